Source: an optimization exercise on an open RTL-to-GDS flow (aim: small area). Production flows keep margins and buffers that such runs may drop. At most, simulation tests tie the RTL to the original design; equivalence was not proved. The runs stand in the order in which they began. Some may have run side by side, so a run need not build on the results above it, and the first need not be the original design. Not every run is shown, and edits may drop behaviour that the tests do not exercise. Function not checked in runs 4 and 5: the RTL went through the layout flow alone. Power is estimated from default activity; no workload was simulated.

==> design.v <==
`timescale 1ns / 1ps
module vga_theme_ctrl(clk, rst, chg, theme);
input clk, rst, chg;
output reg [3:0] theme;
reg [3:0]n_theme;
always@(posedge clk) begin
    if(rst == 1'b1) 
        theme <= 0;
    else
        theme <= n_theme;
end
always@(*) begin
    if(chg == 1'b1) begin
        n_theme = (theme == 2)? 0: theme + 1;
    end
    else begin
        n_theme = theme;
    end
end
endmodule
`timescale 1ns / 1ps
module vga_num2pixel(
    num, theme, max, 
    seg0, seg1, seg2, seg3, seg4, seg5, seg6, seg7, seg8
    );
input [3:0] num;
input [3:0] theme;
input max;
output reg [11:0] seg0, seg1, seg2, seg3, seg4, seg5, seg6, seg7, seg8;
reg [11:0] backgrond, wcolor1;
always@(*) begin
    if(max == 1) begin
        case(theme)
        0: begin
            backgrond = 12'h000;
        end
        1: begin
            backgrond = 12'hfff;
        end
        2: begin
            backgrond = 12'he7d;
        end
        default: begin
            backgrond = 12'h000;
        end
        endcase
        wcolor1 = 12'hfe8;
    end
    else begin
        case(theme)
        0: begin
            backgrond = 12'h000;
            wcolor1 = 12'hfff;
        end
        1: begin
            backgrond = 12'hfff;
            wcolor1 = 12'h000;
        end
        2: begin
            backgrond = 12'he7d;
            wcolor1 = 12'h8f0;
        end
        3: begin
            backgrond = 12'h000;
            wcolor1 = 12'h8f0;
        end
        4: begin
            backgrond = 12'hfff;
            wcolor1 = 12'h0d5;
        end
        5: begin
            backgrond = 12'he7d;
            wcolor1 = 12'h37f;
        end
        default: begin
            backgrond = 12'h000;
            wcolor1 = 12'hfff;
        end
        endcase
    end
end
always@(*) begin
    case(num)
        4'd0: begin
            seg0 = wcolor1;
            seg1 = wcolor1;
            seg2 = wcolor1;
            seg3 = wcolor1;
            seg4 = wcolor1;
            seg5 = wcolor1;
            seg6 = backgrond;
            seg7 = wcolor1;
            seg8 = wcolor1;
        end
        4'd1: begin
            seg0 = backgrond;
            seg1 = wcolor1;
            seg2 = wcolor1;
            seg3 = backgrond;
            seg4 = backgrond;
            seg5 = backgrond;
            seg6 = backgrond;
            seg7 = backgrond;
            seg8 = wcolor1;
        end
        4'd2: begin
            seg0 = wcolor1;
            seg1 = wcolor1;
            seg2 = backgrond;
            seg3 = wcolor1;
            seg4 = wcolor1;
            seg5 = backgrond;
            seg6 = wcolor1;
            seg7 = wcolor1;
            seg8 = wcolor1;
        end
        4'd3: begin
            seg0 = wcolor1;
            seg1 = wcolor1;
            seg2 = wcolor1;
            seg3 = wcolor1;
            seg4 = backgrond;
            seg5 = backgrond;
            seg6 = wcolor1;
            seg7 = wcolor1;
            seg8 = wcolor1;
        end
        4'd4: begin
            seg0 = backgrond;
            seg1 = wcolor1;
            seg2 = wcolor1;
            seg3 = backgrond;
            seg4 = backgrond;
            seg5 = wcolor1;
            seg6 = wcolor1;
            seg7 = wcolor1;
            seg8 = wcolor1;
        end
        4'd5: begin
            seg0 = wcolor1;
            seg1 = backgrond;
            seg2 = wcolor1;
            seg3 = wcolor1;
            seg4 = backgrond;
            seg5 = wcolor1;
            seg6 = wcolor1;
            seg7 = wcolor1;
            seg8 = wcolor1;
        end
        4'd6: begin
            seg0 = wcolor1;
            seg1 = backgrond;
            seg2 = wcolor1;
            seg3 = wcolor1;
            seg4 = wcolor1;
            seg5 = wcolor1;
            seg6 = wcolor1;
            seg7 = wcolor1;
            seg8 = wcolor1;
        end
        4'd7: begin
            seg0 = wcolor1;
            seg1 = wcolor1;
            seg2 = wcolor1;
            seg3 = backgrond;
            seg4 = backgrond;
            seg5 = backgrond;
            seg6 = backgrond;
            seg7 = backgrond;
            seg8 = wcolor1;
        end
        4'd8: begin
            seg0 = wcolor1;
            seg1 = wcolor1;
            seg2 = wcolor1;
            seg3 = wcolor1;
            seg4 = wcolor1;
            seg5 = wcolor1;
            seg6 = wcolor1;
            seg7 = wcolor1;
            seg8 = wcolor1;
        end
        4'd9: begin
            seg0 = wcolor1;
            seg1 = wcolor1;
            seg2 = wcolor1;
            seg3 = backgrond;
            seg4 = backgrond;
            seg5 = wcolor1;
            seg6 = wcolor1;
            seg7 = wcolor1;
            seg8 = wcolor1;
        end
        4'd10: begin
            seg0 = backgrond;
            seg1 = backgrond;
            seg2 = backgrond;
            seg3 = backgrond;
            seg4 = backgrond;
            seg5 = backgrond;
            seg6 = wcolor1;
            seg7 = wcolor1;
            seg8 = wcolor1;
        end
        4'd11: begin
            seg0 = backgrond;
            seg1 = backgrond;
            seg2 = backgrond;
            seg3 = backgrond;
            seg4 = backgrond;
            seg5 = backgrond;
            seg6 = backgrond;
            seg7 = backgrond;
            seg8 = backgrond;
        end
        default: begin
            seg0 = backgrond;
            seg1 = backgrond;
            seg2 = backgrond;
            seg3 = backgrond;
            seg4 = backgrond;
            seg5 = backgrond;
            seg6 = wcolor1;
            seg7 = wcolor1;
            seg8 = wcolor1;
        end
    endcase
end
endmodule
`timescale 1ns / 1ps
module vga_letter2pixel(
    letter, theme, ambiant, shine, clk, rst, hold, valid, steady,
    seg0, seg1, seg2, seg3, seg4, seg5, seg6, seg7, seg8, 
    seg9, sega, segb, segc, segd, sege, segf
    );
input [4:0] letter;
input [3:0]theme;
input ambiant, shine, clk, rst, hold, valid, steady;
output reg[11:0] seg0, seg1, seg2, seg3, seg4, seg5, seg6, seg7, seg8;
output reg[11:0] seg9, sega, segb, segc, segd, sege, segf;
reg [11:0] backgrond, wcolor1;
always@(posedge clk) begin
    if(rst) begin
        backgrond <= 12'h000;
        wcolor1 <= 12'hfff;
    end
    else if(!hold)
    case(theme)
        0: begin
            backgrond <= 12'h000;
            if(ambiant == 1'b1 && valid == 1'b1) begin
                wcolor1 <= (wcolor1[11:4] != 8'hff)? 12'hfff: wcolor1 - 12'h001;
            end
            else begin
                if(shine == 1'b1 && valid == 1'b1) begin
                    wcolor1 <= (wcolor1 == 12'hfff)? 12'hf00 : 12'hfff;
                end
                else begin
                    wcolor1 <= (steady == 1'b1)? 12'hfff : wcolor1;
                end
            end
        end
        1: begin
            backgrond <= 12'hfff;
            if(ambiant == 1'b1) begin
                wcolor1 <= (wcolor1[11:4] != 8'h00)? 12'h000: wcolor1 + 12'h001;
            end
            else begin
                if(shine == 1'b1) begin
                    wcolor1 <= (wcolor1 == 12'h000)? 12'hf00 : 12'h000;
                end
                else begin
                    wcolor1 <= (steady == 1'b1)? 12'h000 : wcolor1;
                end
            end
        end
        2: begin
            backgrond <= 12'he7d;
            if(ambiant == 1'b1) begin
                wcolor1 <= wcolor1 + 12'h001; 
            end
            else begin
                if(shine == 1'b1) begin
                    wcolor1 <= (wcolor1 == 12'hfff)? 12'h8f0 : 12'hfff;
                end
                else begin
                    wcolor1 <= (steady == 1'b1)? 12'hfff : wcolor1;
                end
            end
        end
        default: begin
            backgrond <= 12'h000;
            wcolor1 <= 12'hfff;
        end
    endcase
end
always@(*) begin
    case(letter)
        5'd0: begin
            seg0 = wcolor1;
            seg1 = wcolor1;
            seg2 = wcolor1;
            seg3 = backgrond;
            seg4 = backgrond;
            seg5 = wcolor1;
            seg6 = wcolor1;
            seg7 = wcolor1;
            seg8 = wcolor1;
            seg9 = wcolor1;
            sega = backgrond;
            segb = backgrond;
            segc = backgrond;
            segd = backgrond;
            sege = wcolor1;
            segf = wcolor1;
        end
        5'd1: begin
            seg0 = wcolor1;
            seg1 = wcolor1;
            seg2 = wcolor1;
            seg3 = wcolor1;
            seg4 = wcolor1;
            seg5 = wcolor1;
            seg6 = wcolor1;
            seg7 = wcolor1;
            seg8 = wcolor1;
            seg9 = wcolor1;
            sega = backgrond;
            segb = backgrond;
            segc = backgrond;
            segd = backgrond;
            sege = backgrond;
            segf = wcolor1;
        end
        5'd2: begin
            seg0 = wcolor1;
            seg1 = backgrond;
            seg2 = backgrond;
            seg3 = wcolor1;
            seg4 = wcolor1;
            seg5 = wcolor1;
            seg6 = backgrond;
            seg7 = backgrond;
            seg8 = wcolor1;
            seg9 = backgrond;
            sega = backgrond;
            segb = backgrond;
            segc = backgrond;
            segd = backgrond;
            sege = backgrond;
            segf = backgrond;
        end
        5'd4: begin
            seg0 = wcolor1;
            seg1 = backgrond;
            seg2 = backgrond;
            seg3 = wcolor1;
            seg4 = wcolor1;
            seg5 = wcolor1;
            seg6 = wcolor1;
            seg7 = wcolor1;
            seg8 = wcolor1;
            seg9 = backgrond;
            sega = backgrond;
            segb = backgrond;
            segc = backgrond;
            segd = backgrond;
            sege = backgrond;
            segf = wcolor1;
        end
        5'd6: begin
            seg0 = wcolor1;
            seg1 = backgrond;
            seg2 = wcolor1;
            seg3 = wcolor1;
            seg4 = wcolor1;
            seg5 = wcolor1;
            seg6 = backgrond;
            seg7 = wcolor1;
            seg8 = wcolor1;
            seg9 = backgrond;
            sega = backgrond;
            segb = backgrond;
            segc = backgrond;
            segd = backgrond;
            sege = backgrond;
            segf = wcolor1;
        end
        5'd8: begin
            seg0 = wcolor1;
            seg1 = backgrond;
            seg2 = backgrond;
            seg3 = wcolor1;
            seg4 = backgrond;
            seg5 = backgrond;
            seg6 = backgrond;
            seg7 = backgrond;
            seg8 = backgrond;
            seg9 = backgrond;
            sega = backgrond;
            segb = backgrond;
            segc = backgrond;
            segd = wcolor1;
            sege = wcolor1;
            segf = wcolor1;
        end
        5'd10: begin
            seg0 = backgrond;
            seg1 = backgrond;
            seg2 = backgrond;
            seg3 = backgrond;
            seg4 = wcolor1;
            seg5 = wcolor1;
            seg6 = backgrond;
            seg7 = backgrond;
            seg8 = wcolor1;
            seg9 = backgrond;
            sega = backgrond;
            segb = wcolor1;
            segc = backgrond;
            segd = wcolor1;
            sege = backgrond;
            segf = wcolor1;
        end
        5'd11: begin
            seg0 = backgrond;
            seg1 = backgrond;
            seg2 = backgrond;
            seg3 = wcolor1;
            seg4 = wcolor1;
            seg5 = wcolor1;
            seg6 = backgrond;
            seg7 = backgrond;
            seg8 = wcolor1;
            seg9 = backgrond;
            sega = backgrond;
            segb = backgrond;
            segc = backgrond;
            segd = backgrond;
            sege = backgrond;
            segf = backgrond;
        end
        5'd12: begin
            seg0 = backgrond;
            seg1 = wcolor1;
            seg2 = wcolor1;
            seg3 = backgrond;
            seg4 = wcolor1;
            seg5 = wcolor1;
            seg6 = backgrond;
            seg7 = backgrond;
            seg8 = wcolor1;
            seg9 = wcolor1;
            sega = wcolor1;
            segb = wcolor1;
            segc = backgrond;
            segd = backgrond;
            sege = backgrond;
            segf = wcolor1;
        end
        5'd14: begin
            seg0 = wcolor1;
            seg1 = wcolor1;
            seg2 = wcolor1;
            seg3 = wcolor1;
            seg4 = wcolor1;
            seg5 = wcolor1;
            seg6 = backgrond;
            seg7 = backgrond;
            seg8 = wcolor1;
            seg9 = wcolor1;
            sega = backgrond;
            segb = backgrond;
            segc = backgrond;
            segd = backgrond;
            sege = backgrond;
            segf = backgrond;
        end
        5'd15: begin
            seg0 = wcolor1;
            seg1 = wcolor1;
            seg2 = backgrond;
            seg3 = backgrond;
            seg4 = wcolor1;
            seg5 = wcolor1;
            seg6 = wcolor1;
            seg7 = wcolor1;
            seg8 = wcolor1;
            seg9 = wcolor1;
            sega = backgrond;
            segb = backgrond;
            segc = backgrond;
            segd = backgrond;
            sege = backgrond;
            segf = wcolor1;
        end
        5'd17: begin
            seg0 = wcolor1;
            seg1 = wcolor1;
            seg2 = backgrond;
            seg3 = backgrond;
            seg4 = wcolor1;
            seg5 = wcolor1;
            seg6 = wcolor1;
            seg7 = wcolor1;
            seg8 = wcolor1;
            seg9 = wcolor1;
            sega = backgrond;
            segb = backgrond;
            segc = backgrond;
            segd = wcolor1;
            sege = backgrond;
            segf = wcolor1;
        end
        5'd18: begin
            seg0 = wcolor1;
            seg1 = backgrond;
            seg2 = wcolor1;
            seg3 = wcolor1;
            seg4 = backgrond;
            seg5 = wcolor1;
            seg6 = wcolor1;
            seg7 = wcolor1;
            seg8 = wcolor1;
            seg9 = wcolor1;
            sega = backgrond;
            segb = backgrond;
            segc = backgrond;
            segd = backgrond;
            sege = backgrond;
            segf = wcolor1;
        end
        5'd19: begin
            seg0 = wcolor1;
            seg1 = backgrond;
            seg2 = backgrond;
            seg3 = backgrond;
            seg4 = backgrond;
            seg5 = backgrond;
            seg6 = backgrond;
            seg7 = backgrond;
            seg8 = backgrond;
            seg9 = backgrond;
            sega = backgrond;
            segb = backgrond;
            segc = backgrond;
            segd = backgrond;
            sege = wcolor1;
            segf = wcolor1;
        end
         5'd20: begin
            seg0 = backgrond;
            seg1 = wcolor1;
            seg2 = wcolor1;
            seg3 = wcolor1;
            seg4 = wcolor1;
            seg5 = wcolor1;
            seg6 = backgrond;
            seg7 = backgrond;
            seg8 = backgrond;
            seg9 = backgrond;
            sega = backgrond;
            segb = backgrond;
            segc = backgrond;
            segd = backgrond;
            sege = wcolor1;
            segf = wcolor1;
        end
        default: begin
            seg0 = backgrond;
            seg1 = backgrond;
            seg2 = backgrond;
            seg3 = backgrond;
            seg4 = backgrond;
            seg5 = backgrond;
            seg6 = backgrond;
            seg7 = backgrond;
            seg8 = backgrond;
            seg9 = backgrond;
            sega = backgrond;
            segb = backgrond;
            segc = backgrond;
            segd = backgrond;
            sege = backgrond;
            segf = backgrond;
        end
    endcase
end
endmodule
`timescale 1ns / 1ps
module vga_pixel_gen(
    h_cnt, v_cnt, valid, t_chg, ambiant, shine, clk, rst,  
    state, score0, score1, cnt0, cnt1,
    vgaRed, vgaGreen, vgaBlue
    );
    input [9:0] h_cnt, v_cnt;
    input valid, ambiant, shine, clk, t_chg, rst;
    input [3:0] state;
    input [3:0] score0, score1, cnt0, cnt1;
    output reg [3:0] vgaRed, vgaGreen, vgaBlue;
    wire [3:0] theme;
    wire max;
    reg [3:0] pass;
    assign max = (score0 == 9 && score1 == 9)? 1'b1 : 1'b0;
    always@(*) begin
        case(state)
            4'd3: pass = (score1 > 1 || (score1 == 1 && score0 >= 5))? theme + 3 : theme;
            4'd4: pass = (score1 >= 4 && score0 >= 0)? theme + 3 : theme;
            4'd5: pass = (score1 > 8 || (score1 == 8 && score0 >= 5))? theme + 3 : theme;
            default: pass = theme;
        endcase
    end
    wire [9:0] DRH0, DRH1, DRH2, DRH3, DV0, DV1, DV2, DV3, DV4, DV5;
    wire [9:0] DLH0, DLH1, DLH2, DLH3;
    wire [9:0] DCH0, DCH1, DCH2, DCH3, DCV0, DCV1, DCV2, DCV3, DCV4, DCV5;
    wire [9:0] DTH0, DTH1, DTH2, DTH3, DTV0, DTV1, DTV2, DTV3, DTV4, DTV5;
    wire [9:0] DDH0, DDH1, DDH2, DDH3;
    wire [9:0] S0H0, S0H1, S0H2, S0H3, S0V0, S0V1, S0V2, S0V3, S0V4, S0V5;
    wire [9:0] S1H0, S1H1, S1H2;
    wire [9:0] S2H0, S2H1, S2H2, S2H3;
    wire [9:0] S3H0, S3H1, S3H2, S3H3, S3H1a;
    wire [9:0] S4H0, S4H1, S4H2;
    wire [9:0] T0H0, T0H1, T0H2, T0H3, T0V0, T0V1, T0V2, T0V3, T0V4, T0V5;
    wire [9:0] T1H0, T1H1, T1H2, T1H3;
    wire [9:0] T2H0, T2H1, T2H2, T2H3, T2H1a, T2H1b, T2H1c, T2H1d, T2H1e, T2H1f;
    wire [9:0] T2H1g, T2H1h, T2H1i, T2H1j, T2H1k, T2V0a, T2V0b, T2V0c, T2V0d, T2V0e;  
    wire [9:0] T2Va1, T2Vb1, T2Vc1, T2Vd1, T2Ve1; 
    wire [9:0] T3H0, T3H1, T3H2;
    wire [9:0] B0H0, B0H1, B0H2, B0H3, B1H0, B1H1, B1H2, B1H3, B2H0, B2H1, B2H2, B2H3;
    wire [9:0] B3H0, B3H1, B3H2, B3H2a, B3H2b, B3H3, B0H2a, B6H2a;
    wire [9:0] B4H0, B4H1, B4H2, B5H0, B5H1, B5H2, B5H3, B6H0, B6H1, B6H2, B6H3;
    wire [9:0] B7H0, B7H1, B7H2, B7H3, B8H0, B8H1, B8H2, B9H0, B9H1, B9H2;
    wire [9:0] B0V0, B0V1, B0V2, B0V3, B0V4, B0V5;
    wire [9:0] P0H0, P0H1, P0H2, P0H3, P1H0, P1H1,P1H1a, P1H2, P1H3, P2H0, P2H1, P2H2;
    wire [9:0] P3H0, P3H1, P3H2, P3H3, P4H0, P4H1, P4H2, P4H3;
    wire [9:0] P5H0, P5H1, P5H2, P5H3, P6H0, P6H1, P6H2, P6H3, P7H0, P7H1, P7H2, P7H3;
    wire [9:0] P8H0, P8H1, P8H2, P8H3, P9H0, P9H1, P9H2, P9H3;
    wire [9:0] PaH0, PaH1, PaH2,PaH1a, PaH3, PbH0, PbH1, PbH2, PbH3;
    wire [9:0] P0V0, P0V1, P0V2, P0V3, P0V4, P0V5;  
    wire [9:0] Y0H0, Y0H1, Y0H2, Y0H3, Y1H0, Y1H1, Y1H2, Y1H3, Y2H0, Y2H1, Y2H2, Y2H3;
    wire [9:0] F0H0, F0H1, F0H2, F0H3, F1H0, F1H1, F1H2, F1H3, F2H0, F2H1, F2H2, F2H3;
    wire [9:0] F3H0, F3H1, F3H2, F3H3, F0V0, F0V1, F0V2, F0V3, F0V4, F0V5;
    wire [9:0] G0H0, G0H1,G0H1a, G0H2, G0H3, G1H0, G1H1, G1H2, G1H3;
    wire [9:0] G0V0, G0V1, G0V2, G0V3, G0V4, G0V5;
    wire [11:0] seg_sr [8:0];
    wire [11:0] seg_sl [8:0];
    wire [11:0] seg_cnt0 [8:0];
    wire [11:0] seg_cnt1 [8:0];
    wire [11:0] seg_la [15:0];
    wire [11:0] seg_las [15:0];
    wire [11:0] seg_laa [15:0];
    wire [11:0] seg_lb [15:0];
    wire [11:0] seg_lbs [15:0]; 
    wire [11:0] seg_lc [15:0];
    wire [11:0] seg_le [15:0];
    wire [11:0] seg_les [15:0];
    wire [11:0] seg_lea [15:0];
    wire [11:0] seg_lg [15:0];
    wire [11:0] seg_li [15:0];
    wire [11:0] seg_lk [15:0];
    wire [11:0] seg_lks [15:0];
    wire [11:0] seg_ll [15:0];
    wire [11:0] seg_lls [15:0];
    wire [11:0] seg_lm [15:0];
    wire [11:0] seg_lo [15:0];
    wire [11:0] seg_loa [15:0];
    wire [11:0] seg_lp [15:0];
    wire [11:0] seg_lpa [15:0];
    wire [11:0] seg_lr [15:0];
    wire [11:0] seg_lra [15:0];
    wire [11:0] seg_ls [15:0];
    wire [11:0] seg_lss [15:0];
    wire [11:0] seg_lsa [15:0];
    wire [11:0] seg_lt [15:0];
    wire [11:0] seg_lts [15:0];
    wire [11:0] seg_lta [15:0];
    reg [11:0] backgrond;
    assign DRH0 = 340;  
    assign DRH1 = 350;  
    assign DRH2 = 380;
    assign DRH3 = 390;
    assign DV0 = 190;
    assign DV1 = 200;
    assign DV2 = 230;
    assign DV3 = 240;
    assign DV4 = 270;
    assign DV5 = 280;
    assign DLH0 = 340 - 65;  
    assign DLH1 = 350 - 65;  
    assign DLH2 = 380 - 65;
    assign DLH3 = 390 - 65;
    assign DCH0 = 270;  
    assign DCH1 = 290;  
    assign DCH2 = 350;
    assign DCH3 = 370;
    assign DCV0 = 150;
    assign DCV1 = 170;
    assign DCV2 = 230;
    assign DCV3 = 250;
    assign DCV4 = 310;
    assign DCV5 = 330;
    assign DTH0 = 570;  
    assign DTH1 = 576;  
    assign DTH2 = 594;
    assign DTH3 = 600;
    assign DTV0 = 340;
    assign DTV1 = 346;
    assign DTV2 = 364;
    assign DTV3 = 370;
    assign DTV4 = 394;
    assign DTV5 = 400;
    assign DDH0 = 570 - 40;  
    assign DDH1 = 576 - 40;  
    assign DDH2 = 594 - 40;
    assign DDH3 = 600 - 40;
    assign S0H0 = 135;  
    assign S0H1 = 138;  
    assign S0H2 = 152; 
    assign S0H3 = 155;
    assign S0V0 = 150;
    assign S0V1 = 153;
    assign S0V2 = 169;
    assign S0V3 = 172;
    assign S0V4 = 187;
    assign S0V5 = 190;
    assign S1H0 = 160;  
    assign S1H1 = 163;  
    assign S1H2 = 180;
    assign S2H0 = 185;  
    assign S2H1 = 188;  
    assign S2H2 = 202;
    assign S2H3 = 205;
    assign S3H0 = 210;  
    assign S3H1 = 213;  
    assign S3H1a = 224;
    assign S3H2 = 227;
    assign S3H3 = 230;  
    assign S4H0 = 235;  
    assign S4H1 = 238;  
    assign S4H2 = 255;
    assign T0H0 = 423;  
    assign T0H1 = 432;  
    assign T0H2 = 435; 
    assign T0H3 = 444;
    assign T0V0 = 360;
    assign T0V1 = 363;
    assign T0V2 = 378;
    assign T0V3 = 381;
    assign T0V4 = 397;
    assign T0V5 = 400;
    assign T1H0 = 449;  
    assign T1H1 = 458;  
    assign T1H2 = 461;
    assign T1H3 = 470;
    assign T2H0 = 476;  
    assign T2H1 = 479;  
    assign T2H2 = 491;
    assign T2H3 = 494;
    assign T2H1a = 480;
    assign T2H1b = 481;
    assign T2H1c = 482;
    assign T2H1d = 483;
    assign T2H1e = 484;
    assign T2H1f = 485;
    assign T2H1g = 486;
    assign T2H1h = 487;
    assign T2H1i = 488;
    assign T2H1j = 489;
    assign T2H1k = 490;
    assign T2V0a = 363;
    assign T2Va1 = 364;
    assign T2V0b = 366;
    assign T2Vb1 = 367;
    assign T2V0c = 369;
    assign T2Vc1 = 370;
    assign T2v0d = 372;
    assign T2Vd1 = 373;
    assign T2V0e = 375;
    assign T2Ve1 = 376;
    assign T3H0 = 500;  
    assign T3H1 = 503;  
    assign T3H2 = 520;
    assign B0H0 = 130;  
    assign B0H1 = 135;  
    assign B0H2 = 155;
    assign B0H3 = 160;
    assign B0H2a = 157;
    assign B0V0 = 170;
    assign B0V1 = 175;
    assign B0V2 = 197;
    assign B0V3 = 202;
    assign B0V4 = 225;
    assign B0V5 = 230;
    assign B1H0 = 168;  
    assign B1H1 = 173;  
    assign B1H2 = 193;
    assign B1H3 = 198;
    assign B2H0 = 206;  
    assign B2H1 = 211;  
    assign B2H2 = 231;
    assign B2H3 = 236;
    assign B3H0 = 244;  
    assign B3H1 = 249;  
    assign B3H2 = 269;
    assign B3H3 = 274;
    assign B3H2a = 262;
    assign B3H2b = 267;
    assign B4H0 = 282;  
    assign B4H1 = 287;  
    assign B4H2 = 312; 
    assign B5H0 = 320;  
    assign B5H1 = 332;  
    assign B5H2 = 338;
    assign B5H3 = 350;    
    assign B6H0 = 358;  
    assign B6H1 = 363;  
    assign B6H2 = 382;
    assign B6H3 = 388;
    assign B6H2a = 384;
    assign B7H0 = 393;  
    assign B7H1 = 398;  
    assign B7H2 = 418;
    assign B7H3 = 423; 
    assign B8H0 = 431;  
    assign B8H1 = 436;  
    assign B8H2 = 461;
    assign B9H0 = 468;  
    assign B9H1 = 473;  
    assign B9H2 = 498; 
    assign P0H0 = 155;  
    assign P0H1 = 158;  
    assign P0H2 = 172;
    assign P0H3 = 175;
    assign P0V0 = 360;
    assign P0V1 = 363;
    assign P0V2 = 378;
    assign P0V3 = 381;
    assign P0V4 = 397;
    assign P0V5 = 400;
    assign P1H0 = 180;  
    assign P1H1 = 183;  
    assign P1H1a = 194;
    assign P1H2 = 197;
    assign P1H3 = 200;
    assign P2H0 = 205;  
    assign P2H1 = 208;  
    assign P2H2 = 225;
    assign P3H0 = 230;  
    assign P3H1 = 233;  
    assign P3H2 = 247;
    assign P3H3 = 250;
    assign P4H0 = 255;  
    assign P4H1 = 258;  
    assign P4H2 = 272;
    assign P4H3 = 275;
    assign P5H0 = 295;  
    assign P5H1 = 303;  
    assign P5H2 = 307;
    assign P5H3 = 315;
    assign P6H0 = 320;  
    assign P6H1 = 323;  
    assign P6H2 = 337;
    assign P6H3 = 340;
    assign P7H0 = 360;  
    assign P7H1 = 363;  
    assign P7H2 = 377;
    assign P7H3 = 380;
    assign P8H0 = 385;  
    assign P8H1 = 393;  
    assign P8H2 = 397;
    assign P8H3 = 405;
    assign P9H0 = 410;  
    assign P9H1 = 413;  
    assign P9H2 = 427;
    assign P9H3 = 430;
    assign PaH0 = 435;  
    assign PaH1 = 438;  
    assign PaH1a = 449;
    assign PaH2 = 452;
    assign PaH3 = 455;
    assign PbH0 = 460;  
    assign PbH1 = 468;  
    assign PbH2 = 472;
    assign PbH3 = 480;
    assign Y0H0 = 155;  
    assign Y0H1 = 161;  
    assign Y0H2 = 189;
    assign Y0H3 = 195;
    assign Y1H0 = 205;  
    assign Y1H1 = 211;  
    assign Y1H2 = 239;
    assign Y1H3 = 245;
    assign Y2H0 = 255;  
    assign Y2H1 = 261;  
    assign Y2H2 = 289;
    assign Y2H3 = 295;
    assign F0H0 = 325;  
    assign F0H1 = 331;  
    assign F0H2 = 359;
    assign F0H3 = 365;
    assign F0V0 = 200;
    assign F0V1 = 206;
    assign F0V2 = 237;
    assign F0V3 = 243;
    assign F0V4 = 274;
    assign F0V5 = 280;
    assign F1H0 = 375;  
    assign F1H1 = 381;  
    assign F1H2 = 409;
    assign F1H3 = 415;
    assign F2H0 = 425;  
    assign F2H1 = 431;  
    assign F2H2 = 459;
    assign F2H3 = 465;
    assign F3H0 = 475;  
    assign F3H1 = 481;  
    assign F3H2 = 509;
    assign F3H3 = 515;
    assign G0H0 = 270;  
    assign G0H1 = 276;  
    assign G0H1a = 290;
    assign G0H2 = 304;
    assign G0H3 = 310;
    assign G0V0 = 250;
    assign G0V1 = 256;
    assign G0V2 = 287;
    assign G0V3 = 293;
    assign G0V4 = 324;
    assign G0V5 = 330;
    assign G1H0 = 330;  
    assign G1H1 = 336;  
    assign G1H2 = 364;
    assign G1H3 = 370;
    vga_theme_ctrl theme_ctrl(.clk(clk), .rst(rst), .chg(t_chg), .theme(theme)); 
    always@(posedge clk) begin
    if(rst)
        backgrond <= 12'h000;
    else
    case(theme)
        4'd0: begin
            if(cnt0 <= 5 && cnt1 == 0 && shine == 1) begin
                    backgrond <= (backgrond == 12'h000)? 12'hf00 : 12'h000;
            end
            else begin
                backgrond <= 12'h000;
            end
        end
        4'd1: begin
            if(cnt0 <= 5 && cnt1 == 0 && shine == 1) begin
                    backgrond <= (backgrond == 12'hfff)? 12'hf00 : 12'hfff;
            end
            else begin
                backgrond <= 12'hfff;
            end
        end
        4'd2: begin
            if(cnt0 <= 5 && cnt1 == 0 && shine == 1) begin
                backgrond <= (backgrond == 12'he7d)? 12'hf00 : 12'he7d;
            end
            else begin
                backgrond <= 12'he7d;
            end
        end
        default: begin
            backgrond <= 12'h000;
        end
    endcase
    end
    vga_num2pixel n2p_sr(
        .num(score0), .theme(pass), .max(max), 
        .seg0(seg_sr[0]),.seg1(seg_sr[1]), .seg2(seg_sr[2]),
        .seg3(seg_sr[3]), .seg4(seg_sr[4]), .seg5(seg_sr[5]), .seg6(seg_sr[6]),
        .seg7(seg_sr[7]), .seg8(seg_sr[8])
        );
     vga_num2pixel n2p_sl(
        .num(score1), .theme(pass), .max(max), 
        .seg0(seg_sl[0]), .seg1(seg_sl[1]), .seg2(seg_sl[2]),
        .seg3(seg_sl[3]), .seg4(seg_sl[4]), .seg5(seg_sl[5]), .seg6(seg_sl[6]),
        .seg7(seg_sl[7]), .seg8(seg_sl[8])
        );
     vga_num2pixel n2p_cnt0(
        .num(cnt0), .theme(theme), .max(1'b0), 
        .seg0(seg_cnt0[0]),.seg1(seg_cnt0[1]), .seg2(seg_cnt0[2]),
        .seg3(seg_cnt0[3]), .seg4(seg_cnt0[4]), .seg5(seg_cnt0[5]), .seg6(seg_cnt0[6]),
        .seg7(seg_cnt0[7]), .seg8(seg_cnt0[8])
        );
     vga_num2pixel n2p_cnt1(
        .num(cnt1), .theme(theme), .max(1'b0), 
        .seg0(seg_cnt1[0]),.seg1(seg_cnt1[1]), .seg2(seg_cnt1[2]),
        .seg3(seg_cnt1[3]), .seg4(seg_cnt1[4]), .seg5(seg_cnt1[5]), .seg6(seg_cnt1[6]),
        .seg7(seg_cnt1[7]), .seg8(seg_cnt1[8])
        );
    vga_letter2pixel l2p_ls(
        .letter(5'd18), .theme(theme), .steady(1'b1), 
        .ambiant(1'b0), .shine(1'b0), .clk(clk), .rst(rst), .hold(t_chg), .valid(valid),
        .seg0(seg_ls[0]), .seg1(seg_ls[1]), .seg2(seg_ls[2]), .seg3(seg_ls[3]),
        .seg4(seg_ls[4]), .seg5(seg_ls[5]), .seg6(seg_ls[6]), .seg7(seg_ls[7]),
        .seg8(seg_ls[8]), .seg9(seg_ls[9]), .sega(seg_ls[10]), .segb(seg_ls[11]),
        .segc(seg_ls[12]), .segd(seg_ls[13]), .sege(seg_ls[14]), .segf(seg_ls[15])
    );
    vga_letter2pixel l2p_lc(
        .letter(5'd2), .theme(theme), .steady(1'b1), 
        .ambiant(1'b0), .shine(1'b0), .clk(clk), .rst(rst), .hold(t_chg), .valid(valid),
        .seg0(seg_lc[0]), .seg1(seg_lc[1]), .seg2(seg_lc[2]), .seg3(seg_lc[3]),
        .seg4(seg_lc[4]), .seg5(seg_lc[5]), .seg6(seg_lc[6]), .seg7(seg_lc[7]),
        .seg8(seg_lc[8]), .seg9(seg_lc[9]), .sega(seg_lc[10]), .segb(seg_lc[11]),
        .segc(seg_lc[12]), .segd(seg_lc[13]), .sege(seg_lc[14]), .segf(seg_lc[15])
    );
    vga_letter2pixel l2p_lo(
        .letter(5'd14), .theme(theme), .steady(1'b1), 
        .ambiant(1'b0), .shine(1'b0), .clk(clk), .rst(rst), .hold(t_chg), .valid(valid),
        .seg0(seg_lo[0]), .seg1(seg_lo[1]), .seg2(seg_lo[2]), .seg3(seg_lo[3]),
        .seg4(seg_lo[4]), .seg5(seg_lo[5]), .seg6(seg_lo[6]), .seg7(seg_lo[7]),
        .seg8(seg_lo[8]), .seg9(seg_lo[9]), .sega(seg_lo[10]), .segb(seg_lo[11]),
        .segc(seg_lo[12]), .segd(seg_lo[13]), .sege(seg_lo[14]), .segf(seg_lo[15])
    );
    vga_letter2pixel l2p_lr(
        .letter(5'd17), .theme(theme), .steady(1'b1), 
        .ambiant(1'b0), .shine(1'b0), .clk(clk), .rst(rst), .hold(t_chg), .valid(valid),
        .seg0(seg_lr[0]), .seg1(seg_lr[1]), .seg2(seg_lr[2]), .seg3(seg_lr[3]),
        .seg4(seg_lr[4]), .seg5(seg_lr[5]), .seg6(seg_lr[6]), .seg7(seg_lr[7]),
        .seg8(seg_lr[8]), .seg9(seg_lr[9]), .sega(seg_lr[10]), .segb(seg_lr[11]),
        .segc(seg_lr[12]), .segd(seg_lr[13]), .sege(seg_lr[14]), .segf(seg_lr[15])
    );
    vga_letter2pixel l2p_le(
        .letter(5'd4), .theme(theme), .steady(1'b1), 
        .ambiant(1'b0), .shine(1'b0), .clk(clk), .rst(rst), .hold(t_chg), .valid(valid),
        .seg0(seg_le[0]), .seg1(seg_le[1]), .seg2(seg_le[2]), .seg3(seg_le[3]),
        .seg4(seg_le[4]), .seg5(seg_le[5]), .seg6(seg_le[6]), .seg7(seg_le[7]),
        .seg8(seg_le[8]), .seg9(seg_le[9]), .sega(seg_le[10]), .segb(seg_le[11]),
        .segc(seg_le[12]), .segd(seg_le[13]), .sege(seg_le[14]), .segf(seg_le[15])
    );
    vga_letter2pixel l2p_lt(
        .letter(5'd19), .theme(theme), .steady(1'b1), 
        .ambiant(1'b0), .shine(1'b0), .clk(clk), .rst(rst), .hold(t_chg), .valid(valid),
        .seg0(seg_lt[0]), .seg1(seg_lt[1]), .seg2(seg_lt[2]), .seg3(seg_lt[3]),
        .seg4(seg_lt[4]), .seg5(seg_lt[5]), .seg6(seg_lt[6]), .seg7(seg_lt[7]),
        .seg8(seg_lt[8]), .seg9(seg_lt[9]), .sega(seg_lt[10]), .segb(seg_lt[11]),
        .segc(seg_lt[12]), .segd(seg_lt[13]), .sege(seg_lt[14]), .segf(seg_lt[15])
    );
    vga_letter2pixel l2p_li(
        .letter(5'd8), .theme(theme), .steady(1'b1), 
        .ambiant(1'b0), .shine(1'b0), .clk(clk), .rst(rst), .hold(t_chg), .valid(valid),
        .seg0(seg_li[0]), .seg1(seg_li[1]), .seg2(seg_li[2]), .seg3(seg_li[3]),
        .seg4(seg_li[4]), .seg5(seg_li[5]), .seg6(seg_li[6]), .seg7(seg_li[7]),
        .seg8(seg_li[8]), .seg9(seg_li[9]), .sega(seg_li[10]), .segb(seg_li[11]),
        .segc(seg_li[12]), .segd(seg_li[13]), .sege(seg_li[14]), .segf(seg_li[15])
    );
    vga_letter2pixel l2p_lm(
        .letter(5'd12), .theme(theme), .steady(1'b1), 
        .ambiant(1'b0), .shine(1'b0), .clk(clk), .rst(rst), .hold(t_chg),  .valid(valid),
        .seg0(seg_lm[0]), .seg1(seg_lm[1]), .seg2(seg_lm[2]), .seg3(seg_lm[3]),
        .seg4(seg_lm[4]), .seg5(seg_lm[5]), .seg6(seg_lm[6]), .seg7(seg_lm[7]),
        .seg8(seg_lm[8]), .seg9(seg_lm[9]), .sega(seg_lm[10]), .segb(seg_lm[11]),
        .segc(seg_lm[12]), .segd(seg_lm[13]), .sege(seg_lm[14]), .segf(seg_lm[15])
    );
    vga_letter2pixel l2p_lp(
        .letter(5'd15), .theme(theme), .steady(1'b1), 
        .ambiant(1'b0), .shine(1'b0), .clk(clk), .rst(rst), .hold(t_chg),  .valid(valid),
        .seg0(seg_lp[0]), .seg1(seg_lp[1]), .seg2(seg_lp[2]), .seg3(seg_lp[3]),
        .seg4(seg_lp[4]), .seg5(seg_lp[5]), .seg6(seg_lp[6]), .seg7(seg_lp[7]),
        .seg8(seg_lp[8]), .seg9(seg_lp[9]), .sega(seg_lp[10]), .segb(seg_lp[11]),
        .segc(seg_lp[12]), .segd(seg_lp[13]), .sege(seg_lp[14]), .segf(seg_lp[15])
    );
    vga_letter2pixel l2p_ll(
        .letter(5'd11), .theme(theme), .steady(1'b1), 
        .ambiant(1'b0), .shine(1'b0), .clk(clk), .rst(rst), .hold(t_chg),  .valid(valid),
        .seg0(seg_ll[0]), .seg1(seg_ll[1]), .seg2(seg_ll[2]), .seg3(seg_ll[3]),
        .seg4(seg_ll[4]), .seg5(seg_ll[5]), .seg6(seg_ll[6]), .seg7(seg_ll[7]),
        .seg8(seg_ll[8]), .seg9(seg_ll[9]), .sega(seg_ll[10]), .segb(seg_ll[11]),
        .segc(seg_ll[12]), .segd(seg_ll[13]), .sege(seg_ll[14]), .segf(seg_ll[15])
    );
    vga_letter2pixel l2p_la(
        .letter(5'd0), .theme(theme), .steady(1'b1), 
        .ambiant(1'b0), .shine(1'b0), .clk(clk), .rst(rst), .hold(t_chg),  .valid(valid),
        .seg0(seg_la[0]), .seg1(seg_la[1]), .seg2(seg_la[2]), .seg3(seg_la[3]),
        .seg4(seg_la[4]), .seg5(seg_la[5]), .seg6(seg_la[6]), .seg7(seg_la[7]),
        .seg8(seg_la[8]), .seg9(seg_la[9]), .sega(seg_la[10]), .segb(seg_la[11]),
        .segc(seg_la[12]), .segd(seg_la[13]), .sege(seg_la[14]), .segf(seg_la[15])
    );
    vga_letter2pixel l2p_lg(
        .letter(5'd6), .theme(theme), .steady(1'b1), 
        .ambiant(1'b0), .shine(1'b0), .clk(clk), .rst(rst), .hold(t_chg),  .valid(valid),
        .seg0(seg_lg[0]), .seg1(seg_lg[1]), .seg2(seg_lg[2]), .seg3(seg_lg[3]),
        .seg4(seg_lg[4]), .seg5(seg_lg[5]), .seg6(seg_lg[6]), .seg7(seg_lg[7]),
        .seg8(seg_lg[8]), .seg9(seg_lg[9]), .sega(seg_lg[10]), .segb(seg_lg[11]),
        .segc(seg_lg[12]), .segd(seg_lg[13]), .sege(seg_lg[14]), .segf(seg_lg[15])
    );
    vga_letter2pixel l2p_lbs(
        .letter(5'd1), .theme(theme), .steady(1'b0), 
        .ambiant(1'b0), .shine(shine), .clk(clk), .rst(rst), .hold(t_chg), .valid(valid),
        .seg0(seg_lbs[0]), .seg1(seg_lbs[1]), .seg2(seg_lbs[2]), .seg3(seg_lbs[3]),
        .seg4(seg_lbs[4]), .seg5(seg_lbs[5]), .seg6(seg_lbs[6]), .seg7(seg_lbs[7]),
        .seg8(seg_lbs[8]), .seg9(seg_lbs[9]), .sega(seg_lbs[10]), .segb(seg_lbs[11]),
        .segc(seg_lbs[12]), .segd(seg_lbs[13]), .sege(seg_lbs[14]), .segf(seg_lbs[15])
    );
    vga_letter2pixel l2p_las(
        .letter(5'd0), .theme(theme), .steady(1'b0),
        .ambiant(1'b0), .shine(shine), .clk(clk), .rst(rst), .hold(t_chg), .valid(valid),
        .seg0(seg_las[0]), .seg1(seg_las[1]), .seg2(seg_las[2]), .seg3(seg_las[3]),
        .seg4(seg_las[4]), .seg5(seg_las[5]), .seg6(seg_las[6]), .seg7(seg_las[7]),
        .seg8(seg_las[8]), .seg9(seg_las[9]), .sega(seg_las[10]), .segb(seg_las[11]),
        .segc(seg_las[12]), .segd(seg_las[13]), .sege(seg_las[14]), .segf(seg_las[15])
    );
    vga_letter2pixel l2p_lss(
        .letter(5'd18), .theme(theme), .steady(1'b0), 
        .ambiant(1'b0), .shine(shine), .clk(clk), .rst(rst), .hold(t_chg), .valid(valid),
        .seg0(seg_lss[0]), .seg1(seg_lss[1]), .seg2(seg_lss[2]), .seg3(seg_lss[3]),
        .seg4(seg_lss[4]), .seg5(seg_lss[5]), .seg6(seg_lss[6]), .seg7(seg_lss[7]),
        .seg8(seg_lss[8]), .seg9(seg_lss[9]), .sega(seg_lss[10]), .segb(seg_lss[11]),
        .segc(seg_lss[12]), .segd(seg_lss[13]), .sege(seg_lss[14]), .segf(seg_lss[15])
    );
     vga_letter2pixel l2p_lks(
        .letter(5'd10), .theme(theme), .steady(1'b0),
        .ambiant(1'b0), .shine(shine), .clk(clk), .rst(rst), .hold(t_chg), .valid(valid),
        .seg0(seg_lks[0]), .seg1(seg_lks[1]), .seg2(seg_lks[2]), .seg3(seg_lks[3]),
        .seg4(seg_lks[4]), .seg5(seg_lks[5]), .seg6(seg_lks[6]), .seg7(seg_lks[7]),
        .seg8(seg_lks[8]), .seg9(seg_lks[9]), .sega(seg_lks[10]), .segb(seg_lks[11]),
        .segc(seg_lks[12]), .segd(seg_lks[13]), .sege(seg_lks[14]), .segf(seg_lks[15])
    );
    vga_letter2pixel l2p_les(
        .letter(5'd4), .theme(theme), .steady(1'b0),
        .ambiant(1'b0), .shine(shine), .clk(clk), .rst(rst), .hold(t_chg), .valid(valid),
        .seg0(seg_les[0]), .seg1(seg_les[1]), .seg2(seg_les[2]), .seg3(seg_les[3]),
        .seg4(seg_les[4]), .seg5(seg_les[5]), .seg6(seg_les[6]), .seg7(seg_les[7]),
        .seg8(seg_les[8]), .seg9(seg_les[9]), .sega(seg_les[10]), .segb(seg_les[11]),
        .segc(seg_les[12]), .segd(seg_les[13]), .sege(seg_les[14]), .segf(seg_les[15])
    );
    vga_letter2pixel l2p_lts(
        .letter(5'd19), .theme(theme), .steady(1'b0),
        .ambiant(1'b0), .shine(shine), .clk(clk), .rst(rst), .hold(t_chg), .valid(valid),
        .seg0(seg_lts[0]), .seg1(seg_lts[1]), .seg2(seg_lts[2]), .seg3(seg_lts[3]),
        .seg4(seg_lts[4]), .seg5(seg_lts[5]), .seg6(seg_lts[6]), .seg7(seg_lts[7]),
        .seg8(seg_lts[8]), .seg9(seg_lts[9]), .sega(seg_lts[10]), .segb(seg_lts[11]),
        .segc(seg_lts[12]), .segd(seg_lts[13]), .sege(seg_lts[14]), .segf(seg_lts[15])
    );
    vga_letter2pixel l2p_lls(
        .letter(5'd11), .theme(theme), .steady(1'b0),
        .ambiant(1'b0), .shine(shine), .clk(clk), .rst(rst), .hold(t_chg), .valid(valid),
        .seg0(seg_lls[0]), .seg1(seg_lls[1]), .seg2(seg_lls[2]), .seg3(seg_lls[3]),
        .seg4(seg_lls[4]), .seg5(seg_lls[5]), .seg6(seg_lls[6]), .seg7(seg_lls[7]),
        .seg8(seg_lls[8]), .seg9(seg_lls[9]), .sega(seg_lls[10]), .segb(seg_lls[11]),
        .segc(seg_lls[12]), .segd(seg_lls[13]), .sege(seg_lls[14]), .segf(seg_lls[15])
    );
    vga_letter2pixel l2p_lpa(
        .letter(5'd15), .theme(theme), .steady(1'b0),
        .ambiant(ambiant), .shine(1'b0), .clk(clk), .rst(rst), .hold(t_chg), .valid(valid),
        .seg0(seg_lpa[0]), .seg1(seg_lpa[1]), .seg2(seg_lpa[2]), .seg3(seg_lpa[3]),
        .seg4(seg_lpa[4]), .seg5(seg_lpa[5]), .seg6(seg_lpa[6]), .seg7(seg_lpa[7]),
        .seg8(seg_lpa[8]), .seg9(seg_lpa[9]), .sega(seg_lpa[10]), .segb(seg_lpa[11]),
        .segc(seg_lpa[12]), .segd(seg_lpa[13]), .sege(seg_lpa[14]), .segf(seg_lpa[15])
    );
    vga_letter2pixel l2p_lra(
        .letter(5'd17), .theme(theme), .steady(1'b0),
        .ambiant(ambiant), .shine(1'b0), .clk(clk), .rst(rst), .hold(t_chg), .valid(valid),
        .seg0(seg_lra[0]), .seg1(seg_lra[1]), .seg2(seg_lra[2]), .seg3(seg_lra[3]),
        .seg4(seg_lra[4]), .seg5(seg_lra[5]), .seg6(seg_lra[6]), .seg7(seg_lra[7]),
        .seg8(seg_lra[8]), .seg9(seg_lra[9]), .sega(seg_lra[10]), .segb(seg_lra[11]),
        .segc(seg_lra[12]), .segd(seg_lra[13]), .sege(seg_lra[14]), .segf(seg_lra[15])
    );
    vga_letter2pixel l2p_lea(
        .letter(5'd4), .theme(theme), .steady(1'b0),
        .ambiant(ambiant), .shine(1'b0), .clk(clk), .rst(rst), .hold(t_chg), .valid(valid),
        .seg0(seg_lea[0]), .seg1(seg_lea[1]), .seg2(seg_lea[2]), .seg3(seg_lea[3]),
        .seg4(seg_lea[4]), .seg5(seg_lea[5]), .seg6(seg_lea[6]), .seg7(seg_lea[7]),
        .seg8(seg_lea[8]), .seg9(seg_lea[9]), .sega(seg_lea[10]), .segb(seg_lea[11]),
        .segc(seg_lea[12]), .segd(seg_lea[13]), .sege(seg_lea[14]), .segf(seg_lea[15])
    );
    vga_letter2pixel l2p_lsa(
        .letter(5'd18), .theme(theme), .steady(1'b0),
        .ambiant(ambiant), .shine(1'b0), .clk(clk), .rst(rst), .hold(t_chg), .valid(valid),
        .seg0(seg_lsa[0]), .seg1(seg_lsa[1]), .seg2(seg_lsa[2]), .seg3(seg_lsa[3]),
        .seg4(seg_lsa[4]), .seg5(seg_lsa[5]), .seg6(seg_lsa[6]), .seg7(seg_lsa[7]),
        .seg8(seg_lsa[8]), .seg9(seg_lsa[9]), .sega(seg_lsa[10]), .segb(seg_lsa[11]),
        .segc(seg_lsa[12]), .segd(seg_lsa[13]), .sege(seg_lsa[14]), .segf(seg_lsa[15])
    );
    vga_letter2pixel l2p_lta(
        .letter(5'd19), .theme(theme), .steady(1'b0),
        .ambiant(ambiant), .shine(1'b0), .clk(clk), .rst(rst), .hold(t_chg), .valid(valid),
        .seg0(seg_lta[0]), .seg1(seg_lta[1]), .seg2(seg_lta[2]), .seg3(seg_lta[3]),
        .seg4(seg_lta[4]), .seg5(seg_lta[5]), .seg6(seg_lta[6]), .seg7(seg_lta[7]),
        .seg8(seg_lta[8]), .seg9(seg_lta[9]), .sega(seg_lta[10]), .segb(seg_lta[11]),
        .segc(seg_lta[12]), .segd(seg_lta[13]), .sege(seg_lta[14]), .segf(seg_lta[15])
    );
    vga_letter2pixel l2p_loa(
        .letter(5'd14), .theme(theme), .steady(1'b0),
        .ambiant(ambiant), .shine(1'b0), .clk(clk), .rst(rst), .hold(t_chg), .valid(valid),
        .seg0(seg_loa[0]), .seg1(seg_loa[1]), .seg2(seg_loa[2]), .seg3(seg_loa[3]),
        .seg4(seg_loa[4]), .seg5(seg_loa[5]), .seg6(seg_loa[6]), .seg7(seg_loa[7]),
        .seg8(seg_loa[8]), .seg9(seg_loa[9]), .sega(seg_loa[10]), .segb(seg_loa[11]),
        .segc(seg_loa[12]), .segd(seg_loa[13]), .sege(seg_loa[14]), .segf(seg_loa[15])
    );
    vga_letter2pixel l2p_laa(
        .letter(5'd0), .theme(theme), .steady(1'b0),
        .ambiant(ambiant), .shine(1'b0), .clk(clk), .rst(rst), .hold(t_chg), .valid(valid),
        .seg0(seg_laa[0]), .seg1(seg_laa[1]), .seg2(seg_laa[2]), .seg3(seg_laa[3]),
        .seg4(seg_laa[4]), .seg5(seg_laa[5]), .seg6(seg_laa[6]), .seg7(seg_laa[7]),
        .seg8(seg_laa[8]), .seg9(seg_laa[9]), .sega(seg_laa[10]), .segb(seg_laa[11]),
        .segc(seg_laa[12]), .segd(seg_laa[13]), .sege(seg_laa[14]), .segf(seg_laa[15])
    );
    always @(*) begin
        if(!valid)
            {vgaRed, vgaGreen, vgaBlue} = 12'h0;
          else begin
            case(state)
            4'd0: begin
                if(v_cnt < B0V0) begin
                    {vgaRed, vgaGreen, vgaBlue} = backgrond;
                end
                else if(v_cnt < B0V1)begin
                    if(h_cnt >= B0H0 && h_cnt < B0H2a) begin
                        {vgaRed, vgaGreen, vgaBlue} = seg_lbs[0];
                    end
                    else if(h_cnt >= B1H0 && h_cnt < B1H3) begin
                        {vgaRed, vgaGreen, vgaBlue} = seg_las[0];
                    end
                    else if(h_cnt >= B2H0 && h_cnt < B2H3) begin
                        {vgaRed, vgaGreen, vgaBlue} = seg_lss[0];
                    end
                    else if((h_cnt >= B3H0 && h_cnt < B3H1)||(h_cnt >= B3H2 && h_cnt < B3H3)) begin
                        {vgaRed, vgaGreen, vgaBlue} = seg_lks[5];
                    end
                    else if(h_cnt >= B4H0 && h_cnt < B4H2) begin
                        {vgaRed, vgaGreen, vgaBlue} = seg_les[0];
                    end
                    else if(h_cnt >= B5H0 && h_cnt < B5H3) begin
                        {vgaRed, vgaGreen, vgaBlue} = seg_lts[0];
                    end
                    else if(h_cnt >= B6H0 && h_cnt < B6H2a) begin
                        {vgaRed, vgaGreen, vgaBlue} = seg_lbs[0];
                    end
                    else if(h_cnt >= B7H0 && h_cnt < B7H3) begin
                        {vgaRed, vgaGreen, vgaBlue} = seg_las[0];
                    end
                    else if(h_cnt >= B8H0 && h_cnt < B8H1) begin
                        {vgaRed, vgaGreen, vgaBlue} = seg_lls[5];
                    end
                    else if(h_cnt >= B9H0 && h_cnt < B9H1) begin
                        {vgaRed, vgaGreen, vgaBlue} = seg_lls[5];
                    end
                    else begin
                        {vgaRed, vgaGreen, vgaBlue} = backgrond;
                    end
                end
                else if(v_cnt < B0V2) begin
                    if((h_cnt >= B0H0 && h_cnt < B0H1)||(h_cnt >= B0H2 && h_cnt < B0H3)) begin
                        {vgaRed, vgaGreen, vgaBlue} = seg_lbs[1];
                    end
                    else if((h_cnt >= B1H0 && h_cnt < B1H1)||(h_cnt >= B1H2 && h_cnt < B1H3)) begin
                        {vgaRed, vgaGreen, vgaBlue} = seg_las[1];
                    end
                    else if(h_cnt >= B2H0 && h_cnt < B2H1) begin
                        {vgaRed, vgaGreen, vgaBlue} = seg_lss[5];
                    end
                    else if((h_cnt >= B3H0 && h_cnt < B3H1)||(h_cnt >= B3H2 && h_cnt < B3H3)) begin
                        {vgaRed, vgaGreen, vgaBlue} = seg_lks[4];
                    end
                    else if(h_cnt >= B4H0 && h_cnt < B4H1) begin
                        {vgaRed, vgaGreen, vgaBlue} = seg_les[5];
                    end
                    else if(h_cnt >= B5H1 && h_cnt < B5H2) begin
                        {vgaRed, vgaGreen, vgaBlue} = seg_lts[14];
                    end
                    else if((h_cnt >= B6H0 && h_cnt < B6H1)||(h_cnt >= B6H2 && h_cnt < B6H3)) begin
                        {vgaRed, vgaGreen, vgaBlue} = seg_lbs[1];
                    end
                    else if((h_cnt >= B7H0 && h_cnt < B7H1)||(h_cnt >= B7H2 && h_cnt < B7H3)) begin
                        {vgaRed, vgaGreen, vgaBlue} = seg_las[1];
                    end
                    else if(h_cnt >= B8H0 && h_cnt < B8H1) begin
                        {vgaRed, vgaGreen, vgaBlue} = seg_lls[4];
                    end
                    else if(h_cnt >= B9H0 && h_cnt < B9H1) begin
                        {vgaRed, vgaGreen, vgaBlue} = seg_lls[4];
                    end
                    else begin
                        {vgaRed, vgaGreen, vgaBlue} = backgrond;
                    end
                end
                else if(v_cnt < B0V3) begin
                    if(h_cnt >= B0H0 && h_cnt < B0H2a) begin
                        {vgaRed, vgaGreen, vgaBlue} = seg_lbs[3];
                    end
                    else if(h_cnt >= B1H0 && h_cnt < B1H3) begin
                        {vgaRed, vgaGreen, vgaBlue} = seg_las[15];
                    end
                    else if(h_cnt >= B2H0 && h_cnt < B2H3) begin
                        {vgaRed, vgaGreen, vgaBlue} = seg_lss[15];
                    end
                    else if(h_cnt >= B3H0 && h_cnt < B3H3) begin
                        {vgaRed, vgaGreen, vgaBlue} = seg_lks[15];
                    end
                    else if(h_cnt >= B4H0 && h_cnt < B4H2) begin
                        {vgaRed, vgaGreen, vgaBlue} = seg_les[15];
                    end
                    else if(h_cnt >= B5H1 && h_cnt < B5H2) begin
                        {vgaRed, vgaGreen, vgaBlue} = seg_lts[15];
                    end
                    else if(h_cnt >= B6H0 && h_cnt < B6H3) begin
                        {vgaRed, vgaGreen, vgaBlue} = seg_lbs[15];
                    end
                    else if(h_cnt >= B7H0 && h_cnt < B7H3) begin
                        {vgaRed, vgaGreen, vgaBlue} = seg_las[15];
                    end
                    else if(h_cnt >= B8H0 && h_cnt < B8H1) begin
                        {vgaRed, vgaGreen, vgaBlue} = seg_lls[8];
                    end
                    else if(h_cnt >= B9H0 && h_cnt < B9H1) begin
                        {vgaRed, vgaGreen, vgaBlue} = seg_lls[8];
                    end
                    else begin
                        {vgaRed, vgaGreen, vgaBlue} = backgrond;
                    end
                end
                else if(v_cnt < B0V4) begin
                    if((h_cnt >= B0H0 && h_cnt < B0H1)||(h_cnt >= B0H2 && h_cnt < B0H3)) begin
                        {vgaRed, vgaGreen, vgaBlue} = seg_lbs[2];
                    end
                    else if((h_cnt >= B1H0 && h_cnt < B1H1)||(h_cnt >= B1H2 && h_cnt < B1H3)) begin
                        {vgaRed, vgaGreen, vgaBlue} = seg_las[2];
                    end
                    else if(h_cnt >= B2H2 && h_cnt < B2H3) begin
                        {vgaRed, vgaGreen, vgaBlue} = seg_lss[2];
                    end
                    else if((h_cnt >= B3H0 && h_cnt < B3H1)||(h_cnt >= B3H2a && h_cnt < B3H2b)) begin
                        {vgaRed, vgaGreen, vgaBlue} = seg_lks[4];
                    end
                    else if(h_cnt >= B4H0 && h_cnt < B4H1) begin
                        {vgaRed, vgaGreen, vgaBlue} = seg_les[4];
                    end
                    else if(h_cnt >= B5H1 && h_cnt < B5H2) begin
                        {vgaRed, vgaGreen, vgaBlue} = seg_lts[14];
                    end
                    else if((h_cnt >= B6H0 && h_cnt < B6H1)||(h_cnt >= B6H2 && h_cnt < B6H3)) begin
                        {vgaRed, vgaGreen, vgaBlue} = seg_lbs[2];
                    end
                    else if((h_cnt >= B7H0 && h_cnt < B7H1)||(h_cnt >= B7H2 && h_cnt < B7H3)) begin
                        {vgaRed, vgaGreen, vgaBlue} = seg_las[2];
                    end
                    else if(h_cnt >= B8H0 && h_cnt < B8H1) begin
                        {vgaRed, vgaGreen, vgaBlue} = seg_lls[4];
                    end
                    else if(h_cnt >= B9H0 && h_cnt < B9H1) begin
                        {vgaRed, vgaGreen, vgaBlue} = seg_lls[4];
                    end
                    else begin
                        {vgaRed, vgaGreen, vgaBlue} = backgrond;
                    end
                end
                else if(v_cnt < B0V5) begin
                    if(h_cnt >= B0H0 && h_cnt < B0H2a) begin
                        {vgaRed, vgaGreen, vgaBlue} = seg_lbs[3];
                    end
                    else if((h_cnt >= B1H0 && h_cnt < B1H1)||(h_cnt >= B1H2 && h_cnt < B1H3)) begin
                        {vgaRed, vgaGreen, vgaBlue} = seg_las[2];
                    end
                    else if(h_cnt >= B2H0 && h_cnt < B2H3) begin
                        {vgaRed, vgaGreen, vgaBlue} = seg_lss[3];
                    end
                    else if((h_cnt >= B3H0 && h_cnt < B3H1)||(h_cnt >= B3H2a && h_cnt < B3H2b)) begin
                        {vgaRed, vgaGreen, vgaBlue} = seg_lks[4];
                    end
                    else if(h_cnt >= B4H0 && h_cnt < B4H2) begin
                        {vgaRed, vgaGreen, vgaBlue} = seg_les[3];
                    end
                    else if(h_cnt >= B5H1 && h_cnt < B5H2) begin
                        {vgaRed, vgaGreen, vgaBlue} = seg_lts[14];
                    end
                    else if(h_cnt >= B6H0 && h_cnt < B6H2a) begin
                        {vgaRed, vgaGreen, vgaBlue} = seg_lbs[3];
                    end
                    else if((h_cnt >= B7H0 && h_cnt < B7H1)||(h_cnt >= B7H2 && h_cnt < B7H3)) begin
                        {vgaRed, vgaGreen, vgaBlue} = seg_las[2];
                    end
                    else if(h_cnt >= B8H0 && h_cnt < B8H2) begin
                        {vgaRed, vgaGreen, vgaBlue} = seg_lls[3];
                    end
                    else if(h_cnt >= B9H0 && h_cnt < B9H2) begin
                        {vgaRed, vgaGreen, vgaBlue} = seg_lls[3];
                    end
                    else begin
                        {vgaRed, vgaGreen, vgaBlue} = backgrond;
                    end
                end
                else if(v_cnt < P0V0) begin
                    {vgaRed, vgaGreen, vgaBlue} = backgrond;
                end
                else if(v_cnt < P0V1) begin
                    if(h_cnt >= P0H0 && h_cnt < P0H3) begin
                        {vgaRed, vgaGreen, vgaBlue} = seg_lpa[0];
                    end
                    else if(h_cnt >= P1H0 && h_cnt < P1H3) begin
                        {vgaRed, vgaGreen, vgaBlue} = seg_lra[0];
                    end
                    else if(h_cnt >= P2H0 && h_cnt < P2H2) begin
                        {vgaRed, vgaGreen, vgaBlue} = seg_lea[0];
                    end
                    else if(h_cnt >= P3H0 && h_cnt < P3H3) begin
                        {vgaRed, vgaGreen, vgaBlue} = seg_lsa[0];
                    end
                    else if(h_cnt >= P4H0 && h_cnt < P4H3) begin
                        {vgaRed, vgaGreen, vgaBlue} = seg_lsa[0];
                    end
                    else if(h_cnt >= P5H0 && h_cnt < P5H3) begin
                        {vgaRed, vgaGreen, vgaBlue} = seg_lta[0];
                    end
                    else if(h_cnt >= P6H0 && h_cnt < P6H3) begin
                        {vgaRed, vgaGreen, vgaBlue} = seg_loa[0];
                    end
                    else if(h_cnt >= P7H0 && h_cnt < P7H3) begin
                        {vgaRed, vgaGreen, vgaBlue} = seg_lsa[0];
                    end
                    else if(h_cnt >= P8H0 && h_cnt < P8H3) begin
                        {vgaRed, vgaGreen, vgaBlue} = seg_lta[0];
                    end
                    else if(h_cnt >= P9H0 && h_cnt < P9H3) begin
                        {vgaRed, vgaGreen, vgaBlue} = seg_laa[0];
                    end
                    else if(h_cnt >= PaH0 && h_cnt < PaH3) begin
                        {vgaRed, vgaGreen, vgaBlue} = seg_lra[0];
                    end
                    else if(h_cnt >= PbH0 && h_cnt < PbH3) begin
                        {vgaRed, vgaGreen, vgaBlue} = seg_lta[0];
                    end
                    else begin
                        {vgaRed, vgaGreen, vgaBlue} = backgrond;
                    end
                end
                else if(v_cnt < P0V2) begin
                    if((h_cnt >= P0H0 && h_cnt < P0H1)||(h_cnt >= P0H2 && h_cnt < P0H3)) begin
                        {vgaRed, vgaGreen, vgaBlue} = seg_lpa[5];
                    end
                    else if((h_cnt >= P1H0 && h_cnt < P1H1)||(h_cnt >= P1H2 && h_cnt < P1H3)) begin
                        {vgaRed, vgaGreen, vgaBlue} = seg_lra[5];
                    end
                    else if(h_cnt >= P2H0 && h_cnt < P2H1) begin
                        {vgaRed, vgaGreen, vgaBlue} = seg_lea[5];
                    end
                    else if(h_cnt >= P3H0 && h_cnt < P3H1) begin
                        {vgaRed, vgaGreen, vgaBlue} = seg_lsa[5];
                    end
                    else if(h_cnt >= P4H0 && h_cnt < P4H1) begin
                        {vgaRed, vgaGreen, vgaBlue} = seg_lsa[5];
                    end
                    else if(h_cnt >= P5H1 && h_cnt < P5H2) begin
                        {vgaRed, vgaGreen, vgaBlue} = seg_lta[0];
                    end
                    else if((h_cnt >= P6H0 && h_cnt < P6H1)||(h_cnt >= P6H2 && h_cnt < P6H3)) begin
                        {vgaRed, vgaGreen, vgaBlue} = seg_loa[0];
                    end
                    else if(h_cnt >= P7H0 && h_cnt < P7H1) begin
                        {vgaRed, vgaGreen, vgaBlue} = seg_lsa[0];
                    end
                    else if(h_cnt >= P8H1 && h_cnt < P8H2) begin
                        {vgaRed, vgaGreen, vgaBlue} = seg_lta[0];
                    end
                    else if((h_cnt >= P9H0 && h_cnt < P9H1)||(h_cnt >= P9H2 && h_cnt < P9H3)) begin
                        {vgaRed, vgaGreen, vgaBlue} = seg_laa[0];
                    end
                    else if((h_cnt >= PaH0 && h_cnt < PaH1)||(h_cnt >= PaH2 && h_cnt < PaH3)) begin
                        {vgaRed, vgaGreen, vgaBlue} = seg_lra[0];
                    end
                    else if(h_cnt >= PbH1 && h_cnt < PbH2) begin
                        {vgaRed, vgaGreen, vgaBlue} = seg_lta[0];
                    end
                    else begin
                        {vgaRed, vgaGreen, vgaBlue} = backgrond;
                    end
                end
                else if(v_cnt < P0V3) begin
                    if(h_cnt >= P0H0 && h_cnt < P0H3) begin
                        {vgaRed, vgaGreen, vgaBlue} = seg_lpa[15];
                    end
                    else if(h_cnt >= P1H0 && h_cnt < P1H3) begin
                        {vgaRed, vgaGreen, vgaBlue} = seg_lra[15];
                    end
                    else if(h_cnt >= P2H0 && h_cnt < P2H2) begin
                        {vgaRed, vgaGreen, vgaBlue} = seg_lea[15];
                    end
                    else if(h_cnt >= P3H0 && h_cnt < P3H3) begin
                        {vgaRed, vgaGreen, vgaBlue} = seg_lsa[15];
                    end
                    else if(h_cnt >= P4H0 && h_cnt < P4H3) begin
                        {vgaRed, vgaGreen, vgaBlue} = seg_lsa[15];
                    end
                    else if(h_cnt >= P5H1 && h_cnt < P5H2) begin
                        {vgaRed, vgaGreen, vgaBlue} = seg_lta[0];
                    end
                    else if((h_cnt >= P6H0 && h_cnt < P6H1)||(h_cnt >= P6H2 && h_cnt < P6H3)) begin
                        {vgaRed, vgaGreen, vgaBlue} = seg_loa[0];
                    end
                    else if(h_cnt >= P7H0 && h_cnt < P7H3) begin
                        {vgaRed, vgaGreen, vgaBlue} = seg_lsa[0];
                    end
                    else if(h_cnt >= P8H1 && h_cnt < P8H2) begin
                        {vgaRed, vgaGreen, vgaBlue} = seg_lta[0];
                    end
                    else if(h_cnt >= P9H0 && h_cnt < P9H3) begin
                        {vgaRed, vgaGreen, vgaBlue} = seg_laa[0];
                    end
                    else if(h_cnt >= PaH0 && h_cnt < PaH3) begin
                        {vgaRed, vgaGreen, vgaBlue} = seg_lra[0];
                    end
                    else if(h_cnt >= PbH1 && h_cnt < PbH2) begin
                        {vgaRed, vgaGreen, vgaBlue} = seg_lta[0];
                    end
                    else begin
                        {vgaRed, vgaGreen, vgaBlue} = backgrond;
                    end
                end
                else if(v_cnt < P0V4) begin
                    if(h_cnt >= P0H0 && h_cnt < P0H1) begin
                        {vgaRed, vgaGreen, vgaBlue} = seg_lpa[4];
                    end
                    else if((h_cnt >= P1H0 && h_cnt < P1H1)||(h_cnt >= P1H1a && h_cnt < P1H2)) begin
                        {vgaRed, vgaGreen, vgaBlue} = seg_lra[4];
                    end
                    else if(h_cnt >= P2H0 && h_cnt < P2H1) begin
                        {vgaRed, vgaGreen, vgaBlue} = seg_lea[4];
                    end
                    else if(h_cnt >= P3H2 && h_cnt < P3H3) begin
                        {vgaRed, vgaGreen, vgaBlue} = seg_lsa[2];
                    end
                    else if(h_cnt >= P4H2 && h_cnt < P4H3) begin
                        {vgaRed, vgaGreen, vgaBlue} = seg_lsa[2];
                    end
                    else if(h_cnt >= P5H1 && h_cnt < P5H2) begin
                        {vgaRed, vgaGreen, vgaBlue} = seg_lta[0];
                    end
                    else if((h_cnt >= P6H0 && h_cnt < P6H1)||(h_cnt >= P6H2 && h_cnt < P6H3)) begin
                        {vgaRed, vgaGreen, vgaBlue} = seg_loa[0];
                    end
                    else if(h_cnt >= P7H2 && h_cnt < P7H3) begin
                        {vgaRed, vgaGreen, vgaBlue} = seg_lsa[0];
                    end
                    else if(h_cnt >= P8H1 && h_cnt < P8H2) begin
                        {vgaRed, vgaGreen, vgaBlue} = seg_lta[0];
                    end
                    else if((h_cnt >= P9H0 && h_cnt < P9H1)||(h_cnt >= P9H2 && h_cnt < P9H3)) begin
                        {vgaRed, vgaGreen, vgaBlue} = seg_laa[0];
                    end
                    else if((h_cnt >= PaH0 && h_cnt < PaH1)||(h_cnt >= PaH1a && h_cnt < PaH2)) begin
                        {vgaRed, vgaGreen, vgaBlue} = seg_lra[0];
                    end
                    else if(h_cnt >= PbH1 && h_cnt < PbH2) begin
                        {vgaRed, vgaGreen, vgaBlue} = seg_lta[0];
                    end
                    else begin
                        {vgaRed, vgaGreen, vgaBlue} = backgrond;
                    end
                end
                else if(v_cnt < P0V5) begin
                    if(h_cnt >= P0H0 && h_cnt < P0H1) begin
                        {vgaRed, vgaGreen, vgaBlue} = seg_lpa[4];
                    end
                    else if((h_cnt >= P1H0 && h_cnt < P1H1)||(h_cnt >= P1H1a && h_cnt < P1H2)) begin
                        {vgaRed, vgaGreen, vgaBlue} = seg_lra[4];
                    end
                    else if(h_cnt >= P2H0 && h_cnt < P2H2) begin
                        {vgaRed, vgaGreen, vgaBlue} = seg_lea[3];
                    end
                    else if(h_cnt >= P3H0 && h_cnt < P3H3) begin
                        {vgaRed, vgaGreen, vgaBlue} = seg_lsa[3];
                    end
                    else if(h_cnt >= P4H0 && h_cnt < P4H3) begin
                        {vgaRed, vgaGreen, vgaBlue} = seg_lsa[3];
                    end
                    else if(h_cnt >= P5H1 && h_cnt < P5H2) begin
                        {vgaRed, vgaGreen, vgaBlue} = seg_lta[0];
                    end
                    else if(h_cnt >= P6H0 && h_cnt < P6H3) begin
                        {vgaRed, vgaGreen, vgaBlue} = seg_loa[0];
                    end
                    else if(h_cnt >= P7H0 && h_cnt < P7H3) begin
                        {vgaRed, vgaGreen, vgaBlue} = seg_lsa[0];
                    end
                    else if(h_cnt >= P8H1 && h_cnt < P8H2) begin
                        {vgaRed, vgaGreen, vgaBlue} = seg_lta[0];
                    end
                    else if((h_cnt >= P9H0 && h_cnt < P9H1)||(h_cnt >= P9H2 && h_cnt < P9H3)) begin
                        {vgaRed, vgaGreen, vgaBlue} = seg_laa[0];
                    end
                    else if((h_cnt >= PaH0 && h_cnt < PaH1)||(h_cnt >= PaH1a && h_cnt < PaH2)) begin
                        {vgaRed, vgaGreen, vgaBlue} = seg_lra[0];
                    end
                    else if(h_cnt >= PbH1 && h_cnt < PbH2) begin
                        {vgaRed, vgaGreen, vgaBlue} = seg_lta[0];
                    end
                    else begin
                        {vgaRed, vgaGreen, vgaBlue} = backgrond;
                    end
                end
                else begin
                    {vgaRed, vgaGreen, vgaBlue} = backgrond;
                end
            end
            4'd1: begin
                {vgaRed, vgaGreen, vgaBlue} = backgrond;
            end
            4'd2: begin
                if(v_cnt < DCV0) begin
                    {vgaRed, vgaGreen, vgaBlue} = backgrond;
                end
                else if(v_cnt < DCV1) begin
                    if(h_cnt >= DCH0 && h_cnt < DCH3) begin
                        {vgaRed, vgaGreen, vgaBlue} = seg_cnt0[0];
                    end
                    else begin
                        {vgaRed, vgaGreen, vgaBlue} = backgrond;
                    end
                end
                else if(v_cnt < DCV2) begin
                    if(h_cnt >= DCH0 && h_cnt < DCH1) begin
                        {vgaRed, vgaGreen, vgaBlue} = seg_cnt0[5];
                    end
                    else if(h_cnt >= DCH2 && h_cnt < DCH3) begin
                        {vgaRed, vgaGreen, vgaBlue} = seg_cnt0[1];
                    end
                    else begin
                        {vgaRed, vgaGreen, vgaBlue} = backgrond;
                    end
                end
                else if(v_cnt < DCV3) begin
                   if(h_cnt >= DCH0 && h_cnt < DCH1) begin
                        {vgaRed, vgaGreen, vgaBlue} = seg_cnt0[7];
                   end
                   else if(h_cnt >= DCH1 && h_cnt < DCH2) begin
                        {vgaRed, vgaGreen, vgaBlue} = seg_cnt0[6];
                    end
                    else if(h_cnt >= DCH2 && h_cnt < DCH3) begin
                        {vgaRed, vgaGreen, vgaBlue} = seg_cnt0[8];
                   end
                    else begin
                        {vgaRed, vgaGreen, vgaBlue} = backgrond;
                    end
                end
                else if(v_cnt < DCV4) begin
                    if(h_cnt >= DCH0 && h_cnt < DCH1) begin
                        {vgaRed, vgaGreen, vgaBlue} = seg_cnt0[4];
                    end
                    else if(h_cnt >= DCH2 && h_cnt < DCH3) begin
                        {vgaRed, vgaGreen, vgaBlue} = seg_cnt0[2];
                    end
                    else begin
                        {vgaRed, vgaGreen, vgaBlue} = backgrond;
                    end
                end
                else if(v_cnt < DCV5) begin
                    if(h_cnt >= DCH0 && h_cnt < DCH3) begin
                        {vgaRed, vgaGreen, vgaBlue} = seg_cnt0[3];
                    end
                    else begin
                        {vgaRed, vgaGreen, vgaBlue} = backgrond;
                    end
                end
                else begin
                    {vgaRed, vgaGreen, vgaBlue} = backgrond;
                end
            end
            4'd3, 4'd4, 4'd5, 4'd6: begin
                if(h_cnt < S0H0) begin
                    {vgaRed, vgaGreen, vgaBlue} = backgrond;
                end
                else if(h_cnt < S0H1) begin
                    if(v_cnt >= S0V0 && v_cnt < S0V3) begin
                        {vgaRed, vgaGreen, vgaBlue} = seg_ls[5];
                    end
                    else begin
                        {vgaRed, vgaGreen, vgaBlue} = backgrond;
                    end
                end
                else if(h_cnt < S0H2) begin
                    if(v_cnt >= S0V0 && v_cnt < S0V1) begin
                        {vgaRed, vgaGreen, vgaBlue} = seg_ls[0];
                    end
                    else if(v_cnt >= S0V2 && v_cnt < S0V3) begin
                        {vgaRed, vgaGreen, vgaBlue} = seg_ls[15];
                    end
                    else if(v_cnt >= S0V4 && v_cnt < S0V5) begin
                        {vgaRed, vgaGreen, vgaBlue} = seg_ls[3];
                    end
                    else begin
                        {vgaRed, vgaGreen, vgaBlue} = backgrond;
                    end
                end
                else if(h_cnt < S0H3)begin
                    if(v_cnt >= S0V2 && v_cnt < S0V5) begin
                        {vgaRed, vgaGreen, vgaBlue} = seg_ls[2];
                    end
                    else begin
                        {vgaRed, vgaGreen, vgaBlue} = backgrond;
                    end
                end
                else if(h_cnt < S1H0) begin
                    {vgaRed, vgaGreen, vgaBlue} = backgrond;
                end
                else if(h_cnt < S1H1) begin
                    if(v_cnt >= S0V0 && v_cnt < S0V5) begin
                        {vgaRed, vgaGreen, vgaBlue} = seg_lc[5];
                    end
                    else begin
                        {vgaRed, vgaGreen, vgaBlue} = backgrond;
                    end
                end
                else if(h_cnt < S1H2) begin
                    if(v_cnt >= S0V0 && v_cnt < S0V1) begin
                        {vgaRed, vgaGreen, vgaBlue} = seg_lc[0];
                    end
                    else if(v_cnt >= S0V4 && v_cnt < S0V5) begin
                        {vgaRed, vgaGreen, vgaBlue} = seg_lc[3];
                    end
                    else begin
                        {vgaRed, vgaGreen, vgaBlue} = backgrond;
                    end
                end
                else if(h_cnt < S2H0) begin
                    {vgaRed, vgaGreen, vgaBlue} = backgrond;
                end
                else if(h_cnt < S2H1) begin
                    if(v_cnt >= S0V0 && v_cnt < S0V5) begin
                        {vgaRed, vgaGreen, vgaBlue} = seg_lo[5];
                    end
                    else begin
                        {vgaRed, vgaGreen, vgaBlue} = backgrond;
                    end
                end
                else if(h_cnt < S2H2) begin
                     if(v_cnt >= S0V0 && v_cnt < S0V1) begin
                        {vgaRed, vgaGreen, vgaBlue} = seg_lo[0];
                    end
                    else if(v_cnt >= S0V4 && v_cnt < S0V5) begin
                        {vgaRed, vgaGreen, vgaBlue} = seg_lo[3];
                    end
                    else begin
                        {vgaRed, vgaGreen, vgaBlue} = backgrond;
                    end
                end
                else if(h_cnt < S2H3) begin
                    if(v_cnt >= S0V0 && v_cnt < S0V5) begin
                        {vgaRed, vgaGreen, vgaBlue} = seg_lo[1];
                    end
                    else begin
                        {vgaRed, vgaGreen, vgaBlue} = backgrond;
                    end
                end
                else if(h_cnt < S3H0) begin
                    {vgaRed, vgaGreen, vgaBlue} = backgrond;
                end
                else if(h_cnt < S3H1) begin
                    if(v_cnt >= S0V0 && v_cnt < S0V5) begin
                        {vgaRed, vgaGreen, vgaBlue} = seg_lr[5];
                    end
                    else begin
                        {vgaRed, vgaGreen, vgaBlue} = backgrond;
                    end
                end
                else if(h_cnt < S3H1a) begin
                    if(v_cnt >= S0V0 && v_cnt < S0V1) begin
                        {vgaRed, vgaGreen, vgaBlue} = seg_lr[0];
                    end
                    else if(v_cnt >= S0V2 && v_cnt < S0V3) begin
                        {vgaRed, vgaGreen, vgaBlue} = seg_lr[15];
                    end
                    else begin
                        {vgaRed, vgaGreen, vgaBlue} = backgrond;
                    end
                end
                else if(h_cnt < S3H2) begin
                    if(v_cnt >= S0V0 && v_cnt < S0V1) begin
                        {vgaRed, vgaGreen, vgaBlue} = seg_lr[0];
                    end
                    else if(v_cnt >= S0V2 && v_cnt < S0V5) begin
                        {vgaRed, vgaGreen, vgaBlue} = seg_lr[15];
                    end
                    else begin
                        {vgaRed, vgaGreen, vgaBlue} = backgrond;
                    end
                end
                else if(h_cnt < S3H3) begin
                    if(v_cnt >= S0V0 && v_cnt < S0V3) begin
                        {vgaRed, vgaGreen, vgaBlue} = seg_lr[1];
                    end
                    else begin
                        {vgaRed, vgaGreen, vgaBlue} = backgrond;
                    end
                end
                else if(h_cnt < S4H0) begin
                    {vgaRed, vgaGreen, vgaBlue} = backgrond;
                end
                else if(h_cnt < S4H1) begin
                    if(v_cnt >= S0V0 && v_cnt < S0V5) begin
                        {vgaRed, vgaGreen, vgaBlue} = seg_le[5];
                    end
                    else begin
                        {vgaRed, vgaGreen, vgaBlue} = backgrond;
                    end
                end
                else if(h_cnt < S4H2) begin
                     if(v_cnt >= S0V0 && v_cnt < S0V1) begin
                        {vgaRed, vgaGreen, vgaBlue} = seg_le[0];
                    end
                    else if(v_cnt >= S0V2 && v_cnt < S0V3) begin
                        {vgaRed, vgaGreen, vgaBlue} = seg_le[15];
                    end
                    else if(v_cnt >= S0V4 && v_cnt < S0V5) begin
                        {vgaRed, vgaGreen, vgaBlue} = seg_le[3];
                    end
                    else begin
                        {vgaRed, vgaGreen, vgaBlue} = backgrond;
                    end
                end
                else if(h_cnt < DLH0) begin
                    {vgaRed, vgaGreen, vgaBlue} = backgrond;
                end
                else if(h_cnt < DLH1) begin
                    if(v_cnt >= DV0 && v_cnt < DV2) begin
                        {vgaRed, vgaGreen, vgaBlue} = seg_sl[5];
                    end
                    else if(v_cnt >= DV2 && v_cnt < DV3) begin
                        {vgaRed, vgaGreen, vgaBlue} = seg_sl[7];
                    end
                    else if(v_cnt >= DV3 && v_cnt < DV5) begin
                        {vgaRed, vgaGreen, vgaBlue} = seg_sl[4];
                    end
                    else begin
                        {vgaRed, vgaGreen, vgaBlue} = backgrond;
                    end
                end
                else if(h_cnt < DLH2) begin
                    if(v_cnt >= DV0 && v_cnt < DV1) begin
                        {vgaRed, vgaGreen, vgaBlue} = seg_sl[0];
                    end
                    else if(v_cnt >= DV2 && v_cnt < DV3) begin
                        {vgaRed, vgaGreen, vgaBlue} = seg_sl[6];
                    end
                    else if(v_cnt >= DV4 && v_cnt < DV5) begin
                        {vgaRed, vgaGreen, vgaBlue} = seg_sl[3];
                    end
                    else begin
                        {vgaRed, vgaGreen, vgaBlue} = backgrond;
                    end
                end
                else if(h_cnt < DLH3) begin
                    if(v_cnt >= DV0 && v_cnt < DV2) begin
                         {vgaRed, vgaGreen, vgaBlue} = seg_sl[1];
                    end
                    else if(v_cnt >= DV2 && v_cnt < DV3) begin
                         {vgaRed, vgaGreen, vgaBlue} = seg_sl[8];
                    end
                    else if(v_cnt >= DV3 && v_cnt < DV5) begin
                         {vgaRed, vgaGreen, vgaBlue} =seg_sl[2];
                    end
                    else begin
                        {vgaRed, vgaGreen, vgaBlue} = backgrond;
                    end
                end
                else if(h_cnt < DRH0) begin
                    {vgaRed, vgaGreen, vgaBlue} = backgrond;
                end
                else if(h_cnt < DRH1) begin
                    if(v_cnt >= DV0 && v_cnt < DV2) begin
                        {vgaRed, vgaGreen, vgaBlue} = seg_sr[5];
                    end
                    else if(v_cnt >= DV2 && v_cnt < DV3) begin
                        {vgaRed, vgaGreen, vgaBlue} = seg_sr[7];
                    end
                    else if(v_cnt >= DV3 && v_cnt < DV5) begin
                        {vgaRed, vgaGreen, vgaBlue} = seg_sr[4];
                    end
                    else begin
                        {vgaRed, vgaGreen, vgaBlue} = backgrond;
                    end
                end
                else if(h_cnt < DRH2) begin
                    if(v_cnt >= DV0 && v_cnt < DV1) begin
                        {vgaRed, vgaGreen, vgaBlue} = seg_sr[0];
                    end
                    else if(v_cnt >= DV2 && v_cnt < DV3) begin
                        {vgaRed, vgaGreen, vgaBlue} = seg_sr[6];
                    end
                    else if(v_cnt >= DV4 && v_cnt < DV5) begin
                        {vgaRed, vgaGreen, vgaBlue} = seg_sr[3];
                    end
                    else begin
                         {vgaRed, vgaGreen, vgaBlue} = backgrond;
                    end
                end
                else if(h_cnt < DRH3) begin
                    if(v_cnt >= DV0 && v_cnt < DV2) begin
                        {vgaRed, vgaGreen, vgaBlue} = seg_sr[1];
                    end
                    else if(v_cnt >= DV2 && v_cnt < DV3) begin
                        {vgaRed, vgaGreen, vgaBlue} = seg_sr[8];
                    end
                    else if(v_cnt >= DV3 && v_cnt < DV5) begin
                        {vgaRed, vgaGreen, vgaBlue} =seg_sr[2];
                    end
                    else begin
                        {vgaRed, vgaGreen, vgaBlue} = backgrond;
                    end
                end
                else if(h_cnt < T0H0) begin
                    {vgaRed, vgaGreen, vgaBlue} = backgrond;
                end
                else if(h_cnt < T0H1) begin
                    if(v_cnt >= T0V0 && v_cnt < T0V1) begin
                        {vgaRed, vgaGreen, vgaBlue} = seg_lt[0];
                    end
                    else begin
                        {vgaRed, vgaGreen, vgaBlue} = backgrond;
                    end
                end
                else if(h_cnt < T0H2) begin
                    if(v_cnt >= T0V0 && v_cnt < T0V5) begin
                        {vgaRed, vgaGreen, vgaBlue} = seg_lt[15];
                    end
                    else begin
                        {vgaRed, vgaGreen, vgaBlue} = backgrond;
                    end
                end
                else if(h_cnt < T0H3)begin
                    if(v_cnt >= T0V0 && v_cnt < T0V1) begin
                        {vgaRed, vgaGreen, vgaBlue} = seg_lt[0];
                    end
                    else begin
                        {vgaRed, vgaGreen, vgaBlue} = backgrond;
                    end
                end
                else if(h_cnt < T1H0) begin
                    {vgaRed, vgaGreen, vgaBlue} = backgrond;
                end
                else if(h_cnt < T1H1) begin
                    if(v_cnt >= T0V0 && v_cnt < T0V1) begin
                        {vgaRed, vgaGreen, vgaBlue} = seg_li[0];
                    end
                    else if(v_cnt >= T0V4 && v_cnt < T0V5) begin
                        {vgaRed, vgaGreen, vgaBlue} = seg_li[0];
                    end
                    else begin
                        {vgaRed, vgaGreen, vgaBlue} = backgrond;
                    end
                end
                else if(h_cnt < T1H2) begin
                    if(v_cnt >= T0V0 && v_cnt < T0V5) begin
                        {vgaRed, vgaGreen, vgaBlue} = seg_li[15];
                    end
                    else begin
                        {vgaRed, vgaGreen, vgaBlue} = backgrond;
                    end
                end
                else if(h_cnt < T1H3) begin
                    if(v_cnt >= T0V0 && v_cnt < T0V1) begin
                        {vgaRed, vgaGreen, vgaBlue} = seg_li[0];
                    end
                    else if(v_cnt >= T0V4 && v_cnt < T0V5) begin
                        {vgaRed, vgaGreen, vgaBlue} = seg_li[0];
                    end
                    else begin
                        {vgaRed, vgaGreen, vgaBlue} = backgrond;
                    end
                end
                else if(h_cnt < T2H0) begin
                    {vgaRed, vgaGreen, vgaBlue} = backgrond;
                end
                else if(h_cnt < T2H1) begin
                    if(v_cnt >= T0V0 && v_cnt < T0V5) begin
                        {vgaRed, vgaGreen, vgaBlue} = seg_lm[5];
                    end
                    else begin
                        {vgaRed, vgaGreen, vgaBlue} = backgrond;
                    end
                end
                else if(h_cnt < T2H1a) begin
                    if(v_cnt >= T0V0 && v_cnt <= T2V0a) begin
                        {vgaRed, vgaGreen, vgaBlue} = seg_lm[10];
                    end
                    else begin
                        {vgaRed, vgaGreen, vgaBlue} = backgrond;
                    end 
                end
                else if(h_cnt < T2H1b) begin
                    if(v_cnt >= T2V0a && v_cnt <= T2Va1) begin
                        {vgaRed, vgaGreen, vgaBlue} = seg_lm[10];
                    end
                    else begin
                        {vgaRed, vgaGreen, vgaBlue} = backgrond;
                    end
                end
                else if(h_cnt < T2H1c) begin
                    if(v_cnt >= T2Va1 && v_cnt <= T2V0b) begin
                        {vgaRed, vgaGreen, vgaBlue} = seg_lm[10];
                    end
                    else begin
                        {vgaRed, vgaGreen, vgaBlue} = backgrond;
                    end 
                end
                else if(h_cnt < T2H1d) begin
                    if(v_cnt >= T2V0b && v_cnt <= T2Vb1) begin
                        {vgaRed, vgaGreen, vgaBlue} = seg_lm[10];
                    end
                    else begin
                        {vgaRed, vgaGreen, vgaBlue} = backgrond;
                    end
                end
                else if(h_cnt < T2H1e) begin
                    if(v_cnt >= T2Vb1 && v_cnt <= T2V0c) begin
                        {vgaRed, vgaGreen, vgaBlue} = seg_lm[10];
                    end
                    else begin
                        {vgaRed, vgaGreen, vgaBlue} = backgrond;
                    end 
                end
                else if(h_cnt < T2H1f) begin
                    if(v_cnt >= T2Vb1 && v_cnt <= T2V0c) begin
                        {vgaRed, vgaGreen, vgaBlue} = seg_lm[10];
                    end
                    else begin
                        {vgaRed, vgaGreen, vgaBlue} = backgrond;
                    end
                end
                else if(h_cnt < T2H1g) begin
                    if(v_cnt >= T2Vb1 && v_cnt <= T2V0c) begin
                        {vgaRed, vgaGreen, vgaBlue} = seg_lm[10];
                    end
                    else begin
                        {vgaRed, vgaGreen, vgaBlue} = backgrond;
                    end 
                end
                else if(h_cnt < T2H1h) begin
                    if(v_cnt >= T2V0b && v_cnt <= T2Vb1) begin
                        {vgaRed, vgaGreen, vgaBlue} = seg_lm[10];
                    end
                    else begin
                        {vgaRed, vgaGreen, vgaBlue} = backgrond;
                    end
                end
                else if(h_cnt < T2H1i) begin
                    if(v_cnt >= T2Va1 && v_cnt <= T2V0b) begin
                        {vgaRed, vgaGreen, vgaBlue} = seg_lm[10];
                    end
                    else begin
                        {vgaRed, vgaGreen, vgaBlue} = backgrond;
                    end 
                end
                else if(h_cnt < T2H1j) begin
                    if(v_cnt >= T2V0a && v_cnt <= T2Va1) begin
                        {vgaRed, vgaGreen, vgaBlue} = seg_lm[10];
                    end
                    else begin
                        {vgaRed, vgaGreen, vgaBlue} = backgrond;
                    end
                end
                else if(h_cnt < T2H1k) begin
                    if(v_cnt >= T0V0 && v_cnt <= T2V0a) begin
                        {vgaRed, vgaGreen, vgaBlue} = seg_lm[10];
                    end
                    else begin
                        {vgaRed, vgaGreen, vgaBlue} = backgrond;
                    end
                end
                else if(h_cnt < T2H2) begin
                    if(v_cnt >= T0V0 && v_cnt <= T2V0a) begin
                        {vgaRed, vgaGreen, vgaBlue} = seg_lm[10];
                    end
                    else begin
                        {vgaRed, vgaGreen, vgaBlue} = backgrond;
                    end
                end
                else if(h_cnt < T2H3) begin
                    if(v_cnt >= T0V0 && v_cnt < T0V5) begin
                        {vgaRed, vgaGreen, vgaBlue} = seg_lm[1];
                    end
                    else begin
                        {vgaRed, vgaGreen, vgaBlue} = backgrond;
                    end
                end
                else if(h_cnt < T3H0) begin
                    {vgaRed, vgaGreen, vgaBlue} = backgrond;
                end
                else if(h_cnt < T3H1) begin
                    if(v_cnt >= T0V0 && v_cnt < T0V5) begin
                        {vgaRed, vgaGreen, vgaBlue} = seg_le[5];
                    end
                    else begin
                        {vgaRed, vgaGreen, vgaBlue} = backgrond;
                    end
                end
                else if(h_cnt < T3H2) begin
                    if(v_cnt >= T0V0 && v_cnt < T0V1) begin
                        {vgaRed, vgaGreen, vgaBlue} = seg_le[0];
                    end
                    else if(v_cnt >= T0V2 && v_cnt < T0V3) begin
                        {vgaRed, vgaGreen, vgaBlue} = seg_le[15];
                    end
                    else if(v_cnt >= T0V4 && v_cnt < T0V5) begin
                        {vgaRed, vgaGreen, vgaBlue} = seg_le[3];
                    end
                    else begin
                        {vgaRed, vgaGreen, vgaBlue} = backgrond;
                    end
                end
                else if(h_cnt < DDH0) begin
                {vgaRed, vgaGreen, vgaBlue} = backgrond;
                end
                else if(h_cnt < DDH1) begin
                    if(v_cnt >= DTV0 && v_cnt < DTV2) begin
                        {vgaRed, vgaGreen, vgaBlue} = seg_cnt1[5];
                    end
                    else if(v_cnt >= DTV2 && v_cnt < DTV3) begin
                        {vgaRed, vgaGreen, vgaBlue} = seg_cnt1[7];
                    end
                    else if(v_cnt >= DTV3 && v_cnt < DTV5) begin
                        {vgaRed, vgaGreen, vgaBlue} = seg_cnt1[4];
                    end
                    else begin
                        {vgaRed, vgaGreen, vgaBlue} = backgrond;
                    end
                end
                else if(h_cnt < DDH2) begin
                    if(v_cnt >= DTV0 && v_cnt < DTV1) begin
                        {vgaRed, vgaGreen, vgaBlue} = seg_cnt1[0];
                    end
                    else if(v_cnt >= DTV2 && v_cnt < DTV3) begin
                        {vgaRed, vgaGreen, vgaBlue} = seg_cnt1[6];
                    end
                    else if(v_cnt >= DTV4 && v_cnt < DTV5) begin
                        {vgaRed, vgaGreen, vgaBlue} = seg_cnt1[3];
                    end
                    else begin
                        {vgaRed, vgaGreen, vgaBlue} = backgrond;
                    end
                end
                else if(h_cnt < DDH3) begin
                    if(v_cnt >= DTV0 && v_cnt < DTV2) begin
                         {vgaRed, vgaGreen, vgaBlue} = seg_cnt1[1];
                    end
                    else if(v_cnt >= DTV2 && v_cnt < DTV3) begin
                         {vgaRed, vgaGreen, vgaBlue} = seg_cnt1[8];
                    end
                    else if(v_cnt >= DTV3 && v_cnt < DTV5) begin
                         {vgaRed, vgaGreen, vgaBlue} =seg_cnt1[2];
                    end
                    else begin
                        {vgaRed, vgaGreen, vgaBlue} = backgrond;
                    end
                end
                else if(h_cnt < DTH0) begin
                    {vgaRed, vgaGreen, vgaBlue} = backgrond;
                end
                else if(h_cnt < DTH1) begin
                    if(v_cnt >= DTV0 && v_cnt < DTV2) begin
                        {vgaRed, vgaGreen, vgaBlue} = seg_cnt0[5];
                    end
                    else if(v_cnt >= DTV2 && v_cnt < DTV3) begin
                        {vgaRed, vgaGreen, vgaBlue} = seg_cnt0[7];
                    end
                    else if(v_cnt >= DTV3 && v_cnt < DTV5) begin
                        {vgaRed, vgaGreen, vgaBlue} = seg_cnt0[4];
                    end
                    else begin
                        {vgaRed, vgaGreen, vgaBlue} = backgrond;
                    end
                end
                else if(h_cnt < DTH2) begin
                    if(v_cnt >= DTV0 && v_cnt < DTV1) begin
                        {vgaRed, vgaGreen, vgaBlue} = seg_cnt0[0];
                    end
                    else if(v_cnt >= DTV2 && v_cnt < DTV3) begin
                        {vgaRed, vgaGreen, vgaBlue} = seg_cnt0[6];
                    end
                    else if(v_cnt >= DTV4 && v_cnt < DTV5) begin
                        {vgaRed, vgaGreen, vgaBlue} = seg_cnt0[3];
                    end
                    else begin
                         {vgaRed, vgaGreen, vgaBlue} = backgrond;
                    end
                end
                else if(h_cnt < DTH3) begin
                    if(v_cnt >= DTV0 && v_cnt < DTV2) begin
                        {vgaRed, vgaGreen, vgaBlue} = seg_cnt0[1];
                    end
                    else if(v_cnt >= DTV2 && v_cnt < DTV3) begin
                        {vgaRed, vgaGreen, vgaBlue} = seg_cnt0[8];
                    end
                    else if(v_cnt >= DTV3 && v_cnt < DTV5) begin
                        {vgaRed, vgaGreen, vgaBlue} =seg_cnt0[2];
                    end
                    else begin
                        {vgaRed, vgaGreen, vgaBlue} = backgrond;
                    end
                end
                else begin
                    {vgaRed, vgaGreen, vgaBlue} = backgrond;
                end
            end
            4'd7: begin
                if(v_cnt < F0V0) begin
                    {vgaRed, vgaGreen, vgaBlue} = 12'hfd0;
                end
                else if(v_cnt < F0V1) begin
                    if((h_cnt >= Y0H0 && h_cnt < Y0H1)||(h_cnt >= Y0H2 && h_cnt < Y0H3)) begin
                        {vgaRed, vgaGreen, vgaBlue} = 12'h000;
                    end
                    else if(h_cnt >= Y1H0 && h_cnt < Y1H3)begin
                        {vgaRed, vgaGreen, vgaBlue} = 12'h000;
                    end
                    else if((h_cnt >= Y2H0 && h_cnt < Y2H1)||(h_cnt >= Y2H2 && h_cnt < Y2H3)) begin
                        {vgaRed, vgaGreen, vgaBlue} = 12'h000;
                    end
                    else if(h_cnt >= F0H0 && h_cnt < F0H3)begin
                        {vgaRed, vgaGreen, vgaBlue} = seg_lp[0];
                    end
                    else if(h_cnt >= F1H0 && h_cnt < F1H3) begin
                        {vgaRed, vgaGreen, vgaBlue} = seg_la[0];
                    end
                    else if(h_cnt >= F2H0 && h_cnt < F2H3) begin
                        {vgaRed, vgaGreen, vgaBlue} = seg_ls[0];
                    end
                    else if(h_cnt >= F3H0 && h_cnt < F3H3) begin
                        {vgaRed, vgaGreen, vgaBlue} = seg_ls[0];
                    end
                    else begin
                        {vgaRed, vgaGreen, vgaBlue} = 12'hfd0;
                    end
                end
                else if(v_cnt < F0V2) begin
                    if((h_cnt >= Y0H0 && h_cnt < Y0H1)||(h_cnt >= Y0H2 && h_cnt < Y0H3)) begin
                        {vgaRed, vgaGreen, vgaBlue} = 12'h000;
                    end
                    else if((h_cnt >= Y1H0 && h_cnt < Y1H1)||(h_cnt >= Y1H2 && h_cnt < Y1H3))begin
                        {vgaRed, vgaGreen, vgaBlue} = 12'h000;
                    end
                    else if((h_cnt >= Y2H0 && h_cnt < Y2H1)||(h_cnt >= Y2H2 && h_cnt < Y2H3)) begin
                        {vgaRed, vgaGreen, vgaBlue} = 12'h000;
                    end
                    else if((h_cnt >= F0H0 && h_cnt < F0H1)||(h_cnt >= F0H2 && h_cnt <F0H3))begin
                        {vgaRed, vgaGreen, vgaBlue} = seg_lp[5];
                    end
                    else if((h_cnt >= F1H0 && h_cnt < F1H1)||(h_cnt >= F1H2 && h_cnt <F1H3)) begin
                        {vgaRed, vgaGreen, vgaBlue} = seg_la[5];
                    end
                    else if(h_cnt >= F2H0 && h_cnt < F2H1) begin
                        {vgaRed, vgaGreen, vgaBlue} = seg_ls[5];
                    end
                    else if(h_cnt >= F3H0 && h_cnt < F3H1) begin
                        {vgaRed, vgaGreen, vgaBlue} = seg_ls[5];
                    end
                    else begin
                        {vgaRed, vgaGreen, vgaBlue} = 12'hfd0;
                    end
                end
                else if(v_cnt < F0V3) begin
                    if(h_cnt >= Y0H0 && h_cnt < Y0H3) begin
                        {vgaRed, vgaGreen, vgaBlue} = 12'h000;
                    end
                    else if((h_cnt >= Y1H0 && h_cnt < Y1H1)||(h_cnt >= Y1H2 && h_cnt < Y1H3))begin
                        {vgaRed, vgaGreen, vgaBlue} = 12'h000;
                    end
                    else if((h_cnt >= Y2H0 && h_cnt < Y2H1)||(h_cnt >= Y2H2 && h_cnt < Y2H3)) begin
                        {vgaRed, vgaGreen, vgaBlue} = 12'h000;
                    end
                    else if(h_cnt >= F0H0 && h_cnt < F0H3)begin
                        {vgaRed, vgaGreen, vgaBlue} = seg_lp[0];
                    end
                    else if(h_cnt >= F1H0 && h_cnt < F1H3) begin
                        {vgaRed, vgaGreen, vgaBlue} = seg_la[0];
                    end
                    else if(h_cnt >= F2H0 && h_cnt < F2H3) begin
                        {vgaRed, vgaGreen, vgaBlue} = seg_ls[0];
                    end
                    else if(h_cnt >= F3H0 && h_cnt < F3H3) begin
                        {vgaRed, vgaGreen, vgaBlue} = seg_ls[0];
                    end
                    else begin
                        {vgaRed, vgaGreen, vgaBlue} = 12'hfd0;
                    end
                end
                else if(v_cnt < F0V4) begin
                    if(h_cnt >= Y0H2 && h_cnt < Y0H3) begin
                        {vgaRed, vgaGreen, vgaBlue} = 12'h000;
                    end
                    else if((h_cnt >= Y1H0 && h_cnt < Y1H1)||(h_cnt >= Y1H2 && h_cnt < Y1H3))begin
                        {vgaRed, vgaGreen, vgaBlue} = 12'h000;
                    end
                    else if((h_cnt >= Y2H0 && h_cnt < Y2H1)||(h_cnt >= Y2H2 && h_cnt < Y2H3)) begin
                        {vgaRed, vgaGreen, vgaBlue} = 12'h000;
                    end
                    else if(h_cnt >= F0H0 && h_cnt < F0H1)begin
                        {vgaRed, vgaGreen, vgaBlue} = seg_lp[5];
                    end
                    else if((h_cnt >= F1H0 && h_cnt < F1H1)||(h_cnt >= F1H2 && h_cnt <F1H3)) begin
                        {vgaRed, vgaGreen, vgaBlue} = seg_la[5];
                    end
                    else if(h_cnt >= F2H2 && h_cnt < F2H3) begin
                        {vgaRed, vgaGreen, vgaBlue} = seg_ls[5];
                    end
                    else if(h_cnt >= F3H2 && h_cnt < F3H3) begin
                        {vgaRed, vgaGreen, vgaBlue} = seg_ls[5];
                    end
                    else begin
                        {vgaRed, vgaGreen, vgaBlue} = 12'hfd0;
                    end
                end
                else if(v_cnt < F0V5) begin
                    if(h_cnt >= Y0H0 && h_cnt < Y0H3) begin
                        {vgaRed, vgaGreen, vgaBlue} = 12'h000;
                    end
                    else if(h_cnt >= Y1H0 && h_cnt < Y1H3)begin
                        {vgaRed, vgaGreen, vgaBlue} = 12'h000;
                    end
                    else if(h_cnt >= Y2H0 && h_cnt < Y2H3) begin
                        {vgaRed, vgaGreen, vgaBlue} = 12'h000;
                    end
                    else if(h_cnt >= F0H0 && h_cnt < F0H1)begin
                        {vgaRed, vgaGreen, vgaBlue} = seg_lp[5];
                    end
                    else if((h_cnt >= F1H0 && h_cnt < F1H1)||(h_cnt >= F1H2 && h_cnt <F1H3)) begin
                        {vgaRed, vgaGreen, vgaBlue} = seg_la[5];
                    end
                    else if(h_cnt >= F2H0 && h_cnt < F2H3) begin
                        {vgaRed, vgaGreen, vgaBlue} = seg_ls[5];
                    end
                    else if(h_cnt >= F3H0 && h_cnt < F3H3) begin
                        {vgaRed, vgaGreen, vgaBlue} = seg_ls[5];
                    end
                    else begin
                        {vgaRed, vgaGreen, vgaBlue} = 12'hfd0;
                    end
                end
                else begin
                    {vgaRed, vgaGreen, vgaBlue} = 12'hfd0;
                end
            end
            4'd8: begin
                if(v_cnt < F0V0) begin
                    {vgaRed, vgaGreen, vgaBlue} = 12'h000;
                end
                else if(v_cnt < F0V1) begin
                    if((h_cnt >= Y0H0 && h_cnt < Y0H1)||(h_cnt >= Y0H2 && h_cnt < Y0H3)) begin
                        {vgaRed, vgaGreen, vgaBlue} = 12'hfff;
                    end
                    else if(h_cnt >= Y1H0 && h_cnt < Y1H3)begin
                        {vgaRed, vgaGreen, vgaBlue} = 12'hfff;
                    end
                    else if((h_cnt >= Y2H0 && h_cnt < Y2H1)||(h_cnt >= Y2H2 && h_cnt < Y2H3)) begin
                        {vgaRed, vgaGreen, vgaBlue} = 12'hfff;
                    end
                    else if(h_cnt >= F0H0 && h_cnt < F0H1)begin
                        {vgaRed, vgaGreen, vgaBlue} = seg_ll[5];
                    end
                    else if(h_cnt >= F1H0 && h_cnt < F1H3) begin
                        {vgaRed, vgaGreen, vgaBlue} = seg_lo[0];
                    end
                    else if(h_cnt >= F2H0 && h_cnt < F2H3) begin
                        {vgaRed, vgaGreen, vgaBlue} = seg_ls[0];
                    end
                    else if(h_cnt >= F3H0 && h_cnt < F3H3) begin
                        {vgaRed, vgaGreen, vgaBlue} = seg_le[0];
                    end
                    else begin
                        {vgaRed, vgaGreen, vgaBlue} = 12'h000;
                    end
                end
                else if(v_cnt < F0V2) begin
                    if((h_cnt >= Y0H0 && h_cnt < Y0H1)||(h_cnt >= Y0H2 && h_cnt < Y0H3)) begin
                        {vgaRed, vgaGreen, vgaBlue} = 12'hfff;
                    end
                    else if((h_cnt >= Y1H0 && h_cnt < Y1H1)||(h_cnt >= Y1H2 && h_cnt < Y1H3))begin
                        {vgaRed, vgaGreen, vgaBlue} = 12'hfff;
                    end
                    else if((h_cnt >= Y2H0 && h_cnt < Y2H1)||(h_cnt >= Y2H2 && h_cnt < Y2H3)) begin
                        {vgaRed, vgaGreen, vgaBlue} = 12'hfff;
                    end
                    else if(h_cnt >= F0H0 && h_cnt < F0H1)begin
                        {vgaRed, vgaGreen, vgaBlue} = seg_ll[5];
                    end
                    else if((h_cnt >= F1H0 && h_cnt < F1H1)||(h_cnt >= F1H2 && h_cnt <F1H3)) begin
                        {vgaRed, vgaGreen, vgaBlue} = seg_lo[5];
                    end
                    else if(h_cnt >= F2H0 && h_cnt < F2H1) begin
                        {vgaRed, vgaGreen, vgaBlue} = seg_ls[5];
                    end
                    else if(h_cnt >= F3H0 && h_cnt < F3H1) begin
                        {vgaRed, vgaGreen, vgaBlue} = seg_le[5];
                    end
                    else begin
                        {vgaRed, vgaGreen, vgaBlue} = 12'h000;
                    end
                end
                else if(v_cnt < F0V3) begin
                    if(h_cnt >= Y0H0 && h_cnt < Y0H3) begin
                        {vgaRed, vgaGreen, vgaBlue} = 12'hfff;
                    end
                    else if((h_cnt >= Y1H0 && h_cnt < Y1H1)||(h_cnt >= Y1H2 && h_cnt < Y1H3))begin
                        {vgaRed, vgaGreen, vgaBlue} = 12'hfff;
                    end
                    else if((h_cnt >= Y2H0 && h_cnt < Y2H1)||(h_cnt >= Y2H2 && h_cnt < Y2H3)) begin
                        {vgaRed, vgaGreen, vgaBlue} = 12'hfff;
                    end
                    else if(h_cnt >= F0H0 && h_cnt < F0H1)begin
                        {vgaRed, vgaGreen, vgaBlue} = seg_ll[5];
                    end
                    else if((h_cnt >= F1H0 && h_cnt < F1H1)||(h_cnt >= F1H2 && h_cnt <F1H3)) begin
                        {vgaRed, vgaGreen, vgaBlue} = seg_lo[0];
                    end
                    else if(h_cnt >= F2H0 && h_cnt < F2H3) begin
                        {vgaRed, vgaGreen, vgaBlue} = seg_ls[0];
                    end
                    else if(h_cnt >= F3H0 && h_cnt < F3H3) begin
                        {vgaRed, vgaGreen, vgaBlue} = seg_le[0];
                    end
                    else begin
                        {vgaRed, vgaGreen, vgaBlue} = 12'h000;
                    end
                end
                else if(v_cnt < F0V4) begin
                    if(h_cnt >= Y0H2 && h_cnt < Y0H3) begin
                        {vgaRed, vgaGreen, vgaBlue} = 12'hfff;
                    end
                    else if((h_cnt >= Y1H0 && h_cnt < Y1H1)||(h_cnt >= Y1H2 && h_cnt < Y1H3))begin
                        {vgaRed, vgaGreen, vgaBlue} = 12'hfff;
                    end
                    else if((h_cnt >= Y2H0 && h_cnt < Y2H1)||(h_cnt >= Y2H2 && h_cnt < Y2H3)) begin
                        {vgaRed, vgaGreen, vgaBlue} = 12'hfff;
                    end
                    else if(h_cnt >= F0H0 && h_cnt < F0H1)begin
                        {vgaRed, vgaGreen, vgaBlue} = seg_ll[4];
                    end
                    else if((h_cnt >= F1H0 && h_cnt < F1H1)||(h_cnt >= F1H2 && h_cnt <F1H3)) begin
                        {vgaRed, vgaGreen, vgaBlue} = seg_lo[5];
                    end
                    else if(h_cnt >= F2H2 && h_cnt < F2H3) begin
                        {vgaRed, vgaGreen, vgaBlue} = seg_ls[2];
                    end
                    else if(h_cnt >= F3H0 && h_cnt < F3H1) begin
                        {vgaRed, vgaGreen, vgaBlue} = seg_le[4];
                    end
                    else begin
                        {vgaRed, vgaGreen, vgaBlue} = 12'h000;
                    end
                end
                else if(v_cnt < F0V5) begin
                    if(h_cnt >= Y0H0 && h_cnt < Y0H3) begin
                        {vgaRed, vgaGreen, vgaBlue} = 12'hfff;
                    end
                    else if(h_cnt >= Y1H0 && h_cnt < Y1H3)begin
                        {vgaRed, vgaGreen, vgaBlue} = 12'hfff;
                    end
                    else if(h_cnt >= Y2H0 && h_cnt < Y2H3) begin
                        {vgaRed, vgaGreen, vgaBlue} = 12'hfff;
                    end
                    else if(h_cnt >= F0H0 && h_cnt < F0H3)begin
                        {vgaRed, vgaGreen, vgaBlue} = seg_ll[3];
                    end
                    else if(h_cnt >= F1H0 && h_cnt < F1H3) begin
                        {vgaRed, vgaGreen, vgaBlue} = seg_lo[3];
                    end
                    else if(h_cnt >= F2H0 && h_cnt < F2H3) begin
                        {vgaRed, vgaGreen, vgaBlue} = seg_ls[3];
                    end
                    else if(h_cnt >= F3H0 && h_cnt < F3H3) begin
                        {vgaRed, vgaGreen, vgaBlue} = seg_le[3];
                    end
                    else begin
                        {vgaRed, vgaGreen, vgaBlue} = 12'h000;
                    end
                end
                else begin
                    {vgaRed, vgaGreen, vgaBlue} = 12'h000;
                end
            end
            4'd10: begin
                if(v_cnt < G0V0) begin
                    {vgaRed, vgaGreen, vgaBlue} = backgrond;
                end
                else if(v_cnt < G0V1) begin
                    if(h_cnt >= G0H0 && h_cnt < G0H3) begin
                        {vgaRed, vgaGreen, vgaBlue} = seg_lg[0];
                    end
                    else if(h_cnt >= G1H0 && h_cnt < G1H3) begin
                        {vgaRed, vgaGreen, vgaBlue} = seg_lo[0];
                    end
                    else begin
                        {vgaRed, vgaGreen, vgaBlue} = backgrond;
                    end
                end
                else if(v_cnt < G0V2) begin
                    if(h_cnt >= G0H0 && h_cnt < G0H1) begin
                        {vgaRed, vgaGreen, vgaBlue} = seg_lg[0];
                    end
                    else if((h_cnt >= G1H0 && h_cnt < G1H1)||(h_cnt >= G1H2 && h_cnt < G1H3)) begin
                        {vgaRed, vgaGreen, vgaBlue} = seg_lo[0];
                    end
                    else begin
                        {vgaRed, vgaGreen, vgaBlue} = backgrond;
                    end
                end
                else if(v_cnt < G0V3) begin
                    if((h_cnt >= G0H0 && h_cnt < G0H1)||(h_cnt >= G0H1a && h_cnt < G0H3)) begin
                        {vgaRed, vgaGreen, vgaBlue} = seg_lg[0];
                    end
                    else if((h_cnt >= G1H0 && h_cnt < G1H1)||(h_cnt >= G1H2 && h_cnt < G1H3)) begin
                        {vgaRed, vgaGreen, vgaBlue} = seg_lo[0];
                    end
                    else begin
                        {vgaRed, vgaGreen, vgaBlue} = backgrond;
                    end
                end
                else if(v_cnt < G0V4) begin
                    if((h_cnt >= G0H0 && h_cnt < G0H1)||(h_cnt >= G0H2 && h_cnt < G0H3)) begin
                        {vgaRed, vgaGreen, vgaBlue} = seg_lg[0];
                    end
                    else if((h_cnt >= G1H0 && h_cnt < G1H1)||(h_cnt >= G1H2 && h_cnt < G1H3)) begin
                        {vgaRed, vgaGreen, vgaBlue} = seg_lo[0];
                    end
                    else begin
                        {vgaRed, vgaGreen, vgaBlue} = backgrond;
                    end
                end
                else if(v_cnt < G0V5) begin
                    if(h_cnt >= G0H0 && h_cnt < G0H3) begin
                        {vgaRed, vgaGreen, vgaBlue} = seg_lg[0];
                    end
                    else if(h_cnt >= G1H0 && h_cnt < G1H3) begin
                        {vgaRed, vgaGreen, vgaBlue} = seg_lo[0];
                    end
                    else begin
                        {vgaRed, vgaGreen, vgaBlue} = backgrond;
                    end
                end
                else begin
                    {vgaRed, vgaGreen, vgaBlue} = backgrond;
                end
            end
            4'd12: begin
                {vgaRed, vgaGreen, vgaBlue} = backgrond;
            end
            4'd11: begin
                {vgaRed, vgaGreen, vgaBlue} = backgrond;
            end
            default: begin
                {vgaRed, vgaGreen, vgaBlue} = backgrond;
            end 
            endcase
        end 
    end
endmodule
==> config.mk <==
export PLATFORM = sky130hd
export DESIGN_NAME = vga_pixel_gen
export DESIGN_NICKNAME = vga_pixel_gen
export VERILOG_FILES = /design/flow/design.v
export SDC_FILE = /design/flow/constraint.sdc
export NUM_CORES = 4
export LEC_CHECK = 0
export CAP_MARGIN = 20
export CORE_MARGIN = 2
export CORE_UTILIZATION = 30
export SLEW_MARGIN = 20
==> constraint.sdc <==
create_clock -name core_clock -period 12.0 [get_ports {clk}]
set_input_delay 2.4000 -clock core_clock [delete_from_list [all_inputs] [get_ports {clk}]]
set_output_delay 2.4000 -clock core_clock [all_outputs]
set_load 0.01 [all_outputs]
==> run.sh <==
#!/bin/bash
# synth_recipe.tcl (not shown) runs the flow's synth.tcl, then flattens the netlist and writes it again
# the make line also repeats each setting of config.mk as NAME=value (left out here)
make -C /OpenROAD-flow-scripts/flow DESIGN_CONFIG=/design/flow/config.mk WORK_HOME=/design/flow/orfs CLKGATE_MAP_FILE= SYNTH_SCRIPT=/design/flow/synth_recipe.tcl finish
==> summary.txt, run 1 <==
Synth
Among all flip-flop cells after synthesis, the most frequent one is sky130_fd_sc_hd__dfxtp_1. The number of synthesized flops with an enable pin is 0. Synthesis inferred 121 register bits. The cell count after synthesis came out at 5342. The total of warnings raised by yosys is 6. The proportion of synthesized chip area in sequential cells is approximately 7.4%. The synthesized netlist occupies a cell area of about 0.033 mm^2.

The number of library cell types mapped by synthesis is roughly 120. The proportion of register bits with asynchronous set or reset after synthesis is 0%. A synthesized cell averages 6.14 um^2. The number of nets in the synthesized netlist is between 5000 and 6000.

Clocking
The H-tree was split into 4 levels. The CTS buffer count is 17. Post-CTS repair changed the size of 0 cells. The root buffer cell is sky130_fd_sc_hd__clkbuf_16.

Counting every sink on the clock net gives approximately 120. The clock transition at the registers of the reported paths is 0.06 ns. The CTS tree is yes. The latest clock arrival within the worst-skew pair is around 0.5 ns. The quantity of hold-fixing buffers added after cts is 0. The number of buffers inserted by post-CTS setup repair is 0. The number of buffers between clock root and the deepest sink is 2.

Power
The worst supply voltage drop on vdd is 108 uV. The analysis attributes to cell leakage a power of ~13 nW. The design draws between 3 and 4 mW. Dividing total power by cell area gives a power density of 84.7 mW/mm^2.

Layout
In the final layout, the share of cells above drive strength 1 is between 9 and 10%. The synthesis-to-finish area growth is 9.66%. The number of nets in the layout is 5238.

The end-of-flow core utilization is 33.1%. With fillers left out, the area of the finished cells amounts to 0.0360 mm^2.

Worst setup path
The launching point of the worst reg2reg path is theme_ctrl.theme[1]. The critical path contains buffers and inverters numbering 5 combined. The data arrival time of the critical path is ~8.7 ns.

Among all stages on the critical path, the largest delay is contributed by sky130_fd_sc_hd__clkdlybuf4s50_1. The signal on the critical path passes through clkdlybuf4s50_1, buf_4, nor2_1, nor3_1, nor2_1, buf_4, nor2_1, a211oi_1, o22ai_1, a31o_2, nand4_1, a31oi_1, nor3_1, o21bai_1, buf_4, o2111ai_1, clkdlybuf4s50_1. The kind of critical path is in2out. The worst setup path is captured at an output pin. The largest delay contributor family on the critical path is buffers and inverters. At the worst endpoint, the required time is ~9.6 ns. STA classifies the critical path startpoint as a primary input.

The delay contributed by the slowest stage of the critical path is roughly 1.1 ns. Along the worst path, the maximum fanout reaches 22. The first element of the critical path is h_cnt[0].

STA
Setup repair after global routing left no endpoint under its margin. The headroom to the max-slew limit is 9.91%. The setup slack of the critical path after layout is about 0.9 ns. The final count of negative-setup-slack endpoints is 0. The final critical path takes up a little over 90% of the cycle. The count of endpoints failing hold in the final timing report is 0. The setup clock skew after layout is just under 0.02 ns. The maximum clock frequency is about 90 MHz.

The smallest clock period supported by the final layout is computed as between 10 and 15 ns. For the pin with the worst max-slew slack, the measured transition is approximately 1.3 ns. The number of max-slew violations in the final report is 0. After routing, the total negative slack on setup checks comes to 0 ns.

Global routing
Global routing used between 30% and 40% of the available tracks across all layers. The number of antenna violations at the first check in global routing was 16. The first global-routing pass estimated between 300000 and 400000 um of wire. The remaining global-route overflow is 0. Entering global routing, the biggest net connects 100 pins. The via count of the first global-routing pass is 44000.

Floorplan
The core region area is roughly 0.11 mm^2. The initial utilization of the core area, before any placement, comes to 30.2%. The die covers ~0.11 mm^2. The overall die width is 335 um.

The number of ports placed on the die boundary is 58. The die is approximately 330 um tall. The site row count is about 120.

Min path
The launch point of the worst hold path is l2p_loa.wcolor1[10]. The min-delay analysis places its worst path in the category reg2reg.

Place
Before CTS, the worst setup slack after placement is between 1 and 1.5 ns. Detailed placement finished with a half-perimeter wire length of 177000 um. The placed standard-cell area is roughly 0.035 mm^2. At the end of routability-driven placement, the weighted congestion stood at ~1.2.

Port buffering added between 50 and 60 buffers.

Route
The via total after detailed routing is slightly below 50000. The total routed wirelength is 233000 um. The via count normalized by instance count is between 7 and 8. The number of iterations in the first detailed-routing pass is 8. The count of nets left with antenna violations once routing finished came out at 0. In the final routed layout, each cell accounts on average for 35.2 um. The detailed-route DRC error count is 0. The first-iteration detailed-routing DRC count is 8563.

Run status
The run finished with no timing, DRC or antenna violations.

Flow run
The max-capacitance violation count is 0.
per-stage QoR:
step | instances | hold slack, ns
finish | 6609 | 0.564
global route | 6603 | 0.599
CTS | 6598 | 0.559
detailed placement | 6566 | 0.537
global placement | 6566 | 0.530
floorplan | 5342 | 0.506
cell usage in the layout, fill, tap and decap left out, types with 47 or more instances in the layout:
cell / Yosys / layout
sky130_fd_sc_hd__o21ai_0: 566 / 563
sky130_fd_sc_hd__o22ai_1: 76 / 76
sky130_fd_sc_hd__nand4_1: 59 / 59
sky130_fd_sc_hd__a21o_1: 81 / 81
sky130_fd_sc_hd__nor4_1: 67 / 66
sky130_fd_sc_hd__a31oi_1: 140 / 139
sky130_fd_sc_hd__o221ai_1: 80 / 80
sky130_fd_sc_hd__mux2i_1: 71 / 71
sky130_fd_sc_hd__and2_1: 57 / 57
sky130_fd_sc_hd__nand2b_1: 78 / 78
sky130_fd_sc_hd__buf_4: 6 / 297
sky130_fd_sc_hd__o21a_1: 52 / 52
sky130_fd_sc_hd__inv_1: 68 / 68
sky130_fd_sc_hd__a221oi_1: 50 / 49
sky130_fd_sc_hd__dfxtp_1: 121 / 116
sky130_fd_sc_hd__o211ai_1: 130 / 130
sky130_fd_sc_hd__nor2_1: 478 / 474
sky130_fd_sc_hd__and3_1: 61 / 61
sky130_fd_sc_hd__o31ai_1: 85 / 84
sky130_fd_sc_hd__a211oi_1: 111 / 110
sky130_fd_sc_hd__clkdlybuf4s50_1: 0 / 48
sky130_fd_sc_hd__a21oi_1: 552 / 547
sky130_fd_sc_hd__nand2_1: 532 / 532
sky130_fd_sc_hd__a211o_1: 56 / 56
sky130_fd_sc_hd__nor3_1: 152 / 149
sky130_fd_sc_hd__nand3_1: 211 / 211
sky130_fd_sc_hd__o2111ai_1: 48 / 47
sky130_fd_sc_hd__a221o_1: 71 / 71
flip-flops by register name (all words and copies together), names as in the netlist:
| name | count |
|---|---|
| l2p_lra.wcolor1 | 12 |
| l2p_lta.wcolor1 | 12 |
| l2p_lls.wcolor1 | 4 |
| l2p_las.wcolor1 | 4 |
| l2p_lss.wcolor1 | 4 |
| l2p_laa.wcolor1 | 12 |
| l2p_li.wcolor1 | 1 |
| l2p_loa.wcolor1 | 12 |
| backgrond | 4 |
| l2p_lts.wcolor1 | 4 |
| l2p_lea.wcolor1 | 12 |
| l2p_lpa.wcolor1 | 12 |
| l2p_lks.wcolor1 | 4 |
| theme_ctrl.theme | 4 |
| l2p_les.wcolor1 | 4 |
| l2p_lbs.wcolor1 | 4 |
| l2p_lsa.wcolor1 | 12 |
final timing paths:
kind / end / slack (ns) / cells past startpoint
setup / recovery: vgaRed[3] / 0.89 / 17
hold reg to reg: l2p_loa.wcolor1[10] / 0.56 / 1
setup reg to reg: l2p_lta.wcolor1[6] / 7.05 / 10
hold / removal: l2p_loa.wcolor1[10] / 0.56 / 1
final cells by class:
| class | count | area (um^2) |
|---|---|---|
| Tap cell | 1414 | 1770 |
| Clock inverter | 13 | 156 |
| Timing Repair Buffer | 354 | 2770 |
| Clock buffer | 19 | 453 |
| Multi-Input combinational cell | 4609 | 28100 |
| Fill cell | 12100 | 72700 |
| Sequential cell | 121 | 2430 |
| Antenna cell | 9 | 22.5 |
| Inverter | 70 | 263 |
where the power goes:
part	internal, mW	switching, mW	leakage, nW
registers	0.441	0.150	0.996
clock network	0.321	0.239	0.299
logic	0.571	1.33	11.2
total	1.33	1.72	12.5
cells by family (layout without fill, tap and decap cells):
| kind of cell | after synthesis | count (layout) | synth area share [%] |
|---|---|---|---|
| and+or+nand+nor | 1938 | 1938 | 29.0 |
| buffers and inverters | 612 | 456 | 7.53 |
| xor gates and xnor gates | 19 | 19 | 0.530 |
| AOI/OAI and AO/OA | 2557 | 2557 | 52.5 |
| adders and majority gates | 19 | 19 | 0.724 |
| DFF | 121 | 121 | 7.38 |
| muxes | 76 | 76 | 2.34 |
| other | 0 | 9 | 0 |
routing by layer:
layer  global-route usage (%)  routed length [um]  vias to the layer above
met5                        0                  76                        -
met4                     27.9               19700                       14
met3                     11.1               28600                      947
met2                     57.5               94900                     3963
met1                     49.9               89400                    23300
li1                         -                   -                    20600
cell usage after synthesis, types with 76 or more instances:
cell / number / area (um^2)
sky130_fd_sc_hd__a211oi_1: 111 / 833
sky130_fd_sc_hd__a21o_1: 81 / 608
sky130_fd_sc_hd__a21oi_1: 552 / 2760
sky130_fd_sc_hd__a31oi_1: 140 / 876
sky130_fd_sc_hd__buf_2: 97 / 485
sky130_fd_sc_hd__clkbuf_1: 390 / 1460
sky130_fd_sc_hd__dfxtp_1: 121 / 2420
sky130_fd_sc_hd__nand2_1: 532 / 2000
sky130_fd_sc_hd__nand2b_1: 78 / 488
sky130_fd_sc_hd__nand3_1: 211 / 1060
sky130_fd_sc_hd__nor2_1: 478 / 1790
sky130_fd_sc_hd__nor3_1: 152 / 761
sky130_fd_sc_hd__o211ai_1: 130 / 976
sky130_fd_sc_hd__o21ai_0: 566 / 2830
sky130_fd_sc_hd__o221ai_1: 80 / 701
sky130_fd_sc_hd__o22ai_1: 76 / 475
sky130_fd_sc_hd__o31ai_1: 85 / 638
worst register-to-register path, delay by kind of cell (launching register included):
family / cells / cell delay [ns]
buffers and inverters: 4 / 1.90
AO/OA/AOI/OAI: 4 / 1.76
flip-flops: 1 / 0.74
adder cells (fa/ha/maj): 1 / 0.33
AND/OR/NAND/NOR: 1 / 0.12
==> run 2: changes to the inputs <==
==> design.v (replaced) <==
`timescale 1ns / 1ps
module vga_theme_ctrl(clk, rst, chg, theme);
input clk, rst, chg;
output reg [1:0] theme;
always @(posedge clk) begin
    if (rst)
        theme <= 2'd0;
    else if (chg)
        theme <= (theme == 2'd2) ? 2'd0 : theme + 2'd1;
end
endmodule
`timescale 1ns / 1ps
module vga_num2pixel(num, on);
input [3:0] num;
output reg [8:0] on;    
always @(*) begin
    case (num)
        4'd0:  on = 9'b110111111;
        4'd1:  on = 9'b100000110;
        4'd2:  on = 9'b111011011;
        4'd3:  on = 9'b111001111;
        4'd4:  on = 9'b111100110;
        4'd5:  on = 9'b111101101;
        4'd6:  on = 9'b111111101;
        4'd7:  on = 9'b100000111;
        4'd8:  on = 9'b111111111;
        4'd9:  on = 9'b111100111;
        4'd11: on = 9'b000000000;
        default: on = 9'b111000000;
    endcase
end
endmodule
`timescale 1ns / 1ps
module vga_letter2pixel(clk, rst, hold, theme, valid, shine, ambiant, sfg, hfg, afg);
input clk, rst, hold, valid, shine, ambiant;
input [1:0] theme;
output reg sfg;
output reg [1:0] hfg;
output reg [11:0] afg;
always @(posedge clk) begin
    if (rst) begin
        sfg <= 1'b0;
        hfg <= 2'd0;
        afg <= 12'hfff;
    end
    else if (!hold) begin
        sfg <= (theme == 2'd1);
        case (theme)
            2'd0: begin
                if (shine && valid)
                    hfg <= (hfg == 2'd0) ? 2'd1 : 2'd0;
                if (ambiant && valid)
                    afg <= (afg[11:4] != 8'hff) ? 12'hfff : afg - 12'h001;
            end
            2'd1: begin
                if (shine)
                    hfg <= (hfg == 2'd2) ? 2'd1 : 2'd2;
                if (ambiant)
                    afg <= (afg[11:4] != 8'h00) ? 12'h000 : afg + 12'h001;
            end
            2'd2: begin
                if (shine)
                    hfg <= (hfg == 2'd0) ? 2'd3 : 2'd0;
                if (ambiant)
                    afg <= afg + 12'h001;
            end
            default: begin
                hfg <= 2'd0;
                afg <= 12'hfff;
            end
        endcase
    end
end
endmodule
`timescale 1ns / 1ps
module vga_pixel_gen(
    h_cnt, v_cnt, valid, t_chg, ambiant, shine, clk, rst,
    state, score0, score1, cnt0, cnt1,
    vgaRed, vgaGreen, vgaBlue
    );
    input [9:0] h_cnt, v_cnt;
    input valid, ambiant, shine, clk, t_chg, rst;
    input [3:0] state;
    input [3:0] score0, score1, cnt0, cnt1;
    output reg [3:0] vgaRed, vgaGreen, vgaBlue;
    wire [1:0] theme;
    vga_theme_ctrl theme_ctrl(.clk(clk), .rst(rst), .chg(t_chg), .theme(theme));
    reg [1:0] bgc;
    wire blink = (cnt0 <= 4'd5) && (cnt1 == 4'd0) && shine;
    always @(posedge clk) begin
        if (rst)
            bgc <= 2'd0;
        else if (theme == 2'd3)
            bgc <= 2'd0;
        else if (blink)
            bgc <= (bgc == theme) ? 2'd3 : theme;
        else
            bgc <= theme;
    end
    wire sfg;
    wire [1:0] hfg;
    wire [11:0] afg;
    vga_letter2pixel letters(.clk(clk), .rst(rst), .hold(t_chg), .theme(theme),
        .valid(valid), .shine(shine), .ambiant(ambiant),
        .sfg(sfg), .hfg(hfg), .afg(afg));
    reg [11:0] bg_col, base_col, norm_col, pass_col, h_col;
    always @(*) begin
        case (bgc)
            2'd0: bg_col = 12'h000;
            2'd1: bg_col = 12'hfff;
            2'd2: bg_col = 12'he7d;
            default: bg_col = 12'hf00;
        endcase
        case (theme)
            2'd0: begin base_col = 12'h000; norm_col = 12'hfff; pass_col = 12'h8f0; end
            2'd1: begin base_col = 12'hfff; norm_col = 12'h000; pass_col = 12'h0d5; end
            2'd2: begin base_col = 12'he7d; norm_col = 12'h8f0; pass_col = 12'h37f; end
            default: begin base_col = 12'h000; norm_col = 12'hfff; pass_col = 12'hfff; end
        endcase
        case (hfg)
            2'd0: h_col = 12'hfff;
            2'd1: h_col = 12'hf00;
            2'd2: h_col = 12'h000;
            default: h_col = 12'h8f0;
        endcase
    end
    wire [11:0] s_col = sfg ? 12'h000 : 12'hfff;
    reg pass;
    always @(*) begin
        case (state)
            4'd3: pass = (score1 > 4'd1) || (score1 == 4'd1 && score0 >= 4'd5);
            4'd4: pass = (score1 >= 4'd4);
            4'd5: pass = (score1 > 4'd8) || (score1 == 4'd8 && score0 >= 4'd5);
            default: pass = 1'b0;
        endcase
    end
    wire max = (score0 == 4'd9) && (score1 == 4'd9);
    wire [11:0] score_fg = max ? 12'hfe8 : (pass ? pass_col : norm_col);
    wire [11:0] score_bg = (max && pass) ? 12'h000 : base_col;
    wire [8:0] on_s0, on_s1, on_c0, on_c1;
    vga_num2pixel n_s0(.num(score0), .on(on_s0));
    vga_num2pixel n_s1(.num(score1), .on(on_s1));
    vga_num2pixel n_c0(.num(cnt0), .on(on_c0));
    vga_num2pixel n_c1(.num(cnt1), .on(on_c1));
    wire t_hfg =
        (v_cnt >= 10'd170 && v_cnt < 10'd175 && h_cnt >= 10'd130 && h_cnt < 10'd157) ||
        (v_cnt >= 10'd170 && v_cnt < 10'd175 && h_cnt >= 10'd168 && h_cnt < 10'd198) ||
        (v_cnt >= 10'd170 && v_cnt < 10'd175 && h_cnt >= 10'd206 && h_cnt < 10'd236) ||
        (v_cnt >= 10'd170 && v_cnt < 10'd175 && h_cnt >= 10'd282 && h_cnt < 10'd312) ||
        (v_cnt >= 10'd170 && v_cnt < 10'd175 && h_cnt >= 10'd320 && h_cnt < 10'd350) ||
        (v_cnt >= 10'd170 && v_cnt < 10'd175 && h_cnt >= 10'd358 && h_cnt < 10'd384) ||
        (v_cnt >= 10'd170 && v_cnt < 10'd175 && h_cnt >= 10'd393 && h_cnt < 10'd423) ||
        (v_cnt >= 10'd170 && v_cnt < 10'd197 && h_cnt >= 10'd244 && h_cnt < 10'd249) ||
        (v_cnt >= 10'd170 && v_cnt < 10'd197 && h_cnt >= 10'd269 && h_cnt < 10'd274) ||
        (v_cnt >= 10'd170 && v_cnt < 10'd225 && h_cnt >= 10'd431 && h_cnt < 10'd436) ||
        (v_cnt >= 10'd170 && v_cnt < 10'd225 && h_cnt >= 10'd468 && h_cnt < 10'd473) ||
        (v_cnt >= 10'd175 && v_cnt < 10'd197 && h_cnt >= 10'd130 && h_cnt < 10'd135) ||
        (v_cnt >= 10'd175 && v_cnt < 10'd197 && h_cnt >= 10'd155 && h_cnt < 10'd160) ||
        (v_cnt >= 10'd175 && v_cnt < 10'd197 && h_cnt >= 10'd168 && h_cnt < 10'd173) ||
        (v_cnt >= 10'd175 && v_cnt < 10'd197 && h_cnt >= 10'd193 && h_cnt < 10'd198) ||
        (v_cnt >= 10'd175 && v_cnt < 10'd197 && h_cnt >= 10'd206 && h_cnt < 10'd211) ||
        (v_cnt >= 10'd175 && v_cnt < 10'd197 && h_cnt >= 10'd282 && h_cnt < 10'd287) ||
        (v_cnt >= 10'd175 && v_cnt < 10'd197 && h_cnt >= 10'd358 && h_cnt < 10'd363) ||
        (v_cnt >= 10'd175 && v_cnt < 10'd197 && h_cnt >= 10'd382 && h_cnt < 10'd388) ||
        (v_cnt >= 10'd175 && v_cnt < 10'd197 && h_cnt >= 10'd393 && h_cnt < 10'd398) ||
        (v_cnt >= 10'd175 && v_cnt < 10'd197 && h_cnt >= 10'd418 && h_cnt < 10'd423) ||
        (v_cnt >= 10'd175 && v_cnt < 10'd230 && h_cnt >= 10'd332 && h_cnt < 10'd338) ||
        (v_cnt >= 10'd197 && v_cnt < 10'd202 && h_cnt >= 10'd130 && h_cnt < 10'd157) ||
        (v_cnt >= 10'd197 && v_cnt < 10'd202 && h_cnt >= 10'd168 && h_cnt < 10'd198) ||
        (v_cnt >= 10'd197 && v_cnt < 10'd202 && h_cnt >= 10'd206 && h_cnt < 10'd236) ||
        (v_cnt >= 10'd197 && v_cnt < 10'd202 && h_cnt >= 10'd244 && h_cnt < 10'd274) ||
        (v_cnt >= 10'd197 && v_cnt < 10'd202 && h_cnt >= 10'd282 && h_cnt < 10'd312) ||
        (v_cnt >= 10'd197 && v_cnt < 10'd202 && h_cnt >= 10'd358 && h_cnt < 10'd388) ||
        (v_cnt >= 10'd197 && v_cnt < 10'd202 && h_cnt >= 10'd393 && h_cnt < 10'd423) ||
        (v_cnt >= 10'd202 && v_cnt < 10'd225 && h_cnt >= 10'd130 && h_cnt < 10'd135) ||
        (v_cnt >= 10'd202 && v_cnt < 10'd225 && h_cnt >= 10'd155 && h_cnt < 10'd160) ||
        (v_cnt >= 10'd202 && v_cnt < 10'd225 && h_cnt >= 10'd231 && h_cnt < 10'd236) ||
        (v_cnt >= 10'd202 && v_cnt < 10'd225 && h_cnt >= 10'd282 && h_cnt < 10'd287) ||
        (v_cnt >= 10'd202 && v_cnt < 10'd225 && h_cnt >= 10'd358 && h_cnt < 10'd363) ||
        (v_cnt >= 10'd202 && v_cnt < 10'd225 && h_cnt >= 10'd382 && h_cnt < 10'd388) ||
        (v_cnt >= 10'd202 && v_cnt < 10'd230 && h_cnt >= 10'd168 && h_cnt < 10'd173) ||
        (v_cnt >= 10'd202 && v_cnt < 10'd230 && h_cnt >= 10'd193 && h_cnt < 10'd198) ||
        (v_cnt >= 10'd202 && v_cnt < 10'd230 && h_cnt >= 10'd244 && h_cnt < 10'd249) ||
        (v_cnt >= 10'd202 && v_cnt < 10'd230 && h_cnt >= 10'd262 && h_cnt < 10'd267) ||
        (v_cnt >= 10'd202 && v_cnt < 10'd230 && h_cnt >= 10'd393 && h_cnt < 10'd398) ||
        (v_cnt >= 10'd202 && v_cnt < 10'd230 && h_cnt >= 10'd418 && h_cnt < 10'd423) ||
        (v_cnt >= 10'd225 && v_cnt < 10'd230 && h_cnt >= 10'd130 && h_cnt < 10'd157) ||
        (v_cnt >= 10'd225 && v_cnt < 10'd230 && h_cnt >= 10'd206 && h_cnt < 10'd236) ||
        (v_cnt >= 10'd225 && v_cnt < 10'd230 && h_cnt >= 10'd282 && h_cnt < 10'd312) ||
        (v_cnt >= 10'd225 && v_cnt < 10'd230 && h_cnt >= 10'd358 && h_cnt < 10'd384) ||
        (v_cnt >= 10'd225 && v_cnt < 10'd230 && h_cnt >= 10'd431 && h_cnt < 10'd461) ||
        (v_cnt >= 10'd225 && v_cnt < 10'd230 && h_cnt >= 10'd468 && h_cnt < 10'd498);
    wire t_afg =
        (v_cnt >= 10'd360 && v_cnt < 10'd363 && h_cnt >= 10'd155 && h_cnt < 10'd175) ||
        (v_cnt >= 10'd360 && v_cnt < 10'd363 && h_cnt >= 10'd180 && h_cnt < 10'd200) ||
        (v_cnt >= 10'd360 && v_cnt < 10'd363 && h_cnt >= 10'd205 && h_cnt < 10'd225) ||
        (v_cnt >= 10'd360 && v_cnt < 10'd363 && h_cnt >= 10'd230 && h_cnt < 10'd250) ||
        (v_cnt >= 10'd360 && v_cnt < 10'd363 && h_cnt >= 10'd255 && h_cnt < 10'd275) ||
        (v_cnt >= 10'd360 && v_cnt < 10'd363 && h_cnt >= 10'd295 && h_cnt < 10'd315) ||
        (v_cnt >= 10'd360 && v_cnt < 10'd363 && h_cnt >= 10'd320 && h_cnt < 10'd340) ||
        (v_cnt >= 10'd360 && v_cnt < 10'd363 && h_cnt >= 10'd360 && h_cnt < 10'd380) ||
        (v_cnt >= 10'd360 && v_cnt < 10'd363 && h_cnt >= 10'd385 && h_cnt < 10'd405) ||
        (v_cnt >= 10'd360 && v_cnt < 10'd363 && h_cnt >= 10'd410 && h_cnt < 10'd430) ||
        (v_cnt >= 10'd360 && v_cnt < 10'd363 && h_cnt >= 10'd435 && h_cnt < 10'd455) ||
        (v_cnt >= 10'd360 && v_cnt < 10'd363 && h_cnt >= 10'd460 && h_cnt < 10'd480) ||
        (v_cnt >= 10'd363 && v_cnt < 10'd378 && h_cnt >= 10'd155 && h_cnt < 10'd158) ||
        (v_cnt >= 10'd363 && v_cnt < 10'd378 && h_cnt >= 10'd172 && h_cnt < 10'd175) ||
        (v_cnt >= 10'd363 && v_cnt < 10'd378 && h_cnt >= 10'd180 && h_cnt < 10'd183) ||
        (v_cnt >= 10'd363 && v_cnt < 10'd378 && h_cnt >= 10'd197 && h_cnt < 10'd200) ||
        (v_cnt >= 10'd363 && v_cnt < 10'd378 && h_cnt >= 10'd205 && h_cnt < 10'd208) ||
        (v_cnt >= 10'd363 && v_cnt < 10'd378 && h_cnt >= 10'd230 && h_cnt < 10'd233) ||
        (v_cnt >= 10'd363 && v_cnt < 10'd378 && h_cnt >= 10'd255 && h_cnt < 10'd258) ||
        (v_cnt >= 10'd363 && v_cnt < 10'd378 && h_cnt >= 10'd360 && h_cnt < 10'd363) ||
        (v_cnt >= 10'd363 && v_cnt < 10'd378 && h_cnt >= 10'd410 && h_cnt < 10'd413) ||
        (v_cnt >= 10'd363 && v_cnt < 10'd378 && h_cnt >= 10'd427 && h_cnt < 10'd430) ||
        (v_cnt >= 10'd363 && v_cnt < 10'd378 && h_cnt >= 10'd435 && h_cnt < 10'd438) ||
        (v_cnt >= 10'd363 && v_cnt < 10'd378 && h_cnt >= 10'd452 && h_cnt < 10'd455) ||
        (v_cnt >= 10'd363 && v_cnt < 10'd397 && h_cnt >= 10'd320 && h_cnt < 10'd323) ||
        (v_cnt >= 10'd363 && v_cnt < 10'd397 && h_cnt >= 10'd337 && h_cnt < 10'd340) ||
        (v_cnt >= 10'd363 && v_cnt < 10'd400 && h_cnt >= 10'd303 && h_cnt < 10'd307) ||
        (v_cnt >= 10'd363 && v_cnt < 10'd400 && h_cnt >= 10'd393 && h_cnt < 10'd397) ||
        (v_cnt >= 10'd363 && v_cnt < 10'd400 && h_cnt >= 10'd468 && h_cnt < 10'd472) ||
        (v_cnt >= 10'd378 && v_cnt < 10'd381 && h_cnt >= 10'd155 && h_cnt < 10'd175) ||
        (v_cnt >= 10'd378 && v_cnt < 10'd381 && h_cnt >= 10'd180 && h_cnt < 10'd200) ||
        (v_cnt >= 10'd378 && v_cnt < 10'd381 && h_cnt >= 10'd205 && h_cnt < 10'd225) ||
        (v_cnt >= 10'd378 && v_cnt < 10'd381 && h_cnt >= 10'd230 && h_cnt < 10'd250) ||
        (v_cnt >= 10'd378 && v_cnt < 10'd381 && h_cnt >= 10'd255 && h_cnt < 10'd275) ||
        (v_cnt >= 10'd378 && v_cnt < 10'd381 && h_cnt >= 10'd360 && h_cnt < 10'd380) ||
        (v_cnt >= 10'd378 && v_cnt < 10'd381 && h_cnt >= 10'd410 && h_cnt < 10'd430) ||
        (v_cnt >= 10'd378 && v_cnt < 10'd381 && h_cnt >= 10'd435 && h_cnt < 10'd455) ||
        (v_cnt >= 10'd381 && v_cnt < 10'd397 && h_cnt >= 10'd205 && h_cnt < 10'd208) ||
        (v_cnt >= 10'd381 && v_cnt < 10'd397 && h_cnt >= 10'd247 && h_cnt < 10'd250) ||
        (v_cnt >= 10'd381 && v_cnt < 10'd397 && h_cnt >= 10'd272 && h_cnt < 10'd275) ||
        (v_cnt >= 10'd381 && v_cnt < 10'd397 && h_cnt >= 10'd377 && h_cnt < 10'd380) ||
        (v_cnt >= 10'd381 && v_cnt < 10'd400 && h_cnt >= 10'd155 && h_cnt < 10'd158) ||
        (v_cnt >= 10'd381 && v_cnt < 10'd400 && h_cnt >= 10'd180 && h_cnt < 10'd183) ||
        (v_cnt >= 10'd381 && v_cnt < 10'd400 && h_cnt >= 10'd194 && h_cnt < 10'd197) ||
        (v_cnt >= 10'd381 && v_cnt < 10'd400 && h_cnt >= 10'd410 && h_cnt < 10'd413) ||
        (v_cnt >= 10'd381 && v_cnt < 10'd400 && h_cnt >= 10'd427 && h_cnt < 10'd430) ||
        (v_cnt >= 10'd381 && v_cnt < 10'd400 && h_cnt >= 10'd435 && h_cnt < 10'd438) ||
        (v_cnt >= 10'd381 && v_cnt < 10'd400 && h_cnt >= 10'd449 && h_cnt < 10'd452) ||
        (v_cnt >= 10'd397 && v_cnt < 10'd400 && h_cnt >= 10'd205 && h_cnt < 10'd225) ||
        (v_cnt >= 10'd397 && v_cnt < 10'd400 && h_cnt >= 10'd230 && h_cnt < 10'd250) ||
        (v_cnt >= 10'd397 && v_cnt < 10'd400 && h_cnt >= 10'd255 && h_cnt < 10'd275) ||
        (v_cnt >= 10'd397 && v_cnt < 10'd400 && h_cnt >= 10'd320 && h_cnt < 10'd340) ||
        (v_cnt >= 10'd397 && v_cnt < 10'd400 && h_cnt >= 10'd360 && h_cnt < 10'd380);
    wire b_c0_0 =
        (v_cnt >= 10'd150 && v_cnt < 10'd170 && h_cnt >= 10'd270 && h_cnt < 10'd370);
    wire b_c0_1 =
        (v_cnt >= 10'd170 && v_cnt < 10'd230 && h_cnt >= 10'd350 && h_cnt < 10'd370);
    wire b_c0_2 =
        (v_cnt >= 10'd250 && v_cnt < 10'd310 && h_cnt >= 10'd350 && h_cnt < 10'd370);
    wire b_c0_3 =
        (v_cnt >= 10'd310 && v_cnt < 10'd330 && h_cnt >= 10'd270 && h_cnt < 10'd370);
    wire b_c0_4 =
        (v_cnt >= 10'd250 && v_cnt < 10'd310 && h_cnt >= 10'd270 && h_cnt < 10'd290);
    wire b_c0_5 =
        (v_cnt >= 10'd170 && v_cnt < 10'd230 && h_cnt >= 10'd270 && h_cnt < 10'd290);
    wire b_c0_6 =
        (v_cnt >= 10'd230 && v_cnt < 10'd250 && h_cnt >= 10'd290 && h_cnt < 10'd350);
    wire b_c0_7 =
        (v_cnt >= 10'd230 && v_cnt < 10'd250 && h_cnt >= 10'd270 && h_cnt < 10'd290);
    wire b_c0_8 =
        (v_cnt >= 10'd230 && v_cnt < 10'd250 && h_cnt >= 10'd350 && h_cnt < 10'd370);
    wire s_sfg =
        (v_cnt >= 10'd150 && v_cnt < 10'd153 && h_cnt >= 10'd135 && h_cnt < 10'd152) ||
        (v_cnt >= 10'd150 && v_cnt < 10'd153 && h_cnt >= 10'd160 && h_cnt < 10'd180) ||
        (v_cnt >= 10'd150 && v_cnt < 10'd153 && h_cnt >= 10'd185 && h_cnt < 10'd205) ||
        (v_cnt >= 10'd150 && v_cnt < 10'd153 && h_cnt >= 10'd210 && h_cnt < 10'd230) ||
        (v_cnt >= 10'd150 && v_cnt < 10'd153 && h_cnt >= 10'd235 && h_cnt < 10'd255) ||
        (v_cnt >= 10'd153 && v_cnt < 10'd169 && h_cnt >= 10'd135 && h_cnt < 10'd138) ||
        (v_cnt >= 10'd153 && v_cnt < 10'd169 && h_cnt >= 10'd210 && h_cnt < 10'd213) ||
        (v_cnt >= 10'd153 && v_cnt < 10'd169 && h_cnt >= 10'd227 && h_cnt < 10'd230) ||
        (v_cnt >= 10'd153 && v_cnt < 10'd169 && h_cnt >= 10'd235 && h_cnt < 10'd238) ||
        (v_cnt >= 10'd153 && v_cnt < 10'd187 && h_cnt >= 10'd160 && h_cnt < 10'd163) ||
        (v_cnt >= 10'd153 && v_cnt < 10'd187 && h_cnt >= 10'd185 && h_cnt < 10'd188) ||
        (v_cnt >= 10'd153 && v_cnt < 10'd187 && h_cnt >= 10'd202 && h_cnt < 10'd205) ||
        (v_cnt >= 10'd169 && v_cnt < 10'd172 && h_cnt >= 10'd135 && h_cnt < 10'd155) ||
        (v_cnt >= 10'd169 && v_cnt < 10'd172 && h_cnt >= 10'd210 && h_cnt < 10'd230) ||
        (v_cnt >= 10'd169 && v_cnt < 10'd172 && h_cnt >= 10'd235 && h_cnt < 10'd255) ||
        (v_cnt >= 10'd172 && v_cnt < 10'd187 && h_cnt >= 10'd152 && h_cnt < 10'd155) ||
        (v_cnt >= 10'd172 && v_cnt < 10'd187 && h_cnt >= 10'd235 && h_cnt < 10'd238) ||
        (v_cnt >= 10'd172 && v_cnt < 10'd190 && h_cnt >= 10'd210 && h_cnt < 10'd213) ||
        (v_cnt >= 10'd172 && v_cnt < 10'd190 && h_cnt >= 10'd224 && h_cnt < 10'd227) ||
        (v_cnt >= 10'd187 && v_cnt < 10'd190 && h_cnt >= 10'd138 && h_cnt < 10'd155) ||
        (v_cnt >= 10'd187 && v_cnt < 10'd190 && h_cnt >= 10'd160 && h_cnt < 10'd180) ||
        (v_cnt >= 10'd187 && v_cnt < 10'd190 && h_cnt >= 10'd185 && h_cnt < 10'd205) ||
        (v_cnt >= 10'd187 && v_cnt < 10'd190 && h_cnt >= 10'd235 && h_cnt < 10'd255) ||
        (v_cnt >= 10'd360 && v_cnt < 10'd363 && h_cnt >= 10'd423 && h_cnt < 10'd444) ||
        (v_cnt >= 10'd360 && v_cnt < 10'd363 && h_cnt >= 10'd449 && h_cnt < 10'd470) ||
        (v_cnt >= 10'd360 && v_cnt < 10'd363 && h_cnt >= 10'd476 && h_cnt < 10'd480) ||
        (v_cnt >= 10'd360 && v_cnt < 10'd363 && h_cnt >= 10'd489 && h_cnt < 10'd494) ||
        (v_cnt >= 10'd360 && v_cnt < 10'd363 && h_cnt >= 10'd500 && h_cnt < 10'd520) ||
        (v_cnt >= 10'd363 && v_cnt < 10'd364 && h_cnt >= 10'd476 && h_cnt < 10'd481) ||
        (v_cnt >= 10'd363 && v_cnt < 10'd364 && h_cnt >= 10'd488 && h_cnt < 10'd494) ||
        (v_cnt >= 10'd363 && v_cnt < 10'd378 && h_cnt >= 10'd500 && h_cnt < 10'd503) ||
        (v_cnt >= 10'd363 && v_cnt < 10'd397 && h_cnt >= 10'd458 && h_cnt < 10'd461) ||
        (v_cnt >= 10'd363 && v_cnt < 10'd400 && h_cnt >= 10'd432 && h_cnt < 10'd435) ||
        (v_cnt >= 10'd364 && v_cnt < 10'd365 && h_cnt >= 10'd480 && h_cnt < 10'd482) ||
        (v_cnt >= 10'd364 && v_cnt < 10'd365 && h_cnt >= 10'd487 && h_cnt < 10'd489) ||
        (v_cnt >= 10'd364 && v_cnt < 10'd400 && h_cnt >= 10'd476 && h_cnt < 10'd479) ||
        (v_cnt >= 10'd364 && v_cnt < 10'd400 && h_cnt >= 10'd491 && h_cnt < 10'd494) ||
        (v_cnt >= 10'd365 && v_cnt < 10'd366 && h_cnt >= 10'd481 && h_cnt < 10'd482) ||
        (v_cnt >= 10'd365 && v_cnt < 10'd366 && h_cnt >= 10'd487 && h_cnt < 10'd488) ||
        (v_cnt >= 10'd366 && v_cnt < 10'd367 && h_cnt >= 10'd481 && h_cnt < 10'd483) ||
        (v_cnt >= 10'd366 && v_cnt < 10'd367 && h_cnt >= 10'd486 && h_cnt < 10'd488) ||
        (v_cnt >= 10'd367 && v_cnt < 10'd368 && h_cnt >= 10'd482 && h_cnt < 10'd487) ||
        (v_cnt >= 10'd368 && v_cnt < 10'd370 && h_cnt >= 10'd483 && h_cnt < 10'd486) ||
        (v_cnt >= 10'd378 && v_cnt < 10'd381 && h_cnt >= 10'd500 && h_cnt < 10'd520) ||
        (v_cnt >= 10'd381 && v_cnt < 10'd397 && h_cnt >= 10'd500 && h_cnt < 10'd503) ||
        (v_cnt >= 10'd397 && v_cnt < 10'd400 && h_cnt >= 10'd449 && h_cnt < 10'd470) ||
        (v_cnt >= 10'd397 && v_cnt < 10'd400 && h_cnt >= 10'd500 && h_cnt < 10'd520);
    wire s_sr_0 =
        (v_cnt >= 10'd190 && v_cnt < 10'd200 && h_cnt >= 10'd350 && h_cnt < 10'd380);
    wire s_sr_1 =
        (v_cnt >= 10'd190 && v_cnt < 10'd230 && h_cnt >= 10'd380 && h_cnt < 10'd390);
    wire s_sr_2 =
        (v_cnt >= 10'd240 && v_cnt < 10'd280 && h_cnt >= 10'd380 && h_cnt < 10'd390);
    wire s_sr_3 =
        (v_cnt >= 10'd270 && v_cnt < 10'd280 && h_cnt >= 10'd350 && h_cnt < 10'd380);
    wire s_sr_4 =
        (v_cnt >= 10'd240 && v_cnt < 10'd280 && h_cnt >= 10'd340 && h_cnt < 10'd350);
    wire s_sr_5 =
        (v_cnt >= 10'd190 && v_cnt < 10'd230 && h_cnt >= 10'd340 && h_cnt < 10'd350);
    wire s_sr_6 =
        (v_cnt >= 10'd230 && v_cnt < 10'd240 && h_cnt >= 10'd350 && h_cnt < 10'd380);
    wire s_sr_7 =
        (v_cnt >= 10'd230 && v_cnt < 10'd240 && h_cnt >= 10'd340 && h_cnt < 10'd350);
    wire s_sr_8 =
        (v_cnt >= 10'd230 && v_cnt < 10'd240 && h_cnt >= 10'd380 && h_cnt < 10'd390);
    wire s_sl_0 =
        (v_cnt >= 10'd190 && v_cnt < 10'd200 && h_cnt >= 10'd285 && h_cnt < 10'd315);
    wire s_sl_1 =
        (v_cnt >= 10'd190 && v_cnt < 10'd230 && h_cnt >= 10'd315 && h_cnt < 10'd325);
    wire s_sl_2 =
        (v_cnt >= 10'd240 && v_cnt < 10'd280 && h_cnt >= 10'd315 && h_cnt < 10'd325);
    wire s_sl_3 =
        (v_cnt >= 10'd270 && v_cnt < 10'd280 && h_cnt >= 10'd285 && h_cnt < 10'd315);
    wire s_sl_4 =
        (v_cnt >= 10'd240 && v_cnt < 10'd280 && h_cnt >= 10'd275 && h_cnt < 10'd285);
    wire s_sl_5 =
        (v_cnt >= 10'd190 && v_cnt < 10'd230 && h_cnt >= 10'd275 && h_cnt < 10'd285);
    wire s_sl_6 =
        (v_cnt >= 10'd230 && v_cnt < 10'd240 && h_cnt >= 10'd285 && h_cnt < 10'd315);
    wire s_sl_7 =
        (v_cnt >= 10'd230 && v_cnt < 10'd240 && h_cnt >= 10'd275 && h_cnt < 10'd285);
    wire s_sl_8 =
        (v_cnt >= 10'd230 && v_cnt < 10'd240 && h_cnt >= 10'd315 && h_cnt < 10'd325);
    wire s_cnt0_0 =
        (v_cnt >= 10'd340 && v_cnt < 10'd346 && h_cnt >= 10'd576 && h_cnt < 10'd594);
    wire s_cnt0_1 =
        (v_cnt >= 10'd340 && v_cnt < 10'd364 && h_cnt >= 10'd594 && h_cnt < 10'd600);
    wire s_cnt0_2 =
        (v_cnt >= 10'd370 && v_cnt < 10'd400 && h_cnt >= 10'd594 && h_cnt < 10'd600);
    wire s_cnt0_3 =
        (v_cnt >= 10'd394 && v_cnt < 10'd400 && h_cnt >= 10'd576 && h_cnt < 10'd594);
    wire s_cnt0_4 =
        (v_cnt >= 10'd370 && v_cnt < 10'd400 && h_cnt >= 10'd570 && h_cnt < 10'd576);
    wire s_cnt0_5 =
        (v_cnt >= 10'd340 && v_cnt < 10'd364 && h_cnt >= 10'd570 && h_cnt < 10'd576);
    wire s_cnt0_6 =
        (v_cnt >= 10'd364 && v_cnt < 10'd370 && h_cnt >= 10'd576 && h_cnt < 10'd594);
    wire s_cnt0_7 =
        (v_cnt >= 10'd364 && v_cnt < 10'd370 && h_cnt >= 10'd570 && h_cnt < 10'd576);
    wire s_cnt0_8 =
        (v_cnt >= 10'd364 && v_cnt < 10'd370 && h_cnt >= 10'd594 && h_cnt < 10'd600);
    wire s_cnt1_0 =
        (v_cnt >= 10'd340 && v_cnt < 10'd346 && h_cnt >= 10'd536 && h_cnt < 10'd554);
    wire s_cnt1_1 =
        (v_cnt >= 10'd340 && v_cnt < 10'd364 && h_cnt >= 10'd554 && h_cnt < 10'd560);
    wire s_cnt1_2 =
        (v_cnt >= 10'd370 && v_cnt < 10'd400 && h_cnt >= 10'd554 && h_cnt < 10'd560);
    wire s_cnt1_3 =
        (v_cnt >= 10'd394 && v_cnt < 10'd400 && h_cnt >= 10'd536 && h_cnt < 10'd554);
    wire s_cnt1_4 =
        (v_cnt >= 10'd370 && v_cnt < 10'd400 && h_cnt >= 10'd530 && h_cnt < 10'd536);
    wire s_cnt1_5 =
        (v_cnt >= 10'd340 && v_cnt < 10'd364 && h_cnt >= 10'd530 && h_cnt < 10'd536);
    wire s_cnt1_6 =
        (v_cnt >= 10'd364 && v_cnt < 10'd370 && h_cnt >= 10'd536 && h_cnt < 10'd554);
    wire s_cnt1_7 =
        (v_cnt >= 10'd364 && v_cnt < 10'd370 && h_cnt >= 10'd530 && h_cnt < 10'd536);
    wire s_cnt1_8 =
        (v_cnt >= 10'd364 && v_cnt < 10'd370 && h_cnt >= 10'd554 && h_cnt < 10'd560);
    wire w_sfg =
        (v_cnt >= 10'd200 && v_cnt < 10'd206 && h_cnt >= 10'd325 && h_cnt < 10'd365) ||
        (v_cnt >= 10'd200 && v_cnt < 10'd206 && h_cnt >= 10'd375 && h_cnt < 10'd415) ||
        (v_cnt >= 10'd200 && v_cnt < 10'd206 && h_cnt >= 10'd425 && h_cnt < 10'd465) ||
        (v_cnt >= 10'd200 && v_cnt < 10'd206 && h_cnt >= 10'd475 && h_cnt < 10'd515) ||
        (v_cnt >= 10'd206 && v_cnt < 10'd237 && h_cnt >= 10'd325 && h_cnt < 10'd331) ||
        (v_cnt >= 10'd206 && v_cnt < 10'd237 && h_cnt >= 10'd359 && h_cnt < 10'd365) ||
        (v_cnt >= 10'd206 && v_cnt < 10'd237 && h_cnt >= 10'd375 && h_cnt < 10'd381) ||
        (v_cnt >= 10'd206 && v_cnt < 10'd237 && h_cnt >= 10'd409 && h_cnt < 10'd415) ||
        (v_cnt >= 10'd206 && v_cnt < 10'd237 && h_cnt >= 10'd425 && h_cnt < 10'd431) ||
        (v_cnt >= 10'd206 && v_cnt < 10'd237 && h_cnt >= 10'd475 && h_cnt < 10'd481) ||
        (v_cnt >= 10'd237 && v_cnt < 10'd243 && h_cnt >= 10'd325 && h_cnt < 10'd365) ||
        (v_cnt >= 10'd237 && v_cnt < 10'd243 && h_cnt >= 10'd375 && h_cnt < 10'd415) ||
        (v_cnt >= 10'd237 && v_cnt < 10'd243 && h_cnt >= 10'd425 && h_cnt < 10'd465) ||
        (v_cnt >= 10'd237 && v_cnt < 10'd243 && h_cnt >= 10'd475 && h_cnt < 10'd515) ||
        (v_cnt >= 10'd243 && v_cnt < 10'd274 && h_cnt >= 10'd459 && h_cnt < 10'd465) ||
        (v_cnt >= 10'd243 && v_cnt < 10'd274 && h_cnt >= 10'd509 && h_cnt < 10'd515) ||
        (v_cnt >= 10'd243 && v_cnt < 10'd280 && h_cnt >= 10'd325 && h_cnt < 10'd331) ||
        (v_cnt >= 10'd243 && v_cnt < 10'd280 && h_cnt >= 10'd375 && h_cnt < 10'd381) ||
        (v_cnt >= 10'd243 && v_cnt < 10'd280 && h_cnt >= 10'd409 && h_cnt < 10'd415) ||
        (v_cnt >= 10'd274 && v_cnt < 10'd280 && h_cnt >= 10'd425 && h_cnt < 10'd465) ||
        (v_cnt >= 10'd274 && v_cnt < 10'd280 && h_cnt >= 10'd475 && h_cnt < 10'd515);
    wire w_c000 =
        (v_cnt >= 10'd200 && v_cnt < 10'd206 && h_cnt >= 10'd205 && h_cnt < 10'd245) ||
        (v_cnt >= 10'd200 && v_cnt < 10'd237 && h_cnt >= 10'd155 && h_cnt < 10'd161) ||
        (v_cnt >= 10'd200 && v_cnt < 10'd237 && h_cnt >= 10'd189 && h_cnt < 10'd195) ||
        (v_cnt >= 10'd200 && v_cnt < 10'd274 && h_cnt >= 10'd255 && h_cnt < 10'd261) ||
        (v_cnt >= 10'd200 && v_cnt < 10'd274 && h_cnt >= 10'd289 && h_cnt < 10'd295) ||
        (v_cnt >= 10'd206 && v_cnt < 10'd274 && h_cnt >= 10'd205 && h_cnt < 10'd211) ||
        (v_cnt >= 10'd206 && v_cnt < 10'd274 && h_cnt >= 10'd239 && h_cnt < 10'd245) ||
        (v_cnt >= 10'd237 && v_cnt < 10'd243 && h_cnt >= 10'd155 && h_cnt < 10'd195) ||
        (v_cnt >= 10'd243 && v_cnt < 10'd274 && h_cnt >= 10'd189 && h_cnt < 10'd195) ||
        (v_cnt >= 10'd274 && v_cnt < 10'd280 && h_cnt >= 10'd155 && h_cnt < 10'd195) ||
        (v_cnt >= 10'd274 && v_cnt < 10'd280 && h_cnt >= 10'd205 && h_cnt < 10'd245) ||
        (v_cnt >= 10'd274 && v_cnt < 10'd280 && h_cnt >= 10'd255 && h_cnt < 10'd295);
    wire l_sfg =
        (v_cnt >= 10'd200 && v_cnt < 10'd206 && h_cnt >= 10'd375 && h_cnt < 10'd415) ||
        (v_cnt >= 10'd200 && v_cnt < 10'd206 && h_cnt >= 10'd425 && h_cnt < 10'd465) ||
        (v_cnt >= 10'd200 && v_cnt < 10'd206 && h_cnt >= 10'd475 && h_cnt < 10'd515) ||
        (v_cnt >= 10'd200 && v_cnt < 10'd274 && h_cnt >= 10'd325 && h_cnt < 10'd331) ||
        (v_cnt >= 10'd206 && v_cnt < 10'd237 && h_cnt >= 10'd425 && h_cnt < 10'd431) ||
        (v_cnt >= 10'd206 && v_cnt < 10'd237 && h_cnt >= 10'd475 && h_cnt < 10'd481) ||
        (v_cnt >= 10'd206 && v_cnt < 10'd274 && h_cnt >= 10'd375 && h_cnt < 10'd381) ||
        (v_cnt >= 10'd206 && v_cnt < 10'd274 && h_cnt >= 10'd409 && h_cnt < 10'd415) ||
        (v_cnt >= 10'd237 && v_cnt < 10'd243 && h_cnt >= 10'd425 && h_cnt < 10'd465) ||
        (v_cnt >= 10'd237 && v_cnt < 10'd243 && h_cnt >= 10'd475 && h_cnt < 10'd515) ||
        (v_cnt >= 10'd243 && v_cnt < 10'd274 && h_cnt >= 10'd459 && h_cnt < 10'd465) ||
        (v_cnt >= 10'd243 && v_cnt < 10'd274 && h_cnt >= 10'd475 && h_cnt < 10'd481) ||
        (v_cnt >= 10'd274 && v_cnt < 10'd280 && h_cnt >= 10'd325 && h_cnt < 10'd365) ||
        (v_cnt >= 10'd274 && v_cnt < 10'd280 && h_cnt >= 10'd375 && h_cnt < 10'd415) ||
        (v_cnt >= 10'd274 && v_cnt < 10'd280 && h_cnt >= 10'd425 && h_cnt < 10'd465) ||
        (v_cnt >= 10'd274 && v_cnt < 10'd280 && h_cnt >= 10'd475 && h_cnt < 10'd515);
    wire l_cfff =
        (v_cnt >= 10'd200 && v_cnt < 10'd206 && h_cnt >= 10'd205 && h_cnt < 10'd245) ||
        (v_cnt >= 10'd200 && v_cnt < 10'd237 && h_cnt >= 10'd155 && h_cnt < 10'd161) ||
        (v_cnt >= 10'd200 && v_cnt < 10'd237 && h_cnt >= 10'd189 && h_cnt < 10'd195) ||
        (v_cnt >= 10'd200 && v_cnt < 10'd274 && h_cnt >= 10'd255 && h_cnt < 10'd261) ||
        (v_cnt >= 10'd200 && v_cnt < 10'd274 && h_cnt >= 10'd289 && h_cnt < 10'd295) ||
        (v_cnt >= 10'd206 && v_cnt < 10'd274 && h_cnt >= 10'd205 && h_cnt < 10'd211) ||
        (v_cnt >= 10'd206 && v_cnt < 10'd274 && h_cnt >= 10'd239 && h_cnt < 10'd245) ||
        (v_cnt >= 10'd237 && v_cnt < 10'd243 && h_cnt >= 10'd155 && h_cnt < 10'd195) ||
        (v_cnt >= 10'd243 && v_cnt < 10'd274 && h_cnt >= 10'd189 && h_cnt < 10'd195) ||
        (v_cnt >= 10'd274 && v_cnt < 10'd280 && h_cnt >= 10'd155 && h_cnt < 10'd195) ||
        (v_cnt >= 10'd274 && v_cnt < 10'd280 && h_cnt >= 10'd205 && h_cnt < 10'd245) ||
        (v_cnt >= 10'd274 && v_cnt < 10'd280 && h_cnt >= 10'd255 && h_cnt < 10'd295);
    wire g_sfg =
        (v_cnt >= 10'd250 && v_cnt < 10'd256 && h_cnt >= 10'd270 && h_cnt < 10'd310) ||
        (v_cnt >= 10'd250 && v_cnt < 10'd256 && h_cnt >= 10'd330 && h_cnt < 10'd370) ||
        (v_cnt >= 10'd256 && v_cnt < 10'd324 && h_cnt >= 10'd270 && h_cnt < 10'd276) ||
        (v_cnt >= 10'd256 && v_cnt < 10'd324 && h_cnt >= 10'd330 && h_cnt < 10'd336) ||
        (v_cnt >= 10'd256 && v_cnt < 10'd324 && h_cnt >= 10'd364 && h_cnt < 10'd370) ||
        (v_cnt >= 10'd287 && v_cnt < 10'd293 && h_cnt >= 10'd290 && h_cnt < 10'd310) ||
        (v_cnt >= 10'd293 && v_cnt < 10'd324 && h_cnt >= 10'd304 && h_cnt < 10'd310) ||
        (v_cnt >= 10'd324 && v_cnt < 10'd330 && h_cnt >= 10'd270 && h_cnt < 10'd310) ||
        (v_cnt >= 10'd324 && v_cnt < 10'd330 && h_cnt >= 10'd330 && h_cnt < 10'd370);
    wire [8:0] s_sr = {s_sr_8, s_sr_7, s_sr_6, s_sr_5, s_sr_4, s_sr_3, s_sr_2, s_sr_1, s_sr_0};
    wire [8:0] s_sl = {s_sl_8, s_sl_7, s_sl_6, s_sl_5, s_sl_4, s_sl_3, s_sl_2, s_sl_1, s_sl_0};
    wire [8:0] s_c0 = {s_cnt0_8, s_cnt0_7, s_cnt0_6, s_cnt0_5, s_cnt0_4, s_cnt0_3, s_cnt0_2, s_cnt0_1, s_cnt0_0};
    wire [8:0] s_c1 = {s_cnt1_8, s_cnt1_7, s_cnt1_6, s_cnt1_5, s_cnt1_4, s_cnt1_3, s_cnt1_2, s_cnt1_1, s_cnt1_0};
    wire [8:0] b_c0 = {b_c0_8, b_c0_7, b_c0_6, b_c0_5, b_c0_4, b_c0_3, b_c0_2, b_c0_1, b_c0_0};
    wire s_score_in = |s_sr || |s_sl;
    wire s_score_on = |(s_sr & on_s0) || |(s_sl & on_s1);
    wire s_cnt_in = |s_c0 || |s_c1;
    wire s_cnt_on = |(s_c0 & on_c0) || |(s_c1 & on_c1);
    wire b_cnt_in = |b_c0;
    wire b_cnt_on = |(b_c0 & on_c0);
    always @(*) begin
        if (!valid)
            {vgaRed, vgaGreen, vgaBlue} = 12'h000;
        else begin
            case (state)
                4'd0: {vgaRed, vgaGreen, vgaBlue} = t_hfg ? h_col : (t_afg ? afg : bg_col);
                4'd2: {vgaRed, vgaGreen, vgaBlue} = b_cnt_in ? (b_cnt_on ? norm_col : base_col) : bg_col;
                4'd3, 4'd4, 4'd5, 4'd6:
                      {vgaRed, vgaGreen, vgaBlue} = s_sfg ? s_col :
                                                    s_score_in ? (s_score_on ? score_fg : score_bg) :
                                                    s_cnt_in ? (s_cnt_on ? norm_col : base_col) : bg_col;
                4'd7: {vgaRed, vgaGreen, vgaBlue} = w_sfg ? s_col : (w_c000 ? 12'h000 : 12'hfd0);
                4'd8: {vgaRed, vgaGreen, vgaBlue} = l_sfg ? s_col : (l_cfff ? 12'hfff : 12'h000);
                4'd10: {vgaRed, vgaGreen, vgaBlue} = g_sfg ? s_col : bg_col;
                default: {vgaRed, vgaGreen, vgaBlue} = bg_col;
            endcase
        end
    end
endmodule
==> summary.txt, run 2 <==
Run status
The flow ran to the end and the layout has no timing, DRC or antenna violations.

Flow run
Max-cap violations in this run came to 0.

Layout
letters.afg holds more flip-flops than any other register. Compared with the post-synthesis result, the final layout area differs by 6.62%. After routing the design area is 0.00991 mm^2.

The number of antenna repair diodes is 0. The register with the most flip-flops in the layout has 12 of them. In the final layout, the share of cells above drive strength 1 is under 10%. The most common cell after layout, fill and taps aside is sky130_fd_sc_hd__nand2_1.

For this run, the post-layout net count is about 1400. In the layout the commonest cells are sky130_fd_sc_hd__nand2_1 (124), sky130_fd_sc_hd__nor2_1 (108), sky130_fd_sc_hd__o21ai_0 (86).

Clocking
The clock transition at the registers of the reported paths is about 0.05 ns. In this run the number of H-tree levels came out at 1. The number of buffers inserted by post-CTS setup repair is 0. Gates resized during post-CTS repair numbered 0. In this run, post-CTS hold repair placed 0 buffers. The tree is rooted in a sky130_fd_sc_hd__clkbuf_16.

The clock passes through at most 2 buffers. TritonCTS built the clock tree. Counting the buffers created by CTS gives 3.

The number of sinks handled by clock tree synthesis is 19. The latest clock arrival within the worst-skew pair is 0.25 ns.

Floorplan
The core region area is 0.0305 mm^2. The initial utilization of the core area, before any placement, comes to roughly 30%. The die boundary height is about 180 um. Measured along the x axis, the die boundary spans 180 um.

The number of ports placed on the die boundary is 58. The site row count is 64. The floorplan die area is about 0.032 mm^2.

Power
The total power divided by cell area is 48.9 mW/mm^2. In this run, flip-flops and latches consume between 10% and 20% of the power. The internal power of the cells is 226 uW. The completed layout was analyzed and its total power is around 480 uW.

The switching power is between 200 and 300 uW. In this run the static leakage power is ~3.4 nW. The share of total power consumed by net switching is 53.4%. Across the VDD grid, the largest voltage drop is about 43 uV.

In this run, the combinational gates consume a little over two thirds of the power. The part of the total power dissipated in the clock network is around 14%.

Worst setup path
The startpoint kind of the worst setup timing path is a primary input. The signal on the critical path passes through clkdlybuf4s50_1, buf_4, or4b_1, o32ai_2, a211o_1, o311ai_1, a2111oi_0, nor2b_1, o21ai_2, or3_1, a31oi_1, clkdlybuf4s50_1. The data arrival time of the critical path is a little under 8 ns. The data required time at the worst endpoint is 9.60 ns. The slowest stage of the critical path belongs to the cell sky130_fd_sc_hd__clkdlybuf4s50_1. The largest fanout on the critical path is 29. The kind of critical path is in2out. STA classifies the critical path endpoint as an output pin. The most numerous cell type found on the critical path is sky130_fd_sc_hd__clkdlybuf4s50_1.

The delay contributed by the slowest stage of the critical path is between 1 and 1.5 ns.

STA
The maximum clock frequency is 98.3 MHz. Across the routed clock network, the largest skew measured is 0.00103 ns. Setup repair after global routing left no endpoint under its margin. The count of endpoints failing hold in the final timing report is 0. The clock period minus final worst setup slack is 10.17 ns. Setup slack closes at between 1.5 and 2 ns. The worst pin sits at a relative slew slack of 31.7%. The slew of the pin with the lowest slew margin is just over 1 ns.

In the final timing run, aggregate negative setup slack is 0 ns. Across all hold checks on the routed design, the worst slack comes to approximately 0.5 ns. The final cycle utilization of the critical path is approximately 85%. The number of max-slew violations in the final report is 0. The final count of negative-setup-slack endpoints is 0.

Synth
The top flip-flop cell by instance count after synthesis is sky130_fd_sc_hd__dfxtp_1. The cell accounting for the most synthesized area is sky130_fd_sc_hd__ha_1. The synthesized design contains 19 register bits. Counting distinct cell types in the post-synthesis netlist gives 111. Yosys printed 4 warnings. In this run the cell area of the synthesized design comes to between 0.009 and 0.01 mm^2.

The proportion of register bits with asynchronous set or reset after synthesis is 0%. By area the synthesized netlist is led by sky130_fd_sc_hd__ha_1 (5.3%), sky130_fd_sc_hd__nand2_1 (5.0%), sky130_fd_sc_hd__o21ai_0 (4.6%). After synthesis, the mean cell area works out to between 6 and 7 um^2. Sequential cells were found to cover 4.09% of the synthesized design area. By instance count, the leading cell after synthesis is sky130_fd_sc_hd__nand2_1.

The synthesized design contains 0 enable-type register cells. The number of nets in the synthesized netlist is about 1500. Counting every instance in the synthesized netlist gives roughly 1400.

Of the post-synthesis cell area, the dominant cell type holds 5.25%. After synthesis, the most frequently instantiated cells are sky130_fd_sc_hd__nand2_1 (124), sky130_fd_sc_hd__nor2_1 (108), sky130_fd_sc_hd__o21ai_0 (86).

Global routing
The remaining global-route overflow is 0. The first global-routing pass estimated roughly 68000 um of wire. The pin count of the biggest net entering global routing is 45. The via count of the first global-routing pass was around 11000. The number of antenna violations at the first check in global routing was 0. The global routing usage summed across all routing layers is 26.3%.

Route
The first TritonRoute pass finished after 6 iterations. The total routed wirelength is about 45000 um. In the routed layout, each cell is associated on average with a via count of between 6 and 7.

The detailed-route wire length per cell is about 26 um. The count of nets left with antenna violations once routing finished came out at 0. In the routed design, unresolved DRC markers number 0.

The via total after detailed routing is 11900. The first-iteration detailed-routing DRC count is 2174.

Place
The placed standard-cell area is approximately 0.0098 mm^2. Port buffering added 57 buffers. The minimum setup slack after placement is between 2 and 2.5 ns. The wire-length estimate of the detail-placed layout is between 30000 and 40000 um. At the end of routability-driven placement, the weighted congestion stood at roughly 1.1.

Min path
The worst hold path belongs to the class reg2reg.
-- run 2: power by group through the flow --
| stage | registers [mW] | clock network [mW] | logic (mW) |
|---|---|---|---|
| floorplan | 0.0757 | 0 | 0.225 |
| finish | 0.0792 | 0.0691 | 0.336 |
| detailed placement | 0.0802 | 0 | 0.321 |
| global placement | 0.0798 | 0 | 0.323 |
| global route | 0.0801 | 0.0730 | 0.357 |
| CTS | 0.0788 | 0.0697 | 0.323 |
-- run 2: cell families after synthesis --
kind of cell | share of synthesized area [%]
AND/OR/NAND/NOR | 39.0
AO/OA/AOI/OAI | 39.2
buffers and inverters | 8.97
adder cells (fa/ha/maj) | 5.25
multiplexers | 2.84
flip-flops | 4.09
XOR/XNOR | 0.660
-- run 2: final timing paths --
kind | start | end | slack (ns) | cells past startpoint
max | h_cnt[7] | vgaBlue[0] | 1.83 | 12
min | letters.hfg[0] | letters.hfg[0] | 0.50 | 2
max reg2reg | theme_ctrl.theme[1] | letters.afg[2] | 9.13 | 8
min reg2reg | letters.hfg[0] | letters.hfg[0] | 0.50 | 2
-- run 2: critical path, delay by kind of cell --
kind | cells | cell delay (ns)
AOI/OAI and AO/OA | 6 | 1.66
and+or+nand+nor | 3 | 1.68
buffers and inverters | 3 | 2.03
-- run 2: area by class of cell --
cell class / count / area, um^2
Clock buffer: 4 / 78.8
Fill cell: 3324 / 20600
Inverter: 40 / 150
Tap cell: 396 / 495
Timing Repair Buffer: 80 / 718
Multi-Input combinational cell: 1212 / 8090
Sequential cell: 19 / 380
-- run 2: metal layers --
metal  track usage [%]  vias up  wire length (um)
li1                  -     5328                 -
met1              36.7     5568             19100
met2              38.9      876             18500
met3              5.00      172              4930
met4              11.8        0              2330
met5                 0        -                 0
-- run 2: stage by stage --
step	cells	utilization, %
after floorplan	1389	-
final	1751	32.5
after global routing	1751	32.5
after global placement	1747	32.2
after CTS	1751	32.5
after detailed placement	1747	32.2
--- run 3: outline of the changes from run 2 ---
design.v: 489 -> 2371 lines; modules unchanged: 3
  vga_pixel_gen: edited, 414 -> 36 lines
  vga_pixel_logic: new, 2260 lines, shown in part
==> module vga_pixel_gen as of run 3 <==
module vga_pixel_gen(
    h_cnt, v_cnt, valid, t_chg, ambiant, shine, clk, rst,
    state, score0, score1, cnt0, cnt1,
    vgaRed, vgaGreen, vgaBlue
    );
    input [9:0] h_cnt, v_cnt;
    input valid, ambiant, shine, clk, t_chg, rst;
    input [3:0] state;
    input [3:0] score0, score1, cnt0, cnt1;
    output [3:0] vgaRed, vgaGreen, vgaBlue;
    wire [1:0] theme;
    vga_theme_ctrl theme_ctrl(.clk(clk), .rst(rst), .chg(t_chg), .theme(theme));
    reg [1:0] bgc;
    wire blink = (cnt0 <= 4'd5) && (cnt1 == 4'd0) && shine;
    always @(posedge clk) begin
        if (rst)
            bgc <= 2'd0;
        else if (theme == 2'd3)
            bgc <= 2'd0;
        else if (blink)
            bgc <= (bgc == theme) ? 2'd3 : theme;
        else
            bgc <= theme;
    end
    wire sfg;
    wire [1:0] hfg;
    wire [11:0] afg;
    vga_letter2pixel letters(.clk(clk), .rst(rst), .hold(t_chg), .theme(theme),
        .valid(valid), .shine(shine), .ambiant(ambiant),
        .sfg(sfg), .hfg(hfg), .afg(afg));
    vga_pixel_logic logic_(
        .h_cnt(h_cnt), .v_cnt(v_cnt), .valid(valid), .state(state),
        .score0(score0), .score1(score1), .cnt0(cnt0), .cnt1(cnt1),
        .theme(theme), .bgc(bgc), .sfg(sfg), .hfg(hfg), .afg(afg),
        .vgaRed(vgaRed), .vgaGreen(vgaGreen), .vgaBlue(vgaBlue));
endmodule
==> module vga_pixel_logic as of run 3, first 101 of 2260 lines <==
module vga_pixel_logic(h_cnt, v_cnt, valid, state, score0, score1, cnt0, cnt1, theme, bgc, sfg, hfg, afg, vgaRed, vgaGreen, vgaBlue);
  input [9:0] h_cnt;
  wire [9:0] h_cnt;
  input [9:0] v_cnt;
  wire [9:0] v_cnt;
  input valid;
  wire valid;
  input [3:0] state;
  wire [3:0] state;
  input [3:0] score0;
  wire [3:0] score0;
  input [3:0] score1;
  wire [3:0] score1;
  input [3:0] cnt0;
  wire [3:0] cnt0;
  input [3:0] cnt1;
  wire [3:0] cnt1;
  input [1:0] theme;
  wire [1:0] theme;
  input [1:0] bgc;
  wire [1:0] bgc;
  input sfg;
  wire sfg;
  input [1:0] hfg;
  wire [1:0] hfg;
  input [11:0] afg;
  wire [11:0] afg;
  output [3:0] vgaRed;
  wire [3:0] vgaRed;
  output [3:0] vgaGreen;
  wire [3:0] vgaGreen;
  output [3:0] vgaBlue;
  wire [3:0] vgaBlue;
  wire _0000_;
  wire _0001_;
  wire _0002_;
  wire _0003_;
  wire _0004_;
  wire _0005_;
  wire _0006_;
  wire _0007_;
  wire _0008_;
  wire _0009_;
  wire _0010_;
  wire _0011_;
  wire _0012_;
  wire _0013_;
  wire _0014_;
  wire _0015_;
  wire _0016_;
  wire _0017_;
  wire _0018_;
  wire _0019_;
  wire _0020_;
  wire _0021_;
  wire _0022_;
  wire _0023_;
  wire _0024_;
  wire _0025_;
  wire _0026_;
  wire _0027_;
  wire _0028_;
  wire _0029_;
  wire _0030_;
  wire _0031_;
  wire _0032_;
  wire _0033_;
  wire _0034_;
  wire _0035_;
  wire _0036_;
  wire _0037_;
  wire _0038_;
  wire _0039_;
  wire _0040_;
  wire _0041_;
  wire _0042_;
  wire _0043_;
  wire _0044_;
  wire _0045_;
  wire _0046_;
  wire _0047_;
  wire _0048_;
  wire _0049_;
  wire _0050_;
  wire _0051_;
  wire _0052_;
  wire _0053_;
  wire _0054_;
  wire _0055_;
  wire _0056_;
  wire _0057_;
  wire _0058_;
  wire _0059_;
  wire _0060_;
  wire _0061_;
  wire _0062_;
  wire _0063_;
  wire _0064_;
  wire _0065_;
  wire _0066_;
  wire _0067_;
removed: run.sh
==> flow/run.sh (new file) <==
#!/bin/bash
# Own layout flow: the standard flow, with two changes:
#  - synthesis is the standard synthesis script, but Yosys's abc call maps
#    with an area-oriented script (flow/abc_area_map.script) instead of ORFS's
#    delay-oriented one; registers, names, flattening and renaming unchanged.
#  - port buffers use the smallest buffer (sky130_fd_sc_hd__buf_1).
# Each tool's output goes to a log file of its own in this folder.
set -euo pipefail
W=$(pwd)
cat > "$W/own_synth.tcl" <<EOT
proc abc {args} {
  set i [lsearch -exact \$args -script]
  if {\$i >= 0} { lset args [expr {\$i + 1}] {$W/flow/abc_area_map.script} }
  yosys abc {*}\$args
}
source {$W/synth_recipe.tcl}
EOT
sed "s#SYNTH_SCRIPT=[^ ]*#SYNTH_SCRIPT=$W/own_synth.tcl#" standard.sh > own_standard.sh
grep -q "own_synth.tcl" own_standard.sh
bash own_standard.sh synth > "$W/log_synth.txt" 2>&1
bash own_standard.sh "BUFFER_PORTS_ARGS=-buffer_cell sky130_fd_sc_hd__buf_1" finish > "$W/log_layout.txt" 2>&1
test -f out/final.def
==> flow/abc_area_map.script (new file) <==
strash
dch -f
amap
topo
==> standard.sh (new file) <==
#!/bin/bash
# synth_recipe.tcl (not shown) runs the flow's synth.tcl, then flattens the netlist and writes it again
# the make line also repeats each setting of config.mk as NAME=value (left out here)
make -C /OpenROAD-flow-scripts/flow DESIGN_CONFIG=/design/flow/config.mk WORK_HOME=/design/flow/orfs CLKGATE_MAP_FILE= SYNTH_SCRIPT=/design/flow/synth_recipe.tcl "${@:-finish}"
==> summary.txt, run 3 <==
STA
Static timing analysis puts the maximum clock frequency at 92.1 MHz. The final cycle utilization of the critical path is between 90 and 100%. Measured against its own limit, the worst slew margin works out to ~29%.

The count of endpoints failing hold in the final timing report came to 0. The final count of negative-setup-slack endpoints is 0. The clock period minus final worst setup slack is approximately 11 ns.

The setup clock skew after layout is roughly 0.0063 ns. Setup repair after global routing left no endpoint under its margin. The number of max-slew violations in the final report was 0. Summed over all failing endpoints, the final setup total negative slack is 0 ns. The slew of the pin with the lowest slew margin is around 1.0 ns.

Synth
After synthesis, the mean cell area works out to between 5 and 6 um^2. Counting flops and latches in the post-synthesis netlist gives 19. The top cell type by area accounts for 16.3% of the synthesized area. The total of warnings raised by yosys is 3.

The synthesized instance count is 910. In the post-synthesis netlist, the biggest area contributors are sky130_fd_sc_hd__nor2_1 (16%), sky130_fd_sc_hd__clkinv_1 (11%), sky130_fd_sc_hd__dfxtp_1 (7.5%). The cell accounting for the most synthesized area is sky130_fd_sc_hd__nor2_1.

In the post-synthesis netlist, the cell with the most instances is sky130_fd_sc_hd__nor2_1. Counting instances in the post-synthesis netlist gives the leading cell types as sky130_fd_sc_hd__nor2_1 (220), sky130_fd_sc_hd__clkinv_1 (155), sky130_fd_sc_hd__o21ai_0 (73). The top flip-flop cell by instance count after synthesis is sky130_fd_sc_hd__dfxtp_1.

The synthesized netlist contains 50 unique library cells. The number of nets in the synthesized netlist is 976. The mapped netlist covers roughly 0.0051 mm^2.

The proportion of synthesized chip area in sequential cells is approximately 7.5%. For this run, asynchronously set or reset flops after synthesis account for 0%. The number of synthesized flops with an enable pin is 0.

Worst setup path
The sort of element at the end of the critical path is an output pin. The worst register-to-register path ends at letters.afg[1]. Measured in cells, the most critical reg-to-reg path has a length of 9. The cell depth of the worst setup path is 25. The largest fanout on the critical path is 18. The capturing instance or port of the critical path is vgaBlue[1].

The delay contributed by the slowest stage of the critical path is approximately 0.67 ns. In this run the register-to-register setup slack is about 9.4 ns. The critical path is of the in2out type. Tracing the worst setup path back leads to its startpoint at h_cnt[4]. The data arrival time of the critical path is about 8.5 ns. The number of buffers and inverters on the critical path is 8. The launching point of the worst reg2reg path is theme_ctrl.theme[1]. The startpoint kind of the worst setup timing path is a primary input. The cell with the most instances on the worst path is sky130_fd_sc_hd__clkinv_1.

The cell family contributing the most delay on the critical path is compound AO/OA/AOI/OAI gates. The data required time at the worst endpoint is between 9 and 10 ns. The slowest stage of the critical path belongs to the cell sky130_fd_sc_hd__buf_1.

Clocking
The H-tree depth reported by CTS is 1. The CTS buffer count is 3. The clock transition at the registers of the reported paths is 0.06 ns. The quantity of hold-fixing buffers added after cts is 0. Once the clock tree was built, the resizer swapped 0 gates to a different size. After clock tree synthesis, the setup repair step added 0 buffers.

At the later pin of the worst-skew pair, clock insertion delay measures about 0.26 ns. The number of buffers between clock root and the deepest sink is 2. The cell sitting at the root of the clock tree is a sky130_fd_sc_hd__clkbuf_16. The number of sinks handled by clock tree synthesis is 19. TritonCTS built the clock tree.

Route
In the final routed layout, each cell accounts on average for approximately 20 um. The number of iterations in the first detailed-routing pass is 10. The detailed-route DRC error count is 0.

For this block, the initial DRC count from the detailed router was approximately 1200. The via count normalized by instance count is about 6.4. The final layout contains routed wiring with a total length of between 20000 and 25000 um. The final route contains 7633 vias. Once detail routing completed, the nets flagged for antenna violations numbered 0.

Global routing
The global routing usage summed across all routing layers is around 26%. Entering global routing, the biggest net connects 29 pins. For this run, global-route usage on met2 was measured as approximately 40%. The first-pass GRT wire length is between 30000 and 40000 um.

The number of antenna violations at the first check in global routing came to 0. In this run the most used layer during global routing was met2. The via count of the first global-routing pass is around 7000.

For met1 alone, demand over resource in global routing was about 34%. The met3 track demand over resource is around 5.6%. After global routing the overflow that remains totals 0.

Layout
The repair_antennas step left the layout with diodes totalling 0. The register containing the most flip-flops in the final layout is letters.afg. The number of fill cells in the layout is roughly 1900. The most common cell after layout, fill and taps aside is sky130_fd_sc_hd__nor2_1. The filler-free cell count of the finished design is between 1000 and 1500. The share of cells above drive strength 1 is about 1.1%. In the layout the commonest cells are sky130_fd_sc_hd__nor2_1 (220), sky130_fd_sc_hd__clkinv_1 (155), sky130_fd_sc_hd__o21ai_0 (73). The flip-flop count of the largest register, all copies and words added is 12. The number of nets in the layout is 1045. From synthesis to final layout, the design area changed by 12.4%.

Place
The total half-perimeter wirelength after legalization and detailed placement is 19300 um. The placed instance count is between 1000 and 1500. The final weighted congestion in routability-driven placement is roughly 1.1. The count of buffers added on input and output ports is 57.

Power
The share of total power consumed by net switching is between 40% and 50%. Per report_power, the combinational group accounts for 55.7% of the total. The part of the total power dissipated in the clock network is between 20% and 30%. Cell internal power was estimated by the tool at 169 uW.

The total power divided by cell area is a little under 60 mW/mm^2. For this design the static power due to leakage is about 1.8 nW. The register share of total power is between 20% and 30%. The analysis attributes to net switching a power of about 170 uW. The worst supply voltage drop on vdd is between 70 and 80 uV.

Floorplan
The floorplan die area is about 0.018 mm^2. The floorplan step set the die width to roughly 130 um. The initial cell density of the core is between 30% and 40%. The core region area is around 0.017 mm^2. Measured along the y axis, the die boundary spans between 100 and 150 um. The initialized floorplan defines 47 standard-cell rows. In this run the count of I/O pins placed on the die edge is between 50 and 60.

Min path
In this run the worst hold path is classified as reg2reg. The worst hold path was traced through 2 stages. The launch point of the worst hold path is letters.afg[10].

Run status
The flow ran to the end and the layout has no timing, DRC or antenna violations.

Flow run
The max-capacitance violation count is 0.
## run 3: cell count changes in the layout (fill, tap and decap cells not counted), moves of 20 or more
cell | before | now
sky130_fd_sc_hd__nand2b_1 | 33 | 2
sky130_fd_sc_hd__inv_1 | 39 | 0
sky130_fd_sc_hd__a211o_1 | 21 | 0
sky130_fd_sc_hd__nor2b_1 | 29 | 9
sky130_fd_sc_hd__clkinv_1 | 0 | 155
sky130_fd_sc_hd__clkdlybuf4s50_1 | 52 | 0
sky130_fd_sc_hd__nand2_1 | 124 | 64
sky130_fd_sc_hd__nor2_1 | 108 | 220
sky130_fd_sc_hd__or2_2 | 20 | 0
sky130_fd_sc_hd__mux2i_1 | 23 | 0
sky130_fd_sc_hd__a21oi_1 | 81 | 50
sky130_fd_sc_hd__buf_1 | 0 | 57
sky130_fd_sc_hd__nand3_1 | 64 | 18
sky130_fd_sc_hd__nand4_1 | 30 | 6
## run 3: cell type report
| type | count | area (um^2) | share of cell area (%) |
|---|---|---|---|
| Tap cell | 220 | 275 | 4.83 |
| Clock buffer | 4 | 78.8 | 1.38 |
| Timing Repair Buffer | 64 | 267 | 4.68 |
| Sequential cell | 19 | 380 | 6.68 |
| Multi-Input combinational cell | 736 | 4110 | 72.2 |
| Inverter | 155 | 582 | 10.2 |
## run 3: tightest hold or removal path: stages (launching register included)
cell                       delay (ns)
sky130_fd_sc_hd__dfxtp_1         0.35
sky130_fd_sc_hd__clkinv_1        0.09
sky130_fd_sc_hd__o21ai_0         0.08
## run 3: power groups by stage
| stage | registers [mW] | logic, mW | clock network [mW] |
|---|---|---|---|
| after floorplan | 0.0755 | 0.117 | 0 |
| after global placement | 0.0776 | 0.181 | 0 |
| after detailed placement | 0.0776 | 0.178 | 0 |
| after CTS | 0.0763 | 0.179 | 0.0715 |
| after global routing | 0.0776 | 0.204 | 0.0742 |
| final | 0.0766 | 0.187 | 0.0717 |
## run 3: kinds of logic after synthesis
logic type	count (synthesis)	synth area share, %
AO/OA/AOI/OAI	299	39.9
flip-flops	19	7.51
AND/OR/NAND/NOR	417	36.2
buffers and inverters	155	11.5
adder cells (fa/ha/maj)	20	4.94
## run 3: worst min path at each step
stage / endpoint / slack [ns]
2_1_floorplan: letters.afg[10] / 0.49
3_3_place_gp: letters.afg[10] / 0.55
3_5_place_dp: bgc[1] / 0.56
4_1_cts: letters.afg[10] / 0.58
5_1_grt: letters.afg[10] / 0.62
6_report: letters.afg[10] / 0.57
## run 3: stage by stage
stage | total power, mW | worst slack (ns) | utilization [%] | hold slack [ns] | area, um^2
after floorplan | 0.193 | 2.89 | - | 0.494 | 5070
after global placement | 0.259 | 1.76 | 34.0 | 0.552 | 5620
after detailed placement | 0.255 | 1.49 | 34.0 | 0.561 | 5620
after CTS | 0.327 | 1.50 | 34.5 | 0.579 | 5690
after global routing | 0.356 | 0.694 | 34.5 | 0.618 | 5690
final | 0.335 | 1.14 | 34.5 | 0.574 | 5690
## run 3: layer usage
layer | vias to the layer above | wire length [um]
met5 | - | 0
met4 | 0 | 1310
met3 | 134 | 2860
met2 | 561 | 9950
met1 | 3463 | 9780
li1 | 3475 | -
==> run 4: too many edits to list; what changed since run 3 <==
design.v: 2371 -> 2659 lines; modules unchanged: 0
  vga_theme_ctrl: edited, 10 -> 7 lines
  vga_pixel_logic: edited, 2260 -> 2606 lines, shown in part
  vga_letter2pixel: edited, 41 -> 14 lines
  vga_pixel_gen: edited, 36 -> 29 lines
  removed: vga_num2pixel
  code outside the modules changed too, not shown
==> module vga_theme_ctrl as of run 4 <==
module vga_theme_ctrl(clk, theme_d, theme);
input clk;
input [1:0] theme_d;
output reg [1:0] theme;
always @(posedge clk)
    theme <= theme_d;
endmodule
==> module vga_pixel_logic, changes in run 4, first 54 of 2601 lines <==
@@ -1,3 +1,4 @@
-module vga_pixel_logic(h_cnt, v_cnt, valid, state, score0, score1, cnt0, cnt1, theme, bgc, sfg, hfg, afg, vgaRed, vgaGreen, vgaBlue);
+module vga_pixel_logic(h_cnt, v_cnt, valid, t_chg, ambiant, shine, rst, state, score0, score1, cnt0, cnt1, theme, bgc, sfg, hfg, afg, theme_d, bgc_d, sfg_d, hfg_d
+, afg_d, vgaRed, vgaGreen, vgaBlue);
   input [9:0] h_cnt;
   wire [9:0] h_cnt;
@@ -6,4 +7,12 @@
   input valid;
   wire valid;
+  input t_chg;
+  wire t_chg;
+  input ambiant;
+  wire ambiant;
+  input shine;
+  wire shine;
+  input rst;
+  wire rst;
   input [3:0] state;
   wire [3:0] state;
@@ -26,4 +35,14 @@
   input [11:0] afg;
   wire [11:0] afg;
+  output [1:0] theme_d;
+  wire [1:0] theme_d;
+  output [1:0] bgc_d;
+  wire [1:0] bgc_d;
+  output sfg_d;
+  wire sfg_d;
+  output [1:0] hfg_d;
+  wire [1:0] hfg_d;
+  output [11:0] afg_d;
+  wire [11:0] afg_d;
   output [3:0] vgaRed;
   wire [3:0] vgaRed;
@@ -1139,1122 +1158,1449 @@
   wire _1105_;
   wire _1106_;
-  assign _0810_ = 4'h1 >> { state[2], state[0] };
-  assign _0821_ = 4'h1 >> state[2:1];
-  assign _0832_ = 4'h1 >> { _0821_, state[3] };
-  assign _0843_ = 4'h1 >> { _0832_, _0810_ };
-  assign _0854_ = 4'h2 >> { _0843_, valid };
-  assign _0865_ = 4'h1 >> bgc;
-  assign _0876_ = 4'h8 >> bgc;
-  assign _0887_ = 4'h1 >> { _0876_, _0865_ };
-  assign _0898_ = 4'h8 >> { _0887_, valid };
-  assign _0909_ = 4'h1 >> { _0898_, _0854_ };
-  assign _0920_ = 4'h4 >> { _0821_, state[3] };
-  assign _0931_ = 4'h8 >> { v_cnt[1], v_cnt[2] };
-  assign _0942_ = 4'h1 >> { _0931_, v_cnt[3] };
-  assign _0953_ = 4'h2 >> v_cnt[8:7];
-  assign _0964_ = 4'h4 >> { _0953_, v_cnt[9] };
-  assign _0975_ = 4'h8 >> { _0964_, v_cnt[6] };
-  assign _0986_ = 4'h2 >> { v_cnt[4], v_cnt[5] };
==> module vga_letter2pixel as of run 4 <==
module vga_letter2pixel(clk, sfg_d, hfg_d, afg_d, sfg, hfg, afg);
input clk;
input sfg_d;
input [1:0] hfg_d;
input [11:0] afg_d;
output reg sfg;
output reg [1:0] hfg;
output reg [11:0] afg;
always @(posedge clk) begin
    sfg <= sfg_d;
    hfg <= hfg_d;
    afg <= afg_d;
end
endmodule
==> module vga_pixel_gen as of run 4 <==
module vga_pixel_gen(
    h_cnt, v_cnt, valid, t_chg, ambiant, shine, clk, rst,
    state, score0, score1, cnt0, cnt1,
    vgaRed, vgaGreen, vgaBlue
    );
    input [9:0] h_cnt, v_cnt;
    input valid, ambiant, shine, clk, t_chg, rst;
    input [3:0] state;
    input [3:0] score0, score1, cnt0, cnt1;
    output [3:0] vgaRed, vgaGreen, vgaBlue;
    wire [1:0] theme, theme_d;
    vga_theme_ctrl theme_ctrl(.clk(clk), .theme_d(theme_d), .theme(theme));
    reg [1:0] bgc;
    wire [1:0] bgc_d;
    always @(posedge clk)
        bgc <= bgc_d;
    wire sfg, sfg_d;
    wire [1:0] hfg, hfg_d;
    wire [11:0] afg, afg_d;
    vga_letter2pixel letters(.clk(clk), .sfg_d(sfg_d), .hfg_d(hfg_d), .afg_d(afg_d),
        .sfg(sfg), .hfg(hfg), .afg(afg));
    vga_pixel_logic logic_(
        .h_cnt(h_cnt), .v_cnt(v_cnt), .valid(valid), .t_chg(t_chg),
        .ambiant(ambiant), .shine(shine), .rst(rst), .state(state),
        .score0(score0), .score1(score1), .cnt0(cnt0), .cnt1(cnt1),
        .theme(theme), .bgc(bgc), .sfg(sfg), .hfg(hfg), .afg(afg),
        .theme_d(theme_d), .bgc_d(bgc_d), .sfg_d(sfg_d), .hfg_d(hfg_d), .afg_d(afg_d),
        .vgaRed(vgaRed), .vgaGreen(vgaGreen), .vgaBlue(vgaBlue));
endmodule
--- a/flow/run.sh
+++ b/flow/run.sh
@@ -10,4 +10,5 @@
 cat > "$W/own_synth.tcl" <<EOT
 proc abc {args} {
+  puts "own flow: abc mapping script replaced by '$W/flow/abc_area_map.script'"
   set i [lsearch -exact \$args -script]
   if {\$i >= 0} { lset args [expr {\$i + 1}] {$W/flow/abc_area_map.script} }
==> flow/abc_area_map.script (replaced) <==
strash
dch -f
amap -F 4 -A 10
topo
--- a/config.mk
+++ b/config.mk
@@ -9,3 +9,4 @@
 export CORE_MARGIN = 2
 export CORE_UTILIZATION = 30
+export CTS_BUF_LIST = sky130_fd_sc_hd__clkbuf_4
 export SLEW_MARGIN = 20
==> summary.txt, run 4 <==
Synth
The proportion of register bits with asynchronous set or reset after synthesis is 0%. The post-synthesis area per instance is between 5 and 6 um^2. The cell area that synthesis handed to floorplanning was 0.00494 mm^2. By count the netlist is led by sky130_fd_sc_hd__nor2_1 (197), sky130_fd_sc_hd__clkinv_1 (160), sky130_fd_sc_hd__o21ai_0 (89). The top cell type by area accounts for around 15% of the synthesized area. The total of warnings raised by yosys is 3. Synthesis handed over a netlist of between 800 and 900 instances.

Counting every net in the synthesized netlist gives 949. The number of synthesized register bits is 19. Of all cell types, the one taking the most synthesized area is sky130_fd_sc_hd__nor2_1. The number of synthesized flops with an enable pin is 0. Of the synthesized area, sequential elements account for under 10%. In the post-synthesis netlist, the biggest area contributors are sky130_fd_sc_hd__nor2_1 (15%), sky130_fd_sc_hd__clkinv_1 (12%), sky130_fd_sc_hd__o21ai_0 (9.0%). The most common cell in the synthesized netlist is sky130_fd_sc_hd__nor2_1. The top flip-flop cell by instance count after synthesis is sky130_fd_sc_hd__dfxtp_1. The number of library cell types mapped by synthesis is 45.

Clocking
The number of sinks handled by clock tree synthesis is 19. TritonCTS built the clock tree. No sink is reached through more buffers than the 2 on the longest clock path. The root buffer cell is sky130_fd_sc_hd__clkbuf_4. The latest clock arrival within the worst-skew pair is 0.29 ns.

The H-tree depth reported by CTS is 1. The number of buffers inserted by post-CTS setup repair is 0. In this run, post-CTS repair resized a total of 0 instances.

After clock tree synthesis, the clock-pin slew on the worst setup and hold paths is between 0.1 and 0.15 ns. In this run, CTS created clock tree buffers numbering 3. For this design, the CTS-stage hold fixing added 0 buffers.

Global routing
The first-pass GRT wire length is 37600 um. The via count of the first global-routing pass is 6724. The pin count of the biggest net entering global routing is 20.

The number of antenna violations at the first check in global routing is 0. Global routing consumed, over all layers together, between 20% and 30% of the routing resources. The remaining global-route overflow is 0.

Worst setup path
The sort of element at the end of the critical path is an output pin. The startpoint identified for the worst register-to-register timing path is letters.afg[0]. The worst register-to-register path ends at letters.afg[11]. The first element of the critical path is h_cnt[6]. The data arrival time of the critical path is 7.99 ns. The worst register-to-register path has a depth of 11. Of all nets on the critical path, the largest fanout is 13.

Following the worst setup path forward leads to its endpoint at vgaBlue[1]. The register-to-register path setup slack is 9.49 ns. The startpoint kind of the worst setup timing path is a primary input. The worst setup path is of the in2out kind.

The data required time at the worst endpoint is 9.60 ns.

Min path
The launch point of the worst hold path is letters.afg[7]. The instance count along the most critical hold path is 1. The min-delay analysis places its worst path in the category reg2reg.

Place
The total half-perimeter wirelength after legalization and detailed placement is around 20000 um. Once placement finished, the instance area stood at between 0.005 and 0.006 mm^2. The port buffer count is between 50 and 60. OpenSTA, run right after detailed placement, puts the worst setup slack at ~1.9 ns. The final weighted congestion in routability-driven placement is ~1.1.

STA
Hold is met by 0.506 ns. The count of endpoints failing hold in the final timing report came to 0. The final count of negative-setup-slack endpoints is 0. The clock period minus final worst setup slack is 10.39 ns. The number of max-slew violations in the final report came to 0. For the final database, setup skew stands at roughly 0.0028 ns. For the pin with the worst max-slew slack, the measured transition is 1.06 ns. The setup slack of the critical path after layout is around 1.6 ns. Timing would allow up to 96.3 MHz.

Setup total negative slack on the finished layout was measured at 0 ns. The headroom to the max-slew limit is ~27%. The final cycle utilization of the critical path is 86.6%. Setup repair after global routing left no endpoint under its margin.

Layout
The flip-flop count of the largest register, all copies and words added is 12. The library cell used most frequently in the layout, excluding fill and tap cells, is sky130_fd_sc_hd__nor2_1. The synthesis-to-finish area growth is 11.2%. The share of cells above drive strength 1 is less than 1%. The number of antenna repair diodes is 0. The post-layout instance area is 0.00550 mm^2.

The register with the most flip-flops in the final layout is letters.afg. The number of nets in the layout is 1016. The top cell types in the final layout, fill and taps aside, are sky130_fd_sc_hd__nor2_1 (197), sky130_fd_sc_hd__clkinv_1 (160), sky130_fd_sc_hd__o21ai_0 (89).

Power
Overall power consumption after layout is estimated at 282 uW. For this design the ratio of total power to cell area is roughly 51 mW/mm^2. The leakage component of the power is approximately 1.7 nW. The worst supply voltage drop on vdd is 62.4 uV.

Route
The first routing iteration left about 1100 violations. The first detailed-routing pass took 6 iterations. Dividing the detail-routed wire length by the instance count gives 20.9 um. The remaining number of nets flagged by the antenna check after routing is 0. In the routed layout, each cell is associated on average with a via count of between 6 and 7. For this block, the routed nets add up to roughly 24000 um of wire. The detailed-route DRC error count is 0. The via total after detailed routing is 7248.

Floorplan
Measured along the x axis, the die boundary spans about 130 um. The floorplan has 46 rows. Once the floorplan was initialized, standard cells occupied a little under a third of the core. The die is around 130 um tall.

The floorplan step defined a die boundary enclosing 0.0175 mm^2. During I/O placement, the number of pins put on the boundary was 58. In this run the standard cell core region covers between 0.015 and 0.02 mm^2.

Flow run
The max-capacitance violation count is 0.

Run status
The run finished with no timing, DRC or antenna violations.
[run 4: cell types whose count changed in the layout (fill, tap and decap cells not counted), moves of 8 or more]
cell                      previous run  this run
sky130_fd_sc_hd__nand2_1            64        47
sky130_fd_sc_hd__nand3_1            18        28
sky130_fd_sc_hd__nor2_1            220       197
sky130_fd_sc_hd__nor3_1             41        54
sky130_fd_sc_hd__or4_1               8         0
sky130_fd_sc_hd__o21ai_0            73        89
sky130_fd_sc_hd__a21oi_1            50        40
sky130_fd_sc_hd__o22ai_1            11        26
sky130_fd_sc_hd__a31oi_1            30        16
[run 4: routing by layer]
layer,GRT usage [%],wire length [um]
met1,36.6,10200
met2,41.2,10200
met3,5.11,2720
met4,8.96,1030
met5,0,0
[run 4: how the worst min path moves through the flow]
stage	end	slack, ns
after floorplan	letters.hfg[0]	0.45
after global placement	letters.hfg[0]	0.47
after detailed placement	letters.hfg[0]	0.47
after CTS	letters.hfg[0]	0.50
after global routing	letters.hfg[0]	0.53
final	letters.afg[7]	0.51
[run 4: cell type report]
type,instances,area [um^2]
clock buffers,4,30.0
multi-input cells,698,3960
flip-flops and latches,19,380
fillers,1896,10500
repair buffers,62,251
well taps,216,270
inverters,160,601
[run 4: logic make-up after synthesis]
group / Yosys count / share of synthesized area, %
AOI/OAI and AO/OA: 298 / 40.4
buffers and inverters: 160 / 12.1
and+or+nand+nor: 374 / 33.1
DFF: 19 / 7.69
adders and majority gates: 26 / 6.58
[run 4: stage by stage]
step           util (%)  cells
3_5_place_dp       34.2   1155
6_report           34.3   1159
5_1_grt            34.3   1159
3_3_place_gp       34.2   1155
2_1_floorplan         -    877
4_1_cts            34.3   1159
[run 4: power by group]
group | switching (mW) | leakage, nW | total, mW | internal [mW]
registers | 0.00584 | 0.156 | 0.0734 | 0.0676
clock network | 0.0196 | 0.0184 | 0.0348 | 0.0152
logic | 0.125 | 1.52 | 0.174 | 0.0494
total | 0.150 | 1.70 | 0.282 | 0.132
[run 4: critical path: stages]
cell                       delay [ns]
sky130_fd_sc_hd__buf_1           0.35
sky130_fd_sc_hd__clkinv_1        0.51
sky130_fd_sc_hd__nor2_1          0.37
sky130_fd_sc_hd__clkinv_1        0.16
sky130_fd_sc_hd__nor2_1          0.37
sky130_fd_sc_hd__clkinv_1        0.27
sky130_fd_sc_hd__o22ai_1         0.40
sky130_fd_sc_hd__clkinv_1        0.17
sky130_fd_sc_hd__nor2_1          0.21
sky130_fd_sc_hd__nor2_1          0.10
sky130_fd_sc_hd__o221ai_1        0.18
sky130_fd_sc_hd__o41ai_1         0.12
sky130_fd_sc_hd__a31oi_1         0.30
sky130_fd_sc_hd__nor2_1          0.09
sky130_fd_sc_hd__o21ai_0         0.29
sky130_fd_sc_hd__clkinv_1        0.47
sky130_fd_sc_hd__a21oi_1         0.30
sky130_fd_sc_hd__o21a_1          0.15
sky130_fd_sc_hd__o22ai_1         0.07
sky130_fd_sc_hd__nor2_1          0.17
sky130_fd_sc_hd__nand2_1         0.07
sky130_fd_sc_hd__o32ai_1         0.26
sky130_fd_sc_hd__buf_1           0.18
## Run 5: large edit since run 4, in outline
design.v: 2659 -> 2395 lines; modules unchanged: 3
  vga_pixel_logic: edited, 2606 -> 2342 lines, shown in part
==> module vga_pixel_logic as of run 5, first 95 of 2342 lines <==
module vga_pixel_logic(h_cnt, v_cnt, valid, t_chg, ambiant, shine, rst, state, score0, score1, cnt0, cnt1, theme, bgc, sfg, hfg, afg, theme_d, bgc_d, sfg_d, hfg_d
, afg_d, vgaRed, vgaGreen, vgaBlue);
  input [9:0] h_cnt;
  wire [9:0] h_cnt;
  input [9:0] v_cnt;
  wire [9:0] v_cnt;
  input valid;
  wire valid;
  input t_chg;
  wire t_chg;
  input ambiant;
  wire ambiant;
  input shine;
  wire shine;
  input rst;
  wire rst;
  input [3:0] state;
  wire [3:0] state;
  input [3:0] score0;
  wire [3:0] score0;
  input [3:0] score1;
  wire [3:0] score1;
  input [3:0] cnt0;
  wire [3:0] cnt0;
  input [3:0] cnt1;
  wire [3:0] cnt1;
  input [1:0] theme;
  wire [1:0] theme;
  input [1:0] bgc;
  wire [1:0] bgc;
  input sfg;
  wire sfg;
  input [1:0] hfg;
  wire [1:0] hfg;
  input [11:0] afg;
  wire [11:0] afg;
  output [1:0] theme_d;
  wire [1:0] theme_d;
  output [1:0] bgc_d;
  wire [1:0] bgc_d;
  output sfg_d;
  wire sfg_d;
  output [1:0] hfg_d;
  wire [1:0] hfg_d;
  output [11:0] afg_d;
  wire [11:0] afg_d;
  output [3:0] vgaRed;
  wire [3:0] vgaRed;
  output [3:0] vgaGreen;
  wire [3:0] vgaGreen;
  output [3:0] vgaBlue;
  wire [3:0] vgaBlue;
  wire _0000_;
  wire _0001_;
  wire _0002_;
  wire _0003_;
  wire _0004_;
  wire _0005_;
  wire _0006_;
  wire _0007_;
  wire _0008_;
  wire _0009_;
  wire _0010_;
  wire _0011_;
  wire _0012_;
  wire _0013_;
  wire _0014_;
  wire _0015_;
  wire _0016_;
  wire _0017_;
  wire _0018_;
  wire _0019_;
  wire _0020_;
  wire _0021_;
  wire _0022_;
  wire _0023_;
  wire _0024_;
  wire _0025_;
  wire _0026_;
  wire _0027_;
  wire _0028_;
  wire _0029_;
  wire _0030_;
  wire _0031_;
  wire _0032_;
  wire _0033_;
  wire _0034_;
  wire _0035_;
  wire _0036_;
  wire _0037_;
  wire _0038_;
  wire _0039_;
  wire _0040_;
  wire _0041_;
  wire _0042_;
==> flow/abc_area_map.script (replaced) <==
&get -n
&dch -f
&nf -p -R 1000 -C 32 -F 8
&put
--- a/config.mk
+++ b/config.mk
@@ -8,5 +8,5 @@
 export CAP_MARGIN = 20
 export CORE_MARGIN = 2
-export CORE_UTILIZATION = 30
+export CORE_UTILIZATION = 50
 export CTS_BUF_LIST = sky130_fd_sc_hd__clkbuf_4
 export SLEW_MARGIN = 20
==> summary.txt, run 5 <==
Power
Power comes to ~270 uW. Summed over all cells, the static leakage comes to 1.62 nW. The worst-case IR drop observed on VDD is ~68 uV. The total power divided by cell area is roughly 56 mW/mm^2.

Layout
Relative to the synthesized area, the layout overhead comes to 9.88%. The share of cells above drive strength 1 is 1.39%. The library cells used most frequently in the layout, excluding fill and tap cells, are sky130_fd_sc_hd__nand2_1 (100), sky130_fd_sc_hd__nor2_1 (93), sky130_fd_sc_hd__o21ai_0 (84). The number of antenna diodes in the final layout is 0. The number of nets in the layout is 856. The flip-flop count of the largest register, all copies and words added is 12. Leaving out fill and tap cells, the most frequent cell in the layout is sky130_fd_sc_hd__nand2_1. The post-layout instance area is 0.00479 mm^2. More flip-flops sit in one register than any other, and that register is letters.afg.

Worst setup path
The largest delay contributor family on the critical path is compound AO/OA/AOI/OAI gates. Counting buffers and inverters, the worst setup path is 24 cells deep. Following the worst setup path forward leads to its endpoint at vgaGreen[3]. The number of cell instances on the worst register-to-register path is 10. The data required time at the worst endpoint is about 9.6 ns.

The kind of critical path is in2out. The number of buffer and inverter instances along the worst setup path is 4. The launching point of the worst reg2reg path is letters.afg[0]. The largest individual stage delay along the critical path comes from the cell sky130_fd_sc_hd__o21ai_0.

The signal on the critical path passes through buf_1, clkinv_1, ha_1, clkinv_1, o21ai_0, nor2_1, or4_1, a211oi_1, a21oi_1, o21ai_0, a21oi_1, nor2_1, o22a_1, nor2_1, o221ai_1, o21ai_0, or2_0, nand2b_1, a21boi_0, o21ai_0, a21oi_1, a211oi_1, nor2_1, buf_1. The sort of element at the end of the critical path is an output pin. The data arrival time of the critical path is between 7 and 8 ns. The first element of the critical path is h_cnt[2]. The largest fanout on the critical path is 15. The capture point of the worst reg-to-reg path is letters.afg[7]. The register-to-register path setup slack is 9.66 ns.

The worst setup path is launched from a primary input. For this run, the slowest stage of the critical path takes between 0.6 and 0.7 ns.

Synth
The number of nets handed over by synthesis was a little under 800. Synthesis instantiated 55 different standard cells from the library. The synthesized area is ~0.0044 mm^2. The number of synthesized flops with an enable pin is 0. Sequential elements use under 10% of the synthesized area. Synthesis inferred 19 register bits. The post-synthesis area per instance is slightly above 6 um^2.

Synthesis produced a netlist whose cell count is between 700 and 800. The most frequent cell after synthesis is sky130_fd_sc_hd__nand2_1. The total of warnings raised by yosys is 3.

In this run the biggest area consumer among cell types represents 9.65% of the synthesized area. The proportion of register bits with asynchronous set or reset after synthesis is 0%. The cell accounting for the most synthesized area is sky130_fd_sc_hd__o21ai_0. Ranked by instance count, the synthesized netlist is headed by sky130_fd_sc_hd__nand2_1 (100), sky130_fd_sc_hd__nor2_1 (93), sky130_fd_sc_hd__o21ai_0 (84). In the synthesized netlist the dominant register cell turns out to be sky130_fd_sc_hd__dfxtp_1. Ranked by total cell area, the synthesized netlist is headed by sky130_fd_sc_hd__o21ai_0 (9.7%), sky130_fd_sc_hd__dfxtp_1 (8.7%), sky130_fd_sc_hd__nand2_1 (8.6%).

Clocking
TritonCTS built the clock tree. Clock tree synthesis selected as its root buffer the cell sky130_fd_sc_hd__clkbuf_4. The latest clock arrival within the worst-skew pair is around 0.30 ns. Hold repair after CTS inserted 0 buffers. The count of cells resized by post-cts repair is 0.

The CTS buffer count is 3. The H-tree depth reported by CTS is 1. The tree built by TritonCTS fans out to 19 sinks. No sink is reached through more buffers than the 2 on the longest clock path.

Clock-pin slew was measured on the worst setup and hold paths at 0.10 ns. The number of buffers inserted by post-CTS setup repair is 0.

STA
The final count of negative-setup-slack endpoints is 0. After routing, the total negative slack on setup checks comes to 0 ns. The headroom to the max-slew limit is between 20 and 30%. Setup repair after global routing left no endpoint under its margin. The number of max-slew violations in the final report was 0. The worst-case hold slack is roughly 0.48 ns. The setup slack of the critical path after layout is roughly 1.8 ns. The clock period could shrink to 10.21 ns.

The final cycle utilization of the critical path is a little under nine tenths. The slew of the pin with the lowest slew margin is ~1.1 ns. The setup clock skew after layout is between 0.006 and 0.007 ns.

For this run, the top clock speed supported by timing is roughly 98 MHz. The count of endpoints failing hold in the final timing report is 0.

Route
The number of iterations in the first detailed-routing pass is 9. The detailed-route wire length per cell is about 23 um. The via total after detailed routing is slightly below 7000. The detailed-route DRC error count is 0. The remaining number of nets flagged by the antenna check after routing is 0. After detailed routing, the total wire length is ~21000 um. Dividing the detail-routed via count by the number of cells gives approximately 7.7. The first routing iteration left ~1200 violations.

Place
The HPWL after detailed placement is 16000 um. At the placement stage, the worst setup path has a slack of about 2.2 ns. At the end of routability-driven placement, the weighted congestion stood at 1.13.

The port buffer count is 57. The placed standard-cell area is roughly 0.0048 mm^2.

Global routing
The first-pass GRT wire length is ~33000 um. The pin count of the biggest net entering global routing is 27. The via count of the first global-routing pass came to 6358.

Global routing used 42.0% of the available tracks across all layers. The number of antenna violations at the first check in global routing is 0. The remaining global-route overflow is 0.

Min path
The class of the most critical hold timing path is reg2reg.

Floorplan
The die is between 90 and 100 um tall. During I/O placement, the number of pins put on the boundary was 58. The core region area is roughly 0.0086 mm^2.

In this run the horizontal extent of the chip is approximately 97 um. The die covers 0.00947 mm^2. The initial utilization of the core area, before any placement, comes to about half.

In this run the core area contains 34 standard-cell rows.

Run status
The run finished with no timing, DRC or antenna violations.

Flow run
The max-capacitance violation count is 0.
run 5: metal layers:
metal / global-route usage (%) / vias up / wire length, um
met5: 0 / - / 0
li1: - / 2939 / -
met3: 7.19 / 215 / 2860
met4: 29.1 / 0 / 1950
met2: 67.1 / 698 / 8850
met1: 51.2 / 3052 / 7330
run 5: worst min-delay path, stage by stage (launching register included):
cell and delay, ns:
sky130_fd_sc_hd__dfxtp_1 0.35, sky130_fd_sc_hd__nand2_1 0.06, sky130_fd_sc_hd__nand2_1 0.04
run 5: cells by family after synthesis:
family	share of synthesized area, %
flops	8.73
simple gates	40.8
xor+xnor	0.402
fa+ha+maj	5.46
buf+inv	1.81
mux	0.230
compound gates	42.6
run 5: worst min path at each step:
stage / startpoint / endpoint / slack, ns / cells after the start
floorplan: theme_ctrl.theme[0] / theme_ctrl.theme[0] / 0.44 / 2
global placement: theme_ctrl.theme[0] / theme_ctrl.theme[0] / 0.45 / 2
detailed placement: theme_ctrl.theme[0] / theme_ctrl.theme[0] / 0.46 / 2
CTS: theme_ctrl.theme[0] / theme_ctrl.theme[0] / 0.48 / 2
global route: theme_ctrl.theme[0] / theme_ctrl.theme[0] / 0.51 / 2
finish: theme_ctrl.theme[0] / theme_ctrl.theme[0] / 0.48 / 2
run 5: final cells by class:
class	count	area [um^2]
multi-input combinational	682	3900
fill	879	3810
sequential	19	380
timing repair buffer	64	267
tap	108	135
inverter	21	78.8
clock buffer	3	22.5
clock inverter	1	5.00
run 5: power breakdown:
group	switching, mW	internal, mW	total [mW]	leakage (nW)
clock	0.0204	0.0125	0.0329	0.0177
sequential	0.0106	0.0694	0.0800	0.156
combinational	0.109	0.0466	0.156	1.45
run 5: stage by stage:
| stage | std cells | util (%) |
|---|---|---|
| after floorplan | 722 | - |
| final | 898 | 55.7 |
| after CTS | 898 | 55.7 |
| after global placement | 894 | 55.4 |
| after global routing | 898 | 55.7 |
| after detailed placement | 894 | 55.4 |
==> run 6: changes to the inputs <==
==> design.v (replaced) <==
`timescale 1ns / 1ps
module vga_theme_ctrl(clk, theme_d, theme);
input clk;
input [1:0] theme_d;
output reg [1:0] theme;
always @(posedge clk)
    theme <= theme_d;
endmodule
module vga_pixel_logic(h_cnt, v_cnt, valid, t_chg, ambiant, shine, rst, state, score0, score1, cnt0, cnt1, theme, bgc, hfg, sfg, afg, theme_d, bgc_d, hfg_d, sfg_d, afg_d, vgaRed, vgaGreen, vgaBlue);
  input [9:0] h_cnt;
  input [9:0] v_cnt;
  input valid;
  input t_chg;
  input ambiant;
  input shine;
  input rst;
  input [3:0] state;
  input [3:0] score0;
  input [3:0] score1;
  input [3:0] cnt0;
  input [3:0] cnt1;
  input [1:0] theme;
  input [1:0] bgc;
  input [1:0] hfg;
  input sfg;
  input [11:0] afg;
  output [1:0] theme_d;
  output [1:0] bgc_d;
  output [1:0] hfg_d;
  output sfg_d;
  output [11:0] afg_d;
  output [3:0] vgaRed;
  output [3:0] vgaGreen;
  output [3:0] vgaBlue;
  wire n65;
  wire n66;
  wire n67;
  wire n68;
  wire n69;
  wire n70;
  wire n71;
  wire n72;
  wire n73;
  wire n74;
  wire n75;
  wire n76;
  wire n77;
  wire n78;
  wire n79;
  wire n80;
  wire n81;
  wire n82;
  wire n83;
  wire n84;
  wire n85;
  wire n86;
  wire n87;
  wire n88;
  wire n89;
  wire n90;
  wire n91;
  wire n92;
  wire n93;
  wire n94;
  wire n95;
  wire n96;
  wire n97;
  wire n98;
  wire n99;
  wire n100;
  wire n101;
  wire n102;
  wire n103;
  wire n104;
  wire n105;
  wire n106;
  wire n107;
  wire n108;
  wire n109;
  wire n110;
  wire n111;
  wire n112;
  wire n113;
  wire n114;
  wire n115;
  wire n116;
  wire n117;
  wire n118;
  wire n119;
  wire n120;
  wire n121;
  wire n122;
  wire n123;
  wire n124;
  wire n125;
  wire n126;
  wire n127;
  wire n128;
  wire n129;
  wire n130;
  wire n131;
  wire n132;
  wire n133;
  wire n134;
  wire n135;
  wire n136;
  wire n137;
  wire n138;
  wire n139;
  wire n140;
  wire n141;
  wire n142;
  wire n143;
  wire n144;
  wire n145;
  wire n146;
  wire n147;
  wire n148;
  wire n149;
  wire n150;
  wire n151;
  wire n152;
  wire n153;
  wire n154;
  wire n155;
  wire n156;
  wire n157;
  wire n158;
  wire n159;
  wire n160;
  wire n161;
  wire n162;
  wire n163;
  wire n164;
  wire n165;
  wire n166;
  wire n167;
  wire n168;
  wire n169;
  wire n170;
  wire n171;
  wire n172;
  wire n173;
  wire n174;
  wire n175;
  wire n176;
  wire n177;
  wire n178;
  wire n179;
  wire n180;
  wire n181;
  wire n182;
  wire n183;
  wire n184;
  wire n185;
  wire n186;
  wire n187;
  wire n188;
  wire n189;
  wire n190;
  wire n191;
  wire n192;
  wire n193;
  wire n194;
  wire n195;
  wire n196;
  wire n197;
  wire n198;
  wire n199;
  wire n200;
  wire n201;
  wire n202;
  wire n203;
  wire n204;
  wire n205;
  wire n206;
  wire n207;
  wire n208;
  wire n209;
  wire n210;
  wire n211;
  wire n212;
  wire n213;
  wire n214;
  wire n215;
  wire n216;
  wire n217;
  wire n218;
  wire n219;
  wire n220;
  wire n221;
  wire n222;
  wire n223;
  wire n224;
  wire n225;
  wire n226;
  wire n227;
  wire n228;
  wire n229;
  wire n230;
  wire n231;
  wire n232;
  wire n233;
  wire n234;
  wire n235;
  wire n236;
  wire n237;
  wire n238;
  wire n239;
  wire n240;
  wire n241;
  wire n242;
  wire n243;
  wire n244;
  wire n245;
  wire n246;
  wire n247;
  wire n248;
  wire n249;
  wire n250;
  wire n251;
  wire n252;
  wire n253;
  wire n254;
  wire n255;
  wire n256;
  wire n257;
  wire n258;
  wire n259;
  wire n260;
  wire n261;
  wire n262;
  wire n263;
  wire n264;
  wire n265;
  wire n266;
  wire n267;
  wire n268;
  wire n269;
  wire n270;
  wire n271;
  wire n272;
  wire n273;
  wire n274;
  wire n275;
  wire n276;
  wire n277;
  wire n278;
  wire n279;
  wire n280;
  wire n281;
  wire n282;
  wire n283;
  wire n284;
  wire n285;
  wire n286;
  wire n287;
  wire n288;
  wire n289;
  wire n290;
  wire n291;
  wire n292;
  wire n293;
  wire n294;
  wire n295;
  wire n296;
  wire n297;
  wire n298;
  wire n299;
  wire n300;
  wire n301;
  wire n302;
  wire n303;
  wire n304;
  wire n305;
  wire n306;
  wire n307;
  wire n308;
  wire n309;
  wire n310;
  wire n311;
  wire n312;
  wire n313;
  wire n314;
  wire n315;
  wire n316;
  wire n317;
  wire n318;
  wire n319;
  wire n320;
  wire n321;
  wire n322;
  wire n323;
  wire n324;
  wire n325;
  wire n326;
  wire n327;
  wire n328;
  wire n329;
  wire n330;
  wire n331;
  wire n332;
  wire n333;
  wire n334;
  wire n335;
  wire n336;
  wire n337;
  wire n338;
  wire n339;
  wire n340;
  wire n341;
  wire n342;
  wire n343;
  wire n344;
  wire n345;
  wire n346;
  wire n347;
  wire n348;
  wire n349;
  wire n350;
  wire n351;
  wire n352;
  wire n353;
  wire n354;
  wire n355;
  wire n356;
  wire n357;
  wire n358;
  wire n359;
  wire n360;
  wire n361;
  wire n362;
  wire n363;
  wire n364;
  wire n365;
  wire n366;
  wire n367;
  wire n368;
  wire n369;
  wire n370;
  wire n371;
  wire n372;
  wire n373;
  wire n374;
  wire n375;
  wire n376;
  wire n377;
  wire n378;
  wire n379;
  wire n380;
  wire n381;
  wire n382;
  wire n383;
  wire n384;
  wire n385;
  wire n386;
  wire n387;
  wire n388;
  wire n389;
  wire n390;
  wire n391;
  wire n392;
  wire n393;
  wire n394;
  wire n395;
  wire n396;
  wire n397;
  wire n398;
  wire n399;
  wire n400;
  wire n401;
  wire n402;
  wire n403;
  wire n404;
  wire n405;
  wire n406;
  wire n407;
  wire n408;
  wire n409;
  wire n410;
  wire n411;
  wire n412;
  wire n413;
  wire n414;
  wire n415;
  wire n416;
  wire n417;
  wire n418;
  wire n419;
  wire n420;
  wire n421;
  wire n422;
  wire n423;
  wire n424;
  wire n425;
  wire n426;
  wire n427;
  wire n428;
  wire n429;
  wire n430;
  wire n431;
  wire n432;
  wire n433;
  wire n434;
  wire n435;
  wire n436;
  wire n437;
  wire n438;
  wire n439;
  wire n440;
  wire n441;
  wire n442;
  wire n443;
  wire n444;
  wire n445;
  wire n446;
  wire n447;
  wire n448;
  wire n449;
  wire n450;
  wire n451;
  wire n452;
  wire n453;
  wire n454;
  wire n455;
  wire n456;
  wire n457;
  wire n458;
  wire n459;
  wire n460;
  wire n461;
  wire n462;
  wire n463;
  wire n464;
  wire n465;
  wire n466;
  wire n467;
  wire n468;
  wire n469;
  wire n470;
  wire n471;
  wire n472;
  wire n473;
  wire n474;
  wire n475;
  wire n476;
  wire n477;
  wire n478;
  wire n479;
  wire n480;
  wire n481;
  wire n482;
  wire n483;
  wire n484;
  wire n485;
  wire n486;
  wire n487;
  wire n488;
  wire n489;
  wire n490;
  wire n491;
  wire n492;
  wire n493;
  wire n494;
  wire n495;
  wire n496;
  wire n497;
  wire n498;
  wire n499;
  wire n500;
  wire n501;
  wire n502;
  wire n503;
  wire n504;
  wire n505;
  wire n506;
  wire n507;
  wire n508;
  wire n509;
  wire n510;
  wire n511;
  wire n512;
  wire n513;
  wire n514;
  wire n515;
  wire n516;
  wire n517;
  wire n518;
  wire n519;
  wire n520;
  wire n521;
  wire n522;
  wire n523;
  wire n524;
  wire n525;
  wire n526;
  wire n527;
  wire n528;
  wire n529;
  wire n530;
  wire n531;
  wire n532;
  wire n533;
  wire n534;
  wire n535;
  wire n536;
  wire n537;
  wire n538;
  wire n539;
  wire n540;
  wire n541;
  wire n542;
  wire n543;
  wire n544;
  wire n545;
  wire n546;
  wire n547;
  wire n548;
  wire n549;
  wire n550;
  wire n551;
  wire n552;
  wire n553;
  wire n554;
  wire n555;
  wire n556;
  wire n557;
  wire n558;
  wire n559;
  wire n560;
  wire n561;
  wire n562;
  wire n563;
  wire n564;
  wire n565;
  wire n566;
  wire n567;
  wire n568;
  wire n569;
  wire n570;
  wire n571;
  wire n572;
  wire n573;
  wire n574;
  wire n575;
  wire n576;
  wire n577;
  wire n578;
  wire n579;
  wire n580;
  wire n581;
  wire n582;
  wire n583;
  wire n584;
  wire n585;
  wire n586;
  wire n587;
  wire n588;
  wire n589;
  wire n590;
  wire n591;
  wire n592;
  wire n593;
  wire n594;
  wire n595;
  wire n596;
  wire n597;
  wire n598;
  wire n599;
  wire n600;
  wire n601;
  wire n602;
  wire n603;
  wire n604;
  wire n605;
  wire n606;
  wire n607;
  wire n608;
  wire n609;
  wire n610;
  wire n611;
  wire n612;
  wire n613;
  wire n614;
  wire n615;
  wire n616;
  wire n617;
  wire n618;
  wire n619;
  wire n620;
  wire n621;
  wire n622;
  wire n623;
  wire n624;
  wire n625;
  wire n626;
  wire n627;
  wire n628;
  wire n629;
  wire n630;
  wire n631;
  wire n632;
  wire n633;
  wire n634;
  wire n635;
  wire n636;
  wire n637;
  wire n638;
  wire n639;
  wire n640;
  wire n641;
  wire n642;
  wire n643;
  wire n644;
  wire n645;
  wire n646;
  wire n647;
  wire n648;
  wire n649;
  wire n650;
  wire n651;
  wire n652;
  wire n653;
  wire n654;
  wire n655;
  wire n656;
  wire n657;
  wire n658;
  wire n659;
  wire n660;
  wire n661;
  wire n662;
  wire n663;
  wire n664;
  wire n665;
  wire n666;
  wire n667;
  wire n668;
  wire n669;
  wire n670;
  wire n671;
  wire n672;
  wire n673;
  wire n674;
  wire n675;
  wire n676;
  wire n677;
  wire n678;
  wire n679;
  wire n680;
  wire n681;
  wire n682;
  wire n683;
  wire n684;
  wire n685;
  wire n686;
  wire n687;
  wire n688;
  wire n689;
  wire n690;
  wire n691;
  wire n692;
  wire n693;
  wire n694;
  wire n695;
  wire n696;
  wire n697;
  wire n698;
  wire n699;
  wire n700;
  wire n701;
  wire n702;
  wire n703;
  wire n704;
  wire n705;
  wire n706;
  wire n707;
  wire n708;
  wire n709;
  wire n710;
  wire n711;
  wire n712;
  wire n713;
  wire n714;
  wire n715;
  wire n716;
  wire n717;
  wire n718;
  wire n719;
  wire n720;
  wire n721;
  wire n722;
  wire n723;
  wire n724;
  wire n725;
  wire n726;
  wire n727;
  wire n728;
  wire n729;
  wire n730;
  wire n731;
  wire n732;
  wire n733;
  wire n734;
  wire n735;
  wire n736;
  wire n737;
  wire n738;
  wire n739;
  wire n740;
  wire n741;
  wire n742;
  wire n743;
  wire n744;
  wire n745;
  wire n746;
  wire n747;
  wire n748;
  wire n749;
  wire n750;
  wire n751;
  wire n752;
  wire n753;
  wire n754;
  wire n755;
  wire n756;
  wire n757;
  wire n758;
  wire n759;
  wire n760;
  wire n761;
  wire n762;
  wire n763;
  wire n764;
  wire n765;
  wire n766;
  wire n767;
  wire n768;
  wire n769;
  wire n770;
  wire n771;
  wire n772;
  wire n773;
  wire n774;
  wire n775;
  wire n776;
  wire n777;
  wire n778;
  wire n779;
  wire n780;
  wire n781;
  wire n782;
  wire n783;
  wire n784;
  wire n785;
  wire n786;
  wire n787;
  wire n788;
  wire n789;
  wire n790;
  wire n791;
  wire n792;
  wire n793;
  wire n794;
  wire n795;
  wire n796;
  wire n797;
  wire n798;
  wire n799;
  wire n800;
  wire n801;
  wire n802;
  wire n803;
  wire n804;
  wire n805;
  wire n806;
  wire n807;
  wire n808;
  wire n809;
  wire n810;
  wire n811;
  wire n812;
  wire n813;
  wire n814;
  wire n815;
  wire n816;
  wire n817;
  wire n818;
  wire n819;
  wire n820;
  wire n821;
  wire n822;
  wire n823;
  wire n824;
  wire n825;
  wire n826;
  wire n827;
  wire n828;
  wire n829;
  wire n830;
  wire n831;
  wire n832;
  wire n833;
  wire n834;
  wire n835;
  wire n836;
  wire n837;
  wire n838;
  wire n839;
  wire n840;
  wire n841;
  wire n842;
  wire n843;
  wire n844;
  wire n845;
  wire n846;
  wire n847;
  wire n848;
  wire n849;
  wire n850;
  wire n851;
  wire n852;
  wire n853;
  wire n854;
  wire n855;
  wire n856;
  wire n857;
  wire n858;
  wire n859;
  wire n860;
  wire n861;
  wire n862;
  wire n863;
  wire n864;
  wire n865;
  wire n866;
  wire n867;
  wire n868;
  wire n869;
  wire n870;
  wire n871;
  wire n872;
  wire n873;
  wire n874;
  wire n875;
  wire n876;
  wire n877;
  wire n878;
  wire n879;
  wire n880;
  wire n881;
  wire n882;
  wire n883;
  wire n884;
  wire n885;
  wire n886;
  wire n887;
  wire n888;
  wire n889;
  wire n890;
  wire n891;
  wire n892;
  wire n893;
  wire n894;
  wire n895;
  wire n896;
  wire n897;
  wire n898;
  wire n899;
  wire n900;
  wire n901;
  wire n902;
  wire n903;
  wire n904;
  wire n905;
  wire n906;
  wire n907;
  wire n908;
  wire n909;
  wire n910;
  wire n911;
  wire n912;
  wire n913;
  wire n914;
  wire n915;
  wire n916;
  wire n917;
  wire n918;
  wire n919;
  wire n920;
  wire n921;
  wire n922;
  wire n923;
  wire n924;
  wire n925;
  wire n926;
  wire n927;
  wire n928;
  wire n929;
  wire n930;
  wire n931;
  wire n932;
  wire n933;
  wire n934;
  wire n935;
  wire n936;
  wire n937;
  wire n938;
  wire n939;
  wire n940;
  wire n941;
  wire n942;
  wire n943;
  wire n944;
  wire n945;
  wire n946;
  wire n947;
  wire n948;
  wire n949;
  wire n950;
  wire n951;
  wire n952;
  wire n953;
  wire n954;
  wire n955;
  wire n956;
  wire n957;
  wire n958;
  wire n959;
  wire n960;
  wire n961;
  wire n962;
  wire n963;
  wire n964;
  wire n965;
  wire n966;
  wire n967;
  wire n968;
  wire n969;
  wire n970;
  wire n971;
  wire n972;
  wire n973;
  wire n974;
  wire n975;
  wire n976;
  wire n977;
  wire n978;
  wire n979;
  wire n980;
  wire n981;
  wire n982;
  wire n983;
  wire n984;
  wire n985;
  wire n986;
  wire n987;
  wire n988;
  wire n989;
  wire n990;
  wire n991;
  wire n992;
  wire n993;
  wire n994;
  wire n995;
  wire n996;
  wire n997;
  wire n998;
  wire n999;
  wire n1000;
  wire n1001;
  wire n1002;
  wire n1003;
  wire n1004;
  wire n1005;
  wire n1006;
  wire n1007;
  wire n1008;
  wire n1009;
  wire n1010;
  wire n1011;
  wire n1012;
  wire n1013;
  wire n1014;
  wire n1015;
  wire n1016;
  wire n1017;
  wire n1018;
  wire n1019;
  wire n1020;
  wire n1021;
  wire n1022;
  wire n1023;
  wire n1024;
  wire n1025;
  wire n1026;
  wire n1027;
  wire n1028;
  wire n1029;
  wire n1030;
  wire n1031;
  wire n1032;
  wire n1033;
  wire n1034;
  wire n1035;
  wire n1036;
  wire n1037;
  wire n1038;
  wire n1039;
  wire n1040;
  wire n1041;
  wire n1042;
  wire n1043;
  wire n1044;
  wire n1045;
  wire n1046;
  wire n1047;
  wire n1048;
  wire n1049;
  wire n1050;
  wire n1051;
  wire n1052;
  wire n1053;
  wire n1054;
  wire n1055;
  wire n1056;
  wire n1057;
  wire n1058;
  wire n1059;
  wire n1060;
  wire n1061;
  wire n1062;
  wire n1063;
  wire n1064;
  wire n1065;
  wire n1066;
  wire n1067;
  wire n1068;
  wire n1069;
  wire n1070;
  wire n1071;
  wire n1072;
  wire n1073;
  wire n1074;
  wire n1075;
  wire n1076;
  wire n1077;
  wire n1078;
  wire n1079;
  wire n1080;
  wire n1081;
  wire n1082;
  wire n1083;
  wire n1084;
  wire n1085;
  wire n1086;
  wire n1087;
  wire n1088;
  wire n1089;
  wire n1090;
  wire n1091;
  wire n1092;
  wire n1093;
  wire n1094;
  wire n1095;
  wire n1096;
  wire n1097;
  wire n1098;
  wire n1099;
  wire n1100;
  wire n1101;
  wire n1102;
  wire n1103;
  wire n1104;
  wire n1105;
  wire n1106;
  wire n1107;
  wire n1108;
  wire n1109;
  wire n1110;
  wire n1111;
  wire n1112;
  wire n1113;
  wire n1114;
  wire n1115;
  wire n1116;
  wire n1117;
  wire n1118;
  wire n1119;
  wire n1120;
  wire n1121;
  wire n1122;
  wire n1123;
  wire n1124;
  wire n1125;
  wire n1126;
  wire n1127;
  wire n1128;
  wire n1129;
  wire n1130;
  wire n1131;
  wire n1132;
  wire n1133;
  wire n1134;
  wire n1135;
  wire n1136;
  wire n1137;
  wire n1138;
  wire n1139;
  wire n1140;
  wire n1141;
  wire n1142;
  wire n1143;
  assign n65 = ~rst & t_chg;
  assign n66 = ~theme[1] & ~theme[0];
  assign n67 = n66 & n65;
  assign n68 = ~rst & ~t_chg;
  assign n69 = n68 & theme[0];
  assign n70 = ~n69 & ~n67;
  assign n71 = n68 & theme[1];
  assign n72 = ~theme[1] & theme[0];
  assign n73 = n72 & n65;
  assign n74 = ~n73 & ~n71;
  assign n75 = n72 & ~rst;
  assign n76 = ~cnt1[2] & ~cnt1[1];
  assign n77 = n76 & ~cnt1[3];
  assign n78 = cnt0[2] & cnt0[1];
  assign n79 = ~rst & shine;
  assign n80 = ~cnt1[0] & ~cnt0[3];
  assign n81 = n80 & n79;
  assign n82 = n81 & ~n78;
  assign n83 = n82 & n77;
  assign n84 = ~bgc[1] & ~theme[1];
  assign n85 = bgc[1] & theme[1];
  assign n86 = ~n85 & ~n84;
  assign n87 = ~n86 & ~bgc[0];
  assign n88 = n87 & n83;
  assign n89 = ~n88 & ~n75;
  assign n90 = theme[1] & ~rst;
  assign n91 = ~bgc[0] & ~theme[0];
  assign n92 = bgc[0] & theme[0];
  assign n93 = ~n92 & ~n91;
  assign n94 = ~n93 & ~bgc[1];
  assign n95 = n94 & n83;
  assign n96 = ~n95 & ~n90;
  assign n97 = n66 & ~valid;
  assign n98 = n68 & shine;
  assign n99 = n98 & ~n97;
  assign n100 = ~n99 & ~rst;
  assign n101 = n100 & hfg[0];
  assign n102 = ~hfg[1] & ~hfg[0];
  assign n103 = ~n102 & ~n72;
  assign n104 = ~n103 & n99;
  assign n105 = hfg[1] & ~hfg[0];
  assign n106 = ~n105 & n72;
  assign n107 = ~n106 & n104;
  assign n108 = ~n107 & ~n101;
  assign n109 = n100 & hfg[1];
  assign n110 = ~n105 & ~n66;
  assign n111 = n110 & n104;
  assign n112 = ~n111 & ~n109;
  assign n113 = n65 & sfg;
  assign n114 = n72 & n68;
  assign n115 = ~n114 & ~n113;
  assign n116 = ambiant & ~t_chg;
  assign n117 = n116 & n72;
  assign n118 = ~afg[10] & ~afg[9];
  assign n119 = n118 & ~afg[11];
  assign n120 = ~afg[4] & theme[0];
  assign n121 = ~afg[6] & ~afg[5];
  assign n122 = ~afg[8] & ~afg[7];
  assign n123 = n122 & n121;
  assign n124 = n123 & n120;
  assign n125 = n124 & n119;
  assign n126 = ~n125 & n117;
  assign n127 = n116 & ~n97;
  assign n128 = n127 & ~afg[0];
  assign n129 = n128 & ~n126;
  assign n130 = ~n127 & afg[0];
  assign n131 = n116 & valid;
  assign n132 = n131 & n66;
  assign n133 = ~n132 & ~rst;
  assign n134 = afg[10] & afg[9];
  assign n135 = n134 & afg[11];
  assign n136 = afg[4] & ~rst;
  assign n137 = afg[6] & afg[5];
  assign n138 = afg[8] & afg[7];
  assign n139 = n138 & n137;
  assign n140 = n139 & n136;
  assign n141 = n140 & n135;
  assign n142 = ~n141 & ~n133;
  assign n143 = ~n142 & ~n130;
  assign n144 = n143 & ~n129;
  assign n145 = n116 & ~n66;
  assign n146 = ~n145 & afg[0];
  assign n147 = ~n132 & ~afg[0];
  assign n148 = ~n147 & ~n146;
  assign n149 = n148 & afg[1];
  assign n150 = ~n148 & ~afg[1];
  assign n151 = ~n150 & ~n126;
  assign n152 = n151 & ~n149;
  assign n153 = ~n152 & ~n142;
  assign n154 = afg[1] & afg[0];
  assign n155 = ~afg[1] & ~afg[0];
  assign n156 = ~n155 & ~n154;
  assign n157 = ~n156 & n148;
  assign n158 = n157 & afg[2];
  assign n159 = ~n157 & ~afg[2];
  assign n160 = ~n159 & ~n126;
  assign n161 = n160 & ~n158;
  assign n162 = ~n161 & ~n142;
  assign n163 = n155 & ~afg[2];
  assign n164 = n163 & n131;
  assign n165 = n164 & ~afg[3];
  assign n166 = ~n164 & afg[3];
  assign n167 = ~n166 & ~n165;
  assign n168 = ~n167 & ~n145;
  assign n169 = ~n125 & ~theme[1];
  assign n170 = n154 & afg[2];
  assign n171 = n170 & afg[3];
  assign n172 = ~n170 & ~afg[3];
  assign n173 = ~n172 & n116;
  assign n174 = n173 & ~n171;
  assign n175 = n174 & ~n169;
  assign n176 = ~n175 & ~n142;
  assign n177 = n176 & ~n168;
  assign n178 = n171 & n116;
  assign n179 = n178 & afg[4];
  assign n180 = ~n178 & ~afg[4];
  assign n181 = ~n180 & ~n169;
  assign n182 = n181 & ~n179;
  assign n183 = ~n145 & afg[4];
  assign n184 = n183 & ~n165;
  assign n185 = ~n184 & ~n142;
  assign n186 = n185 & ~n182;
  assign n187 = n179 & theme[1];
  assign n188 = n187 & afg[5];
  assign n189 = ~n187 & ~afg[5];
  assign n190 = ~n189 & ~n117;
  assign n191 = n190 & ~n188;
  assign n192 = ~n191 & n133;
  assign n193 = ~n188 & ~afg[6];
  assign n194 = n188 & afg[6];
  assign n195 = ~n194 & ~n117;
  assign n196 = n195 & ~n193;
  assign n197 = ~n196 & ~n142;
  assign n198 = n195 & afg[7];
  assign n199 = n194 & ~afg[7];
  assign n200 = ~n199 & n133;
  assign n201 = n200 & ~n198;
  assign n202 = n194 & afg[7];
  assign n203 = ~n202 & ~afg[8];
  assign n204 = n202 & afg[8];
  assign n205 = ~n204 & ~n117;
  assign n206 = n205 & ~n203;
  assign n207 = ~n206 & n133;
  assign n208 = n205 & afg[9];
  assign n209 = n204 & ~afg[9];
  assign n210 = ~n209 & n133;
  assign n211 = n210 & ~n208;
  assign n212 = n204 & afg[9];
  assign n213 = ~n212 & ~afg[10];
  assign n214 = n212 & afg[10];
  assign n215 = ~n214 & ~n117;
  assign n216 = n215 & ~n213;
  assign n217 = ~n216 & n133;
  assign n218 = n215 & afg[11];
  assign n219 = n214 & ~afg[11];
  assign n220 = ~n219 & n133;
  assign n221 = n220 & ~n218;
  assign n222 = bgc[0] & valid;
  assign n223 = ~state[2] & ~state[1];
  assign n224 = ~n223 & ~state[3];
  assign n225 = ~state[2] & ~state[0];
  assign n226 = ~n225 & ~n224;
  assign n227 = ~n226 & valid;
  assign n228 = ~n227 & ~n222;
  assign n229 = n223 & ~state[3];
  assign n230 = ~v_cnt[8] & v_cnt[7];
  assign n231 = n230 & ~v_cnt[9];
  assign n232 = ~v_cnt[5] & ~v_cnt[4];
  assign n233 = n232 & ~v_cnt[3];
  assign n234 = v_cnt[5] & v_cnt[4];
  assign n235 = ~n234 & v_cnt[6];
  assign n236 = n235 & ~n233;
  assign n237 = n236 & n231;
  assign n238 = ~v_cnt[2] & ~v_cnt[1];
  assign n239 = ~n238 & v_cnt[3];
  assign n240 = ~n239 & n232;
  assign n241 = ~n240 & n237;
  assign n242 = ~v_cnt[2] & ~v_cnt[0];
  assign n243 = n242 & ~v_cnt[1];
  assign n244 = ~n243 & v_cnt[5];
  assign n245 = h_cnt[1] & h_cnt[0];
  assign n246 = n245 & h_cnt[2];
  assign n247 = ~n246 & ~h_cnt[3];
  assign n248 = h_cnt[6] & h_cnt[5];
  assign n249 = ~h_cnt[9] & h_cnt[7];
  assign n250 = n249 & ~h_cnt[8];
  assign n251 = n250 & n248;
  assign n252 = n251 & ~n247;
  assign n253 = ~h_cnt[3] & ~h_cnt[2];
  assign n254 = ~n253 & h_cnt[4];
  assign n255 = ~h_cnt[6] & h_cnt[4];
  assign n256 = n255 & n245;
  assign n257 = ~n256 & ~n254;
  assign n258 = h_cnt[8] & ~h_cnt[7];
  assign n259 = n258 & ~h_cnt[9];
  assign n260 = n259 & ~h_cnt[6];
  assign n261 = n260 & ~h_cnt[5];
  assign n262 = n261 & n257;
  assign n263 = ~n262 & ~n252;
  assign n264 = n263 & ~n244;
  assign n265 = ~h_cnt[4] & ~h_cnt[3];
  assign n266 = ~h_cnt[1] & ~h_cnt[0];
  assign n267 = ~n266 & h_cnt[2];
  assign n268 = n267 & h_cnt[3];
  assign n269 = n268 & n255;
  assign n270 = h_cnt[4] & h_cnt[3];
  assign n271 = n270 & h_cnt[1];
  assign n272 = n271 & h_cnt[2];
  assign n273 = ~n272 & ~h_cnt[5];
  assign n274 = n273 & ~n269;
  assign n275 = ~n274 & ~n253;
  assign n276 = ~n275 & ~n265;
  assign n277 = ~n268 & ~h_cnt[4];
  assign n278 = ~n277 & ~n254;
  assign n279 = n250 & ~n245;
  assign n280 = ~n279 & n278;
  assign n281 = ~h_cnt[6] & h_cnt[5];
  assign n282 = h_cnt[6] & ~h_cnt[5];
  assign n283 = n282 & ~h_cnt[4];
  assign n284 = ~n283 & ~n281;
  assign n285 = n284 & ~n255;
  assign n286 = n249 & h_cnt[8];
  assign n287 = n286 & h_cnt[6];
  assign n288 = n287 & ~n247;
  assign n289 = ~n288 & n249;
  assign n290 = n289 & ~n285;
  assign n291 = n290 & ~n280;
  assign n292 = n291 & ~n276;
  assign n293 = ~n292 & ~h_cnt[5];
  assign n294 = ~n293 & ~n259;
  assign n295 = h_cnt[2] & h_cnt[1];
  assign n296 = h_cnt[6] & ~h_cnt[4];
  assign n297 = n296 & ~n295;
  assign n298 = ~n297 & ~n265;
  assign n299 = ~n295 & ~h_cnt[3];
  assign n300 = ~n299 & ~n282;
  assign n301 = ~n300 & ~n298;
  assign n302 = n250 & ~h_cnt[5];
  assign n303 = ~n302 & ~n248;
  assign n304 = ~n303 & ~n301;
  assign n305 = ~n270 & ~h_cnt[6];
  assign n306 = n305 & h_cnt[5];
  assign n307 = ~n306 & ~n304;
  assign n308 = ~n307 & ~n294;
  assign n309 = h_cnt[3] & h_cnt[2];
  assign n310 = ~n309 & ~h_cnt[4];
  assign n311 = n310 & n251;
  assign n312 = n270 & n259;
  assign n313 = n265 & n250;
  assign n314 = ~n313 & ~n312;
  assign n315 = ~h_cnt[6] & ~h_cnt[5];
  assign n316 = ~h_cnt[2] & ~h_cnt[1];
  assign n317 = ~n316 & n315;
  assign n318 = n317 & ~n314;
  assign n319 = ~n318 & ~n311;
  assign n320 = n319 & ~n308;
  assign n321 = n259 & h_cnt[6];
  assign n322 = ~n245 & ~h_cnt[2];
  assign n323 = ~n322 & h_cnt[3];
  assign n324 = ~n323 & ~h_cnt[4];
  assign n325 = n324 & n321;
  assign n326 = n325 & ~n320;
  assign n327 = n254 & n251;
  assign n328 = ~n246 & ~h_cnt[4];
  assign n329 = n286 & n281;
  assign n330 = n329 & ~n328;
  assign n331 = n330 & n278;
  assign n332 = ~n331 & ~n327;
  assign n333 = n266 & ~h_cnt[2];
  assign n334 = ~n333 & h_cnt[3];
  assign n335 = n334 & h_cnt[4];
  assign n336 = ~n335 & ~n332;
  assign n337 = ~h_cnt[6] & ~h_cnt[2];
  assign n338 = n265 & ~h_cnt[5];
  assign n339 = n338 & n286;
  assign n340 = n339 & n337;
  assign n341 = n321 & h_cnt[5];
  assign n342 = n341 & n272;
  assign n343 = ~n342 & ~n340;
  assign n344 = n318 & ~n246;
  assign n345 = n286 & n282;
  assign n346 = ~n334 & n254;
  assign n347 = n346 & n345;
  assign n348 = n323 & n255;
  assign n349 = n348 & n302;
  assign n350 = ~n349 & ~n347;
  assign n351 = n350 & ~n344;
  assign n352 = n351 & n343;
  assign n353 = n352 & ~n336;
  assign n354 = n353 & ~n326;
  assign n355 = n354 & n264;
  assign n356 = ~n336 & n320;
  assign n357 = ~h_cnt[5] & h_cnt[1];
  assign n358 = h_cnt[6] & h_cnt[2];
  assign n359 = ~n358 & ~n357;
  assign n360 = ~h_cnt[4] & h_cnt[3];
  assign n361 = n360 & ~n337;
  assign n362 = n361 & ~n359;
  assign n363 = ~n337 & ~n316;
  assign n364 = h_cnt[4] & ~h_cnt[3];
  assign n365 = ~n282 & ~n281;
  assign n366 = n365 & n364;
  assign n367 = n366 & ~n363;
  assign n368 = ~n367 & ~n362;
  assign n369 = h_cnt[5] & h_cnt[4];
  assign n370 = ~h_cnt[5] & ~h_cnt[4];
  assign n371 = ~n370 & ~n369;
  assign n372 = ~n371 & n284;
  assign n373 = n372 & n368;
  assign n374 = n278 & ~h_cnt[5];
  assign n375 = ~n369 & ~h_cnt[6];
  assign n376 = ~n375 & n286;
  assign n377 = n376 & ~n374;
  assign n378 = n377 & ~n373;
  assign n379 = ~n378 & ~n264;
  assign n380 = n379 & n356;
  assign n381 = ~n380 & ~n355;
  assign n382 = n324 & ~n299;
  assign n383 = n382 & ~n263;
  assign n384 = ~n383 & ~n381;
  assign n385 = ~n384 & n241;
  assign n386 = n281 & n250;
  assign n387 = n386 & ~n346;
  assign n388 = ~n268 & h_cnt[6];
  assign n389 = ~n388 & ~n280;
  assign n390 = ~n389 & n250;
  assign n391 = n390 & n320;
  assign n392 = ~n391 & ~n387;
  assign n393 = n299 & n251;
  assign n394 = n265 & ~n246;
  assign n395 = ~n394 & n305;
  assign n396 = n395 & n302;
  assign n397 = ~n396 & ~n393;
  assign n398 = ~n322 & ~n246;
  assign n399 = n398 & n252;
  assign n400 = n316 & ~h_cnt[3];
  assign n401 = ~n400 & h_cnt[4];
  assign n402 = n401 & h_cnt[6];
  assign n403 = n402 & n302;
  assign n404 = ~n403 & ~n399;
  assign n405 = n404 & n397;
  assign n406 = n405 & n392;
  assign n407 = n322 & ~h_cnt[3];
  assign n408 = ~n407 & ~n406;
  assign n409 = n302 & h_cnt[6];
  assign n410 = n409 & ~n408;
  assign n411 = ~h_cnt[4] & ~h_cnt[1];
  assign n412 = ~n411 & n410;
  assign n413 = ~n401 & n259;
  assign n414 = n413 & n374;
  assign n415 = v_cnt[1] & v_cnt[0];
  assign n416 = ~n415 & v_cnt[3];
  assign n417 = ~v_cnt[1] & ~v_cnt[0];
  assign n418 = ~v_cnt[3] & ~v_cnt[2];
  assign n419 = v_cnt[3] & v_cnt[2];
  assign n420 = ~n419 & ~n418;
  assign n421 = n420 & ~n417;
  assign n422 = ~n421 & ~n416;
  assign n423 = ~n422 & ~v_cnt[4];
  assign n424 = ~n423 & ~n414;
  assign n425 = n424 & n354;
  assign n426 = n425 & ~n412;
  assign n427 = ~n426 & ~n241;
  assign n428 = n315 & n286;
  assign n429 = ~n334 & ~h_cnt[4];
  assign n430 = ~n429 & n428;
  assign n431 = n409 & n299;
  assign n432 = ~n431 & ~n430;
  assign n433 = ~n394 & ~n250;
  assign n434 = ~n286 & n265;
  assign n435 = ~n434 & n281;
  assign n436 = n435 & ~n433;
  assign n437 = ~n436 & n432;
  assign n438 = ~n400 & n277;
  assign n439 = n438 & ~n437;
  assign n440 = n310 & h_cnt[6];
  assign n441 = ~n440 & n413;
  assign n442 = n441 & n282;
  assign n443 = n411 & h_cnt[0];
  assign n444 = n443 & ~n432;
  assign n445 = ~n444 & ~n442;
  assign n446 = n445 & ~n439;
  assign n447 = n446 & ~n427;
  assign n448 = ~n414 & ~n321;
  assign n449 = ~n448 & n274;
  assign n450 = ~n449 & ~v_cnt[6];
  assign n451 = ~n441 & v_cnt[6];
  assign n452 = n451 & n343;
  assign n453 = n452 & n332;
  assign n454 = ~n453 & ~n450;
  assign n455 = n423 & ~n347;
  assign n456 = n455 & n437;
  assign n457 = n456 & ~n454;
  assign n458 = n457 & n356;
  assign n459 = ~n458 & ~n447;
  assign n460 = ~n459 & ~n385;
  assign n461 = v_cnt[5] & ~v_cnt[4];
  assign n462 = n461 & ~n239;
  assign n463 = n419 & v_cnt[4];
  assign n464 = ~n463 & v_cnt[5];
  assign n465 = n464 & ~n462;
  assign n466 = v_cnt[2] & v_cnt[1];
  assign n467 = ~n466 & ~v_cnt[3];
  assign n468 = ~n467 & n234;
  assign n469 = ~n468 & ~v_cnt[6];
  assign n470 = n469 & ~n465;
  assign n471 = v_cnt[6] & v_cnt[5];
  assign n472 = n471 & n231;
  assign n473 = n467 & ~v_cnt[4];
  assign n474 = ~n473 & n472;
  assign n475 = ~n474 & n231;
  assign n476 = n475 & ~n470;
  assign n477 = n476 & ~n460;
  assign n478 = ~v_cnt[9] & v_cnt[8];
  assign n479 = n478 & ~v_cnt[7];
  assign n480 = n479 & v_cnt[6];
  assign n481 = n480 & n234;
  assign n482 = ~v_cnt[6] & ~v_cnt[5];
  assign n483 = v_cnt[7] & ~v_cnt[4];
  assign n484 = n483 & n482;
  assign n485 = n484 & n478;
  assign n486 = ~n485 & ~n481;
  assign n487 = v_cnt[5] & v_cnt[3];
  assign n488 = n487 & n480;
  assign n489 = ~n488 & n486;
  assign n490 = n322 & h_cnt[5];
  assign n491 = ~n490 & ~n291;
  assign n492 = ~n321 & ~h_cnt[2];
  assign n493 = n302 & n266;
  assign n494 = ~n493 & ~n492;
  assign n495 = n494 & ~n491;
  assign n496 = ~n266 & ~h_cnt[2];
  assign n497 = ~n496 & n250;
  assign n498 = n497 & n406;
  assign n499 = ~n498 & ~n495;
  assign n500 = ~n360 & ~n358;
  assign n501 = n360 & n358;
  assign n502 = ~n501 & ~n464;
  assign n503 = ~n502 & ~n500;
  assign n504 = n503 & ~n499;
  assign n505 = ~n316 & h_cnt[3];
  assign n506 = ~n505 & h_cnt[4];
  assign n507 = n506 & ~n263;
  assign n508 = n341 & n270;
  assign n509 = ~n508 & ~n339;
  assign n510 = n496 & h_cnt[6];
  assign n511 = n510 & ~n509;
  assign n512 = ~n511 & ~n507;
  assign n513 = ~n512 & ~n464;
  assign n514 = ~n287 & h_cnt[2];
  assign n515 = ~n514 & ~h_cnt[5];
  assign n516 = n386 & ~n245;
  assign n517 = ~n516 & ~n515;
  assign n518 = n364 & ~n333;
  assign n519 = n407 & ~h_cnt[4];
  assign n520 = ~n519 & ~n518;
  assign n521 = ~n520 & ~n492;
  assign n522 = ~n270 & ~n265;
  assign n523 = n522 & ~n295;
  assign n524 = ~n316 & ~h_cnt[4];
  assign n525 = ~n524 & ~n523;
  assign n526 = n464 & n413;
  assign n527 = n526 & n525;
  assign n528 = ~n527 & ~n521;
  assign n529 = ~n528 & ~n517;
  assign n530 = ~n432 & ~n267;
  assign n531 = ~n522 & ~n316;
  assign n532 = n464 & ~h_cnt[3];
  assign n533 = ~n532 & n531;
  assign n534 = ~n533 & ~n360;
  assign n535 = ~n534 & n530;
  assign n536 = ~n394 & h_cnt[5];
  assign n537 = n536 & n260;
  assign n538 = n537 & ~n348;
  assign n539 = ~n267 & ~h_cnt[3];
  assign n540 = ~n539 & ~n323;
  assign n541 = ~n540 & ~n398;
  assign n542 = n541 & n538;
  assign n543 = n302 & n270;
  assign n544 = n286 & h_cnt[5];
  assign n545 = n544 & n522;
  assign n546 = ~n545 & ~n543;
  assign n547 = ~n322 & ~n295;
  assign n548 = n547 & ~h_cnt[6];
  assign n549 = n548 & ~n546;
  assign n550 = ~n549 & ~n542;
  assign n551 = n550 & ~n535;
  assign n552 = n551 & ~n529;
  assign n553 = n552 & ~n513;
  assign n554 = n553 & ~n504;
  assign n555 = ~n554 & ~n489;
  assign n556 = ~n238 & v_cnt[4];
  assign n557 = ~n417 & v_cnt[2];
  assign n558 = ~n557 & n556;
  assign n559 = ~v_cnt[4] & ~v_cnt[2];
  assign n560 = n559 & ~n415;
  assign n561 = ~n560 & ~n558;
  assign n562 = ~n561 & n488;
  assign n563 = n419 & ~n417;
  assign n564 = n563 & n485;
  assign n565 = ~n564 & ~n562;
  assign n566 = n449 & ~n401;
  assign n567 = ~n566 & ~n428;
  assign n568 = n333 & n265;
  assign n569 = ~n568 & ~n567;
  assign n570 = ~n539 & ~n268;
  assign n571 = n570 & h_cnt[4];
  assign n572 = ~n571 & n569;
  assign n573 = n345 & ~n310;
  assign n574 = ~n573 & ~n538;
  assign n575 = n574 & ~n572;
  assign n576 = ~n575 & ~v_cnt[4];
  assign n577 = ~n576 & ~n292;
  assign n578 = ~v_cnt[4] & v_cnt[2];
  assign n579 = n578 & ~n321;
  assign n580 = ~n579 & ~n577;
  assign n581 = n265 & h_cnt[0];
  assign n582 = ~n581 & ~n531;
  assign n583 = ~n582 & ~n406;
  assign n584 = ~n583 & n251;
  assign n585 = n409 & h_cnt[4];
  assign n586 = n309 & h_cnt[4];
  assign n587 = ~n586 & ~n265;
  assign n588 = n587 & n341;
  assign n589 = ~n588 & ~n262;
  assign n590 = n589 & ~n585;
  assign n591 = n590 & ~n584;
  assign n592 = n591 & ~n580;
  assign n593 = ~n592 & ~n565;
  assign n594 = ~n593 & ~n555;
  assign n595 = n594 & ~n477;
  assign n596 = n595 & n229;
  assign n597 = ~n415 & v_cnt[4];
  assign n598 = v_cnt[3] & ~v_cnt[2];
  assign n599 = n598 & ~n597;
  assign n600 = ~n464 & ~v_cnt[1];
  assign n601 = ~n600 & ~n599;
  assign n602 = ~n601 & n244;
  assign n603 = ~n602 & ~n465;
  assign n604 = n322 & h_cnt[3];
  assign n605 = n604 & n302;
  assign n606 = n605 & ~n603;
  assign n607 = ~n606 & n406;
  assign n608 = ~n505 & ~h_cnt[4];
  assign n609 = n608 & ~n490;
  assign n610 = ~v_cnt[5] & v_cnt[4];
  assign n611 = n610 & ~n467;
  assign n612 = ~n611 & ~n462;
  assign n613 = ~n612 & n397;
  assign n614 = ~n613 & n603;
  assign n615 = n337 & n270;
  assign n616 = ~n615 & n298;
  assign n617 = n616 & ~n530;
  assign n618 = ~n617 & ~n614;
  assign n619 = n618 & ~n609;
  assign n620 = ~n612 & n609;
  assign n621 = n620 & ~n618;
  assign n622 = n610 & ~n418;
  assign n623 = n622 & ~n239;
  assign n624 = ~n242 & ~v_cnt[1];
  assign n625 = ~n624 & n623;
  assign n626 = n608 & ~n365;
  assign n627 = ~n608 & ~n282;
  assign n628 = ~n627 & v_cnt[4];
  assign n629 = n628 & ~n626;
  assign n630 = ~n284 & ~v_cnt[4];
  assign n631 = ~n630 & n602;
  assign n632 = n631 & ~n629;
  assign n633 = ~n632 & ~n625;
  assign n634 = n633 & ~n621;
  assign n635 = n634 & ~n619;
  assign n636 = n231 & ~v_cnt[6];
  assign n637 = n636 & ~n635;
  assign n638 = n637 & ~n607;
  assign n639 = n295 & ~n247;
  assign n640 = ~n639 & n582;
  assign n641 = ~n640 & h_cnt[5];
  assign n642 = n461 & ~v_cnt[2];
  assign n643 = ~n642 & ~n398;
  assign n644 = ~n415 & n333;
  assign n645 = ~n644 & ~n643;
  assign n646 = n645 & ~n641;
  assign n647 = n417 & n333;
  assign n648 = ~n415 & ~n398;
  assign n649 = ~n648 & h_cnt[0];
  assign n650 = v_cnt[1] & h_cnt[1];
  assign n651 = ~n650 & ~h_cnt[0];
  assign n652 = ~n651 & ~h_cnt[3];
  assign n653 = n652 & ~n649;
  assign n654 = ~n653 & ~n647;
  assign n655 = ~n654 & v_cnt[3];
  assign n656 = n547 & ~n416;
  assign n657 = ~n656 & ~n655;
  assign n658 = ~n598 & v_cnt[6];
  assign n659 = n658 & ~n556;
  assign n660 = n659 & ~h_cnt[4];
  assign n661 = n660 & ~n657;
  assign n662 = ~n661 & ~n646;
  assign n663 = ~n270 & ~h_cnt[5];
  assign n664 = ~n358 & ~n296;
  assign n665 = ~n664 & ~n663;
  assign n666 = n665 & ~n662;
  assign n667 = n362 & ~n267;
  assign n668 = n369 & ~h_cnt[6];
  assign n669 = n668 & n407;
  assign n670 = ~n669 & ~n667;
  assign n671 = n670 & ~n666;
  assign n672 = ~n671 & ~n489;
  assign n673 = ~n581 & n525;
  assign n674 = ~n673 & n282;
  assign n675 = v_cnt[5] & ~h_cnt[6];
  assign n676 = n675 & ~n586;
  assign n677 = n676 & n536;
  assign n678 = ~n677 & ~n674;
  assign n679 = ~n565 & ~v_cnt[4];
  assign n680 = n679 & ~n678;
  assign n681 = ~n680 & ~n672;
  assign n682 = ~n681 & n286;
  assign n683 = ~h_cnt[8] & ~h_cnt[7];
  assign n684 = n683 & h_cnt[9];
  assign n685 = n338 & ~h_cnt[6];
  assign n686 = n685 & n684;
  assign n687 = n369 & n287;
  assign n688 = n687 & ~n299;
  assign n689 = ~n688 & ~n686;
  assign n690 = ~n689 & ~n565;
  assign n691 = ~n690 & ~n682;
  assign n692 = n691 & ~n638;
  assign n693 = ~n692 & sfg;
  assign n694 = state[1] & state[0];
  assign n695 = n694 & state[2];
  assign n696 = ~n225 & ~n223;
  assign n697 = n696 & ~n695;
  assign n698 = n697 & ~n693;
  assign n699 = n225 & n224;
  assign n700 = ~n699 & ~n698;
  assign n701 = n419 & v_cnt[1];
  assign n702 = n234 & ~v_cnt[6];
  assign n703 = n702 & n701;
  assign n704 = ~n703 & ~n235;
  assign n705 = ~n704 & n231;
  assign n706 = ~n586 & ~n348;
  assign n707 = ~n706 & h_cnt[5];
  assign n708 = n338 & ~n267;
  assign n709 = n708 & h_cnt[6];
  assign n710 = ~n709 & ~n707;
  assign n711 = ~n699 & n259;
  assign n712 = n711 & ~n710;
  assign n713 = ~n699 & n428;
  assign n714 = n713 & n301;
  assign n715 = ~n714 & ~n712;
  assign n716 = ~n715 & n705;
  assign n717 = ~n240 & v_cnt[6];
  assign n718 = ~n717 & n479;
  assign n719 = n472 & v_cnt[4];
  assign n720 = n719 & n239;
  assign n721 = ~n720 & ~n718;
  assign n722 = ~n721 & n259;
  assign n723 = n699 & n259;
  assign n724 = n723 & ~n373;
  assign n725 = n711 & ~n257;
  assign n726 = n725 & n274;
  assign n727 = n711 & ~n274;
  assign n728 = n727 & ~n707;
  assign n729 = ~n728 & ~n726;
  assign n730 = ~n729 & ~v_cnt[4];
  assign n731 = ~n730 & ~n724;
  assign n732 = ~n731 & ~n722;
  assign n733 = ~n732 & ~n716;
  assign n734 = ~n733 & n474;
  assign n735 = ~n699 & n684;
  assign n736 = n608 & n281;
  assign n737 = ~n305 & ~h_cnt[5];
  assign n738 = n737 & ~n402;
  assign n739 = ~n738 & ~n736;
  assign n740 = ~n739 & n735;
  assign n741 = n735 & ~n316;
  assign n742 = n522 & n371;
  assign n743 = n742 & ~n365;
  assign n744 = n743 & n741;
  assign n745 = ~n306 & n255;
  assign n746 = n745 & ~n737;
  assign n747 = n746 & n741;
  assign n748 = ~n747 & ~n744;
  assign n749 = n748 & ~n740;
  assign n750 = n659 & ~n489;
  assign n751 = n750 & ~n749;
  assign n752 = ~n751 & ~n734;
  assign n753 = ~n273 & h_cnt[6];
  assign n754 = ~n476 & ~n237;
  assign n755 = ~n754 & n724;
  assign n756 = n755 & n753;
  assign n757 = ~n622 & ~n461;
  assign n758 = ~n757 & n480;
  assign n759 = n758 & n744;
  assign n760 = ~n759 & ~n756;
  assign n761 = n760 & ~n716;
  assign n762 = v_cnt[4] & v_cnt[3];
  assign n763 = ~n762 & n482;
  assign n764 = n763 & n479;
  assign n765 = ~n764 & ~n719;
  assign n766 = ~n765 & ~n715;
  assign n767 = n479 & n469;
  assign n768 = ~n767 & ~n719;
  assign n769 = ~n768 & n724;
  assign n770 = n769 & n753;
  assign n771 = n744 & ~n486;
  assign n772 = ~n771 & ~n770;
  assign n773 = n772 & ~n766;
  assign n774 = ~n525 & n281;
  assign n775 = ~n774 & n375;
  assign n776 = n775 & n755;
  assign n777 = n726 & n705;
  assign n778 = n758 & n747;
  assign n779 = ~n778 & ~n777;
  assign n780 = n779 & ~n776;
  assign n781 = n780 & n773;
  assign n782 = n623 & n480;
  assign n783 = n782 & n740;
  assign n784 = n728 & ~n704;
  assign n785 = n724 & ~n612;
  assign n786 = ~n785 & ~n784;
  assign n787 = ~n236 & n231;
  assign n788 = n787 & ~n786;
  assign n789 = ~n788 & ~n783;
  assign n790 = n485 & n239;
  assign n791 = n790 & n740;
  assign n792 = n718 & ~n469;
  assign n793 = n792 & n724;
  assign n794 = ~n701 & ~v_cnt[4];
  assign n795 = ~n794 & n764;
  assign n796 = n795 & n728;
  assign n797 = ~n796 & ~n793;
  assign n798 = n797 & ~n791;
  assign n799 = n775 & n769;
  assign n800 = n747 & ~n486;
  assign n801 = ~n765 & n726;
  assign n802 = ~n801 & ~n800;
  assign n803 = n802 & ~n799;
  assign n804 = n803 & n798;
  assign n805 = n804 & n789;
  assign n806 = n805 & n781;
  assign n807 = n806 & n761;
  assign n808 = n807 & n752;
  assign n809 = n808 & ~n700;
  assign n810 = ~n612 & n422;
  assign n811 = ~n482 & h_cnt[4];
  assign n812 = ~n811 & ~n810;
  assign n813 = ~n812 & n774;
  assign n814 = ~n418 & v_cnt[6];
  assign n815 = n814 & n371;
  assign n816 = ~n815 & n368;
  assign n817 = n816 & ~n813;
  assign n818 = ~n817 & n722;
  assign n819 = ~n818 & state[1];
  assign n820 = n819 & state[3];
  assign n821 = ~n820 & ~n809;
  assign n822 = n821 & ~n596;
  assign n823 = ~n822 & bgc[0];
  assign n824 = n477 & n229;
  assign n825 = n824 & ~hfg[1];
  assign n826 = n569 & n540;
  assign n827 = n270 & n246;
  assign n828 = ~n827 & n428;
  assign n829 = n341 & ~n247;
  assign n830 = n829 & h_cnt[4];
  assign n831 = ~n830 & ~n828;
  assign n832 = n831 & ~n826;
  assign n833 = n334 & n255;
  assign n834 = ~n833 & ~n388;
  assign n835 = ~n834 & ~n832;
  assign n836 = n333 & ~h_cnt[3];
  assign n837 = ~n836 & ~n323;
  assign n838 = ~n837 & ~n536;
  assign n839 = ~n663 & n287;
  assign n840 = n839 & n838;
  assign n841 = ~n840 & ~n835;
  assign n842 = n829 & ~n268;
  assign n843 = ~n842 & n841;
  assign n844 = ~n843 & n241;
  assign n845 = n686 & n322;
  assign n846 = n544 & n334;
  assign n847 = ~n846 & ~n376;
  assign n848 = ~n838 & ~n575;
  assign n849 = ~n848 & ~n847;
  assign n850 = ~n849 & ~n845;
  assign n851 = n838 & n522;
  assign n852 = n851 & ~n765;
  assign n853 = n328 & n281;
  assign n854 = n853 & n241;
  assign n855 = n764 & n556;
  assign n856 = ~n466 & n232;
  assign n857 = n856 & n237;
  assign n858 = n597 & n418;
  assign n859 = n563 & ~v_cnt[4];
  assign n860 = ~n859 & ~n858;
  assign n861 = ~n860 & n472;
  assign n862 = ~n861 & ~n857;
  assign n863 = n862 & ~n855;
  assign n864 = n863 & ~n854;
  assign n865 = n864 & ~n852;
  assign n866 = ~n865 & ~n850;
  assign n867 = n687 & n268;
  assign n868 = ~n867 & ~n845;
  assign n869 = n868 & ~n835;
  assign n870 = ~n869 & ~n765;
  assign n871 = ~n277 & h_cnt[5];
  assign n872 = ~n708 & n321;
  assign n873 = n872 & ~n871;
  assign n874 = ~n873 & n831;
  assign n875 = ~n874 & ~n862;
  assign n876 = ~n875 & ~n870;
  assign n877 = n876 & ~n866;
  assign n878 = n877 & ~n844;
  assign n879 = ~n878 & n695;
  assign n880 = ~n819 & state[3];
  assign n881 = ~n880 & ~n879;
  assign n882 = n765 & ~n241;
  assign n883 = ~n882 & ~n841;
  assign n884 = ~n855 & n832;
  assign n885 = ~n857 & ~n855;
  assign n886 = ~n885 & ~n874;
  assign n887 = n886 & ~n884;
  assign n888 = ~n887 & ~state[1];
  assign n889 = n888 & ~n883;
  assign n890 = n889 & ~n866;
  assign n891 = ~n890 & sfg;
  assign n892 = n765 & ~n237;
  assign n893 = n584 & n271;
  assign n894 = ~n855 & ~n708;
  assign n895 = n894 & ~n641;
  assign n896 = ~n536 & n260;
  assign n897 = n896 & ~n895;
  assign n898 = ~n305 & ~n265;
  assign n899 = n898 & ~n570;
  assign n900 = n899 & ~n392;
  assign n901 = ~n900 & ~n897;
  assign n902 = n901 & ~n410;
  assign n903 = n902 & ~n893;
  assign n904 = ~n903 & ~n892;
  assign n905 = ~n838 & ~h_cnt[6];
  assign n906 = ~n905 & n237;
  assign n907 = ~n861 & ~n855;
  assign n908 = n907 & ~n906;
  assign n909 = n371 & h_cnt[6];
  assign n910 = n909 & ~n885;
  assign n911 = ~n348 & ~n281;
  assign n912 = n911 & ~n910;
  assign n913 = ~n912 & n250;
  assign n914 = n913 & ~n908;
  assign n915 = ~n914 & ~n904;
  assign n916 = n915 & n890;
  assign n917 = ~n916 & ~n891;
  assign n918 = n917 & ~n881;
  assign n919 = ~n918 & ~n226;
  assign n920 = n878 & n695;
  assign n921 = n920 & n915;
  assign n922 = ~n921 & n919;
  assign n923 = n698 & ~n692;
  assign n924 = ~n923 & n922;
  assign n925 = n924 & ~n825;
  assign n926 = ~n699 & ~h_cnt[9];
  assign n927 = score0[3] & ~score0[2];
  assign n928 = score1[3] & score1[0];
  assign n929 = n928 & n927;
  assign n930 = ~score1[2] & ~score1[1];
  assign n931 = ~score0[1] & score0[0];
  assign n932 = n931 & n930;
  assign n933 = n932 & n929;
  assign n934 = n933 & n926;
  assign n935 = ~n285 & score1[1];
  assign n936 = n285 & score0[1];
  assign n937 = ~n936 & n926;
  assign n938 = n937 & ~n935;
  assign n939 = n375 & h_cnt[9];
  assign n940 = n939 & ~cnt1[1];
  assign n941 = ~n939 & ~n926;
  assign n942 = n941 & ~cnt0[1];
  assign n943 = ~n942 & ~n940;
  assign n944 = n943 & ~n938;
  assign n945 = ~score1[2] & ~h_cnt[9];
  assign n946 = ~cnt1[2] & h_cnt[9];
  assign n947 = ~n946 & ~n945;
  assign n948 = ~n947 & ~n285;
  assign n949 = n285 & ~score0[2];
  assign n950 = ~n949 & ~n948;
  assign n951 = ~n950 & ~n941;
  assign n952 = n941 & ~cnt0[2];
  assign n953 = ~n952 & ~n951;
  assign n954 = n953 & ~n944;
  assign n955 = ~n954 & ~n761;
  assign n956 = ~n285 & score1[0];
  assign n957 = n285 & score0[0];
  assign n958 = ~n957 & n926;
  assign n959 = n958 & ~n956;
  assign n960 = n939 & ~cnt1[0];
  assign n961 = n941 & ~cnt0[0];
  assign n962 = ~n961 & ~n960;
  assign n963 = n962 & ~n959;
  assign n964 = n963 & n773;
  assign n965 = n964 & ~n955;
  assign n966 = n953 & n944;
  assign n967 = n966 & n806;
  assign n968 = ~n954 & ~n805;
  assign n969 = ~n953 & n944;
  assign n970 = ~n969 & ~n781;
  assign n971 = ~n970 & n761;
  assign n972 = n971 & ~n968;
  assign n973 = ~n972 & ~n967;
  assign n974 = ~n973 & ~n963;
  assign n975 = ~n974 & ~n965;
  assign n976 = ~n953 & ~n944;
  assign n977 = ~score1[3] & ~h_cnt[9];
  assign n978 = ~cnt1[3] & h_cnt[9];
  assign n979 = ~n978 & ~n977;
  assign n980 = ~n979 & ~n285;
  assign n981 = n285 & ~score0[3];
  assign n982 = ~n981 & ~n980;
  assign n983 = ~n982 & ~n941;
  assign n984 = n941 & ~cnt0[3];
  assign n985 = ~n984 & ~n983;
  assign n986 = ~n985 & n976;
  assign n987 = n986 & ~n975;
  assign n988 = ~n976 & ~n798;
  assign n989 = ~n988 & n752;
  assign n990 = ~n985 & n966;
  assign n991 = ~n990 & ~n989;
  assign n992 = ~n965 & ~n808;
  assign n993 = ~n944 & ~n780;
  assign n994 = ~n993 & n789;
  assign n995 = n994 & ~n992;
  assign n996 = n995 & ~n991;
  assign n997 = ~n985 & ~n974;
  assign n998 = n963 & ~n953;
  assign n999 = ~n998 & ~n752;
  assign n1000 = ~n999 & ~n976;
  assign n1001 = n1000 & ~n997;
  assign n1002 = ~n1001 & ~n996;
  assign n1003 = n1002 & ~n987;
  assign n1004 = n1003 & n72;
  assign n1005 = score1[2] & ~state[0];
  assign n1006 = ~n1005 & ~score1[3];
  assign n1007 = ~n1006 & ~state[1];
  assign n1008 = ~n1007 & ~n694;
  assign n1009 = ~score0[1] & ~score0[0];
  assign n1010 = ~n1009 & score0[2];
  assign n1011 = ~n1010 & ~score0[3];
  assign n1012 = ~n1011 & score1[0];
  assign n1013 = ~n1012 & ~score1[3];
  assign n1014 = ~state[1] & state[0];
  assign n1015 = n1014 & ~score1[0];
  assign n1016 = n1015 & n1011;
  assign n1017 = ~n1016 & ~n1013;
  assign n1018 = ~n1017 & n930;
  assign n1019 = ~n1018 & ~n1008;
  assign n1020 = ~n933 & ~h_cnt[9];
  assign n1021 = n1020 & n1019;
  assign n1022 = n1021 & n66;
  assign n1023 = ~n1021 & ~n66;
  assign n1024 = ~n1023 & ~n934;
  assign n1025 = n1024 & ~n1022;
  assign n1026 = ~n1025 & n1003;
  assign n1027 = ~n1026 & ~n1004;
  assign n1028 = ~n1027 & ~n934;
  assign n1029 = n1019 & n934;
  assign n1030 = ~n1029 & ~n808;
  assign n1031 = n1030 & n72;
  assign n1032 = ~n1031 & ~n1003;
  assign n1033 = ~n1032 & ~n700;
  assign n1034 = n1033 & ~n1028;
  assign n1035 = ~n594 & n229;
  assign n1036 = n1035 & afg[8];
  assign n1037 = ~n1036 & ~n1034;
  assign n1038 = n1037 & n925;
  assign n1039 = n1038 & ~n823;
  assign n1040 = ~n1039 & ~n228;
  assign n1041 = ~bgc[1] & ~bgc[0];
  assign n1042 = bgc[1] & bgc[0];
  assign n1043 = ~n1042 & ~n1041;
  assign n1044 = ~n1043 & n226;
  assign n1045 = ~n1044 & valid;
  assign n1046 = ~n1045 & ~n222;
  assign n1047 = ~n820 & ~n596;
  assign n1048 = ~n1047 & ~n1041;
  assign n1049 = ~n1048 & n925;
  assign n1050 = ~n1049 & ~n1046;
  assign n1051 = n1030 & ~n66;
  assign n1052 = ~n1051 & ~n1003;
  assign n1053 = ~n1052 & ~n700;
  assign n1054 = n1053 & ~n1028;
  assign n1055 = ~n1041 & n809;
  assign n1056 = ~n1055 & ~n1054;
  assign n1057 = ~n1056 & n227;
  assign n1058 = ~state[0] & valid;
  assign n1059 = n1058 & n1035;
  assign n1060 = n1059 & afg[9];
  assign n1061 = ~n1060 & ~n1057;
  assign n1062 = n1061 & ~n1050;
  assign n1063 = n1021 & theme[1];
  assign n1064 = n1063 & n1003;
  assign n1065 = ~n1064 & n1057;
  assign n1066 = n1059 & afg[10];
  assign n1067 = ~n1066 & ~n1065;
  assign n1068 = n1067 & ~n1050;
  assign n1069 = n824 & hfg[0];
  assign n1070 = n1035 & afg[11];
  assign n1071 = n1004 & ~n934;
  assign n1072 = ~n1071 & n1053;
  assign n1073 = ~n1072 & ~n1055;
  assign n1074 = ~n1073 & ~n1064;
  assign n1075 = ~n1074 & ~n1070;
  assign n1076 = n1075 & ~n1069;
  assign n1077 = ~n1076 & n227;
  assign n1078 = ~n1077 & ~n1050;
  assign n1079 = hfg[1] & hfg[0];
  assign n1080 = ~n1079 & ~n102;
  assign n1081 = ~n1080 & n824;
  assign n1082 = ~n1043 & n595;
  assign n1083 = n477 & ~n102;
  assign n1084 = ~n1083 & n229;
  assign n1085 = n1084 & ~n1082;
  assign n1086 = ~n1085 & ~n1081;
  assign n1087 = ~n594 & ~afg[4];
  assign n1088 = ~n1087 & ~n1086;
  assign n1089 = ~n923 & n919;
  assign n1090 = n1043 & ~n821;
  assign n1091 = ~n1090 & n1089;
  assign n1092 = n1091 & ~n1072;
  assign n1093 = ~n1026 & n698;
  assign n1094 = n1093 & ~n1052;
  assign n1095 = ~n1094 & n922;
  assign n1096 = n1095 & n1092;
  assign n1097 = n934 & ~n820;
  assign n1098 = n1097 & n1003;
  assign n1099 = n1098 & n922;
  assign n1100 = ~n1099 & ~n1096;
  assign n1101 = ~n1100 & ~n1088;
  assign n1102 = ~n1101 & n1045;
  assign n1103 = ~n594 & ~afg[5];
  assign n1104 = ~n1103 & ~n1086;
  assign n1105 = ~n1104 & n1092;
  assign n1106 = ~n1105 & n1045;
  assign n1107 = ~n594 & ~afg[6];
  assign n1108 = ~n1107 & ~n1086;
  assign n1109 = ~n1108 & n1096;
  assign n1110 = ~n1109 & n1045;
  assign n1111 = ~n1044 & ~n228;
  assign n1112 = ~n1063 & n1033;
  assign n1113 = n1112 & ~n1096;
  assign n1114 = n823 & ~bgc[1];
  assign n1115 = ~n1114 & n1089;
  assign n1116 = n1035 & afg[7];
  assign n1117 = ~n1116 & ~n921;
  assign n1118 = n1117 & ~n1081;
  assign n1119 = n1118 & n1115;
  assign n1120 = n1119 & ~n1113;
  assign n1121 = ~n1120 & n1111;
  assign n1122 = n1054 & n699;
  assign n1123 = ~n1122 & ~n1094;
  assign n1124 = n1123 & n1091;
  assign n1125 = n1124 & ~n1085;
  assign n1126 = ~n1125 & n1045;
  assign n1127 = n1124 & ~n594;
  assign n1128 = n1127 & ~afg[0];
  assign n1129 = ~n1128 & n1126;
  assign n1130 = n1035 & afg[1];
  assign n1131 = ~n1130 & ~n824;
  assign n1132 = ~n1131 & ~n1083;
  assign n1133 = n1033 & n1027;
  assign n1134 = ~n1133 & ~n1132;
  assign n1135 = n1134 & n1115;
  assign n1136 = ~n1135 & n1111;
  assign n1137 = n1127 & ~afg[2];
  assign n1138 = ~n1137 & n1126;
  assign n1139 = ~n594 & ~afg[3];
  assign n1140 = ~n1139 & n1085;
  assign n1141 = n1091 & ~n1054;
  assign n1142 = n1141 & ~n1140;
  assign n1143 = ~n1142 & n1045;
  assign theme_d[0] = ~n70;
  assign theme_d[1] = ~n74;
  assign bgc_d[0] = ~n89;
  assign bgc_d[1] = ~n96;
  assign hfg_d[0] = ~n108;
  assign hfg_d[1] = ~n112;
  assign sfg_d = ~n115;
  assign afg_d[0] = ~n144;
  assign afg_d[1] = ~n153;
  assign afg_d[2] = ~n162;
  assign afg_d[3] = ~n177;
  assign afg_d[4] = ~n186;
  assign afg_d[5] = ~n192;
  assign afg_d[6] = ~n197;
  assign afg_d[7] = ~n201;
  assign afg_d[8] = ~n207;
  assign afg_d[9] = ~n211;
  assign afg_d[10] = ~n217;
  assign afg_d[11] = ~n221;
  assign vgaRed[0] = n1040;
  assign vgaRed[1] = ~n1062;
  assign vgaRed[2] = ~n1068;
  assign vgaRed[3] = ~n1078;
  assign vgaGreen[0] = n1102;
  assign vgaGreen[1] = n1106;
  assign vgaGreen[2] = n1110;
  assign vgaGreen[3] = n1121;
  assign vgaBlue[0] = n1129;
  assign vgaBlue[1] = n1136;
  assign vgaBlue[2] = n1138;
  assign vgaBlue[3] = n1143;
endmodule
`timescale 1ns / 1ps
module vga_letter2pixel(clk, sfg_d, hfg_d, afg_d, sfg, hfg, afg);
input clk;
input sfg_d;
input [1:0] hfg_d;
input [11:0] afg_d;
output reg sfg;
output reg [1:0] hfg;
output reg [11:0] afg;
always @(posedge clk) begin
    sfg <= sfg_d;
    hfg <= hfg_d;
    afg <= afg_d;
end
endmodule
`timescale 1ns / 1ps
module vga_pixel_gen(
    h_cnt, v_cnt, valid, t_chg, ambiant, shine, clk, rst,
    state, score0, score1, cnt0, cnt1,
    vgaRed, vgaGreen, vgaBlue
    );
    input [9:0] h_cnt, v_cnt;
    input valid, ambiant, shine, clk, t_chg, rst;
    input [3:0] state;
    input [3:0] score0, score1, cnt0, cnt1;
    output [3:0] vgaRed, vgaGreen, vgaBlue;
    wire [1:0] theme, theme_d;
    vga_theme_ctrl theme_ctrl(.clk(clk), .theme_d(theme_d), .theme(theme));
    reg [1:0] bgc;
    wire [1:0] bgc_d;
    always @(posedge clk)
        bgc <= bgc_d;
    wire sfg, sfg_d;
    wire [1:0] hfg, hfg_d;
    wire [11:0] afg, afg_d;
    vga_letter2pixel letters(.clk(clk), .sfg_d(sfg_d), .hfg_d(hfg_d), .afg_d(afg_d),
        .sfg(sfg), .hfg(hfg), .afg(afg));
    vga_pixel_logic logic_(
        .h_cnt(h_cnt), .v_cnt(v_cnt), .valid(valid), .t_chg(t_chg),
        .ambiant(ambiant), .shine(shine), .rst(rst), .state(state),
        .score0(score0), .score1(score1), .cnt0(cnt0), .cnt1(cnt1),
        .theme(theme), .bgc(bgc), .sfg(sfg), .hfg(hfg), .afg(afg),
        .theme_d(theme_d), .bgc_d(bgc_d), .sfg_d(sfg_d), .hfg_d(hfg_d), .afg_d(afg_d),
        .vgaRed(vgaRed), .vgaGreen(vgaGreen), .vgaBlue(vgaBlue));
endmodule
--- a/config.mk
+++ b/config.mk
@@ -9,4 +9,4 @@
 export CORE_MARGIN = 2
 export CORE_UTILIZATION = 50
-export CTS_BUF_LIST = sky130_fd_sc_hd__clkbuf_4
+export CTS_BUF_LIST = sky130_fd_sc_hd__clkbuf_8
 export SLEW_MARGIN = 20
==> summary.txt, run 6 <==
Global routing
For this run, the total global-route usage over all layers was measured as 40.2%. The via count of the first global-routing pass is around 5500. The pin count of the biggest net entering global routing is 31. The remaining global-route overflow is 0. The number of antenna violations at the first check in global routing is 0.

The first-pass GRT wire length is 28600 um.

Power
The part of the total power dissipated in the clock network is between 15 and 20%. The register share of total power is ~28%. The share of total power consumed by net switching is approximately 50%. The leakage component of the power is approximately 1.6 nW.

The proportion of power drawn by combinational gates is approximately 55%. The total power divided by cell area is approximately 64 mW/mm^2. The worst supply voltage drop on vdd is 81.5 uV. The switching power is roughly 150 uW. The post-route total power is 292 uW. The internal power of the cells is ~150 uW.

Route
The first-iteration detailed-routing DRC count is 952. The total routed wirelength is 18400 um. The number of iterations in the first detailed-routing pass is 8. In the routed design, unresolved DRC markers number 0. After detailed routing, the average wire length per cell comes to roughly 22 um.

Once detail routing completed, the nets flagged for antenna violations numbered 0. The via total after detailed routing is just over 6000. The via count normalized by instance count is about 7.2.

Synth
The commonest cells after synthesis are sky130_fd_sc_hd__nand2_1 (102), sky130_fd_sc_hd__nor2_1 (91), sky130_fd_sc_hd__o21ai_0 (71). The top flip-flop cell by instance count after synthesis is sky130_fd_sc_hd__dfxtp_1. The synthesized design devotes to its leading area cell type a little under a tenth of total area. The proportion of register bits with asynchronous set or reset after synthesis is 0%. The proportion of synthesized chip area in sequential cells is a little under a tenth.

The average instance in the mapped netlist occupies roughly 6 um^2. The number of different library cells used by synthesis comes to just under 60. The synthesized design contains 19 register bits. The biggest area contributor in the post-synthesis netlist is sky130_fd_sc_hd__nand2_1. The most frequent cell after synthesis is sky130_fd_sc_hd__nand2_1.

The number of nets in the synthesized netlist is around 750. After synthesis, the cell types taking the most area are sky130_fd_sc_hd__nand2_1 (9.2%), sky130_fd_sc_hd__dfxtp_1 (9.2%), sky130_fd_sc_hd__o21ai_0 (8.5%). Counting flops with a built-in enable in the synthesized netlist gives 0.

The synthesized instance count is between 600 and 700. The cell area that synthesis handed to floorplanning was a little over 0.004 mm^2. The total of warnings raised by yosys is 3.

STA
The count of endpoints failing hold in the final timing report is 0. The number of max-slew violations in the final report is 0. Summed over all failing endpoints, the final setup total negative slack is 0 ns. The worst path needs 10.86 ns of the cycle, external delays included.

Setup repair after global routing left no endpoint under its margin. The maximum clock frequency is 92.0 MHz. The final count of negative-setup-slack endpoints is 0. The slew of the pin with the lowest slew margin is roughly 1.1 ns. Measured against its own limit, the worst slew margin works out to between 20% and 30%. The setup slack of the critical path after layout is around 1.1 ns. The worst path uses 90.5% of the clock period. For the final database, setup skew stands at 0.00183 ns.

Across all hold checks on the routed design, the worst slack comes to between 0.5 and 0.6 ns.

Flow run
The tool flagged a number of max-cap violations equal to 0.

Clocking
The number of sinks handled by clock tree synthesis is 19. Clock-pin slew was measured on the worst setup and hold paths at approximately 0.080 ns. The number of buffers inserted by post-CTS setup repair is 0. TritonCTS built the clock tree. Clock latency on the worst-skew pair, taken at its later pin, is ~0.27 ns. The quantity of hold-fixing buffers added after cts is 0. In this run, CTS created clock tree buffers numbering 3. The number of buffers between clock root and the deepest sink is 2.

The H-tree depth reported by CTS is 1. The root buffer cell is sky130_fd_sc_hd__clkbuf_8. The number of gates resized after CTS was 0.

Min path
The min-delay analysis places its worst path in the category reg2reg.

Place
In this run the cell area measured after placement is approximately 0.0045 mm^2. The minimum setup slack after placement is around 1.6 ns. The congestion estimate from routability-driven global placement came to 1.13. Once placement completed, the tool counted placed cells totaling about 840. The port buffer count is between 50 and 60.

After legalization and detailed placement, the total HPWL measured 14300 um.

Layout
0 antenna diodes ended up in the layout. The top cell types in the final layout, fill and taps aside, are sky130_fd_sc_hd__nand2_1 (102), sky130_fd_sc_hd__nor2_1 (91), sky130_fd_sc_hd__o21ai_0 (71). Leaving out filler cells and counting taps, the final layout contains between 800 and 900. The end-of-flow core utilization is a little under three fifths. The post-layout instance area is 0.00454 mm^2. The register with the most flip-flops in the layout has 12 of them.

The share of cells above drive strength 1 is ~1.6%. letters.afg holds more flip-flops than any other register. The number of nets in the layout is between 800 and 900. The synthesis-to-finish area growth is 9.30%. The most common cell after layout, fill and taps aside is sky130_fd_sc_hd__nand2_1.

Worst setup path
Walking the worst path, the cells encountered are buf_1, and2_0, clkinv_1, ha_1, nor4_1, o21ai_0, o21ai_0, a22oi_1, or2_0, a21boi_0, o32ai_1, nor3_1, o211ai_1, o41ai_1, a21oi_1, a21boi_0, o311ai_0, nor3_1, o21bai_1, a21oi_1, buf_1. The data required time at the worst endpoint is ~9.6 ns. STA puts the critical path data arrival time at about 8.5 ns. Of all nets on the critical path, the largest fanout is 11. The startpoint kind of the worst setup timing path is a primary input. The sort of element at the end of the critical path is an output pin. The delay contributed by the slowest stage of the critical path is 0.64 ns.

The worst setup path is of the in2out kind. The slowest stage of the critical path is the sky130_fd_sc_hd__nor4_1 cell.

Floorplan
The floorplan step set the die height to roughly 95 um. The initial cell density of the core is between 50% and 60%. The floorplan die area is slightly above 0.009 mm^2. The number of ports placed on the die boundary is 58. After floorplanning, the core was divided into 33 placement rows. The overall die width is around 95 um. The floorplan step defined a core boundary enclosing just over 0.008 mm^2.

Run status
The run finished with no timing, DRC or antenna violations.
[run 6: cell type report]
cell class                      count  area (um^2)
Inverter                           27          101
Timing Repair Buffer               65          274
Fill cell                         816         3590
Sequential cell                    19          380
Tap cell                          105          131
Multi-Input combinational cell    626         3610
Clock buffer                        3         41.3
Clock inverter                      1         7.51
[run 6: layer usage]
layer | track usage [%] | part of all wire, % | vias to the layer above
met5 | 0 | 0 | -
met4 | 12.4 | 4.0 | 0
met3 | 14.5 | 17 | 104
met2 | 57.1 | 39 | 607
met1 | 56.2 | 40 | 2674
li1 | - | - | 2718
[run 6: final timing paths]
| path | cells past startpoint | to | slack, ns | start |
|---|---|---|---|---|
| max | 21 | vgaGreen[0] | 1.14 | h_cnt[0] |
| min | 2 | letters.hfg[1] | 0.51 | letters.hfg[1] |
| max reg2reg | 9 | letters.afg[11] | 9.74 | letters.afg[0] |
| min reg2reg | 2 | letters.hfg[1] | 0.51 | letters.hfg[1] |
[run 6: cells by family after synthesis]
family | Yosys count | synth area share (%)
flip-flops | 19 | 9.15
buffers and inverters | 36 | 4.06
AND/OR/NAND/NOR | 329 | 37.3
adder cells (fa/ha/maj) | 21 | 6.32
XOR/XNOR | 5 | 1.05
multiplexers | 3 | 0.753
AO/OA/AOI/OAI | 268 | 41.3
[run 6: critical path, delay by kind of cell]
| family | cells | cell delay [ns] |
|---|---|---|
| adders and majority gates | 1 | 0.43 |
| buffers and inverters | 3 | 0.85 |
| AOI/OAI and AO/OA | 12 | 2.94 |
| and+or+nand+nor | 5 | 1.84 |
[run 6: power by group through the flow]
stage                     combinational [mW]  sequential [mW]  clock [mW]
final                                  0.162           0.0825      0.0479
after global routing                   0.174           0.0831      0.0502
after CTS                              0.153           0.0816      0.0484
after detailed placement               0.152           0.0830           0
after global placement                 0.150           0.0824           0
after floorplan                        0.100           0.0789           0
==> run 7: changes to the inputs <==
--- a/config.mk
+++ b/config.mk
@@ -10,3 +10,4 @@
 export CORE_UTILIZATION = 50
 export CTS_BUF_LIST = sky130_fd_sc_hd__clkbuf_8
+export GPL_TIMING_DRIVEN = 0
 export SLEW_MARGIN = 20
==> summary.txt, run 7 <==
Floorplan
In this run the standard cell core region covers 0.00813 mm^2. 58 I/O pins were placed. The initial cell density of the core is roughly half. The site row count is 33. The overall die width is approximately 95 um. The die covers approximately 0.009 mm^2. The die boundary height is between 90 and 100 um.

Route
The detailed-route DRC error count is 0. The routed layout has just over 6000 vias. In this run, the number of DRC markers left after iteration 0 of detailed routing was slightly below 1000. The detailed-route wire length per cell is roughly 22 um. The via count normalized by instance count is just over 7. The remaining number of nets flagged by the antenna check after routing is 0.

For this block, the routed nets add up to 18500 um of wire. The first detailed-routing pass ran for 6 iterations.

Clocking
The CTS buffer count is 3. At the later pin of the worst-skew pair, clock insertion delay measures approximately 0.27 ns. In this run the post-CTS setup repair buffer count came out at 0. The H-tree depth reported by CTS is 1. The quantity of hold-fixing buffers added after cts is 0. In this run, post-CTS repair resized a total of 0 instances. The CTS tree is yes. The clock drives 19 sinks. Clock tree synthesis selected as its root buffer the cell sky130_fd_sc_hd__clkbuf_8. The clock transition at the registers of the reported paths is about 0.09 ns.

The number of buffers between clock root and the deepest sink is 2.

Synth
A synthesized cell averages between 6 and 7 um^2. The number of library cell types mapped by synthesis is 59. The synthesized area is 0.00416 mm^2. The number of nets in the synthesized netlist is 748. The share of the synthesized area in the top cell type is under 10%. In the post-synthesis netlist, the cell with the most instances is sky130_fd_sc_hd__nand2_1. The largest total area in the synthesized netlist belongs to sky130_fd_sc_hd__nand2_1. The total of warnings raised by yosys is 3. The proportion of register bits with asynchronous set or reset after synthesis is 0%.

The proportion of synthesized chip area in sequential cells is under 10%. The number of synthesized flops with an enable pin is 0. By area the synthesized netlist is led by sky130_fd_sc_hd__nand2_1 (9.2%), sky130_fd_sc_hd__dfxtp_1 (9.2%), sky130_fd_sc_hd__o21ai_0 (8.5%).

Among all flip-flop cells after synthesis, the most frequent one is sky130_fd_sc_hd__dfxtp_1. The synthesized instance count is around 680. In this run, synthesis produced a sequential element count of 19.

The commonest cells after synthesis are sky130_fd_sc_hd__nand2_1 (102), sky130_fd_sc_hd__nor2_1 (91), sky130_fd_sc_hd__o21ai_0 (71).

STA
The count of endpoints failing hold in the final timing report is 0. The number of max-slew violations in the final report came to 0. Setup repair after global routing left no endpoint under its margin. The smallest clock period supported by the final layout is computed as between 10 and 15 ns. Once routing completed, OpenROAD measured the worst setup slack at between 0.6 and 0.7 ns.

In the finished design, the share of the clock period the worst path needs comes to between 90% and 100%. After routing, the total negative slack on setup checks comes to 0 ns. The maximum clock frequency is 87.8 MHz. The worst-case hold slack is approximately 0.52 ns. On the final layout, the worst clock skew is 0.00258 ns. Setup violations remaining at the end of the flow were counted as 0. Measured against its own limit, the worst slew margin works out to approximately 24%.

The slew of the pin with the lowest slew margin is 1.13 ns.

Worst setup path
The kind of critical path is in2out. The critical path starts at h_cnt[0]. The largest fanout on the critical path is 11. The capture point of the worst reg-to-reg path is letters.afg[11].

STA classifies the critical path endpoint as an output pin. STA classifies the critical path startpoint as a primary input. The largest delay contributor family on the critical path is compound AO/OA/AOI/OAI gates. For the worst setup path, the data required time is roughly 9.6 ns. The delay contributed by the slowest stage of the critical path is 0.79 ns. The cell that appears most often on the critical path is sky130_fd_sc_hd__o21ai_0. The slowest stage of the critical path is the sky130_fd_sc_hd__o21ai_0 cell. The worst register-to-register path has a setup slack of a little under 10 ns.

The number of cells on the worst reg-to-reg path is 9. Counting both buffers and inverters, the worst setup path holds a total of 4. The launching point of the worst reg2reg path is letters.afg[0].

Data on the critical path arrives at its endpoint at between 8 and 9 ns.

Place
Once placement finished, the instance area stood at approximately 0.0045 mm^2. Buffers placed on the I/O ports in this run total 57. In this run, placement finished with an instance count of approximately 840. The minimum setup slack after placement is 0.704 ns. The congestion estimate from routability-driven global placement came to around 1.1. Once detailed placement completed, the half-perimeter wirelength came to 14400 um.

Layout
The post-layout instance area is around 0.0046 mm^2. For this run, the share of the core covered by cells in the final layout is 56.3%. The most common cell after layout, fill and taps aside is sky130_fd_sc_hd__nand2_1.

The area of the multi-input gates is roughly 0.0036 mm^2. The register containing the most flip-flops in the final layout is letters.afg. The number of antenna repair diodes is 0.

The final layout contains a little over 800 nets. The register with the most flip-flops in the layout has 12 of them. The share of cells above drive strength 1 is between 2 and 2.5%. The sequential cells in the finished layout cover a total of ~380 um^2. Counting the fill cells in the layout gives 798. The library cells used most frequently in the layout, excluding fill and tap cells, are sky130_fd_sc_hd__nand2_1 (102), sky130_fd_sc_hd__nor2_1 (91), sky130_fd_sc_hd__o21ai_0 (71).

The area growth from synthesis to layout is 10.2%. The filler-free cell count of the finished design is 849.

Min path
The launch point of the worst hold path is letters.hfg[1]. The instance count along the most critical hold path is 2. The class of the most critical hold timing path is reg2reg. The destination of the worst hold path is letters.hfg[1].

Power
The worst supply voltage drop on vdd is 86.7 uV. The leakage component of the power is between 1.5 and 2 nW. The design draws about 300 uW. Power spread over the standard cell area amounts to roughly 65 mW/mm^2.

Global routing
The first global-routing pass estimated ~28000 um of wire. Entering global routing, the biggest net connects 31 pins. The remaining global-route overflow is 0. The number of antenna violations at the first check in global routing was 0. The global routing usage summed across all routing layers is approximately two fifths. The via count of the first global-routing pass is about 5400.

Run status
The flow ran to the end and the layout has no timing, DRC or antenna violations.

Flow run
The max-capacitance violation count is 0.
-- run 7: cell counts after synthesis --
No cell type changed its count.
-- run 7: cell families (layout without fill, tap and decap cells) --
| kind of cell | count (synthesis) | after routing | synth area share (%) |
|---|---|---|---|
| buf+inv | 36 | 99 | 4.06 |
| compound gates | 268 | 268 | 41.3 |
| flops | 19 | 19 | 9.15 |
| simple gates | 329 | 329 | 37.3 |
| mux | 3 | 3 | 0.753 |
| fa+ha+maj | 21 | 21 | 6.32 |
| xor+xnor | 5 | 5 | 1.05 |
-- run 7: worst max-delay path by stage --
stage          slack, ns           to  cells past startpoint
2_1_floorplan       3.27    vgaRed[2]                     19
3_3_place_gp        0.43  vgaGreen[0]                     23
3_5_place_dp        0.70  vgaGreen[0]                     23
4_1_cts             0.68  vgaGreen[0]                     23
5_1_grt             0.33  vgaGreen[0]                     25
6_report            0.61  vgaGreen[0]                     25
-- run 7: per-layer routing --
layer  vias to the layer above  wire, um  GRT usage, %
met4                         0       493          9.06
li1                       2726         -             -
met2                       596      7350          57.9
met1                      2768      7440          58.0
met5                         -         0             0
met3                        67      3170          11.5
-- run 7: final cells by class --
| type | instances | area share, % |
|---|---|---|
| inverter | 27 | 2.21 |
| timing repair buffer | 59 | 5.05 |
| multi-input combinational | 626 | 79.0 |
| clock inverter | 1 | 0.164 |
| tap | 105 | 2.87 |
| clock buffer | 3 | 0.902 |
| buffer | 9 | 1.48 |
| sequential | 19 | 8.31 |
-- run 7: worst register-to-register path: cells and delay by family, from the launching register on --
| family | cells | cell delay (ns) |
|---|---|---|
| AOI/OAI and AO/OA | 1 | 0.10 |
| adders and majority gates | 1 | 0.20 |
| DFF | 1 | 0.44 |
| and+or+nand+nor | 7 | 1.48 |
-- run 7: power breakdown --
| group | switching [mW] | internal (mW) |
|---|---|---|
| Sequential | 0.0121 | 0.0705 |
| Combinational | 0.109 | 0.0544 |
| Clock | 0.0268 | 0.0235 |
| Total | 0.148 | 0.149 |
==> run 8: changes to the inputs <==
==> design.v (replaced) <==
`timescale 1ns / 1ps
module vga_theme_ctrl(clk, theme_d, theme);
input clk;
input [1:0] theme_d;
output reg [1:0] theme;
always @(posedge clk)
    theme <= theme_d;
endmodule
module vga_pixel_logic(h_cnt, v_cnt, valid, t_chg, ambiant, shine, rst, state, score0, score1, cnt0, cnt1, theme, bgc, hfg, sfg, afg, theme_d, bgc_d, hfg_d, sfg_d, afg_d, vgaRed, vgaGreen, vgaBlue);
  input [9:0] h_cnt;
  input [9:0] v_cnt;
  input valid;
  input t_chg;
  input ambiant;
  input shine;
  input rst;
  input [3:0] state;
  input [3:0] score0;
  input [3:0] score1;
  input [3:0] cnt0;
  input [3:0] cnt1;
  input [1:0] theme;
  input [1:0] bgc;
  input [1:0] hfg;
  input sfg;
  input [11:0] afg;
  output [1:0] theme_d;
  output [1:0] bgc_d;
  output [1:0] hfg_d;
  output sfg_d;
  output [11:0] afg_d;
  output [3:0] vgaRed;
  output [3:0] vgaGreen;
  output [3:0] vgaBlue;
  wire n65;
  wire n66;
  wire n67;
  wire n68;
  wire n69;
  wire n70;
  wire n71;
  wire n72;
  wire n73;
  wire n74;
  wire n75;
  wire n76;
  wire n77;
  wire n78;
  wire n79;
  wire n80;
  wire n81;
  wire n82;
  wire n83;
  wire n84;
  wire n85;
  wire n86;
  wire n87;
  wire n88;
  wire n89;
  wire n90;
  wire n91;
  wire n92;
  wire n93;
  wire n94;
  wire n95;
  wire n96;
  wire n97;
  wire n98;
  wire n99;
  wire n100;
  wire n101;
  wire n102;
  wire n103;
  wire n104;
  wire n105;
  wire n106;
  wire n107;
  wire n108;
  wire n109;
  wire n110;
  wire n111;
  wire n112;
  wire n113;
  wire n114;
  wire n115;
  wire n116;
  wire n117;
  wire n118;
  wire n119;
  wire n120;
  wire n121;
  wire n122;
  wire n123;
  wire n124;
  wire n125;
  wire n126;
  wire n127;
  wire n128;
  wire n129;
  wire n130;
  wire n131;
  wire n132;
  wire n133;
  wire n134;
  wire n135;
  wire n136;
  wire n137;
  wire n138;
  wire n139;
  wire n140;
  wire n141;
  wire n142;
  wire n143;
  wire n144;
  wire n145;
  wire n146;
  wire n147;
  wire n148;
  wire n149;
  wire n150;
  wire n151;
  wire n152;
  wire n153;
  wire n154;
  wire n155;
  wire n156;
  wire n157;
  wire n158;
  wire n159;
  wire n160;
  wire n161;
  wire n162;
  wire n163;
  wire n164;
  wire n165;
  wire n166;
  wire n167;
  wire n168;
  wire n169;
  wire n170;
  wire n171;
  wire n172;
  wire n173;
  wire n174;
  wire n175;
  wire n176;
  wire n177;
  wire n178;
  wire n179;
  wire n180;
  wire n181;
  wire n182;
  wire n183;
  wire n184;
  wire n185;
  wire n186;
  wire n187;
  wire n188;
  wire n189;
  wire n190;
  wire n191;
  wire n192;
  wire n193;
  wire n194;
  wire n195;
  wire n196;
  wire n197;
  wire n198;
  wire n199;
  wire n200;
  wire n201;
  wire n202;
  wire n203;
  wire n204;
  wire n205;
  wire n206;
  wire n207;
  wire n208;
  wire n209;
  wire n210;
  wire n211;
  wire n212;
  wire n213;
  wire n214;
  wire n215;
  wire n216;
  wire n217;
  wire n218;
  wire n219;
  wire n220;
  wire n221;
  wire n222;
  wire n223;
  wire n224;
  wire n225;
  wire n226;
  wire n227;
  wire n228;
  wire n229;
  wire n230;
  wire n231;
  wire n232;
  wire n233;
  wire n234;
  wire n235;
  wire n236;
  wire n237;
  wire n238;
  wire n239;
  wire n240;
  wire n241;
  wire n242;
  wire n243;
  wire n244;
  wire n245;
  wire n246;
  wire n247;
  wire n248;
  wire n249;
  wire n250;
  wire n251;
  wire n252;
  wire n253;
  wire n254;
  wire n255;
  wire n256;
  wire n257;
  wire n258;
  wire n259;
  wire n260;
  wire n261;
  wire n262;
  wire n263;
  wire n264;
  wire n265;
  wire n266;
  wire n267;
  wire n268;
  wire n269;
  wire n270;
  wire n271;
  wire n272;
  wire n273;
  wire n274;
  wire n275;
  wire n276;
  wire n277;
  wire n278;
  wire n279;
  wire n280;
  wire n281;
  wire n282;
  wire n283;
  wire n284;
  wire n285;
  wire n286;
  wire n287;
  wire n288;
  wire n289;
  wire n290;
  wire n291;
  wire n292;
  wire n293;
  wire n294;
  wire n295;
  wire n296;
  wire n297;
  wire n298;
  wire n299;
  wire n300;
  wire n301;
  wire n302;
  wire n303;
  wire n304;
  wire n305;
  wire n306;
  wire n307;
  wire n308;
  wire n309;
  wire n310;
  wire n311;
  wire n312;
  wire n313;
  wire n314;
  wire n315;
  wire n316;
  wire n317;
  wire n318;
  wire n319;
  wire n320;
  wire n321;
  wire n322;
  wire n323;
  wire n324;
  wire n325;
  wire n326;
  wire n327;
  wire n328;
  wire n329;
  wire n330;
  wire n331;
  wire n332;
  wire n333;
  wire n334;
  wire n335;
  wire n336;
  wire n337;
  wire n338;
  wire n339;
  wire n340;
  wire n341;
  wire n342;
  wire n343;
  wire n344;
  wire n345;
  wire n346;
  wire n347;
  wire n348;
  wire n349;
  wire n350;
  wire n351;
  wire n352;
  wire n353;
  wire n354;
  wire n355;
  wire n356;
  wire n357;
  wire n358;
  wire n359;
  wire n360;
  wire n361;
  wire n362;
  wire n363;
  wire n364;
  wire n365;
  wire n366;
  wire n367;
  wire n368;
  wire n369;
  wire n370;
  wire n371;
  wire n372;
  wire n373;
  wire n374;
  wire n375;
  wire n376;
  wire n377;
  wire n378;
  wire n379;
  wire n380;
  wire n381;
  wire n382;
  wire n383;
  wire n384;
  wire n385;
  wire n386;
  wire n387;
  wire n388;
  wire n389;
  wire n390;
  wire n391;
  wire n392;
  wire n393;
  wire n394;
  wire n395;
  wire n396;
  wire n397;
  wire n398;
  wire n399;
  wire n400;
  wire n401;
  wire n402;
  wire n403;
  wire n404;
  wire n405;
  wire n406;
  wire n407;
  wire n408;
  wire n409;
  wire n410;
  wire n411;
  wire n412;
  wire n413;
  wire n414;
  wire n415;
  wire n416;
  wire n417;
  wire n418;
  wire n419;
  wire n420;
  wire n421;
  wire n422;
  wire n423;
  wire n424;
  wire n425;
  wire n426;
  wire n427;
  wire n428;
  wire n429;
  wire n430;
  wire n431;
  wire n432;
  wire n433;
  wire n434;
  wire n435;
  wire n436;
  wire n437;
  wire n438;
  wire n439;
  wire n440;
  wire n441;
  wire n442;
  wire n443;
  wire n444;
  wire n445;
  wire n446;
  wire n447;
  wire n448;
  wire n449;
  wire n450;
  wire n451;
  wire n452;
  wire n453;
  wire n454;
  wire n455;
  wire n456;
  wire n457;
  wire n458;
  wire n459;
  wire n460;
  wire n461;
  wire n462;
  wire n463;
  wire n464;
  wire n465;
  wire n466;
  wire n467;
  wire n468;
  wire n469;
  wire n470;
  wire n471;
  wire n472;
  wire n473;
  wire n474;
  wire n475;
  wire n476;
  wire n477;
  wire n478;
  wire n479;
  wire n480;
  wire n481;
  wire n482;
  wire n483;
  wire n484;
  wire n485;
  wire n486;
  wire n487;
  wire n488;
  wire n489;
  wire n490;
  wire n491;
  wire n492;
  wire n493;
  wire n494;
  wire n495;
  wire n496;
  wire n497;
  wire n498;
  wire n499;
  wire n500;
  wire n501;
  wire n502;
  wire n503;
  wire n504;
  wire n505;
  wire n506;
  wire n507;
  wire n508;
  wire n509;
  wire n510;
  wire n511;
  wire n512;
  wire n513;
  wire n514;
  wire n515;
  wire n516;
  wire n517;
  wire n518;
  wire n519;
  wire n520;
  wire n521;
  wire n522;
  wire n523;
  wire n524;
  wire n525;
  wire n526;
  wire n527;
  wire n528;
  wire n529;
  wire n530;
  wire n531;
  wire n532;
  wire n533;
  wire n534;
  wire n535;
  wire n536;
  wire n537;
  wire n538;
  wire n539;
  wire n540;
  wire n541;
  wire n542;
  wire n543;
  wire n544;
  wire n545;
  wire n546;
  wire n547;
  wire n548;
  wire n549;
  wire n550;
  wire n551;
  wire n552;
  wire n553;
  wire n554;
  wire n555;
  wire n556;
  wire n557;
  wire n558;
  wire n559;
  wire n560;
  wire n561;
  wire n562;
  wire n563;
  wire n564;
  wire n565;
  wire n566;
  wire n567;
  wire n568;
  wire n569;
  wire n570;
  wire n571;
  wire n572;
  wire n573;
  wire n574;
  wire n575;
  wire n576;
  wire n577;
  wire n578;
  wire n579;
  wire n580;
  wire n581;
  wire n582;
  wire n583;
  wire n584;
  wire n585;
  wire n586;
  wire n587;
  wire n588;
  wire n589;
  wire n590;
  wire n591;
  wire n592;
  wire n593;
  wire n594;
  wire n595;
  wire n596;
  wire n597;
  wire n598;
  wire n599;
  wire n600;
  wire n601;
  wire n602;
  wire n603;
  wire n604;
  wire n605;
  wire n606;
  wire n607;
  wire n608;
  wire n609;
  wire n610;
  wire n611;
  wire n612;
  wire n613;
  wire n614;
  wire n615;
  wire n616;
  wire n617;
  wire n618;
  wire n619;
  wire n620;
  wire n621;
  wire n622;
  wire n623;
  wire n624;
  wire n625;
  wire n626;
  wire n627;
  wire n628;
  wire n629;
  wire n630;
  wire n631;
  wire n632;
  wire n633;
  wire n634;
  wire n635;
  wire n636;
  wire n637;
  wire n638;
  wire n639;
  wire n640;
  wire n641;
  wire n642;
  wire n643;
  wire n644;
  wire n645;
  wire n646;
  wire n647;
  wire n648;
  wire n649;
  wire n650;
  wire n651;
  wire n652;
  wire n653;
  wire n654;
  wire n655;
  wire n656;
  wire n657;
  wire n658;
  wire n659;
  wire n660;
  wire n661;
  wire n662;
  wire n663;
  wire n664;
  wire n665;
  wire n666;
  wire n667;
  wire n668;
  wire n669;
  wire n670;
  wire n671;
  wire n672;
  wire n673;
  wire n674;
  wire n675;
  wire n676;
  wire n677;
  wire n678;
  wire n679;
  wire n680;
  wire n681;
  wire n682;
  wire n683;
  wire n684;
  wire n685;
  wire n686;
  wire n687;
  wire n688;
  wire n689;
  wire n690;
  wire n691;
  wire n692;
  wire n693;
  wire n694;
  wire n695;
  wire n696;
  wire n697;
  wire n698;
  wire n699;
  wire n700;
  wire n701;
  wire n702;
  wire n703;
  wire n704;
  wire n705;
  wire n706;
  wire n707;
  wire n708;
  wire n709;
  wire n710;
  wire n711;
  wire n712;
  wire n713;
  wire n714;
  wire n715;
  wire n716;
  wire n717;
  wire n718;
  wire n719;
  wire n720;
  wire n721;
  wire n722;
  wire n723;
  wire n724;
  wire n725;
  wire n726;
  wire n727;
  wire n728;
  wire n729;
  wire n730;
  wire n731;
  wire n732;
  wire n733;
  wire n734;
  wire n735;
  wire n736;
  wire n737;
  wire n738;
  wire n739;
  wire n740;
  wire n741;
  wire n742;
  wire n743;
  wire n744;
  wire n745;
  wire n746;
  wire n747;
  wire n748;
  wire n749;
  wire n750;
  wire n751;
  wire n752;
  wire n753;
  wire n754;
  wire n755;
  wire n756;
  wire n757;
  wire n758;
  wire n759;
  wire n760;
  wire n761;
  wire n762;
  wire n763;
  wire n764;
  wire n765;
  wire n766;
  wire n767;
  wire n768;
  wire n769;
  wire n770;
  wire n771;
  wire n772;
  wire n773;
  wire n774;
  wire n775;
  wire n776;
  wire n777;
  wire n778;
  wire n779;
  wire n780;
  wire n781;
  wire n782;
  wire n783;
  wire n784;
  wire n785;
  wire n786;
  wire n787;
  wire n788;
  wire n789;
  wire n790;
  wire n791;
  wire n792;
  wire n793;
  wire n794;
  wire n795;
  wire n796;
  wire n797;
  wire n798;
  wire n799;
  wire n800;
  wire n801;
  wire n802;
  wire n803;
  wire n804;
  wire n805;
  wire n806;
  wire n807;
  wire n808;
  wire n809;
  wire n810;
  wire n811;
  wire n812;
  wire n813;
  wire n814;
  wire n815;
  wire n816;
  wire n817;
  wire n818;
  wire n819;
  wire n820;
  wire n821;
  wire n822;
  wire n823;
  wire n824;
  wire n825;
  wire n826;
  wire n827;
  wire n828;
  wire n829;
  wire n830;
  wire n831;
  wire n832;
  wire n833;
  wire n834;
  wire n835;
  wire n836;
  wire n837;
  wire n838;
  wire n839;
  wire n840;
  wire n841;
  wire n842;
  wire n843;
  wire n844;
  wire n845;
  wire n846;
  wire n847;
  wire n848;
  wire n849;
  wire n850;
  wire n851;
  wire n852;
  wire n853;
  wire n854;
  wire n855;
  wire n856;
  wire n857;
  wire n858;
  wire n859;
  wire n860;
  wire n861;
  wire n862;
  wire n863;
  wire n864;
  wire n865;
  wire n866;
  wire n867;
  wire n868;
  wire n869;
  wire n870;
  wire n871;
  wire n872;
  wire n873;
  wire n874;
  wire n875;
  wire n876;
  wire n877;
  wire n878;
  wire n879;
  wire n880;
  wire n881;
  wire n882;
  wire n883;
  wire n884;
  wire n885;
  wire n886;
  wire n887;
  wire n888;
  wire n889;
  wire n890;
  wire n891;
  wire n892;
  wire n893;
  wire n894;
  wire n895;
  wire n896;
  wire n897;
  wire n898;
  wire n899;
  wire n900;
  wire n901;
  wire n902;
  wire n903;
  wire n904;
  wire n905;
  wire n906;
  wire n907;
  wire n908;
  wire n909;
  wire n910;
  wire n911;
  wire n912;
  wire n913;
  wire n914;
  wire n915;
  wire n916;
  wire n917;
  wire n918;
  wire n919;
  wire n920;
  wire n921;
  wire n922;
  wire n923;
  wire n924;
  wire n925;
  wire n926;
  wire n927;
  wire n928;
  wire n929;
  wire n930;
  wire n931;
  wire n932;
  wire n933;
  wire n934;
  wire n935;
  wire n936;
  wire n937;
  wire n938;
  wire n939;
  wire n940;
  wire n941;
  wire n942;
  wire n943;
  wire n944;
  wire n945;
  wire n946;
  wire n947;
  wire n948;
  wire n949;
  wire n950;
  wire n951;
  wire n952;
  wire n953;
  wire n954;
  wire n955;
  wire n956;
  wire n957;
  wire n958;
  wire n959;
  wire n960;
  wire n961;
  wire n962;
  wire n963;
  wire n964;
  wire n965;
  wire n966;
  wire n967;
  wire n968;
  wire n969;
  wire n970;
  wire n971;
  wire n972;
  wire n973;
  wire n974;
  wire n975;
  wire n976;
  wire n977;
  wire n978;
  wire n979;
  wire n980;
  wire n981;
  wire n982;
  wire n983;
  wire n984;
  wire n985;
  wire n986;
  wire n987;
  wire n988;
  wire n989;
  wire n990;
  wire n991;
  wire n992;
  wire n993;
  wire n994;
  wire n995;
  wire n996;
  wire n997;
  wire n998;
  wire n999;
  wire n1000;
  wire n1001;
  wire n1002;
  wire n1003;
  wire n1004;
  wire n1005;
  wire n1006;
  wire n1007;
  wire n1008;
  wire n1009;
  wire n1010;
  wire n1011;
  wire n1012;
  wire n1013;
  wire n1014;
  wire n1015;
  wire n1016;
  wire n1017;
  wire n1018;
  wire n1019;
  wire n1020;
  wire n1021;
  wire n1022;
  wire n1023;
  wire n1024;
  wire n1025;
  wire n1026;
  wire n1027;
  wire n1028;
  wire n1029;
  wire n1030;
  wire n1031;
  wire n1032;
  wire n1033;
  wire n1034;
  wire n1035;
  wire n1036;
  wire n1037;
  wire n1038;
  wire n1039;
  wire n1040;
  wire n1041;
  wire n1042;
  wire n1043;
  wire n1044;
  wire n1045;
  wire n1046;
  wire n1047;
  wire n1048;
  wire n1049;
  wire n1050;
  wire n1051;
  wire n1052;
  wire n1053;
  wire n1054;
  wire n1055;
  wire n1056;
  wire n1057;
  wire n1058;
  wire n1059;
  wire n1060;
  wire n1061;
  wire n1062;
  wire n1063;
  wire n1064;
  wire n1065;
  wire n1066;
  wire n1067;
  wire n1068;
  wire n1069;
  wire n1070;
  wire n1071;
  wire n1072;
  wire n1073;
  wire n1074;
  wire n1075;
  wire n1076;
  wire n1077;
  wire n1078;
  wire n1079;
  wire n1080;
  wire n1081;
  wire n1082;
  wire n1083;
  wire n1084;
  wire n1085;
  wire n1086;
  wire n1087;
  wire n1088;
  wire n1089;
  wire n1090;
  wire n1091;
  wire n1092;
  wire n1093;
  wire n1094;
  wire n1095;
  wire n1096;
  wire n1097;
  wire n1098;
  wire n1099;
  wire n1100;
  wire n1101;
  wire n1102;
  wire n1103;
  wire n1104;
  wire n1105;
  wire n1106;
  wire n1107;
  wire n1108;
  wire n1109;
  wire n1110;
  wire n1111;
  wire n1112;
  wire n1113;
  wire n1114;
  wire n1115;
  wire n1116;
  wire n1117;
  wire n1118;
  wire n1119;
  wire n1120;
  wire n1121;
  wire n1122;
  wire n1123;
  wire n1124;
  wire n1125;
  wire n1126;
  wire n1127;
  wire n1128;
  assign n65 = ~theme[1] & ~theme[0];
  assign n66 = ~rst & t_chg;
  assign n67 = n66 & n65;
  assign n68 = ~rst & ~t_chg;
  assign n69 = n68 & theme[0];
  assign n70 = ~n69 & ~n67;
  assign n71 = n68 & theme[1];
  assign n72 = ~theme[1] & theme[0];
  assign n73 = n72 & n66;
  assign n74 = ~n73 & ~n71;
  assign n75 = n72 & ~rst;
  assign n76 = ~cnt1[2] & ~cnt1[1];
  assign n77 = n76 & ~cnt1[3];
  assign n78 = cnt0[2] & cnt0[1];
  assign n79 = ~rst & shine;
  assign n80 = ~cnt1[0] & ~cnt0[3];
  assign n81 = n80 & n79;
  assign n82 = n81 & ~n78;
  assign n83 = n82 & n77;
  assign n84 = ~bgc[1] & ~theme[1];
  assign n85 = bgc[1] & theme[1];
  assign n86 = ~n85 & ~n84;
  assign n87 = ~n86 & ~bgc[0];
  assign n88 = n87 & n83;
  assign n89 = ~n88 & ~n75;
  assign n90 = theme[1] & ~rst;
  assign n91 = ~bgc[0] & ~theme[0];
  assign n92 = bgc[0] & theme[0];
  assign n93 = ~n92 & ~n91;
  assign n94 = ~n93 & ~bgc[1];
  assign n95 = n94 & n83;
  assign n96 = ~n95 & ~n90;
  assign n97 = ~hfg[1] & ~hfg[0];
  assign n98 = hfg[0] & ~theme[1];
  assign n99 = ~n98 & ~n97;
  assign n100 = ~n99 & n72;
  assign n101 = n65 & ~valid;
  assign n102 = n68 & shine;
  assign n103 = n102 & ~n101;
  assign n104 = ~n97 & ~n72;
  assign n105 = ~n104 & n103;
  assign n106 = n105 & ~n100;
  assign n107 = hfg[0] & ~rst;
  assign n108 = n107 & ~n103;
  assign n109 = ~n108 & ~n106;
  assign n110 = ~n99 & ~n65;
  assign n111 = ~n110 & n103;
  assign n112 = hfg[1] & ~rst;
  assign n113 = ~n112 & ~n103;
  assign n114 = ~n113 & ~n111;
  assign n115 = n66 & sfg;
  assign n116 = n72 & n68;
  assign n117 = ~n116 & ~n115;
  assign n118 = ambiant & ~t_chg;
  assign n119 = n118 & ~n101;
  assign n120 = n119 & n65;
  assign n121 = ~n120 & ~rst;
  assign n122 = afg[10] & afg[9];
  assign n123 = n122 & afg[11];
  assign n124 = afg[8] & afg[7];
  assign n125 = afg[4] & ~rst;
  assign n126 = afg[6] & afg[5];
  assign n127 = n126 & n125;
  assign n128 = n127 & n124;
  assign n129 = n128 & n123;
  assign n130 = ~n129 & ~n121;
  assign n131 = n118 & n72;
  assign n132 = ~afg[9] & ~afg[8];
  assign n133 = ~afg[11] & ~afg[10];
  assign n134 = n133 & n132;
  assign n135 = ~afg[5] & ~afg[4];
  assign n136 = ~afg[7] & ~afg[6];
  assign n137 = n136 & n135;
  assign n138 = n137 & n134;
  assign n139 = ~n138 & n131;
  assign n140 = n119 & ~afg[0];
  assign n141 = n140 & ~n139;
  assign n142 = ~n119 & afg[0];
  assign n143 = ~n142 & ~n141;
  assign n144 = n143 & ~n130;
  assign n145 = ~n65 & ~afg[0];
  assign n146 = n65 & afg[0];
  assign n147 = ~n146 & ~n145;
  assign n148 = n147 & n119;
  assign n149 = n148 & afg[1];
  assign n150 = ~n148 & ~afg[1];
  assign n151 = ~n150 & ~n139;
  assign n152 = n151 & ~n149;
  assign n153 = ~n152 & ~n130;
  assign n154 = afg[1] & afg[0];
  assign n155 = ~afg[1] & ~afg[0];
  assign n156 = ~n155 & ~n154;
  assign n157 = ~n156 & n148;
  assign n158 = n157 & afg[2];
  assign n159 = ~n157 & ~afg[2];
  assign n160 = ~n159 & ~n139;
  assign n161 = n160 & ~n158;
  assign n162 = ~n161 & ~n130;
  assign n163 = n155 & ~afg[2];
  assign n164 = n154 & afg[2];
  assign n165 = ~n164 & ~n163;
  assign n166 = ~n165 & n148;
  assign n167 = n166 & afg[3];
  assign n168 = ~n166 & ~afg[3];
  assign n169 = ~n168 & ~n139;
  assign n170 = n169 & ~n167;
  assign n171 = ~n170 & ~n130;
  assign n172 = n164 & afg[3];
  assign n173 = n172 & n148;
  assign n174 = ~n173 & ~afg[4];
  assign n175 = n172 & afg[4];
  assign n176 = ~afg[1] & ~theme[1];
  assign n177 = ~afg[3] & ~afg[2];
  assign n178 = n177 & n176;
  assign n179 = ~n178 & ~n175;
  assign n180 = ~n179 & n148;
  assign n181 = ~n180 & ~n139;
  assign n182 = n181 & ~n174;
  assign n183 = ~n182 & ~n130;
  assign n184 = n118 & theme[1];
  assign n185 = n184 & n175;
  assign n186 = ~n185 & ~afg[5];
  assign n187 = n185 & afg[5];
  assign n188 = ~n187 & ~n131;
  assign n189 = n188 & ~n186;
  assign n190 = ~n189 & n121;
  assign n191 = n188 & afg[6];
  assign n192 = n187 & ~afg[6];
  assign n193 = ~n192 & ~n130;
  assign n194 = n193 & ~n191;
  assign n195 = n187 & afg[6];
  assign n196 = ~n195 & ~afg[7];
  assign n197 = n195 & afg[7];
  assign n198 = ~n197 & ~n131;
  assign n199 = n198 & ~n196;
  assign n200 = ~n199 & n121;
  assign n201 = ~n197 & ~afg[8];
  assign n202 = n195 & n124;
  assign n203 = ~n202 & ~n131;
  assign n204 = n203 & ~n201;
  assign n205 = ~n204 & n121;
  assign n206 = n203 & afg[9];
  assign n207 = n202 & ~afg[9];
  assign n208 = ~n207 & n121;
  assign n209 = n208 & ~n206;
  assign n210 = n202 & afg[9];
  assign n211 = ~n210 & ~afg[10];
  assign n212 = n210 & afg[10];
  assign n213 = ~n212 & ~n131;
  assign n214 = n213 & ~n211;
  assign n215 = ~n214 & n121;
  assign n216 = n213 & afg[11];
  assign n217 = n212 & ~afg[11];
  assign n218 = ~n217 & n121;
  assign n219 = n218 & ~n216;
  assign n220 = ~state[2] & ~state[0];
  assign n221 = ~state[2] & ~state[1];
  assign n222 = ~n221 & ~state[3];
  assign n223 = ~n222 & ~n220;
  assign n224 = n223 & ~bgc[0];
  assign n225 = ~n224 & valid;
  assign n226 = ~h_cnt[9] & h_cnt[8];
  assign n227 = n226 & ~h_cnt[7];
  assign n228 = ~v_cnt[9] & v_cnt[8];
  assign n229 = n228 & ~v_cnt[7];
  assign n230 = ~v_cnt[2] & ~v_cnt[1];
  assign n231 = ~n230 & v_cnt[3];
  assign n232 = ~n231 & ~v_cnt[4];
  assign n233 = n232 & ~v_cnt[5];
  assign n234 = ~n233 & v_cnt[6];
  assign n235 = ~n234 & n229;
  assign n236 = v_cnt[4] & v_cnt[3];
  assign n237 = ~n236 & ~v_cnt[5];
  assign n238 = n229 & ~v_cnt[6];
  assign n239 = n238 & n237;
  assign n240 = ~v_cnt[8] & v_cnt[7];
  assign n241 = n240 & ~v_cnt[9];
  assign n242 = n241 & v_cnt[6];
  assign n243 = v_cnt[5] & v_cnt[4];
  assign n244 = n243 & n242;
  assign n245 = ~n244 & ~n239;
  assign n246 = ~n245 & n231;
  assign n247 = ~n246 & ~n235;
  assign n248 = ~n247 & n227;
  assign n249 = h_cnt[2] & h_cnt[1];
  assign n250 = ~n249 & ~h_cnt[3];
  assign n251 = ~n250 & h_cnt[4];
  assign n252 = ~h_cnt[6] & h_cnt[5];
  assign n253 = ~h_cnt[2] & ~h_cnt[1];
  assign n254 = ~h_cnt[4] & ~h_cnt[3];
  assign n255 = n254 & n253;
  assign n256 = ~n255 & n252;
  assign n257 = n256 & ~n251;
  assign n258 = ~v_cnt[6] & ~v_cnt[5];
  assign n259 = ~n258 & h_cnt[4];
  assign n260 = v_cnt[2] & v_cnt[1];
  assign n261 = ~n260 & v_cnt[3];
  assign n262 = v_cnt[3] & v_cnt[0];
  assign n263 = ~v_cnt[1] & ~v_cnt[0];
  assign n264 = ~n263 & v_cnt[2];
  assign n265 = n264 & ~n262;
  assign n266 = ~n265 & ~n261;
  assign n267 = ~n260 & ~v_cnt[3];
  assign n268 = ~v_cnt[5] & v_cnt[4];
  assign n269 = n268 & ~n267;
  assign n270 = v_cnt[5] & ~v_cnt[4];
  assign n271 = n270 & ~n231;
  assign n272 = ~n271 & ~n269;
  assign n273 = ~n272 & n266;
  assign n274 = ~n273 & ~n259;
  assign n275 = ~n274 & n257;
  assign n276 = ~h_cnt[6] & ~h_cnt[2];
  assign n277 = ~n276 & ~n253;
  assign n278 = h_cnt[6] & h_cnt[5];
  assign n279 = ~h_cnt[6] & ~h_cnt[5];
  assign n280 = ~n279 & ~n278;
  assign n281 = h_cnt[4] & ~h_cnt[3];
  assign n282 = n281 & ~n280;
  assign n283 = n282 & ~n277;
  assign n284 = ~h_cnt[4] & h_cnt[3];
  assign n285 = h_cnt[6] & h_cnt[2];
  assign n286 = ~h_cnt[5] & h_cnt[1];
  assign n287 = n286 & ~n276;
  assign n288 = ~n287 & ~n285;
  assign n289 = ~n288 & n284;
  assign n290 = h_cnt[5] & h_cnt[4];
  assign n291 = ~h_cnt[5] & ~h_cnt[4];
  assign n292 = ~n291 & ~n290;
  assign n293 = ~v_cnt[3] & ~v_cnt[2];
  assign n294 = ~n293 & v_cnt[6];
  assign n295 = n294 & n292;
  assign n296 = ~n295 & ~n289;
  assign n297 = n296 & ~n283;
  assign n298 = n297 & ~n275;
  assign n299 = ~n298 & n248;
  assign n300 = ~n299 & state[1];
  assign n301 = n300 & state[3];
  assign n302 = n221 & ~state[3];
  assign n303 = ~n243 & n242;
  assign n304 = ~v_cnt[4] & ~v_cnt[3];
  assign n305 = n304 & ~v_cnt[5];
  assign n306 = ~n305 & n303;
  assign n307 = n306 & ~n233;
  assign n308 = ~h_cnt[1] & ~h_cnt[0];
  assign n309 = ~n308 & n284;
  assign n310 = ~n309 & ~n281;
  assign n311 = n284 & h_cnt[2];
  assign n312 = ~n311 & ~h_cnt[4];
  assign n313 = n253 & ~h_cnt[3];
  assign n314 = ~n313 & h_cnt[4];
  assign n315 = n227 & ~h_cnt[5];
  assign n316 = n315 & ~n314;
  assign n317 = n316 & ~n312;
  assign n318 = n226 & h_cnt[7];
  assign n319 = n254 & ~h_cnt[5];
  assign n320 = n319 & n318;
  assign n321 = h_cnt[4] & h_cnt[3];
  assign n322 = n321 & n227;
  assign n323 = n322 & h_cnt[5];
  assign n324 = ~n323 & ~n320;
  assign n325 = ~n324 & ~h_cnt[2];
  assign n326 = n325 & h_cnt[7];
  assign n327 = h_cnt[6] & ~h_cnt[5];
  assign n328 = n327 & n318;
  assign n329 = n227 & h_cnt[6];
  assign n330 = n329 & n290;
  assign n331 = n330 & n249;
  assign n332 = ~n331 & ~n328;
  assign n333 = n332 & ~n326;
  assign n334 = ~h_cnt[3] & ~h_cnt[2];
  assign n335 = ~n334 & h_cnt[4];
  assign n336 = n308 & ~h_cnt[2];
  assign n337 = ~n336 & n321;
  assign n338 = ~n337 & n335;
  assign n339 = n318 & h_cnt[6];
  assign n340 = ~n339 & ~n338;
  assign n341 = n339 & n338;
  assign n342 = ~n341 & ~n340;
  assign n343 = ~n342 & ~n333;
  assign n344 = ~n343 & ~n317;
  assign n345 = ~h_cnt[9] & h_cnt[7];
  assign n346 = n345 & ~h_cnt[8];
  assign n347 = n346 & n327;
  assign n348 = n334 & ~h_cnt[0];
  assign n349 = ~n308 & h_cnt[2];
  assign n350 = n349 & h_cnt[3];
  assign n351 = n350 & ~n292;
  assign n352 = ~n351 & h_cnt[6];
  assign n353 = ~h_cnt[6] & h_cnt[4];
  assign n354 = n280 & ~h_cnt[4];
  assign n355 = ~n354 & ~n353;
  assign n356 = h_cnt[1] & h_cnt[0];
  assign n357 = ~n356 & n252;
  assign n358 = n357 & n346;
  assign n359 = ~n358 & ~n343;
  assign n360 = n249 & h_cnt[0];
  assign n361 = n360 & n320;
  assign n362 = n345 & ~n311;
  assign n363 = n362 & ~n361;
  assign n364 = ~n363 & n359;
  assign n365 = ~n364 & ~n355;
  assign n366 = n321 & h_cnt[2];
  assign n367 = ~h_cnt[6] & h_cnt[0];
  assign n368 = ~n367 & ~h_cnt[1];
  assign n369 = ~n368 & n366;
  assign n370 = ~n369 & ~h_cnt[5];
  assign n371 = ~n370 & ~n334;
  assign n372 = ~n371 & ~n254;
  assign n373 = ~n372 & n365;
  assign n374 = n346 & ~h_cnt[5];
  assign n375 = n227 & h_cnt[5];
  assign n376 = ~n375 & ~n374;
  assign n377 = ~n280 & ~h_cnt[4];
  assign n378 = n377 & n250;
  assign n379 = n249 & h_cnt[3];
  assign n380 = ~n379 & n327;
  assign n381 = ~n380 & ~n353;
  assign n382 = ~n292 & h_cnt[3];
  assign n383 = n382 & ~n381;
  assign n384 = ~n383 & ~n378;
  assign n385 = n384 & ~n376;
  assign n386 = n385 & ~n373;
  assign n387 = n346 & n254;
  assign n388 = ~n387 & ~n322;
  assign n389 = n279 & ~n253;
  assign n390 = n389 & ~n388;
  assign n391 = n346 & n278;
  assign n392 = n391 & n312;
  assign n393 = ~n392 & ~n390;
  assign n394 = n393 & ~n386;
  assign n395 = n394 & n352;
  assign n396 = n394 & n338;
  assign n397 = n327 & ~n314;
  assign n398 = n321 & n279;
  assign n399 = ~n398 & ~n397;
  assign n400 = ~n360 & n319;
  assign n401 = ~n400 & n399;
  assign n402 = ~n356 & ~h_cnt[2];
  assign n403 = ~n402 & h_cnt[3];
  assign n404 = ~n403 & ~n250;
  assign n405 = ~n360 & ~n281;
  assign n406 = n405 & ~n404;
  assign n407 = ~n406 & n278;
  assign n408 = ~n407 & n401;
  assign n409 = n408 & ~n396;
  assign n410 = ~n409 & ~n395;
  assign n411 = ~n410 & ~n348;
  assign n412 = ~n411 & n347;
  assign n413 = ~n412 & n344;
  assign n414 = ~n413 & ~n310;
  assign n415 = ~n266 & ~v_cnt[4];
  assign n416 = ~n415 & ~n414;
  assign n417 = ~n416 & ~n307;
  assign n418 = ~n350 & ~n313;
  assign n419 = ~n418 & h_cnt[5];
  assign n420 = n334 & n308;
  assign n421 = ~n379 & ~h_cnt[4];
  assign n422 = n421 & ~n420;
  assign n423 = n422 & ~n419;
  assign n424 = n347 & n250;
  assign n425 = n318 & n279;
  assign n426 = n312 & ~n309;
  assign n427 = ~n426 & n425;
  assign n428 = ~n427 & ~n424;
  assign n429 = ~n360 & n254;
  assign n430 = ~n429 & ~n346;
  assign n431 = ~n318 & n254;
  assign n432 = ~n431 & n252;
  assign n433 = n432 & ~n430;
  assign n434 = ~n433 & n428;
  assign n435 = ~n434 & n423;
  assign n436 = n403 & n353;
  assign n437 = n436 & n374;
  assign n438 = ~n437 & ~n343;
  assign n439 = ~n402 & ~n249;
  assign n440 = ~n429 & h_cnt[5];
  assign n441 = n440 & ~n423;
  assign n442 = ~n441 & n329;
  assign n443 = n442 & ~n439;
  assign n444 = ~n360 & ~h_cnt[6];
  assign n445 = n444 & ~n388;
  assign n446 = n356 & n353;
  assign n447 = ~n446 & ~n335;
  assign n448 = n447 & n227;
  assign n449 = n448 & n279;
  assign n450 = ~n360 & ~h_cnt[3];
  assign n451 = ~n450 & n391;
  assign n452 = ~n451 & ~n449;
  assign n453 = n230 & ~v_cnt[0];
  assign n454 = ~n453 & v_cnt[5];
  assign n455 = ~n454 & n452;
  assign n456 = ~n455 & n307;
  assign n457 = ~n456 & ~n445;
  assign n458 = n457 & ~n443;
  assign n459 = n458 & n438;
  assign n460 = ~n352 & ~h_cnt[4];
  assign n461 = ~n460 & n318;
  assign n462 = ~n452 & n404;
  assign n463 = ~n462 & ~n461;
  assign n464 = n281 & ~h_cnt[5];
  assign n465 = n314 & ~n280;
  assign n466 = ~n465 & ~n464;
  assign n467 = n466 & ~n463;
  assign n468 = ~n467 & ~n458;
  assign n469 = n468 & n394;
  assign n470 = ~n469 & ~n459;
  assign n471 = ~n470 & ~n435;
  assign n472 = n471 & ~n417;
  assign n473 = ~n447 & n391;
  assign n474 = ~n360 & ~h_cnt[4];
  assign n475 = n318 & n257;
  assign n476 = ~n475 & n438;
  assign n477 = ~n476 & ~n474;
  assign n478 = n477 & ~n373;
  assign n479 = ~n478 & ~n473;
  assign n480 = v_cnt[6] & h_cnt[6];
  assign n481 = ~n480 & ~n353;
  assign n482 = n481 & n227;
  assign n483 = ~n482 & n344;
  assign n484 = n483 & n479;
  assign n485 = ~n380 & ~v_cnt[6];
  assign n486 = n485 & ~n414;
  assign n487 = ~n486 & ~n484;
  assign n488 = n434 & n394;
  assign n489 = n488 & n417;
  assign n490 = n489 & ~n487;
  assign n491 = ~n490 & ~n472;
  assign n492 = ~n344 & h_cnt[6];
  assign n493 = ~n338 & h_cnt[6];
  assign n494 = ~n493 & ~n479;
  assign n495 = ~n494 & ~n492;
  assign n496 = n495 & ~n491;
  assign n497 = n241 & ~v_cnt[6];
  assign n498 = n497 & v_cnt[5];
  assign n499 = n498 & ~n232;
  assign n500 = ~n499 & ~n303;
  assign n501 = n304 & ~n260;
  assign n502 = ~n501 & v_cnt[5];
  assign n503 = n502 & n242;
  assign n504 = ~n503 & ~n500;
  assign n505 = n504 & ~n496;
  assign n506 = v_cnt[7] & ~v_cnt[4];
  assign n507 = n506 & n228;
  assign n508 = n507 & n258;
  assign n509 = n229 & v_cnt[6];
  assign n510 = ~n304 & v_cnt[5];
  assign n511 = n510 & n509;
  assign n512 = ~n511 & ~n508;
  assign n513 = ~n346 & h_cnt[2];
  assign n514 = ~n513 & n410;
  assign n515 = ~n428 & ~n349;
  assign n516 = ~n515 & h_cnt[2];
  assign n517 = n516 & n365;
  assign n518 = ~n517 & ~n514;
  assign n519 = h_cnt[7] & h_cnt[6];
  assign n520 = n519 & ~n310;
  assign n521 = n236 & v_cnt[2];
  assign n522 = ~n521 & v_cnt[5];
  assign n523 = ~n519 & ~n284;
  assign n524 = ~n523 & n522;
  assign n525 = n524 & ~n520;
  assign n526 = ~n525 & ~n289;
  assign n527 = ~n526 & ~n518;
  assign n528 = ~n308 & h_cnt[6];
  assign n529 = n528 & n325;
  assign n530 = ~n253 & h_cnt[3];
  assign n531 = ~n530 & h_cnt[4];
  assign n532 = ~n531 & ~n515;
  assign n533 = n531 & n452;
  assign n534 = ~n533 & ~n255;
  assign n535 = n534 & ~n532;
  assign n536 = ~n535 & ~n529;
  assign n537 = n522 & ~n425;
  assign n538 = ~n537 & ~n536;
  assign n539 = ~n476 & n439;
  assign n540 = ~n402 & ~h_cnt[3];
  assign n541 = n540 & ~n359;
  assign n542 = n522 & ~h_cnt[1];
  assign n543 = ~n542 & ~h_cnt[6];
  assign n544 = ~n528 & h_cnt[4];
  assign n545 = n334 & n315;
  assign n546 = n545 & ~n544;
  assign n547 = n546 & ~n543;
  assign n548 = ~n474 & n252;
  assign n549 = n548 & n448;
  assign n550 = ~n549 & ~n547;
  assign n551 = n550 & ~n541;
  assign n552 = n551 & ~n539;
  assign n553 = ~n402 & n254;
  assign n554 = ~n553 & ~n552;
  assign n555 = ~n554 & ~n538;
  assign n556 = n555 & ~n527;
  assign n557 = ~n556 & ~n512;
  assign n558 = ~v_cnt[4] & v_cnt[2];
  assign n559 = n558 & n262;
  assign n560 = ~n264 & ~n230;
  assign n561 = ~n560 & v_cnt[4];
  assign n562 = ~n509 & ~n260;
  assign n563 = ~n562 & v_cnt[3];
  assign n564 = n563 & ~n561;
  assign n565 = ~n564 & ~n559;
  assign n566 = ~n508 & ~n243;
  assign n567 = v_cnt[1] & v_cnt[0];
  assign n568 = ~n567 & ~v_cnt[2];
  assign n569 = n568 & v_cnt[5];
  assign n570 = ~n569 & n566;
  assign n571 = ~n570 & ~n565;
  assign n572 = n558 & ~n329;
  assign n573 = ~n436 & ~n366;
  assign n574 = ~n573 & h_cnt[5];
  assign n575 = ~n425 & ~n316;
  assign n576 = ~n308 & ~h_cnt[4];
  assign n577 = ~n576 & ~n518;
  assign n578 = ~n577 & ~n575;
  assign n579 = n227 & ~h_cnt[6];
  assign n580 = n579 & n440;
  assign n581 = ~n580 & ~n578;
  assign n582 = ~n581 & ~n574;
  assign n583 = n328 & ~n312;
  assign n584 = ~n583 & ~n582;
  assign n585 = ~n584 & ~v_cnt[4];
  assign n586 = ~n585 & ~n373;
  assign n587 = ~n586 & ~n572;
  assign n588 = n386 & h_cnt[6];
  assign n589 = ~n588 & ~n391;
  assign n590 = n530 & n290;
  assign n591 = n590 & ~n325;
  assign n592 = ~n591 & ~n254;
  assign n593 = ~n592 & ~n336;
  assign n594 = n593 & n518;
  assign n595 = ~n594 & ~n589;
  assign n596 = ~n595 & ~n449;
  assign n597 = n596 & ~n587;
  assign n598 = ~n597 & n571;
  assign n599 = ~n598 & ~n557;
  assign n600 = n599 & ~n505;
  assign n601 = n600 & n302;
  assign n602 = ~n601 & ~n301;
  assign n603 = n270 & ~v_cnt[2];
  assign n604 = ~n510 & ~n237;
  assign n605 = ~n604 & ~n603;
  assign n606 = n261 & n243;
  assign n607 = ~n606 & ~n522;
  assign n608 = n607 & n605;
  assign n609 = n608 & ~n500;
  assign n610 = ~n609 & ~n306;
  assign n611 = n222 & n220;
  assign n612 = n425 & ~n384;
  assign n613 = ~n349 & n319;
  assign n614 = n613 & h_cnt[6];
  assign n615 = ~n614 & ~n574;
  assign n616 = ~n615 & n227;
  assign n617 = ~n616 & ~n612;
  assign n618 = ~n617 & ~n611;
  assign n619 = n618 & ~n610;
  assign n620 = n314 & n278;
  assign n621 = n421 & n279;
  assign n622 = n611 & n227;
  assign n623 = n622 & ~n621;
  assign n624 = n623 & ~n620;
  assign n625 = ~n611 & n227;
  assign n626 = n625 & ~n447;
  assign n627 = n625 & ~n370;
  assign n628 = n627 & ~n574;
  assign n629 = ~n628 & ~n626;
  assign n630 = ~n629 & ~v_cnt[4];
  assign n631 = ~n630 & ~n624;
  assign n632 = ~n631 & ~n248;
  assign n633 = ~n632 & ~n619;
  assign n634 = ~n633 & n503;
  assign n635 = ~h_cnt[8] & ~h_cnt[7];
  assign n636 = n635 & h_cnt[9];
  assign n637 = n636 & ~n611;
  assign n638 = ~n530 & n354;
  assign n639 = ~n638 & n399;
  assign n640 = ~n639 & n637;
  assign n641 = n252 & h_cnt[3];
  assign n642 = ~n641 & ~n464;
  assign n643 = ~n642 & ~n253;
  assign n644 = n643 & n637;
  assign n645 = ~n644 & ~n640;
  assign n646 = ~n230 & v_cnt[4];
  assign n647 = v_cnt[3] & ~v_cnt[2];
  assign n648 = ~n647 & ~n646;
  assign n649 = n648 & n511;
  assign n650 = n649 & ~n645;
  assign n651 = ~n650 & ~n634;
  assign n652 = ~n267 & n243;
  assign n653 = ~n652 & n238;
  assign n654 = ~n653 & n245;
  assign n655 = ~n291 & h_cnt[6];
  assign n656 = n655 & ~n380;
  assign n657 = n656 & n624;
  assign n658 = ~n657 & ~n618;
  assign n659 = ~n658 & ~n654;
  assign n660 = ~n657 & n245;
  assign n661 = ~n660 & n659;
  assign n662 = n626 & n370;
  assign n663 = n662 & ~n610;
  assign n664 = ~n290 & ~h_cnt[6];
  assign n665 = n664 & ~n257;
  assign n666 = n665 & n623;
  assign n667 = n666 & ~n500;
  assign n668 = ~n293 & n268;
  assign n669 = ~n668 & ~n270;
  assign n670 = ~n669 & n509;
  assign n671 = n670 & n644;
  assign n672 = ~n671 & ~n667;
  assign n673 = n672 & ~n663;
  assign n674 = n673 & ~n661;
  assign n675 = n657 & ~n500;
  assign n676 = ~n675 & ~n619;
  assign n677 = n644 & ~n566;
  assign n678 = n668 & n640;
  assign n679 = n678 & ~n231;
  assign n680 = ~n679 & ~n677;
  assign n681 = ~n509 & ~n508;
  assign n682 = ~n681 & ~n680;
  assign n683 = n624 & n235;
  assign n684 = n683 & n654;
  assign n685 = n508 & n231;
  assign n686 = n685 & n640;
  assign n687 = ~n304 & ~n261;
  assign n688 = n687 & n239;
  assign n689 = n688 & n628;
  assign n690 = ~n689 & ~n686;
  assign n691 = n690 & ~n684;
  assign n692 = n628 & n609;
  assign n693 = ~n272 & n241;
  assign n694 = n693 & n624;
  assign n695 = ~n694 & ~n692;
  assign n696 = ~n695 & ~n306;
  assign n697 = n666 & ~n654;
  assign n698 = n662 & ~n245;
  assign n699 = ~n698 & ~n697;
  assign n700 = n699 & ~n696;
  assign n701 = n700 & n691;
  assign n702 = n701 & ~n682;
  assign n703 = n702 & n676;
  assign n704 = n703 & n674;
  assign n705 = n704 & n651;
  assign n706 = ~h_cnt[5] & h_cnt[3];
  assign n707 = n706 & v_cnt[5];
  assign n708 = n707 & n402;
  assign n709 = ~n708 & n410;
  assign n710 = ~n453 & v_cnt[3];
  assign n711 = ~n710 & n269;
  assign n712 = n606 & ~n568;
  assign n713 = n712 & ~n327;
  assign n714 = n276 & h_cnt[3];
  assign n715 = ~n714 & h_cnt[4];
  assign n716 = n284 & ~h_cnt[6];
  assign n717 = ~n716 & ~n249;
  assign n718 = n717 & ~n715;
  assign n719 = ~n718 & ~n713;
  assign n720 = n719 & ~n515;
  assign n721 = ~n605 & ~n280;
  assign n722 = n721 & n402;
  assign n723 = ~n722 & ~n608;
  assign n724 = n723 & ~n720;
  assign n725 = ~n254 & ~n253;
  assign n726 = n402 & ~n291;
  assign n727 = ~n726 & ~n725;
  assign n728 = n603 & ~n252;
  assign n729 = n728 & n710;
  assign n730 = ~n729 & ~n727;
  assign n731 = n730 & ~n724;
  assign n732 = n712 & n280;
  assign n733 = n727 & ~n721;
  assign n734 = n733 & ~n732;
  assign n735 = ~n734 & ~n731;
  assign n736 = ~n735 & ~n711;
  assign n737 = n497 & n346;
  assign n738 = n737 & ~n736;
  assign n739 = n738 & ~n709;
  assign n740 = n636 & n319;
  assign n741 = n440 & n318;
  assign n742 = ~n366 & n270;
  assign n743 = n742 & n741;
  assign n744 = ~n743 & ~n740;
  assign n745 = ~n744 & ~h_cnt[6];
  assign n746 = n251 & ~h_cnt[5];
  assign n747 = ~v_cnt[4] & ~h_cnt[5];
  assign n748 = ~n747 & ~n251;
  assign n749 = n255 & ~h_cnt[0];
  assign n750 = ~n749 & n339;
  assign n751 = n750 & ~n748;
  assign n752 = n751 & ~n746;
  assign n753 = ~n752 & ~n745;
  assign n754 = ~n753 & n571;
  assign n755 = n439 & n284;
  assign n756 = ~n567 & ~n439;
  assign n757 = ~n756 & h_cnt[0];
  assign n758 = ~v_cnt[1] & ~h_cnt[0];
  assign n759 = v_cnt[2] & ~h_cnt[3];
  assign n760 = n759 & ~n758;
  assign n761 = n760 & ~n757;
  assign n762 = h_cnt[3] & ~h_cnt[2];
  assign n763 = n762 & ~v_cnt[2];
  assign n764 = ~n763 & ~n336;
  assign n765 = n764 & ~n761;
  assign n766 = ~n568 & ~n264;
  assign n767 = ~n766 & n308;
  assign n768 = ~n767 & ~v_cnt[4];
  assign n769 = n768 & ~n765;
  assign n770 = ~n646 & n439;
  assign n771 = n770 & n266;
  assign n772 = ~n771 & ~n769;
  assign n773 = v_cnt[6] & ~h_cnt[4];
  assign n774 = n773 & ~n772;
  assign n775 = ~n774 & ~n755;
  assign n776 = ~n775 & n278;
  assign n777 = ~n349 & n289;
  assign n778 = n603 & h_cnt[3];
  assign n779 = ~n778 & n356;
  assign n780 = n366 & n327;
  assign n781 = ~n285 & ~n276;
  assign n782 = n281 & h_cnt[5];
  assign n783 = n782 & ~n781;
  assign n784 = ~n783 & ~n780;
  assign n785 = ~n784 & ~n779;
  assign n786 = ~n785 & ~n777;
  assign n787 = n786 & ~n776;
  assign n788 = ~n512 & n318;
  assign n789 = n788 & ~n787;
  assign n790 = ~n789 & ~n754;
  assign n791 = n790 & ~n739;
  assign n792 = ~n791 & sfg;
  assign n793 = state[1] & state[0];
  assign n794 = ~n793 & ~state[2];
  assign n795 = n793 & state[2];
  assign n796 = ~n795 & ~n794;
  assign n797 = n796 & ~n792;
  assign n798 = ~n797 & ~n611;
  assign n799 = ~n798 & n705;
  assign n800 = ~n799 & n602;
  assign n801 = ~n800 & bgc[0];
  assign n802 = ~n300 & state[3];
  assign n803 = ~n420 & ~n403;
  assign n804 = ~n803 & ~n440;
  assign n805 = ~n804 & ~n584;
  assign n806 = n568 & ~v_cnt[3];
  assign n807 = ~n806 & n565;
  assign n808 = ~n807 & n503;
  assign n809 = n646 & n239;
  assign n810 = n609 & n261;
  assign n811 = ~n810 & ~n809;
  assign n812 = n474 & n252;
  assign n813 = n812 & n307;
  assign n814 = ~n402 & n321;
  assign n815 = ~n814 & ~h_cnt[5];
  assign n816 = ~n403 & n291;
  assign n817 = ~n816 & n815;
  assign n818 = n817 & ~n245;
  assign n819 = ~n818 & ~n813;
  assign n820 = n819 & n811;
  assign n821 = n820 & ~n808;
  assign n822 = n741 & ~n426;
  assign n823 = ~n356 & n276;
  assign n824 = n823 & n740;
  assign n825 = ~n824 & ~n339;
  assign n826 = n825 & ~n822;
  assign n827 = ~n826 & ~n821;
  assign n828 = n827 & ~n805;
  assign n829 = ~n450 & n330;
  assign n830 = n360 & n321;
  assign n831 = ~n830 & n425;
  assign n832 = ~n831 & ~n829;
  assign n833 = n832 & ~n816;
  assign n834 = ~n337 & ~n329;
  assign n835 = ~n349 & ~h_cnt[3];
  assign n836 = ~n835 & ~n350;
  assign n837 = ~n836 & n329;
  assign n838 = ~n837 & ~n834;
  assign n839 = n838 & ~n833;
  assign n840 = n804 & n339;
  assign n841 = n840 & n401;
  assign n842 = ~n841 & ~n839;
  assign n843 = ~n613 & n442;
  assign n844 = n843 & n440;
  assign n845 = ~n844 & n842;
  assign n846 = ~n845 & n307;
  assign n847 = ~n825 & ~n352;
  assign n848 = ~n847 & ~n839;
  assign n849 = ~n848 & ~n245;
  assign n850 = ~n843 & n832;
  assign n851 = ~n810 & ~n808;
  assign n852 = ~n851 & ~n850;
  assign n853 = ~n852 & ~n849;
  assign n854 = n853 & ~n846;
  assign n855 = n854 & ~n828;
  assign n856 = ~n855 & n795;
  assign n857 = ~n856 & ~n802;
  assign n858 = ~n306 & n245;
  assign n859 = ~n615 & n288;
  assign n860 = ~n859 & ~n407;
  assign n861 = ~n860 & ~n836;
  assign n862 = ~n861 & ~n227;
  assign n863 = n862 & ~n412;
  assign n864 = ~n863 & ~n858;
  assign n865 = n292 & h_cnt[6];
  assign n866 = n865 & ~n811;
  assign n867 = n804 & n306;
  assign n868 = ~n867 & ~n809;
  assign n869 = n868 & ~n808;
  assign n870 = ~n815 & ~h_cnt[6];
  assign n871 = n870 & ~n869;
  assign n872 = ~n871 & ~n866;
  assign n873 = n872 & ~n864;
  assign n874 = ~n336 & h_cnt[5];
  assign n875 = ~n874 & ~n613;
  assign n876 = n875 & ~n809;
  assign n877 = n579 & ~n440;
  assign n878 = n877 & ~n876;
  assign n879 = ~n878 & ~n346;
  assign n880 = ~n879 & ~n873;
  assign n881 = ~n850 & n809;
  assign n882 = ~n858 & ~n842;
  assign n883 = ~n832 & n810;
  assign n884 = ~n883 & ~state[1];
  assign n885 = n884 & ~n882;
  assign n886 = n885 & ~n881;
  assign n887 = n886 & ~n828;
  assign n888 = n887 & ~n880;
  assign n889 = ~n887 & sfg;
  assign n890 = ~n889 & ~n888;
  assign n891 = n890 & ~n857;
  assign n892 = ~n891 & ~n223;
  assign n893 = ~n880 & n795;
  assign n894 = n893 & n855;
  assign n895 = ~n894 & n892;
  assign n896 = n505 & n302;
  assign n897 = n896 & ~hfg[1];
  assign n898 = n797 & ~n791;
  assign n899 = ~n898 & ~n897;
  assign n900 = n899 & n895;
  assign n901 = ~n611 & ~h_cnt[9];
  assign n902 = score0[3] & ~score0[2];
  assign n903 = score1[3] & score1[0];
  assign n904 = n903 & n902;
  assign n905 = ~score1[2] & ~score1[1];
  assign n906 = ~score0[1] & score0[0];
  assign n907 = n906 & n905;
  assign n908 = n907 & n904;
  assign n909 = n908 & n901;
  assign n910 = ~n355 & score1[1];
  assign n911 = n355 & score0[1];
  assign n912 = ~n911 & n901;
  assign n913 = n912 & ~n910;
  assign n914 = n664 & h_cnt[9];
  assign n915 = n914 & ~cnt1[1];
  assign n916 = ~n914 & ~n901;
  assign n917 = n916 & ~cnt0[1];
  assign n918 = ~n917 & ~n915;
  assign n919 = n918 & ~n913;
  assign n920 = ~score1[2] & ~h_cnt[9];
  assign n921 = ~cnt1[2] & h_cnt[9];
  assign n922 = ~n921 & ~n920;
  assign n923 = ~n922 & ~n355;
  assign n924 = n355 & ~score0[2];
  assign n925 = ~n924 & ~n923;
  assign n926 = ~n925 & ~n916;
  assign n927 = n916 & ~cnt0[2];
  assign n928 = ~n927 & ~n926;
  assign n929 = ~n928 & ~n919;
  assign n930 = ~score1[3] & ~h_cnt[9];
  assign n931 = ~cnt1[3] & h_cnt[9];
  assign n932 = ~n931 & ~n930;
  assign n933 = ~n932 & ~n355;
  assign n934 = n355 & ~score0[3];
  assign n935 = ~n934 & ~n933;
  assign n936 = ~n935 & ~n916;
  assign n937 = n916 & ~cnt0[3];
  assign n938 = ~n937 & ~n936;
  assign n939 = ~n938 & n929;
  assign n940 = n691 & n651;
  assign n941 = ~n940 & ~n928;
  assign n942 = ~n941 & n919;
  assign n943 = n644 & ~n353;
  assign n944 = n943 & ~n674;
  assign n945 = ~n943 & n674;
  assign n946 = ~n945 & ~n944;
  assign n947 = ~n946 & n651;
  assign n948 = ~n929 & ~n691;
  assign n949 = ~n948 & n947;
  assign n950 = ~n949 & ~n942;
  assign n951 = ~n696 & ~n678;
  assign n952 = n951 & ~n950;
  assign n953 = ~n952 & ~n939;
  assign n954 = n928 & ~n919;
  assign n955 = ~n943 & n676;
  assign n956 = ~n955 & ~n954;
  assign n957 = ~n956 & ~n659;
  assign n958 = n957 & ~n953;
  assign n959 = n355 & ~score0[0];
  assign n960 = ~n355 & ~score1[0];
  assign n961 = ~n960 & n901;
  assign n962 = n961 & ~n959;
  assign n963 = n914 & cnt1[0];
  assign n964 = n916 & cnt0[0];
  assign n965 = ~n964 & ~n963;
  assign n966 = n965 & ~n962;
  assign n967 = n966 & ~n651;
  assign n968 = ~n966 & ~n938;
  assign n969 = ~n968 & ~n929;
  assign n970 = n969 & ~n967;
  assign n971 = ~n970 & ~n958;
  assign n972 = ~n919 & n702;
  assign n973 = n919 & ~n702;
  assign n974 = ~n973 & ~n972;
  assign n975 = n974 & n947;
  assign n976 = n938 & n651;
  assign n977 = ~n968 & n928;
  assign n978 = n977 & ~n976;
  assign n979 = n978 & ~n975;
  assign n980 = ~n946 & ~n938;
  assign n981 = ~n980 & n919;
  assign n982 = n966 & ~n928;
  assign n983 = n982 & ~n704;
  assign n984 = n983 & ~n981;
  assign n985 = ~n984 & ~n979;
  assign n986 = n985 & ~n971;
  assign n987 = ~n986 & ~n705;
  assign n988 = n987 & n72;
  assign n989 = score1[2] & ~state[0];
  assign n990 = ~n989 & ~score1[3];
  assign n991 = ~n990 & ~state[1];
  assign n992 = ~n991 & ~n793;
  assign n993 = ~score0[1] & ~score0[0];
  assign n994 = ~n993 & score0[2];
  assign n995 = ~n994 & ~score0[3];
  assign n996 = ~n995 & score1[0];
  assign n997 = ~n996 & ~score1[3];
  assign n998 = ~state[1] & state[0];
  assign n999 = n998 & ~score1[0];
  assign n1000 = n999 & n995;
  assign n1001 = ~n1000 & ~n997;
  assign n1002 = ~n1001 & n905;
  assign n1003 = ~n1002 & ~n992;
  assign n1004 = ~n908 & ~h_cnt[9];
  assign n1005 = n1004 & n1003;
  assign n1006 = n1005 & n65;
  assign n1007 = ~n1005 & ~n65;
  assign n1008 = ~n1007 & ~n909;
  assign n1009 = n1008 & ~n1006;
  assign n1010 = ~n1009 & n987;
  assign n1011 = ~n1010 & ~n988;
  assign n1012 = ~n1011 & ~n909;
  assign n1013 = n1003 & n909;
  assign n1014 = ~n1013 & ~n705;
  assign n1015 = n1014 & n72;
  assign n1016 = ~n1015 & ~n987;
  assign n1017 = ~n1016 & ~n798;
  assign n1018 = n1017 & ~n1012;
  assign n1019 = ~n599 & n302;
  assign n1020 = n1019 & afg[8];
  assign n1021 = ~n1020 & ~n1018;
  assign n1022 = n1021 & n900;
  assign n1023 = n1022 & ~n801;
  assign n1024 = ~n1023 & n225;
  assign n1025 = ~bgc[1] & ~bgc[0];
  assign n1026 = ~n1025 & ~n602;
  assign n1027 = ~n1026 & n900;
  assign n1028 = bgc[1] & bgc[0];
  assign n1029 = ~n1028 & ~n1025;
  assign n1030 = ~n1029 & n223;
  assign n1031 = ~n1030 & valid;
  assign n1032 = ~n1031 & ~n225;
  assign n1033 = ~n1032 & ~n1027;
  assign n1034 = n1014 & ~n65;
  assign n1035 = ~n1034 & ~n987;
  assign n1036 = ~n1035 & ~n798;
  assign n1037 = n1036 & ~n1012;
  assign n1038 = ~n1025 & n799;
  assign n1039 = ~n1038 & ~n1037;
  assign n1040 = ~n223 & valid;
  assign n1041 = n1040 & ~n1039;
  assign n1042 = ~state[0] & valid;
  assign n1043 = n1042 & n1019;
  assign n1044 = n1043 & afg[9];
  assign n1045 = ~n1044 & ~n1041;
  assign n1046 = n1045 & ~n1033;
  assign n1047 = n1043 & afg[10];
  assign n1048 = n1005 & theme[1];
  assign n1049 = n1048 & n987;
  assign n1050 = ~n1049 & n1041;
  assign n1051 = ~n1050 & ~n1047;
  assign n1052 = n1051 & ~n1033;
  assign n1053 = n1019 & afg[11];
  assign n1054 = n896 & hfg[0];
  assign n1055 = n988 & ~n909;
  assign n1056 = ~n1055 & n1036;
  assign n1057 = ~n1056 & ~n1038;
  assign n1058 = ~n1057 & ~n1049;
  assign n1059 = ~n1058 & ~n1054;
  assign n1060 = n1059 & ~n1053;
  assign n1061 = ~n1060 & n1040;
  assign n1062 = ~n1061 & ~n1033;
  assign n1063 = hfg[1] & hfg[0];
  assign n1064 = ~n1063 & ~n97;
  assign n1065 = ~n1064 & n896;
  assign n1066 = ~n1029 & n600;
  assign n1067 = n505 & ~n97;
  assign n1068 = ~n1067 & n302;
  assign n1069 = n1068 & ~n1066;
  assign n1070 = ~n1069 & ~n1065;
  assign n1071 = ~n599 & ~afg[4];
  assign n1072 = ~n1071 & ~n1070;
  assign n1073 = ~n898 & n892;
  assign n1074 = ~n799 & ~n301;
  assign n1075 = ~n1074 & n1029;
  assign n1076 = ~n1075 & n1073;
  assign n1077 = n1076 & ~n1056;
  assign n1078 = ~n1010 & n797;
  assign n1079 = n1078 & ~n1035;
  assign n1080 = ~n1079 & n895;
  assign n1081 = n1080 & n1077;
  assign n1082 = n909 & ~n301;
  assign n1083 = n1082 & n987;
  assign n1084 = n1083 & n895;
  assign n1085 = ~n1084 & ~n1081;
  assign n1086 = ~n1085 & ~n1072;
  assign n1087 = ~n1086 & n1031;
  assign n1088 = ~n599 & ~afg[5];
  assign n1089 = ~n1088 & ~n1070;
  assign n1090 = ~n1089 & n1077;
  assign n1091 = ~n1090 & n1031;
  assign n1092 = ~n599 & ~afg[6];
  assign n1093 = ~n1092 & ~n1070;
  assign n1094 = ~n1093 & n1081;
  assign n1095 = ~n1094 & n1031;
  assign n1096 = n1031 & ~n224;
  assign n1097 = n801 & ~bgc[1];
  assign n1098 = ~n1097 & n1073;
  assign n1099 = ~n1048 & n1017;
  assign n1100 = n1099 & ~n1081;
  assign n1101 = n1019 & afg[7];
  assign n1102 = ~n1065 & ~n894;
  assign n1103 = n1102 & ~n1101;
  assign n1104 = n1103 & ~n1100;
  assign n1105 = n1104 & n1098;
  assign n1106 = ~n1105 & n1096;
  assign n1107 = n1037 & n611;
  assign n1108 = ~n1107 & ~n1079;
  assign n1109 = n1108 & n1076;
  assign n1110 = n1109 & ~n1069;
  assign n1111 = ~n1110 & n1031;
  assign n1112 = n1109 & ~n599;
  assign n1113 = n1112 & ~afg[0];
  assign n1114 = ~n1113 & n1111;
  assign n1115 = n1019 & afg[1];
  assign n1116 = ~n1115 & ~n896;
  assign n1117 = ~n1116 & ~n1067;
  assign n1118 = n1017 & n1011;
  assign n1119 = ~n1118 & ~n1117;
  assign n1120 = n1119 & n1098;
  assign n1121 = ~n1120 & n1096;
  assign n1122 = n1112 & ~afg[2];
  assign n1123 = ~n1122 & n1111;
  assign n1124 = ~n599 & ~afg[3];
  assign n1125 = ~n1124 & n1069;
  assign n1126 = n1076 & ~n1037;
  assign n1127 = n1126 & ~n1125;
  assign n1128 = ~n1127 & n1031;
  assign theme_d[0] = ~n70;
  assign theme_d[1] = ~n74;
  assign bgc_d[0] = ~n89;
  assign bgc_d[1] = ~n96;
  assign hfg_d[0] = ~n109;
  assign hfg_d[1] = n114;
  assign sfg_d = ~n117;
  assign afg_d[0] = ~n144;
  assign afg_d[1] = ~n153;
  assign afg_d[2] = ~n162;
  assign afg_d[3] = ~n171;
  assign afg_d[4] = ~n183;
  assign afg_d[5] = ~n190;
  assign afg_d[6] = ~n194;
  assign afg_d[7] = ~n200;
  assign afg_d[8] = ~n205;
  assign afg_d[9] = ~n209;
  assign afg_d[10] = ~n215;
  assign afg_d[11] = ~n219;
  assign vgaRed[0] = n1024;
  assign vgaRed[1] = ~n1046;
  assign vgaRed[2] = ~n1052;
  assign vgaRed[3] = ~n1062;
  assign vgaGreen[0] = n1087;
  assign vgaGreen[1] = n1091;
  assign vgaGreen[2] = n1095;
  assign vgaGreen[3] = n1106;
  assign vgaBlue[0] = n1114;
  assign vgaBlue[1] = n1121;
  assign vgaBlue[2] = n1123;
  assign vgaBlue[3] = n1128;
endmodule
`timescale 1ns / 1ps
module vga_letter2pixel(clk, sfg_d, hfg_d, afg_d, sfg, hfg, afg);
input clk;
input sfg_d;
input [1:0] hfg_d;
input [11:0] afg_d;
output reg sfg;
output reg [1:0] hfg;
output reg [11:0] afg;
always @(posedge clk) begin
    sfg <= sfg_d;
    hfg <= hfg_d;
    afg <= afg_d;
end
endmodule
`timescale 1ns / 1ps
module vga_pixel_gen(
    h_cnt, v_cnt, valid, t_chg, ambiant, shine, clk, rst,
    state, score0, score1, cnt0, cnt1,
    vgaRed, vgaGreen, vgaBlue
    );
    input [9:0] h_cnt, v_cnt;
    input valid, ambiant, shine, clk, t_chg, rst;
    input [3:0] state;
    input [3:0] score0, score1, cnt0, cnt1;
    output [3:0] vgaRed, vgaGreen, vgaBlue;
    wire [1:0] theme, theme_d;
    vga_theme_ctrl theme_ctrl(.clk(clk), .theme_d(theme_d), .theme(theme));
    reg [1:0] bgc;
    wire [1:0] bgc_d;
    always @(posedge clk)
        bgc <= bgc_d;
    wire sfg, sfg_d;
    wire [1:0] hfg, hfg_d;
    wire [11:0] afg, afg_d;
    vga_letter2pixel letters(.clk(clk), .sfg_d(sfg_d), .hfg_d(hfg_d), .afg_d(afg_d),
        .sfg(sfg), .hfg(hfg), .afg(afg));
    vga_pixel_logic logic_(
        .h_cnt(h_cnt), .v_cnt(v_cnt), .valid(valid), .t_chg(t_chg),
        .ambiant(ambiant), .shine(shine), .rst(rst), .state(state),
        .score0(score0), .score1(score1), .cnt0(cnt0), .cnt1(cnt1),
        .theme(theme), .bgc(bgc), .sfg(sfg), .hfg(hfg), .afg(afg),
        .theme_d(theme_d), .bgc_d(bgc_d), .sfg_d(sfg_d), .hfg_d(hfg_d), .afg_d(afg_d),
        .vgaRed(vgaRed), .vgaGreen(vgaGreen), .vgaBlue(vgaBlue));
endmodule
--- a/config.mk
+++ b/config.mk
@@ -10,4 +10,3 @@
 export CORE_UTILIZATION = 50
 export CTS_BUF_LIST = sky130_fd_sc_hd__clkbuf_8
-export GPL_TIMING_DRIVEN = 0
 export SLEW_MARGIN = 20
==> summary.txt, run 8 <==
Global routing
The via count of the first global-routing pass came to ~5400. The remaining global-route overflow is 0. The global routing usage summed across all routing layers is 42.5%.

The first-pass GRT wire length is ~30000 um. The pin count of the biggest net entering global routing is 28. The number of antenna violations at the first check in global routing was 1.

STA
Across all hold checks on the routed design, the worst slack comes to 0.511 ns. Setup repair after global routing left no endpoint under its margin. The number of max-slew violations in the final report came to 0. At the pin with the least slew margin, the transition time is approximately 1 ns. The setup slack of the critical path after layout is around 1.3 ns. Setup violations remaining at the end of the flow were counted as 0. On the final layout, the worst clock skew is about 0.0056 ns. The worst path needs ~11 ns of the cycle, external delays included. Measured against its own limit, the worst slew margin works out to a little over a third.

The summed negative setup slack over all endpoints is 0 ns. The count of endpoints failing hold in the final timing report was 0. The maximum clock frequency is approximately 94 MHz. The final cycle utilization of the critical path is roughly nine tenths.

Synth
The total of warnings raised by yosys is 3. By area the synthesized netlist is led by sky130_fd_sc_hd__dfxtp_1 (9.4%), sky130_fd_sc_hd__nand2_1 (8.8%), sky130_fd_sc_hd__a21oi_1 (8.3%). The synthesized design contains 0 enable-type register cells. The synthesized area is 0.00406 mm^2. The synthesized design spends more area on one cell type than any other, namely sky130_fd_sc_hd__dfxtp_1. The most frequent cell after synthesis is sky130_fd_sc_hd__nand2_1. In this run the biggest area consumer among cell types represents 9.37% of the synthesized area. The number of library cell types mapped by synthesis is slightly below 60.

The synthesized instance count is between 600 and 700. For this run, the register share of the synthesized area comes to under 10%. Counting flops with an async set or reset pin after synthesis yields a share of 0%. The number of nets in the synthesized netlist is 720. After synthesis, the mean cell area works out to 6.15 um^2. The number of synthesized register bits is 19. After synthesis, the most frequently instantiated cells are sky130_fd_sc_hd__nand2_1 (95), sky130_fd_sc_hd__nor2_1 (83), sky130_fd_sc_hd__a21oi_1 (67), sky130_fd_sc_hd__o21ai_0 (67).

In the synthesized netlist the dominant register cell turns out to be sky130_fd_sc_hd__dfxtp_1.

Layout
Counting flops per register, the top entry is letters.afg. Cells with a size suffix above 1 make up under 10% of the layout. The number of antenna repair diodes is 0.

The number of fill cells in the layout is ~800. Relative to the synthesized area, the layout overhead comes to 10.5%. The flip-flop count of the largest register, all copies and words added is 12.

In the layout the commonest cells are sky130_fd_sc_hd__nand2_1 (95), sky130_fd_sc_hd__nor2_1 (83), sky130_fd_sc_hd__a21oi_1 (67), sky130_fd_sc_hd__o21ai_0 (67), sky130_fd_sc_hd__buf_1 (57). The most common cell after layout, fill and taps aside is sky130_fd_sc_hd__nand2_1. After the last flow step, the layout net total stands at around 790.

Min path
The instance count along the most critical hold path is 2. The destination of the worst hold path is letters.hfg[1]. The class of the most critical hold timing path is reg2reg. The worst hold path begins at letters.hfg[1].

Place
Detailed placement ended at an HPWL of about 14000 um. The final weighted congestion in routability-driven placement is 1.18. The minimum setup slack after placement is approximately 1.6 ns.

During placement, the flow inserted port buffers numbering 57.

Worst setup path
The data arrival time of the critical path is approximately 8.3 ns. The setup path with the least slack is of type in2out. The endpoint identified for the worst register-to-register timing path is letters.afg[11].

The register-to-register path setup slack is 9.93 ns. The data required time at the worst endpoint is 9.60 ns. The sort of element at the end of the critical path is an output pin. The launching point of the worst reg2reg path is letters.afg[1].

The largest fanout on the critical path is 16. The number of cell instances on the worst register-to-register path is 8. The startpoint kind of the worst setup timing path is a primary input.

Clocking
For this design, the CTS-stage hold fixing added 0 buffers. The CTS tree is yes. The clock transition at the registers of the reported paths is about 0.08 ns. Clock tree synthesis found a total of 19 sinks. Counting along the longest clock path gives a buffer depth of 2. The count of cells resized by post-cts repair is 0. In this run the clock root is driven by a sky130_fd_sc_hd__clkbuf_8. The latest clock arrival within the worst-skew pair is 0.27 ns. The H-tree depth reported by CTS is 1. The CTS buffer count is 3. The number of setup buffers added after CTS is 0.

Route
The via total after detailed routing is approximately 6100. The via count normalized by instance count is between 7 and 8. The number of iterations in the first detailed-routing pass is 9. The detailed-route DRC error count is 0. The detailed-route wire length per cell is roughly 23 um. In this run, the number of DRC markers left after iteration 0 of detailed routing was about 1100.

The total routed wirelength is 18800 um. The detail route stage leaves a number of antenna-violating nets equal to 0.

Floorplan
The initial utilization of the core area, before any placement, comes to around 52%. The number of ports placed on the die boundary is slightly below 60. The die covers about 0.009 mm^2. The core region is ~0.0078 mm^2. In this run the vertical extent of the chip is about 94 um. The overall die width is 94.1 um. The site row count is 32.

Power
The proportion of power drawn by combinational gates is about 56%. The internal power of the cells is 145 uW. VDD sags by at most ~55 uV. The share of total power consumed by net switching is between 40% and 50%.

The share of total power dissipated in sequential elements is approximately 28%. The total power divided by cell area is 64.3 mW/mm^2. The clock network burns 16.7% of the power. Summed over all nets, the switching power comes to approximately 140 uW. The analysis attributes to cell leakage a power of between 1.5 and 2 nW. Overall power consumption after layout is estimated at 288 uW.

Flow run
Across the run, the number of max-cap violations was 0.

Run status
The flow ran to the end and the layout has no timing, DRC or antenna violations.
-- run 8: kinds of logic after synthesis --
family,Yosys count,share of synthesized area (%)
flip-flops,19,9.37
XOR/XNOR,10,2.16
AND/OR/NAND/NOR,310,36.4
buffers and inverters,32,3.79
AO/OA/AOI/OAI,269,42.5
multiplexers,6,1.48
adder cells (fa/ha/maj),14,4.31
-- run 8: how the worst max path moves through the flow --
stage | start | end | slack, ns | cells after the start
finish | h_cnt[4] | vgaGreen[3] | 1.31 | 28
global route | h_cnt[4] | vgaGreen[3] | 0.64 | 28
CTS | h_cnt[4] | vgaGreen[3] | 1.53 | 28
detailed placement | h_cnt[4] | vgaGreen[3] | 1.57 | 28
global placement | h_cnt[4] | vgaGreen[1] | 1.70 | 27
floorplan | h_cnt[9] | vgaGreen[3] | 2.81 | 26
-- run 8: critical path: stages --
cell	delay [ns]
sky130_fd_sc_hd__buf_1	0.50
sky130_fd_sc_hd__or2_0	0.45
sky130_fd_sc_hd__nor2_1	0.15
sky130_fd_sc_hd__a22oi_1	0.28
sky130_fd_sc_hd__nor2_1	0.09
sky130_fd_sc_hd__a222oi_1	0.22
sky130_fd_sc_hd__nor2_1	0.13
sky130_fd_sc_hd__a31oi_1	0.21
sky130_fd_sc_hd__a21boi_0	0.16
sky130_fd_sc_hd__nand2_1	0.14
sky130_fd_sc_hd__o2111ai_1	0.15
sky130_fd_sc_hd__o221ai_1	0.19
sky130_fd_sc_hd__o211ai_1	0.13
sky130_fd_sc_hd__o21a_1	0.16
sky130_fd_sc_hd__a32oi_1	0.28
sky130_fd_sc_hd__o22ai_1	0.13
sky130_fd_sc_hd__nand2_1	0.09
sky130_fd_sc_hd__a32oi_1	0.11
sky130_fd_sc_hd__o21ai_0	0.37
sky130_fd_sc_hd__o2111ai_1	0.21
sky130_fd_sc_hd__mux2i_1	0.15
sky130_fd_sc_hd__a21boi_0	0.21
sky130_fd_sc_hd__and2_0	0.17
sky130_fd_sc_hd__a21boi_0	0.41
sky130_fd_sc_hd__nand4_1	0.24
sky130_fd_sc_hd__a311oi_1	0.34
sky130_fd_sc_hd__nor3_1	0.07
sky130_fd_sc_hd__buf_1	0.16
-- run 8: final cells by class --
class                      count  area [um^2]  area share, %
clock buffer                   3         41.3          0.921
clock inverter                 1         5.00          0.112
inverter                      23         86.3           1.92
multi-input combinational    609         3530           78.6
sequential                    19          380           8.48
tap                          102          128           2.85
timing repair buffer          71          319           7.11
-- run 8: power groups by stage --
| stage | Sequential (mW) | Combinational [mW] | Clock (mW) |
|---|---|---|---|
| 3_3_place_gp | 0.0806 | 0.149 | 0 |
| 3_5_place_dp | 0.0812 | 0.151 | 0 |
| 6_report | 0.0804 | 0.160 | 0.0480 |
| 4_1_cts | 0.0798 | 0.152 | 0.0475 |
| 2_1_floorplan | 0.0774 | 0.0972 | 0 |
| 5_1_grt | 0.0814 | 0.172 | 0.0510 |
-- run 8: per-stage QoR --
step / cells / area, um^2 / utilization [%]
after floorplan: 660 / 4060 / -
after global placement: 824 / 4440 / 56.9
after detailed placement: 824 / 4440 / 56.9
after CTS: 828 / 4490 / 57.5
after global routing: 828 / 4490 / 57.5
final: 828 / 4490 / 57.5
-- run 8: metal layers --
metal  GRT usage [%]  wire length (um)
met2            61.7              7480
met5               0                17
met3            12.8              2930
met4            15.2              1040
met1            58.9              7310
==> run 9: changes to the inputs <==
--- a/flow/run.sh
+++ b/flow/run.sh
@@ -1,9 +1,3 @@
 #!/bin/bash
-# Own layout flow: the standard flow, with two changes:
-#  - synthesis is the standard synthesis script, but Yosys's abc call maps
-#    with an area-oriented script (flow/abc_area_map.script) instead of ORFS's
-#    delay-oriented one; registers, names, flattening and renaming unchanged.
-#  - port buffers use the smallest buffer (sky130_fd_sc_hd__buf_1).
-# Each tool's output goes to a log file of its own in this folder.
 set -euo pipefail
 W=$(pwd)
==> flow/abc_area_map.script (replaced) <==
&get -n
&dch -f
&nf -p -R 1000 -C 32 -F 8
&put
mfs3 -ae
mfs3 -ae
==> summary.txt, run 9 <==
Floorplan
The number of ports placed on the die boundary is 58. The site row count is 32. The core region area is 0.00773 mm^2. In this run the horizontal extent of the chip is between 90 and 100 um. In this run the vertical extent of the chip is a little over 90 um. The die covers 0.00874 mm^2. The initial cell density of the core is about half.

Global routing
The pin count of the biggest net entering global routing is 26. The number of antenna violations at the first check in global routing is 0. The via count of the first global-routing pass came to 5446. The first-pass GRT wire length is 28800 um. The global routing usage summed across all routing layers is roughly two fifths.

The remaining global-route overflow is 0.

Synth
Of all flip-flops after synthesis, the portion carrying an async set or reset was 0%. Ranked by instance count, the synthesized netlist is headed by sky130_fd_sc_hd__nand2_1 (104), sky130_fd_sc_hd__nor2_1 (75), sky130_fd_sc_hd__a21oi_1 (72). Synthesis inferred 19 register bits. The number of synthesized flops with an enable pin is 0. The top flip-flop cell by instance count after synthesis is sky130_fd_sc_hd__dfxtp_1.

The synthesized instance count is approximately 660. The cell accounting for the most synthesized area is sky130_fd_sc_hd__nand2_1. The synthesized area is around 0.004 mm^2. The proportion of synthesized chip area in sequential cells is a little under a tenth. By area the synthesized netlist is led by sky130_fd_sc_hd__nand2_1 (9.7%), sky130_fd_sc_hd__dfxtp_1 (9.5%), sky130_fd_sc_hd__a21oi_1 (9.0%). The share of the synthesized area in the top cell type is 9.75%. The post-synthesis area per instance is slightly above 6 um^2. The netlist uses between 50 and 60 different library cells. During synthesis, Yosys emitted a total of 3 warnings. The most frequent cell after synthesis is sky130_fd_sc_hd__nand2_1. When the netlist entered floorplanning its net count stood at slightly above 700.

Power
The total power divided by cell area is roughly 65 mW/mm^2. VDD sags by at most approximately 41 uV. In this run the static leakage power is 1.53 nW.

STA
Hold is met by 0.509 ns. For the pin with the worst max-slew slack, the measured transition is ~1 ns. The clock period minus final worst setup slack is between 10 and 15 ns.

Setup violations remaining at the end of the flow were counted as 0. The summed negative setup slack over all endpoints is 0 ns. Setup repair after global routing left no endpoint under its margin. Of the available clock period, the critical path in the final layout requires between 90% and 100%. The maximum clock frequency is about 92 MHz. The number of max-slew violations in the final report is 0. The worst pin sits at a relative slew slack of approximately a third.

The setup clock skew after layout is between 0.01 and 0.015 ns. The count of endpoints failing hold in the final timing report is 0.

Layout
The filler-free cell count of the finished design is between 800 and 900. At the end of the flow, the number of nets in the layout was 781. The most common cell after layout, fill and taps aside is sky130_fd_sc_hd__nand2_1. In the layout the commonest cells are sky130_fd_sc_hd__nand2_1 (104), sky130_fd_sc_hd__nor2_1 (75), sky130_fd_sc_hd__a21oi_1 (72). The share of cells above drive strength 1 is approximately 1.5%. The register with the most flip-flops in the layout has 12 of them. From synthesis to final layout, the design area changed by 9.31%. The post-layout instance area is 0.00438 mm^2. The number of antenna repair diodes is 0. For this run, the share of the core covered by cells in the final layout is a little under three fifths. The register containing the most flip-flops in the final layout is letters.afg.

Route
The via count normalized by instance count is approximately 7.4. The length of routed met2 wiring is about 7400 um. After the first detailed-routing iteration, the DRC count stood at ~1200. In this run the top signal layer used is met4.

After detailed routing, the wire length on met1 is roughly 6900 um. The via total after detailed routing is 6042. In the final routed layout, each cell accounts on average for approximately 22 um. The detailed-route DRC error count is 0. The final layout contains routed wiring with a total length of around 18000 um.

The count of nets left with antenna violations once routing finished came out at 0. Wire segments on met3 add up to ~2800 um in the final route. The number of iterations in the first detailed-routing pass is 9.

Worst setup path
The startpoint kind of the worst setup timing path is a primary input. The worst register-to-register path begins at theme_ctrl.theme[0]. The data required time at the worst endpoint is roughly 9.6 ns. The capture point of the worst reg-to-reg path is letters.afg[0]. The first element of the critical path is h_cnt[4]. STA classifies the critical path endpoint as an output pin. The data arrival time of the critical path is approximately 8.5 ns.

Measured in cells, the most critical reg-to-reg path has a length of 6. The largest fanout on the critical path is 21. The register-to-register path setup slack is around 9.9 ns. The kind of critical path is in2out.

Flow run
Across the run, the number of max-cap violations was 0.

Min path
The destination of the worst hold path is letters.hfg[1]. The launch point of the worst hold path is letters.hfg[1]. The instance count along the most critical hold path is 2.

The min-delay analysis places its worst path in the category reg2reg.

Clocking
The clock drives 19 sinks. The count of cells resized by post-cts repair is 0. In this run the clock root is driven by a sky130_fd_sc_hd__clkbuf_8.

Counting along the longest clock path gives a buffer depth of 2. TritonCTS built the clock tree. In this run, CTS created clock tree buffers numbering 3. Post-CTS timing repair inserted 0 buffers for setup. The clock reaches the later pin of the worst-skew pair after 0.28 ns. The quantity of hold-fixing buffers added after cts is 0.

CTS built an H-tree with a depth of 1. The clock transition at the registers of the reported paths is 0.09 ns.

Run status
The flow ran to the end and the layout has no timing, DRC or antenna violations.

Place
The final weighted congestion in routability-driven placement is 1.17. The port buffer count is 57. Summed over all nets, the half-perimeter wirelength after detailed placement is ~14000 um. The placed standard-cell area is around 0.0043 mm^2. The number of placed instances, taps included, is between 800 and 900.
==> run 9: cell types whose count changed after synthesis, sizes merged, moves of 2 or more <==
cell / previous run / this run
a21oi: 67 / 72
nand4: 7 / 5
nand2: 95 / 104
or2: 7 / 9
clkinv: 23 / 35
and2: 11 / 7
a21o: 11 / 8
nor2: 83 / 75
nor2b: 14 / 10
==> run 9: worst max-delay path by stage <==
stage	cells after the start	slack [ns]	endpoint
final	27	1.08	vgaGreen[3]
after global routing	27	0.75	vgaGreen[3]
after CTS	27	1.49	vgaGreen[3]
after detailed placement	27	1.60	vgaGreen[3]
after global placement	24	1.72	vgaGreen[3]
after floorplan	25	2.91	vgaGreen[1]
==> run 9: kinds of logic (layout without fill, tap and decap cells) <==
family	count (synthesis)	in the layout	share of synthesized area, %
multiplexers	6	6	1.50
flip-flops	19	19	9.50
AND/OR/NAND/NOR	300	300	35.0
XOR/XNOR	10	10	2.19
adder cells (fa/ha/maj)	14	14	4.38
AO/OA/AOI/OAI	268	268	42.5
buffers and inverters	44	103	4.97
==> run 9: per-layer routing <==
| metal | up-vias | track usage [%] |
|---|---|---|
| met4 | 0 | 17.3 |
| met3 | 136 | 9.35 |
| li1 | 2635 | - |
| met2 | 577 | 61.7 |
| met1 | 2694 | 57.7 |
| met5 | - | 0 |
==> run 9: cell type report <==
cell class / count / area, um^2
timing repair buffer: 64 / 267
clock inverter: 1 / 5.00
tap: 102 / 128
multi-input combinational: 598 / 3420
sequential: 19 / 380
clock buffer: 3 / 41.3
fill: 802 / 3350
inverter: 35 / 131
==> run 9: power by group <==
part	total [mW]	internal [mW]	switching, mW	leakage [nW]
clock network	0.0499	0.0233	0.0267	0.0255
logic	0.156	0.0503	0.105	1.35
registers	0.0799	0.0695	0.0104	0.156
total	0.285	0.143	0.142	1.53
==> run 9: critical path, stage by stage <==
cell	delay, ns
sky130_fd_sc_hd__buf_1	0.68
sky130_fd_sc_hd__clkinv_1	0.55
sky130_fd_sc_hd__ha_1	0.47
sky130_fd_sc_hd__clkinv_1	0.13
sky130_fd_sc_hd__a31oi_1	0.33
sky130_fd_sc_hd__nor2_1	0.09
sky130_fd_sc_hd__a21oi_1	0.23
sky130_fd_sc_hd__nor2_1	0.11
sky130_fd_sc_hd__nor2_1	0.10
sky130_fd_sc_hd__nor2_1	0.06
sky130_fd_sc_hd__o21ai_0	0.09
sky130_fd_sc_hd__nand2_1	0.13
sky130_fd_sc_hd__xnor2_1	0.18
sky130_fd_sc_hd__nor3_1	0.27
sky130_fd_sc_hd__o21ai_0	0.15
sky130_fd_sc_hd__a211oi_1	0.26
sky130_fd_sc_hd__a21oi_1	0.08
sky130_fd_sc_hd__o32ai_1	0.30
sky130_fd_sc_hd__a21o_1	0.30
sky130_fd_sc_hd__o31ai_1	0.18
sky130_fd_sc_hd__o21ai_0	0.16
sky130_fd_sc_hd__clkinv_1	0.15
sky130_fd_sc_hd__o31ai_1	0.19
sky130_fd_sc_hd__nand4_1	0.28
sky130_fd_sc_hd__a311oi_1	0.39
sky130_fd_sc_hd__nor3_1	0.09
sky130_fd_sc_hd__buf_1	0.17
==> run 9: stage by stage <==
stage,power (mW),setup slack [ns]
2_1_floorplan,0.174,2.91
3_3_place_gp,0.226,1.72
3_5_place_dp,0.227,1.60
4_1_cts,0.276,1.49
5_1_grt,0.300,0.748
6_report,0.285,1.08
==> run 10: changes to the inputs <==
--- a/config.mk
+++ b/config.mk
@@ -6,7 +6,7 @@
 export NUM_CORES = 4
 export LEC_CHECK = 0
-export CAP_MARGIN = 20
+export CAP_MARGIN = 0
 export CORE_MARGIN = 2
 export CORE_UTILIZATION = 50
 export CTS_BUF_LIST = sky130_fd_sc_hd__clkbuf_8
-export SLEW_MARGIN = 20
+export SLEW_MARGIN = 0
==> summary.txt, run 10 <==
Flow run
The max-capacitance violation count is 0.

Route
The via total after detailed routing is between 6000 and 7000. The total routed wirelength is between 15000 and 20000 um. The detailed-route wire length per cell is 22.2 um.

The first-iteration detailed-routing DRC count is around 1200. Dividing the detail-routed via count by the number of cells gives roughly 7.4. After detailed routing, the number of remaining DRC violations is 0. The count of nets left with antenna violations once routing finished came out at 0.

The number of iterations in the first detailed-routing pass is 9.

Global routing
Across every metal layer, demand over resource in global routing totals between 40% and 50%. The via count of the first global-routing pass is around 5400. For this run the aggregate overflow at the end of global routing stands at 0.

Entering global routing, the biggest net connects 26 pins. The first global-routing pass estimated 28800 um of wire. The number of antenna violations at the first check in global routing is 0.

Power
For this design the static power due to leakage is around 1.5 nW. The switching power is about 140 uW. In this run, flip-flops and latches consume 28.0% of the power. Combinational cells account for ~55% of the total power. Across the VDD grid, the largest voltage drop is a little over 40 uV. The clock network burns between 10% and 20% of the power.

Cell internal power was estimated by the tool at 143 uW. The share of total power consumed by net switching is between 40 and 50%. In this run the power density over the cells is around 65 mW/mm^2.

Layout
Once layout is complete, the cells apart from fillers number approximately 800. The number of nets in the layout is slightly below 800. Summing all flip-flop and latch instances after layout gives about 380 um^2. Fill cells in the final layout number 802. The share of cells above drive strength 1 is ~1.5%.

The register containing the most flip-flops in the final layout is letters.afg. Compared with the post-synthesis result, the final layout area differs by 9.31%. The library cells used most frequently in the layout, excluding fill and tap cells, are sky130_fd_sc_hd__nand2_1 (104), sky130_fd_sc_hd__nor2_1 (75), sky130_fd_sc_hd__a21oi_1 (72).

The register with the most flip-flops in the layout has 12 of them. The area of the multi-input gates is 0.00342 mm^2. The repair_antennas step left the layout with diodes totalling 0. The library cell used most frequently in the layout, excluding fill and tap cells, is sky130_fd_sc_hd__nand2_1.

STA
The number of max-slew violations in the final report is 0. Between clock sinks in the finished design, the worst skew comes to ~0.012 ns. The clock period minus final worst setup slack is 10.92 ns.

In the final timing run, aggregate negative setup slack is 0 ns. The headroom to the max-slew limit is 32.4%. Setup repair after global routing left no endpoint under its margin.

The count of endpoints failing hold in the final timing report is 0. Setup violations remaining at the end of the flow were counted as 0. The maximum clock frequency is 91.6 MHz. Of the available clock period, the critical path in the final layout requires between 90 and 100%. At the pin with the least slew margin, the transition time is between 1 and 1.5 ns. The setup slack of the critical path after layout is between 1 and 1.5 ns.

Synth
The proportion of synthesized chip area in sequential cells is a little under a tenth. The post-synthesis area per instance is a little over 6 um^2. In the synthesized netlist the dominant register cell turns out to be sky130_fd_sc_hd__dfxtp_1. After synthesis, the netlist uses 56 different library cells. The number of synthesized register bits is 19. The proportion of register bits with asynchronous set or reset after synthesis is 0%.

The number of synthesized flops with an enable pin is 0. Ranked by total cell area, the synthesized netlist is headed by sky130_fd_sc_hd__nand2_1 (9.7%), sky130_fd_sc_hd__dfxtp_1 (9.5%), sky130_fd_sc_hd__a21oi_1 (9.0%). The synthesized instance count is roughly 660.

The share of the synthesized area in the top cell type is 9.75%. The cell accounting for the most synthesized area is sky130_fd_sc_hd__nand2_1. The total of warnings raised by yosys is 3.

The commonest cells after synthesis are sky130_fd_sc_hd__nand2_1 (104), sky130_fd_sc_hd__nor2_1 (75), sky130_fd_sc_hd__a21oi_1 (72). The number of nets in the synthesized netlist is around 720. The synthesized area is roughly 0.0040 mm^2.

The most common cell in the synthesized netlist is sky130_fd_sc_hd__nand2_1.

Clocking
The clock transition at the registers of the reported paths is about 0.09 ns. Buffers inserted during clock tree synthesis total 3. The root buffer cell is sky130_fd_sc_hd__clkbuf_8. Clock tree synthesis found a total of 19 sinks. The quantity of hold-fixing buffers added after cts is 0. After clock tree synthesis, the setup repair step added 0 buffers. The latest clock arrival within the worst-skew pair is between 0.2 and 0.3 ns. The longest clock path from root to sink contains 2 buffers.

After clock tree synthesis, the repair step resized 0 gates. In this run the number of H-tree levels came out at 1. TritonCTS built the clock tree.

Worst setup path
The startpoint kind of the worst setup timing path is a primary input. The data arrival time of the critical path is ~8.5 ns. The capture point of the worst reg-to-reg path is letters.afg[0]. STA puts the critical path data required time at approximately 9.6 ns. The capturing instance or port of the critical path is vgaGreen[3]. The slowest stage of the critical path is the sky130_fd_sc_hd__buf_1 cell. The largest single stage delay on the critical path is 0.68 ns. In this run the worst setup path begins at h_cnt[4]. The launching point of the worst reg2reg path is theme_ctrl.theme[0].

The sort of element at the end of the critical path is an output pin. For the worst flop-to-flop path, the logic depth is 6. The largest fanout on the critical path is 21. The cell with the most instances on the worst path is sky130_fd_sc_hd__nor2_1. The critical path in this run is classified as in2out. The register-to-register path setup slack is 9.90 ns.

Place
The final weighted congestion in routability-driven placement is ~1.2. The minimum setup slack after placement is between 1.5 and 2 ns. The placed instance count is between 800 and 900. The total half-perimeter wirelength after legalization and detailed placement is about 14000 um. The count of buffers added on input and output ports is 57.

Floorplan
The number of ports placed on the die boundary is 58. Measured along the y axis, the die boundary spans slightly above 90 um. The floorplan die area is 0.00874 mm^2.

For this configuration, the core starts out at a cell density of around 52%. The site row count is 32. Measured along the x axis, the die boundary spans 93.5 um. The total area inside the core boundary comes to a little under 0.008 mm^2.

Min path
In this run the worst hold path is classified as reg2reg.

Run status
The flow ran to the end and the layout has no timing, DRC or antenna violations.
-- run 10: cell counts in the layout (fill, tap and decap cells not counted) --
No cell type changed its count.
-- run 10: worst min path at each step --
stage / start / end / depth (start not counted)
floorplan: letters.sfg / letters.sfg / 1
global placement: letters.hfg[1] / letters.hfg[1] / 2
detailed placement: letters.hfg[1] / letters.hfg[1] / 2
CTS: letters.hfg[1] / letters.hfg[1] / 2
global route: letters.hfg[1] / letters.hfg[1] / 2
finish: letters.hfg[1] / letters.hfg[1] / 2
-- run 10: critical path, delay by kind of cell --
kind / cells / cell delay, ns
xor gates and xnor gates: 1 / 0.18
AOI/OAI and AO/OA: 12 / 2.66
buffers and inverters: 5 / 1.68
adders and majority gates: 1 / 0.47
and+or+nand+nor: 8 / 1.13
-- run 10: power by group through the flow --
stage | sequential (mW) | clock (mW) | combinational (mW)
final | 0.0799 | 0.0499 | 0.156
after CTS | 0.0794 | 0.0492 | 0.147
after global routing | 0.0809 | 0.0527 | 0.167
after global placement | 0.0802 | 0 | 0.146
after floorplan | 0.0774 | 0 | 0.0968
after detailed placement | 0.0807 | 0 | 0.146
-- run 10: per-stage QoR --
stage / hold slack (ns) / total power [mW] / utilization [%] / instance area, um^2
5_1_grt: 0.540 / 0.300 / 56.6 / 4380
2_1_floorplan: 0.459 / 0.174 / - / 4000
3_3_place_gp: 0.483 / 0.226 / 56.0 / 4330
6_report: 0.509 / 0.285 / 56.6 / 4380
3_5_place_dp: 0.486 / 0.227 / 56.0 / 4330
4_1_cts: 0.502 / 0.276 / 56.6 / 4380
-- run 10: cell families after synthesis --
logic type,share of synthesized area (%)
xor gates and xnor gates,2.19
adders and majority gates,4.38
DFF,9.50
buffers and inverters,4.97
muxes,1.50
AOI/OAI and AO/OA,42.5
and+or+nand+nor,35.0
-- run 10: final cells by class --
type / count / area share [%]
tap: 102 / 2.92
clock inverter: 1 / 0.114
inverter: 35 / 3.00
timing repair buffer: 64 / 6.09
sequential: 19 / 8.69
clock buffer: 3 / 0.943
multi-input combinational: 598 / 78.2
-- run 10: layer usage --
metal,part of all wire (%),GRT usage (%)
met3,15,9.35
met1,38,57.7
met2,40,61.7
met4,6.5,17.3
met5,0,0
==> run 11: changes to the inputs <==
==> design.v (replaced) <==
`timescale 1ns / 1ps
module vga_theme_ctrl(clk, theme_d, theme);
input clk;
input [1:0] theme_d;
output reg [1:0] theme;
always @(posedge clk)
    theme <= theme_d;
endmodule
module vga_pixel_logic(h_cnt, v_cnt, valid, t_chg, ambiant, shine, rst, state, score0, score1, cnt0, cnt1, theme, bgc, hfg, sfg, afg, theme_d, bgc_d, hfg_d, sfg_d, afg_d, vgaRed, vgaGreen, vgaBlue);
  input [9:0] h_cnt;
  input [9:0] v_cnt;
  input valid;
  input t_chg;
  input ambiant;
  input shine;
  input rst;
  input [3:0] state;
  input [3:0] score0;
  input [3:0] score1;
  input [3:0] cnt0;
  input [3:0] cnt1;
  input [1:0] theme;
  input [1:0] bgc;
  input [1:0] hfg;
  input sfg;
  input [11:0] afg;
  output [1:0] theme_d;
  output [1:0] bgc_d;
  output [1:0] hfg_d;
  output sfg_d;
  output [11:0] afg_d;
  output [3:0] vgaRed;
  output [3:0] vgaGreen;
  output [3:0] vgaBlue;
  wire n65;
  wire n66;
  wire n67;
  wire n68;
  wire n69;
  wire n70;
  wire n71;
  wire n72;
  wire n73;
  wire n74;
  wire n75;
  wire n76;
  wire n77;
  wire n78;
  wire n79;
  wire n80;
  wire n81;
  wire n82;
  wire n83;
  wire n84;
  wire n85;
  wire n86;
  wire n87;
  wire n88;
  wire n89;
  wire n90;
  wire n91;
  wire n92;
  wire n93;
  wire n94;
  wire n95;
  wire n96;
  wire n97;
  wire n98;
  wire n99;
  wire n100;
  wire n101;
  wire n102;
  wire n103;
  wire n104;
  wire n105;
  wire n106;
  wire n107;
  wire n108;
  wire n109;
  wire n110;
  wire n111;
  wire n112;
  wire n113;
  wire n114;
  wire n115;
  wire n116;
  wire n117;
  wire n118;
  wire n119;
  wire n120;
  wire n121;
  wire n122;
  wire n123;
  wire n124;
  wire n125;
  wire n126;
  wire n127;
  wire n128;
  wire n129;
  wire n130;
  wire n131;
  wire n132;
  wire n133;
  wire n134;
  wire n135;
  wire n136;
  wire n137;
  wire n138;
  wire n139;
  wire n140;
  wire n141;
  wire n142;
  wire n143;
  wire n144;
  wire n145;
  wire n146;
  wire n147;
  wire n148;
  wire n149;
  wire n150;
  wire n151;
  wire n152;
  wire n153;
  wire n154;
  wire n155;
  wire n156;
  wire n157;
  wire n158;
  wire n159;
  wire n160;
  wire n161;
  wire n162;
  wire n163;
  wire n164;
  wire n165;
  wire n166;
  wire n167;
  wire n168;
  wire n169;
  wire n170;
  wire n171;
  wire n172;
  wire n173;
  wire n174;
  wire n175;
  wire n176;
  wire n177;
  wire n178;
  wire n179;
  wire n180;
  wire n181;
  wire n182;
  wire n183;
  wire n184;
  wire n185;
  wire n186;
  wire n187;
  wire n188;
  wire n189;
  wire n190;
  wire n191;
  wire n192;
  wire n193;
  wire n194;
  wire n195;
  wire n196;
  wire n197;
  wire n198;
  wire n199;
  wire n200;
  wire n201;
  wire n202;
  wire n203;
  wire n204;
  wire n205;
  wire n206;
  wire n207;
  wire n208;
  wire n209;
  wire n210;
  wire n211;
  wire n212;
  wire n213;
  wire n214;
  wire n215;
  wire n216;
  wire n217;
  wire n218;
  wire n219;
  wire n220;
  wire n221;
  wire n222;
  wire n223;
  wire n224;
  wire n225;
  wire n226;
  wire n227;
  wire n228;
  wire n229;
  wire n230;
  wire n231;
  wire n232;
  wire n233;
  wire n234;
  wire n235;
  wire n236;
  wire n237;
  wire n238;
  wire n239;
  wire n240;
  wire n241;
  wire n242;
  wire n243;
  wire n244;
  wire n245;
  wire n246;
  wire n247;
  wire n248;
  wire n249;
  wire n250;
  wire n251;
  wire n252;
  wire n253;
  wire n254;
  wire n255;
  wire n256;
  wire n257;
  wire n258;
  wire n259;
  wire n260;
  wire n261;
  wire n262;
  wire n263;
  wire n264;
  wire n265;
  wire n266;
  wire n267;
  wire n268;
  wire n269;
  wire n270;
  wire n271;
  wire n272;
  wire n273;
  wire n274;
  wire n275;
  wire n276;
  wire n277;
  wire n278;
  wire n279;
  wire n280;
  wire n281;
  wire n282;
  wire n283;
  wire n284;
  wire n285;
  wire n286;
  wire n287;
  wire n288;
  wire n289;
  wire n290;
  wire n291;
  wire n292;
  wire n293;
  wire n294;
  wire n295;
  wire n296;
  wire n297;
  wire n298;
  wire n299;
  wire n300;
  wire n301;
  wire n302;
  wire n303;
  wire n304;
  wire n305;
  wire n306;
  wire n307;
  wire n308;
  wire n309;
  wire n310;
  wire n311;
  wire n312;
  wire n313;
  wire n314;
  wire n315;
  wire n316;
  wire n317;
  wire n318;
  wire n319;
  wire n320;
  wire n321;
  wire n322;
  wire n323;
  wire n324;
  wire n325;
  wire n326;
  wire n327;
  wire n328;
  wire n329;
  wire n330;
  wire n331;
  wire n332;
  wire n333;
  wire n334;
  wire n335;
  wire n336;
  wire n337;
  wire n338;
  wire n339;
  wire n340;
  wire n341;
  wire n342;
  wire n343;
  wire n344;
  wire n345;
  wire n346;
  wire n347;
  wire n348;
  wire n349;
  wire n350;
  wire n351;
  wire n352;
  wire n353;
  wire n354;
  wire n355;
  wire n356;
  wire n357;
  wire n358;
  wire n359;
  wire n360;
  wire n361;
  wire n362;
  wire n363;
  wire n364;
  wire n365;
  wire n366;
  wire n367;
  wire n368;
  wire n369;
  wire n370;
  wire n371;
  wire n372;
  wire n373;
  wire n374;
  wire n375;
  wire n376;
  wire n377;
  wire n378;
  wire n379;
  wire n380;
  wire n381;
  wire n382;
  wire n383;
  wire n384;
  wire n385;
  wire n386;
  wire n387;
  wire n388;
  wire n389;
  wire n390;
  wire n391;
  wire n392;
  wire n393;
  wire n394;
  wire n395;
  wire n396;
  wire n397;
  wire n398;
  wire n399;
  wire n400;
  wire n401;
  wire n402;
  wire n403;
  wire n404;
  wire n405;
  wire n406;
  wire n407;
  wire n408;
  wire n409;
  wire n410;
  wire n411;
  wire n412;
  wire n413;
  wire n414;
  wire n415;
  wire n416;
  wire n417;
  wire n418;
  wire n419;
  wire n420;
  wire n421;
  wire n422;
  wire n423;
  wire n424;
  wire n425;
  wire n426;
  wire n427;
  wire n428;
  wire n429;
  wire n430;
  wire n431;
  wire n432;
  wire n433;
  wire n434;
  wire n435;
  wire n436;
  wire n437;
  wire n438;
  wire n439;
  wire n440;
  wire n441;
  wire n442;
  wire n443;
  wire n444;
  wire n445;
  wire n446;
  wire n447;
  wire n448;
  wire n449;
  wire n450;
  wire n451;
  wire n452;
  wire n453;
  wire n454;
  wire n455;
  wire n456;
  wire n457;
  wire n458;
  wire n459;
  wire n460;
  wire n461;
  wire n462;
  wire n463;
  wire n464;
  wire n465;
  wire n466;
  wire n467;
  wire n468;
  wire n469;
  wire n470;
  wire n471;
  wire n472;
  wire n473;
  wire n474;
  wire n475;
  wire n476;
  wire n477;
  wire n478;
  wire n479;
  wire n480;
  wire n481;
  wire n482;
  wire n483;
  wire n484;
  wire n485;
  wire n486;
  wire n487;
  wire n488;
  wire n489;
  wire n490;
  wire n491;
  wire n492;
  wire n493;
  wire n494;
  wire n495;
  wire n496;
  wire n497;
  wire n498;
  wire n499;
  wire n500;
  wire n501;
  wire n502;
  wire n503;
  wire n504;
  wire n505;
  wire n506;
  wire n507;
  wire n508;
  wire n509;
  wire n510;
  wire n511;
  wire n512;
  wire n513;
  wire n514;
  wire n515;
  wire n516;
  wire n517;
  wire n518;
  wire n519;
  wire n520;
  wire n521;
  wire n522;
  wire n523;
  wire n524;
  wire n525;
  wire n526;
  wire n527;
  wire n528;
  wire n529;
  wire n530;
  wire n531;
  wire n532;
  wire n533;
  wire n534;
  wire n535;
  wire n536;
  wire n537;
  wire n538;
  wire n539;
  wire n540;
  wire n541;
  wire n542;
  wire n543;
  wire n544;
  wire n545;
  wire n546;
  wire n547;
  wire n548;
  wire n549;
  wire n550;
  wire n551;
  wire n552;
  wire n553;
  wire n554;
  wire n555;
  wire n556;
  wire n557;
  wire n558;
  wire n559;
  wire n560;
  wire n561;
  wire n562;
  wire n563;
  wire n564;
  wire n565;
  wire n566;
  wire n567;
  wire n568;
  wire n569;
  wire n570;
  wire n571;
  wire n572;
  wire n573;
  wire n574;
  wire n575;
  wire n576;
  wire n577;
  wire n578;
  wire n579;
  wire n580;
  wire n581;
  wire n582;
  wire n583;
  wire n584;
  wire n585;
  wire n586;
  wire n587;
  wire n588;
  wire n589;
  wire n590;
  wire n591;
  wire n592;
  wire n593;
  wire n594;
  wire n595;
  wire n596;
  wire n597;
  wire n598;
  wire n599;
  wire n600;
  wire n601;
  wire n602;
  wire n603;
  wire n604;
  wire n605;
  wire n606;
  wire n607;
  wire n608;
  wire n609;
  wire n610;
  wire n611;
  wire n612;
  wire n613;
  wire n614;
  wire n615;
  wire n616;
  wire n617;
  wire n618;
  wire n619;
  wire n620;
  wire n621;
  wire n622;
  wire n623;
  wire n624;
  wire n625;
  wire n626;
  wire n627;
  wire n628;
  wire n629;
  wire n630;
  wire n631;
  wire n632;
  wire n633;
  wire n634;
  wire n635;
  wire n636;
  wire n637;
  wire n638;
  wire n639;
  wire n640;
  wire n641;
  wire n642;
  wire n643;
  wire n644;
  wire n645;
  wire n646;
  wire n647;
  wire n648;
  wire n649;
  wire n650;
  wire n651;
  wire n652;
  wire n653;
  wire n654;
  wire n655;
  wire n656;
  wire n657;
  wire n658;
  wire n659;
  wire n660;
  wire n661;
  wire n662;
  wire n663;
  wire n664;
  wire n665;
  wire n666;
  wire n667;
  wire n668;
  wire n669;
  wire n670;
  wire n671;
  wire n672;
  wire n673;
  wire n674;
  wire n675;
  wire n676;
  wire n677;
  wire n678;
  wire n679;
  wire n680;
  wire n681;
  wire n682;
  wire n683;
  wire n684;
  wire n685;
  wire n686;
  wire n687;
  wire n688;
  wire n689;
  wire n690;
  wire n691;
  wire n692;
  wire n693;
  wire n694;
  wire n695;
  wire n696;
  wire n697;
  wire n698;
  wire n699;
  wire n700;
  wire n701;
  wire n702;
  wire n703;
  wire n704;
  wire n705;
  wire n706;
  wire n707;
  wire n708;
  wire n709;
  wire n710;
  wire n711;
  wire n712;
  wire n713;
  wire n714;
  wire n715;
  wire n716;
  wire n717;
  wire n718;
  wire n719;
  wire n720;
  wire n721;
  wire n722;
  wire n723;
  wire n724;
  wire n725;
  wire n726;
  wire n727;
  wire n728;
  wire n729;
  wire n730;
  wire n731;
  wire n732;
  wire n733;
  wire n734;
  wire n735;
  wire n736;
  wire n737;
  wire n738;
  wire n739;
  wire n740;
  wire n741;
  wire n742;
  wire n743;
  wire n744;
  wire n745;
  wire n746;
  wire n747;
  wire n748;
  wire n749;
  wire n750;
  wire n751;
  wire n752;
  wire n753;
  wire n754;
  wire n755;
  wire n756;
  wire n757;
  wire n758;
  wire n759;
  wire n760;
  wire n761;
  wire n762;
  wire n763;
  wire n764;
  wire n765;
  wire n766;
  wire n767;
  wire n768;
  wire n769;
  wire n770;
  wire n771;
  wire n772;
  wire n773;
  wire n774;
  wire n775;
  wire n776;
  wire n777;
  wire n778;
  wire n779;
  wire n780;
  wire n781;
  wire n782;
  wire n783;
  wire n784;
  wire n785;
  wire n786;
  wire n787;
  wire n788;
  wire n789;
  wire n790;
  wire n791;
  wire n792;
  wire n793;
  wire n794;
  wire n795;
  wire n796;
  wire n797;
  wire n798;
  wire n799;
  wire n800;
  wire n801;
  wire n802;
  wire n803;
  wire n804;
  wire n805;
  wire n806;
  wire n807;
  wire n808;
  wire n809;
  wire n810;
  wire n811;
  wire n812;
  wire n813;
  wire n814;
  wire n815;
  wire n816;
  wire n817;
  wire n818;
  wire n819;
  wire n820;
  wire n821;
  wire n822;
  wire n823;
  wire n824;
  wire n825;
  wire n826;
  wire n827;
  wire n828;
  wire n829;
  wire n830;
  wire n831;
  wire n832;
  wire n833;
  wire n834;
  wire n835;
  wire n836;
  wire n837;
  wire n838;
  wire n839;
  wire n840;
  wire n841;
  wire n842;
  wire n843;
  wire n844;
  wire n845;
  wire n846;
  wire n847;
  wire n848;
  wire n849;
  wire n850;
  wire n851;
  wire n852;
  wire n853;
  wire n854;
  wire n855;
  wire n856;
  wire n857;
  wire n858;
  wire n859;
  wire n860;
  wire n861;
  wire n862;
  wire n863;
  wire n864;
  wire n865;
  wire n866;
  wire n867;
  wire n868;
  wire n869;
  wire n870;
  wire n871;
  wire n872;
  wire n873;
  wire n874;
  wire n875;
  wire n876;
  wire n877;
  wire n878;
  wire n879;
  wire n880;
  wire n881;
  wire n882;
  wire n883;
  wire n884;
  wire n885;
  wire n886;
  wire n887;
  wire n888;
  wire n889;
  wire n890;
  wire n891;
  wire n892;
  wire n893;
  wire n894;
  wire n895;
  wire n896;
  wire n897;
  wire n898;
  wire n899;
  wire n900;
  wire n901;
  wire n902;
  wire n903;
  wire n904;
  wire n905;
  wire n906;
  wire n907;
  wire n908;
  wire n909;
  wire n910;
  wire n911;
  wire n912;
  wire n913;
  wire n914;
  wire n915;
  wire n916;
  wire n917;
  wire n918;
  wire n919;
  wire n920;
  wire n921;
  wire n922;
  wire n923;
  wire n924;
  wire n925;
  wire n926;
  wire n927;
  wire n928;
  wire n929;
  wire n930;
  wire n931;
  wire n932;
  wire n933;
  wire n934;
  wire n935;
  wire n936;
  wire n937;
  wire n938;
  wire n939;
  wire n940;
  wire n941;
  wire n942;
  wire n943;
  wire n944;
  wire n945;
  wire n946;
  wire n947;
  wire n948;
  wire n949;
  wire n950;
  wire n951;
  wire n952;
  wire n953;
  wire n954;
  wire n955;
  wire n956;
  wire n957;
  wire n958;
  wire n959;
  wire n960;
  wire n961;
  wire n962;
  wire n963;
  wire n964;
  wire n965;
  wire n966;
  wire n967;
  wire n968;
  wire n969;
  wire n970;
  wire n971;
  wire n972;
  wire n973;
  wire n974;
  wire n975;
  wire n976;
  wire n977;
  wire n978;
  wire n979;
  wire n980;
  wire n981;
  wire n982;
  wire n983;
  wire n984;
  wire n985;
  wire n986;
  wire n987;
  wire n988;
  wire n989;
  wire n990;
  wire n991;
  wire n992;
  wire n993;
  wire n994;
  wire n995;
  wire n996;
  wire n997;
  wire n998;
  wire n999;
  wire n1000;
  wire n1001;
  wire n1002;
  wire n1003;
  wire n1004;
  wire n1005;
  wire n1006;
  wire n1007;
  wire n1008;
  wire n1009;
  wire n1010;
  wire n1011;
  wire n1012;
  wire n1013;
  wire n1014;
  wire n1015;
  wire n1016;
  wire n1017;
  wire n1018;
  wire n1019;
  wire n1020;
  wire n1021;
  wire n1022;
  wire n1023;
  wire n1024;
  wire n1025;
  wire n1026;
  wire n1027;
  wire n1028;
  wire n1029;
  wire n1030;
  wire n1031;
  wire n1032;
  wire n1033;
  wire n1034;
  wire n1035;
  wire n1036;
  wire n1037;
  wire n1038;
  wire n1039;
  wire n1040;
  wire n1041;
  wire n1042;
  wire n1043;
  wire n1044;
  wire n1045;
  wire n1046;
  wire n1047;
  wire n1048;
  wire n1049;
  wire n1050;
  wire n1051;
  wire n1052;
  wire n1053;
  wire n1054;
  wire n1055;
  wire n1056;
  wire n1057;
  wire n1058;
  wire n1059;
  wire n1060;
  wire n1061;
  wire n1062;
  wire n1063;
  wire n1064;
  wire n1065;
  wire n1066;
  wire n1067;
  wire n1068;
  wire n1069;
  wire n1070;
  wire n1071;
  wire n1072;
  wire n1073;
  wire n1074;
  wire n1075;
  wire n1076;
  wire n1077;
  wire n1078;
  wire n1079;
  wire n1080;
  wire n1081;
  wire n1082;
  wire n1083;
  wire n1084;
  wire n1085;
  wire n1086;
  wire n1087;
  wire n1088;
  wire n1089;
  wire n1090;
  wire n1091;
  wire n1092;
  wire n1093;
  wire n1094;
  wire n1095;
  wire n1096;
  wire n1097;
  wire n1098;
  wire n1099;
  wire n1100;
  wire n1101;
  wire n1102;
  wire n1103;
  wire n1104;
  wire n1105;
  wire n1106;
  wire n1107;
  wire n1108;
  wire n1109;
  wire n1110;
  wire n1111;
  wire n1112;
  wire n1113;
  wire n1114;
  wire n1115;
  wire n1116;
  wire n1117;
  wire n1118;
  wire n1119;
  wire n1120;
  wire n1121;
  wire n1122;
  assign n65 = ~theme[1] & ~theme[0];
  assign n66 = ~n65 & t_chg;
  assign n67 = ~theme[0] & ~t_chg;
  assign n68 = ~n67 & ~rst;
  assign n69 = n68 & ~n66;
  assign n70 = theme[1] & ~rst;
  assign n71 = ~n70 & ~t_chg;
  assign n72 = ~theme[1] & theme[0];
  assign n73 = n72 & ~rst;
  assign n74 = ~n73 & t_chg;
  assign n75 = ~n74 & ~n71;
  assign n76 = cnt0[2] & cnt0[1];
  assign n77 = ~rst & shine;
  assign n78 = ~cnt1[0] & ~cnt0[3];
  assign n79 = n78 & n77;
  assign n80 = n79 & ~n76;
  assign n81 = ~bgc[1] & ~theme[1];
  assign n82 = bgc[1] & theme[1];
  assign n83 = ~n82 & ~n81;
  assign n84 = ~cnt1[2] & ~cnt1[1];
  assign n85 = n84 & ~cnt1[3];
  assign n86 = n85 & ~n83;
  assign n87 = n86 & n80;
  assign n88 = n87 & ~bgc[0];
  assign n89 = ~n88 & ~n73;
  assign n90 = ~bgc[0] & theme[0];
  assign n91 = bgc[0] & ~theme[0];
  assign n92 = ~n91 & ~n90;
  assign n93 = n92 & n87;
  assign n94 = ~n93 & ~n70;
  assign n95 = hfg[1] & hfg[0];
  assign n96 = n95 & n70;
  assign n97 = ~hfg[1] & ~hfg[0];
  assign n98 = ~n97 & n73;
  assign n99 = ~n98 & ~n96;
  assign n100 = n65 & ~valid;
  assign n101 = shine & ~t_chg;
  assign n102 = n101 & ~n100;
  assign n103 = n102 & ~n99;
  assign n104 = ~hfg[0] & ~rst;
  assign n105 = n104 & ~n102;
  assign n106 = ~n105 & ~n103;
  assign n107 = ~n102 & hfg[1];
  assign n108 = ~n95 & ~theme[0];
  assign n109 = ~n108 & ~theme[1];
  assign n110 = ~n109 & n102;
  assign n111 = ~n110 & ~rst;
  assign n112 = n111 & ~n107;
  assign n113 = ~n72 & ~t_chg;
  assign n114 = ~sfg & t_chg;
  assign n115 = ~n114 & ~rst;
  assign n116 = n115 & ~n113;
  assign n117 = ambiant & ~t_chg;
  assign n118 = n117 & ~n100;
  assign n119 = n118 & n65;
  assign n120 = afg[9] & afg[8];
  assign n121 = afg[11] & afg[10];
  assign n122 = n121 & n120;
  assign n123 = afg[5] & afg[4];
  assign n124 = afg[7] & afg[6];
  assign n125 = n124 & n123;
  assign n126 = n125 & n122;
  assign n127 = ~n126 & n119;
  assign n128 = ~n127 & ~rst;
  assign n129 = n117 & n72;
  assign n130 = ~afg[9] & ~afg[8];
  assign n131 = ~afg[11] & ~afg[10];
  assign n132 = n131 & n130;
  assign n133 = ~afg[5] & ~afg[4];
  assign n134 = ~afg[7] & ~afg[6];
  assign n135 = n134 & n133;
  assign n136 = n135 & n132;
  assign n137 = ~n136 & n129;
  assign n138 = ~n137 & ~afg[0];
  assign n139 = n138 & ~n118;
  assign n140 = ~n138 & n118;
  assign n141 = ~n140 & ~n139;
  assign n142 = ~n141 & n128;
  assign n143 = ~n65 & ~afg[0];
  assign n144 = n65 & afg[0];
  assign n145 = ~n144 & ~n143;
  assign n146 = n145 & n118;
  assign n147 = n146 & afg[1];
  assign n148 = ~n146 & ~afg[1];
  assign n149 = ~n148 & ~n137;
  assign n150 = n149 & ~n147;
  assign n151 = ~n150 & n128;
  assign n152 = ~afg[1] & ~afg[0];
  assign n153 = afg[1] & afg[0];
  assign n154 = ~n153 & ~n152;
  assign n155 = ~n154 & n146;
  assign n156 = n155 & afg[2];
  assign n157 = ~n155 & ~afg[2];
  assign n158 = ~n157 & ~n137;
  assign n159 = n158 & ~n156;
  assign n160 = ~n159 & n128;
  assign n161 = afg[2] & afg[1];
  assign n162 = ~afg[2] & ~afg[1];
  assign n163 = ~n162 & ~n161;
  assign n164 = ~n163 & n155;
  assign n165 = n164 & afg[3];
  assign n166 = ~n164 & ~afg[3];
  assign n167 = ~n166 & ~n137;
  assign n168 = n167 & ~n165;
  assign n169 = ~n168 & n128;
  assign n170 = n164 & ~theme[1];
  assign n171 = ~n170 & afg[4];
  assign n172 = ~n171 & ~n165;
  assign n173 = afg[0] & theme[1];
  assign n174 = afg[4] & afg[3];
  assign n175 = n174 & n173;
  assign n176 = n161 & n117;
  assign n177 = n176 & n175;
  assign n178 = ~n177 & ~n137;
  assign n179 = n178 & ~n172;
  assign n180 = ~n179 & n128;
  assign n181 = ~n119 & ~rst;
  assign n182 = n177 & afg[5];
  assign n183 = ~n177 & ~afg[5];
  assign n184 = ~n183 & ~n129;
  assign n185 = n184 & ~n182;
  assign n186 = ~n185 & n181;
  assign n187 = ~n182 & ~afg[6];
  assign n188 = n182 & afg[6];
  assign n189 = ~n188 & ~n129;
  assign n190 = n189 & ~n187;
  assign n191 = ~n190 & n181;
  assign n192 = n189 & afg[7];
  assign n193 = n188 & ~afg[7];
  assign n194 = ~n193 & n181;
  assign n195 = n194 & ~n192;
  assign n196 = n188 & afg[7];
  assign n197 = n196 & afg[8];
  assign n198 = ~n196 & ~afg[8];
  assign n199 = ~n198 & ~n129;
  assign n200 = n199 & ~n197;
  assign n201 = ~n200 & n181;
  assign n202 = n197 & afg[9];
  assign n203 = ~n197 & ~afg[9];
  assign n204 = ~n203 & ~n129;
  assign n205 = n204 & ~n202;
  assign n206 = ~n205 & n181;
  assign n207 = ~n202 & ~afg[10];
  assign n208 = n202 & afg[10];
  assign n209 = ~n208 & ~n129;
  assign n210 = n209 & ~n207;
  assign n211 = ~n210 & n181;
  assign n212 = n209 & afg[11];
  assign n213 = n208 & ~afg[11];
  assign n214 = ~n213 & n181;
  assign n215 = n214 & ~n212;
  assign n216 = ~state[2] & ~state[0];
  assign n217 = h_cnt[6] & h_cnt[5];
  assign n218 = ~h_cnt[3] & ~h_cnt[2];
  assign n219 = n218 & ~h_cnt[1];
  assign n220 = n219 & n217;
  assign n221 = ~h_cnt[6] & ~h_cnt[5];
  assign n222 = h_cnt[4] & h_cnt[3];
  assign n223 = n222 & ~h_cnt[5];
  assign n224 = ~h_cnt[6] & h_cnt[4];
  assign n225 = h_cnt[6] & ~h_cnt[4];
  assign n226 = ~n225 & ~n224;
  assign n227 = n226 & ~n223;
  assign n228 = ~n227 & ~n221;
  assign n229 = ~n228 & ~n220;
  assign n230 = h_cnt[5] & h_cnt[4];
  assign n231 = ~h_cnt[5] & ~h_cnt[4];
  assign n232 = h_cnt[3] & h_cnt[2];
  assign n233 = n232 & h_cnt[1];
  assign n234 = ~n233 & n231;
  assign n235 = ~n234 & ~n230;
  assign n236 = ~n235 & n229;
  assign n237 = ~n236 & n216;
  assign n238 = ~n219 & h_cnt[5];
  assign n239 = h_cnt[8] & ~h_cnt[7];
  assign n240 = n239 & ~h_cnt[9];
  assign n241 = ~n230 & ~h_cnt[6];
  assign n242 = n241 & n240;
  assign n243 = n242 & ~n238;
  assign n244 = n243 & n237;
  assign n245 = ~v_cnt[2] & ~v_cnt[1];
  assign n246 = ~n245 & v_cnt[3];
  assign n247 = ~n246 & ~v_cnt[4];
  assign n248 = v_cnt[7] & ~v_cnt[6];
  assign n249 = ~v_cnt[9] & ~v_cnt[8];
  assign n250 = n249 & n248;
  assign n251 = n250 & v_cnt[5];
  assign n252 = n251 & ~n247;
  assign n253 = v_cnt[7] & v_cnt[6];
  assign n254 = n253 & n249;
  assign n255 = ~v_cnt[4] & ~v_cnt[3];
  assign n256 = v_cnt[2] & v_cnt[1];
  assign n257 = ~n256 & n255;
  assign n258 = ~n257 & v_cnt[5];
  assign n259 = ~n258 & n254;
  assign n260 = ~n259 & ~n252;
  assign n261 = ~n260 & n244;
  assign n262 = v_cnt[5] & v_cnt[4];
  assign n263 = n262 & n254;
  assign n264 = v_cnt[4] & v_cnt[3];
  assign n265 = ~n264 & ~v_cnt[5];
  assign n266 = ~v_cnt[9] & v_cnt[8];
  assign n267 = n266 & ~v_cnt[7];
  assign n268 = n267 & ~v_cnt[6];
  assign n269 = n268 & n265;
  assign n270 = ~n269 & ~n263;
  assign n271 = ~h_cnt[9] & h_cnt[7];
  assign n272 = n271 & ~h_cnt[8];
  assign n273 = n272 & h_cnt[6];
  assign n274 = h_cnt[2] & h_cnt[1];
  assign n275 = n274 & h_cnt[0];
  assign n276 = ~h_cnt[2] & ~h_cnt[1];
  assign n277 = ~n276 & ~n275;
  assign n278 = n277 & n222;
  assign n279 = ~n278 & n273;
  assign n280 = n240 & h_cnt[6];
  assign n281 = n222 & h_cnt[2];
  assign n282 = ~n281 & n280;
  assign n283 = ~n282 & ~n279;
  assign n284 = h_cnt[1] & h_cnt[0];
  assign n285 = ~n284 & ~h_cnt[2];
  assign n286 = n230 & h_cnt[3];
  assign n287 = n286 & n240;
  assign n288 = n287 & ~n285;
  assign n289 = n288 & n283;
  assign n290 = n222 & h_cnt[1];
  assign n291 = n271 & h_cnt[8];
  assign n292 = n291 & ~h_cnt[5];
  assign n293 = n292 & ~h_cnt[6];
  assign n294 = n293 & ~n290;
  assign n295 = ~n294 & ~n280;
  assign n296 = ~h_cnt[1] & ~h_cnt[0];
  assign n297 = ~n296 & h_cnt[2];
  assign n298 = ~n297 & ~h_cnt[3];
  assign n299 = ~n298 & ~n232;
  assign n300 = n299 & ~n226;
  assign n301 = ~n274 & ~h_cnt[3];
  assign n302 = n301 & n231;
  assign n303 = n302 & ~n300;
  assign n304 = n303 & ~n295;
  assign n305 = ~n304 & ~n289;
  assign n306 = ~n305 & ~n216;
  assign n307 = n306 & ~n270;
  assign n308 = ~h_cnt[8] & ~h_cnt[7];
  assign n309 = n308 & h_cnt[9];
  assign n310 = n309 & ~n216;
  assign n311 = h_cnt[5] & h_cnt[3];
  assign n312 = ~h_cnt[5] & ~h_cnt[3];
  assign n313 = ~n312 & ~n311;
  assign n314 = ~n313 & ~n276;
  assign n315 = n314 & ~n225;
  assign n316 = n315 & n310;
  assign n317 = n316 & ~n236;
  assign n318 = ~v_cnt[5] & ~v_cnt[4];
  assign n319 = n318 & n266;
  assign n320 = n319 & n248;
  assign n321 = n267 & v_cnt[6];
  assign n322 = n321 & n262;
  assign n323 = ~n322 & ~n320;
  assign n324 = ~n323 & n317;
  assign n325 = n324 & ~n224;
  assign n326 = n290 & h_cnt[2];
  assign n327 = ~n326 & ~h_cnt[5];
  assign n328 = ~n327 & n280;
  assign n329 = n328 & n237;
  assign n330 = ~n256 & ~v_cnt[3];
  assign n331 = ~n330 & n262;
  assign n332 = ~n331 & n268;
  assign n333 = ~n332 & ~n263;
  assign n334 = ~n333 & n329;
  assign n335 = ~n334 & ~n325;
  assign n336 = n335 & ~n307;
  assign n337 = ~n262 & n254;
  assign n338 = n256 & v_cnt[3];
  assign n339 = n262 & n250;
  assign n340 = n339 & n338;
  assign n341 = ~n340 & ~n337;
  assign n342 = n222 & ~h_cnt[6];
  assign n343 = n342 & n297;
  assign n344 = ~n343 & n327;
  assign n345 = n240 & ~n216;
  assign n346 = ~n218 & h_cnt[4];
  assign n347 = n284 & n224;
  assign n348 = ~n347 & ~n346;
  assign n349 = ~n348 & n345;
  assign n350 = n349 & n344;
  assign n351 = n350 & ~n341;
  assign n352 = n321 & ~v_cnt[5];
  assign n353 = ~v_cnt[3] & ~v_cnt[2];
  assign n354 = ~n353 & v_cnt[4];
  assign n355 = n354 & n352;
  assign n356 = n321 & v_cnt[5];
  assign n357 = n356 & ~v_cnt[4];
  assign n358 = ~n357 & ~n355;
  assign n359 = ~n358 & n317;
  assign n360 = n359 & n224;
  assign n361 = ~n360 & ~n351;
  assign n362 = n361 & n336;
  assign n363 = n362 & ~n261;
  assign n364 = ~h_cnt[6] & h_cnt[5];
  assign n365 = ~n226 & ~h_cnt[5];
  assign n366 = ~n365 & ~n364;
  assign n367 = ~n216 & ~h_cnt[9];
  assign n368 = n367 & n366;
  assign n369 = n368 & ~score0[2];
  assign n370 = n367 & ~n366;
  assign n371 = n370 & ~score1[2];
  assign n372 = n241 & h_cnt[9];
  assign n373 = n372 & ~cnt1[2];
  assign n374 = ~n372 & ~n367;
  assign n375 = n374 & ~cnt0[2];
  assign n376 = ~n375 & ~n373;
  assign n377 = n376 & ~n371;
  assign n378 = n377 & ~n369;
  assign n379 = n368 & ~score0[1];
  assign n380 = n370 & ~score1[1];
  assign n381 = n372 & ~cnt1[1];
  assign n382 = n374 & ~cnt0[1];
  assign n383 = ~n382 & ~n381;
  assign n384 = n383 & ~n380;
  assign n385 = n384 & ~n379;
  assign n386 = n385 & ~n378;
  assign n387 = ~n386 & ~n363;
  assign n388 = n240 & n237;
  assign n389 = n388 & n260;
  assign n390 = n246 & v_cnt[4];
  assign n391 = ~n390 & n254;
  assign n392 = n391 & n389;
  assign n393 = ~v_cnt[4] & v_cnt[3];
  assign n394 = n393 & v_cnt[2];
  assign n395 = v_cnt[4] & ~v_cnt[3];
  assign n396 = n395 & n245;
  assign n397 = ~n396 & ~n394;
  assign n398 = ~n397 & n356;
  assign n399 = n337 & n258;
  assign n400 = ~n399 & ~n398;
  assign n401 = n400 & ~n392;
  assign n402 = n401 & ~n387;
  assign n403 = n368 & score0[0];
  assign n404 = n370 & score1[0];
  assign n405 = n372 & cnt1[0];
  assign n406 = n374 & cnt0[0];
  assign n407 = ~n406 & ~n405;
  assign n408 = n407 & ~n404;
  assign n409 = n408 & ~n403;
  assign n410 = ~n385 & ~n244;
  assign n411 = n410 & n362;
  assign n412 = ~n411 & n409;
  assign n413 = ~n385 & n378;
  assign n414 = n256 & v_cnt[4];
  assign n415 = ~n394 & ~n265;
  assign n416 = ~n415 & ~n414;
  assign n417 = ~n416 & n250;
  assign n418 = n417 & n389;
  assign n419 = n345 & ~n344;
  assign n420 = n419 & ~n289;
  assign n421 = n318 & ~v_cnt[3];
  assign n422 = ~n421 & n337;
  assign n423 = ~n422 & ~n341;
  assign n424 = n423 & n420;
  assign n425 = h_cnt[6] & ~h_cnt[5];
  assign n426 = ~n219 & h_cnt[4];
  assign n427 = ~n426 & n425;
  assign n428 = ~n222 & ~h_cnt[5];
  assign n429 = ~n428 & n241;
  assign n430 = n429 & ~n314;
  assign n431 = ~n430 & ~n427;
  assign n432 = ~n431 & n310;
  assign n433 = n355 & ~n246;
  assign n434 = n433 & n432;
  assign n435 = ~n434 & ~n424;
  assign n436 = n435 & ~n418;
  assign n437 = n368 & score0[3];
  assign n438 = n370 & score1[3];
  assign n439 = n372 & cnt1[3];
  assign n440 = n374 & cnt0[3];
  assign n441 = ~n440 & ~n439;
  assign n442 = n441 & ~n438;
  assign n443 = n442 & ~n437;
  assign n444 = n443 & ~n385;
  assign n445 = ~n444 & ~n436;
  assign n446 = ~n445 & ~n413;
  assign n447 = n446 & ~n386;
  assign n448 = n443 & ~n329;
  assign n449 = n448 & n447;
  assign n450 = n449 & ~n412;
  assign n451 = ~n450 & ~n402;
  assign n452 = n352 & n247;
  assign n453 = ~n452 & ~n268;
  assign n454 = ~n453 & ~n332;
  assign n455 = n454 & n388;
  assign n456 = ~n338 & ~v_cnt[4];
  assign n457 = ~n456 & n269;
  assign n458 = n457 & n420;
  assign n459 = n320 & n246;
  assign n460 = n459 & n432;
  assign n461 = ~n460 & ~n458;
  assign n462 = n461 & ~n455;
  assign n463 = n462 & n436;
  assign n464 = n263 & n246;
  assign n465 = ~n464 & n453;
  assign n466 = ~n465 & n244;
  assign n467 = n350 & ~n270;
  assign n468 = ~n467 & ~n324;
  assign n469 = ~n468 & ~n325;
  assign n470 = ~n469 & ~n466;
  assign n471 = n470 & n463;
  assign n472 = ~n471 & ~n413;
  assign n473 = ~n341 & n306;
  assign n474 = n329 & ~n260;
  assign n475 = n359 & ~n224;
  assign n476 = ~n475 & ~n474;
  assign n477 = n476 & ~n473;
  assign n478 = n385 & n378;
  assign n479 = ~n478 & ~n477;
  assign n480 = ~n479 & ~n472;
  assign n481 = ~n480 & n409;
  assign n482 = ~n463 & ~n447;
  assign n483 = ~n477 & n446;
  assign n484 = ~n483 & n336;
  assign n485 = n484 & ~n482;
  assign n486 = ~n485 & ~n409;
  assign n487 = ~n486 & ~n481;
  assign n488 = n487 & ~n451;
  assign n489 = ~n409 & ~n378;
  assign n490 = ~n489 & ~n401;
  assign n491 = ~n385 & ~n378;
  assign n492 = ~n491 & ~n443;
  assign n493 = n492 & ~n490;
  assign n494 = ~n493 & ~n488;
  assign n495 = n432 & n398;
  assign n496 = n420 & n399;
  assign n497 = ~n496 & ~n495;
  assign n498 = n497 & ~n392;
  assign n499 = n498 & n477;
  assign n500 = n499 & n471;
  assign n501 = n500 & n363;
  assign n502 = ~state[2] & ~state[1];
  assign n503 = state[1] & state[0];
  assign n504 = n503 & state[2];
  assign n505 = ~n504 & ~n502;
  assign n506 = n505 & ~state[3];
  assign n507 = n506 & ~n501;
  assign n508 = n507 & n494;
  assign n509 = ~score0[1] & ~score0[0];
  assign n510 = ~n509 & score0[2];
  assign n511 = ~n510 & ~score0[3];
  assign n512 = ~n511 & score1[0];
  assign n513 = ~n512 & ~score1[3];
  assign n514 = ~score1[0] & ~state[1];
  assign n515 = n514 & n511;
  assign n516 = ~n515 & ~n513;
  assign n517 = ~score1[2] & ~score1[1];
  assign n518 = n517 & state[0];
  assign n519 = n518 & ~n516;
  assign n520 = score1[2] & ~state[0];
  assign n521 = ~n520 & ~score1[3];
  assign n522 = ~n521 & ~state[1];
  assign n523 = ~n522 & ~n503;
  assign n524 = ~n523 & ~h_cnt[9];
  assign n525 = n524 & ~n519;
  assign n526 = score0[3] & ~score0[2];
  assign n527 = score1[3] & score1[0];
  assign n528 = n527 & n526;
  assign n529 = ~score0[1] & score0[0];
  assign n530 = n529 & n517;
  assign n531 = n530 & n528;
  assign n532 = n531 & n525;
  assign n533 = ~n532 & n507;
  assign n534 = n533 & ~n65;
  assign n535 = ~n534 & ~n508;
  assign n536 = n531 & n367;
  assign n537 = n494 & n72;
  assign n538 = n525 & n65;
  assign n539 = ~n525 & ~n65;
  assign n540 = ~n539 & ~n536;
  assign n541 = n540 & ~n538;
  assign n542 = ~n541 & n494;
  assign n543 = ~n542 & ~n537;
  assign n544 = ~n543 & ~n536;
  assign n545 = ~n544 & ~n535;
  assign n546 = n533 & n72;
  assign n547 = ~n546 & ~n508;
  assign n548 = ~n547 & n545;
  assign n549 = n231 & ~h_cnt[3];
  assign n550 = n549 & n291;
  assign n551 = ~n550 & ~n287;
  assign n552 = n218 & ~h_cnt[6];
  assign n553 = n233 & h_cnt[6];
  assign n554 = ~n553 & ~n552;
  assign n555 = ~n554 & ~n551;
  assign n556 = n346 & n273;
  assign n557 = ~n232 & n225;
  assign n558 = ~n557 & n240;
  assign n559 = n558 & ~n426;
  assign n560 = ~n559 & ~n556;
  assign n561 = n364 & h_cnt[4];
  assign n562 = n561 & ~h_cnt[2];
  assign n563 = ~h_cnt[4] & ~h_cnt[3];
  assign n564 = n563 & ~n275;
  assign n565 = ~n285 & n222;
  assign n566 = ~n565 & ~n564;
  assign n567 = n566 & h_cnt[5];
  assign n568 = n567 & ~h_cnt[6];
  assign n569 = ~n568 & ~n562;
  assign n570 = ~n231 & ~n230;
  assign n571 = n291 & ~h_cnt[6];
  assign n572 = n571 & n570;
  assign n573 = n572 & n569;
  assign n574 = n296 & ~h_cnt[2];
  assign n575 = ~n574 & h_cnt[3];
  assign n576 = n575 & n293;
  assign n577 = n272 & ~h_cnt[6];
  assign n578 = ~n563 & h_cnt[5];
  assign n579 = n578 & n577;
  assign n580 = n302 & n273;
  assign n581 = ~n580 & ~n579;
  assign n582 = n581 & ~n576;
  assign n583 = n582 & ~n573;
  assign n584 = ~n285 & h_cnt[3];
  assign n585 = ~n584 & n231;
  assign n586 = n585 & n299;
  assign n587 = ~n275 & h_cnt[4];
  assign n588 = h_cnt[5] & ~h_cnt[4];
  assign n589 = n588 & n575;
  assign n590 = ~n589 & ~n587;
  assign n591 = n313 & h_cnt[2];
  assign n592 = n591 & ~n590;
  assign n593 = ~n301 & n230;
  assign n594 = n593 & ~n592;
  assign n595 = ~n594 & ~n586;
  assign n596 = n239 & ~h_cnt[6];
  assign n597 = n596 & n564;
  assign n598 = n597 & n595;
  assign n599 = n553 & h_cnt[0];
  assign n600 = h_cnt[6] & ~h_cnt[3];
  assign n601 = n600 & h_cnt[4];
  assign n602 = n601 & ~n297;
  assign n603 = ~n602 & ~n343;
  assign n604 = n603 & ~n599;
  assign n605 = ~h_cnt[8] & h_cnt[7];
  assign n606 = n605 & ~n604;
  assign n607 = ~n606 & ~n598;
  assign n608 = n577 & ~h_cnt[5];
  assign n609 = n219 & ~h_cnt[4];
  assign n610 = ~n609 & n608;
  assign n611 = n610 & n607;
  assign n612 = ~n276 & h_cnt[3];
  assign n613 = n612 & n430;
  assign n614 = n301 & n225;
  assign n615 = ~n342 & h_cnt[5];
  assign n616 = n615 & ~n614;
  assign n617 = ~n616 & ~n613;
  assign n618 = ~n617 & n240;
  assign n619 = ~n557 & ~n425;
  assign n620 = ~n619 & n272;
  assign n621 = n620 & ~n234;
  assign n622 = ~n621 & ~n618;
  assign n623 = n622 & ~n611;
  assign n624 = n623 & n583;
  assign n625 = n624 & n560;
  assign n626 = ~v_cnt[1] & ~v_cnt[0];
  assign n627 = ~n626 & v_cnt[2];
  assign n628 = ~n627 & n423;
  assign n629 = v_cnt[1] & v_cnt[0];
  assign n630 = n629 & v_cnt[2];
  assign n631 = ~n630 & ~v_cnt[4];
  assign n632 = ~n631 & n252;
  assign n633 = n259 & ~n247;
  assign n634 = n254 & v_cnt[5];
  assign n635 = n626 & ~v_cnt[4];
  assign n636 = n635 & n353;
  assign n637 = n636 & n634;
  assign n638 = ~n637 & ~n633;
  assign n639 = n638 & ~n632;
  assign n640 = n639 & ~n628;
  assign n641 = n640 & ~n625;
  assign n642 = ~n641 & ~n555;
  assign n643 = ~n642 & ~v_cnt[5];
  assign n644 = n297 & h_cnt[3];
  assign n645 = n644 & ~n236;
  assign n646 = ~h_cnt[5] & h_cnt[0];
  assign n647 = ~n646 & n219;
  assign n648 = ~n647 & ~h_cnt[4];
  assign n649 = n648 & ~n645;
  assign n650 = n649 & ~n583;
  assign n651 = n240 & ~h_cnt[5];
  assign n652 = ~n218 & h_cnt[5];
  assign n653 = n652 & n272;
  assign n654 = n653 & ~n575;
  assign n655 = ~n654 & ~n651;
  assign n656 = ~n655 & h_cnt[6];
  assign n657 = n656 & ~n560;
  assign n658 = n566 & n272;
  assign n659 = ~n281 & ~h_cnt[5];
  assign n660 = ~n659 & ~n619;
  assign n661 = n660 & n658;
  assign n662 = ~n584 & ~n301;
  assign n663 = n662 & n559;
  assign n664 = n663 & ~h_cnt[5];
  assign n665 = ~n664 & ~n661;
  assign n666 = ~n665 & ~n638;
  assign n667 = ~n666 & ~n657;
  assign n668 = n667 & ~n650;
  assign n669 = n644 & n231;
  assign n670 = ~n669 & n291;
  assign n671 = n670 & ~n229;
  assign n672 = ~n671 & ~n663;
  assign n673 = n672 & n623;
  assign n674 = ~n673 & n640;
  assign n675 = ~n674 & n668;
  assign n676 = ~n675 & n634;
  assign n677 = n656 & ~n233;
  assign n678 = ~n677 & n624;
  assign n679 = n631 & ~v_cnt[6];
  assign n680 = n679 & ~n678;
  assign n681 = ~n575 & n425;
  assign n682 = ~n681 & n346;
  assign n683 = ~n232 & ~h_cnt[4];
  assign n684 = ~n683 & n364;
  assign n685 = ~n684 & ~n346;
  assign n686 = ~n685 & n291;
  assign n687 = n575 & ~n275;
  assign n688 = ~n687 & n686;
  assign n689 = n688 & ~n682;
  assign n690 = ~n563 & n559;
  assign n691 = ~n690 & ~n621;
  assign n692 = n285 & ~h_cnt[3];
  assign n693 = ~n692 & ~n644;
  assign n694 = ~n565 & ~h_cnt[5];
  assign n695 = n694 & ~n693;
  assign n696 = n695 & ~n422;
  assign n697 = n696 & ~n691;
  assign n698 = ~n697 & ~n689;
  assign n699 = n698 & ~n680;
  assign n700 = n699 & ~n676;
  assign n701 = n700 & ~n643;
  assign n702 = ~n701 & ~n260;
  assign n703 = n610 & ~n566;
  assign n704 = n588 & n280;
  assign n705 = n704 & n662;
  assign n706 = n278 & n243;
  assign n707 = ~n706 & ~n555;
  assign n708 = n707 & ~n705;
  assign n709 = n708 & ~n703;
  assign n710 = n709 & n668;
  assign n711 = ~n710 & ~n640;
  assign n712 = ~n711 & ~n702;
  assign n713 = n356 & ~n255;
  assign n714 = ~n713 & ~n320;
  assign n715 = ~n627 & v_cnt[7];
  assign n716 = ~n629 & ~v_cnt[2];
  assign n717 = ~n716 & ~v_cnt[7];
  assign n718 = ~n717 & n393;
  assign n719 = n718 & ~n715;
  assign n720 = n719 & ~n714;
  assign n721 = ~n627 & n390;
  assign n722 = n721 & n356;
  assign n723 = ~n722 & ~n720;
  assign n724 = n285 & n280;
  assign n725 = n590 & n273;
  assign n726 = ~n725 & ~n724;
  assign n727 = ~n646 & ~h_cnt[1];
  assign n728 = ~n727 & h_cnt[2];
  assign n729 = ~n285 & ~h_cnt[4];
  assign n730 = n729 & n728;
  assign n731 = ~n730 & ~n311;
  assign n732 = ~n731 & ~n726;
  assign n733 = ~n313 & ~n284;
  assign n734 = ~n240 & ~h_cnt[2];
  assign n735 = ~n291 & h_cnt[2];
  assign n736 = ~n735 & n425;
  assign n737 = ~n284 & h_cnt[5];
  assign n738 = n737 & n577;
  assign n739 = ~n738 & ~n736;
  assign n740 = ~n739 & ~n734;
  assign n741 = n740 & n733;
  assign n742 = n651 & n219;
  assign n743 = ~n742 & ~n741;
  assign n744 = n743 & ~n732;
  assign n745 = ~n683 & ~n346;
  assign n746 = ~n745 & ~n586;
  assign n747 = ~n746 & n744;
  assign n748 = ~n312 & h_cnt[6];
  assign n749 = ~n232 & n221;
  assign n750 = ~n749 & n271;
  assign n751 = n750 & ~n748;
  assign n752 = n751 & ~n747;
  assign n753 = ~n300 & n292;
  assign n754 = n568 & n240;
  assign n755 = ~n754 & ~n753;
  assign n756 = n574 & ~h_cnt[3];
  assign n757 = n756 & ~h_cnt[4];
  assign n758 = ~n757 & ~v_cnt[4];
  assign n759 = n758 & ~n755;
  assign n760 = ~n759 & ~n752;
  assign n761 = ~n760 & ~n627;
  assign n762 = ~n283 & v_cnt[4];
  assign n763 = n651 & n348;
  assign n764 = n763 & ~n762;
  assign n765 = ~n274 & ~h_cnt[4];
  assign n766 = n765 & ~n574;
  assign n767 = ~n766 & n621;
  assign n768 = n578 & ~n283;
  assign n769 = ~n768 & ~n767;
  assign n770 = n769 & ~n764;
  assign n771 = n770 & ~n761;
  assign n772 = ~n771 & ~n723;
  assign n773 = ~n650 & ~n612;
  assign n774 = ~n773 & n293;
  assign n775 = n264 & v_cnt[2];
  assign n776 = ~n775 & v_cnt[5];
  assign n777 = ~n551 & ~n296;
  assign n778 = ~n277 & n230;
  assign n779 = ~n778 & ~n549;
  assign n780 = n272 & ~n219;
  assign n781 = n780 & ~n779;
  assign n782 = ~n781 & ~n777;
  assign n783 = ~n782 & h_cnt[6];
  assign n784 = n692 & n224;
  assign n785 = n784 & n240;
  assign n786 = ~n785 & ~n783;
  assign n787 = ~n786 & ~n776;
  assign n788 = ~n787 & ~n774;
  assign n789 = ~n567 & n297;
  assign n790 = ~n789 & ~n788;
  assign n791 = n695 & n273;
  assign n792 = ~n273 & h_cnt[4];
  assign n793 = ~n792 & n776;
  assign n794 = ~n793 & ~n791;
  assign n795 = ~n794 & ~n744;
  assign n796 = n608 & n222;
  assign n797 = n568 & n291;
  assign n798 = ~n797 & ~n796;
  assign n799 = ~n285 & ~n274;
  assign n800 = n799 & ~n798;
  assign n801 = ~n733 & ~n693;
  assign n802 = n801 & n754;
  assign n803 = ~n574 & ~h_cnt[3];
  assign n804 = ~n803 & ~n563;
  assign n805 = ~n804 & ~n729;
  assign n806 = n805 & n740;
  assign n807 = ~n806 & ~n802;
  assign n808 = n807 & ~n800;
  assign n809 = n808 & ~n795;
  assign n810 = n809 & ~n790;
  assign n811 = ~n810 & ~n714;
  assign n812 = ~n811 & ~n772;
  assign n813 = n812 & n712;
  assign n814 = n813 & ~bgc[0];
  assign n815 = ~n712 & ~hfg[0];
  assign n816 = n502 & ~state[3];
  assign n817 = n816 & ~n815;
  assign n818 = ~n812 & ~afg[8];
  assign n819 = ~n818 & n817;
  assign n820 = n819 & ~n814;
  assign n821 = ~h_cnt[5] & h_cnt[1];
  assign n822 = ~n821 & n285;
  assign n823 = ~n822 & ~n728;
  assign n824 = n600 & ~n570;
  assign n825 = ~n222 & h_cnt[6];
  assign n826 = n825 & ~n824;
  assign n827 = n826 & n823;
  assign n828 = n575 & n562;
  assign n829 = n364 & ~h_cnt[4];
  assign n830 = n829 & n692;
  assign n831 = ~n830 & ~n828;
  assign n832 = n831 & ~n827;
  assign n833 = n832 & ~n223;
  assign n834 = ~n833 & n658;
  assign n835 = ~n692 & ~n563;
  assign n836 = ~n835 & ~n801;
  assign n837 = ~n300 & n273;
  assign n838 = n837 & ~n836;
  assign n839 = n838 & n744;
  assign n840 = ~n612 & n366;
  assign n841 = n346 & ~n314;
  assign n842 = n612 & h_cnt[6];
  assign n843 = ~n842 & n272;
  assign n844 = n843 & ~n841;
  assign n845 = n844 & ~n840;
  assign n846 = ~n845 & ~n839;
  assign n847 = n846 & ~n834;
  assign n848 = ~n626 & n393;
  assign n849 = ~n848 & ~n847;
  assign n850 = n658 & n221;
  assign n851 = ~n850 & ~n839;
  assign n852 = ~n851 & ~n849;
  assign n853 = ~n832 & n272;
  assign n854 = ~v_cnt[1] & v_cnt[0];
  assign n855 = ~n854 & ~v_cnt[5];
  assign n856 = n855 & ~n246;
  assign n857 = n856 & ~n846;
  assign n858 = ~n857 & ~n853;
  assign n859 = n858 & ~n852;
  assign n860 = n417 & ~n262;
  assign n861 = n860 & ~n859;
  assign n862 = ~h_cnt[5] & h_cnt[4];
  assign n863 = n862 & n273;
  assign n864 = ~n716 & n264;
  assign n865 = n864 & ~n863;
  assign n866 = n570 & n273;
  assign n867 = n866 & n563;
  assign n868 = ~n867 & ~n865;
  assign n869 = n868 & ~n853;
  assign n870 = n869 & ~n846;
  assign n871 = n341 & n252;
  assign n872 = n871 & ~n847;
  assign n873 = n872 & ~n870;
  assign n874 = n686 & n217;
  assign n875 = n563 & n221;
  assign n876 = n875 & n309;
  assign n877 = ~n876 & ~n874;
  assign n878 = ~n877 & ~n723;
  assign n879 = ~n723 & ~n569;
  assign n880 = n823 & ~v_cnt[0];
  assign n881 = ~n880 & ~n574;
  assign n882 = ~n716 & ~n627;
  assign n883 = ~n882 & ~n881;
  assign n884 = n277 & ~v_cnt[1];
  assign n885 = ~n884 & v_cnt[2];
  assign n886 = ~n885 & n803;
  assign n887 = n629 & ~n277;
  assign n888 = ~n887 & ~n575;
  assign n889 = ~n888 & v_cnt[2];
  assign n890 = ~n889 & n660;
  assign n891 = n890 & ~n886;
  assign n892 = n891 & ~n883;
  assign n893 = ~n892 & ~n879;
  assign n894 = v_cnt[5] & ~v_cnt[4];
  assign n895 = n894 & ~n893;
  assign n896 = n784 & h_cnt[5];
  assign n897 = ~n301 & h_cnt[4];
  assign n898 = ~n897 & ~h_cnt[5];
  assign n899 = n898 & ~n757;
  assign n900 = n899 & n720;
  assign n901 = n396 & h_cnt[5];
  assign n902 = ~n901 & ~h_cnt[3];
  assign n903 = n823 & ~h_cnt[4];
  assign n904 = n903 & ~n902;
  assign n905 = ~n904 & ~n592;
  assign n906 = n905 & ~n900;
  assign n907 = ~n906 & h_cnt[6];
  assign n908 = ~n907 & ~n896;
  assign n909 = n908 & ~n895;
  assign n910 = ~n714 & n291;
  assign n911 = n910 & ~n909;
  assign n912 = ~n911 & ~n878;
  assign n913 = n912 & ~n873;
  assign n914 = n913 & ~n861;
  assign n915 = ~n914 & ~n216;
  assign n916 = ~n915 & n501;
  assign n917 = ~n916 & ~state[3];
  assign n918 = ~n627 & n255;
  assign n919 = ~n918 & v_cnt[5];
  assign n920 = ~n919 & n238;
  assign n921 = ~n920 & ~h_cnt[4];
  assign n922 = n775 & n629;
  assign n923 = n364 & ~v_cnt[5];
  assign n924 = n923 & ~n922;
  assign n925 = ~n552 & ~n364;
  assign n926 = n925 & ~n220;
  assign n927 = ~n926 & ~n924;
  assign n928 = n927 & ~n921;
  assign n929 = n842 & ~h_cnt[2];
  assign n930 = ~n929 & ~n233;
  assign n931 = ~n930 & ~n570;
  assign n932 = n232 & n225;
  assign n933 = n570 & ~n353;
  assign n934 = ~n933 & ~n561;
  assign n935 = ~n934 & v_cnt[6];
  assign n936 = ~n935 & ~n932;
  assign n937 = n936 & ~n931;
  assign n938 = n937 & ~n928;
  assign n939 = n240 & state[3];
  assign n940 = n939 & ~n593;
  assign n941 = n940 & ~n465;
  assign n942 = n941 & ~n938;
  assign n943 = ~n942 & n505;
  assign n944 = n943 & ~n917;
  assign n945 = n944 & bgc[0];
  assign n946 = ~n422 & n270;
  assign n947 = n756 & ~n588;
  assign n948 = ~n862 & ~n756;
  assign n949 = ~n948 & ~n947;
  assign n950 = ~n949 & ~h_cnt[9];
  assign n951 = n950 & ~n607;
  assign n952 = ~n951 & ~n791;
  assign n953 = ~n952 & ~n946;
  assign n954 = n949 & n422;
  assign n955 = ~n245 & v_cnt[4];
  assign n956 = n955 & n269;
  assign n957 = n716 & n395;
  assign n958 = n627 & n393;
  assign n959 = ~n958 & ~n957;
  assign n960 = ~n959 & n634;
  assign n961 = ~n960 & ~n956;
  assign n962 = n961 & ~n954;
  assign n963 = ~n694 & n577;
  assign n964 = n963 & ~n962;
  assign n965 = n956 & n243;
  assign n966 = n318 & ~n256;
  assign n967 = n966 & n422;
  assign n968 = ~n967 & ~n956;
  assign n969 = ~n968 & n866;
  assign n970 = ~n969 & ~n965;
  assign n971 = n970 & ~n964;
  assign n972 = n971 & ~n953;
  assign n973 = ~n967 & n644;
  assign n974 = ~n973 & n280;
  assign n975 = n974 & ~n595;
  assign n976 = n967 & n294;
  assign n977 = n588 & n422;
  assign n978 = ~n977 & ~n862;
  assign n979 = n687 & n571;
  assign n980 = n979 & ~n978;
  assign n981 = ~n980 & ~n976;
  assign n982 = n981 & ~n975;
  assign n983 = ~n982 & ~n946;
  assign n984 = n949 & n566;
  assign n985 = ~n877 & n285;
  assign n986 = ~n589 & n241;
  assign n987 = ~n986 & n291;
  assign n988 = ~n987 & ~n985;
  assign n989 = ~n988 & ~n984;
  assign n990 = ~n585 & n428;
  assign n991 = n990 & ~n270;
  assign n992 = ~n991 & ~n967;
  assign n993 = n992 & n962;
  assign n994 = ~n993 & n989;
  assign n995 = ~n994 & ~n983;
  assign n996 = ~n966 & ~n567;
  assign n997 = ~n996 & n422;
  assign n998 = ~n997 & ~n960;
  assign n999 = n644 & n588;
  assign n1000 = ~n999 & ~n824;
  assign n1001 = n1000 & ~n295;
  assign n1002 = n1001 & ~n998;
  assign n1003 = ~n693 & ~n270;
  assign n1004 = n1003 & ~n877;
  assign n1005 = ~n1004 & ~n505;
  assign n1006 = n1005 & ~n1002;
  assign n1007 = n1006 & n995;
  assign n1008 = n1007 & state[2];
  assign n1009 = n1008 & n972;
  assign n1010 = ~n943 & state[1];
  assign n1011 = ~n1010 & ~n915;
  assign n1012 = ~n1007 & ~sfg;
  assign n1013 = n1012 & ~n1011;
  assign n1014 = ~n502 & ~state[3];
  assign n1015 = ~n1014 & ~n216;
  assign n1016 = n1001 & n956;
  assign n1017 = n949 & ~n270;
  assign n1018 = n1017 & n989;
  assign n1019 = ~n1018 & ~n1016;
  assign n1020 = n1019 & n995;
  assign n1021 = ~n1020 & ~sfg;
  assign n1022 = ~n1021 & n972;
  assign n1023 = state[3] & ~state[1];
  assign n1024 = n1023 & ~n1022;
  assign n1025 = ~n1024 & ~n1015;
  assign n1026 = n1025 & ~n1013;
  assign n1027 = n1026 & ~n1009;
  assign n1028 = n1027 & ~n945;
  assign n1029 = n1028 & ~n820;
  assign n1030 = n1029 & ~n548;
  assign n1031 = n1015 & ~bgc[0];
  assign n1032 = ~n1031 & valid;
  assign n1033 = n1032 & ~n1030;
  assign n1034 = n816 & n813;
  assign n1035 = ~n1034 & ~n944;
  assign n1036 = ~bgc[1] & ~bgc[0];
  assign n1037 = ~n1036 & ~n1035;
  assign n1038 = n816 & ~n712;
  assign n1039 = n1038 & hfg[0];
  assign n1040 = ~n1039 & n1027;
  assign n1041 = n1040 & ~n1037;
  assign n1042 = n1041 & ~n545;
  assign n1043 = n1031 & ~bgc[1];
  assign n1044 = ~n1043 & valid;
  assign n1045 = n1044 & ~n1042;
  assign n1046 = n817 & ~n812;
  assign n1047 = ~state[0] & valid;
  assign n1048 = n1047 & n1046;
  assign n1049 = n1048 & afg[9];
  assign n1050 = ~n1049 & ~n1045;
  assign n1051 = n1048 & afg[10];
  assign n1052 = ~n536 & theme[1];
  assign n1053 = n1052 & n508;
  assign n1054 = ~n1053 & n1045;
  assign n1055 = ~n1054 & ~n1051;
  assign n1056 = n537 & ~n536;
  assign n1057 = ~n1056 & ~n535;
  assign n1058 = ~n531 & theme[1];
  assign n1059 = n1058 & n525;
  assign n1060 = n1059 & n494;
  assign n1061 = ~n1060 & n1057;
  assign n1062 = n1046 & afg[11];
  assign n1063 = n1038 & hfg[1];
  assign n1064 = ~n1063 & ~n1062;
  assign n1065 = n1064 & ~n1061;
  assign n1066 = n1065 & n1041;
  assign n1067 = ~n1066 & n1044;
  assign n1068 = n1048 & afg[4];
  assign n1069 = bgc[1] & bgc[0];
  assign n1070 = n1069 & n1015;
  assign n1071 = ~n1070 & n1044;
  assign n1072 = n1056 & ~n525;
  assign n1073 = ~n1072 & ~n535;
  assign n1074 = ~n1069 & n1037;
  assign n1075 = ~bgc[1] & bgc[0];
  assign n1076 = n1075 & n1034;
  assign n1077 = ~n1063 & n1026;
  assign n1078 = n1077 & ~n1076;
  assign n1079 = n1078 & ~n1009;
  assign n1080 = n1079 & ~n1074;
  assign n1081 = n1080 & ~n1073;
  assign n1082 = ~n1081 & n1071;
  assign n1083 = n536 & n494;
  assign n1084 = n1083 & n1080;
  assign n1085 = ~n1084 & n1082;
  assign n1086 = ~n1085 & ~n1068;
  assign n1087 = n1078 & ~n1074;
  assign n1088 = n1087 & ~n1057;
  assign n1089 = ~n1088 & n1071;
  assign n1090 = n1048 & afg[5];
  assign n1091 = ~n1090 & ~n1089;
  assign n1092 = n1048 & afg[6];
  assign n1093 = ~n1092 & ~n1082;
  assign n1094 = n1071 & ~n1031;
  assign n1095 = ~n1060 & ~n547;
  assign n1096 = n1095 & ~n1072;
  assign n1097 = n945 & ~bgc[1];
  assign n1098 = n1046 & afg[7];
  assign n1099 = ~n1098 & ~n1097;
  assign n1100 = n1099 & ~n1096;
  assign n1101 = n1100 & n1079;
  assign n1102 = ~n1101 & n1094;
  assign n1103 = n1048 & afg[0];
  assign n1104 = ~n1087 & ~n1041;
  assign n1105 = ~n542 & ~n535;
  assign n1106 = ~n1105 & ~n1104;
  assign n1107 = ~n1106 & n1071;
  assign n1108 = ~n1107 & ~n1103;
  assign n1109 = n1026 & n815;
  assign n1110 = ~n1109 & ~n1078;
  assign n1111 = n1046 & afg[1];
  assign n1112 = ~n547 & n543;
  assign n1113 = ~n1112 & ~n1097;
  assign n1114 = n1113 & ~n1111;
  assign n1115 = n1114 & ~n1110;
  assign n1116 = ~n1115 & n1094;
  assign n1117 = n1048 & afg[2];
  assign n1118 = ~n1117 & ~n1107;
  assign n1119 = n1046 & afg[3];
  assign n1120 = ~n1119 & ~n545;
  assign n1121 = n1120 & ~n1104;
  assign n1122 = ~n1121 & n1071;
  assign theme_d[0] = n69;
  assign theme_d[1] = n75;
  assign bgc_d[0] = ~n89;
  assign bgc_d[1] = ~n94;
  assign hfg_d[0] = n106;
  assign hfg_d[1] = ~n112;
  assign sfg_d = n116;
  assign afg_d[0] = ~n142;
  assign afg_d[1] = ~n151;
  assign afg_d[2] = ~n160;
  assign afg_d[3] = ~n169;
  assign afg_d[4] = ~n180;
  assign afg_d[5] = ~n186;
  assign afg_d[6] = ~n191;
  assign afg_d[7] = ~n195;
  assign afg_d[8] = ~n201;
  assign afg_d[9] = ~n206;
  assign afg_d[10] = ~n211;
  assign afg_d[11] = ~n215;
  assign vgaRed[0] = n1033;
  assign vgaRed[1] = ~n1050;
  assign vgaRed[2] = ~n1055;
  assign vgaRed[3] = n1067;
  assign vgaGreen[0] = ~n1086;
  assign vgaGreen[1] = ~n1091;
  assign vgaGreen[2] = ~n1093;
  assign vgaGreen[3] = n1102;
  assign vgaBlue[0] = ~n1108;
  assign vgaBlue[1] = n1116;
  assign vgaBlue[2] = ~n1118;
  assign vgaBlue[3] = n1122;
endmodule
`timescale 1ns / 1ps
module vga_letter2pixel(clk, sfg_d, hfg_d, afg_d, sfg, hfg, afg);
input clk;
input sfg_d;
input [1:0] hfg_d;
input [11:0] afg_d;
output reg sfg;
output reg [1:0] hfg;
output reg [11:0] afg;
always @(posedge clk) begin
    sfg <= sfg_d;
    hfg <= hfg_d;
    afg <= afg_d;
end
endmodule
`timescale 1ns / 1ps
module vga_pixel_gen(
    h_cnt, v_cnt, valid, t_chg, ambiant, shine, clk, rst,
    state, score0, score1, cnt0, cnt1,
    vgaRed, vgaGreen, vgaBlue
    );
    input [9:0] h_cnt, v_cnt;
    input valid, ambiant, shine, clk, t_chg, rst;
    input [3:0] state;
    input [3:0] score0, score1, cnt0, cnt1;
    output [3:0] vgaRed, vgaGreen, vgaBlue;
    wire [1:0] theme, theme_d;
    vga_theme_ctrl theme_ctrl(.clk(clk), .theme_d(theme_d), .theme(theme));
    reg [1:0] bgc;
    wire [1:0] bgc_d;
    always @(posedge clk)
        bgc <= bgc_d;
    wire sfg, sfg_d;
    wire [1:0] hfg, hfg_d;
    wire [11:0] afg, afg_d;
    vga_letter2pixel letters(.clk(clk), .sfg_d(sfg_d), .hfg_d(hfg_d), .afg_d(afg_d),
        .sfg(sfg), .hfg(hfg), .afg(afg));
    vga_pixel_logic logic_(
        .h_cnt(h_cnt), .v_cnt(v_cnt), .valid(valid), .t_chg(t_chg),
        .ambiant(ambiant), .shine(shine), .rst(rst), .state(state),
        .score0(score0), .score1(score1), .cnt0(cnt0), .cnt1(cnt1),
        .theme(theme), .bgc(bgc), .sfg(sfg), .hfg(hfg), .afg(afg),
        .theme_d(theme_d), .bgc_d(bgc_d), .sfg_d(sfg_d), .hfg_d(hfg_d), .afg_d(afg_d),
        .vgaRed(vgaRed), .vgaGreen(vgaGreen), .vgaBlue(vgaBlue));
endmodule
--- a/config.mk
+++ b/config.mk
@@ -6,7 +6,7 @@
 export NUM_CORES = 4
 export LEC_CHECK = 0
-export CAP_MARGIN = 0
+export CAP_MARGIN = 20
 export CORE_MARGIN = 2
 export CORE_UTILIZATION = 50
 export CTS_BUF_LIST = sky130_fd_sc_hd__clkbuf_8
-export SLEW_MARGIN = 0
+export SLEW_MARGIN = 20
==> summary.txt, run 11 <==
Worst setup path
STA classifies the critical path startpoint as a primary input. The data required time at the worst endpoint is ~9.6 ns. STA puts the critical path data arrival time at ~8.2 ns. The largest single stage delay on the critical path is between 0.5 and 0.6 ns.

On the critical path, the stage with the largest delay is an instance of sky130_fd_sc_hd__or4_1. By startpoint and endpoint, the worst setup path is classified as in2out. The sort of element at the end of the critical path is an output pin. The largest fanout on the critical path is 18. Among the stages of the critical path, the cell type that occurs most often is sky130_fd_sc_hd__nand2_1.

STA
For the pin with the worst max-slew slack, the measured transition is about 1.2 ns. The final cycle utilization of the critical path is 88.1%. The setup clock skew after layout is around 0.015 ns. The number of max-slew violations in the final report came to 0. Setup slack on the critical path of the routed design comes to approximately 1.4 ns. The count of endpoints failing hold in the final timing report is 0.

Based on the critical path, the design can be clocked at up to approximately 95 MHz. The summed negative setup slack over all endpoints is 0 ns. Setup repair after global routing left no endpoint under its margin. The worst path in the final design needs a cycle of ~11 ns, including I/O delays and setup. The final count of negative-setup-slack endpoints is 0. The headroom to the max-slew limit is 20.4%.

Synth
The mapped netlist covers ~0.004 mm^2. Yosys mapped a number of flops with a built-in enable equal to 0. The number of synthesized register bits is 19.

The cell accounting for the most synthesized area is sky130_fd_sc_hd__nand2_1. The synthesized netlist contains 58 unique library cells. After synthesis, the cell types taking the most area are sky130_fd_sc_hd__nand2_1 (9.8%), sky130_fd_sc_hd__dfxtp_1 (9.8%), sky130_fd_sc_hd__o21ai_0 (9.6%). Ranked by instance count, the synthesized netlist is headed by sky130_fd_sc_hd__nand2_1 (102), sky130_fd_sc_hd__nor2_1 (91), sky130_fd_sc_hd__o21ai_0 (75). The top flip-flop cell by instance count after synthesis is sky130_fd_sc_hd__dfxtp_1.

The proportion of synthesized chip area in sequential cells is ~9.8%. The top cell type by area accounts for 9.83% of the synthesized area. Synthesis produced a netlist with a net count of just over 700. The proportion of register bits with asynchronous set or reset after synthesis is 0%. The total of warnings raised by yosys is 3. By instance count, the leading cell after synthesis is sky130_fd_sc_hd__nand2_1.

The post-synthesis area per instance is between 5 and 6 um^2. The cell count after synthesis came out at 655.

Clocking
Once the clock tree was built, the setup fixing pass inserted 0 buffers. The latest clock arrival within the worst-skew pair is ~0.27 ns. The count of cells resized by post-cts repair is 0. For this design, the sink count on the clock tree is 19.

Counting along the longest clock path gives a buffer depth of 2. TritonCTS created 3 clock buffers. The root buffer cell is sky130_fd_sc_hd__clkbuf_8. Clock-pin slew was measured on the worst setup and hold paths at about 0.090 ns.

The quantity of hold-fixing buffers added after cts is 0. TritonCTS built the clock tree. CTS built an H-tree with a depth of 1.

Floorplan
The die boundary height is between 90 and 100 um. After floorplanning, the core was divided into 32 placement rows. After floorplanning, the core was sized to cover about 0.0076 mm^2. From left edge to right edge, the die measures about 92 um. The floorplan die area is around 0.0085 mm^2. 58 I/O pins were placed. Once the floorplan was initialized, standard cells occupied between 50% and 60% of the core.

Place
The minimum setup slack after placement is approximately 1.7 ns. The placed standard-cell area is 0.00427 mm^2. The port buffer count is 57. The placed instance count is 818. The final weighted congestion in routability-driven placement is around 1.1.

The HPWL after detailed placement is between 10000 and 15000 um.

Run status
The run finished with no timing, DRC or antenna violations.

Layout
The finished layout holds just over 800 standard cells, fillers aside. letters.afg holds more flip-flops than any other register. The number of nets in the layout is 776. The share of cells above drive strength 1 is roughly 1.8%. The most common cell after layout, fill and taps aside is sky130_fd_sc_hd__nand2_1. The number of antenna diodes in the final layout is 0. The post-layout instance area is 0.00431 mm^2. The register with the most flip-flops in the layout has 12 of them.

The library cells used most frequently in the layout, excluding fill and tap cells, are sky130_fd_sc_hd__nand2_1 (102), sky130_fd_sc_hd__nor2_1 (91), sky130_fd_sc_hd__o21ai_0 (75). Compared with the post-synthesis result, the final layout area differs by 10.7%.

Route
After the first detailed-routing iteration, the DRC count stood at 1068. The remaining number of nets flagged by the antenna check after routing is 0. The via count normalized by instance count is between 7 and 8.

In the routed design, unresolved DRC markers number 0. The total routed wirelength is 18400 um. In the final routed layout, each cell accounts on average for around 22 um.

The first detailed-routing pass ran for 7 iterations. The via total after detailed routing is slightly above 6000.

Global routing
For this run the aggregate overflow at the end of global routing stands at 0. The via count of the first global-routing pass is roughly 5500. The pin count of the biggest net entering global routing is 24. The global routing usage summed across all routing layers is 42.7%. The first-pass GRT wire length is 28800 um. The number of antenna violations at the first check in global routing came to 0.

Power
The total power divided by cell area is 63.1 mW/mm^2. The leakage component of the power is roughly 1.5 nW. The worst supply voltage drop on vdd is approximately 42 uV.

Flow run
The max-capacitance violation count is 0.

Min path
The class of the most critical hold timing path is reg2reg.
-- run 11: kinds of logic after synthesis --
family                     synth area share, %
and+or+nand+nor                           38.5
muxes                                    0.257
buffers and inverters                     4.34
xor gates and xnor gates                  1.57
AOI/OAI and AO/OA                         42.6
adders and majority gates                 2.89
DFF                                       9.77
-- run 11: cell type report --
cell class	count	area (um^2)
Tap cell	102	128
Multi-Input combinational cell	596	3350
Clock buffer	3	41.3
Sequential cell	19	380
Inverter	35	131
Timing Repair Buffer	66	282
Fill cell	767	3330
Clock inverter	1	5.00
-- run 11: worst paths after layout --
path,from,cells after the start,slack [ns],to
setup / recovery,h_cnt[2],29,1.43,vgaGreen[0]
hold / removal,letters.sfg,2,0.54,letters.sfg
setup reg to reg,theme_ctrl.theme[1],9,9.68,letters.afg[4]
hold reg to reg,letters.sfg,2,0.54,letters.sfg
-- run 11: metrics by stage --
step	total power, mW	hold slack, ns	utilization (%)
2_1_floorplan	0.163	0.488	-
3_3_place_gp	0.215	0.518	55.8
3_5_place_dp	0.216	0.513	55.8
4_1_cts	0.263	0.533	56.4
5_1_grt	0.285	0.585	56.4
6_report	0.272	0.540	56.4
-- run 11: where the power goes --
part           internal [mW]  total, mW  switching (mW)
logic                 0.0455      0.145          0.0995
clock network         0.0232     0.0474          0.0242
registers             0.0696     0.0797          0.0102
total                  0.138      0.272           0.134
-- run 11: layer usage --
metal | part of all wire (%) | track usage, % | up-vias | routed length (um)
met1 | 37 | 56.7 | 2723 | 6810
met4 | 6.2 | 19.5 | 0 | 1140
met3 | 16 | 13.9 | 132 | 2990
met5 | 0 | 0 | - | 0
li1 | - | - | 2636 | -
met2 | 40 | 62.3 | 572 | 7440
-- run 11: worst max-delay path: cells and delay by family --
family | cells | cell delay (ns)
simple gates | 16 | 3.12
compound gates | 11 | 1.97
buf+inv | 2 | 0.67

[re-timing with driven ports]
In the flow no input, the clock included, has a driving cell. The finished layouts below were timed again as built, in two steps.
Step 1, drivers: a clkbuf_16 drives clk and a buf_2 each remaining input, both assumed.
Step 2, shift: input delay + t, output delay - t, t = (earliest + latest rising clock arrival at the registers) / 2. This alone moves slack from input paths to output paths.
a / b / c = ideal / step 1 / step 2; a / b = the first two.
run	t (ns)	setup slack, ns	worst setup path at the end	latest minus earliest clock arrival (ns)
run 1	0.568	0.890 / 0.770 / 0.770	input to output	0.019 / 0.020
run 2	0.281	1.827 / 1.801 / 1.801	input to output	0.001 / 0.001
run 3	0.281	1.137 / 1.108 / 1.108	input to output	0.006 / 0.006
run 4	0.311	1.613 / 1.591 / 1.591	input to output	0.003 / 0.003
run 5	0.322	1.794 / 1.770 / 1.770	input to output	0.006 / 0.006
run 6	0.295	1.136 / 1.114 / 1.114	input to output	0.003 / 0.003
run 7	0.296	0.610 / 0.591 / 0.591	input to output	0.003 / 0.003
run 8	0.292	1.308 / 1.278 / 1.278	input to output	0.005 / 0.006
run 9	0.294	1.082 / 1.055 / 1.055	input to output	0.013 / 0.013
run 10	0.294	1.082 / 1.055 / 1.055	input to output	0.013 / 0.013
run 11	0.290	1.427 / 1.402 / 1.402	input to output	0.016 / 0.015
After both steps every run listed still meets setup and hold. For run 1, which loses most, drivers alone change the setup slack by -0.120 ns; drivers and shift together by -0.120 ns.
